From an optimization exercise on the open Yosys and OpenROAD flow, aimed at small area, a short achievable clock period and few clock cycles per item; shortcuts taken in it are not production practice. Where RTL was checked, it was by simulation tests only, not by an equivalence proof against the original. The runs stand in the order in which they began. Some may have run side by side, so a run need not build on the results above it, and the first need not be the original design. The series may have gaps, and a smaller design here may also do less where the tests do not look. For runs 2 to 6, 8, 9, 14 to 17 and 31, only the layout was checked, not whether the RTL still works. Power figures rest on the tool's default switching activity, not on a simulated workload.

==> flow/design.v <==
`timescale 1ns / 1ps
module bin2BCD(
    input           clk,
    input           rst,
    input           en,
    input   [11:0]  bin_d_in,
    output  [15:0]  bcd_d_out,
    output          rdy
    );
    reg [11:0] bin_q;
    reg        result_rdy;
    always @(posedge clk) begin
        bin_q      <= bin_d_in;
        result_rdy <= en & ~rst;
    end
    function [3:0] add3;
        input [3:0] d;
        add3 = (d > 4) ? d + 4'd3 : d;
    endfunction
    reg [27:0] s;
    integer i;
    always @(*) begin
        s = {16'b0, bin_q};
        for (i = 0; i < 12; i = i + 1) begin
            s[15:12] = add3(s[15:12]);
            s[19:16] = add3(s[19:16]);
            s[23:20] = add3(s[23:20]);
            s[27:24] = add3(s[27:24]);
            s = s << 1;
        end
    end
    assign bcd_d_out = s[27:12];
    assign rdy       = result_rdy;
endmodule
==> flow/run.sh <==
#!/bin/bash
# synth_recipe.tcl (not shown) runs the flow's synth.tcl, then flattens the netlist and writes it again
# the make line also repeats each setting of config.mk as NAME=value (left out here)
make -C /OpenROAD-flow-scripts/flow DESIGN_CONFIG=/design/flow/config.mk WORK_HOME=/design/flow/orfs CLKGATE_MAP_FILE= SYNTH_SCRIPT=/design/flow/synth_recipe.tcl finish
==> flow/config.mk <==
export PLATFORM = sky130hd
export DESIGN_NAME = bin2BCD
export DESIGN_NICKNAME = bin2BCD
export VERILOG_FILES = /design/flow/design.v
export SDC_FILE = /design/flow/constraint.sdc
export NUM_CORES = 4
export LEC_CHECK = 0
export CAP_MARGIN = 20
export CORE_MARGIN = 2
export CORE_UTILIZATION = 40
export SLEW_MARGIN = 20
==> flow/constraint.sdc <==
create_clock -name core_clock -period 5.0 [get_ports {clk}]
set_input_delay 1.0000 -clock core_clock [delete_from_list [all_inputs] [get_ports {clk}]]
set_output_delay 1.0000 -clock core_clock [all_outputs]
set_load 0.01 [all_outputs]
==> results_dict.tcl, run 1 <==
set metrics [dict create \
    outcome "complete, but fails checks" \
    so_faults "negative setup slack" \
    min_path_type "in2reg" \
    fmax_mhz 143 \
    postRouteAntennaNets 0 \
    synth_ff_type "dfxtp_1" \
    finalHoldViolCount 0 \
    design.portCount 32 \
    leakage_uw 0.00261 \
    synthArstFlopShare 0 \
    fin_crit_ns 7.00 \
    synth-edff-count 0 \
    clk_pin_slew_ns 0.07 \
    synth.ff_latch_count 13 \
    syn-num-nets 470 \
    fp.dieArea_um2 8600 \
    worst_path_max_delay_cell "or4_4" \
    htree_levels 1 \
    wirelength_mm 11.6 \
    layout_common_cells "196 x buf_4, 28 x nand2_1, 25 x nor2_1, 24 x buf_6, 23 x a21oi_1" \
    dpl.hpwl_mm 7.88 \
    yosysSeqAreaShare 0.0827 \
    maxSlewHeadroom 0.660 \
    yosysUniqueCellTypes 89 \
    die_h_um 92.7 \
    numCtsBuffers 3 \
    clk_path_buf_depth 2 \
    vias 4362 \
    end_kind "output port" \
    diodes 0 \
    syn-cell-area_um2 3150 \
    critPathRequiredTime_ns 4.00 \
    maxSlewViolCount 0 \
    cts-root-buf "clkbuf_8" \
    grt_pass1_vias 4200 \
    port_buffers 30 \
    final_common_cell "buf_4" \
    cts_tree "done" \
    grt_max_degree 15 \
    arrival_ns 6.00 \
    coreArea_um2 7690 \
    syn_inst 434 \
    avgSynthCellArea_um2 7.25 \
    drc_errors 0 \
    crit_path_start_kind "flip-flop" \
    pre_cts_ws_ns -2.12 \
    clock-sinks 13 \
    initial_core_util 0.410 \
    rsz0062_at_grt "true" \
    drv_cap 0 \
    yosys_warnings 1 \
    power_density_nw_per_um2 484 \
    globalplace.congestion 0.953 \
    drtPass1Iterations 5 \
    critPathKind "reg2out" \
    grt.total_usage 0.258 \
    initialDrtViolationCount 283 \
    tightest_slew_ns 0.509 \
    wl_per_cell_um 15.3 \
    critPathMaxStageDelay_ns 0.42 \
    setup_ws_ns -2.00 \
    period_share 1.40 \
    vdd_drop_max_mv 0.611 \
    worstPathMaxFanout 7 \
    crit_top_cell "ha_4" \
    std_cell_rows 32 \
    p_total_uw 2920 \
    layout-drive-gt1-share 0.593 \
    setup_viol 14 \
    syn_to_final_growth_pct 91.6 \
    nets 696 \
    vias_per_cell 5.73 \
    antenna_found_initial 0 \
    fp.dieW_um 92.7 \
    grt_first_pass_wirelength_mm 18.8 \
    overflow 0 \
]
[layout make-up]
cell class / instances / area (um^2)
Timing Repair Buffer: 249 / 2030
Tap cell: 102 / 128
Fill cell: 537 / 1660
Inverter: 27 / 111
Clock buffer: 3 / 41.3
Sequential cell: 13 / 263
Multi-Input combinational cell: 366 / 3460
Clock inverter: 1 / 5.00
[metrics by stage]
step / TNS [ns] / utilization / hold slack (ns) / instance area [um^2] / cells
final: -23.66 / 0.785 / 1.18 / 6030 / 761
after global routing: -27.09 / 0.785 / 1.18 / 6030 / 761
after CTS: -22.09 / 0.737 / 1.18 / 5670 / 749
after detailed placement: -25.98 / 0.661 / 1.45 / 5080 / 707
after global placement: -24.07 / 0.661 / 1.45 / 5080 / 707
after floorplan: -20.23 / - / 1.03 / 3580 / 434
[final timing paths]
check  cells past startpoint          endpoint               from  slack, ns
min                        1  bin_q[5]$_DFF_P_        bin_d_in[5]       1.18
max                       28      bcd_d_out[4]  bin_q[10]$_DFF_P_      -2.00
[report_power, final]
part	internal (uW)	switching (uW)
combinational	1480	1210
sequential	109	4.94
clock	55.5	53.8
total	1640	1270
[synth_stat cells (8+ instances only)]
master | n | area, um^2
nand2_1 | 37 | 139
nor2_1 | 36 | 135
a21oi_1 | 31 | 155
inv_1 | 26 | 97.6
ha_1 | 21 | 263
nor3_1 | 18 | 90.1
o211ai_1 | 17 | 128
o21ai_0 | 15 | 75.1
dfxtp_1 | 13 | 260
nand3_1 | 13 | 65.1
mux2i_1 | 12 | 120
xnor2_1 | 12 | 105
nand4_1 | 11 | 68.8
buf_2 | 10 | 50.1
clkbuf_1 | 8 | 30.0
[logic make-up (layout without fill, tap and decap cells)]
| group | after synthesis | in the layout | synth area share |
|---|---|---|---|
| AND/OR/NAND/NOR | 158 | 158 | 0.254 |
| AO/OA/AOI/OAI | 150 | 150 | 0.368 |
| buffers and inverters | 55 | 280 | 0.0874 |
| adder cells (fa/ha/maj) | 21 | 21 | 0.0835 |
| multiplexers | 20 | 20 | 0.0739 |
| XOR/XNOR | 16 | 16 | 0.0493 |
| flip-flops | 13 | 13 | 0.0827 |
| other | 1 | 1 | 0.00119 |
[state kept, by name (all words and copies together) (netlist names)]
signal / cells
bin_q: 12
result_rdy: 1
[timing repair]
item                                    CTS  global route
pin swaps                                55            33
gates resized for setup                 119            54
setup buffers                            41            15
hold buffers                              0             0
endpoints found under the setup margin   14            14
[critical path, delay by kind of cell, from the launching register on]
kind,cells,cell delay [ns]
buf+inv,4,0.41
mux,2,0.53
compound gates,6,1.33
simple gates,10,2.05
xor+xnor,1,0.16
flops,1,0.33
fa+ha+maj,5,0.92
[per-layer routing]
metal | share of wire | up-vias | GRT usage
li1 | - | 2090 | -
met1 | 0.43 | 2086 | 0.335
met2 | 0.51 | 163 | 0.473
met3 | 0.046 | 23 | 0.0260
met4 | 0.014 | 0 | 0.0368
met5 | 0 | - | 0
Testbench counts, summed over its fixed seeds: cycles 8,000, items 4,000.
==> run 2, diff against run 1 <==
==> flow/design.v (replaced) <==
`timescale 1ns / 1ps
module bin2BCD(
    input           clk,
    input           rst,
    input           en,
    input   [11:0]  bin_d_in,
    output  [15:0]  bcd_d_out,
    output          rdy
    );
    function [3:0] add3;
        input [3:0] d;
        reg o3;
        begin
            o3 = d[3] | (d[2] & (d[1] | d[0]));
            add3[3] = o3;
            add3[2] = (d[2] & ~d[1] & ~d[0]) | (d[3] & d[0]);
            add3[1] = (d[3] & ~d[0]) | (d[1] & ~d[2]) | (d[1] & d[0]);
            add3[0] = d[0] ^ o3;
        end
    endfunction
    function [27:0] step;
        input [27:0] x;
        begin
            step = {add3(x[27:24]), add3(x[23:20]), add3(x[19:16]), add3(x[15:12]), x[11:0]} << 1;
        end
    endfunction
    reg  [27:0] s1, s2;
    reg  [21:8] mid;
    reg         result_rdy;
    integer i;
    always @(*) begin
        s1 = {16'b0, bin_d_in};
        for (i = 0; i < 8; i = i + 1)
            s1 = step(s1);
    end
    always @(posedge clk) begin
        mid        <= s1[21:8];
        result_rdy <= en & ~rst;
    end
    always @(*) begin
        s2 = 28'b0;
        s2[21:8] = mid;
        for (i = 8; i < 12; i = i + 1)
            s2 = step(s2);
    end
    assign bcd_d_out = s2[27:12];
    assign rdy       = result_rdy;
endmodule
--- a/flow/config.mk
+++ b/flow/config.mk
@@ -7,2 +7,3 @@
 export LEC_CHECK = 0
+export ABC_AREA = 1
 export CAP_MARGIN = 20
==> run 2 against run 1 <==
  * Now clean on timing, DRC and antenna
  * Combinational power shrank 79%
  * Setup slack better by 3.4 ns
  * Sequential power grew 28%
  * Hold slack got worse by 0.0069 ns
  * Fmax increased by 96%
  * Clock power is 42% lower
  * Power decreased by 73%
  * Largest cell class unchanged
  * Highest routed layer unchanged
==> results_dict.tcl, run 2 <==
set metrics [dict create \
    outcome "complete, no violations" \
    cts_resized 0 \
    synth_commonest_cells "47 x nand2_1, 45 x inv_1, 24 x nand2_2" \
    fp.dieArea_um2 3800 \
    drv_cap 0 \
    critPathRequiredTime_ns 4.00 \
    worstPathMaxFanout 5 \
    coreArea_um2 3100 \
    port_buffers 30 \
    numCtsBuffers 3 \
    avgSynthCellArea_um2 6.09 \
    syn_to_final_growth_pct 27.6 \
    grt_first_pass_wirelength_mm 4.29 \
    yosysTopAreaCell "dfxtp_1" \
    vdd_drop_max_mv 0.167 \
    maxSlewViolCount 0 \
    setup_viol 0 \
    leakage_uw 0.000856 \
    globalplace.congestion 0.738 \
    crit_top_cell "nand2_1" \
    clk_path_buf_depth 2 \
    pre_cts_ws_ns 1.70 \
    wl_per_cell_um 8.81 \
    fin_cells 294 \
    synth_ff_type "dfxtp_1" \
    setup_tns_ns 0 \
    synthDominantCellAreaShare 0.226 \
    synth.most_common_cell "nand2_1" \
    rsz0062_at_grt "false" \
    arrival_ns 2.57 \
    top_register "mid" \
    diodes 0 \
    initial_core_util 0.428 \
    cts_setup_buffers 0 \
    period_share 0.715 \
    cts_tree "done" \
    dp_cells 290 \
    largest_registers "mid x14, result_rdy x1" \
    largest_reg_flops 14 \
    postRouteAntennaNets 0 \
    grt_max_degree 9 \
    overflow 0 \
    final_core_util 0.546 \
    drc_errors 0 \
    layout_common_cells "47 x nand2_1, 45 x inv_1, 30 x clkdlybuf4s50_1, 24 x nand2_2, 16 x o22ai_1" \
    drtPass1Iterations 4 \
    layout-drive-gt1-share 0.196 \
    htree_levels 1 \
    syn-cell-area_um2 1330 \
    critPathKind "reg2out" \
    end_kind "output port" \
    nets 266 \
    critPathMaxStageDelay_ns 0.53 \
    yosysUniqueCellTypes 23 \
    die_h_um 61.6 \
    syn_inst 218 \
    cts-root-buf "clkbuf_4" \
    power_density_nw_per_um2 463 \
    syn-num-nets 233 \
    fmax_mhz 280 \
    vias 1382 \
    final_common_cell "nand2_1" \
    vias_per_cell 4.70 \
    crit_path_start_kind "flip-flop" \
    cts_hold_buf 0 \
    path_cells "o21ai_1, nand2_2, xor2_2, nand2_2, nand2_1, nand2_2, nand2_1, nand3_2, nand2_2, nand2_2, nand2_1, nand2_1, nand2_1, nand2_1, nand2_2, nand2_1, nand2_1, clkdlybuf4s50_1" \
    setup_ws_ns 1.43 \
    min_path_type "in2reg" \
    initialDrtViolationCount 38 \
    startpoint "mid[17]$_DFF_P_" \
    grt_pass1_vias 1142 \
    design.portCount 32 \
    worst_path_max_delay_cell "clkdlybuf4s50_1" \
    wirelength_mm 2.59 \
    synth-edff-count 0 \
    dpl.hpwl_mm 2.32 \
    finalHoldViolCount 0 \
    holdCritStartpoint "bin_d_in[3]" \
    clock-sinks 15 \
    antenna_found_initial 0 \
    synth.ff_latch_count 15 \
    fp.dieW_um 61.6 \
    grt.total_usage 0.146 \
    yosysSeqAreaShare 0.226 \
    crit_family "simple AND/OR/NAND/NOR gates" \
    path_buf_inv 1 \
    synthArstFlopShare 0 \
    synthTopCellsByArea "dfxtp_1 23%, nand2_1 13%, inv_1 13%, nand2_2 11%, o22ai_1 7.5%" \
    fin_crit_ns 3.57 \
    std_cell_rows 20 \
    clk_pin_slew_ns 0.08 \
    yosys_warnings 1 \
]
==> run 2: changes by cell type after synthesis, moves of 12 or more <==
cell,before,now
a21oi_1,31,1
nor2_1,36,6
nand2_2,1,24
ha_1,21,0
inv_1,26,45
nor3_1,18,1
o211ai_1,17,0
mux2i_1,12,0
==> run 2: cells by family after synthesis <==
logic type / Yosys count / synth area share
AO/OA/AOI/OAI: 42 / 0.191
buffers and inverters: 53 / 0.156
flip-flops: 15 / 0.226
AND/OR/NAND/NOR: 103 / 0.392
other: 1 / 0.00282
XOR/XNOR: 4 / 0.0321
==> run 2: area by class of cell <==
cell class | instances | area, um^2
tap | 44 | 55.1
sequential | 15 | 300
timing repair buffer | 30 | 300
clock buffer | 4 | 26.3
multi-input combinational | 150 | 821
fill | 341 | 1410
inverter | 51 | 191
==> run 2: final timing paths <==
kind / to / slack (ns) / depth (start not counted)
max: bcd_d_out[5] / 1.43 / 18
min: mid[11]$_DFF_P_ / 1.17 / 1
==> run 2: routing by layer <==
metal	vias up	part of all wire	routed length, um	global-route usage
li1	757	-	-	-
met4	0	0.010	26	0.0547
met3	2	0.019	48	0.0189
met1	607	0.46	1180	0.165
met5	-	0	0	0
met2	16	0.52	1340	0.277
==> run 2: through the flow <==
stage | hold WS [ns] | power [uW] | area [um^2]
after floorplan | 1.03 | 513 | 1330
after global placement | 1.45 | 710 | 1670
after detailed placement | 1.45 | 728 | 1670
after CTS | 1.16 | 794 | 1690
after global routing | 1.15 | 861 | 1690
final | 1.17 | 784 | 1690
==> run 2: power by group <==
part | switching [uW] | internal, uW
combinational | 312 | 263
sequential | 10.0 | 136
clock | 32.5 | 30.9
total | 354 | 430
==> run 3, diff against run 2 <==
--- a/flow/design.v
+++ b/flow/design.v
@@ -27,3 +27,3 @@
     reg  [27:0] s1, s2;
-    reg  [21:8] mid;
+    reg  [18:6] mid;
     reg         result_rdy;
@@ -32,3 +32,3 @@
         s1 = {16'b0, bin_d_in};
-        for (i = 0; i < 8; i = i + 1)
+        for (i = 0; i < 6; i = i + 1)
             s1 = step(s1);
@@ -36,3 +36,3 @@
     always @(posedge clk) begin
-        mid        <= s1[21:8];
+        mid        <= s1[18:6];
         result_rdy <= en & ~rst;
@@ -41,4 +41,4 @@
         s2 = 28'b0;
-        s2[21:8] = mid;
-        for (i = 8; i < 12; i = i + 1)
+        s2[18:6] = mid;
+        for (i = 6; i < 12; i = i + 1)
             s2 = step(s2);
==> run 3 against run 2 <==
  * Synthesized area grew 3.9%
  * Core utilization down 1.5 points
  * Sequential cell count shrank 1
  * Power increased by 18%
  * First-iteration DRC count rose by 21%
  * Hold slack lost 0.020 ns
  * Count of clock-buffer cells in the layout unchanged
  * Routed wire length shrank 8.1%
  * Global-route usage decreased by 1.5 points
  * Non-clock buffer count did not move
  * Cell count increased by 1.4%
  * Highest routed layer unchanged
==> results_dict.tcl, run 3 <==
set metrics [dict create \
    outcome "complete, no violations" \
    critPathRequiredTime_ns 4.00 \
    crit_path_start_kind "flip-flop" \
    numCtsBuffers 3 \
    arrival_ns 3.13 \
    synth-compound-area-share 0.218 \
    antenna_found_initial 0 \
    leakage_uw 0.000879 \
    initial_core_util 0.416 \
    vias 1344 \
    design.portCount 32 \
    drc_errors 0 \
    top_register "mid" \
    met3_usage 0.0108 \
    p_total_uw 924 \
    postRouteAntennaNets 0 \
    worstPathMaxFanout 6 \
    power_density_nw_per_um2 526 \
    final_common_cell "inv_1" \
    syn-num-nets 235 \
    syn_to_final_growth_pct 27.5 \
    period_share 0.826 \
    die_h_um 62.7 \
    yosys_warnings 1 \
    largest_reg_flops 13 \
    std_cell_rows 21 \
    htree_levels 1 \
    synth.most_common_cell "inv_1" \
    final_core_util 0.531 \
    wl_per_cell_um 7.99 \
    largest_registers "mid x13, result_rdy x1" \
    critPathKind "reg2out" \
    vias_per_cell 4.51 \
    synth_fa_ha_area_frac 0 \
    cts-root-buf "clkbuf_4" \
    fp.dieArea_um2 3930 \
    drtPass1Iterations 4 \
    clk_path_buf_depth 2 \
    synthTopCellsByArea "dfxtp_1 20%, nand2_2 13%, inv_1 10%, nand2_1 10%, nand3_1 6.5%" \
    yosysSeqAreaShare 0.203 \
    setup_tns_ns 0 \
    avgSynthCellArea_um2 6.27 \
    port_buffers 30 \
    setup_viol 0 \
    nets 268 \
    met1_usage 0.177 \
    fmax_mhz 242 \
    synth_commonest_cells "38 x inv_1, 37 x nand2_1, 29 x nand2_2" \
    vdd_drop_max_mv 0.219 \
    whs_ns 1.15 \
    grt_pass1_vias 1161 \
    min_to "mid[8]$_DFF_P_" \
    grt.total_usage 0.131 \
    clk_pin_slew_ns 0.09 \
    setup_ws_ns 0.872 \
    synth-xor-area-share 0.0254 \
    end_kind "output port" \
    synth_top_family_by_area "simple AND/OR/NAND/NOR gates" \
    clock-sinks 14 \
    whs_path_depth 1 \
    synth_ff_type "dfxtp_1" \
    synth.ff_latch_count 14 \
    layout-drive-gt1-share 0.230 \
    overflow 0 \
    globalplace.congestion 0.787 \
    cts_setup_buffers 0 \
    cts_hold_buf 0 \
    fp.dieW_um 62.7 \
    synthArstFlopShare 0 \
    yosysUniqueCellTypes 28 \
    synth-edff-count 0 \
    global_route.usage.met2 0.218 \
    cts_tree "done" \
    cts_resized 0 \
    yosysTopAreaCell "dfxtp_1" \
    grt-busiest-layer "met2" \
    coreArea_um2 3310 \
    holdCritStartpoint "bin_d_in[2]" \
    syn-cell-area_um2 1380 \
    pre_cts_ws_ns 1.17 \
    finalHoldViolCount 0 \
    grt_first_pass_wirelength_mm 4.40 \
    layout_common_cells "38 x inv_1, 37 x nand2_1, 30 x clkdlybuf4s50_1, 29 x nand2_2, 18 x nand3_1" \
    drv_cap 0 \
    initialDrtViolationCount 46 \
    syn_inst 220 \
    rsz0062_at_grt "false" \
    wirelength_mm 2.38 \
    fin_crit_ns 4.13 \
    maxSlewViolCount 0 \
    grt_max_degree 9 \
    diodes 0 \
    min_path_type "in2reg" \
    dpl.hpwl_mm 2.08 \
    synthDominantCellAreaShare 0.203 \
    synth_simple_gate_area_frac 0.415 \
    muxShareOfSynthArea 0 \
]
run 3: cell types whose count changed after synthesis, sizes merged, moves of 2 or more:
| cell | delta |
|---|---|
| o21ai | +2 |
| inv | -6 |
| a21oi | +4 |
| a22oi | -2 |
| o22ai | -3 |
| nor2 | +5 |
| and2 | +2 |
run 3: critical path, stage by stage, from the launching register on:
cell             delay, ns
dfxtp_1               0.42
inv_1                 0.11
o22ai_2               0.26
inv_2                 0.10
nand3_1               0.13
nand3_2               0.10
nand2_2               0.09
nand2_4               0.06
nand2_1               0.08
nand3_1               0.08
nand2_2               0.08
nand2_2               0.08
nand2_1               0.09
nand3_1               0.08
nand2_2               0.08
nand2_2               0.08
nand2_1               0.11
nand3_2               0.08
nand2_2               0.08
nand3_1               0.07
nand2_1               0.07
clkdlybuf4s50_1       0.53
run 3: how the worst max path moves through the flow:
stage / from / end / depth (start not counted)
floorplan: mid[12]$_DFF_P_ / bcd_d_out[9] / 22
global placement: mid[12]$_DFF_P_ / bcd_d_out[1] / 21
detailed placement: mid[12]$_DFF_P_ / bcd_d_out[1] / 21
CTS: mid[12]$_DFF_P_ / bcd_d_out[1] / 21
global route: mid[12]$_DFF_P_ / bcd_d_out[5] / 24
finish: mid[12]$_DFF_P_ / bcd_d_out[1] / 21
run 3: area by class of cell:
class,count,area (um^2)
Multi-Input combinational cell,158,911
Tap cell,46,57.6
Timing Repair Buffer,30,300
Inverter,46,173
Sequential cell,14,280
Clock buffer,4,36.3
Fill cell,364,1550
run 3: cell families after synthesis:
| group | after synthesis |
|---|---|
| AO/OA/AOI/OAI | 44 |
| other | 1 |
| XOR/XNOR | 4 |
| flip-flops | 14 |
| AND/OR/NAND/NOR | 109 |
| buffers and inverters | 48 |
run 3: power by group:
group          total, uW  internal [uW]  switching [uW]
Sequential           129            122            7.73
Combinational        714            326             388
Clock               81.4           44.3            37.1
run 3: metal layers:
metal	vias to the layer above	part of all wire
met2	17	0.44
li1	764	-
met3	2	0.021
met4	0	0.0071
met1	561	0.54
met5	-	0
run 3: through the flow:
step	instances	instance area [um^2]
finish	298	1760
floorplan	220	1380
CTS	298	1760
detailed placement	294	1720
global placement	294	1720
global route	298	1760
==> run 4, diff against run 3 <==
--- a/flow/design.v
+++ b/flow/design.v
@@ -27,3 +27,3 @@
     reg  [27:0] s1, s2;
-    reg  [18:6] mid;
+    reg  [22:9] mid;
     reg         result_rdy;
@@ -32,3 +32,3 @@
         s1 = {16'b0, bin_d_in};
-        for (i = 0; i < 6; i = i + 1)
+        for (i = 0; i < 9; i = i + 1)
             s1 = step(s1);
@@ -36,3 +36,3 @@
     always @(posedge clk) begin
-        mid        <= s1[18:6];
+        mid        <= s1[22:9];
         result_rdy <= en & ~rst;
@@ -41,4 +41,4 @@
         s2 = 28'b0;
-        s2[18:6] = mid;
-        for (i = 6; i < 12; i = i + 1)
+        s2[22:9] = mid;
+        for (i = 9; i < 12; i = i + 1)
             s2 = step(s2);
==> run 4 against run 3 <==
  * Routed wire length is 0.76% lower
  * Power down 15%
  * Combinational power down 21%
  * Critical endpoint unchanged
  * Die area is 6.0% lower
  * Highest routed layer unchanged
  * Final area is 5.8% lower
  * Synthesized area decreased by 6.4%
  * Sequential cell count up 1
  * Clock power fell by 21%
  * Via count fell by 1.5%
  * Hold slack better by 0.012 ns
  * Critical path depth decreased by 9
  * Still clean
==> results_dict.tcl, run 4 <==
set metrics [dict create \
    clk_pin_slew_ns 0.08 \
    final_common_cell "inv_1" \
    largest_reg_flops 14 \
    grt_first_pass_wirelength_mm 4.13 \
    dpl.hpwl_mm 2.11 \
    maxSlewViolCount 0 \
    design.portCount 32 \
    cts_hold_buf 0 \
    critPathKind "reg2out" \
    synth.most_common_cell "inv_1" \
    worstPathMaxFanout 7 \
    layout_common_cells "39 x inv_1, 37 x nand2_1, 30 x clkdlybuf4s50_1, 20 x nand2_2, 15 x dfxtp_1" \
    largest_registers "mid x14, result_rdy x1" \
    layout-drive-gt1-share 0.179 \
    cts_tree "done" \
    postRouteAntennaNets 0 \
    outcome "complete, no violations" \
    die_h_um 60.8 \
    whs_ns 1.16 \
    std_cell_rows 20 \
    synth-edff-count 0 \
    end_kind "output port" \
    initialDrtViolationCount 38 \
    synth.ff_latch_count 15 \
    wirelength_mm 2.36 \
    fp.dieW_um 60.8 \
    whs_path_depth 1 \
    grt_max_degree 9 \
    holdCritStartpoint "bin_d_in[1]" \
    dp_cells 280 \
    drtPass1Iterations 4 \
    overflow 0 \
    yosys_warnings 1 \
    numCtsBuffers 3 \
    grt.total_usage 0.144 \
    synthTopCellsByArea "dfxtp_1 23%, inv_1 11%, nand2_1 11%, nand2_2 9.7%, o22ai_1 5.8%" \
    fp.dieArea_um2 3700 \
    yosysSeqAreaShare 0.233 \
    setup_tns_ns 0 \
    synthDominantCellAreaShare 0.233 \
    place_area_um2 1630 \
    synthArstFlopShare 0 \
    grt_pass1_vias 1133 \
    syn_to_final_growth_pct 28.4 \
    fin_crit_ns 3.76 \
    leakage_uw 0.000803 \
    rsz0062_at_grt "false" \
    htree_levels 1 \
    nets 256 \
    period_share 0.751 \
    globalplace.congestion 0.770 \
    clk_path_buf_depth 2 \
    wl_per_cell_um 8.32 \
    setup_viol 0 \
    vdd_drop_max_mv 0.163 \
    avgSynthCellArea_um2 6.20 \
    diodes 0 \
    coreArea_um2 3050 \
    yosysTopAreaCell "dfxtp_1" \
    syn-cell-area_um2 1290 \
    critPathRequiredTime_ns 4.00 \
    power_density_nw_per_um2 473 \
    fin_cells 284 \
    syn_inst 208 \
    crit_path_start_kind "flip-flop" \
    vias 1324 \
    syn-num-nets 223 \
    antenna_found_initial 0 \
    min_path_type "in2reg" \
    arrival_ns 2.76 \
    top_register "mid" \
    clock-sinks 15 \
    drc_errors 0 \
    drv_cap 0 \
    nFillCells 318 \
    cts_setup_buffers 0 \
    min_to "mid[10]$_DFF_P_" \
    finalHoldViolCount 0 \
    synth_commonest_cells "39 x inv_1, 37 x nand2_1, 20 x nand2_2" \
    fmax_mhz 266 \
    cts-root-buf "clkbuf_4" \
    vias_per_cell 4.66 \
    port_buffers 30 \
    synth_ff_type "dfxtp_1" \
    cts_resized 0 \
    p_total_uw 784 \
    fin_area_um2 1660 \
    yosysUniqueCellTypes 24 \
    initial_core_util 0.423 \
]
==> run 4: worst max path at each step <==
stage                         start            to  cells after the start  slack [ns]
floorplan           mid[20]$_DFF_P_  bcd_d_out[9]                     11        2.00
global placement    mid[12]$_DFF_P_  bcd_d_out[1]                     12        1.59
detailed placement  mid[12]$_DFF_P_  bcd_d_out[1]                     12        1.52
CTS                 mid[12]$_DFF_P_  bcd_d_out[1]                     12        1.20
global route        mid[12]$_DFF_P_  bcd_d_out[1]                     12        0.98
finish              mid[12]$_DFF_P_  bcd_d_out[1]                     12        1.24
==> run 4: power breakdown <==
group	switching, uW	internal [uW]
clock	33.3	30.9
combinational	288	274
sequential	16.1	142
==> run 4: per-layer routing <==
| layer | global-route usage | vias to the layer above | wire, um |
|---|---|---|---|
| met3 | 0.0256 | 2 | 78 |
| li1 | - | 722 | - |
| met2 | 0.260 | 25 | 1160 |
| met5 | 0 | - | 0 |
| met1 | 0.171 | 575 | 1110 |
| met4 | 0.0466 | 0 | 19 |
==> run 4: critical path: stages, from the launching register on <==
cell and delay [ns]:
dfxtp_1 0.34, inv_1 0.07, nand2_1 0.06, a21oi_2 0.31, xor2_1 0.26, nand2_1 0.07, nand2_1 0.07, nand2_1 0.14
xor2_1 0.21, nor2_1 0.07, o21ai_1 0.18, xor2_1 0.15, clkdlybuf4s50_1 0.55
==> run 4: stage by stage <==
| step | worst slack, ns | utilization |
|---|---|---|
| after floorplan | 2.00 | - |
| after global placement | 1.59 | 0.534 |
| after detailed placement | 1.52 | 0.534 |
| after CTS | 1.20 | 0.543 |
| after global routing | 0.983 | 0.543 |
| final | 1.24 | 0.543 |
==> run 4: area by class of cell <==
cell class / count / area (um^2) / share of cell area
clock buffer: 4 / 26.3 / 0.0159
tap: 44 / 55.1 / 0.0332
inverter: 47 / 176 / 0.106
timing repair buffer: 30 / 300 / 0.181
multi-input combinational: 144 / 798 / 0.482
sequential: 15 / 300 / 0.181
==> run 4: cell families (layout without fill, tap and decap cells) <==
group           count (synthesis)  count (layout)  synth area share
xor+xnor                        8               8            0.0543
compound gates                 48              48             0.223
other cells                     1               1           0.00291
buf+inv                        49              81             0.148
flops                          15              15             0.233
simple gates                   87              87             0.338
==> run 5, diff against run 4 <==
--- a/flow/design.v
+++ b/flow/design.v
@@ -27,3 +27,3 @@
     reg  [27:0] s1, s2;
-    reg  [22:9] mid;
+    reg  [26:12] mid;
     reg         result_rdy;
@@ -32,3 +32,3 @@
         s1 = {16'b0, bin_d_in};
-        for (i = 0; i < 9; i = i + 1)
+        for (i = 0; i < 12; i = i + 1)
             s1 = step(s1);
@@ -36,3 +36,3 @@
     always @(posedge clk) begin
-        mid        <= s1[22:9];
+        mid        <= s1[26:12];
         result_rdy <= en & ~rst;
@@ -41,4 +41,4 @@
         s2 = 28'b0;
-        s2[22:9] = mid;
-        for (i = 9; i < 12; i = i + 1)
+        s2[26:12] = mid;
+        for (i = 12; i < 12; i = i + 1)
             s2 = step(s2);
==> run 5 against run 4 <==
  * Via count increased by 1.6%
  * Core utilization decreased by 1.0 points
  * Routed wire length increased by 1.3%
  * Cell count increased by 5.6%
  * Die area increased by 10%
  * Non-clock buffer count unchanged
  * Count of clock-buffer cells in the layout decreased by 1
  * Global-route usage decreased by 2.2 points
  * Clock power decreased by 5.6%
  * Synthesized area increased by 11%
  * Synthesized cell count increased by 6.7%
  * Largest cell class unchanged
==> results_dict.tcl, run 5 <==
set metrics [dict create \
    outcome "complete, no violations" \
    yosys_warnings 1 \
    syn-num-nets 237 \
    critPathMaxStageDelay_ns 0.45 \
    clk_pin_slew_ns 0.08 \
    cts_resized 0 \
    cts_tree "done" \
    layout-drive-gt1-share 0.260 \
    drtPass1Iterations 4 \
    overflow 0 \
    cts_hold_buf 0 \
    fin_cells 300 \
    comb_power_share 0.680 \
    setup_tns_ns 0 \
    avgSynthCellArea_um2 6.45 \
    synthDominantCellAreaShare 0.224 \
    synthArstFlopShare 0 \
    synth_commonest_cells "47 x nand2_1, 36 x inv_1, 29 x nand2_2" \
    synth-xor-area-share 0.0184 \
    leakage_uw 0.000888 \
    p_sw_frac 0.441 \
    diodes 0 \
    port_buffers 30 \
    synth_fa_ha_area_frac 0 \
    end_kind "flip-flop" \
    synth-compound-area-share 0.176 \
    worstPathMaxFanout 5 \
    initial_core_util 0.422 \
    clock-sinks 16 \
    fp.dieW_um 63.8 \
    min_path_type "in2reg" \
    cts_setup_buffers 0 \
    vias_per_cell 4.48 \
    vdd_drop_max_mv 0.134 \
    crit_family "simple AND/OR/NAND/NOR gates" \
    grt_pass1_vias 1095 \
    dp_cells 297 \
    vias 1345 \
    yosysTopAreaCell "dfxtp_1" \
    wirelength_mm 2.39 \
    synth_simple_gate_area_frac 0.457 \
    arrival_ns 4.26 \
    power_density_nw_per_um2 430 \
    syn-cell-area_um2 1430 \
    nets 271 \
    yosysUniqueCellTypes 28 \
    synthTopCellsByArea "dfxtp_1 22%, nand2_2 13%, nand2_1 12%, inv_1 9.4%, nand3_1 6.3%" \
    die_h_um 63.8 \
    muxShareOfSynthArea 0 \
    p_int_uw 433 \
    maxSlewViolCount 0 \
    antenna_found_initial 0 \
    period_share 0.818 \
    fmax_mhz 245 \
    largest_reg_flops 15 \
    path_buf_inv 2 \
    grt_max_degree 9 \
    cts-root-buf "clkbuf_4" \
    grt.total_usage 0.121 \
    initialDrtViolationCount 52 \
    top_register "mid" \
    htree_levels 1 \
    power_frac_seq 0.242 \
    drc_errors 0 \
    clockPowerShare 0.078 \
    std_cell_rows 21 \
    crit_path_start_kind "input pin" \
    critPathKind "in2reg" \
    globalplace.congestion 0.745 \
    p_total_uw 775 \
    coreArea_um2 3390 \
    finalHoldViolCount 0 \
    synth-edff-count 0 \
    design.portCount 32 \
    final_common_cell "nand2_1" \
    clk_path_buf_depth 2 \
    syn_to_final_growth_pct 26.0 \
    postRouteAntennaNets 0 \
    switching_power_uw 342 \
    synth.ff_latch_count 16 \
    worst_path_max_delay_cell "clkdlybuf4s50_1" \
    fp.dieArea_um2 4070 \
    largest_registers "mid x15, result_rdy x1" \
    grt_first_pass_wirelength_mm 4.17 \
    synth_ff_type "dfxtp_1" \
    dpl.hpwl_mm 2.09 \
    layout_common_cells "47 x nand2_1, 36 x inv_1, 30 x clkdlybuf4s50_1, 29 x nand2_2, 18 x nand3_1" \
    synth_top_family_by_area "simple AND/OR/NAND/NOR gates" \
    crit_top_cell "nand2_2" \
    rsz0062_at_grt "false" \
    critPathRequiredTime_ns 5.18 \
    synth.most_common_cell "nand2_1" \
    fin_crit_ns 4.09 \
    setup_viol 0 \
    numCtsBuffers 3 \
    syn_inst 222 \
    yosysSeqAreaShare 0.224 \
    wl_per_cell_um 7.98 \
    drv_cap 0 \
]
## run 5: final cells by class
type / count / area, um^2
Timing Repair Buffer: 30 / 300
Inverter: 44 / 168
Sequential cell: 16 / 320
Multi-Input combinational cell: 161 / 936
Tap cell: 46 / 57.6
Fill cell: 344 / 1590
Clock buffer: 3 / 22.5
## run 5: worst paths after layout
| check | start | endpoint | cells past startpoint |
|---|---|---|---|
| setup / recovery | bin_d_in[10] | mid[17]$_DFF_P_ | 35 |
| hold / removal | bin_d_in[0] | mid[12]$_DFF_P_ | 1 |
## run 5: stage by stage
stage	instance area, um^2	worst slack, ns	utilization	hold slack (ns)
2_1_floorplan	1430	1.40	-	1.03
3_3_place_gp	1780	0.554	0.526	1.46
3_5_place_dp	1780	0.598	0.526	1.47
4_1_cts	1800	0.880	0.532	1.17
5_1_grt	1800	0.466	0.532	1.16
6_report	1800	0.910	0.532	1.17
## run 5: logic make-up after synthesis
kind of cell           after synthesis
other                                1
AND/OR/NAND/NOR                    120
XOR/XNOR                             3
flip-flops                          16
AO/OA/AOI/OAI                       37
buffers and inverters               45
## run 5: power by group through the flow
| stage | logic, uW | clock network (uW) | registers (uW) |
|---|---|---|---|
| 3_3_place_gp | 528 | 0 | 190 |
| 2_1_floorplan | 354 | 0 | 217 |
| 6_report | 527 | 60.6 | 187 |
| 5_1_grt | 589 | 70.4 | 191 |
| 3_5_place_dp | 529 | 0 | 191 |
| 4_1_cts | 531 | 63.7 | 188 |
## run 5: per-layer routing
metal | share of wire | track usage
met3 | 0.023 | 0.00704
met2 | 0.44 | 0.193
met1 | 0.53 | 0.168
met5 | 0 | 0
met4 | 0.0046 | 0.0571
==> run 6, diff against run 5 <==
--- a/flow/design.v
+++ b/flow/design.v
@@ -27,3 +27,3 @@
     reg  [27:0] s1, s2;
-    reg  [26:12] mid;
+    reg  [25:11] mid;
     reg         result_rdy;
@@ -32,3 +32,3 @@
         s1 = {16'b0, bin_d_in};
-        for (i = 0; i < 12; i = i + 1)
+        for (i = 0; i < 11; i = i + 1)
             s1 = step(s1);
@@ -36,3 +36,3 @@
     always @(posedge clk) begin
-        mid        <= s1[26:12];
+        mid        <= s1[25:11];
         result_rdy <= en & ~rst;
@@ -41,4 +41,4 @@
         s2 = 28'b0;
-        s2[26:12] = mid;
-        for (i = 12; i < 12; i = i + 1)
+        s2[25:11] = mid;
+        for (i = 11; i < 12; i = i + 1)
             s2 = step(s2);
==> run 6 against run 5 <==
  * Global-route usage rose by 3.0 points
  * Die area fell by 6.2%
  * Setup slack improved by 0.33 ns
  * Non-clock buffer count did not move
  * Highest routed layer unchanged
==> results_dict.tcl, run 6 <==
set metrics [dict create \
    outcome "complete, no violations" \
    clk_pin_slew_ns 0.08 \
    period_share 0.751 \
    synth_ff_type "dfxtp_1" \
    worst_path_max_delay_cell "clkdlybuf4s50_1" \
    synthDominantCellAreaShare 0.240 \
    arrival_ns 3.93 \
    multi_input_area_um2 825 \
    final_common_cell "nand2_1" \
    ff_latch_area_um2 320 \
    grt_max_degree 10 \
    muxShareOfSynthArea 0 \
    startpoint "bin_d_in[9]" \
    setup_tns_ns 0 \
    critPathRequiredTime_ns 5.18 \
    finalHoldViolCount 0 \
    synth_simple_gate_area_frac 0.392 \
    synth-edff-count 0 \
    synth.most_common_cell "nand2_1" \
    drc_errors 0 \
    setup_viol 0 \
    globalplace.congestion 0.768 \
    grt_pass1_vias 1223 \
    clk_path_buf_depth 2 \
    dp_cells 284 \
    top_register "mid" \
    drtPass1Iterations 4 \
    dpl.hpwl_mm 2.32 \
    diodes 0 \
    synth_fa_ha_area_frac 0 \
    critPathKind "in2reg" \
    end_kind "flip-flop" \
    synth_top_family_by_area "simple AND/OR/NAND/NOR gates" \
    wirelength_mm 2.61 \
    met1_usage 0.154 \
    postRouteAntennaNets 0 \
    cts_tree "done" \
    cts_setup_buffers 0 \
    whs_ns 1.16 \
    leakage_uw 0.000830 \
    worstPathMaxFanout 6 \
    fin_area_um2 1700 \
    coreArea_um2 3130 \
    synth.ff_latch_count 16 \
    yosysUniqueCellTypes 26 \
    syn-num-nets 229 \
    synth_commonest_cells "39 x nand2_1, 33 x inv_1, 26 x nand2_2" \
    power_density_nw_per_um2 437 \
    design.portCount 32 \
    met3_usage 0.0145 \
    grt-busiest-layer "met2" \
    global_route.usage.met2 0.314 \
    grt_first_pass_wirelength_mm 4.49 \
    port_buffers 30 \
    synth-compound-area-share 0.196 \
    htree_levels 1 \
    grt.total_usage 0.151 \
    min_path_type "in2reg" \
    vdd_drop_max_mv 0.130 \
    syn_inst 214 \
    fin_cells 288 \
    synthTopCellsByArea "dfxtp_1 24%, nand2_2 12%, nand2_1 11%, inv_1 9.3%, nand3_1 5.2%" \
    overflow 0 \
    nets 260 \
    initial_core_util 0.427 \
    fp.dieW_um 61.8 \
    clock-sinks 16 \
    avgSynthCellArea_um2 6.24 \
    syn_to_final_growth_pct 27.3 \
    yosysTopAreaCell "dfxtp_1" \
    rsz0062_at_grt "false" \
    holdCritStartpoint "bin_d_in[0]" \
    synthArstFlopShare 0 \
    yosys_warnings 1 \
    cts-root-buf "clkbuf_4" \
    std_cell_rows 20 \
    fp.dieArea_um2 3820 \
    initialDrtViolationCount 27 \
    layout-drive-gt1-share 0.217 \
    cts_resized 0 \
    layout_common_cells "39 x nand2_1, 33 x inv_1, 30 x clkdlybuf4s50_1, 26 x nand2_2, 16 x dfxtp_1" \
    critPathMaxStageDelay_ns 0.55 \
    maxSlewViolCount 0 \
    nFillCells 316 \
    place_area_um2 1670 \
    yosysSeqAreaShare 0.240 \
    largest_reg_flops 15 \
    wl_per_cell_um 9.07 \
    largest_registers "mid x15, result_rdy x1" \
    cts_hold_buf 0 \
    crit_top_cell "nand2_2" \
    syn-cell-area_um2 1340 \
    numCtsBuffers 3 \
    drv_cap 0 \
    antenna_found_initial 0 \
    die_h_um 61.8 \
    whs_path_depth 1 \
    vias_per_cell 4.74 \
    fin_crit_ns 3.76 \
    synth-xor-area-share 0.0262 \
    fmax_mhz 266 \
    crit_path_start_kind "input pin" \
    vias 1365 \
]
## run 6: critical path: cells and delay by family
kind / cells / cell delay [ns]
and+or+nand+nor: 30 / 2.32
buffers and inverters: 2 / 0.60
## run 6: power breakdown
part           switching (uW)  internal (uW)
logic                     244            222
clock network            37.4           44.3
registers                25.2            170
total                     307            436
## run 6: worst paths after layout
path / end / slack [ns]
worst max-delay path: mid[13]$_DFF_P_ / 1.24
worst min-delay path: mid[11]$_DFF_P_ / 1.16
## run 6: area by class of cell
class                      instances  share of cell area
sequential                        16               0.188
clock buffer                       4              0.0213
multi-input combinational        150               0.485
timing repair buffer              30               0.176
tap                               44              0.0324
inverter                          44              0.0971
## run 6: cells by family (layout without fill, tap and decap cells)
| group | Yosys count | in the layout |
|---|---|---|
| flops | 16 | 16 |
| simple gates | 102 | 102 |
| buf+inv | 48 | 78 |
| xor+xnor | 4 | 4 |
| compound gates | 43 | 43 |
| other cells | 1 | 1 |
## run 6: stage by stage
stage | total power (uW) | setup slack (ns) | utilization
global placement | 650 | 1.06 | 0.532
floorplan | 486 | 1.80 | -
finish | 743 | 1.24 | 0.544
global route | 820 | 0.888 | 0.544
CTS | 752 | 1.24 | 0.544
detailed placement | 670 | 0.957 | 0.532
## run 6: routing by layer
| layer | wire length (um) | part of all wire |
|---|---|---|
| met1 | 1140 | 0.44 |
| met3 | 77 | 0.029 |
| met2 | 1360 | 0.52 |
| met5 | 0 | 0 |
| met4 | 27 | 0.010 |
==> run 7, diff against run 6 <==
--- a/flow/design.v
+++ b/flow/design.v
@@ -27,3 +27,3 @@
     reg  [27:0] s1, s2;
-    reg  [25:11] mid;
+    reg  [24:10] mid;
     reg         result_rdy;
@@ -32,3 +32,3 @@
         s1 = {16'b0, bin_d_in};
-        for (i = 0; i < 11; i = i + 1)
+        for (i = 0; i < 10; i = i + 1)
             s1 = step(s1);
@@ -36,3 +36,3 @@
     always @(posedge clk) begin
-        mid        <= s1[25:11];
+        mid        <= s1[24:10];
         result_rdy <= en & ~rst;
@@ -41,4 +41,4 @@
         s2 = 28'b0;
-        s2[25:11] = mid;
-        for (i = 11; i < 12; i = i + 1)
+        s2[24:10] = mid;
+        for (i = 10; i < 12; i = i + 1)
             s2 = step(s2);
==> run 7 against run 6 <==
  * Fmax is 11% higher
  * Sequential power is 7% lower
  * Non-clock buffer count is the same
  * Largest power group unchanged
==> results_dict.tcl, run 7 <==
set metrics [dict create \
    grt.total_usage 0.155 \
    cts_resized 0 \
    critPathRequiredTime_ns 5.19 \
    syn-cell-area_um2 1320 \
    multi_input_area_um2 787 \
    htree_levels 1 \
    worstPathMaxFanout 5 \
    nets 262 \
    initialDrtViolationCount 33 \
    fp.dieArea_um2 3780 \
    numCtsBuffers 3 \
    synthDominantCellAreaShare 0.242 \
    synthTopCellsByArea "dfxtp_1 24%, inv_1 13%, nand2_1 12%, o22ai_1 8.5%, nand2_2 7.1%" \
    fin_crit_ns 3.40 \
    cts-root-buf "clkbuf_4" \
    nFillCells 333 \
    outcome "complete, no violations" \
    synth_commonest_cells "47 x inv_1, 42 x nand2_1, 18 x o22ai_1" \
    grt_pass1_vias 1140 \
    drv_cap 0 \
    wl_per_cell_um 9.21 \
    port_buffers 30 \
    whs_ns 1.16 \
    power_density_nw_per_um2 459 \
    largest_reg_flops 15 \
    arrival_ns 3.58 \
    end_kind "flip-flop" \
    fmax_mhz 294 \
    diodes 0 \
    synth_ff_type "dfxtp_1" \
    min_to "mid[11]$_DFF_P_" \
    finalHoldViolCount 0 \
    syn_to_final_growth_pct 27.2 \
    syn-num-nets 230 \
    largest_registers "mid x15, result_rdy x1" \
    yosysSeqAreaShare 0.242 \
    yosysTopAreaCell "dfxtp_1" \
    top_register "mid" \
    layout-drive-gt1-share 0.143 \
    overflow 0 \
    synth.most_common_cell "inv_1" \
    antenna_found_initial 0 \
    std_cell_rows 20 \
    clock-sinks 16 \
    leakage_uw 0.000861 \
    ff_latch_area_um2 320 \
    critPathKind "in2reg" \
    final_core_util 0.542 \
    grt_first_pass_wirelength_mm 4.40 \
    holdCritStartpoint "bin_d_in[1]" \
    setup_tns_ns 0 \
    path_cells "clkdlybuf4s50_1, nand3_1, o21ai_1, inv_2, o22ai_1, nand2_1, nand2_1, o21ai_0, nand2_2, nand2_4, nand2_2, nand3_2, nand2_2, nand2_4, nand2_2, nand3_2, nand2_2, nand2_2, nand2_1, nand2_1" \
    vias 1343 \
    synth.ff_latch_count 16 \
    clk_path_buf_depth 2 \
    min_path_type "in2reg" \
    globalplace.congestion 0.745 \
    drc_errors 0 \
    drtPass1Iterations 4 \
    worst_path_max_delay_cell "clkdlybuf4s50_1" \
    crit_top_cell "nand2_2" \
    coreArea_um2 3100 \
    fp.dieW_um 61.5 \
    initial_core_util 0.426 \
    die_h_um 61.5 \
    grt_max_degree 9 \
    whs_path_depth 1 \
    design.portCount 32 \
    wirelength_mm 2.66 \
    crit_path_start_kind "input pin" \
    rsz0062_at_grt "false" \
    dpl.hpwl_mm 2.37 \
    vdd_drop_max_mv 0.140 \
    yosys_warnings 1 \
    setup_viol 0 \
    syn_inst 215 \
    final_common_cell "inv_1" \
    postRouteAntennaNets 0 \
    cts_hold_buf 0 \
    cts_setup_buffers 0 \
    critPathMaxStageDelay_ns 0.54 \
    period_share 0.679 \
    synth-edff-count 0 \
    maxSlewViolCount 0 \
    cts_tree "done" \
    avgSynthCellArea_um2 6.15 \
    layout_common_cells "47 x inv_1, 42 x nand2_1, 30 x clkdlybuf4s50_1, 18 x o22ai_1, 16 x dfxtp_1" \
    vias_per_cell 4.65 \
    clk_pin_slew_ns 0.08 \
    synthArstFlopShare 0 \
    yosysUniqueCellTypes 23 \
]
run 7: per-layer routing:
metal / GRT usage / routed length [um] / vias to the layer above / part of all wire
li1: - / - / 739 / -
met1: 0.175 / 1210 / 583 / 0.46
met2: 0.283 / 1340 / 17 / 0.50
met3: 0.0315 / 79 / 4 / 0.030
met4: 0.0638 / 34 / 0 / 0.013
met5: 0 / 0 / - / 0
run 7: how the worst max path moves through the flow:
stage	cells past startpoint	endpoint	from	slack (ns)
floorplan	16	mid[13]$_DFF_P_	bin_d_in[9]	2.07
global placement	16	mid[13]$_DFF_P_	bin_d_in[11]	1.40
detailed placement	20	mid[13]$_DFF_P_	bin_d_in[11]	1.27
CTS	20	mid[13]$_DFF_P_	bin_d_in[11]	1.59
global route	21	mid[13]$_DFF_P_	bin_d_in[9]	1.28
finish	20	mid[13]$_DFF_P_	bin_d_in[11]	1.60
run 7: metrics by stage:
step	setup WS, ns	std cells	cell area [um^2]	total power (uW)
2_1_floorplan	2.07	215	1320	501
3_3_place_gp	1.40	286	1660	698
3_5_place_dp	1.27	286	1660	715
4_1_cts	1.59	289	1680	780
5_1_grt	1.28	289	1680	844
6_report	1.60	289	1680	772
run 7: logic make-up after synthesis:
family	after synthesis	synth area share
and+or+nand+nor	93	0.338
buffers and inverters	55	0.162
AOI/OAI and AO/OA	44	0.215
DFF	16	0.242
xor gates and xnor gates	6	0.0398
other	1	0.00284
run 7: layout make-up:
| class | count | area share |
|---|---|---|
| inverter | 52 | 0.116 |
| clock buffer | 3 | 0.0134 |
| timing repair buffer | 30 | 0.179 |
| sequential | 16 | 0.191 |
| tap | 44 | 0.0328 |
| multi-input combinational | 144 | 0.468 |
run 7: power by group:
group | switching [uW] | internal [uW] | total (uW)
Combinational | 273 | 254 | 527
Clock | 36.0 | 28.0 | 63.9
Sequential | 21.0 | 160 | 181
run 7: worst max-delay path, delay by kind of cell:
family,cells,cell delay [ns]
simple gates,15,1.25
compound gates,3,0.69
buf+inv,2,0.63
Testbench counts for the RTL of run 7, summed over its fixed seeds: cycles 8,000, items 4,000.
==> run 8, diff against run 7 <==
==> flow/design.v (replaced) <==
`timescale 1ns / 1ps
module bin2BCD(
    input           clk,
    input           rst,
    input           en,
    input   [11:0]  bin_d_in,
    output  [15:0]  bcd_d_out,
    output          rdy
    );
    function [3:0] step;
        input [2:0] r;
        input       b;
        reg q;
        begin
            q = r[2] | (r[1] & (r[0] | b));
            step[3] = q;
            step[2] = (r[1] & ~r[0] & ~b) | (r[2] & b);
            step[1] = (r[2] & ~b) | (r[0] & ~r[1]) | (r[0] & b);
            step[0] = b ^ q;
        end
    endfunction
    function [2:0] bin3;
        input [2:0] r;
        bin3 = r;
    endfunction
    reg  [10:0] q0;
    reg  [2:0]  r0;
    integer i;
    always @(*) begin
        r0 = 3'b000;
        for (i = 10; i >= 0; i = i - 1)
            {q0[i], r0} = step(r0, bin_d_in[i + 1]);
    end
    reg  [8:0]  q0_q;     
    reg  [3:0]  units;
    reg         result_rdy;
    always @(posedge clk) begin
        q0_q       <= q0[8:0];
        units      <= {bin3(r0), bin_d_in[0]};
        result_rdy <= en & ~rst;
    end
    reg  [7:0]  q1;       
    reg  [2:0]  r1;
    reg  [4:0]  q2;       
    reg  [2:0]  r2;
    always @(*) begin
        r1 = 3'b000;
        for (i = 7; i >= 0; i = i - 1)
            {q1[i], r1} = step(r1, q0_q[i + 1]);
        r2 = 3'b000;
        for (i = 4; i >= 0; i = i - 1)
            {q2[i], r2} = step(r2, q1[i + 1]);
    end
    assign bcd_d_out = {1'b0, q2[2:0], bin3(r2), q1[0], bin3(r1), q0_q[0], units};
    assign rdy       = result_rdy;
endmodule
==> flow/flow/run.sh (new file) <==
#!/bin/bash
# Standard ORFS layout, with the smallest buffer (buf_1) as the port buffer.
set -euo pipefail
export BUFFER_PORTS_ARGS="-buffer_cell sky130_fd_sc_hd__buf_1"
bash standard.sh finish > flow_make.log 2>&1
==> flow/standard.sh (new file) <==
#!/bin/bash
# synth_recipe.tcl (not shown) runs the flow's synth.tcl, then flattens the netlist and writes it again
# the make line also repeats each setting of config.mk as NAME=value (left out here)
make -C /OpenROAD-flow-scripts/flow DESIGN_CONFIG=/design/flow/config.mk WORK_HOME=/design/flow/orfs CLKGATE_MAP_FILE= SYNTH_SCRIPT=/design/flow/synth_recipe.tcl "${@:-finish}"
removed: flow/run.sh
==> run 8 against run 7 <==
  * Sequential share of layout area is 0.38 points lower
  * Synthesized area is 0.76% lower
  * Count of clock-buffer cells in the layout is 1 higher
  * Die area is 0.71% lower
  * Highest routed layer unchanged
==> results_dict.tcl, run 8 <==
set metrics [dict create \
    outcome "complete, no violations" \
    grt_first_pass_wirelength_mm 4.15 \
    drc_errors 0 \
    syn_to_final_growth_pct 14.4 \
    layout-drive-gt1-share 0.213 \
    yosysUniqueCellTypes 30 \
    comb_power_share 0.666 \
    endpoint "bcd_d_out[5]" \
    min_path_type "in2reg" \
    cts-root-buf "clkbuf_4" \
    rsz0062_at_grt "false" \
    vias 1275 \
    htree_levels 1 \
    power_frac_seq 0.222 \
    grt_pass1_vias 1086 \
    path_cells "inv_1, nor3_1, nor2_2, xor2_1, inv_2, o21bai_2, nand2_1, xor2_1, inv_2, o21ai_1, nand2_2, xor2_1, nand2_1, nand2_1, nand2_2, xor2_1, inv_1, nor2_1, o21ai_2, xor2_1, buf_1" \
    overflow 0 \
    crit_family "simple AND/OR/NAND/NOR gates" \
    period_share 0.875 \
    clk_path_buf_depth 2 \
    initialDrtViolationCount 35 \
    cts_tree "done" \
    critPathRequiredTime_ns 4.00 \
    leakage_uw 0.000724 \
    largest_registers "q0_q x9, units x4, result_rdy x1" \
    maxSlewViolCount 0 \
    startpoint "q0_q[8]$_DFF_P_" \
    critPathMaxStageDelay_ns 0.36 \
    coreArea_um2 3080 \
    synthTopCellsByArea "dfxtp_1 21%, nand2_2 11%, nand2_1 9.7%, inv_1 9.4%, nand3_1 5.3%" \
    std_cell_rows 20 \
    worst_path_max_delay_cell "dfxtp_1" \
    drv_cap 0 \
    synth.most_common_cell "nand2_1" \
    wirelength_mm 2.36 \
    yosysTopAreaCell "dfxtp_1" \
    clockPowerShare 0.112 \
    synth_commonest_cells "34 x nand2_1, 33 x inv_1, 23 x nand2_2" \
    p_sw_frac 0.499 \
    vdd_drop_max_mv 0.129 \
    final_common_cell "nand2_1" \
    fin_crit_ns 4.38 \
    globalplace.congestion 0.719 \
    diodes 0 \
    wl_per_cell_um 8.30 \
    finalHoldViolCount 0 \
    yosys_warnings 1 \
    port_buffers 30 \
    numCtsBuffers 3 \
    path_buf_inv 5 \
    yosysSeqAreaShare 0.214 \
    crit_path_start_kind "flip-flop" \
    antenna_found_initial 0 \
    cts_resized 0 \
    crit_top_cell "xor2_1" \
    die_h_um 61.3 \
    synth_ff_type "dfxtp_1" \
    setup_viol 0 \
    ff_latch_area_um2 280 \
    end_kind "output port" \
    switching_power_uw 344 \
    vias_per_cell 4.49 \
    p_int_uw 345 \
    syn-num-nets 223 \
    fp.dieW_um 61.3 \
    grt_max_degree 9 \
    syn_inst 208 \
    postRouteAntennaNets 0 \
    fp.dieArea_um2 3750 \
    cts_setup_buffers 0 \
    final_core_util 0.487 \
    setup_tns_ns 0 \
    syn-cell-area_um2 1310 \
    cp.depth 21 \
    design.portCount 32 \
    drt-met1-wl_mm 1.26 \
    initial_core_util 0.426 \
    cts_hold_buf 0 \
    avgSynthCellArea_um2 6.30 \
    synthDominantCellAreaShare 0.214 \
    layout_common_cells "34 x nand2_1, 33 x inv_1, 30 x buf_1, 23 x nand2_2" \
    top_register "q0_q" \
    synth.ff_latch_count 14 \
    top_layer "met4" \
    power_density_nw_per_um2 459 \
    met2WireLength_mm 1.01 \
    worstPathMaxFanout 7 \
    clock-sinks 14 \
    nets 256 \
    nFillCells 353 \
    critPathKind "reg2out" \
    largest_reg_flops 9 \
    dpl.hpwl_mm 2.09 \
    wl_met3_um 58 \
    synthArstFlopShare 0 \
    clk_pin_slew_ns 0.08 \
    arrival_ns 3.38 \
    synth-edff-count 0 \
    multi_input_area_um2 866 \
    drtPass1Iterations 4 \
    fmax_mhz 229 \
    grt.total_usage 0.142 \
]
## run 8: layout make-up
type | count | share of cell area
inverter | 40 | 0.100
timing repair buffer | 30 | 0.0751
tap | 44 | 0.0367
sequential | 14 | 0.187
multi-input combinational | 152 | 0.577
clock buffer | 4 | 0.0242
## run 8: worst min-delay path by stage
stage                           start          endpoint  slack [ns]  cells past startpoint
final                     bin_d_in[0]  units[0]$_DFF_P_        0.82                      1
after global routing      bin_d_in[0]  units[0]$_DFF_P_        0.79                      1
after CTS                 bin_d_in[0]  units[0]$_DFF_P_        0.81                      1
after detailed placement  bin_d_in[0]  units[0]$_DFF_P_        1.09                      1
after global placement    bin_d_in[0]  units[0]$_DFF_P_        1.09                      1
after floorplan           bin_d_in[0]  units[0]$_DFF_P_        1.03                      0
## run 8: kinds of logic after synthesis
family	after synthesis	share of synthesized area
flip-flops	14	0.214
other	1	0.00286
AND/OR/NAND/NOR	99	0.391
buffers and inverters	42	0.126
XOR/XNOR	7	0.0468
AO/OA/AOI/OAI	45	0.219
## run 8: layer usage
metal,vias to the layer above,track usage
met5,-,0
met4,0,0.0745
met3,2,0.00840
met2,15,0.219
met1,525,0.199
li1,733,-
## run 8: power groups by stage
stage / logic, uW / clock network (uW) / registers [uW]
after floorplan: 356 / 0 / 158
after global routing: 530 / 86.9 / 156
after detailed placement: 464 / 0 / 156
final: 458 / 77.3 / 153
after CTS: 465 / 80.9 / 153
after global placement: 463 / 0 / 156
## run 8: metrics by stage
step / hold WS [ns] / power [uW] / instance area [um^2] / setup slack, ns / std cells
floorplan: 1.03 / 513 / 1310 / 1.14 / 208
global placement: 1.09 / 618 / 1460 / 0.965 / 280
detailed placement: 1.09 / 620 / 1460 / 0.912 / 280
CTS: 0.806 / 699 / 1500 / 0.592 / 284
global route: 0.793 / 773 / 1500 / 0.261 / 284
finish: 0.818 / 688 / 1500 / 0.625 / 284
==> run 9, diff against run 8 <==
--- a/flow/design.v
+++ b/flow/design.v
@@ -9,12 +9,12 @@
     );
-    function [3:0] step;
-        input [2:0] r;
+    function [5:0] step;
+        input [4:0] r;
         input       b;
-        reg q;
         begin
-            q = r[2] | (r[1] & (r[0] | b));
-            step[3] = q;
-            step[2] = (r[1] & ~r[0] & ~b) | (r[2] & b);
-            step[1] = (r[2] & ~b) | (r[0] & ~r[1]) | (r[0] & b);
-            step[0] = b ^ q;
+            step[5] = r[4] | r[3] | (r[2] & b);
+            step[0] = b ? r[2] : r[0];
+            step[1] = b ? r[0] : r[3];
+            step[2] = b ? r[3] : r[1];
+            step[3] = b ? r[1] : r[4];
+            step[4] = b ? r[4] : r[2];
         end
@@ -22,10 +22,10 @@
     function [2:0] bin3;
-        input [2:0] r;
-        bin3 = r;
+        input [4:0] r;
+        bin3 = {r[4], r[3] | r[2], r[3] | r[1]};
     endfunction
     reg  [10:0] q0;
-    reg  [2:0]  r0;
+    reg  [4:0]  r0;
     integer i;
     always @(*) begin
-        r0 = 3'b000;
+        r0 = 5'b00001;
         for (i = 10; i >= 0; i = i - 1)
@@ -42,10 +42,10 @@
     reg  [7:0]  q1;       
-    reg  [2:0]  r1;
+    reg  [4:0]  r1;
     reg  [4:0]  q2;       
-    reg  [2:0]  r2;
+    reg  [4:0]  r2;
     always @(*) begin
-        r1 = 3'b000;
+        r1 = 5'b00001;
         for (i = 7; i >= 0; i = i - 1)
             {q1[i], r1} = step(r1, q0_q[i + 1]);
-        r2 = 3'b000;
+        r2 = 5'b00001;
         for (i = 4; i >= 0; i = i - 1)
==> run 9 against run 8 <==
  * Global-route usage is 2.6 points higher
  * Die area is 19% higher
  * Synthesized area is 20% higher
  * Fmax is 39% higher
  * Largest cell class unchanged
==> results_dict.tcl, run 9 <==
set metrics [dict create \
    outcome "complete, no violations" \
    cts-root-buf "clkbuf_8" \
    synth-edff-count 0 \
    htree_levels 1 \
    pre_cts_ws_ns 2.11 \
    dp_cells 377 \
    crit_path_start_kind "flip-flop" \
    synthDominantCellAreaShare 0.283 \
    period_share 0.629 \
    clk_pin_slew_ns 0.06 \
    overflow 0 \
    worst_path_max_delay_cell "dfxtp_1" \
    vias_per_cell 4.88 \
    nets 349 \
    fp.dieArea_um2 4460 \
    grt_pass1_vias 1613 \
    syn-num-nets 318 \
    wl_per_cell_um 8.70 \
    fin_crit_ns 3.15 \
    yosysSeqAreaShare 0.178 \
    cts_setup_buffers 0 \
    synthArstFlopShare 0 \
    vias 1861 \
    numCtsBuffers 3 \
    syn_inst 303 \
    end_kind "output port" \
    drv_cap 0 \
    top_register "q0_q" \
    critPathKind "reg2out" \
    final_core_util 0.478 \
    setup_ws_ns 1.85 \
    yosys_warnings 1 \
    synth_ff_type "dfxtp_1" \
    dpl.hpwl_mm 2.87 \
    yosysUniqueCellTypes 23 \
    grt_first_pass_wirelength_mm 6.15 \
    clk_path_buf_depth 2 \
    nFillCells 399 \
    antenna_found_initial 0 \
    cts_tree "done" \
    fp.dieW_um 66.8 \
    largest_registers "q0_q x9, units x4, result_rdy x1" \
    largest_reg_flops 9 \
    diodes 0 \
    synthTopCellsByArea "nand2_1 28%, nand3_1 19%, dfxtp_1 18%, inv_1 7.9%, o21ai_1 5.1%" \
    initialDrtViolationCount 82 \
    fin_area_um2 1780 \
    rsz0062_at_grt "false" \
    design.portCount 32 \
    setup_viol 0 \
    std_cell_rows 22 \
    drc_errors 0 \
    grt_max_degree 11 \
    syn_to_final_growth_pct 12.8 \
    power_density_nw_per_um2 302 \
    fmax_mhz 318 \
    yosysTopAreaCell "nand2_1" \
    grt.total_usage 0.168 \
    clock-sinks 14 \
    finalHoldViolCount 0 \
    synth.ff_latch_count 14 \
    leakage_uw 0.000965 \
    worstPathMaxFanout 6 \
    critPathMaxStageDelay_ns 0.32 \
    final_common_cell "nand2_1" \
    synth_commonest_cells "119 x nand2_1, 60 x nand3_1, 33 x inv_1" \
    min_path_type "in2reg" \
    layout-drive-gt1-share 0.0541 \
    cts_hold_buf 0 \
    arrival_ns 2.15 \
    wirelength_mm 3.32 \
    port_buffers 30 \
    cts_resized 0 \
    drtPass1Iterations 4 \
    layout_common_cells "119 x nand2_1, 60 x nand3_1, 33 x inv_1, 30 x buf_1, 16 x o21ai_1" \
    die_h_um 66.8 \
    syn-cell-area_um2 1580 \
    setup_tns_ns 0 \
    maxSlewViolCount 0 \
    globalplace.congestion 0.851 \
    place_area_um2 1720 \
    initial_core_util 0.424 \
    critPathRequiredTime_ns 4.00 \
    path_cells "inv_1, nand2_1, nand2_1, o21ai_1, o21ai_1, o21ai_1, or2_1, nand2_2, nand3_1, o21ai_1, nor2_1, nand2_1, nand2_1, inv_1, buf_1" \
    coreArea_um2 3720 \
    synth.most_common_cell "nand2_1" \
    vdd_drop_max_mv 0.0830 \
    fin_cells 381 \
    postRouteAntennaNets 0 \
    avgSynthCellArea_um2 5.20 \
]
==> run 9: cell types whose count changed in the layout (fill, tap and decap cells not counted), sizes merged, moves of 4 or more <==
| cell | delta |
|---|---|
| nand2 | +65 |
| nand3 | +44 |
| xor2 | -7 |
| o21ai | +6 |
| a21oi | -5 |
| o22a | -5 |
| nand4 | +4 |
| o211ai | +4 |
| o22ai | -4 |
| or2 | -4 |
==> run 9: final timing paths <==
check                  startpoint                to  slack [ns]  depth (start not counted)
setup / recovery  q0_q[8]$_DFF_P_      bcd_d_out[9]        1.85                         15
hold / removal        bin_d_in[0]  units[0]$_DFF_P_        0.87                          1
==> run 9: cells by family after synthesis <==
logic type / count (synthesis) / share of synthesized area
compound gates: 37 / 0.133
flops: 14 / 0.178
simple gates: 208 / 0.578
other cells: 1 / 0.00238
buf+inv: 43 / 0.110
==> run 9: worst max-delay path, delay by kind of cell (launching register included) <==
kind | cells | cell delay, ns
AOI/OAI and AO/OA | 4 | 0.55
buffers and inverters | 3 | 0.27
DFF | 1 | 0.32
and+or+nand+nor | 8 | 0.75
==> run 9: metrics by stage <==
step | hold WS [ns] | power (uW)
floorplan | 1.03 | 365
global placement | 1.09 | 434
detailed placement | 1.12 | 434
CTS | 0.864 | 544
global route | 0.869 | 599
finish | 0.867 | 537
==> run 9: final cells by class <==
type / instances / area (um^2) / area share
multi-input combinational: 246 / 1120 / 0.632
sequential: 14 / 280 / 0.158
inverter: 39 / 146 / 0.0823
timing repair buffer: 30 / 113 / 0.0633
tap: 48 / 60.1 / 0.0338
clock buffer: 4 / 55.1 / 0.0310
==> run 9: per-layer routing <==
metal  global-route usage  vias up  share of wire
met4               0.0459        0         0.0072
met2                0.298       21           0.46
met3               0.0101        2          0.021
met1                0.218      783           0.51
li1                     -     1055              -
met5                    0        -              0
==> run 9: report_power, final <==
group	total (uW)	switching, uW	internal, uW
clock	106	36.9	69.6
combinational	294	195	99.7
sequential	136	10.3	126
==> run 10, diff against run 9 <==
==> flow/design.v (replaced) <==
`timescale 1ns / 1ps
module bin2BCD(
    input           clk,
    input           rst,
    input           en,
    input   [11:0]  bin_d_in,
    output  [15:0]  bcd_d_out,
    output          rdy
    );
    function [3:0] add3;
        input [3:0] d;
        reg o3;
        begin
            o3 = d[3] | (d[2] & (d[1] | d[0]));
            add3[3] = o3;
            add3[2] = (d[2] & ~d[1] & ~d[0]) | (d[3] & d[0]);
            add3[1] = (d[3] & ~d[0]) | (d[1] & ~d[2]) | (d[1] & d[0]);
            add3[0] = d[0] ^ o3;
        end
    endfunction
    function [27:0] step;
        input [27:0] x;
        begin
            step = {add3(x[27:24]), add3(x[23:20]), add3(x[19:16]), add3(x[15:12]), x[11:0]} << 1;
        end
    endfunction
    reg  [27:0] s1, s2;
    reg  [24:10] mid;
    reg         result_rdy;
    integer i;
    always @(*) begin
        s1 = {16'b0, bin_d_in};
        for (i = 0; i < 10; i = i + 1)
            s1 = step(s1);
    end
    always @(posedge clk) begin
        mid        <= s1[24:10];
        result_rdy <= en & ~rst;
    end
    always @(*) begin
        s2 = 28'b0;
        s2[24:10] = mid;
        for (i = 10; i < 12; i = i + 1)
            s2 = step(s2);
    end
    assign bcd_d_out = s2[27:12];
    assign rdy       = result_rdy;
endmodule
--- a/flow/config.mk
+++ b/flow/config.mk
@@ -11,2 +11,3 @@
 export CORE_UTILIZATION = 40
+export SETUP_SLACK_MARGIN = 2.4
 export SLEW_MARGIN = 20
==> run 10 against run 9 <==
  * Still clean on timing, DRC and antenna
  * Hold slack worse by 0.067 ns
  * Fmax grew 11%
  * Critical path depth is 9 higher
  * Cell count shrank 19%
  * Die area is 15% lower
  * Setup slack gained 0.30 ns
  * Count of clock-buffer cells in the layout is the same
  * Via count is 23% lower
  * Global-route usage is 2.4 points lower
  * Synthesized area shrank 16%
  * Routed wire length fell by 16%
  * Sequential power grew about 40%
  * Critical path type is now in2reg
  * Critical endpoint is now mid[13]$_DFF_P_
==> results_dict.tcl, run 10 <==
set metrics [dict create \
    outcome "complete, no violations" \
    path_cells "buf_8, inv_8, buf_4, nand3_4, o21ai_4, inv_2, nand3_1, nand3_2, nand2_2, nand2_4, nand2_2, nand3_2, nand2_2, nand2_4, nand2_4, nand3_2, nand2_2, nand2_4, nand2_4, nand3_2, nand2_2, nand2_2, nand2_1, nand2_1" \
    worst_path_max_delay_cell "o21ai_4" \
    die_h_um 61.5 \
    synth.ff_latch_count 16 \
    fin_crit_ns 2.84 \
    path_buf_inv 4 \
    synth_commonest_cells "47 x inv_1, 42 x nand2_1, 18 x o22ai_1" \
    critPathMaxStageDelay_ns 0.21 \
    wl_per_cell_um 9.07 \
    vias_per_cell 4.63 \
    avgSynthCellArea_um2 6.15 \
    min_path_type "in2reg" \
    crit_top_cell "nand2_2" \
    drv_cap 0 \
    numCtsBuffers 3 \
    fp.dieW_um 61.5 \
    setup_tns_ns 0 \
    overflow 0 \
    maxSlewViolCount 0 \
    layout_common_cells "38 x inv_1, 31 x nand2_1, 20 x nand2_2, 20 x buf_1, 17 x buf_4" \
    yosysSeqAreaShare 0.242 \
    clk_pin_slew_ns 0.09 \
    fmax_mhz 352 \
    grt_max_degree 10 \
    clk_path_buf_depth 2 \
    syn-cell-area_um2 1320 \
    antenna_found_initial 0 \
    syn_to_final_growth_pct 45.9 \
    fp.dieArea_um2 3780 \
    vias 1425 \
    yosys_warnings 1 \
    grt_first_pass_wirelength_mm 4.15 \
    pre_cts_ws_ns 1.57 \
    drtPass1Iterations 5 \
    yosysTopAreaCell "dfxtp_1" \
    vdd_drop_max_mv 0.130 \
    diodes 0 \
    wirelength_mm 2.80 \
    arrival_ns 3.03 \
    synth.most_common_cell "inv_1" \
    coreArea_um2 3100 \
    synthArstFlopShare 0 \
    initialDrtViolationCount 27 \
    syn-num-nets 230 \
    std_cell_rows 20 \
    port_buffers 30 \
    globalplace.congestion 0.756 \
    largest_registers "mid x15, result_rdy x1" \
    grt_pass1_vias 1105 \
    cts-root-buf "clkbuf_4" \
    grt.total_usage 0.143 \
    design.portCount 32 \
    drc_errors 0 \
    largest_reg_flops 15 \
    initial_core_util 0.426 \
    finalHoldViolCount 0 \
    synth-edff-count 0 \
    top_register "mid" \
    critPathKind "in2reg" \
    synth_ff_type "dfxtp_1" \
    crit_family "simple AND/OR/NAND/NOR gates" \
    period_share 0.568 \
    critPathRequiredTime_ns 5.19 \
    cts_tree "done" \
    synthDominantCellAreaShare 0.242 \
    synthTopCellsByArea "dfxtp_1 24%, inv_1 13%, nand2_1 12%, o22ai_1 8.5%, nand2_2 7.1%" \
    end_kind "flip-flop" \
    setup_viol 0 \
    syn_inst 215 \
    leakage_uw 0.000975 \
    power_density_nw_per_um2 436 \
    crit_path_start_kind "input pin" \
    layout-drive-gt1-share 0.424 \
    final_common_cell "inv_1" \
    whs_ns 0.800 \
    yosysUniqueCellTypes 23 \
    dpl.hpwl_mm 1.94 \
    rsz0062_at_grt "true" \
    nets 280 \
    htree_levels 1 \
    worstPathMaxFanout 6 \
    final_core_util 0.621 \
    clock-sinks 16 \
    setup_ws_ns 2.16 \
    postRouteAntennaNets 0 \
]
-- run 10: final timing paths --
path,slack (ns),depth (start not counted),end,start
max,2.16,24,mid[13]$_DFF_P_,bin_d_in[9]
min,0.80,1,mid[11]$_DFF_P_,bin_d_in[1]
-- run 10: routing by layer --
metal,wire length (um),track usage
met5,0,0
met4,31,0.0456
met3,65,0.0315
met2,1420,0.239
met1,1280,0.185
-- run 10: stage by stage --
stage / power, uW / instance area (um^2) / instances
after floorplan: 504 / 1350 / 215
after global placement: 601 / 1500 / 286
after detailed placement: 601 / 1500 / 286
after CTS: 758 / 1770 / 301
after global routing: 932 / 1930 / 308
final: 841 / 1930 / 308
-- run 10: area by class of cell --
| type | count | area [um^2] |
|---|---|---|
| multi-input combinational | 144 | 1000 |
| sequential | 16 | 332 |
| fill | 307 | 1170 |
| clock buffer | 4 | 36.3 |
| tap | 44 | 55.1 |
| inverter | 52 | 205 |
| timing repair buffer | 48 | 299 |
-- run 10: repair_timing --
item                       in CTS  in global routing
hold buffers                    0                  0
gates resized for setup        45                 40
setup buffers                  11                  7
pin swaps                      18                 22
setup endpoints to repair      18                 22
-- run 10: power by group --
group          internal [uW]  switching, uW  leakage (uW)  total [uW]
logic                    251            319      0.000819         570
registers                165           25.4      0.000135         190
clock network           44.3           37.1     0.0000210        81.4
total                    460            382      0.000975         841
-- run 10: kinds of logic after synthesis --
logic type,count (synthesis),share of synthesized area
flops,16,0.242
simple gates,93,0.338
compound gates,44,0.215
xor+xnor,6,0.0398
other cells,1,0.00284
buf+inv,55,0.162
Testbench counts for the RTL of run 10, summed over its fixed seeds: cycles 8,000, items 4,000.
==> run 11, diff against run 10 <==
--- a/flow/config.mk
+++ b/flow/config.mk
@@ -11,3 +11,4 @@
 export CORE_UTILIZATION = 40
-export SETUP_SLACK_MARGIN = 2.4
+export CTS_CLUSTER_DIAMETER = 200
+export CTS_CLUSTER_SIZE = 40
 export SLEW_MARGIN = 20
==> run 11 against run 10 <==
  * Via count shrank 9.3%
  * Sequential power is 6% lower
  * Highest routed layer unchanged
  * Global-route usage decreased by 1.7 points
  * Synthesized area stayed put
  * Count of clock-buffer cells in the layout is the same
  * Cell count fell by 5.8%
  * Non-clock buffer count down 18
  * First-iteration DRC count rose by 74%
==> results_dict.tcl, run 11 <==
set metrics [dict create \
    outcome "complete, no violations" \
    diodes 0 \
    leakage_uw 0.000789 \
    synth.most_common_cell "inv_1" \
    worst_path_max_delay_cell "o21ai_1" \
    crit_path_start_kind "input pin" \
    cts_tree "done" \
    cts_hold_buf 0 \
    antenna_found_initial 0 \
    setup_viol 0 \
    dpl.hpwl_mm 1.92 \
    rsz0062_at_grt "false" \
    initialDrtViolationCount 47 \
    yosysTopAreaCell "dfxtp_1" \
    largest_reg_flops 15 \
    grt.total_usage 0.126 \
    maxSlewViolCount 0 \
    die_h_um 61.5 \
    avgSynthCellArea_um2 6.15 \
    critPathKind "in2reg" \
    layout_common_cells "47 x inv_1, 42 x nand2_1, 30 x buf_1, 18 x o22ai_1, 16 x dfxtp_1" \
    wl_per_cell_um 7.50 \
    period_share 0.593 \
    yosys_warnings 1 \
    synthTopCellsByArea "dfxtp_1 24%, inv_1 13%, nand2_1 12%, o22ai_1 8.5%, nand2_2 7.1%" \
    worstPathMaxFanout 4 \
    design.portCount 32 \
    critPathRequiredTime_ns 5.19 \
    path_buf_inv 3 \
    cts-root-buf "clkbuf_4" \
    largest_registers "mid x15, result_rdy x1" \
    fp.dieArea_um2 3780 \
    fp.dieW_um 61.5 \
    grt_max_degree 10 \
    synth_commonest_cells "47 x inv_1, 42 x nand2_1, 18 x o22ai_1" \
    clk_path_buf_depth 2 \
    crit_family "compound AO/OA/AOI/OAI gates" \
    top_register "mid" \
    min_path_type "in2reg" \
    yosysSeqAreaShare 0.242 \
    critPathMaxStageDelay_ns 0.33 \
    drc_errors 0 \
    grt_first_pass_wirelength_mm 3.68 \
    wirelength_mm 2.17 \
    final_common_cell "inv_1" \
    drtPass1Iterations 4 \
    setup_tns_ns 0 \
    htree_levels 1 \
    whs_ns 0.803 \
    arrival_ns 3.15 \
    numCtsBuffers 3 \
    dp_cells 286 \
    clock-sinks 16 \
    finalHoldViolCount 0 \
    clk_pin_slew_ns 0.09 \
    syn_inst 215 \
    postRouteAntennaNets 0 \
    globalplace.congestion 0.774 \
    cts_resized 0 \
    coreArea_um2 3100 \
    synth.ff_latch_count 16 \
    final_core_util 0.485 \
    vias 1292 \
    port_buffers 30 \
    fmax_mhz 337 \
    path_cells "buf_1, nand3_1, o21ai_1, inv_2, o22ai_1, nand2_1, o22ai_1, inv_1, o21ai_0, nand2_2, nand3_1, nand3_2, nand2_2, nand2_2, nand2_1, nand2_1" \
    synthArstFlopShare 0 \
    yosysUniqueCellTypes 23 \
    cts_setup_buffers 0 \
    initial_core_util 0.426 \
    synth-edff-count 0 \
    power_density_nw_per_um2 444 \
    nets 262 \
    synth_ff_type "dfxtp_1" \
    pre_cts_ws_ns 1.72 \
    syn-cell-area_um2 1320 \
    syn-num-nets 230 \
    drv_cap 0 \
    vias_per_cell 4.46 \
    overflow 0 \
    syn_to_final_growth_pct 14.0 \
    grt_pass1_vias 1019 \
    fin_crit_ns 2.97 \
    layout-drive-gt1-share 0.146 \
    vdd_drop_max_mv 0.119 \
    setup_ws_ns 2.03 \
    synthDominantCellAreaShare 0.242 \
    nFillCells 362 \
    end_kind "flip-flop" \
    fin_cells 290 \
    std_cell_rows 20 \
]
[run 11: cell count changes in the layout (fill, tap and decap cells not counted), moves of 6 or more]
cell	delta
nand2_1	+11
buf_2	-6
inv_1	+9
buf_4	-17
buf_1	+10
inv_2	-7
[run 11: metal layers]
layer | GRT usage | wire [um]
met5 | 0 | 0
met4 | 0.0547 | 34
met3 | 0.0189 | 55
met2 | 0.213 | 949
met1 | 0.159 | 1130
[run 11: area by class of cell]
cell class              instances  area, um^2  area share
clock buffers                   4        36.3      0.0241
inverters                      52         195       0.130
multi-input cells             144         787       0.522
flip-flops and latches         16         320       0.213
well taps                      44        55.1      0.0365
repair buffers                 30         113      0.0748
[run 11: power breakdown]
group | switching, uW | internal [uW]
registers | 19.5 | 160
clock network | 36.8 | 44.3
logic | 262 | 147
total | 319 | 351
[run 11: logic make-up (layout without fill, tap and decap cells)]
group,after synthesis,after routing,synth area share
AO/OA/AOI/OAI,44,44,0.215
other,1,1,0.00284
XOR/XNOR,6,6,0.0398
flip-flops,16,16,0.242
AND/OR/NAND/NOR,93,93,0.338
buffers and inverters,55,86,0.162
[run 11: worst paths after layout]
| check | startpoint | slack (ns) | end | cells after the start |
|---|---|---|---|---|
| max | bin_d_in[11] | 2.03 | mid[13]$_DFF_P_ | 16 |
| min | bin_d_in[2] | 0.80 | mid[12]$_DFF_P_ | 1 |
[run 11: metrics by stage]
step	power [uW]	cell area, um^2
floorplan	501	1320
global placement	595	1470
detailed placement	596	1470
CTS	679	1510
global route	755	1510
finish	669	1510
==> run 12, diff against run 11 <==
==> flow/flow/run.sh (replaced) <==
#!/bin/bash
# Standard ORFS layout with two changes: the port buffers are buf_1, and
# synthesis maps the logic with the ABC script in flow/abc_area.script
# (a copy of ORFS's scripts folder with only that file replaced).
set -euo pipefail
export BUFFER_PORTS_ARGS="-buffer_cell sky130_fd_sc_hd__buf_1"
rm -rf scripts_mod
cp -r "$FLOW_HOME/scripts" scripts_mod
cp flow/abc_area.script scripts_mod/abc_area.script
bash standard.sh SCRIPTS_DIR="$PWD/scripts_mod" synth > flow_synth.log 2>&1
bash standard.sh finish > flow_make.log 2>&1
==> flow/flow/abc_area.script (new file) <==
strash
&get -n
&deepsyn -T 20
&put
balance; rewrite; refactor; balance; rewrite; rewrite -z; balance; refactor -z; rewrite -z; balance
dch -f
amap
topo
--- a/flow/config.mk
+++ b/flow/config.mk
@@ -11,4 +11,2 @@
 export CORE_UTILIZATION = 40
-export CTS_CLUSTER_DIAMETER = 200
-export CTS_CLUSTER_SIZE = 40
 export SLEW_MARGIN = 20
==> run 12 against run 11 <==
  * Final area rose by 20%
  * Hold slack lost 0.0040 ns
  * Synthesized area shrank 20%
  * Routed wire length up 46%
  * The layout now fails its checks (negative setup slack)
  * Non-clock buffer count grew 49
  * Sequential share of layout area fell by 3.5 points
  * Highest routed layer unchanged
  * Fmax shrank 43%
  * Critical endpoint is now mid[16]$_DFF_P_
  * Power grew 19%
  * Via count up 7.4%
  * Core utilization grew 24 points
  * Critical path type unchanged
  * Setup slack got worse by 2.2 ns
  * First-iteration DRC count is 40% lower
==> results_dict.tcl, run 12 <==
set metrics [dict create \
    grt.total_usage 0.176 \
    clk_path_buf_depth 2 \
    critPathKind "in2reg" \
    die_h_um 55.5 \
    worst_path_max_delay_cell "a211oi_4" \
    outcome "complete, but fails checks" \
    setup_ws_ns -0.164 \
    arrival_ns 5.35 \
    synth_commonest_cells "44 x nor2_1, 25 x clkinv_1, 23 x o21ai_0" \
    period_share 1.03 \
    numCtsBuffers 3 \
    critPathRequiredTime_ns 5.19 \
    initialDrtViolationCount 28 \
    finalHoldViolCount 0 \
    final_common_cell "buf_4" \
    setup_viol 5 \
    fin_area_um2 1800 \
    multi_input_area_um2 803 \
    critPathMaxStageDelay_ns 0.28 \
    drv_cap 0 \
    syn_to_final_growth_pct 69.8 \
    leakage_uw 0.000745 \
    overflow 0 \
    rsz0062_at_grt "true" \
    yosysSeqAreaShare 0.302 \
    wl_per_cell_um 11.3 \
    ff_latch_area_um2 320 \
    dpl.hpwl_mm 2.17 \
    synth.most_common_cell "nor2_1" \
    wirelength_mm 3.16 \
    diodes 0 \
    p_total_uw 798 \
    coreArea_um2 2500 \
    yosysUniqueCellTypes 22 \
    syn-cell-area_um2 1060 \
    antenna_found_initial 0 \
    so_faults "negative setup slack" \
    maxSlewViolCount 0 \
    pre_cts_ws_ns -0.400 \
    fin_cells 281 \
    drc_errors 0 \
    end_kind "flip-flop" \
    drtPass1Iterations 4 \
    largest_registers "mid x15, result_rdy x1" \
    synth.ff_latch_count 16 \
    top_register "mid" \
    cts-root-buf "clkbuf_4" \
    yosys_warnings 1 \
    crit_path_start_kind "input pin" \
    synth_ff_type "dfxtp_1" \
    grt_pass1_vias 1180 \
    final_core_util 0.722 \
    design.portCount 32 \
    worstPathMaxFanout 4 \
    synth-edff-count 0 \
    port_buffers 30 \
    yosysTopAreaCell "dfxtp_1" \
    syn-num-nets 186 \
    std_cell_rows 18 \
    htree_levels 1 \
    nets 267 \
    initial_core_util 0.425 \
    avgSynthCellArea_um2 6.21 \
    fin_crit_ns 5.16 \
    clock-sinks 16 \
    power_density_nw_per_um2 442 \
    postRouteAntennaNets 0 \
    vias 1388 \
    fmax_mhz 194 \
    globalplace.congestion 0.817 \
    min_path_type "in2reg" \
    place_area_um2 1510 \
    layout_common_cells "46 x buf_4, 29 x nor2_1, 27 x buf_1, 21 x clkinv_1, 16 x dfxtp_1" \
    synthArstFlopShare 0 \
    dp_cells 264 \
    fp.dieArea_um2 3080 \
    grt_first_pass_wirelength_mm 4.64 \
    synthTopCellsByArea "dfxtp_1 30%, nor2_1 16%, o21ai_0 11%, clkinv_1 8.8%, o22ai_1 7.1%" \
    vias_per_cell 4.94 \
    largest_reg_flops 15 \
    nFillCells 218 \
    syn_inst 171 \
    cts_hold_buf 0 \
    vdd_drop_max_mv 0.378 \
    grt_max_degree 10 \
    cts_tree "done" \
    clk_pin_slew_ns 0.09 \
    synthDominantCellAreaShare 0.302 \
    layout-drive-gt1-share 0.371 \
    fp.dieW_um 55.5 \
]
run 12: cell count changes in the layout (fill, tap and decap cells not counted), sizes merged, moves of 4 or more:
cell,before,now
nand2,60,11
a21oi,7,12
nor2b,0,5
nand3,17,0
or2,0,4
nor2,15,44
inv,52,0
xor2,6,0
buf,30,78
clkinv,0,25
o21ai,16,23
o22ai,18,12
run 12: cell families after synthesis:
logic type,count (synthesis),synth area share
simple gates,67,0.266
other cells,1,0.00353
buf+inv,28,0.106
compound gates,59,0.323
flops,16,0.302
run 12: cell type report:
| cell class | instances | area share |
|---|---|---|
| multi-input cells | 127 | 0.445 |
| flip-flops and latches | 16 | 0.178 |
| repair buffers | 79 | 0.282 |
| well taps | 30 | 0.0208 |
| clock buffers | 4 | 0.0201 |
| inverters | 25 | 0.0548 |
run 12: layer usage:
metal | share of wire | vias up | global-route usage
li1 | - | 750 | -
met3 | 0.028 | 4 | 0.0258
met1 | 0.42 | 603 | 0.222
met2 | 0.54 | 31 | 0.306
met5 | 0 | - | 0
met4 | 0.0082 | 0 | 0.0557
run 12: through the flow:
step / setup TNS, ns / hold slack [ns]
floorplan: -0.265 / 1.03
global placement: -0.724 / 1.09
detailed placement: -2.31 / 1.09
CTS: 0 / 0.789
global route: -2.07 / 0.782
finish: -0.576 / 0.799
run 12: report_power, final:
group | internal (uW) | switching [uW]
registers | 162 | 20.2
logic | 236 | 296
clock network | 44.3 | 39.3
total | 443 | 356
run 12: worst max-delay path: cells and delay by family:
family | cells | cell delay, ns
buffers and inverters | 8 | 0.75
AOI/OAI and AO/OA | 12 | 1.66
and+or+nand+nor | 16 | 1.92
run 12: worst paths after layout:
kind | startpoint | endpoint | cells past startpoint
max | bin_d_in[9] | mid[16]$_DFF_P_ | 36
min | bin_d_in[2] | mid[12]$_DFF_P_ | 1
run 12: timing repair:
item                                    in CTS  in global routing
endpoints found under the setup margin       5                  8
hold endpoints to repair                     0                  0
gates resized for setup                      6                 47
pin swaps                                    3                 33
setup buffers                                0                 13
==> run 13, diff against run 12 <==
--- a/flow/flow/run.sh
+++ b/flow/flow/run.sh
@@ -2,3 +2,3 @@
 # Standard ORFS layout with two changes: the port buffers are buf_1, and
-# synthesis maps the logic with the ABC script in flow/abc_area.script
+# synthesis maps the logic with the ABC script in flow/abc_area.script (ORFS's area script without its buffering and sizing steps)
 # (a copy of ORFS's scripts folder with only that file replaced).
==> flow/flow/abc_area.script (replaced) <==
strash
dch
map -B 0.9
topo
==> run 13 against run 12 <==
  * Now clean on timing, DRC and antenna
  * Core utilization shrank 23 points
  * Fmax grew 49%
  * Critical path type unchanged
  * Highest routed layer is now met3
  * Via count is 6.8% lower
==> results_dict.tcl, run 13 <==
set metrics [dict create \
    outcome "complete, no violations" \
    drc_errors 0 \
    power_density_nw_per_um2 469 \
    rsz0062_at_grt "false" \
    muxShareOfSynthArea 0 \
    syn_to_final_growth_pct 13.9 \
    synth_top_family_by_area "simple AND/OR/NAND/NOR gates" \
    vdd_drop_max_mv 0.149 \
    synth.ff_latch_count 16 \
    min_path_type "in2reg" \
    dp_cells 273 \
    synth_fa_ha_area_frac 0 \
    arrival_ns 3.64 \
    fin_crit_ns 3.46 \
    critPathKind "in2reg" \
    layout-drive-gt1-share 0.0163 \
    maxSlewViolCount 0 \
    wirelength_mm 2.05 \
    syn-num-nets 230 \
    cts-root-buf "clkbuf_4" \
    top_register "mid" \
    final_core_util 0.488 \
    setup_viol 0 \
    syn_inst 215 \
    clk_path_buf_depth 2 \
    grt_first_pass_wirelength_mm 3.69 \
    yosysSeqAreaShare 0.264 \
    grt_max_degree 10 \
    die_h_um 59.1 \
    path_cells "buf_1, clkinv_1, a21oi_1, nand2_1, nand2_1, nand2_1, nand2_1, clkinv_1, a22oi_1, nand2_1, o21ai_0, nand3_1, nand2_1, clkinv_1, o21ai_0, nand3_1, nand2_1, nand2_1, nand2_1, nand2_1, nand2_1, nand2_1" \
    critPathMaxStageDelay_ns 0.30 \
    fin_cells 277 \
    grt_pass1_vias 1002 \
    synth_simple_gate_area_frac 0.307 \
    synth.most_common_cell "nand2_1" \
    synthDominantCellAreaShare 0.264 \
    synth-xor-area-share 0.0433 \
    diodes 0 \
    finalHoldViolCount 0 \
    synth_ff_type "dfxtp_1" \
    port_buffers 30 \
    drtPass1Iterations 4 \
    end_kind "flip-flop" \
    synthTopCellsByArea "dfxtp_1 26%, nand2_1 19%, clkinv_1 16%, o22ai_1 9.3%, nand3_1 7.0%" \
    cts_tree "done" \
    globalplace.congestion 0.777 \
    fp.dieArea_um2 3490 \
    cts_hold_buf 0 \
    yosysTopAreaCell "dfxtp_1" \
    worst_path_max_delay_cell "o21ai_0" \
    leakage_uw 0.000602 \
    wl_per_cell_um 7.42 \
    critPathRequiredTime_ns 5.18 \
    grt.total_usage 0.132 \
    initialDrtViolationCount 30 \
    postRouteAntennaNets 0 \
    setup_tns_ns 0 \
    largest_registers "mid x15, result_rdy x1" \
    worstPathMaxFanout 6 \
    antenna_found_initial 0 \
    yosysUniqueCellTypes 15 \
    overflow 0 \
    vias 1293 \
    clk_pin_slew_ns 0.09 \
    period_share 0.693 \
    vias_per_cell 4.67 \
    numCtsBuffers 3 \
    initial_core_util 0.429 \
    nets 262 \
    crit_top_cell "nand2_1" \
    final_common_cell "nand2_1" \
    synthArstFlopShare 0 \
    whs_ns 0.798 \
    avgSynthCellArea_um2 5.64 \
    synth_commonest_cells "60 x nand2_1, 52 x clkinv_1, 18 x o22ai_1" \
    htree_levels 1 \
    synth-edff-count 0 \
    yosys_warnings 1 \
    drv_cap 0 \
    coreArea_um2 2830 \
    largest_reg_flops 15 \
    clock-sinks 16 \
    syn-cell-area_um2 1210 \
    crit_path_start_kind "input pin" \
    design.portCount 32 \
    std_cell_rows 19 \
    fp.dieW_um 59.1 \
    fmax_mhz 289 \
    cts_resized 0 \
    cts_setup_buffers 0 \
    layout_common_cells "60 x nand2_1, 52 x clkinv_1, 30 x buf_1, 18 x o22ai_1, 17 x nand3_1" \
    synth-compound-area-share 0.206 \
    dpl.hpwl_mm 1.81 \
]
run 13: cell families after synthesis:
kind of cell           after synthesis
AND/OR/NAND/NOR                     93
buffers and inverters               55
AO/OA/AOI/OAI                       44
flip-flops                          16
XOR/XNOR                             6
other                                1
run 13: power breakdown:
part / internal, uW / switching, uW / leakage (uW)
sequential: 160 / 21.5 / 0.000134
clock: 44.3 / 38.4 / 0.0000210
combinational: 136 / 248 / 0.000447
run 13: per-layer routing:
metal,up-vias,wire length (um),track usage
met4,0,0,0.0487
met5,-,0,0
met3,0,64,0.0197
met1,521,1120,0.177
met2,23,865,0.214
li1,749,-,-
run 13: cell type report:
| cell class | count | area, um^2 |
|---|---|---|
| multi-input cells | 144 | 678 |
| repair buffers | 30 | 113 |
| clock buffers | 4 | 36.3 |
| flip-flops and latches | 16 | 320 |
| well taps | 31 | 38.8 |
| fillers | 308 | 1450 |
| inverters | 52 | 195 |
run 13: final timing paths:
check | end | slack [ns] | start | depth (start not counted)
worst max-delay path | mid[17]$_DFF_P_ | 1.54 | bin_d_in[9] | 22
worst min-delay path | mid[10]$_DFF_P_ | 0.80 | bin_d_in[0] | 1
run 13: per-stage QoR:
step	setup slack, ns	cell area (um^2)	total power (uW)
after floorplan	1.75	1210	478
after global placement	1.23	1350	574
after detailed placement	1.26	1350	572
after CTS	1.57	1380	656
after global routing	1.09	1380	727
final	1.54	1380	648
run 13: critical path: cells and delay by family:
kind | cells | cell delay, ns
compound gates | 4 | 1.05
simple gates | 14 | 1.25
buf+inv | 4 | 0.34
==> run 14, diff against run 13 <==
==> flow/design.v (replaced) <==
`timescale 1ns / 1ps
module bin2BCD(
    input           clk,
    input           rst,
    input           en,
    input   [11:0]  bin_d_in,
    output  [15:0]  bcd_d_out,
    output          rdy
    );
    function [3:0] step1;
        input [2:0] r;
        input [0:0] b;
        begin
            step1[3] = (r[1] & b[0]) | r[2] | (r[1] & r[0]);
            step1[2] = (r[2] & b[0]) | (r[1] & ~r[0] & ~b[0]);
            step1[1] = (r[2] & ~b[0]) | (~r[1] & r[0]) | (r[0] & b[0]);
            step1[0] = (r[2] & ~b[0]) | (~r[2] & ~r[1] & b[0]) | (r[1] & r[0] & ~b[0]);
        end
    endfunction
    wire [10:0] c = bin_d_in[11:1];
    wire [0:0] q0s0q;
    wire [2:0] q0s0r;
    wire [0:0] q0s1q;
    wire [2:0] q0s1r;
    wire [0:0] q0s2q;
    wire [2:0] q0s2r;
    wire [0:0] q0s3q;
    wire [2:0] q0s3r;
    wire [0:0] q0s4q;
    wire [2:0] q0s4r;
    wire [0:0] q0s5q;
    wire [2:0] q0s5r;
    wire [0:0] q0s6q;
    wire [2:0] q0s6r;
    wire [0:0] q0s7q;
    wire [2:0] q0s7r;
    wire [0:0] q0s8q;
    wire [2:0] q0s8r;
    wire [0:0] q0s9q;
    wire [2:0] q0s9r;
    wire [0:0] q0s10q;
    wire [2:0] q0s10r;
    wire [0:0] q1s0q;
    wire [2:0] q1s0r;
    wire [0:0] q1s1q;
    wire [2:0] q1s1r;
    wire [0:0] q1s2q;
    wire [2:0] q1s2r;
    wire [0:0] q1s3q;
    wire [2:0] q1s3r;
    wire [0:0] q1s4q;
    wire [2:0] q1s4r;
    wire [0:0] q1s5q;
    wire [2:0] q1s5r;
    wire [0:0] q1s6q;
    wire [2:0] q1s6r;
    wire [0:0] q1s7q;
    wire [2:0] q1s7r;
    wire [0:0] q2s0q;
    wire [2:0] q2s0r;
    wire [0:0] q2s1q;
    wire [2:0] q2s1r;
    wire [0:0] q2s2q;
    wire [2:0] q2s2r;
    wire [0:0] q2s3q;
    wire [2:0] q2s3r;
    wire [0:0] q2s4q;
    wire [2:0] q2s4r;
    assign {q0s0q, q0s0r} = step1(3'd0, {c[10]});
    assign {q0s1q, q0s1r} = step1(q0s0r, {c[9]});
    assign {q0s2q, q0s2r} = step1(q0s1r, {c[8]});
    assign {q0s3q, q0s3r} = step1(q0s2r, {c[7]});
    assign {q0s4q, q0s4r} = step1(q0s3r, {c[6]});
    assign {q0s5q, q0s5r} = step1(q0s4r, {c[5]});
    assign {q0s6q, q0s6r} = step1(q0s5r, {c[4]});
    assign {q0s7q, q0s7r} = step1(q0s6r, {c[3]});
    assign {q0s8q, q0s8r} = step1(q0s7r, {c[2]});
    assign {q0s9q, q0s9r} = step1(q0s8r, {c[1]});
    assign {q0s10q, q0s10r} = step1(q0s9r, {c[0]});
    reg  [2:0] q0_r;
    reg  q0_8;
    reg  q0_7;
    reg  q0_6;
    reg  q0_5;
    reg  q0_4;
    reg  q0_3;
    reg  q0_2;
    reg  q0_1;
    reg  b0;
    reg  x_q0s10q_0;
    reg         result_rdy;
    always @(posedge clk) begin
        q0_r <= q0s10r;
        q0_8 <= q0s2q[0];
        q0_7 <= q0s3q[0];
        q0_6 <= q0s4q[0];
        q0_5 <= q0s5q[0];
        q0_4 <= q0s6q[0];
        q0_3 <= q0s7q[0];
        q0_2 <= q0s8q[0];
        q0_1 <= q0s9q[0];
        b0 <= bin_d_in[0];
        x_q0s10q_0 <= q0s10q[0];
        result_rdy <= en & ~rst;
    end
    assign {q1s0q, q1s0r} = step1(3'd0, {q0_8});
    assign {q1s1q, q1s1r} = step1(q1s0r, {q0_7});
    assign {q1s2q, q1s2r} = step1(q1s1r, {q0_6});
    assign {q1s3q, q1s3r} = step1(q1s2r, {q0_5});
    assign {q1s4q, q1s4r} = step1(q1s3r, {q0_4});
    assign {q1s5q, q1s5r} = step1(q1s4r, {q0_3});
    assign {q1s6q, q1s6r} = step1(q1s5r, {q0_2});
    assign {q1s7q, q1s7r} = step1(q1s6r, {q0_1});
    assign {q2s0q, q2s0r} = step1(3'd0, {q1s2q[0]});
    assign {q2s1q, q2s1r} = step1(q2s0r, {q1s3q[0]});
    assign {q2s2q, q2s2r} = step1(q2s1r, {q1s4q[0]});
    assign {q2s3q, q2s3r} = step1(q2s2r, {q1s5q[0]});
    assign {q2s4q, q2s4r} = step1(q2s3r, {q1s6q[0]});
    assign bcd_d_out = {1'b0, q2s2q[0], q2s3q[0], q2s4q[0], q2s4r, q1s7q[0], q1s7r, x_q0s10q_0, q0_r, b0};
    assign rdy       = result_rdy;
endmodule
==> run 14 against run 13 <==
  * Die area increased by 24%
  * Count of clock-buffer cells in the layout unchanged
  * Routed wire length increased by 48%
  * Combinational power increased by 33%
  * Sequential share of layout area decreased by 6.8 points
  * Cell count increased by 36%
  * Largest cell class unchanged
  * Power increased by 19%
  * Sequential power decreased by 15%
  * Global-route usage increased by 2.0 points
  * First-iteration DRC count increased by 50%
  * Critical path depth decreased by 2
  * Highest routed layer is now met4
  * Sequential cell count decreased by 2
==> results_dict.tcl, run 14 <==
set metrics [dict create \
    largest_reg_flops 3 \
    crit_path_start_kind "flip-flop" \
    worstPathMaxFanout 4 \
    fmax_mhz 229 \
    vias 1773 \
    wl_per_cell_um 8.04 \
    synth_commonest_cells "105 x nand2_1, 55 x clkinv_1, 35 x nand3_1" \
    maxSlewViolCount 0 \
    drtPass1Iterations 4 \
    crit_top_cell "nand2_1" \
    fin_crit_ns 4.36 \
    critPathRequiredTime_ns 4.00 \
    drv_cap 0 \
    setup_tns_ns 0 \
    holdCritStartpoint "bin_d_in[0]" \
    globalplace.congestion 0.863 \
    worst_path_max_delay_cell "dfxtp_1" \
    met2WireLength_mm 1.30 \
    comb_power_share 0.664 \
    syn_to_final_growth_pct 11.4 \
    synth.ff_latch_count 14 \
    antenna_found_initial 0 \
    crit_family "simple AND/OR/NAND/NOR gates" \
    syn_inst 303 \
    clock-sinks 14 \
    wirelength_mm 3.04 \
    avgSynthCellArea_um2 5.05 \
    yosysUniqueCellTypes 18 \
    switching_power_uw 389 \
    p_int_uw 381 \
    synth.most_common_cell "nand2_1" \
    drt-met1-wl_mm 1.65 \
    period_share 0.872 \
    coreArea_um2 3660 \
    p_sw_frac 0.505 \
    dp_cells 374 \
    critPathKind "reg2out" \
    power_density_nw_per_um2 451 \
    vias_per_cell 4.69 \
    synthDominantCellAreaShare 0.257 \
    initialDrtViolationCount 45 \
    power_frac_seq 0.202 \
    path_buf_inv 6 \
    outcome "complete, no violations" \
    grt_first_pass_wirelength_mm 5.40 \
    multi_input_area_um2 992 \
    postRouteAntennaNets 0 \
    fin_cells 378 \
    std_cell_rows 22 \
    port_buffers 30 \
    synthTopCellsByArea "nand2_1 26%, dfxtp_1 18%, clkinv_1 13%, nand3_1 11%, nor2_1 7.6%" \
    vdd_drop_max_mv 0.113 \
    clk_pin_slew_ns 0.05 \
    htree_levels 1 \
    min_to "b0$_DFF_P_" \
    initial_core_util 0.418 \
    fp.dieW_um 65.9 \
    diodes 0 \
    die_h_um 65.9 \
    finalHoldViolCount 0 \
    synthArstFlopShare 0 \
    clk_path_buf_depth 2 \
    synth-edff-count 0 \
    overflow 0 \
    syn-num-nets 318 \
    design.portCount 32 \
    arrival_ns 3.36 \
    whs_path_depth 1 \
    fp.dieArea_um2 4340 \
    top_layer "met4" \
    grt_pass1_vias 1427 \
    top_register "q0_r" \
    setup_viol 0 \
    drc_errors 0 \
    cts_hold_buf 0 \
    clockPowerShare 0.134 \
    layout-drive-gt1-share 0.0152 \
    critPathMaxStageDelay_ns 0.37 \
    wl_met3_um 61 \
    dpl.hpwl_mm 2.66 \
    min_path_type "in2reg" \
    final_common_cell "nand2_1" \
    yosysTopAreaCell "nand2_1" \
    synth_ff_type "dfxtp_1" \
    grt_max_degree 9 \
    ff_latch_area_um2 280 \
    path_cells "nand2_1, nand2_1, nand2_1, clkinv_1, nor2_1, o21ai_0, clkinv_1, nand2_1, nand2_1, o22ai_1, nor2_1, nor3_1, clkinv_1, nor2_1, clkinv_1, nand2_1, clkinv_1, or2_2, a31oi_1, buf_1" \
    nFillCells 439 \
    cts_setup_buffers 0 \
    end_kind "output port" \
    cts-root-buf "clkbuf_8" \
    syn-cell-area_um2 1530 \
    cts_tree "done" \
    grt.total_usage 0.151 \
    p_total_uw 770 \
    leakage_uw 0.000783 \
    rsz0062_at_grt "false" \
    whs_ns 0.856 \
    nets 346 \
    numCtsBuffers 3 \
    cts_resized 0 \
    yosys_warnings 1 \
    layout_common_cells "105 x nand2_1, 55 x clkinv_1, 35 x nand3_1, 31 x nor2_1, 30 x buf_1" \
    yosysSeqAreaShare 0.183 \
]
==> run 14: changes by cell type after synthesis, sizes merged, moves of 3 or more <==
cell	change
nand2	+45
nand3	+18
o22ai	-17
nor2	+16
a21oi	+9
xor2	-6
a31oi	+4
buf	+4
nand4	+4
nor3	+4
clkinv	+3
o211ai	+3
==> run 14: power groups by stage <==
stage	combinational, uW	clock [uW]	sequential (uW)
final	511	103	155
after floorplan	422	0	160
after CTS	515	107	155
after global placement	511	0	157
after global routing	597	116	159
after detailed placement	513	0	157
==> run 14: stage by stage <==
stage | setup slack [ns] | instance area [um^2] | utilization
global route | 0.0798 | 1710 | 0.466
detailed placement | 0.896 | 1650 | 0.451
finish | 0.639 | 1710 | 0.466
global placement | 0.966 | 1650 | 0.451
CTS | 0.625 | 1710 | 0.466
floorplan | 1.34 | 1530 | -
==> run 14: worst max path at each step <==
stage | to | from | slack, ns | cells after the start
floorplan | bcd_d_out[9] | q0_6$_DFF_P_ | 1.34 | 17
global placement | bcd_d_out[9] | q0_8$_DFF_P_ | 0.97 | 20
detailed placement | bcd_d_out[9] | q0_8$_DFF_P_ | 0.90 | 20
CTS | bcd_d_out[9] | q0_8$_DFF_P_ | 0.63 | 20
global route | bcd_d_out[9] | q0_8$_DFF_P_ | 0.08 | 20
finish | bcd_d_out[9] | q0_8$_DFF_P_ | 0.64 | 20
==> run 14: cell type report <==
type | count | share of cell area
Clock buffer | 4 | 0.0323
Inverter | 55 | 0.121
Multi-Input combinational cell | 227 | 0.581
Sequential cell | 14 | 0.164
Tap cell | 48 | 0.0352
Timing Repair Buffer | 30 | 0.0660
==> run 14: routing by layer <==
| metal | up-vias | global-route usage |
|---|---|---|
| met5 | - | 0 |
| met4 | 0 | 0.0625 |
| met3 | 2 | 0.0102 |
| met2 | 22 | 0.241 |
| met1 | 726 | 0.211 |
| li1 | 1023 | - |
==> run 14: kinds of logic after synthesis <==
family / share of synthesized area
compound gates: 0.156
buf+inv: 0.169
flops: 0.183
other cells: 0.00245
simple gates: 0.489
==> run 15, diff against run 14 <==
==> flow/design.v (replaced) <==
`timescale 1ns / 1ps
module bin2BCD(
    input           clk,
    input           rst,
    input           en,
    input   [11:0]  bin_d_in,
    output  [15:0]  bcd_d_out,
    output          rdy
    );
    function [3:0] step;
        input [2:0] r;
        input       b;
        reg q;
        begin
            q = r[2] | (r[1] & (r[0] | b));
            step[3] = q;
            step[2] = (r[1] & ~r[0] & ~b) | (r[2] & b);
            step[1] = (r[2] & ~b) | (r[0] & ~r[1]) | (r[0] & b);
            step[0] = b ^ q;
        end
    endfunction
    function [2:0] bin3;
        input [2:0] r;
        bin3 = r;
    endfunction
    reg  [10:0] q0;
    reg  [2:0]  r0;
    integer i;
    always @(*) begin
        r0 = 3'b000;
        for (i = 10; i >= 0; i = i - 1)
            {q0[i], r0} = step(r0, bin_d_in[i + 1]);
    end
    reg  [8:0]  q0_q;     
    reg  [3:0]  units;
    reg         result_rdy;
    always @(posedge clk) begin
        q0_q       <= q0[8:0];
        units      <= {bin3(r0), bin_d_in[0]};
        result_rdy <= en & ~rst;
    end
    reg  [7:0]  q1;       
    reg  [2:0]  r1;
    reg  [4:0]  q2;       
    reg  [2:0]  r2;
    always @(*) begin
        r1 = 3'b000;
        for (i = 7; i >= 0; i = i - 1)
            {q1[i], r1} = step(r1, q0_q[i + 1]);
        r2 = 3'b000;
        for (i = 4; i >= 0; i = i - 1)
            {q2[i], r2} = step(r2, q1[i + 1]);
    end
    assign bcd_d_out = {1'b0, q2[2:0], bin3(r2), q1[0], bin3(r1), q0_q[0], units};
    assign rdy       = result_rdy;
endmodule
==> run 15 against run 14 <==
  * Setup slack lost 0.075 ns
  * Core utilization rose by 3.2 points
  * Synthesized area fell by 22%
  * Final area decreased by 18%
  * Critical path depth increased by 3
  * Die area down 20%
  * Critical endpoint is now bcd_d_out[5]
==> results_dict.tcl, run 15 <==
set metrics [dict create \
    drc_errors 0 \
    synth-xor-area-share 0.0511 \
    clock-sinks 14 \
    numCtsBuffers 3 \
    fin_crit_ns 4.44 \
    fp.dieW_um 58.7 \
    layout-drive-gt1-share 0.0917 \
    muxShareOfSynthArea 0 \
    nFillCells 305 \
    power_density_nw_per_um2 479 \
    synth_fa_ha_area_frac 0 \
    syn-num-nets 223 \
    worstPathMaxFanout 7 \
    die_h_um 58.7 \
    grt_first_pass_wirelength_mm 3.77 \
    diodes 0 \
    synth-compound-area-share 0.224 \
    drv_cap 0 \
    wl_met3_um 64 \
    startpoint "q0_q[6]$_DFF_P_" \
    overflow 0 \
    final_common_cell "nand2_1" \
    synth_top_family_by_area "simple AND/OR/NAND/NOR gates" \
    grt_max_degree 9 \
    outcome "complete, no violations" \
    met2WireLength_um 833 \
    fmax_mhz 225 \
    min_path_type "in2reg" \
    yosysTopAreaCell "dfxtp_1" \
    clk_path_buf_depth 2 \
    design.portCount 32 \
    crit_path_start_kind "flip-flop" \
    grt_pass1_vias 965 \
    p_sw_frac 0.496 \
    initialDrtViolationCount 41 \
    critPathKind "reg2out" \
    finalHoldViolCount 0 \
    setup_tns_ns 0 \
    end_kind "output port" \
    globalplace.congestion 0.804 \
    yosysUniqueCellTypes 20 \
    wl_per_cell_um 8.03 \
    vdd_drop_max_mv 0.172 \
    top_layer "met4" \
    top_register "q0_q" \
    whs_ns 0.812 \
    critPathRequiredTime_ns 4.00 \
    cts_hold_buf 0 \
    antenna_found_initial 0 \
    htree_levels 1 \
    layout_common_cells "55 x nand2_1, 39 x clkinv_1, 30 x buf_1, 21 x o21ai_0, 20 x nand3_1" \
    p_int_uw 338 \
    synth_simple_gate_area_frac 0.350 \
    period_share 0.887 \
    arrival_ns 3.44 \
    maxSlewViolCount 0 \
    synthTopCellsByArea "dfxtp_1 23%, nand2_1 18%, clkinv_1 13%, o21ai_0 9.6%, nand3_1 8.4%" \
    initial_core_util 0.427 \
    grt.total_usage 0.139 \
    synth-edff-count 0 \
    cts_setup_buffers 0 \
    drt-met1-wl_mm 1.23 \
    port_buffers 30 \
    rsz0062_at_grt "false" \
    syn-cell-area_um2 1200 \
    synth.most_common_cell "nand2_1" \
    dpl.hpwl_mm 1.89 \
    synth.ff_latch_count 14 \
    cts_tree "done" \
    comb_power_share 0.650 \
    synth_commonest_cells "57 x nand2_1, 40 x clkinv_1, 23 x o21ai_0" \
    setup_viol 0 \
    postRouteAntennaNets 0 \
    cts_resized 0 \
    yosysSeqAreaShare 0.234 \
    leakage_uw 0.000601 \
    nets 256 \
    cts-root-buf "clkbuf_4" \
    largest_registers "q0_q x9, units x4, result_rdy x1" \
    coreArea_um2 2810 \
    power_frac_seq 0.230 \
    endpoint "bcd_d_out[5]" \
    vias 1272 \
    synthDominantCellAreaShare 0.234 \
    clockPowerShare 0.120 \
    switching_power_uw 332 \
    vias_per_cell 4.69 \
    wirelength_mm 2.18 \
    yosys_warnings 1 \
    fp.dieArea_um2 3450 \
    syn_to_final_growth_pct 16.6 \
    largest_reg_flops 9 \
    drtPass1Iterations 15 \
    synth_ff_type "dfxtp_1" \
    syn_inst 208 \
    synthArstFlopShare 0 \
    clk_pin_slew_ns 0.08 \
    std_cell_rows 19 \
    avgSynthCellArea_um2 5.76 \
]
run 15: changes by cell type after synthesis, sizes merged, moves of 4 or more:
cell    previous run  this run
buf                7         2
nor3               5         1
clkinv            55        40
or2                1         6
o21ai             18        23
a21oi             16         7
xor2               0         7
o22a               0         5
nand2            105        57
nand3             35        20
nor2              31        13
run 15: logic make-up (layout without fill, tap and decap cells):
logic type,Yosys count,in the layout
AOI/OAI and AO/OA,45,45
other,1,1
buffers and inverters,42,74
DFF,14,14
xor gates and xnor gates,7,7
and+or+nand+nor,99,99
run 15: how the worst min path moves through the flow:
stage                startpoint          endpoint  depth (start not counted)
finish              bin_d_in[0]  units[0]$_DFF_P_                          1
global route        bin_d_in[0]  units[0]$_DFF_P_                          1
CTS                 bin_d_in[0]  units[0]$_DFF_P_                          1
detailed placement  bin_d_in[0]  units[0]$_DFF_P_                          1
global placement    bin_d_in[0]  units[0]$_DFF_P_                          1
floorplan           bin_d_in[0]  units[0]$_DFF_P_                          0
run 15: stage by stage:
| step | setup slack [ns] | power [uW] | cell area [um^2] | cells | utilization |
|---|---|---|---|---|---|
| 4_1_cts | 0.189 | 657 | 1370 | 271 | 0.489 |
| 3_5_place_dp | 0.524 | 576 | 1340 | 267 | 0.476 |
| 6_report | 0.565 | 670 | 1400 | 271 | 0.498 |
| 3_3_place_gp | 0.565 | 578 | 1340 | 267 | 0.476 |
| 5_1_grt | 0.0258 | 749 | 1400 | 271 | 0.498 |
| 2_1_floorplan | 0.726 | 476 | 1200 | 208 | - |
run 15: power groups by stage:
stage / clock network [uW] / registers [uW] / logic, uW
4_1_cts: 82.4 / 153 / 421
2_1_floorplan: 0 / 158 / 318
5_1_grt: 89.6 / 158 / 501
3_3_place_gp: 0 / 155 / 423
3_5_place_dp: 0 / 156 / 420
6_report: 80.2 / 154 / 436
run 15: final cells by class:
cell class | count | area, um^2 | area share
Multi-Input combinational cell | 152 | 779 | 0.558
Inverter | 40 | 150 | 0.107
Sequential cell | 14 | 280 | 0.201
Timing Repair Buffer | 30 | 113 | 0.0806
Clock buffer | 4 | 36.3 | 0.0260
Tap cell | 31 | 38.8 | 0.0278
run 15: routing by layer:
layer  vias to the layer above  GRT usage
li1                        739          -
met1                       509      0.206
met2                        20      0.189
met3                         4     0.0132
met4                         0     0.0877
met5                         -          0
run 15: critical path, stage by stage, from the launching register on:
cell and delay, ns:
dfxtp_1 0.34, clkinv_1 0.09, nor2_1 0.10, clkinv_1 0.10
a21oi_1 0.14, nor2_1 0.10, xor2_1 0.24, inv_2 0.08
o21bai_4 0.14, nand2_1 0.10, xor2_1 0.18, clkinv_1 0.11
o21ai_1 0.15, nand2_2 0.12, xor2_2 0.17, nand2_1 0.06
nand2_1 0.06, nand2_2 0.13, xor2_1 0.16, clkinv_1 0.10
nor2_2 0.10, o21ai_1 0.09, xor2_1 0.13, buf_1 0.16
==> run 16, diff against run 15 <==
==> flow/design.v (replaced) <==
`timescale 1ns / 1ps
module bin2BCD(
    input           clk,
    input           rst,
    input           en,
    input   [11:0]  bin_d_in,
    output  [15:0]  bcd_d_out,
    output          rdy
    );
    function [3:0] add3;
        input [3:0] d;
        reg o3;
        begin
            o3 = d[3] | (d[2] & (d[1] | d[0]));
            add3[3] = o3;
            add3[2] = (d[2] & ~d[1] & ~d[0]) | (d[3] & d[0]);
            add3[1] = (d[3] & ~d[0]) | (d[1] & ~d[2]) | (d[1] & d[0]);
            add3[0] = d[0] ^ o3;
        end
    endfunction
    function [27:0] step;
        input [27:0] x;
        begin
            step = {add3(x[27:24]), add3(x[23:20]), add3(x[19:16]), add3(x[15:12]), x[11:0]} << 1;
        end
    endfunction
    reg  [27:0] s1, s2;
    reg  [25:11] mid;
    reg         result_rdy;
    integer i;
    always @(*) begin
        s1 = {16'b0, bin_d_in};
        for (i = 0; i < 11; i = i + 1)
            s1 = step(s1);
    end
    always @(posedge clk) begin
        mid        <= s1[25:11];
        result_rdy <= en & ~rst;
    end
    always @(*) begin
        s2 = 28'b0;
        s2[25:11] = mid;
        for (i = 11; i < 12; i = i + 1)
            s2 = step(s2);
    end
    assign bcd_d_out = s2[27:12];
    assign rdy       = result_rdy;
endmodule
==> flow/flow/run.sh (replaced) <==
#!/bin/bash
# Standard ORFS layout, with the smallest buffer (buf_1) as the port buffer.
set -euo pipefail
export BUFFER_PORTS_ARGS="-buffer_cell sky130_fd_sc_hd__buf_1"
bash standard.sh finish > flow_make.log 2>&1
removed: flow/flow/abc_area.script
==> run 16 against run 15 <==
  * Sequential power grew 25%
  * Synthesized area grew 11%
  * Final area grew 8.3%
  * Non-clock buffer count is the same
  * Routed wire length shrank 0.41%
  * Cell count grew 6.3%
  * Via count grew 0.39%
  * Synthesized cell count grew 2.9%
  * Fmax grew 34%
  * Combinational power shrank 16%
  * Critical endpoint is now mid[17]$_DFF_P_
  * Hold slack lost 0.0054 ns
  * Sequential share of layout area grew 1.1 points
  * Critical path type is now in2reg
==> results_dict.tcl, run 16 <==
set metrics [dict create \
    outcome "complete, no violations" \
    yosysSeqAreaShare 0.240 \
    synthArstFlopShare 0 \
    comb_power_share 0.574 \
    coreArea_um2 3130 \
    avgSynthCellArea_um2 6.24 \
    top_register "mid" \
    arrival_ns 3.48 \
    holdCritStartpoint "bin_d_in[1]" \
    synth-edff-count 0 \
    vdd_drop_max_mv 0.104 \
    yosysUniqueCellTypes 26 \
    fmax_mhz 303 \
    p_sw_frac 0.456 \
    rsz0062_at_grt "false" \
    synth.most_common_cell "nand2_1" \
    path_buf_inv 3 \
    nets 260 \
    crit_path_start_kind "input pin" \
    cts_tree "done" \
    wirelength_mm 2.17 \
    final_common_cell "nand2_1" \
    critPathKind "in2reg" \
    grt.total_usage 0.123 \
    synthTopCellsByArea "dfxtp_1 24%, nand2_2 12%, nand2_1 11%, inv_1 9.3%, nand3_1 5.2%" \
    drtPass1Iterations 4 \
    fin_crit_ns 3.30 \
    diodes 0 \
    yosysTopAreaCell "dfxtp_1" \
    postRouteAntennaNets 0 \
    syn_inst 214 \
    synth_commonest_cells "39 x nand2_1, 33 x inv_1, 26 x nand2_2" \
    clockPowerShare 0.125 \
    cts_setup_buffers 0 \
    vias 1277 \
    htree_levels 1 \
    crit_top_cell "nand2_2" \
    fp.dieW_um 61.8 \
    std_cell_rows 20 \
    setup_viol 0 \
    worst_path_max_delay_cell "buf_1" \
    largest_registers "mid x15, result_rdy x1" \
    switching_power_uw 292 \
    largest_reg_flops 15 \
    p_total_uw 640 \
    syn_to_final_growth_pct 13.3 \
    maxSlewViolCount 0 \
    drc_errors 0 \
    synthDominantCellAreaShare 0.240 \
    clk_path_buf_depth 2 \
    layout-drive-gt1-share 0.217 \
    overflow 0 \
    min_path_type "in2reg" \
    grt_max_degree 10 \
    nFillCells 352 \
    synth_ff_type "dfxtp_1" \
    clk_pin_slew_ns 0.09 \
    wl_per_cell_um 7.52 \
    port_buffers 30 \
    fp.dieArea_um2 3820 \
    layout_common_cells "39 x nand2_1, 33 x inv_1, 30 x buf_1, 26 x nand2_2, 16 x dfxtp_1" \
    leakage_uw 0.000751 \
    startpoint "bin_d_in[9]" \
    end_kind "flip-flop" \
    period_share 0.661 \
    cts_resized 0 \
    dpl.hpwl_mm 1.90 \
    critPathMaxStageDelay_ns 0.17 \
    synth.ff_latch_count 16 \
    design.portCount 32 \
    critPathRequiredTime_ns 5.18 \
    setup_tns_ns 0 \
    vias_per_cell 4.43 \
    cts-root-buf "clkbuf_4" \
    power_frac_seq 0.300 \
    numCtsBuffers 3 \
    die_h_um 61.8 \
    yosys_warnings 1 \
    crit_family "simple AND/OR/NAND/NOR gates" \
    whs_ns 0.807 \
    clock-sinks 16 \
    antenna_found_initial 0 \
    p_int_uw 348 \
    globalplace.congestion 0.742 \
    syn-num-nets 229 \
    worstPathMaxFanout 6 \
    grt_first_pass_wirelength_mm 3.68 \
    power_density_nw_per_um2 422 \
    initial_core_util 0.427 \
    drv_cap 0 \
    syn-cell-area_um2 1340 \
    cts_hold_buf 0 \
    finalHoldViolCount 0 \
    initialDrtViolationCount 26 \
    grt_pass1_vias 1013 \
]
run 16: metrics by stage:
step                       util  cells  worst slack [ns]  area [um^2]
after floorplan               -    214              1.80         1340
after global placement    0.472    284              1.36         1480
after detailed placement  0.472    284              1.37         1480
after CTS                 0.484    288              1.67         1510
after global routing      0.484    288              1.28         1510
final                     0.484    288              1.70         1510
run 16: power by group through the flow:
stage	clock network [uW]	logic (uW)	registers [uW]
after detailed placement	0	371	196
after global routing	90.9	430	198
after global placement	0	370	196
after CTS	83.2	371	193
final	80.1	367	192
after floorplan	0	294	192
run 16: final cells by class:
type	instances	area, um^2	area share
multi-input combinational	150	825	0.545
sequential	16	320	0.212
inverter	44	165	0.109
timing repair buffer	30	113	0.0744
tap	44	55.1	0.0364
clock buffer	4	36.3	0.0240
run 16: cells by family (layout without fill, tap and decap cells):
logic type | count (synthesis) | count (layout) | synth area share
simple gates | 102 | 102 | 0.392
buf+inv | 48 | 78 | 0.143
compound gates | 43 | 43 | 0.196
flops | 16 | 16 | 0.240
xor+xnor | 4 | 4 | 0.0262
other cells | 1 | 1 | 0.00281
run 16: worst paths after layout:
kind / depth (start not counted) / slack (ns) / to
setup / recovery: 32 / 1.70 / mid[17]$_DFF_P_
hold / removal: 1 / 0.81 / mid[12]$_DFF_P_
run 16: metal layers:
metal	vias to the layer above	track usage	wire length, um
met5	-	0	0
met4	0	0.0638	0
met3	0	0.00621	47
met2	18	0.208	932
met1	522	0.158	1190
li1	737	-	-
==> run 17, diff against run 16 <==
--- a/flow/design.v
+++ b/flow/design.v
@@ -27,3 +27,3 @@
     reg  [27:0] s1, s2;
-    reg  [25:11] mid;
+    reg  [22:9] mid;
     reg         result_rdy;
@@ -32,3 +32,3 @@
         s1 = {16'b0, bin_d_in};
-        for (i = 0; i < 11; i = i + 1)
+        for (i = 0; i < 9; i = i + 1)
             s1 = step(s1);
@@ -36,3 +36,3 @@
     always @(posedge clk) begin
-        mid        <= s1[25:11];
+        mid        <= s1[22:9];
         result_rdy <= en & ~rst;
@@ -41,4 +41,4 @@
         s2 = 28'b0;
-        s2[25:11] = mid;
-        for (i = 11; i < 12; i = i + 1)
+        s2[22:9] = mid;
+        for (i = 9; i < 12; i = i + 1)
             s2 = step(s2);
==> run 17 against run 16 <==
  * Still clean on timing, DRC and antenna
  * Critical path depth down 20
  * Routed wire length decreased by 1.8%
  * Die area fell by 3.2%
  * Synthesized area is 3.5% lower
  * Count of clock-buffer cells in the layout fell by 1
  * Fmax shrank 1.1%
  * Non-clock buffer count is the same
  * Core utilization fell by 0.24 points
  * Final area decreased by 2.9%
  * Global-route usage increased by 0.50 points
  * Combinational power grew 19%
  * Highest routed layer is now met4
==> results_dict.tcl, run 17 <==
set metrics [dict create \
    die_h_um 60.8 \
    critPathRequiredTime_ns 4.00 \
    yosysTopAreaCell "dfxtp_1" \
    yosysUniqueCellTypes 24 \
    leakage_uw 0.000726 \
    port_buffers 30 \
    coreArea_um2 3050 \
    diodes 0 \
    worstPathMaxFanout 7 \
    synth_commonest_cells "39 x inv_1, 37 x nand2_1, 20 x nand2_2" \
    crit_top_cell "nand2_1" \
    final_common_cell "inv_1" \
    fmax_mhz 299 \
    clock-sinks 15 \
    path_cells "inv_1, nand2_1, a21oi_2, xor2_1, nand2_1, nand2_1, nand2_1, xor2_1, nor2_1, o21ai_1, xor2_1, buf_1" \
    layout_common_cells "39 x inv_1, 37 x nand2_1, 30 x buf_1, 20 x nand2_2, 15 x dfxtp_1" \
    cts_setup_buffers 0 \
    numCtsBuffers 3 \
    vias_per_cell 4.40 \
    wl_per_cell_um 7.49 \
    design.portCount 32 \
    cts_resized 0 \
    drtPass1Iterations 4 \
    fp.dieW_um 60.8 \
    syn_inst 208 \
    vdd_drop_max_mv 0.131 \
    initial_core_util 0.423 \
    vias 1251 \
    grt_pass1_vias 984 \
    grt_max_degree 10 \
    period_share 0.668 \
    whs_ns 0.811 \
    postRouteAntennaNets 0 \
    syn-cell-area_um2 1290 \
    largest_registers "mid x14, result_rdy x1" \
    power_density_nw_per_um2 447 \
    synth.most_common_cell "inv_1" \
    top_register "mid" \
    avgSynthCellArea_um2 6.20 \
    grt.total_usage 0.128 \
    setup_viol 0 \
    syn-num-nets 223 \
    layout-drive-gt1-share 0.183 \
    std_cell_rows 20 \
    outcome "complete, no violations" \
    end_kind "output port" \
    nFillCells 349 \
    crit_path_start_kind "flip-flop" \
    fin_crit_ns 3.34 \
    cts-root-buf "clkbuf_4" \
    maxSlewViolCount 0 \
    cts_tree "done" \
    arrival_ns 2.34 \
    dpl.hpwl_mm 1.86 \
    path_buf_inv 2 \
    wirelength_mm 2.13 \
    fin_cells 284 \
    fp.dieArea_um2 3700 \
    yosys_warnings 1 \
    antenna_found_initial 0 \
    dp_cells 280 \
    clk_path_buf_depth 2 \
    synth_ff_type "dfxtp_1" \
    yosysSeqAreaShare 0.233 \
    globalplace.congestion 0.731 \
    min_path_type "in2reg" \
    largest_reg_flops 14 \
    worst_path_max_delay_cell "dfxtp_1" \
    drc_errors 0 \
    synthTopCellsByArea "dfxtp_1 23%, inv_1 11%, nand2_1 11%, nand2_2 9.7%, o22ai_1 5.8%" \
    setup_tns_ns 0 \
    synth.ff_latch_count 15 \
    place_area_um2 1440 \
    critPathMaxStageDelay_ns 0.35 \
    synth-edff-count 0 \
    clk_pin_slew_ns 0.08 \
    nets 256 \
    initialDrtViolationCount 32 \
    crit_family "XOR/XNOR gates" \
    overflow 0 \
    htree_levels 1 \
    cts_hold_buf 0 \
    grt_first_pass_wirelength_mm 3.73 \
    rsz0062_at_grt "false" \
    synthArstFlopShare 0 \
    fin_area_um2 1470 \
    synthDominantCellAreaShare 0.233 \
    syn_to_final_growth_pct 14.0 \
    finalHoldViolCount 0 \
    critPathKind "reg2out" \
    drv_cap 0 \
]
run 17: cell families after synthesis:
group,share of synthesized area
buffers and inverters,0.148
and+or+nand+nor,0.338
xor gates and xnor gates,0.0543
DFF,0.233
AOI/OAI and AO/OA,0.223
other,0.00291
run 17: worst paths after layout:
path                            start         endpoint  slack (ns)  cells after the start
worst max-delay path  mid[12]$_DFF_P_     bcd_d_out[1]        1.66                     12
worst min-delay path      bin_d_in[1]  mid[10]$_DFF_P_        0.81                      1
run 17: cell type report:
| cell class | instances | area [um^2] | share of cell area |
|---|---|---|---|
| inverters | 47 | 176 | 0.120 |
| flip-flops and latches | 15 | 300 | 0.204 |
| clock inverters | 1 | 5.00 | 0.00340 |
| repair buffers | 30 | 113 | 0.0766 |
| multi-input cells | 144 | 798 | 0.543 |
| well taps | 44 | 55.1 | 0.0374 |
| clock buffers | 3 | 22.5 | 0.0153 |
run 17: where the power goes:
part | leakage, uW | total (uW) | switching, uW | internal (uW)
clock | 0.0000177 | 63.2 | 33.6 | 29.6
combinational | 0.000583 | 436 | 280 | 156
sequential | 0.000126 | 157 | 15.4 | 142
total | 0.000726 | 657 | 329 | 328
run 17: metrics by stage:
stage,worst slack (ns),total power (uW),utilization
finish,1.66,657,0.482
global route,1.40,738,0.482
CTS,1.63,665,0.482
floorplan,2.00,499,-
global placement,1.94,600,0.473
detailed placement,1.94,600,0.473
run 17: routing by layer:
layer	vias to the layer above	global-route usage	routed length, um
li1	724	-	-
met1	506	0.187	1160
met2	19	0.192	884
met3	2	0.0149	60
met4	0	0.0466	25
met5	-	0	0
==> run 18, diff against run 17 <==
--- a/flow/design.v
+++ b/flow/design.v
@@ -27,3 +27,3 @@
     reg  [27:0] s1, s2;
-    reg  [22:9] mid;
+    reg  [24:10] mid;
     reg         result_rdy;
@@ -32,3 +32,3 @@
         s1 = {16'b0, bin_d_in};
-        for (i = 0; i < 9; i = i + 1)
+        for (i = 0; i < 10; i = i + 1)
             s1 = step(s1);
@@ -36,3 +36,3 @@
     always @(posedge clk) begin
-        mid        <= s1[22:9];
+        mid        <= s1[24:10];
         result_rdy <= en & ~rst;
@@ -41,4 +41,4 @@
         s2 = 28'b0;
-        s2[22:9] = mid;
-        for (i = 9; i < 12; i = i + 1)
+        s2[24:10] = mid;
+        for (i = 10; i < 12; i = i + 1)
             s2 = step(s2);
--- a/flow/config.mk
+++ b/flow/config.mk
@@ -10,3 +10,3 @@
 export CORE_MARGIN = 2
-export CORE_UTILIZATION = 40
+export CORE_UTILIZATION = 60
 export SLEW_MARGIN = 20
==> run 18 against run 17 <==
  * Highest routed layer unchanged
  * Largest cell class unchanged
  * Critical path type is now in2reg
  * Via count increased by 9.6%
  * Hold slack worse by 0.0074 ns
  * Critical path depth up 10
==> results_dict.tcl, run 18 <==
set metrics [dict create \
    maxSlewViolCount 0 \
    synth_ff_type "dfxtp_1" \
    leakage_uw 0.000789 \
    syn-num-nets 230 \
    cts_hold_buf 0 \
    cts_resized 0 \
    endpoint "mid[13]$_DFF_P_" \
    fp.dieW_um 50.9 \
    diodes 0 \
    design.portCount 32 \
    avgSynthCellArea_um2 6.15 \
    grt_pass1_vias 1239 \
    dpl.hpwl_mm 2.15 \
    vias_per_cell 5.02 \
    numCtsBuffers 3 \
    top_register "mid" \
    largest_reg_flops 15 \
    crit_path_start_kind "input pin" \
    nFillCells 172 \
    setup_tns_ns 0 \
    grt.total_usage 0.212 \
    vias 1371 \
    end_kind "flip-flop" \
    clock-sinks 16 \
    syn_inst 215 \
    syn_to_final_growth_pct 12.4 \
    outcome "complete, no violations" \
    synthArstFlopShare 0 \
    initial_core_util 0.653 \
    globalplace.congestion 0.736 \
    postRouteAntennaNets 0 \
    clk_path_buf_depth 2 \
    critPathRequiredTime_ns 5.18 \
    grt_first_pass_wirelength_mm 4.37 \
    antenna_found_initial 0 \
    arrival_ns 3.21 \
    nets 262 \
    cts-root-buf "clkbuf_4" \
    port_buffers 30 \
    yosysTopAreaCell "dfxtp_1" \
    cts_setup_buffers 0 \
    finalHoldViolCount 0 \
    layout_common_cells "47 x inv_1, 42 x nand2_1, 30 x buf_1, 18 x o22ai_1, 16 x dfxtp_1" \
    yosysUniqueCellTypes 23 \
    fp.dieArea_um2 2590 \
    drtPass1Iterations 4 \
    synth_commonest_cells "47 x inv_1, 42 x nand2_1, 18 x o22ai_1" \
    ff_latch_area_um2 320 \
    drv_cap 0 \
    drc_errors 0 \
    multi_input_area_um2 787 \
    cts_tree "done" \
    fmax_mhz 331 \
    whs_ns 0.804 \
    htree_levels 1 \
    vdd_drop_max_mv 0.286 \
    min_path_type "in2reg" \
    overflow 0 \
    std_cell_rows 16 \
    largest_registers "mid x15, result_rdy x1" \
    power_density_nw_per_um2 459 \
    final_common_cell "inv_1" \
    layout-drive-gt1-share 0.146 \
    syn-cell-area_um2 1320 \
    period_share 0.605 \
    die_h_um 50.9 \
    fin_crit_ns 3.02 \
    synth-edff-count 0 \
    synthTopCellsByArea "dfxtp_1 24%, inv_1 13%, nand2_1 12%, o22ai_1 8.5%, nand2_2 7.1%" \
    rsz0062_at_grt "false" \
    yosys_warnings 1 \
    clk_pin_slew_ns 0.09 \
    wirelength_mm 2.47 \
    synth.most_common_cell "inv_1" \
    synth.ff_latch_count 16 \
    critPathKind "in2reg" \
    wl_per_cell_um 9.05 \
    yosysSeqAreaShare 0.242 \
    setup_viol 0 \
    coreArea_um2 2020 \
    worstPathMaxFanout 4 \
    grt_max_degree 10 \
    initialDrtViolationCount 25 \
    startpoint "bin_d_in[11]" \
    synthDominantCellAreaShare 0.242 \
]
run 18: changes by cell type after synthesis, sizes merged, moves of 2 or more:
cell	previous run	this run
a21oi	10	7
inv	47	52
nand3	15	17
nor2	12	15
o21ai	20	16
o22ai	12	18
run 18: critical path, cell delays in order:
cell and delay [ns]:
buf_1 0.16, nand2_1 0.09, nand2_1 0.07, nand2_2 0.06, nand2_1 0.07, nand2_2 0.06, nand2_2 0.07, nand2_1 0.07
nand2_1 0.08, inv_2 0.05, o22ai_1 0.21, nand2_1 0.11, o22ai_1 0.13, inv_1 0.12, o21ai_0 0.28, nand2_2 0.13
nand3_1 0.12, nand3_2 0.10, nand2_2 0.08, nand2_2 0.05, nand2_1 0.05, nand2_1 0.05
run 18: stage by stage:
step,utilization,power [uW],area [um^2],instances,worst slack (ns)
final,0.735,682,1490,273,1.98
after global routing,0.735,749,1490,273,1.55
after CTS,0.735,685,1490,273,1.98
after detailed placement,0.717,604,1450,269,1.68
after global placement,0.717,582,1450,269,1.81
after floorplan,-,501,1320,215,2.07
run 18: power by group:
part | total (uW) | switching [uW] | internal [uW]
Clock | 80.9 | 36.6 | 44.3
Sequential | 181 | 20.8 | 160
Combinational | 420 | 274 | 147
run 18: cell type report:
type / count / share of cell area
multi-input cells: 144 / 0.530
flip-flops and latches: 16 / 0.216
inverters: 52 / 0.131
repair buffers: 30 / 0.0758
clock buffers: 4 / 0.0244
well taps: 27 / 0.0227
run 18: per-layer routing:
metal / part of all wire / vias up / global-route usage
li1: - / 740 / -
met1: 0.44 / 603 / 0.221
met2: 0.53 / 24 / 0.426
met3: 0.019 / 4 / 0.00877
met4: 0.018 / 0 / 0.0946
met5: 0 / - / 0
run 18: worst min-delay path by stage:
stage | start | end | cells after the start
6_report | bin_d_in[0] | mid[10]$_DFF_P_ | 1
5_1_grt | bin_d_in[0] | mid[10]$_DFF_P_ | 1
4_1_cts | bin_d_in[0] | mid[10]$_DFF_P_ | 1
3_5_place_dp | bin_d_in[0] | mid[10]$_DFF_P_ | 1
3_3_place_gp | bin_d_in[1] | mid[11]$_DFF_P_ | 1
2_1_floorplan | bin_d_in[0] | mid[10]$_DFF_P_ | 0
run 18: kinds of logic after synthesis:
family | synth area share
simple gates | 0.338
buf+inv | 0.162
compound gates | 0.215
flops | 0.242
xor+xnor | 0.0398
other cells | 0.00284
Testbench counts for the RTL of run 18, summed over its fixed seeds: cycles 8,000, items 4,000.
==> run 19, diff against run 18 <==
--- a/flow/config.mk
+++ b/flow/config.mk
@@ -7,6 +7,5 @@
 export LEC_CHECK = 0
-export ABC_AREA = 1
 export CAP_MARGIN = 20
 export CORE_MARGIN = 2
-export CORE_UTILIZATION = 60
+export CORE_UTILIZATION = 40
 export SLEW_MARGIN = 20
==> run 19 against run 18 <==
  * Still clean on timing, DRC and antenna
  * Power is 15% lower
  * Non-clock buffer count is 1 higher
  * Cell count is 27% higher
  * Final area is 40% higher
  * Critical path depth is 13 lower
  * Via count is 41% higher
  * Core utilization is 30 points lower
  * Hold slack better by 0.040 ns
  * Highest routed layer unchanged
==> results_dict.tcl, run 19 <==
set metrics [dict create \
    yosys_warnings 1 \
    clk_path_buf_depth 2 \
    design.portCount 32 \
    vias_per_cell 5.58 \
    min_path_type "in2reg" \
    largest_registers "mid x15, result_rdy x1" \
    yosysTopAreaCell "dfxtp_1" \
    port_buffers 30 \
    cts_resized 0 \
    avgSynthCellArea_um2 7.23 \
    coreArea_um2 4790 \
    cts-root-buf "clkbuf_8" \
    clk_pin_slew_ns 0.05 \
    whs_ns 0.844 \
    fp.dieW_um 74.8 \
    syn_inst 277 \
    postRouteAntennaNets 0 \
    arrival_ns 3.87 \
    fin_crit_ns 3.74 \
    grt_first_pass_wirelength_mm 7.02 \
    setup_tns_ns 0 \
    yosysSeqAreaShare 0.160 \
    initialDrtViolationCount 75 \
    cts_tree "done" \
    yosysUniqueCellTypes 73 \
    tightest_slew_ns 1.04 \
    vias 1936 \
    drv_cap 0 \
    synthTopCellsByArea "dfxtp_1 16%, nand2_1 4.3%, a21oi_1 4.0%, nor2_1 3.9%, nand2b_1 3.7%" \
    clock-sinks 16 \
    wirelength_mm 4.20 \
    initial_core_util 0.419 \
    path_cells "buf_1, clkinv_1, xnor2_1, o2111ai_2, nand2_2, maj3_2, a211oi_4, o21bai_1, a211o_1" \
    maxSlewViolCount 0 \
    drtPass1Iterations 4 \
    cts_hold_buf 0 \
    synth_ff_type "dfxtp_1" \
    wl_per_cell_um 12.1 \
    overflow 0 \
    critPathRequiredTime_ns 5.13 \
    place_area_um2 2040 \
    synthDominantCellAreaShare 0.160 \
    synthArstFlopShare 0 \
    pre_cts_ws_ns 1.01 \
    setup_ws_ns 1.26 \
    drc_errors 0 \
    holdCritStartpoint "bin_d_in[2]" \
    syn-cell-area_um2 2000 \
    syn_to_final_growth_pct 4.00 \
    leakage_uw 0.000744 \
    largest_reg_flops 15 \
    cts_setup_buffers 0 \
    rsz0062_at_grt "false" \
    fp.dieArea_um2 5590 \
    outcome "complete, no violations" \
    worst_path_max_delay_cell "buf_1" \
    final_common_cell "buf_1" \
    synth.ff_latch_count 16 \
    numCtsBuffers 3 \
    min_to "mid[12]$_DFF_P_" \
    synth-edff-count 0 \
    finalHoldViolCount 0 \
    diodes 0 \
    whs_path_depth 1 \
    critPathKind "in2reg" \
    globalplace.congestion 0.800 \
    die_h_um 74.8 \
    layout_common_cells "30 x buf_1, 23 x nand2_1, 21 x nor2_1, 16 x a21oi_1, 16 x dfxtp_1" \
    layout-drive-gt1-share 0.0750 \
    nets 297 \
    fin_area_um2 2080 \
    fin_cells 347 \
    grt.total_usage 0.154 \
    syn-num-nets 292 \
    top_register "mid" \
    worstPathMaxFanout 27 \
    std_cell_rows 25 \
    vdd_drop_max_mv 0.110 \
    maxSlewHeadroom 0.310 \
    period_share 0.748 \
    grt_pass1_vias 1580 \
    critPathMaxStageDelay_ns 0.75 \
    power_density_nw_per_um2 277 \
    synth.most_common_cell "nand2_1" \
    dp_cells 344 \
    fmax_mhz 268 \
    htree_levels 1 \
    dpl.hpwl_mm 2.95 \
    end_kind "flip-flop" \
    antenna_found_initial 0 \
    crit_path_start_kind "input pin" \
    setup_viol 0 \
    grt_max_degree 30 \
    synth_commonest_cells "23 x nand2_1, 21 x nor2_1, 16 x a21oi_1, 16 x dfxtp_1" \
]
run 19: cell count changes in the layout (fill, tap and decap cells not counted), sizes merged, moves of 6 or more:
cell,before,now
o22ai,18,3
xnor2,0,8
nand3,17,9
nor2,15,21
mux2i,0,6
xor2,6,0
a21oi,7,16
nand2b,0,12
a31oi,0,8
inv,52,7
nand2,60,24
nor2b,0,7
run 19: power breakdown:
part           switching [uW]  leakage (uW)  internal (uW)
Clock                    38.0     0.0000216           53.3
Sequential               31.3      0.000134            148
Combinational             177      0.000588            130
run 19: logic make-up (layout without fill, tap and decap cells):
group,after synthesis,after routing,share of synthesized area
buffers and inverters,39,42,0.0974
muxes,7,7,0.0356
DFF,16,16,0.160
xor gates and xnor gates,8,8,0.0350
other,1,1,0.00187
adders and majority gates,4,4,0.0206
and+or+nand+nor,108,108,0.305
AOI/OAI and AO/OA,94,94,0.344
run 19: worst max path at each step:
stage	start	end	depth (start not counted)
floorplan	bin_d_in[11]	mid[20]$_DFF_P_	10
global placement	bin_d_in[11]	mid[20]$_DFF_P_	9
detailed placement	bin_d_in[11]	mid[20]$_DFF_P_	9
CTS	bin_d_in[11]	mid[20]$_DFF_P_	9
global route	bin_d_in[11]	mid[20]$_DFF_P_	9
finish	bin_d_in[11]	mid[20]$_DFF_P_	9
run 19: final cells by class:
type                       count  area [um^2]
fill                         513         2700
multi-input combinational    222         1490
sequential                    16          320
timing repair buffer          31          120
tap                           67         83.8
clock buffer                   3         41.3
inverter                       8         30.0
run 19: per-stage QoR:
| step | util | power [uW] |
|---|---|---|
| after floorplan | - | 428 |
| final | 0.435 | 578 |
| after global routing | 0.435 | 634 |
| after global placement | 0.427 | 486 |
| after detailed placement | 0.427 | 488 |
| after CTS | 0.435 | 582 |
run 19: critical path, delay by kind of cell:
kind / cells / cell delay, ns
buffers and inverters: 2 / 1.09
AND/OR/NAND/NOR: 1 / 0.12
XOR/XNOR: 1 / 0.22
adder cells (fa/ha/maj): 1 / 0.34
AO/OA/AOI/OAI: 4 / 1.08
run 19: layer usage:
metal	vias to the layer above	GRT usage	part of all wire
met4	0	0.0595	0.015
met5	-	0	0
met3	6	0.0120	0.025
met1	867	0.212	0.52
li1	1032	-	-
met2	31	0.251	0.44
==> run 20, diff against run 19 <==
--- a/flow/config.mk
+++ b/flow/config.mk
@@ -7,2 +7,3 @@
 export LEC_CHECK = 0
+export ABC_AREA = 1
 export CAP_MARGIN = 20
@@ -10,2 +11,3 @@
 export CORE_UTILIZATION = 40
+export SETUP_SLACK_MARGIN = 2.1
 export SLEW_MARGIN = 20
==> run 20 against run 19 <==
  * Largest cell class unchanged
  * Critical path type unchanged
  * Die area down 32%
  * Via count down 29%
  * Hold slack worse by 0.035 ns
==> results_dict.tcl, run 20 <==
set metrics [dict create \
    outcome "complete, no violations" \
    drv_cap 0 \
    setup_tns_ns 0 \
    dp_cells 286 \
    vias 1378 \
    overflow 0 \
    leakage_uw 0.000867 \
    maxSlewViolCount 0 \
    syn-num-nets 230 \
    wl_met3_um 84 \
    critPathKind "in2reg" \
    whs_path_depth 1 \
    final_common_cell "inv_1" \
    synthArstFlopShare 0 \
    htree_levels 1 \
    syn_inst 215 \
    fmax_mhz 347 \
    p_total_uw 730 \
    cts_hold_buf 0 \
    clock-sinks 16 \
    fin_cells 297 \
    postRouteAntennaNets 0 \
    coreArea_um2 3100 \
    design.portCount 32 \
    layout_common_cells "41 x inv_1, 35 x nand2_1, 27 x buf_1, 20 x nand2_2, 17 x o22ai_1" \
    std_cell_rows 20 \
    period_share 0.577 \
    nets 269 \
    initial_core_util 0.426 \
    top_layer "met4" \
    synth_commonest_cells "47 x inv_1, 42 x nand2_1, 18 x o22ai_1" \
    largest_reg_flops 15 \
    fp.dieArea_um2 3780 \
    syn_to_final_growth_pct 29.4 \
    clk_path_buf_depth 2 \
    grt.total_usage 0.131 \
    cts-root-buf "clkbuf_4" \
    yosysTopAreaCell "dfxtp_1" \
    fin_crit_ns 2.88 \
    met2WireLength_mm 1.23 \
    drtPass1Iterations 4 \
    numCtsBuffers 3 \
    antenna_found_initial 0 \
    port_buffers 30 \
    setup_viol 0 \
    synth.most_common_cell "inv_1" \
    globalplace.congestion 0.794 \
    syn-cell-area_um2 1320 \
    vias_per_cell 4.64 \
    vdd_drop_max_mv 0.123 \
    synth.ff_latch_count 16 \
    layout-drive-gt1-share 0.285 \
    initialDrtViolationCount 47 \
    synthTopCellsByArea "dfxtp_1 24%, inv_1 13%, nand2_1 12%, o22ai_1 8.5%, nand2_2 7.1%" \
    nFillCells 342 \
    crit_path_start_kind "input pin" \
    top_register "mid" \
    rsz0062_at_grt "true" \
    diodes 0 \
    min_path_type "in2reg" \
    end_kind "flip-flop" \
    cts_tree "done" \
    wl_per_cell_um 8.53 \
    clk_pin_slew_ns 0.08 \
    yosysSeqAreaShare 0.242 \
    critPathRequiredTime_ns 5.18 \
    avgSynthCellArea_um2 6.15 \
    finalHoldViolCount 0 \
    grt_first_pass_wirelength_mm 3.82 \
    grt_max_degree 10 \
    synth-edff-count 0 \
    yosysUniqueCellTypes 23 \
    wirelength_mm 2.53 \
    largest_registers "mid x15, result_rdy x1" \
    worstPathMaxFanout 6 \
    yosys_warnings 1 \
    drt-met1-wl_mm 1.20 \
    die_h_um 61.5 \
    place_area_um2 1470 \
    fp.dieW_um 61.5 \
    fin_area_um2 1710 \
    synthDominantCellAreaShare 0.242 \
    drc_errors 0 \
    grt_pass1_vias 1080 \
    dpl.hpwl_mm 1.93 \
    synth_ff_type "dfxtp_1" \
    power_density_nw_per_um2 427 \
    arrival_ns 3.06 \
]
-- run 20: critical path, stage by stage --
cell	delay, ns
buf_8	0.11
nand2_4	0.06
nand2_2	0.05
nand2_2	0.09
nand2_2	0.05
nand2_2	0.06
nand2_2	0.06
nand2_2	0.07
nand3_2	0.06
nand2_2	0.07
nand2_2	0.06
nand2_2	0.07
nand3_2	0.06
nand2_2	0.09
nand2_4	0.08
o21ai_2	0.16
nand3_1	0.09
nand2_1	0.07
inv_2	0.05
o21ai_2	0.14
nand3_1	0.09
nand2_1	0.11
nand2_2	0.08
nand2_2	0.08
nand2_2	0.05
nand2_1	0.05
nand2_1	0.04
-- run 20: cell type report --
cell class                      count  area (um^2)  share of cell area
Sequential cell                    16          322               0.188
Clock buffer                        4         36.3              0.0212
Tap cell                           44         55.1              0.0322
Timing Repair Buffer               37          195               0.114
Multi-Input combinational cell    144          901               0.527
Inverter                           52          200               0.117
-- run 20: cells by family (layout without fill, tap and decap cells) --
kind of cell           count (synthesis)  after routing  synth area share
AO/OA/AOI/OAI                         44             44             0.215
XOR/XNOR                               6              6            0.0398
buffers and inverters                 55             93             0.162
flip-flops                            16             16             0.242
other                                  1              1           0.00284
AND/OR/NAND/NOR                       93             93             0.338
-- run 20: routing by layer --
metal / global-route usage / vias to the layer above
met5: 0 / -
met3: 0.0189 / 2
met4: 0.0547 / 0
li1: - / 751
met1: 0.152 / 600
met2: 0.240 / 25
-- run 20: per-stage QoR --
stage | util | hold slack [ns] | setup slack (ns)
after floorplan | - | 1.03 | 2.11
after global placement | 0.475 | 1.09 | 1.70
after detailed placement | 0.475 | 1.10 | 1.73
after CTS | 0.499 | 0.798 | 2.10
after global routing | 0.551 | 0.789 | 1.88
final | 0.551 | 0.809 | 2.12
-- run 20: where the power goes --
part / leakage [uW] / internal (uW) / switching (uW)
logic: 0.000712 / 179 / 284
clock network: 0.0000210 / 44.3 / 35.6
registers: 0.000134 / 161 / 26.4
-- run 20: repair_timing --
item / 4_1_cts / 5_1_grt
gates resized for setup: 7 / 42
setup endpoints to repair: 3 / 13
pin swaps: 6 / 14
endpoints found under the hold margin: 0 / 0
setup buffers: 3 / 4
-- run 20: worst paths after layout --
| check | startpoint | to | slack [ns] |
|---|---|---|---|
| min | bin_d_in[2] | mid[12]$_DFF_P_ | 0.81 |
| max | bin_d_in[11] | mid[17]$_DFF_P_ | 2.12 |
==> run 21, diff against run 20 <==
--- a/flow/config.mk
+++ b/flow/config.mk
@@ -11,3 +11,3 @@
 export CORE_UTILIZATION = 40
-export SETUP_SLACK_MARGIN = 2.1
+export SETUP_SLACK_MARGIN = 2.2
 export SLEW_MARGIN = 20
==> run 21 against run 20 <==
  * Die area unchanged
  * Global-route usage decreased by 0.12 points
  * Synthesized area unchanged
  * Routed wire length decreased by 1.5%
  * Count of clock-buffer cells in the layout unchanged
  * Combinational power increased by about 10%
  * Critical path depth unchanged
  * Non-clock buffer count increased by 7
  * Synthesized cell count unchanged
  * Critical path type unchanged
  * Largest cell class unchanged
  * Highest routed layer unchanged
==> results_dict.tcl, run 21 <==
set metrics [dict create \
    outcome "complete, no violations" \
    period_share 0.565 \
    crit_top_cell "nand2_2" \
    initialDrtViolationCount 32 \
    wl_per_cell_um 8.21 \
    clock-sinks 16 \
    globalplace.congestion 0.718 \
    finalHoldViolCount 0 \
    grt_max_degree 10 \
    layout_common_cells "41 x inv_1, 34 x nand2_1, 24 x buf_1, 20 x nand2_2, 15 x nor2_1" \
    synth-edff-count 0 \
    cts-root-buf "clkbuf_4" \
    grt.total_usage 0.130 \
    drc_errors 0 \
    yosys_warnings 1 \
    synthTopCellsByArea "dfxtp_1 24%, inv_1 13%, nand2_1 12%, o22ai_1 8.5%, nand2_2 7.1%" \
    crit_path_start_kind "input pin" \
    startpoint "bin_d_in[9]" \
    nets 276 \
    clk_path_buf_depth 2 \
    vdd_drop_max_mv 0.123 \
    antenna_found_initial 0 \
    wirelength_mm 2.50 \
    cp.depth 27 \
    fp.dieArea_um2 3780 \
    rsz0062_at_grt "true" \
    initial_core_util 0.426 \
    critPathMaxStageDelay_ns 0.23 \
    nFillCells 322 \
    cts_hold_buf 0 \
    clk_pin_slew_ns 0.09 \
    fin_cells 304 \
    yosysSeqAreaShare 0.242 \
    worstPathMaxFanout 6 \
    power_density_nw_per_um2 427 \
    path_buf_inv 4 \
    synthArstFlopShare 0 \
    die_h_um 61.5 \
    port_buffers 30 \
    overflow 0 \
    synth_commonest_cells "47 x inv_1, 42 x nand2_1, 18 x o22ai_1" \
    vias_per_cell 4.49 \
    synth_ff_type "dfxtp_1" \
    syn_inst 215 \
    setup_viol 0 \
    fin_area_um2 1830 \
    leakage_uw 0.000927 \
    design.portCount 32 \
    setup_ws_ns 2.18 \
    maxSlewViolCount 0 \
    cts_tree "done" \
    avgSynthCellArea_um2 6.15 \
    fmax_mhz 354 \
    fin_crit_ns 2.82 \
    dp_cells 286 \
    diodes 0 \
    layout-drive-gt1-share 0.346 \
    setup_tns_ns 0 \
    arrival_ns 3.02 \
    final_common_cell "inv_1" \
    min_path_type "in2reg" \
    syn-num-nets 230 \
    worst_path_max_delay_cell "a22oi_2" \
    yosysTopAreaCell "dfxtp_1" \
    critPathRequiredTime_ns 5.19 \
    numCtsBuffers 3 \
    largest_registers "mid x15, result_rdy x1" \
    endpoint "mid[17]$_DFF_P_" \
    std_cell_rows 20 \
    synth.ff_latch_count 16 \
    dpl.hpwl_mm 1.87 \
    grt_first_pass_wirelength_mm 3.77 \
    yosysUniqueCellTypes 23 \
    fp.dieW_um 61.5 \
    vias 1364 \
    synthDominantCellAreaShare 0.242 \
    place_area_um2 1500 \
    postRouteAntennaNets 0 \
    syn-cell-area_um2 1320 \
    grt_pass1_vias 1039 \
    top_register "mid" \
    crit_family "simple AND/OR/NAND/NOR gates" \
    synth.most_common_cell "inv_1" \
    end_kind "flip-flop" \
    drv_cap 0 \
    critPathKind "in2reg" \
    whs_ns 0.798 \
    largest_reg_flops 15 \
    drtPass1Iterations 4 \
    htree_levels 1 \
    syn_to_final_growth_pct 38.4 \
    coreArea_um2 3100 \
    pre_cts_ws_ns 1.58 \
]
## run 21: cell counts after synthesis
Identical to the previous run, type by type.
## run 21: area by class of cell
cell class,count,area [um^2],share of cell area
Multi-Input combinational cell,144,952,0.521
Sequential cell,16,323,0.176
Tap cell,44,55.1,0.0301
Inverter,52,203,0.111
Timing Repair Buffer,44,260,0.142
Clock buffer,4,36.3,0.0198
## run 21: how the worst min path moves through the flow
stage                 from              end  depth (start not counted)
2_1_floorplan  bin_d_in[0]  mid[10]$_DFF_P_                          0
6_report       bin_d_in[1]  mid[11]$_DFF_P_                          1
3_3_place_gp   bin_d_in[1]  mid[11]$_DFF_P_                          1
3_5_place_dp   bin_d_in[0]  mid[10]$_DFF_P_                          1
5_1_grt        bin_d_in[0]  mid[10]$_DFF_P_                          1
4_1_cts        bin_d_in[1]  mid[11]$_DFF_P_                          1
## run 21: routing by layer
layer,vias up,part of all wire,wire length (um),track usage
li1,768,-,-,-
met1,577,0.49,1230,0.171
met2,17,0.47,1160,0.208
met3,2,0.029,73,0.0252
met4,0,0.011,27,0.0547
met5,-,0,0,0
## run 21: stage by stage
| step | util | power (uW) |
|---|---|---|
| 2_1_floorplan | - | 504 |
| 3_3_place_gp | 0.483 | 599 |
| 3_5_place_dp | 0.483 | 598 |
| 4_1_cts | 0.530 | 705 |
| 5_1_grt | 0.590 | 865 |
| 6_report | 0.590 | 780 |
## run 21: where the power goes
part | internal (uW) | total, uW | switching, uW | leakage (uW)
clock | 44.3 | 82.3 | 38.0 | 0.0000210
combinational | 212 | 510 | 298 | 0.000772
sequential | 161 | 188 | 27.3 | 0.000134
## run 21: kinds of logic (layout without fill, tap and decap cells)
family,Yosys count,in the layout,synth area share
AO/OA/AOI/OAI,44,44,0.215
XOR/XNOR,6,6,0.0398
buffers and inverters,55,100,0.162
flip-flops,16,16,0.242
other,1,1,0.00284
AND/OR/NAND/NOR,93,93,0.338
## run 21: repair_timing
action	4_1_cts	5_1_grt
setup buffers	6	8
pin swaps	9	16
cloned	0	0
resized for setup	22	37
endpoints found under the hold margin	0	0
setup endpoints to repair	11	13
==> run 22, diff against run 21 <==
--- a/flow/config.mk
+++ b/flow/config.mk
@@ -11,3 +11,2 @@
 export CORE_UTILIZATION = 40
-export SETUP_SLACK_MARGIN = 2.2
 export SLEW_MARGIN = 20
==> run 22 against run 21 <==
  * Cell count decreased by 4.6%
  * Combinational power decreased by about 20%
  * Synthesized cell count unchanged
  * Largest cell class unchanged
  * Core utilization decreased by 10 points
  * Count of clock-buffer cells in the layout unchanged
  * Highest routed layer unchanged
  * Final area decreased by 18%
  * Clock power decreased by 1%
  * Non-clock buffer count decreased by 14
  * Sequential power decreased by 5%
  * Die area unchanged
==> results_dict.tcl, run 22 <==
set metrics [dict create \
    layout_common_cells "47 x inv_1, 42 x nand2_1, 30 x buf_1, 18 x o22ai_1, 16 x dfxtp_1" \
    rsz0062_at_grt "false" \
    setup_viol 0 \
    avgSynthCellArea_um2 6.15 \
    grt_first_pass_wirelength_mm 3.68 \
    setup_tns_ns 0 \
    fin_crit_ns 2.97 \
    top_register "mid" \
    power_frac_seq 0.268 \
    initialDrtViolationCount 47 \
    coreArea_um2 3100 \
    synth_ff_type "dfxtp_1" \
    setup_ws_ns 2.03 \
    critPathRequiredTime_ns 5.19 \
    crit_path_start_kind "input pin" \
    clock-sinks 16 \
    place_area_um2 1470 \
    postRouteAntennaNets 0 \
    layout-drive-gt1-share 0.146 \
    dpl.hpwl_mm 1.92 \
    period_share 0.593 \
    yosysTopAreaCell "dfxtp_1" \
    wirelength_mm 2.17 \
    min_path_type "in2reg" \
    port_buffers 30 \
    syn_inst 215 \
    clockPowerShare 0.121 \
    syn-cell-area_um2 1320 \
    nFillCells 362 \
    yosysSeqAreaShare 0.242 \
    synth.most_common_cell "inv_1" \
    fp.dieW_um 61.5 \
    grt.total_usage 0.126 \
    synth.ff_latch_count 16 \
    leakage_uw 0.000789 \
    outcome "complete, no violations" \
    clk_pin_slew_ns 0.09 \
    pre_cts_ws_ns 1.72 \
    switching_power_uw 319 \
    synthDominantCellAreaShare 0.242 \
    drtPass1Iterations 4 \
    diodes 0 \
    synth_commonest_cells "47 x inv_1, 42 x nand2_1, 18 x o22ai_1" \
    syn_to_final_growth_pct 14.0 \
    overflow 0 \
    fin_area_um2 1510 \
    worstPathMaxFanout 4 \
    synth-edff-count 0 \
    synthArstFlopShare 0 \
    vias_per_cell 4.46 \
    synthTopCellsByArea "dfxtp_1 24%, inv_1 13%, nand2_1 12%, o22ai_1 8.5%, nand2_2 7.1%" \
    yosysUniqueCellTypes 23 \
    numCtsBuffers 3 \
    arrival_ns 3.15 \
    clk_path_buf_depth 2 \
    critPathKind "in2reg" \
    die_h_um 61.5 \
    drv_cap 0 \
    cts_hold_buf 0 \
    vias 1292 \
    initial_core_util 0.426 \
    p_sw_frac 0.476 \
    vdd_drop_max_mv 0.119 \
    antenna_found_initial 0 \
    nets 262 \
    end_kind "flip-flop" \
    wl_per_cell_um 7.50 \
    std_cell_rows 20 \
    cts_resized 0 \
    syn-num-nets 230 \
    cts_setup_buffers 0 \
    yosys_warnings 1 \
    cts_tree "done" \
    fp.dieArea_um2 3780 \
    grt_pass1_vias 1019 \
    cts-root-buf "clkbuf_4" \
    htree_levels 1 \
    globalplace.congestion 0.774 \
    fmax_mhz 337 \
    p_int_uw 351 \
    design.portCount 32 \
    largest_registers "mid x15, result_rdy x1" \
    largest_reg_flops 15 \
    power_density_nw_per_um2 444 \
    finalHoldViolCount 0 \
    maxSlewViolCount 0 \
    final_common_cell "inv_1" \
    comb_power_share 0.611 \
    drc_errors 0 \
    grt_max_degree 10 \
]
## run 22: cell types whose count changed in the layout (fill, tap and decap cells not counted), sizes merged
cell    previous run  this run
clkbuf             5         4
buf               43        30
## run 22: stage by stage
| stage | hold WS (ns) | total power, uW | std cells | utilization |
|---|---|---|---|---|
| after detailed placement | 1.10 | 596 | 286 | 0.474 |
| after global routing | 0.783 | 755 | 290 | 0.485 |
| after floorplan | 1.03 | 501 | 215 | - |
| final | 0.803 | 669 | 290 | 0.485 |
| after global placement | 1.09 | 595 | 286 | 0.474 |
| after CTS | 0.794 | 679 | 290 | 0.485 |
## run 22: kinds of logic (layout without fill, tap and decap cells)
logic type	Yosys count	in the layout	synth area share
compound gates	44	44	0.215
other cells	1	1	0.00284
buf+inv	55	86	0.162
flops	16	16	0.242
xor+xnor	6	6	0.0398
simple gates	93	93	0.338
## run 22: worst paths after layout
path	from	end	slack (ns)	cells past startpoint
max	bin_d_in[11]	mid[13]$_DFF_P_	2.03	16
min	bin_d_in[2]	mid[12]$_DFF_P_	0.80	1
## run 22: worst max-delay path: stages
cell,delay (ns)
buf_1,0.16
nand3_1,0.18
o21ai_1,0.33
inv_2,0.09
o22ai_1,0.22
nand2_1,0.10
o22ai_1,0.12
inv_1,0.12
o21ai_0,0.29
nand2_2,0.12
nand3_1,0.12
nand3_2,0.10
nand2_2,0.07
nand2_2,0.05
nand2_1,0.05
nand2_1,0.04
## run 22: routing by layer
layer  track usage  routed length (um)
met1         0.159                1130
met3        0.0189                  55
met2         0.213                 949
met4        0.0547                  34
met5             0                   0
## run 22: cell type report
cell class              instances  area (um^2)  area share
repair buffers                 30          113      0.0748
multi-input cells             144          787       0.522
inverters                      52          195       0.130
flip-flops and latches         16          320       0.213
well taps                      44         55.1      0.0365
clock buffers                   4         36.3      0.0241
## run 22: power by group through the flow
stage	clock (uW)	combinational, uW	sequential (uW)
floorplan	0	321	179
global placement	0	412	183
detailed placement	0	413	183
CTS	85.2	414	180
global route	90.7	480	184
finish	81.1	409	179
==> run 23, diff against run 22 <==
==> flow/flow/run.sh (replaced) <==
#!/bin/bash
# Standard ORFS layout with two changes: the port buffers are buf_1, and
# synthesis maps the logic with the ABC script in flow/abc_area.script (a variant of ORFS's area script)
# (a copy of ORFS's scripts folder with only that file replaced).
set -euo pipefail
export BUFFER_PORTS_ARGS="-buffer_cell sky130_fd_sc_hd__buf_1"
rm -rf scripts_mod
cp -r "$FLOW_HOME/scripts" scripts_mod
cp flow/abc_area.script scripts_mod/abc_area.script
bash standard.sh SCRIPTS_DIR="$PWD/scripts_mod" synth > flow_synth.log 2>&1
bash standard.sh finish > flow_make.log 2>&1
==> flow/flow/abc_area.script (new file) <==
strash
dch
map -B 0.9
topo
stime -c
upsize -c
dnsize -c
==> run 23 against run 22 <==
  * Still clean
  * Die area grew 1.2%
  * Synthesized cell count unchanged
  * Via count up 0.23%
  * Combinational power rose by 2%
  * Critical path type unchanged
  * Largest cell class unchanged
==> results_dict.tcl, run 23 <==
set metrics [dict create \
    yosysSeqAreaShare 0.239 \
    setup_viol 0 \
    min_path_type "in2reg" \
    grt_pass1_vias 1010 \
    critPathRequiredTime_ns 5.18 \
    pre_cts_ws_ns 1.79 \
    synthArstFlopShare 0 \
    crit_path_start_kind "input pin" \
    critPathKind "in2reg" \
    grt.total_usage 0.126 \
    synth_ff_type "dfxtp_1" \
    cp.depth 28 \
    clock-sinks 16 \
    postRouteAntennaNets 0 \
    nets 262 \
    initialDrtViolationCount 28 \
    grt_max_degree 10 \
    vias 1295 \
    cts_setup_buffers 0 \
    end_kind "flip-flop" \
    critPathMaxStageDelay_ns 0.14 \
    cts-root-buf "clkbuf_4" \
    worstPathMaxFanout 6 \
    synth-edff-count 0 \
    arrival_ns 3.08 \
    min_to "mid[11]$_DFF_P_" \
    grt_first_pass_wirelength_mm 3.73 \
    crit_family "simple AND/OR/NAND/NOR gates" \
    crit_top_cell "nand2_2" \
    holdCritStartpoint "bin_d_in[1]" \
    yosys_warnings 1 \
    period_share 0.579 \
    whs_path_depth 1 \
    final_common_cell "nand2_1" \
    coreArea_um2 3280 \
    drc_errors 0 \
    setup_ws_ns 2.11 \
    fp.dieArea_um2 3830 \
    fin_crit_ns 2.89 \
    antenna_found_initial 0 \
    largest_registers "mid x15, result_rdy x1" \
    outcome "complete, no violations" \
    fmax_mhz 345 \
    syn-num-nets 230 \
    design.portCount 32 \
    dpl.hpwl_mm 1.88 \
    layout_common_cells "40 x nand2_1, 33 x clkinv_1, 30 x buf_1, 17 x nand2_2, 17 x o22ai_1" \
    yosysTopAreaCell "dfxtp_1" \
    synth.most_common_cell "nand2_1" \
    overflow 0 \
    leakage_uw 0.000680 \
    diodes 0 \
    cts_tree "done" \
    layout-drive-gt1-share 0.195 \
    drtPass1Iterations 4 \
    clk_pin_slew_ns 0.09 \
    path_buf_inv 1 \
    numCtsBuffers 3 \
    largest_reg_flops 15 \
    syn_to_final_growth_pct 14.0 \
    wirelength_mm 2.10 \
    setup_tns_ns 0 \
    globalplace.congestion 0.765 \
    vdd_drop_max_mv 0.107 \
    rsz0062_at_grt "false" \
    synthDominantCellAreaShare 0.239 \
    syn_inst 215 \
    syn-cell-area_um2 1340 \
    top_register "mid" \
    avgSynthCellArea_um2 6.23 \
    drv_cap 0 \
    worst_path_max_delay_cell "buf_1" \
    vias_per_cell 4.43 \
    wl_per_cell_um 7.18 \
    yosysUniqueCellTypes 24 \
    htree_levels 1 \
    maxSlewViolCount 0 \
    port_buffers 30 \
    synthTopCellsByArea "dfxtp_1 24%, nand2_1 11%, clkinv_1 9.3%, nand2_2 7.9%, o22ai_1 7.9%" \
    synth.ff_latch_count 16 \
    finalHoldViolCount 0 \
    synth_commonest_cells "40 x nand2_1, 33 x clkinv_1, 17 x nand2_2, 17 x o22ai_1, 16 x dfxtp_1" \
    cts_resized 0 \
    die_h_um 61.9 \
    std_cell_rows 21 \
    fp.dieW_um 61.9 \
    power_density_nw_per_um2 445 \
    initial_core_util 0.408 \
    clk_path_buf_depth 2 \
    cts_hold_buf 0 \
]
run 23: routing by layer:
| layer | routed length (um) | track usage | up-vias |
|---|---|---|---|
| li1 | - | - | 749 |
| met4 | 26 | 0.0638 | 0 |
| met1 | 1110 | 0.163 | 526 |
| met3 | 41 | 0.0124 | 2 |
| met5 | 0 | 0 | - |
| met2 | 915 | 0.208 | 18 |
run 23: stage by stage:
| step | hold WS [ns] | util | cell area (um^2) | power, uW | cells |
|---|---|---|---|---|---|
| 2_1_floorplan | 1.03 | - | 1340 | 512 | 215 |
| 3_3_place_gp | 1.09 | 0.454 | 1490 | 606 | 288 |
| 3_5_place_dp | 1.09 | 0.454 | 1490 | 607 | 288 |
| 4_1_cts | 0.791 | 0.465 | 1530 | 689 | 292 |
| 5_1_grt | 0.797 | 0.465 | 1530 | 769 | 292 |
| 6_report | 0.802 | 0.465 | 1530 | 680 | 292 |
run 23: how the worst max path moves through the flow:
stage | startpoint | to | slack, ns
6_report | bin_d_in[11] | mid[13]$_DFF_P_ | 2.11
2_1_floorplan | bin_d_in[9] | mid[13]$_DFF_P_ | 2.11
3_3_place_gp | bin_d_in[11] | mid[13]$_DFF_P_ | 1.78
4_1_cts | mid[12]$_DFF_P_ | bcd_d_out[1] | 2.08
3_5_place_dp | bin_d_in[11] | mid[13]$_DFF_P_ | 1.79
5_1_grt | bin_d_in[10] | mid[13]$_DFF_P_ | 1.78
run 23: cells by family (layout without fill, tap and decap cells):
group	count (synthesis)	count (layout)	share of synthesized area
other	1	1	0.00280
buffers and inverters	55	86	0.170
AND/OR/NAND/NOR	93	93	0.341
XOR/XNOR	6	6	0.0393
flip-flops	16	16	0.239
AO/OA/AOI/OAI	44	44	0.207
run 23: final cells by class:
class                   count  area (um^2)
clock buffers               4         36.3
repair buffers             30          113
multi-input cells         144          791
well taps                  46         57.6
fillers                   351         1760
inverters                  52          209
flip-flops and latches     16          320
run 23: report_power, final:
| part | internal (uW) | switching [uW] |
|---|---|---|
| Combinational | 151 | 267 |
| Clock | 44.3 | 36.9 |
| Sequential | 160 | 21.2 |
| Total | 355 | 325 |
==> run 24, diff against run 23 <==
==> flow/flow/abc_area.script (replaced) <==
strash
balance
dch
map -B 0.9
topo
stime -c
buffer -c
upsize -c
dnsize -c
==> run 24 against run 23 <==
  * Count of clock-buffer cells in the layout did not move
  * Synthesized cell count rose by 1.4%
  * Sequential share of layout area down 0.37 points
  * Critical path depth decreased by 2
  * Sequential cell count is the same
  * Still clean on timing, DRC and antenna
  * Combinational power is 1% higher
  * Cell count up 1.0%
  * Non-clock buffer count unchanged
  * Critical endpoint is now mid[17]$_DFF_P_
  * Highest routed layer unchanged
  * Sequential power increased by 3%
  * Setup slack got worse by 0.094 ns
  * Global-route usage grew 1.4 points
  * Critical path type unchanged
  * Largest cell class unchanged
==> results_dict.tcl, run 24 <==
set metrics [dict create \
    min_to "mid[10]$_DFF_P_" \
    finalHoldViolCount 0 \
    postRouteAntennaNets 0 \
    largest_registers "mid x15, result_rdy x1" \
    dpl.hpwl_mm 2.01 \
    grt_max_degree 10 \
    yosysTopAreaCell "dfxtp_1" \
    critPathKind "in2reg" \
    fin_area_um2 1550 \
    synth.ff_latch_count 16 \
    power_frac_seq 0.272 \
    clockPowerShare 0.116 \
    setup_viol 0 \
    port_buffers 30 \
    vdd_drop_max_mv 0.101 \
    crit_top_cell "nand2_2" \
    holdCritStartpoint "bin_d_in[0]" \
    syn_inst 218 \
    clk_pin_slew_ns 0.08 \
    overflow 0 \
    critPathRequiredTime_ns 5.18 \
    diodes 0 \
    final_core_util 0.469 \
    yosysSeqAreaShare 0.234 \
    syn-num-nets 233 \
    coreArea_um2 3310 \
    place_area_um2 1520 \
    maxSlewViolCount 0 \
    whs_path_depth 1 \
    fin_crit_ns 2.99 \
    synthArstFlopShare 0 \
    leakage_uw 0.000805 \
    end_kind "flip-flop" \
    crit_path_start_kind "input pin" \
    synth.most_common_cell "nand2_1" \
    layout_common_cells "38 x nand2_1, 36 x inv_1, 30 x buf_1, 18 x nand2_2, 18 x nor2_1" \
    cts_hold_buf 0 \
    clock-sinks 16 \
    worstPathMaxFanout 7 \
    worst_path_max_delay_cell "buf_1" \
    synthDominantCellAreaShare 0.234 \
    initialDrtViolationCount 40 \
    synth_ff_type "dfxtp_1" \
    comb_power_share 0.613 \
    wl_per_cell_um 7.86 \
    synth_commonest_cells "38 x nand2_1, 36 x inv_1, 18 x nand2_2, 18 x nor2_1, 16 x dfxtp_1" \
    setup_tns_ns 0 \
    antenna_found_initial 0 \
    top_register "mid" \
    critPathMaxStageDelay_ns 0.16 \
    wirelength_mm 2.32 \
    nets 265 \
    synthTopCellsByArea "dfxtp_1 23%, nand2_1 10%, inv_1 9.9%, nand2_2 8.2%, o22ai_1 5.0%" \
    setup_ws_ns 2.01 \
    period_share 0.598 \
    grt_first_pass_wirelength_mm 4.60 \
    vias 1316 \
    power_density_nw_per_um2 443 \
    vias_per_cell 4.46 \
    arrival_ns 3.17 \
    pre_cts_ws_ns 1.72 \
    switching_power_uw 330 \
    globalplace.congestion 0.743 \
    final_common_cell "nand2_1" \
    outcome "complete, no violations" \
    drc_errors 0 \
    cts_resized 0 \
    p_int_uw 359 \
    htree_levels 1 \
    initial_core_util 0.413 \
    die_h_um 62.4 \
    largest_reg_flops 15 \
    min_path_type "in2reg" \
    grt.total_usage 0.140 \
    yosys_warnings 1 \
    rsz0062_at_grt "false" \
    syn-cell-area_um2 1370 \
    cts-root-buf "clkbuf_4" \
    cts_tree "done" \
    layout-drive-gt1-share 0.213 \
    drv_cap 0 \
    fp.dieW_um 62.4 \
    p_sw_frac 0.479 \
    fp.dieArea_um2 3900 \
    cts_setup_buffers 0 \
    syn_to_final_growth_pct 13.7 \
    synth-edff-count 0 \
    grt_pass1_vias 1197 \
    yosysUniqueCellTypes 29 \
    numCtsBuffers 3 \
    fmax_mhz 335 \
    drtPass1Iterations 4 \
    std_cell_rows 21 \
    design.portCount 32 \
    avgSynthCellArea_um2 6.27 \
    clk_path_buf_depth 2 \
]
[run 24: cell count changes in the layout (fill, tap and decap cells not counted), sizes merged, moves of 2 or more]
cell    before  now
nor2        15   18
nand3       17   15
clkinv      33    0
a22o         0    2
inv         18   51
o21ai       16   19
o22ai       18   12
a21oi        7    9
[run 24: kinds of logic after synthesis]
family	count (synthesis)	synth area share
buffers and inverters	54	0.154
AND/OR/NAND/NOR	94	0.345
flip-flops	16	0.234
XOR/XNOR	6	0.0385
AO/OA/AOI/OAI	47	0.225
other	1	0.00274
[run 24: layout make-up]
cell class                      count  area (um^2)
Inverter                           51          191
Timing Repair Buffer               30          113
Clock buffer                        4         36.3
Tap cell                           46         57.6
Fill cell                         377         1760
Sequential cell                    16          320
Multi-Input combinational cell    148          836
[run 24: routing by layer]
layer,track usage,part of all wire,vias up
li1,-,-,748
met1,0.179,0.51,540
met2,0.230,0.43,24
met3,0.0108,0.034,4
met4,0.0833,0.024,0
met5,0,0,-
[run 24: stage by stage]
step	total power, uW	hold WS, ns	std cells
after floorplan	515	1.03	218
after global placement	613	1.09	291
after CTS	697	0.791	295
after detailed placement	615	1.10	291
after global routing	772	0.785	295
final	689	0.804	295
[run 24: worst max path at each step]
stage                       from         endpoint
global placement    bin_d_in[11]  mid[17]$_DFF_P_
global route        bin_d_in[11]  mid[17]$_DFF_P_
detailed placement  bin_d_in[11]  mid[17]$_DFF_P_
CTS                 bin_d_in[11]  mid[17]$_DFF_P_
floorplan            bin_d_in[9]  mid[17]$_DFF_P_
finish              bin_d_in[11]  mid[17]$_DFF_P_
[run 24: power groups by stage]
stage | Sequential (uW) | Combinational (uW) | Clock (uW)
after floorplan | 185 | 331 | 0
after global placement | 190 | 423 | 0
after detailed placement | 190 | 425 | 0
after CTS | 187 | 426 | 84.1
after global routing | 193 | 488 | 90.7
final | 187 | 422 | 79.6
[run 24: worst max-delay path: cells and delay by family]
family          cells  cell delay (ns)
compound gates      2             0.30
buf+inv             2             0.21
simple gates       22             1.68
==> run 25, diff against run 24 <==
==> flow/flow/abc_area.script (replaced) <==
strash
dch
if -K 4
mfs2 -W 8 -M 5000
strash
dch
map -B 0.9
topo
stime -c
buffer -c
upsize -c
dnsize -c
==> run 25 against run 24 <==
  * Cell count up 8.1%
  * Routed wire length up 9.4%
  * Clock power up 2%
  * Core utilization up 0.31 points
  * Power down 4.4%
  * Via count up 12%
  * Combinational power down 4%
  * Final area up 2.3%
  * Fmax up 6.0%
  * Highest routed layer unchanged
==> results_dict.tcl, run 25 <==
set metrics [dict create \
    outcome "complete, no violations" \
    wirelength_mm 2.54 \
    std_cell_rows 21 \
    worst_path_max_delay_cell "dfxtp_1" \
    clockPowerShare 0.123 \
    comb_power_share 0.613 \
    wl_per_cell_um 7.96 \
    synth_commonest_cells "72 x nand2_1, 31 x inv_1, 25 x nand3_1" \
    antenna_found_initial 0 \
    vdd_drop_max_mv 0.104 \
    end_kind "output port" \
    syn_to_final_growth_pct 13.4 \
    synthArstFlopShare 0 \
    switching_power_uw 317 \
    power_frac_seq 0.265 \
    crit_family "compound AO/OA/AOI/OAI gates" \
    syn-num-nets 257 \
    globalplace.congestion 0.866 \
    synth_ff_type "dfxtp_1" \
    grt_max_degree 10 \
    layout-drive-gt1-share 0.117 \
    numCtsBuffers 3 \
    cts_resized 0 \
    yosysUniqueCellTypes 29 \
    port_buffers 30 \
    grt_first_pass_wirelength_mm 4.66 \
    initialDrtViolationCount 45 \
    htree_levels 1 \
    grt_pass1_vias 1261 \
    drv_cap 0 \
    maxSlewViolCount 0 \
    diodes 0 \
    crit_path_start_kind "flip-flop" \
    min_path_type "in2reg" \
    holdCritStartpoint "bin_d_in[1]" \
    p_total_uw 659 \
    yosysTopAreaCell "dfxtp_1" \
    critPathKind "reg2out" \
    cts_setup_buffers 0 \
    path_buf_inv 2 \
    coreArea_um2 3360 \
    setup_viol 0 \
    whs_path_depth 1 \
    synth.ff_latch_count 16 \
    period_share 0.564 \
    finalHoldViolCount 0 \
    clock-sinks 16 \
    critPathRequiredTime_ns 4.00 \
    fp.dieW_um 63.2 \
    leakage_uw 0.000829 \
    largest_reg_flops 15 \
    fp.dieArea_um2 3990 \
    top_register "mid" \
    nFillCells 407 \
    worstPathMaxFanout 7 \
    syn-cell-area_um2 1400 \
    clk_pin_slew_ns 0.08 \
    setup_tns_ns 0 \
    synthDominantCellAreaShare 0.229 \
    overflow 0 \
    drtPass1Iterations 4 \
    p_int_uw 341 \
    synthTopCellsByArea "dfxtp_1 23%, nand2_1 19%, nand3_1 8.9%, inv_1 8.3%, nand2_2 6.3%" \
    critPathMaxStageDelay_ns 0.33 \
    avgSynthCellArea_um2 5.79 \
    yosys_warnings 1 \
    nets 289 \
    synth.most_common_cell "nand2_1" \
    design.portCount 32 \
    power_density_nw_per_um2 415 \
    tightest_slew_ns 0.584 \
    vias_per_cell 4.63 \
    dpl.hpwl_mm 2.18 \
    p_sw_frac 0.482 \
    initial_core_util 0.417 \
    path_cells "o21ai_0, nand2_1, xor2_1, inv_1, nor2_1, o21ai_0, xor2_1, buf_1" \
    synth-edff-count 0 \
    clk_path_buf_depth 2 \
    maxSlewHeadroom 0.606 \
    final_common_cell "nand2_1" \
    grt.total_usage 0.138 \
    arrival_ns 1.82 \
    cts-root-buf "clkbuf_4" \
    syn_inst 242 \
    die_h_um 63.2 \
    yosysSeqAreaShare 0.229 \
    vias 1477 \
    drc_errors 0 \
    postRouteAntennaNets 0 \
    fin_crit_ns 2.82 \
    layout_common_cells "72 x nand2_1, 31 x inv_1, 30 x buf_1, 25 x nand3_1, 21 x nor2_1" \
    cts_hold_buf 0 \
    rsz0062_at_grt "false" \
    fmax_mhz 355 \
    min_to "mid[11]$_DFF_P_" \
    largest_registers "mid x15, result_rdy x1" \
    cts_tree "done" \
]
run 25: kinds of logic after synthesis:
kind of cell / after synthesis / synth area share
other cells: 1 / 0.00268
buf+inv: 40 / 0.112
compound gates: 39 / 0.174
xor+xnor: 6 / 0.0375
simple gates: 140 / 0.445
flops: 16 / 0.229
run 25: metal layers:
layer / GRT usage / vias up / routed length, um
li1: - / 836 / -
met1: 0.178 / 617 / 1320
met2: 0.235 / 21 / 1130
met3: 0.00714 / 3 / 66
met4: 0.0652 / 0 / 21
met5: 0 / - / 0
run 25: power by group through the flow:
stage	clock network [uW]	registers, uW	logic [uW]
after global placement	0	177	403
after CTS	84.8	175	406
after floorplan	0	174	309
final	80.9	174	404
after detailed placement	0	178	405
after global routing	91.6	179	470
run 25: final cells by class:
cell class	count	area, um^2	area share
well taps	46	57.6	0.0362
multi-input cells	186	923	0.581
clock buffers	4	36.3	0.0228
repair buffers	30	113	0.0709
flip-flops and latches	16	320	0.202
inverters	37	139	0.0874
run 25: worst max path at each step:
| stage | depth (start not counted) | end | slack [ns] | startpoint |
|---|---|---|---|---|
| global route | 8 | bcd_d_out[1] | 1.93 | mid[13]$_DFF_P_ |
| detailed placement | 16 | mid[17]$_DFF_P_ | 2.05 | bin_d_in[11] |
| CTS | 8 | bcd_d_out[5] | 2.14 | mid[17]$_DFF_P_ |
| global placement | 16 | mid[20]$_DFF_P_ | 2.03 | bin_d_in[11] |
| finish | 8 | bcd_d_out[1] | 2.18 | mid[13]$_DFF_P_ |
| floorplan | 16 | mid[17]$_DFF_P_ | 2.46 | bin_d_in[11] |
run 25: metrics by stage:
stage / cell area (um^2) / setup slack, ns / hold slack, ns / cells / util
final: 1590 / 2.18 / 0.802 / 319 / 0.472
after global placement: 1550 / 2.03 / 1.09 / 315 / 0.462
after floorplan: 1400 / 2.46 / 1.03 / 242 / -
after global routing: 1590 / 1.93 / 0.798 / 319 / 0.472
after detailed placement: 1550 / 2.05 / 1.09 / 315 / 0.462
after CTS: 1590 / 2.14 / 0.795 / 319 / 0.472
==> run 26, diff against run 25 <==
==> flow/flow/abc_area.script (replaced) <==
strash
dch
if -K 3
mfs2 -W 8 -M 5000
strash
dch
map -B 0.9
topo
stime -c
buffer -c
upsize -c
dnsize -c
==> run 26 against run 25 <==
  * Largest cell class unchanged
  * Setup slack lost 0.061 ns
  * Sequential power grew 4%
  * Routed wire length fell by 9.6%
  * Via count shrank 11%
==> results_dict.tcl, run 26 <==
set metrics [dict create \
    outcome "complete, no violations" \
    grt_max_degree 10 \
    yosysTopAreaCell "dfxtp_1" \
    diodes 0 \
    setup_tns_ns 0 \
    cts-root-buf "clkbuf_4" \
    arrival_ns 1.88 \
    whs_path_depth 1 \
    layout-drive-gt1-share 0.212 \
    fin_cells 291 \
    synthArstFlopShare 0 \
    synth_ff_type "dfxtp_1" \
    drv_cap 0 \
    yosysSeqAreaShare 0.237 \
    global_route.usage.met2 0.240 \
    numCtsBuffers 3 \
    cts_resized 0 \
    synth.most_common_cell "nand2_1" \
    met1_usage 0.160 \
    clock-sinks 16 \
    grt_first_pass_wirelength_mm 3.97 \
    clk_pin_slew_ns 0.08 \
    top_register "mid" \
    syn_inst 214 \
    avgSynthCellArea_um2 6.31 \
    grt_pass1_vias 1105 \
    synth.ff_latch_count 16 \
    initialDrtViolationCount 37 \
    largest_reg_flops 15 \
    finalHoldViolCount 0 \
    holdCritStartpoint "bin_d_in[0]" \
    coreArea_um2 3280 \
    layout_common_cells "46 x nand2_1, 36 x inv_1, 30 x buf_1, 25 x nand2_2, 16 x dfxtp_1" \
    wirelength_mm 2.30 \
    leakage_uw 0.000777 \
    whs_ns 0.803 \
    period_share 0.576 \
    p_sw_frac 0.478 \
    synth-edff-count 0 \
    syn-num-nets 229 \
    setup_viol 0 \
    yosys_warnings 1 \
    fp.dieArea_um2 3860 \
    p_int_uw 350 \
    drtPass1Iterations 4 \
    rsz0062_at_grt "false" \
    syn_to_final_growth_pct 13.9 \
    vias_per_cell 4.52 \
    initial_core_util 0.411 \
    vias 1314 \
    clockPowerShare 0.121 \
    maxSlewViolCount 0 \
    clk_path_buf_depth 2 \
    power_frac_seq 0.271 \
    startpoint "mid[16]$_DFF_P_" \
    critPathRequiredTime_ns 4.00 \
    largest_registers "mid x15, result_rdy x1" \
    fin_crit_ns 2.88 \
    power_density_nw_per_um2 436 \
    design.portCount 32 \
    final_common_cell "nand2_1" \
    syn-cell-area_um2 1350 \
    met3_usage 0.0124 \
    synth_commonest_cells "46 x nand2_1, 36 x inv_1, 25 x nand2_2" \
    overflow 0 \
    end_kind "output port" \
    grt.total_usage 0.133 \
    critPathKind "reg2out" \
    min_path_type "in2reg" \
    crit_path_start_kind "flip-flop" \
    cts_hold_buf 0 \
    endpoint "bcd_d_out[5]" \
    synthDominantCellAreaShare 0.237 \
    yosysUniqueCellTypes 25 \
    p_total_uw 670 \
    fmax_mhz 347 \
    dp_cells 287 \
    globalplace.congestion 0.758 \
    wl_per_cell_um 7.89 \
    switching_power_uw 320 \
    postRouteAntennaNets 0 \
    cts_tree "done" \
    htree_levels 1 \
    port_buffers 30 \
    antenna_found_initial 0 \
    cts_setup_buffers 0 \
    std_cell_rows 21 \
    dpl.hpwl_mm 2.01 \
    drc_errors 0 \
    comb_power_share 0.609 \
    die_h_um 62.1 \
    fp.dieW_um 62.1 \
    vdd_drop_max_mv 0.0923 \
    synthTopCellsByArea "dfxtp_1 24%, nand2_1 13%, nand2_2 12%, inv_1 10%, nand3_2 4.4%" \
    nets 261 \
    worstPathMaxFanout 4 \
    grt-busiest-layer "met2" \
]
-- run 26: how the worst min path moves through the flow --
stage	endpoint	slack, ns
finish	mid[10]$_DFF_P_	0.80
global route	mid[12]$_DFF_P_	0.79
CTS	mid[11]$_DFF_P_	0.79
detailed placement	mid[10]$_DFF_P_	1.09
global placement	mid[11]$_DFF_P_	1.09
floorplan	mid[10]$_DFF_P_	1.03
-- run 26: metrics by stage --
stage	utilization	worst slack, ns	area (um^2)
after detailed placement	0.457	1.93	1500
after CTS	0.468	2.08	1540
final	0.468	2.12	1540
after global placement	0.457	1.95	1500
after floorplan	-	2.28	1350
after global routing	0.468	1.83	1540
-- run 26: worst max-delay path, cell delays in order (launching register included) --
cell	delay, ns
dfxtp_1	0.35
nor2_1	0.13
inv_1	0.05
a21oi_1	0.22
xor2_1	0.12
nand2_1	0.07
o21ai_0	0.08
o21ai_0	0.26
xor2_1	0.16
buf_1	0.16
-- run 26: per-layer routing --
layer  routed length, um  share of wire
met1                1120           0.49
met2                1080           0.47
met3                  57          0.025
met4                  38          0.017
met5                   0              0
-- run 26: cell families (layout without fill, tap and decap cells) --
group	Yosys count	after routing	share of synthesized area
and+or+nand+nor	106	106	0.385
DFF	16	16	0.237
AOI/OAI and AO/OA	41	41	0.209
xor gates and xnor gates	6	6	0.0389
buffers and inverters	44	75	0.128
other	1	1	0.00278
-- run 26: final cells by class --
class	count	area, um^2
Fill cell	363	1750
Multi-Input combinational cell	154	857
Sequential cell	16	320
Inverter	41	154
Timing Repair Buffer	30	113
Tap cell	46	57.6
Clock buffer	4	36.3
-- run 26: power by group through the flow --
stage	registers, uW	clock network, uW	logic, uW
2_1_floorplan	180	0	316
3_3_place_gp	185	0	407
3_5_place_dp	185	0	412
4_1_cts	182	85.3	413
5_1_grt	186	88.9	485
6_report	181	80.9	408
==> run 27, diff against run 26 <==
==> flow/flow/abc_area.script (replaced) <==
strash
dch
if -K 6
mfs -W 6
strash
dch
map -B 0.9
topo
stime -c
buffer -c
upsize -c
dnsize -c
==> run 27 against run 26 <==
  * Synthesized area is 3.8% lower
  * Final area down 3.5%
  * Power shrank 2.1%
  * Core utilization grew 1.4 points
==> results_dict.tcl, run 27 <==
set metrics [dict create \
    critPathRequiredTime_ns 4.00 \
    nFillCells 339 \
    wirelength_mm 2.12 \
    finalHoldViolCount 0 \
    setup_tns_ns 0 \
    dpl.hpwl_mm 1.83 \
    period_share 0.592 \
    nets 256 \
    cts_hold_buf 0 \
    maxSlewViolCount 0 \
    std_cell_rows 20 \
    path_cells "nor2_1, o21ai_1, xor2_1, nor2_1, o21ai_0, xor2_1, buf_1" \
    path_buf_inv 1 \
    grt_pass1_vias 972 \
    grt.total_usage 0.123 \
    largest_reg_flops 15 \
    synth.most_common_cell "nand2_1" \
    drc_errors 0 \
    clk_path_buf_depth 2 \
    setup_ws_ns 2.04 \
    coreArea_um2 3080 \
    synth-edff-count 0 \
    cts-root-buf "clkbuf_4" \
    synthArstFlopShare 0 \
    synth_simple_gate_area_frac 0.298 \
    layout_common_cells "42 x nand2_1, 37 x inv_1, 30 x buf_1, 17 x nor2_1" \
    fmax_mhz 338 \
    ff_latch_area_um2 320 \
    initial_core_util 0.422 \
    port_buffers 30 \
    synth_top_family_by_area "simple AND/OR/NAND/NOR gates" \
    power_density_nw_per_um2 442 \
    worstPathMaxFanout 6 \
    fin_crit_ns 2.96 \
    critPathMaxStageDelay_ns 0.39 \
    syn-num-nets 224 \
    design.portCount 32 \
    vias 1276 \
    rsz0062_at_grt "false" \
    vias_per_cell 4.49 \
    synth-xor-area-share 0.0472 \
    multi_input_area_um2 791 \
    postRouteAntennaNets 0 \
    synth_commonest_cells "42 x nand2_1, 37 x inv_1, 17 x nor2_1" \
    cts_tree "done" \
    outcome "complete, no violations" \
    overflow 0 \
    drtPass1Iterations 4 \
    synthDominantCellAreaShare 0.247 \
    yosysSeqAreaShare 0.247 \
    leakage_uw 0.000748 \
    worst_path_max_delay_cell "dfxtp_1" \
    wl_per_cell_um 7.48 \
    fin_area_um2 1480 \
    syn_inst 209 \
    arrival_ns 1.96 \
    layout-drive-gt1-share 0.171 \
    place_area_um2 1450 \
    yosysUniqueCellTypes 24 \
    yosysTopAreaCell "dfxtp_1" \
    largest_registers "mid x15, result_rdy x1" \
    vdd_drop_max_mv 0.126 \
    cts_setup_buffers 0 \
    syn_to_final_growth_pct 14.3 \
    fp.dieW_um 61.0 \
    synthTopCellsByArea "dfxtp_1 25%, nand2_1 12%, inv_1 11%, nand2_2 7.2%, o21ai_0 6.2%" \
    fp.dieArea_um2 3720 \
    clk_pin_slew_ns 0.08 \
    antenna_found_initial 0 \
    drv_cap 0 \
    cts_resized 0 \
    syn-cell-area_um2 1300 \
    final_core_util 0.482 \
    top_register "mid" \
    min_path_type "in2reg" \
    globalplace.congestion 0.748 \
    crit_path_start_kind "flip-flop" \
    initialDrtViolationCount 31 \
    diodes 0 \
    synth-compound-area-share 0.261 \
    critPathKind "reg2out" \
    avgSynthCellArea_um2 6.21 \
    synth_ff_type "dfxtp_1" \
    clock-sinks 16 \
    yosys_warnings 1 \
    grt_first_pass_wirelength_mm 3.63 \
    crit_family "compound AO/OA/AOI/OAI gates" \
    die_h_um 61.0 \
    pre_cts_ws_ns 1.78 \
    htree_levels 1 \
    setup_viol 0 \
    grt_max_degree 10 \
    synth_fa_ha_area_frac 0 \
    synth.ff_latch_count 16 \
    end_kind "output port" \
    numCtsBuffers 3 \
    muxShareOfSynthArea 0 \
    final_common_cell "nand2_1" \
]
[run 27: cell count changes after synthesis, moves of 2 or more]
cell     change
inv_2        +3
nand3_2      -5
nor2_2       -2
nand2_2     -10
nor2_1       +2
o21ai_0      +5
nand2_1      -4
o21ai_1      +2
o22ai_1      -2
xor2_1       +2
[run 27: layer usage]
metal | track usage | vias up | wire length [um]
met1 | 0.166 | 529 | 1080
met5 | 0 | - | 0
met2 | 0.206 | 23 | 948
li1 | - | 720 | -
met3 | 0.00640 | 4 | 62
met4 | 0.0466 | 0 | 38
[run 27: worst paths after layout]
kind                             from               to  depth (start not counted)
worst max-delay path  mid[16]$_DFF_P_     bcd_d_out[5]                          7
worst min-delay path      bin_d_in[1]  mid[11]$_DFF_P_                          1
[run 27: cell type report]
class	count	area share
clock buffer	4	0.0245
multi-input combinational	145	0.533
timing repair buffer	30	0.0759
inverter	45	0.114
tap	44	0.0371
sequential	16	0.216
[run 27: stage by stage]
step	hold WS, ns	cells	power [uW]
after floorplan	1.03	209	486
after global placement	1.09	280	578
after detailed placement	1.10	280	581
after CTS	0.796	284	665
after global routing	0.791	284	736
final	0.807	284	656
[run 27: cells by family (layout without fill, tap and decap cells)]
kind of cell,Yosys count,after routing
and+or+nand+nor,87,87
AOI/OAI and AO/OA,50,50
other,1,1
xor gates and xnor gates,7,7
DFF,16,16
buffers and inverters,48,79
[run 27: power breakdown]
part           internal, uW  total, uW  switching (uW)
logic                   141        391             250
clock network          44.3       80.7            36.4
registers               160        184            24.1
==> run 28, diff against run 27 <==
==> flow/flow/abc_area.script (replaced) <==
strash
dch
if -K 4
mfs -W 8
strash
dch
map -B 0.9
topo
stime -c
upsize -c
dnsize -c
==> run 28 against run 27 <==
  * Clock power is essentially flat
  * Count of clock-buffer cells in the layout is the same
  * Largest power group unchanged
  * Synthesized cell count grew 0.96%
  * Synthesized area shrank 5.8%
  * Highest routed layer unchanged
  * Routed wire length shrank 3.2%
  * Via count shrank 1.1%
==> results_dict.tcl, run 28 <==
set metrics [dict create \
    syn_to_final_growth_pct 14.0 \
    vdd_drop_max_mv 0.111 \
    clock-sinks 16 \
    design.portCount 32 \
    std_cell_rows 20 \
    fmax_mhz 339 \
    power_density_nw_per_um2 458 \
    initialDrtViolationCount 35 \
    synth_simple_gate_area_frac 0.281 \
    grt_first_pass_wirelength_mm 3.61 \
    cts-root-buf "clkbuf_4" \
    leakage_uw 0.000648 \
    drc_errors 0 \
    clk_pin_slew_ns 0.08 \
    vias_per_cell 4.59 \
    syn_inst 211 \
    wl_per_cell_um 7.48 \
    coreArea_um2 2980 \
    dpl.hpwl_mm 1.77 \
    outcome "complete, no violations" \
    numCtsBuffers 3 \
    clk_path_buf_depth 2 \
    muxShareOfSynthArea 0 \
    antenna_found_initial 0 \
    crit_path_start_kind "flip-flop" \
    arrival_ns 1.95 \
    htree_levels 1 \
    pre_cts_ws_ns 1.83 \
    synth.ff_latch_count 16 \
    syn-num-nets 226 \
    nets 258 \
    synth_ff_type "dfxtp_1" \
    synth-edff-count 0 \
    power_frac_seq 0.286 \
    layout_common_cells "58 x nand2_1, 30 x buf_1, 25 x clkinv_1, 16 x dfxtp_1, 15 x o21ai_0" \
    cts_setup_buffers 0 \
    switching_power_uw 301 \
    globalplace.congestion 0.710 \
    fp.dieArea_um2 3520 \
    synthArstFlopShare 0 \
    final_common_cell "nand2_1" \
    synth-xor-area-share 0.0429 \
    p_int_uw 338 \
    die_h_um 59.3 \
    comb_power_share 0.589 \
    yosysSeqAreaShare 0.262 \
    setup_viol 0 \
    overflow 0 \
    grt_max_degree 10 \
    drv_cap 0 \
    cts_resized 0 \
    synth_commonest_cells "58 x nand2_1, 25 x clkinv_1, 16 x dfxtp_1" \
    fin_crit_ns 2.95 \
    p_sw_frac 0.471 \
    diodes 0 \
    fin_cells 275 \
    largest_registers "mid x15, result_rdy x1" \
    clockPowerShare 0.126 \
    yosysUniqueCellTypes 23 \
    min_path_type "in2reg" \
    finalHoldViolCount 0 \
    nFillCells 320 \
    grt.total_usage 0.130 \
    wirelength_mm 2.06 \
    layout-drive-gt1-share 0.0992 \
    fp.dieW_um 59.3 \
    vias 1262 \
    multi_input_area_um2 704 \
    grt_pass1_vias 1010 \
    postRouteAntennaNets 0 \
    dp_cells 271 \
    yosys_warnings 1 \
    setup_ws_ns 2.05 \
    largest_reg_flops 15 \
    port_buffers 30 \
    synth.most_common_cell "nand2_1" \
    end_kind "output port" \
    initial_core_util 0.411 \
    synthTopCellsByArea "dfxtp_1 26%, nand2_1 18%, clkinv_1 7.7%, o21ai_0 6.1%, o22ai_1 5.6%" \
    critPathKind "reg2out" \
    synth-compound-area-share 0.248 \
    cts_hold_buf 0 \
    cts_tree "done" \
    maxSlewViolCount 0 \
    setup_tns_ns 0 \
    drtPass1Iterations 4 \
    avgSynthCellArea_um2 5.80 \
    ff_latch_area_um2 320 \
    rsz0062_at_grt "false" \
    synth_fa_ha_area_frac 0 \
    critPathRequiredTime_ns 4.00 \
    syn-cell-area_um2 1220 \
    worstPathMaxFanout 3 \
    yosysTopAreaCell "dfxtp_1" \
    top_register "mid" \
    synthDominantCellAreaShare 0.262 \
    period_share 0.590 \
    synth_top_family_by_area "simple AND/OR/NAND/NOR gates" \
]
==> run 28: cell count changes after synthesis, moves of 2 or more <==
| cell | previous run | this run |
|---|---|---|
| clkinv_1 | 0 | 25 |
| inv_1 | 37 | 9 |
| inv_2 | 8 | 14 |
| nand2_1 | 42 | 58 |
| nand2_2 | 15 | 2 |
| nor2_1 | 17 | 14 |
| o21ai_1 | 6 | 9 |
| o21ai_2 | 6 | 1 |
| o22ai_1 | 5 | 11 |
| o22ai_2 | 3 | 1 |
==> run 28: stage by stage <==
| stage | hold slack (ns) | area, um^2 | total power (uW) | util |
|---|---|---|---|---|
| finish | 0.811 | 1400 | 639 | 0.468 |
| global route | 0.786 | 1400 | 722 | 0.468 |
| CTS | 0.794 | 1400 | 649 | 0.468 |
| detailed placement | 1.09 | 1360 | 564 | 0.456 |
| global placement | 1.09 | 1360 | 564 | 0.456 |
| floorplan | 1.03 | 1220 | 471 | - |
==> run 28: cell families (layout without fill, tap and decap cells) <==
family / after synthesis / count (layout)
compound gates: 51 / 51
xor+xnor: 6 / 6
buf+inv: 51 / 82
flops: 16 / 16
other cells: 1 / 1
simple gates: 86 / 86
==> run 28: cell type report <==
| cell class | count | area share |
|---|---|---|
| Clock buffer | 4 | 0.0260 |
| Inverter | 48 | 0.129 |
| Multi-Input combinational cell | 144 | 0.505 |
| Sequential cell | 16 | 0.230 |
| Tap cell | 33 | 0.0296 |
| Timing Repair Buffer | 30 | 0.0807 |
==> run 28: worst paths after layout <==
path	start	endpoint	slack, ns	depth (start not counted)
min	bin_d_in[2]	mid[12]$_DFF_P_	0.81	1
max	mid[16]$_DFF_P_	bcd_d_out[5]	2.05	8
==> run 28: power groups by stage <==
stage          Clock (uW)  Sequential, uW  Combinational (uW)
6_report             80.4             183                 376
5_1_grt              91.0             188                 443
4_1_cts              86.6             182                 380
3_5_place_dp            0             185                 379
3_3_place_gp            0             185                 379
2_1_floorplan           0             181                 290
==> run 28: metal layers <==
metal  up-vias  wire length, um  global-route usage
li1        734                -                   -
met1       504             1070               0.160
met2        22              897               0.220
met3         2               62             0.00655
met4         0               27              0.0779
met5         -                0                   0
==> run 28: critical path, cell delays in order (launching register included) <==
cell and delay, ns:
dfxtp_1 0.33, nor2_1 0.14, clkinv_1 0.08, a21oi_1 0.28
xor2_1 0.20, nor2_1 0.07, o21ai_0 0.24, xor2_1 0.17
buf_1 0.16
==> run 29, diff against run 28 <==
==> flow/flow/abc_area.script (replaced) <==
strash
dch
if -K 4
mfs -W 10 -a
strash
dch
map -B 0.9
topo
stime -c
upsize -c
dnsize -c
==> run 29 against run 28 <==
  * Die area grew 4.4%
  * Sequential power is essentially flat
  * Sequential share of layout area shrank 0.91 points
  * Sequential cell count is the same
  * First-iteration DRC count shrank 11%
  * Hold slack gained 0.00080 ns
  * Final area grew 4.1%
  * Power is essentially flat
  * Routed wire length grew 7.2%
  * Combinational power grew 5.3%
  * Critical path depth is the same
  * Setup slack gained 0.0045 ns
  * Largest cell class unchanged
  * Largest power group unchanged
  * Highest routed layer unchanged
==> results_dict.tcl, run 29 <==
set metrics [dict create \
    outcome "complete, no violations" \
    min_path_type "in2reg" \
    fmax_mhz 340 \
    place_area_um2 1430 \
    drc_errors 0 \
    fin_area_um2 1450 \
    cts-root-buf "clkbuf_4" \
    startpoint "mid[12]$_DFF_P_" \
    port_buffers 30 \
    dpl.hpwl_mm 1.92 \
    grt_pass1_vias 1111 \
    synthDominantCellAreaShare 0.250 \
    wirelength_mm 2.21 \
    design.portCount 32 \
    synth_commonest_cells "45 x nand2_1, 22 x clkinv_1, 16 x dfxtp_1" \
    syn-num-nets 226 \
    antenna_found_initial 0 \
    vdd_drop_max_mv 0.120 \
    initialDrtViolationCount 31 \
    numCtsBuffers 3 \
    arrival_ns 1.95 \
    setup_ws_ns 2.05 \
    die_h_um 60.6 \
    nets 258 \
    setup_viol 0 \
    synth.ff_latch_count 16 \
    pre_cts_ws_ns 1.86 \
    rsz0062_at_grt "false" \
    leakage_uw 0.000664 \
    syn-cell-area_um2 1280 \
    synthTopCellsByArea "dfxtp_1 25%, nand2_1 13%, nand2_2 7.3%, clkinv_1 6.4%, o21ai_0 5.5%" \
    yosysSeqAreaShare 0.250 \
    worstPathMaxFanout 3 \
    critPathKind "reg2out" \
    finalHoldViolCount 0 \
    maxSlewViolCount 0 \
    drv_cap 0 \
    drtPass1Iterations 4 \
    layout-drive-gt1-share 0.170 \
    grt_first_pass_wirelength_mm 4.02 \
    yosys_warnings 1 \
    synth.most_common_cell "nand2_1" \
    yosysUniqueCellTypes 24 \
    htree_levels 1 \
    cts_setup_buffers 0 \
    largest_reg_flops 15 \
    setup_tns_ns 0 \
    std_cell_rows 20 \
    avgSynthCellArea_um2 6.07 \
    synth_ff_type "dfxtp_1" \
    clock-sinks 16 \
    wl_per_cell_um 7.74 \
    vias_per_cell 4.62 \
    yosysTopAreaCell "dfxtp_1" \
    coreArea_um2 3050 \
    clk_pin_slew_ns 0.08 \
    period_share 0.589 \
    crit_path_start_kind "flip-flop" \
    postRouteAntennaNets 0 \
    cts_tree "done" \
    critPathRequiredTime_ns 4.00 \
    grt.total_usage 0.137 \
    overflow 0 \
    fp.dieArea_um2 3670 \
    end_kind "output port" \
    synth-edff-count 0 \
    top_register "mid" \
    holdCritStartpoint "bin_d_in[1]" \
    fp.dieW_um 60.6 \
    largest_registers "mid x15, result_rdy x1" \
    clk_path_buf_depth 2 \
    power_density_nw_per_um2 440 \
    cts_hold_buf 0 \
    diodes 0 \
    synthArstFlopShare 0 \
    grt_max_degree 9 \
    cts_resized 0 \
    layout_common_cells "45 x nand2_1, 30 x buf_1, 22 x clkinv_1, 16 x dfxtp_1, 15 x nand2_2" \
    final_common_cell "nand2_1" \
    initial_core_util 0.420 \
    syn_to_final_growth_pct 13.4 \
    globalplace.congestion 0.772 \
    final_core_util 0.476 \
    syn_inst 211 \
    fin_crit_ns 2.95 \
    vias 1316 \
]
## run 29: worst paths after layout
path | endpoint | slack (ns) | cells past startpoint
max | bcd_d_out[1] | 2.05 | 8
min | mid[11]$_DFF_P_ | 0.81 | 1
## run 29: cell families (layout without fill, tap and decap cells)
| family | count (synthesis) | after routing | synth area share |
|---|---|---|---|
| flip-flops | 16 | 16 | 0.250 |
| AND/OR/NAND/NOR | 85 | 85 | 0.292 |
| AO/OA/AOI/OAI | 52 | 52 | 0.259 |
| XOR/XNOR | 6 | 6 | 0.0410 |
| other | 1 | 1 | 0.00293 |
| buffers and inverters | 51 | 81 | 0.155 |
## run 29: worst max-delay path, stage by stage, from the launching register on
cell and delay, ns:
dfxtp_1 0.34, nor2_1 0.14, clkinv_1 0.08, a21oi_1 0.26, xor2_1 0.20, nor2_1 0.07, o21ai_0 0.26, xor2_1 0.16
buf_1 0.16
## run 29: routing by layer
metal / track usage / part of all wire
met5: 0 / 0
met4: 0.0559 / 0.011
met3: 0.0128 / 0.020
met2: 0.241 / 0.45
met1: 0.172 / 0.52
## run 29: final cells by class
type                    instances  area, um^2
flip-flops and latches         16         320
clock buffers                   3        22.5
well taps                      44        55.1
inverters                      48         180
repair buffers                 30         113
multi-input cells             144         762
fillers                       350        1600
## run 29: report_power, final
group	internal, uW	switching (uW)
Combinational	141	255
Clock	27.9	32.7
Sequential	160	22.5
## run 29: per-stage QoR
stage	hold WS, ns	total power (uW)	cells
global route	0.802	719	285
detailed placement	1.10	585	282
CTS	0.805	647	285
finish	0.811	639	285
floorplan	1.03	489	211
global placement	1.09	585	282
==> run 30, diff against run 29 <==
==> flow/flow/abc_area.script (replaced) <==
strash
dch
if -K 4
mfs -W 8
strash
dch
map -B 0.9
topo
stime -c
buffer -c
upsize -c
dnsize -c
==> run 30 against run 29 <==
  * Still clean
  * Count of clock-buffer cells in the layout is 1 higher
  * Core utilization is 0.73 points lower
  * Die area is 4.2% lower
  * First-iteration DRC count is 52% higher
  * Setup slack better by 0.048 ns
  * Non-clock buffer count stayed put
  * Fmax is 1.7% higher
  * Highest routed layer is now met3
==> results_dict.tcl, run 30 <==
set metrics [dict create \
    outcome "complete, no violations" \
    cp.depth 28 \
    vias 1287 \
    diodes 0 \
    top_register "mid" \
    cts-root-buf "clkbuf_4" \
    grt_first_pass_wirelength_mm 3.59 \
    vias_per_cell 4.68 \
    nFillCells 340 \
    syn-cell-area_um2 1220 \
    nets 258 \
    syn-num-nets 226 \
    initial_core_util 0.411 \
    crit_path_start_kind "input pin" \
    worstPathMaxFanout 4 \
    grt_pass1_vias 950 \
    synth_ff_type "dfxtp_1" \
    final_common_cell "nand2_1" \
    fin_crit_ns 2.90 \
    critPathRequiredTime_ns 5.18 \
    whs_path_depth 1 \
    drv_cap 0 \
    fp.dieW_um 59.3 \
    synthTopCellsByArea "dfxtp_1 26%, nand2_1 18%, inv_1 12%, o21ai_0 6.1%, o22ai_1 5.6%" \
    critPathKind "in2reg" \
    initialDrtViolationCount 47 \
    clk_path_buf_depth 2 \
    grt_max_degree 10 \
    drc_errors 0 \
    cts_hold_buf 0 \
    layout_common_cells "58 x nand2_1, 38 x inv_1, 30 x buf_1, 16 x dfxtp_1, 15 x o21ai_0" \
    power_density_nw_per_um2 455 \
    grt.total_usage 0.127 \
    worst_path_max_delay_cell "buf_1" \
    synthDominantCellAreaShare 0.262 \
    fp.dieArea_um2 3520 \
    largest_registers "mid x15, result_rdy x1" \
    drtPass1Iterations 4 \
    largest_reg_flops 15 \
    rsz0062_at_grt "false" \
    yosysSeqAreaShare 0.262 \
    cts_tree "done" \
    synth.most_common_cell "nand2_1" \
    port_buffers 30 \
    path_buf_inv 1 \
    end_kind "flip-flop" \
    postRouteAntennaNets 0 \
    maxSlewViolCount 0 \
    critPathMaxStageDelay_ns 0.16 \
    antenna_found_initial 0 \
    yosysUniqueCellTypes 22 \
    synthArstFlopShare 0 \
    cts_resized 0 \
    min_path_type "in2reg" \
    wl_per_cell_um 7.59 \
    clk_pin_slew_ns 0.09 \
    period_share 0.579 \
    numCtsBuffers 3 \
    syn_to_final_growth_pct 14.0 \
    cts_setup_buffers 0 \
    globalplace.congestion 0.754 \
    whs_ns 0.808 \
    synth.ff_latch_count 16 \
    coreArea_um2 2980 \
    clock-sinks 16 \
    synth_commonest_cells "58 x nand2_1, 38 x inv_1, 16 x dfxtp_1" \
    die_h_um 59.3 \
    arrival_ns 3.08 \
    fmax_mhz 345 \
    p_total_uw 635 \
    setup_tns_ns 0 \
    avgSynthCellArea_um2 5.80 \
    crit_top_cell "nand2_1" \
    yosysTopAreaCell "dfxtp_1" \
    synth-edff-count 0 \
    syn_inst 211 \
    dpl.hpwl_mm 1.80 \
    wirelength_mm 2.09 \
    htree_levels 1 \
    leakage_uw 0.000735 \
    finalHoldViolCount 0 \
    vdd_drop_max_mv 0.116 \
    crit_family "simple AND/OR/NAND/NOR gates" \
    overflow 0 \
    design.portCount 32 \
    yosys_warnings 1 \
    layout-drive-gt1-share 0.0826 \
    setup_viol 0 \
    std_cell_rows 20 \
]
## run 30: power breakdown
group	switching (uW)	internal, uW
combinational	241	133
sequential	21.9	160
clock	35.9	44.2
total	298	337
## run 30: path summary, 6_finish.rpt
| kind | start | end |
|---|---|---|
| max | bin_d_in[11] | mid[13]$_DFF_P_ |
| min | bin_d_in[2] | mid[12]$_DFF_P_ |
## run 30: cell families (layout without fill, tap and decap cells)
family	count (synthesis)	after routing	synth area share
AOI/OAI and AO/OA	51	51	0.248
xor gates and xnor gates	6	6	0.0429
buffers and inverters	51	82	0.163
DFF	16	16	0.262
other	1	1	0.00306
and+or+nand+nor	86	86	0.281
## run 30: layout make-up
class / count / area (um^2) / area share
well taps: 33 / 41.3 / 0.0296
multi-input cells: 144 / 704 / 0.505
inverters: 48 / 180 / 0.129
flip-flops and latches: 16 / 320 / 0.230
clock buffers: 4 / 36.3 / 0.0260
repair buffers: 30 / 113 / 0.0807
## run 30: per-layer routing
layer / global-route usage / share of wire
met4: 0.0682 / 0
met3: 0.00655 / 0.023
met1: 0.182 / 0.55
met2: 0.190 / 0.42
met5: 0 / 0
## run 30: per-stage QoR
stage          instance area [um^2]   util  setup slack [ns]  instances
3_3_place_gp                   1360  0.456              1.84        271
3_5_place_dp                   1360  0.456              1.79        271
4_1_cts                        1400  0.468              2.09        275
2_1_floorplan                  1220      -              2.22        211
5_1_grt                        1400  0.468              1.68        275
6_report                       1400  0.468              2.10        275
==> run 31, diff against run 30 <==
--- a/flow/design.v
+++ b/flow/design.v
@@ -27,3 +27,3 @@
     reg  [27:0] s1, s2;
-    reg  [24:10] mid;
+    reg  [22:9] mid;
     reg         result_rdy;
@@ -32,3 +32,3 @@
         s1 = {16'b0, bin_d_in};
-        for (i = 0; i < 10; i = i + 1)
+        for (i = 0; i < 9; i = i + 1)
             s1 = step(s1);
@@ -36,3 +36,3 @@
     always @(posedge clk) begin
-        mid        <= s1[24:10];
+        mid        <= s1[22:9];
         result_rdy <= en & ~rst;
@@ -41,4 +41,4 @@
         s2 = 28'b0;
-        s2[24:10] = mid;
-        for (i = 10; i < 12; i = i + 1)
+        s2[22:9] = mid;
+        for (i = 9; i < 12; i = i + 1)
             s2 = step(s2);
==> run 31 against run 30 <==
  * Still clean on timing, DRC and antenna
  * Via count fell by 2.2%
  * Final area rose by 3.7%
  * Non-clock buffer count did not move
  * Die area grew 3.2%
  * Fmax shrank 11%
  * Synthesized area grew 3.5%
==> results_dict.tcl, run 31 <==
set metrics [dict create \
    outcome "complete, no violations" \
    layout_common_cells "52 x nand2_1, 41 x inv_1, 30 x buf_1, 19 x o21ai_0, 15 x dfxtp_1" \
    yosysUniqueCellTypes 25 \
    synth_top_family_by_area "simple AND/OR/NAND/NOR gates" \
    syn_inst 214 \
    fin_area_um2 1450 \
    design.portCount 32 \
    wl_per_cell_um 7.13 \
    place_area_um2 1420 \
    nets 262 \
    grt_first_pass_wirelength_mm 3.56 \
    fin_crit_ns 3.25 \
    vias 1259 \
    yosysTopAreaCell "dfxtp_1" \
    synthArstFlopShare 0 \
    crit_family "compound AO/OA/AOI/OAI gates" \
    setup_viol 0 \
    clk_path_buf_depth 2 \
    critPathKind "reg2out" \
    wirelength_mm 2.07 \
    worst_path_max_delay_cell "dfxtp_1" \
    min_path_type "in2reg" \
    initial_core_util 0.418 \
    grt_max_degree 10 \
    clk_pin_slew_ns 0.08 \
    avgSynthCellArea_um2 5.92 \
    end_kind "output port" \
    ff_latch_area_um2 300 \
    synth-compound-area-share 0.255 \
    synth.ff_latch_count 15 \
    nFillCells 338 \
    syn_to_final_growth_pct 14.2 \
    layout-drive-gt1-share 0.126 \
    power_density_nw_per_um2 445 \
    period_share 0.651 \
    htree_levels 1 \
    synth-edff-count 0 \
    diodes 0 \
    critPathMaxStageDelay_ns 0.37 \
    synthDominantCellAreaShare 0.237 \
    path_buf_inv 3 \
    clock-sinks 15 \
    path_cells "inv_2, a21oi_1, nor2_2, xor2_1, o21ai_0, nand2_1, xor2_1, inv_1, nor2_1, o21ai_1, xor2_1, buf_1" \
    std_cell_rows 20 \
    synth_ff_type "dfxtp_1" \
    arrival_ns 2.25 \
    antenna_found_initial 0 \
    drtPass1Iterations 4 \
    crit_path_start_kind "flip-flop" \
    syn-cell-area_um2 1270 \
    cts-root-buf "clkbuf_4" \
    synth.most_common_cell "nand2_1" \
    synthTopCellsByArea "dfxtp_1 24%, nand2_1 15%, inv_1 12%, o21ai_0 7.5%, nand2_2 5.4%" \
    drv_cap 0 \
    setup_tns_ns 0 \
    cts_tree "done" \
    largest_reg_flops 14 \
    port_buffers 30 \
    coreArea_um2 3030 \
    die_h_um 60.3 \
    drc_errors 0 \
    synth_fa_ha_area_frac 0 \
    initialDrtViolationCount 43 \
    multi_input_area_um2 767 \
    yosys_warnings 1 \
    top_register "mid" \
    maxSlewViolCount 0 \
    vias_per_cell 4.34 \
    dpl.hpwl_mm 1.78 \
    cts_resized 0 \
    muxShareOfSynthArea 0 \
    grt_pass1_vias 949 \
    globalplace.congestion 0.760 \
    cp.depth 12 \
    postRouteAntennaNets 0 \
    vdd_drop_max_mv 0.136 \
    finalHoldViolCount 0 \
    grt.total_usage 0.123 \
    worstPathMaxFanout 7 \
    endpoint "bcd_d_out[1]" \
    crit_top_cell "xor2_1" \
    syn-num-nets 229 \
    synth_simple_gate_area_frac 0.292 \
    leakage_uw 0.000732 \
    synth-xor-area-share 0.0553 \
    fp.dieArea_um2 3630 \
    overflow 0 \
    numCtsBuffers 3 \
    synth_commonest_cells "52 x nand2_1, 41 x inv_1, 19 x o21ai_0" \
    cts_hold_buf 0 \
    critPathRequiredTime_ns 4.00 \
    fp.dieW_um 60.3 \
    cts_setup_buffers 0 \
    rsz0062_at_grt "false" \
    largest_registers "mid x14, result_rdy x1" \
    fmax_mhz 307 \
    startpoint "mid[12]$_DFF_P_" \
    yosysSeqAreaShare 0.237 \
    final_common_cell "nand2_1" \
]
[run 31: kinds of logic after synthesis]
group	after synthesis
xor gates and xnor gates	8
other	1
buffers and inverters	51
and+or+nand+nor	87
DFF	15
AOI/OAI and AO/OA	52
[run 31: per-layer routing]
metal | track usage | vias up | share of wire
met5 | 0 | - | 0
met4 | 0.0381 | 0 | 0
met3 | 0.0195 | 0 | 0.025
met2 | 0.193 | 14 | 0.45
met1 | 0.173 | 506 | 0.53
li1 | - | 739 | -
[run 31: where the power goes]
part,internal (uW),total [uW],switching (uW)
registers,142,157,14.4
logic,150,426,276
clock network,29.6,62.0,32.5
total,321,644,323
[run 31: worst min path at each step]
stage | startpoint | to | slack (ns) | depth (start not counted)
floorplan | bin_d_in[1] | mid[10]$_DFF_P_ | 1.03 | 0
global placement | bin_d_in[1] | mid[10]$_DFF_P_ | 1.09 | 1
detailed placement | bin_d_in[1] | mid[10]$_DFF_P_ | 1.10 | 1
CTS | bin_d_in[1] | mid[10]$_DFF_P_ | 0.80 | 1
global route | bin_d_in[0] | mid[9]$_DFF_P_ | 0.80 | 1
finish | bin_d_in[1] | mid[10]$_DFF_P_ | 0.81 | 1
[run 31: metrics by stage]
step	total power, uW	setup WS, ns	util	hold WS [ns]	instances
after global placement	585	2.03	0.469	1.09	286
after detailed placement	586	2.02	0.469	1.10	286
after CTS	650	1.71	0.478	0.804	290
after global routing	722	1.45	0.478	0.799	290
after floorplan	487	2.14	-	1.03	214
final	644	1.75	0.478	0.814	290
[run 31: area by class of cell]
| cell class | count | share of cell area |
|---|---|---|
| Clock buffer | 3 | 0.0156 |
| Clock inverter | 1 | 0.00346 |
| Inverter | 49 | 0.127 |
| Multi-Input combinational cell | 148 | 0.530 |
| Sequential cell | 15 | 0.208 |
| Tap cell | 44 | 0.0381 |
| Timing Repair Buffer | 30 | 0.0779 |
==> run 32, diff against run 31 <==
--- a/flow/design.v
+++ b/flow/design.v
@@ -27,3 +27,3 @@
     reg  [27:0] s1, s2;
-    reg  [22:9] mid;
+    reg  [24:10] mid;
     reg         result_rdy;
@@ -32,3 +32,3 @@
         s1 = {16'b0, bin_d_in};
-        for (i = 0; i < 9; i = i + 1)
+        for (i = 0; i < 10; i = i + 1)
             s1 = step(s1);
@@ -36,3 +36,3 @@
     always @(posedge clk) begin
-        mid        <= s1[22:9];
+        mid        <= s1[24:10];
         result_rdy <= en & ~rst;
@@ -41,4 +41,4 @@
         s2 = 28'b0;
-        s2[22:9] = mid;
-        for (i = 9; i < 12; i = i + 1)
+        s2[24:10] = mid;
+        for (i = 10; i < 12; i = i + 1)
             s2 = step(s2);
--- a/flow/flow/run.sh
+++ b/flow/flow/run.sh
@@ -6,2 +6,3 @@
 export BUFFER_PORTS_ARGS="-buffer_cell sky130_fd_sc_hd__buf_1"
+export CTS_ARGS="-sink_clustering_enable -repair_clock_nets -sink_clustering_size 20 -sink_clustering_max_diameter 200"
 rm -rf scripts_mod
==> run 32 against run 31 <==
  * Still clean
  * Sequential cell count grew 1
  * Combinational power is 12% lower
  * Core utilization fell by 0.92 points
  * Synthesized area is 3.4% lower
  * Non-clock buffer count unchanged
  * Power shrank 1.4%
==> results_dict.tcl, run 32 <==
set metrics [dict create \
    outcome "complete, no violations" \
    coreArea_um2 2980 \
    setup_tns_ns 0 \
    period_share 0.579 \
    synth_commonest_cells "58 x nand2_1, 38 x inv_1, 16 x dfxtp_1" \
    layout-drive-gt1-share 0.0826 \
    multi_input_area_um2 704 \
    grt_first_pass_wirelength_mm 3.59 \
    avgSynthCellArea_um2 5.80 \
    clock-sinks 16 \
    design.portCount 32 \
    yosys_warnings 1 \
    whs_ns 0.808 \
    synth_top_family_by_area "simple AND/OR/NAND/NOR gates" \
    final_core_util 0.468 \
    dpl.hpwl_mm 1.80 \
    fp.dieW_um 59.3 \
    cts_resized 0 \
    drv_cap 0 \
    synth_simple_gate_area_frac 0.281 \
    synthTopCellsByArea "dfxtp_1 26%, nand2_1 18%, inv_1 12%, o21ai_0 6.1%, o22ai_1 5.6%" \
    cts_hold_buf 0 \
    maxSlewViolCount 0 \
    fin_crit_ns 2.90 \
    worstPathMaxFanout 4 \
    p_total_uw 635 \
    syn-num-nets 226 \
    syn_inst 211 \
    yosysUniqueCellTypes 22 \
    syn_to_final_growth_pct 14.0 \
    end_kind "flip-flop" \
    nFillCells 340 \
    finalHoldViolCount 0 \
    rsz0062_at_grt "false" \
    nets 258 \
    wl_per_cell_um 7.59 \
    overflow 0 \
    power_density_nw_per_um2 455 \
    diodes 0 \
    drtPass1Iterations 4 \
    vias_per_cell 4.68 \
    cts-root-buf "clkbuf_4" \
    top_register "mid" \
    port_buffers 30 \
    synth.most_common_cell "nand2_1" \
    clk_path_buf_depth 2 \
    synth-xor-area-share 0.0429 \
    numCtsBuffers 3 \
    yosysSeqAreaShare 0.262 \
    synth_fa_ha_area_frac 0 \
    die_h_um 59.3 \
    muxShareOfSynthArea 0 \
    fmax_mhz 345 \
    clk_pin_slew_ns 0.09 \
    crit_path_start_kind "input pin" \
    place_area_um2 1360 \
    vdd_drop_max_mv 0.116 \
    synthDominantCellAreaShare 0.262 \
    largest_reg_flops 15 \
    ff_latch_area_um2 320 \
    arrival_ns 3.08 \
    final_common_cell "nand2_1" \
    setup_viol 0 \
    initial_core_util 0.411 \
    cts_tree "done" \
    fin_area_um2 1400 \
    layout_common_cells "58 x nand2_1, 38 x inv_1, 30 x buf_1, 16 x dfxtp_1, 15 x o21ai_0" \
    drc_errors 0 \
    wirelength_mm 2.09 \
    grt_max_degree 10 \
    synth-edff-count 0 \
    min_path_type "in2reg" \
    initialDrtViolationCount 47 \
    htree_levels 1 \
    antenna_found_initial 0 \
    syn-cell-area_um2 1220 \
    grt.total_usage 0.127 \
    largest_registers "mid x15, result_rdy x1" \
    worst_path_max_delay_cell "buf_1" \
    synth.ff_latch_count 16 \
    grt_pass1_vias 950 \
    std_cell_rows 20 \
    critPathRequiredTime_ns 5.18 \
    critPathKind "in2reg" \
    yosysTopAreaCell "dfxtp_1" \
    synth-compound-area-share 0.248 \
    critPathMaxStageDelay_ns 0.16 \
    leakage_uw 0.000735 \
    postRouteAntennaNets 0 \
    synth_ff_type "dfxtp_1" \
    fp.dieArea_um2 3520 \
    vias 1287 \
    globalplace.congestion 0.754 \
    synthArstFlopShare 0 \
    cts_setup_buffers 0 \
    crit_top_cell "nand2_1" \
]
run 32: cell count changes in the layout (fill, tap and decap cells not counted), moves of 3 or more:
cell / previous run / this run
o31ai_1: 3 / 0
a22oi_1: 2 / 6
inv_1: 41 / 38
nand2_2: 11 / 2
nand2_1: 52 / 58
nand3_1: 8 / 11
o21ai_0: 19 / 15
run 32: layout make-up:
type                    instances  area share
multi-input cells             144       0.505
clock buffers                   4      0.0260
repair buffers                 30      0.0807
inverters                      48       0.129
well taps                      33      0.0296
flip-flops and latches         16       0.230
run 32: worst max-delay path, delay by kind of cell:
kind / cells / cell delay [ns]
and+or+nand+nor: 27 / 1.94
buffers and inverters: 1 / 0.16
run 32: routing by layer:
layer  wire length [um]  global-route usage
met5                  0                   0
met4                  0              0.0682
met3                 49             0.00655
met2                884               0.190
met1               1150               0.182
run 32: cells by family after synthesis:
family	Yosys count
AO/OA/AOI/OAI	51
XOR/XNOR	6
buffers and inverters	51
flip-flops	16
other	1
AND/OR/NAND/NOR	86
run 32: stage by stage:
stage / setup WS [ns] / instances
finish: 2.10 / 275
global route: 1.68 / 275
CTS: 2.09 / 275
detailed placement: 1.79 / 271
global placement: 1.84 / 271
floorplan: 2.22 / 211
run 32: final timing paths:
kind / from / end / slack [ns] / cells past startpoint
max: bin_d_in[11] / mid[13]$_DFF_P_ / 2.10 / 28
min: bin_d_in[2] / mid[12]$_DFF_P_ / 0.81 / 1
run 32: where the power goes:
group / internal (uW) / switching [uW] / total (uW)
combinational: 133 / 241 / 373
sequential: 160 / 21.9 / 182
clock: 44.2 / 35.9 / 80.1
total: 337 / 298 / 635
Testbench counts for the RTL of run 32, summed over its fixed seeds: cycles 8,000, items 4,000.
==> run 33, diff against run 32 <==
--- a/flow/flow/run.sh
+++ b/flow/flow/run.sh
@@ -6,3 +6,3 @@
 export BUFFER_PORTS_ARGS="-buffer_cell sky130_fd_sc_hd__buf_1"
-export CTS_ARGS="-sink_clustering_enable -repair_clock_nets -sink_clustering_size 20 -sink_clustering_max_diameter 200"
+export CTS_ARGS="-sink_clustering_enable -repair_clock_nets -sink_clustering_size 20 -sink_clustering_max_diameter 200 -sink_buffer_max_cap_derate 1.0 -root_buf sky130_fd_sc_hd__clkbuf_8 -buf_list sky130_fd_sc_hd__clkbuf_8"
 rm -rf scripts_mod
==> run 33 against run 32 <==
  * Still clean on timing, DRC and antenna
  * Global-route usage grew 0.50 points
  * Final area grew 1.3%
  * Sequential power is essentially flat
  * Core utilization grew 0.63 points
  * Count of clock-buffer cells in the layout is the same
  * First-iteration DRC count is the same
  * Clock power grew 36%
  * Sequential share of layout area shrank 0.30 points
  * Die area is the same
  * Critical endpoint unchanged
  * Largest power group unchanged
==> results_dict.tcl, run 33 <==
set metrics [dict create \
    outcome "complete, no violations" \
    nFillCells 337 \
    setup_viol 0 \
    nets 258 \
    clk_pin_slew_ns 0.06 \
    grt_first_pass_wirelength_mm 3.65 \
    clockPowerShare 0.164 \
    power_frac_seq 0.274 \
    postRouteAntennaNets 0 \
    holdCritStartpoint "bin_d_in[2]" \
    dpl.hpwl_mm 1.80 \
    arrival_ns 3.08 \
    synth.ff_latch_count 16 \
    cts_hold_buf 0 \
    worstPathMaxFanout 4 \
    syn_to_final_growth_pct 15.5 \
    coreArea_um2 2980 \
    wl_per_cell_um 7.65 \
    cts_resized 0 \
    largest_registers "mid x15, result_rdy x1" \
    die_h_um 59.3 \
    fin_crit_ns 2.94 \
    synth.most_common_cell "nand2_1" \
    synth_commonest_cells "58 x nand2_1, 38 x inv_1, 16 x dfxtp_1" \
    drv_cap 0 \
    initial_core_util 0.411 \
    grt.total_usage 0.132 \
    htree_levels 1 \
    fmax_mhz 341 \
    rsz0062_at_grt "false" \
    setup_ws_ns 2.06 \
    syn_inst 211 \
    clk_path_buf_depth 2 \
    vdd_drop_max_mv 0.121 \
    place_area_um2 1360 \
    globalplace.congestion 0.754 \
    port_buffers 30 \
    cts-root-buf "clkbuf_8" \
    fin_cells 275 \
    top_register "mid" \
    wirelength_mm 2.11 \
    leakage_uw 0.000743 \
    drc_errors 0 \
    p_total_uw 665 \
    end_kind "flip-flop" \
    cts_setup_buffers 0 \
    final_common_cell "nand2_1" \
    grt_max_degree 10 \
    synth-edff-count 0 \
    yosys_warnings 1 \
    synth_ff_type "dfxtp_1" \
    largest_reg_flops 15 \
    yosysTopAreaCell "dfxtp_1" \
    p_sw_frac 0.454 \
    comb_power_share 0.562 \
    setup_tns_ns 0 \
    whs_path_depth 1 \
    synthDominantCellAreaShare 0.262 \
    layout-drive-gt1-share 0.0826 \
    yosysUniqueCellTypes 22 \
    critPathRequiredTime_ns 5.14 \
    syn-cell-area_um2 1220 \
    drtPass1Iterations 4 \
    synthArstFlopShare 0 \
    maxSlewViolCount 0 \
    p_int_uw 363 \
    min_path_type "in2reg" \
    min_to "mid[12]$_DFF_P_" \
    vias_per_cell 4.66 \
    vias 1281 \
    diodes 0 \
    initialDrtViolationCount 47 \
    crit_path_start_kind "input pin" \
    clock-sinks 16 \
    numCtsBuffers 3 \
    dp_cells 271 \
    switching_power_uw 302 \
    fp.dieW_um 59.3 \
    design.portCount 32 \
    std_cell_rows 20 \
    fin_area_um2 1410 \
    fp.dieArea_um2 3520 \
    avgSynthCellArea_um2 5.80 \
    period_share 0.587 \
    cts_tree "done" \
    grt_pass1_vias 949 \
    synthTopCellsByArea "dfxtp_1 26%, nand2_1 18%, inv_1 12%, o21ai_0 6.1%, o22ai_1 5.6%" \
    critPathKind "in2reg" \
    power_density_nw_per_um2 470 \
    finalHoldViolCount 0 \
    syn-num-nets 226 \
    layout_common_cells "58 x nand2_1, 38 x inv_1, 30 x buf_1, 16 x dfxtp_1, 15 x o21ai_0" \
    pre_cts_ws_ns 1.79 \
    overflow 0 \
    antenna_found_initial 0 \
    yosysSeqAreaShare 0.262 \
]
==> run 33: cell counts after synthesis <==
No cell type changed its count.
==> run 33: metrics by stage <==
step	hold WS [ns]	util
2_1_floorplan	1.03	-
6_report	0.844	0.475
5_1_grt	0.841	0.475
4_1_cts	0.843	0.475
3_5_place_dp	1.10	0.456
3_3_place_gp	1.09	0.456
==> run 33: critical path, stage by stage <==
cell and delay [ns]:
buf_1 0.16, nand2_1 0.12, nand2_1 0.12, nand2_1 0.07, nand2_1 0.06, nand3_1 0.06, nand2_1 0.08, nand2_1 0.05
nand2_1 0.07, nand3_1 0.07, nand2_1 0.08, nand2_1 0.05, nand2_1 0.08, nand3_1 0.07, nand2_1 0.08, nand2_1 0.05
nand2_1 0.08, nand3_1 0.07, nand2_1 0.09, nand2_1 0.05, nand2_1 0.09, nand3_1 0.07, nand2_1 0.08, nand2_1 0.07
nand2_1 0.06, nand2_1 0.07, nand2_1 0.06, nand2_1 0.04
==> run 33: kinds of logic (layout without fill, tap and decap cells) <==
group / after synthesis / after routing / share of synthesized area
and+or+nand+nor: 86 / 86 / 0.281
xor gates and xnor gates: 6 / 6 / 0.0429
other: 1 / 1 / 0.00306
buffers and inverters: 51 / 82 / 0.163
AOI/OAI and AO/OA: 51 / 51 / 0.248
DFF: 16 / 16 / 0.262
==> run 33: how the worst max path moves through the flow <==
stage                            start              end  slack, ns
after floorplan            bin_d_in[9]  mid[13]$_DFF_P_       2.22
after global placement    bin_d_in[11]  mid[13]$_DFF_P_       1.84
after detailed placement  bin_d_in[11]  mid[13]$_DFF_P_       1.79
after CTS                 bin_d_in[11]  mid[13]$_DFF_P_       2.05
after global routing      bin_d_in[11]  mid[13]$_DFF_P_       1.63
final                     bin_d_in[11]  mid[13]$_DFF_P_       2.06
==> run 33: final cells by class <==
cell class	instances	area, um^2	share of cell area
multi-input cells	144	704	0.498
flip-flops and latches	16	320	0.227
well taps	33	41.3	0.0292
inverters	48	180	0.127
repair buffers	30	113	0.0796
clock buffers	4	55.1	0.0389
==> run 33: power groups by stage <==
stage / registers (uW) / clock network [uW] / logic, uW
finish: 182 / 109 / 373
global route: 187 / 117 / 437
CTS: 182 / 111 / 376
detailed placement: 185 / 0 / 375
global placement: 185 / 0 / 375
floorplan: 180 / 0 / 286
==> run 33: metal layers <==
metal,share of wire,vias up,GRT usage
li1,-,732,-
met1,0.54,519,0.182
met2,0.41,26,0.198
met3,0.028,4,0.0197
met4,0.023,0,0.0682
met5,0,-,0
==> run 34, diff against run 33 <==
--- a/flow/flow/run.sh
+++ b/flow/flow/run.sh
@@ -6,3 +6,2 @@
 export BUFFER_PORTS_ARGS="-buffer_cell sky130_fd_sc_hd__buf_1"
-export CTS_ARGS="-sink_clustering_enable -repair_clock_nets -sink_clustering_size 20 -sink_clustering_max_diameter 200 -sink_buffer_max_cap_derate 1.0 -root_buf sky130_fd_sc_hd__clkbuf_8 -buf_list sky130_fd_sc_hd__clkbuf_8"
 rm -rf scripts_mod
==> flow/flow/abc_area.script (replaced) <==
strash
balance
dch
if -K 4
mfs -W 12
strash
dch -f
map -B 0.9
topo
stime -c
buffer -c
upsize -c
dnsize -c
==> run 34 against run 33 <==
  * Critical path type unchanged
  * Via count rose by 0.78%
  * Count of clock-buffer cells in the layout unchanged
  * Critical endpoint is now mid[18]$_DFF_P_
  * Core utilization up 0.31 points
  * Non-clock buffer count unchanged
  * Largest power group unchanged
  * Synthesized cell count grew 0.47%
  * First-iteration DRC count is 15% lower
  * Critical path depth shrank 10
  * Combinational power up 2%
  * Hold slack got worse by 0.036 ns
  * Die area rose by 3.8%
==> results_dict.tcl, run 34 <==
set metrics [dict create \
    syn_inst 212 \
    overflow 0 \
    p_int_uw 341 \
    avgSynthCellArea_um2 6.01 \
    wl_per_cell_um 7.43 \
    endpoint "mid[18]$_DFF_P_" \
    path_cells "buf_1, nand3_1, o21ai_0, inv_1, o22ai_1, inv_2, nand3_1, nand2_1, nand2_1, nand2_1, nand2_1, inv_2, nand2_1, nand2_1, o21ai_2, inv_1, o21ai_1, o21ai_0" \
    fmax_mhz 346 \
    yosys_warnings 1 \
    cts_resized 0 \
    synthArstFlopShare 0 \
    grt_first_pass_wirelength_mm 3.73 \
    vdd_drop_max_mv 0.106 \
    coreArea_um2 3050 \
    synth_ff_type "dfxtp_1" \
    vias_per_cell 4.50 \
    initial_core_util 0.417 \
    grt_pass1_vias 1003 \
    setup_viol 0 \
    worst_path_max_delay_cell "buf_1" \
    synth-xor-area-share 0.0413 \
    path_buf_inv 5 \
    grt_max_degree 10 \
    grt.total_usage 0.130 \
    layout-drive-gt1-share 0.115 \
    critPathKind "in2reg" \
    whs_path_depth 1 \
    period_share 0.578 \
    yosysUniqueCellTypes 22 \
    largest_reg_flops 15 \
    crit_top_cell "nand2_1" \
    clock-sinks 16 \
    synth-edff-count 0 \
    cts_setup_buffers 0 \
    worstPathMaxFanout 4 \
    maxSlewViolCount 0 \
    diodes 0 \
    power_frac_seq 0.282 \
    nets 259 \
    yosysSeqAreaShare 0.251 \
    synth_simple_gate_area_frac 0.272 \
    globalplace.congestion 0.770 \
    synth.most_common_cell "nand2_1" \
    whs_ns 0.808 \
    vias 1291 \
    drc_errors 0 \
    postRouteAntennaNets 0 \
    p_sw_frac 0.471 \
    synth_fa_ha_area_frac 0 \
    syn-num-nets 227 \
    layout_common_cells "49 x nand2_1, 44 x inv_1, 30 x buf_1, 19 x o21ai_0, 16 x dfxtp_1" \
    port_buffers 30 \
    rsz0062_at_grt "false" \
    drv_cap 0 \
    syn-cell-area_um2 1270 \
    largest_registers "mid x15, result_rdy x1" \
    clk_pin_slew_ns 0.08 \
    cts_hold_buf 0 \
    antenna_found_initial 0 \
    arrival_ns 3.06 \
    final_common_cell "nand2_1" \
    synth.ff_latch_count 16 \
    wirelength_mm 2.13 \
    finalHoldViolCount 0 \
    fp.dieArea_um2 3650 \
    fin_crit_ns 2.89 \
    critPathMaxStageDelay_ns 0.24 \
    yosysTopAreaCell "dfxtp_1" \
    dpl.hpwl_mm 1.85 \
    switching_power_uw 303 \
    syn_to_final_growth_pct 14.5 \
    startpoint "bin_d_in[11]" \
    synth-compound-area-share 0.270 \
    critPathRequiredTime_ns 5.17 \
    cts-root-buf "clkbuf_4" \
    min_path_type "in2reg" \
    die_h_um 60.4 \
    clockPowerShare 0.125 \
    crit_path_start_kind "input pin" \
    synthDominantCellAreaShare 0.251 \
    htree_levels 1 \
    design.portCount 32 \
    numCtsBuffers 3 \
    end_kind "flip-flop" \
    setup_tns_ns 0 \
    synthTopCellsByArea "dfxtp_1 25%, nand2_1 14%, inv_1 13%, o21ai_0 7.5%, nand2_2 4.4%" \
    outcome "complete, no violations" \
    cp.depth 18 \
    drtPass1Iterations 4 \
    crit_family "simple AND/OR/NAND/NOR gates" \
    clk_path_buf_depth 2 \
    initialDrtViolationCount 40 \
    fp.dieW_um 60.4 \
    cts_tree "done" \
    synth_commonest_cells "49 x nand2_1, 44 x inv_1, 19 x o21ai_0" \
    leakage_uw 0.000751 \
    top_register "mid" \
    synth_top_family_by_area "simple AND/OR/NAND/NOR gates" \
    std_cell_rows 20 \
    power_density_nw_per_um2 441 \
    p_total_uw 644 \
    muxShareOfSynthArea 0 \
    comb_power_share 0.594 \
]
-- run 34: changes by cell type after synthesis, sizes merged --
cell   previous run  this run
o21ai            25        30
inv              48        50
nand2            60        58
nor2             15        13
o22ai            12        10
-- run 34: cells by family after synthesis --
family,Yosys count
buf+inv,53
flops,16
simple gates,82
other cells,1
compound gates,54
xor+xnor,6
-- run 34: worst min path at each step --
| stage | from | slack [ns] | to |
|---|---|---|---|
| global placement | bin_d_in[1] | 1.09 | mid[11]$_DFF_P_ |
| floorplan | bin_d_in[0] | 1.03 | mid[10]$_DFF_P_ |
| detailed placement | bin_d_in[2] | 1.10 | mid[12]$_DFF_P_ |
| global route | bin_d_in[1] | 0.79 | mid[11]$_DFF_P_ |
| CTS | bin_d_in[2] | 0.80 | mid[12]$_DFF_P_ |
| finish | bin_d_in[2] | 0.81 | mid[12]$_DFF_P_ |
-- run 34: area by class of cell --
cell class,instances,area [um^2]
multi-input cells,143,747
inverters,50,188
flip-flops and latches,16,320
well taps,44,55.1
repair buffers,30,113
fillers,339,1590
clock buffers,4,36.3
-- run 34: layer usage --
| layer | routed length (um) | vias to the layer above | GRT usage |
|---|---|---|---|
| li1 | - | 733 | - |
| met1 | 1100 | 535 | 0.176 |
| met2 | 928 | 19 | 0.202 |
| met3 | 64 | 4 | 0.0128 |
| met4 | 43 | 0 | 0.0745 |
| met5 | 0 | - | 0 |
-- run 34: stage by stage --
step	instance area (um^2)	cells	utilization	setup WS, ns
after floorplan	1270	212	-	2.21
after global placement	1420	283	0.466	1.81
after detailed placement	1420	283	0.466	1.81
after CTS	1460	287	0.478	2.08
after global routing	1460	287	0.478	1.74
final	1460	287	0.478	2.11
-- run 34: power groups by stage --
stage	clock [uW]	combinational (uW)	sequential [uW]
final	80.3	382	181
after global routing	89.6	446	186
after CTS	84.3	386	182
after detailed placement	0	385	185
after global placement	0	385	185
after floorplan	0	296	180
==> run 35, diff against run 34 <==
==> flow/flow/abc_area.script (replaced) <==
strash
balance
dch
if -K 4 -a
mfs -W 8
strash
dch -f
map -B 0.9
topo
stime -c
upsize -c
dnsize -c
==> run 35 against run 34 <==
  * Still clean
  * Combinational power grew 2%
  * Die area shrank 1.4%
  * Setup slack lost 0.028 ns
  * Sequential cell count is the same
  * Sequential power is essentially flat
  * Routed wire length shrank 3.4%
  * Final area shrank 1.3%
  * Core utilization shrank 0.22 points
==> results_dict.tcl, run 35 <==
set metrics [dict create \
    outcome "complete, no violations" \
    top_layer "met4" \
    end_kind "output port" \
    clk_path_buf_depth 2 \
    grt_pass1_vias 1005 \
    postRouteAntennaNets 0 \
    std_cell_rows 20 \
    crit_path_start_kind "flip-flop" \
    coreArea_um2 3030 \
    wirelength_mm 2.06 \
    fin_cells 282 \
    syn_to_final_growth_pct 14.8 \
    numCtsBuffers 3 \
    drtPass1Iterations 4 \
    vdd_drop_max_mv 0.116 \
    fp.dieArea_um2 3600 \
    yosysSeqAreaShare 0.255 \
    synth.most_common_cell "nand2_1" \
    synth.ff_latch_count 16 \
    yosysUniqueCellTypes 25 \
    vias 1265 \
    antenna_found_initial 0 \
    fp.dieW_um 60.0 \
    nets 254 \
    cts_resized 0 \
    synth-edff-count 0 \
    diodes 0 \
    cts-root-buf "clkbuf_4" \
    whs_ns 0.810 \
    critPathKind "reg2out" \
    syn-cell-area_um2 1250 \
    fmax_mhz 343 \
    design.portCount 32 \
    final_common_cell "nand2_1" \
    avgSynthCellArea_um2 6.06 \
    largest_reg_flops 15 \
    vias_per_cell 4.49 \
    die_h_um 60.0 \
    met2WireLength_um 877 \
    cts_hold_buf 0 \
    min_path_type "in2reg" \
    dp_cells 278 \
    syn_inst 207 \
    synthArstFlopShare 0 \
    leakage_uw 0.000644 \
    layout-drive-gt1-share 0.164 \
    min_to "mid[12]$_DFF_P_" \
    initialDrtViolationCount 23 \
    setup_viol 0 \
    arrival_ns 1.92 \
    clk_pin_slew_ns 0.08 \
    synthTopCellsByArea "dfxtp_1 26%, nand2_1 13%, clkinv_1 7.2%, o21ai_0 6.4%, nand2_2 6.0%" \
    grt.total_usage 0.132 \
    cts_tree "done" \
    cts_setup_buffers 0 \
    initial_core_util 0.414 \
    setup_tns_ns 0 \
    synthDominantCellAreaShare 0.255 \
    dpl.hpwl_mm 1.82 \
    wl_per_cell_um 7.30 \
    fin_crit_ns 2.92 \
    finalHoldViolCount 0 \
    largest_registers "mid x15, result_rdy x1" \
    rsz0062_at_grt "false" \
    wl_met3_um 55 \
    overflow 0 \
    critPathRequiredTime_ns 4.00 \
    worstPathMaxFanout 3 \
    yosys_warnings 1 \
    yosysTopAreaCell "dfxtp_1" \
    whs_path_depth 1 \
    layout_common_cells "45 x nand2_1, 30 x buf_1, 24 x clkinv_1, 16 x o21ai_0, 16 x dfxtp_1" \
    synth_commonest_cells "45 x nand2_1, 24 x clkinv_1, 16 x dfxtp_1, 16 x o21ai_0, 15 x inv_2" \
    grt_first_pass_wirelength_mm 3.77 \
    globalplace.congestion 0.708 \
    maxSlewViolCount 0 \
    synth_ff_type "dfxtp_1" \
    holdCritStartpoint "bin_d_in[2]" \
    drc_errors 0 \
    syn-num-nets 222 \
    drt-met1-wl_mm 1.08 \
    grt_max_degree 10 \
    period_share 0.584 \
    top_register "mid" \
    port_buffers 30 \
    drv_cap 0 \
    htree_levels 1 \
    clock-sinks 16 \
    power_density_nw_per_um2 452 \
]
run 35: cell count changes after synthesis, moves of 3 or more:
cell	change
o21ai_1	+4
inv_1	-37
nand2_1	-4
clkinv_1	+24
inv_2	+9
nand2_2	+3
o21ai_2	-3
o21ai_0	-3
run 35: power by group:
part	total, uW	switching [uW]	leakage (uW)	internal [uW]
registers	183	22.5	0.000134	160
clock network	80.3	36.0	0.0000210	44.3
logic	388	249	0.000489	139
run 35: worst max-delay path by stage:
stage	from	endpoint	slack [ns]
finish	mid[12]$_DFF_P_	bcd_d_out[1]	2.08
global route	bin_d_in[11]	mid[13]$_DFF_P_	1.71
CTS	mid[12]$_DFF_P_	bcd_d_out[1]	2.05
detailed placement	bin_d_in[11]	mid[14]$_DFF_P_	1.82
global placement	bin_d_in[11]	mid[14]$_DFF_P_	1.81
floorplan	bin_d_in[9]	mid[14]$_DFF_P_	2.18
run 35: cells by family (layout without fill, tap and decap cells):
family | count (synthesis) | after routing | share of synthesized area
AO/OA/AOI/OAI | 53 | 53 | 0.260
flip-flops | 16 | 16 | 0.255
other | 1 | 1 | 0.00299
buffers and inverters | 49 | 80 | 0.153
AND/OR/NAND/NOR | 82 | 82 | 0.287
XOR/XNOR | 6 | 6 | 0.0419
run 35: stage by stage:
step	total power (uW)	area [um^2]	setup slack (ns)	util
finish	651	1440	2.08	0.476
global route	729	1440	1.71	0.476
CTS	658	1440	2.05	0.476
detailed placement	577	1400	1.82	0.464
global placement	577	1400	1.81	0.464
floorplan	484	1250	2.18	-
run 35: layout make-up:
| type | instances | area, um^2 |
|---|---|---|
| Clock buffer | 4 | 36.3 |
| Fill cell | 340 | 1590 |
| Inverter | 46 | 173 |
| Multi-Input combinational cell | 142 | 743 |
| Sequential cell | 16 | 320 |
| Tap cell | 44 | 55.1 |
| Timing Repair Buffer | 30 | 113 |
run 35: metal layers:
| layer | up-vias | track usage |
|---|---|---|
| li1 | 725 | - |
| met1 | 515 | 0.181 |
| met2 | 21 | 0.208 |
| met3 | 4 | 0.0130 |
| met4 | 0 | 0.0571 |
| met5 | - | 0 |
run 35: worst max-delay path: stages, from the launching register on:
cell,delay (ns)
dfxtp_1,0.33
nor2_1,0.13
clkinv_1,0.08
a21oi_1,0.27
xor2_1,0.20
nor2_1,0.07
o21ai_0,0.24
xor2_1,0.16
buf_1,0.16
==> run 36, diff against run 35 <==
==> flow/flow/abc_area.script (replaced) <==
strash
dch
if -K 4
mfs -W 8
strash
dch
map -B 0.9
topo
stime -c
buffer -c
upsize -c
dnsize -c
--- a/flow/config.mk
+++ b/flow/config.mk
@@ -10,3 +10,3 @@
 export CORE_MARGIN = 2
-export CORE_UTILIZATION = 40
+export CORE_UTILIZATION = 55
 export SLEW_MARGIN = 20
==> run 36 against run 35 <==
  * Critical endpoint is now bcd_d_out[5]
  * Critical path type unchanged
  * Sequential cell count stayed put
  * Sequential power hardly changed
  * Final area down 4.5%
  * Largest power group unchanged
  * Routed wire length increased by 13%
  * Fmax fell by 0.47%
==> results_dict.tcl, run 36 <==
set metrics [dict create \
    top_register "mid" \
    power_frac_seq 0.290 \
    vias_per_cell 4.89 \
    synthArstFlopShare 0 \
    avgSynthCellArea_um2 5.80 \
    endpoint "bcd_d_out[5]" \
    comb_power_share 0.612 \
    period_share 0.587 \
    outcome "complete, no violations" \
    grt_first_pass_wirelength_mm 4.18 \
    postRouteAntennaNets 0 \
    end_kind "output port" \
    arrival_ns 1.93 \
    antenna_found_initial 0 \
    fmax_mhz 341 \
    die_h_um 51.2 \
    syn-cell-area_um2 1220 \
    syn_inst 211 \
    nFillCells 210 \
    design.portCount 32 \
    fp.dieArea_um2 2620 \
    place_area_um2 1350 \
    synth.ff_latch_count 16 \
    largest_registers "mid x15, result_rdy x1" \
    wirelength_mm 2.32 \
    setup_viol 0 \
    ff_latch_area_um2 320 \
    final_common_cell "nand2_1" \
    diodes 0 \
    htree_levels 1 \
    synthTopCellsByArea "dfxtp_1 26%, nand2_1 18%, inv_1 12%, o21ai_0 6.1%, o22ai_1 5.6%" \
    multi_input_area_um2 704 \
    min_path_type "in2reg" \
    cts_resized 0 \
    yosysTopAreaCell "dfxtp_1" \
    p_sw_frac 0.488 \
    synth_commonest_cells "58 x nand2_1, 38 x inv_1, 16 x dfxtp_1" \
    grt_max_degree 9 \
    cts-root-buf "clkbuf_4" \
    yosys_warnings 1 \
    synthDominantCellAreaShare 0.262 \
    whs_ns 0.814 \
    rsz0062_at_grt "false" \
    leakage_uw 0.000728 \
    cts_hold_buf 0 \
    clockPowerShare 0.098 \
    worstPathMaxFanout 3 \
    drv_cap 0 \
    vdd_drop_max_mv 0.251 \
    startpoint "mid[16]$_DFF_P_" \
    clk_pin_slew_ns 0.08 \
    syn_to_final_growth_pct 12.4 \
    syn-num-nets 226 \
    largest_reg_flops 15 \
    synth_ff_type "dfxtp_1" \
    grt_pass1_vias 1155 \
    setup_tns_ns 0 \
    yosysUniqueCellTypes 22 \
    synth-edff-count 0 \
    layout-drive-gt1-share 0.0788 \
    port_buffers 30 \
    maxSlewViolCount 0 \
    critPathRequiredTime_ns 4.00 \
    yosysSeqAreaShare 0.262 \
    grt.total_usage 0.202 \
    initialDrtViolationCount 28 \
    fin_crit_ns 2.93 \
    finalHoldViolCount 0 \
    switching_power_uw 306 \
    power_density_nw_per_um2 455 \
    overflow 0 \
    cts_tree "done" \
    nets 258 \
    synth.most_common_cell "nand2_1" \
    p_int_uw 320 \
    critPathKind "reg2out" \
    layout_common_cells "58 x nand2_1, 38 x inv_1, 30 x buf_1, 16 x dfxtp_1, 15 x o21ai_0" \
    fin_area_um2 1380 \
    clk_path_buf_depth 2 \
    drc_errors 0 \
    drtPass1Iterations 4 \
    crit_path_start_kind "flip-flop" \
    coreArea_um2 2150 \
    globalplace.congestion 0.726 \
    numCtsBuffers 3 \
    cts_setup_buffers 0 \
    fin_cells 269 \
    std_cell_rows 17 \
    wl_per_cell_um 8.63 \
    initial_core_util 0.570 \
    fp.dieW_um 51.2 \
    vias 1315 \
    dpl.hpwl_mm 1.97 \
    clock-sinks 16 \
    dp_cells 266 \
]
-- run 36: per-layer routing --
layer / GRT usage / vias up / share of wire
met5: 0 / - / 0
met4: 0.0946 / 0 / 0.016
met3: 0.0117 / 4 / 0.037
met2: 0.385 / 26 / 0.50
met1: 0.226 / 552 / 0.45
li1: - / 733 / -
-- run 36: logic make-up (layout without fill, tap and decap cells) --
family / Yosys count / count (layout) / synth area share
flip-flops: 16 / 16 / 0.262
AO/OA/AOI/OAI: 51 / 51 / 0.248
XOR/XNOR: 6 / 6 / 0.0429
other: 1 / 1 / 0.00306
buffers and inverters: 51 / 81 / 0.163
AND/OR/NAND/NOR: 86 / 86 / 0.281
-- run 36: power groups by stage --
stage / registers [uW] / clock network [uW] / logic (uW)
global placement: 183 / 0 / 360
CTS: 182 / 64.2 / 384
detailed placement: 185 / 0 / 383
global route: 185 / 68.0 / 444
finish: 182 / 61.1 / 383
floorplan: 180 / 0 / 286
-- run 36: worst min path at each step --
stage                            from  depth (start not counted)  slack, ns              end
final                     bin_d_in[2]                          1       0.81  mid[12]$_DFF_P_
after global routing      bin_d_in[2]                          1       0.81  mid[12]$_DFF_P_
after CTS                 bin_d_in[2]                          1       0.81  mid[12]$_DFF_P_
after detailed placement  bin_d_in[2]                          1       1.10  mid[12]$_DFF_P_
after global placement    bin_d_in[0]                          1       1.09  mid[10]$_DFF_P_
after floorplan           bin_d_in[0]                          0       1.03  mid[10]$_DFF_P_
-- run 36: through the flow --
step,setup WS (ns),total power [uW],utilization
floorplan,2.22,466,-
global placement,1.94,544,0.630
detailed placement,1.79,568,0.630
CTS,2.07,630,0.640
global route,1.72,697,0.640
finish,2.07,626,0.640
-- run 36: critical path, stage by stage (launching register included) --
cell and delay [ns]:
dfxtp_1 0.33, nor2_1 0.13, inv_1 0.06, a21oi_1 0.28, xor2_1 0.20, nor2_1 0.07, o21ai_0 0.26, xor2_1 0.17
buf_1 0.16
-- run 36: cell type report --
class	instances	share of cell area
clock buffer	3	0.0164
inverter	48	0.131
multi-input combinational	144	0.512
sequential	16	0.233
tap	28	0.0255
timing repair buffer	30	0.0819
==> run 37, diff against run 36 <==
--- a/flow/config.mk
+++ b/flow/config.mk
@@ -10,3 +10,5 @@
 export CORE_MARGIN = 2
-export CORE_UTILIZATION = 55
+export CORE_UTILIZATION = 40
+export GPL_ROUTABILITY_DRIVEN = 0
+export GPL_TIMING_DRIVEN = 0
 export SLEW_MARGIN = 20
==> run 37 against run 36 <==
  * Sequential cell count unchanged
  * Still clean on timing, DRC and antenna
  * Die area up 34%
  * Clock power up 31%
  * Sequential power hardly changed
  * Sequential share of layout area shrank 0.64 points
  * Routed wire length fell by 11%
  * Final area increased by 2.8%
  * Power rose by 1.4%
  * Non-clock buffer count increased by 3
  * Via count shrank 2.8%
  * Setup slack improved by 0.033 ns
==> results_dict.tcl, run 37 <==
set metrics [dict create \
    synth-edff-count 0 \
    final_common_cell "nand2_1" \
    finalHoldViolCount 0 \
    coreArea_um2 2980 \
    comb_power_share 0.588 \
    holdCritStartpoint "bin_d_in[1]" \
    synth.most_common_cell "nand2_1" \
    arrival_ns 3.13 \
    multi_input_area_um2 704 \
    outcome "complete, no violations" \
    synth_top_family_by_area "simple AND/OR/NAND/NOR gates" \
    yosysUniqueCellTypes 22 \
    synthDominantCellAreaShare 0.262 \
    cts_setup_buffers 0 \
    syn-cell-area_um2 1220 \
    rsz0062_at_grt "false" \
    power_frac_seq 0.286 \
    synth_ff_type "dfxtp_1" \
    end_kind "flip-flop" \
    synth-xor-area-share 0.0429 \
    nFillCells 326 \
    fp.dieArea_um2 3520 \
    synth_fa_ha_area_frac 0 \
    yosysSeqAreaShare 0.262 \
    syn_to_final_growth_pct 15.5 \
    crit_top_cell "nand2_1" \
    synth.ff_latch_count 16 \
    clk_pin_slew_ns 0.09 \
    dpl.hpwl_mm 1.75 \
    fp.dieW_um 59.3 \
    p_int_uw 338 \
    worstPathMaxFanout 4 \
    path_buf_inv 3 \
    dp_cells 274 \
    overflow 0 \
    critPathKind "in2reg" \
    p_sw_frac 0.468 \
    muxShareOfSynthArea 0 \
    grt_pass1_vias 959 \
    cts-root-buf "clkbuf_4" \
    synthArstFlopShare 0 \
    largest_registers "mid x15, result_rdy x1" \
    synth-compound-area-share 0.248 \
    grt_max_degree 10 \
    antenna_found_initial 0 \
    avgSynthCellArea_um2 5.80 \
    critPathMaxStageDelay_ns 0.20 \
    ff_latch_area_um2 320 \
    final_core_util 0.475 \
    power_density_nw_per_um2 449 \
    vias 1278 \
    crit_path_start_kind "input pin" \
    crit_family "simple AND/OR/NAND/NOR gates" \
    syn-num-nets 226 \
    layout_common_cells "58 x nand2_1, 38 x inv_1, 30 x buf_1, 16 x dfxtp_1, 15 x o21ai_0" \
    leakage_uw 0.000747 \
    initialDrtViolationCount 36 \
    clockPowerShare 0.126 \
    largest_reg_flops 15 \
    nets 261 \
    critPathRequiredTime_ns 5.23 \
    syn_inst 211 \
    whs_ns 0.802 \
    diodes 0 \
    fin_cells 278 \
    port_buffers 30 \
    vias_per_cell 4.60 \
    postRouteAntennaNets 0 \
    setup_tns_ns 0 \
    clock-sinks 16 \
    die_h_um 59.3 \
    switching_power_uw 297 \
    top_register "mid" \
    wl_per_cell_um 7.41 \
    layout-drive-gt1-share 0.0898 \
    fin_crit_ns 2.90 \
    min_to "mid[11]$_DFF_P_" \
    yosys_warnings 1 \
    grt_first_pass_wirelength_mm 3.60 \
    synth_simple_gate_area_frac 0.281 \
    synth_commonest_cells "58 x nand2_1, 38 x inv_1, 16 x dfxtp_1" \
    htree_levels 1 \
    cts_resized 0 \
    numCtsBuffers 3 \
    min_path_type "in2reg" \
    wirelength_mm 2.06 \
    maxSlewViolCount 0 \
    std_cell_rows 20 \
    yosysTopAreaCell "dfxtp_1" \
    initial_core_util 0.411 \
    setup_viol 0 \
    cts_hold_buf 0 \
    clk_path_buf_depth 2 \
    period_share 0.580 \
    whs_path_depth 1 \
    worst_path_max_delay_cell "o22ai_1" \
    fmax_mhz 345 \
    design.portCount 32 \
    drc_errors 0 \
    vdd_drop_max_mv 0.110 \
    drv_cap 0 \
    path_cells "buf_1, nand2_1, nand2_1, nand2_1, inv_1, nand2_1, o21ai_1, nand2_1, o22ai_1, inv_2, o21ai_1, nand2_1, nand2_1, o21ai_1, o21ai_0, nand2_1, nand2_1, nand2_1, nand2_1, nand2_1, nand2_1" \
    synthTopCellsByArea "dfxtp_1 26%, nand2_1 18%, inv_1 12%, o21ai_0 6.1%, o22ai_1 5.6%" \
    cts_tree "done" \
    grt.total_usage 0.129 \
    drtPass1Iterations 4 \
]
-- run 37: changes by cell type in the layout (fill, tap and decap cells not counted) --
cell and delta:
clkbuf_1 +1, buf_4 +2, clkbuf_8 +1
-- run 37: stage by stage --
stage	area, um^2	total power, uW	setup WS [ns]
global route	1410	716	1.61
detailed placement	1380	560	1.80
floorplan	1220	466	2.22
CTS	1410	640	2.10
finish	1410	635	2.10
global placement	1380	560	1.81
-- run 37: worst max-delay path by stage --
stage,start,end,slack [ns],cells after the start
2_1_floorplan,bin_d_in[9],mid[13]$_DFF_P_,2.22,28
3_3_place_gp,bin_d_in[11],mid[13]$_DFF_P_,1.81,20
3_5_place_dp,bin_d_in[11],mid[13]$_DFF_P_,1.80,28
4_1_cts,mid[16]$_DFF_P_,bcd_d_out[5],2.10,8
5_1_grt,bin_d_in[11],mid[13]$_DFF_P_,1.61,21
6_report,bin_d_in[11],mid[13]$_DFF_P_,2.10,21
-- run 37: routing by layer --
metal	vias up	track usage	share of wire
met5	-	0	0
met1	521	0.176	0.55
met2	15	0.198	0.41
met3	2	0.0131	0.021
met4	0	0.0682	0.0092
li1	740	-	-
-- run 37: power by group through the flow --
| stage | clock (uW) | combinational (uW) | sequential (uW) |
|---|---|---|---|
| floorplan | 0 | 286 | 180 |
| global placement | 0 | 375 | 185 |
| detailed placement | 0 | 375 | 185 |
| CTS | 82.6 | 376 | 182 |
| global route | 87.9 | 441 | 187 |
| finish | 80.2 | 373 | 182 |
-- run 37: cell type report --
cell class / instances / share of cell area
plain buffers: 3 / 0.0133
clock buffers: 4 / 0.0257
inverters: 48 / 0.127
multi-input cells: 144 / 0.498
flip-flops and latches: 16 / 0.227
well taps: 33 / 0.0292
repair buffers: 30 / 0.0796
-- run 37: logic make-up after synthesis --
kind of cell,count (synthesis)
AND/OR/NAND/NOR,86
AO/OA/AOI/OAI,51
buffers and inverters,51
flip-flops,16
XOR/XNOR,6
other,1
==> run 38, diff against run 37 <==
--- a/flow/config.mk
+++ b/flow/config.mk
@@ -10,5 +10,3 @@
 export CORE_MARGIN = 2
-export CORE_UTILIZATION = 40
-export GPL_ROUTABILITY_DRIVEN = 0
-export GPL_TIMING_DRIVEN = 0
+export CORE_UTILIZATION = 70
 export SLEW_MARGIN = 20
==> run 38 against run 37 <==
  * Hold slack hardly changed
  * Final area is 2.7% lower
  * Die area is 40% lower
  * Synthesized cell count stayed put
  * Routed wire length is 7.0% higher
  * Sequential power hardly changed
  * First-iteration DRC count is 47% lower
  * Power is 1.6% higher
  * Critical path depth is 1 higher
  * Via count is 2.1% higher
  * Cell count is 6.8% lower
  * Critical path type unchanged
==> results_dict.tcl, run 38 <==
set metrics [dict create \
    wirelength_mm 2.20 \
    port_buffers 30 \
    synth_fa_ha_area_frac 0 \
    critPathMaxStageDelay_ns 0.21 \
    setup_tns_ns 0 \
    whs_path_depth 1 \
    min_to "mid[10]$_DFF_P_" \
    numCtsBuffers 3 \
    diodes 0 \
    fin_cells 259 \
    fp.dieArea_um2 2100 \
    dpl.hpwl_mm 1.87 \
    largest_registers "mid x15, result_rdy x1" \
    arrival_ns 3.09 \
    fmax_mhz 345 \
    largest_reg_flops 15 \
    fin_crit_ns 2.90 \
    grt.total_usage 0.217 \
    synthDominantCellAreaShare 0.262 \
    synth_commonest_cells "58 x nand2_1, 38 x inv_1, 16 x dfxtp_1" \
    power_density_nw_per_um2 469 \
    cts_hold_buf 0 \
    syn-cell-area_um2 1220 \
    crit_top_cell "nand2_1" \
    critPathKind "in2reg" \
    place_area_um2 1340 \
    grt_max_degree 10 \
    ff_latch_area_um2 320 \
    finalHoldViolCount 0 \
    fin_area_um2 1380 \
    synth_ff_type "dfxtp_1" \
    vdd_drop_max_mv 0.270 \
    coreArea_um2 1690 \
    std_cell_rows 15 \
    synth-xor-area-share 0.0429 \
    cts_setup_buffers 0 \
    initialDrtViolationCount 19 \
    htree_levels 1 \
    drv_cap 0 \
    syn_to_final_growth_pct 12.4 \
    clk_path_buf_depth 2 \
    whs_ns 0.801 \
    worstPathMaxFanout 4 \
    yosysUniqueCellTypes 22 \
    vias_per_cell 5.04 \
    synth_simple_gate_area_frac 0.281 \
    grt_pass1_vias 942 \
    synth-edff-count 0 \
    muxShareOfSynthArea 0 \
    globalplace.congestion 0.776 \
    yosysTopAreaCell "dfxtp_1" \
    synth_top_family_by_area "simple AND/OR/NAND/NOR gates" \
    vias 1305 \
    worst_path_max_delay_cell "o22ai_1" \
    yosys_warnings 1 \
    syn_inst 211 \
    rsz0062_at_grt "false" \
    path_cells "buf_1, nand2_1, nand2_1, nand2_1, inv_1, nand2_1, o21ai_1, nand2_1, o22ai_1, inv_2, o21ai_1, nand2_1, nand2_1, o21ai_1, nand2_1, nand2_2, inv_2, nand2_1, nand2_1, nand2_1, nand2_1, nand2_1" \
    layout_common_cells "58 x nand2_1, 38 x inv_1, 30 x buf_1, 16 x dfxtp_1, 15 x o21ai_0" \
    synthArstFlopShare 0 \
    critPathRequiredTime_ns 5.19 \
    synthTopCellsByArea "dfxtp_1 26%, nand2_1 18%, inv_1 12%, o21ai_0 6.1%, o22ai_1 5.6%" \
    multi_input_area_um2 704 \
    fp.dieW_um 45.8 \
    min_path_type "in2reg" \
    setup_viol 0 \
    top_register "mid" \
    nFillCells 114 \
    nets 258 \
    end_kind "flip-flop" \
    holdCritStartpoint "bin_d_in[0]" \
    synth-compound-area-share 0.248 \
    wl_per_cell_um 8.51 \
    antenna_found_initial 0 \
    synth.most_common_cell "nand2_1" \
    yosysSeqAreaShare 0.262 \
    drtPass1Iterations 4 \
    cts-root-buf "clkbuf_4" \
    initial_core_util 0.724 \
    leakage_uw 0.000735 \
    clock-sinks 16 \
    final_common_cell "nand2_1" \
    grt_first_pass_wirelength_mm 3.35 \
    cts_resized 0 \
    maxSlewViolCount 0 \
    avgSynthCellArea_um2 5.80 \
    period_share 0.580 \
    drc_errors 0 \
    synth.ff_latch_count 16 \
    cts_tree "done" \
    dp_cells 255 \
    postRouteAntennaNets 0 \
    layout-drive-gt1-share 0.0826 \
    clk_pin_slew_ns 0.08 \
    design.portCount 32 \
    crit_path_start_kind "input pin" \
    overflow 0 \
    syn-num-nets 226 \
    outcome "complete, no violations" \
    die_h_um 45.8 \
]
[run 38: critical path, delay by kind of cell]
family / cells / cell delay [ns]
compound gates: 4 / 0.62
buf+inv: 4 / 0.37
simple gates: 14 / 1.08
[run 38: where the power goes]
group | switching [uW] | internal, uW | leakage (uW) | total [uW]
Combinational | 248 | 133 | 0.000580 | 380
Clock | 37.3 | 44.4 | 0.0000210 | 81.7
Sequential | 23.0 | 160 | 0.000134 | 183
[run 38: worst max-delay path by stage]
| stage | startpoint | to | slack [ns] | cells after the start |
|---|---|---|---|---|
| after floorplan | bin_d_in[9] | mid[13]$_DFF_P_ | 2.22 | 28 |
| after global placement | bin_d_in[11] | mid[17]$_DFF_P_ | 1.94 | 21 |
| after detailed placement | bin_d_in[11] | mid[17]$_DFF_P_ | 1.80 | 22 |
| after CTS | mid[16]$_DFF_P_ | bcd_d_out[5] | 2.10 | 8 |
| after global routing | bin_d_in[11] | mid[13]$_DFF_P_ | 1.71 | 21 |
| final | bin_d_in[11] | mid[17]$_DFF_P_ | 2.10 | 22 |
[run 38: cell families (layout without fill, tap and decap cells)]
group | after synthesis | in the layout
other | 1 | 1
AND/OR/NAND/NOR | 86 | 86
buffers and inverters | 51 | 82
XOR/XNOR | 6 | 6
AO/OA/AOI/OAI | 51 | 51
flip-flops | 16 | 16
[run 38: layout make-up]
type | instances | share of cell area
Timing Repair Buffer | 30 | 0.0819
Multi-Input combinational cell | 144 | 0.512
Inverter | 48 | 0.131
Sequential cell | 16 | 0.233
Clock buffer | 4 | 0.0264
Tap cell | 17 | 0.0155
[run 38: through the flow]
| stage | setup WS (ns) | power, uW | utilization |
|---|---|---|---|
| floorplan | 2.22 | 466 | - |
| global placement | 1.94 | 543 | 0.793 |
| detailed placement | 1.80 | 563 | 0.793 |
| CTS | 2.10 | 645 | 0.814 |
| global route | 1.71 | 713 | 0.814 |
| finish | 2.10 | 645 | 0.814 |
[run 38: per-layer routing]
layer | part of all wire | GRT usage | vias up
met5 | 0 | 0 | -
met4 | 0.0059 | 0.0857 | 0
met3 | 0.027 | 0.0357 | 2
met2 | 0.49 | 0.414 | 23
met1 | 0.48 | 0.231 | 542
li1 | - | - | 738
==> run 39, diff against run 38 <==
==> flow/flow/abc_area.script (replaced) <==
strash
dc2
dch
if -K 4
mfs -W 8
strash
dc2
dch -f
map -B 0.9
topo
stime -c
buffer -c
upsize -c
dnsize -c
--- a/flow/config.mk
+++ b/flow/config.mk
@@ -10,3 +10,4 @@
 export CORE_MARGIN = 2
-export CORE_UTILIZATION = 70
+export CORE_UTILIZATION = 55
+export PLACE_DENSITY = 0.8
 export SLEW_MARGIN = 20
==> run 39 against run 38 <==
  * Still clean on timing, DRC and antenna
  * Setup slack got worse by 0.15 ns
  * Critical path depth is 4 higher
  * Fmax decreased by 4.8%
==> results_dict.tcl, run 39 <==
set metrics [dict create \
    cts_tree "done" \
    dpl.hpwl_mm 2.03 \
    avgSynthCellArea_um2 5.92 \
    yosysSeqAreaShare 0.265 \
    vias 1320 \
    initial_core_util 0.598 \
    syn-cell-area_um2 1210 \
    fin_crit_ns 3.05 \
    syn_inst 204 \
    yosysTopAreaCell "dfxtp_1" \
    fp.dieArea_um2 2590 \
    synth-compound-area-share 0.267 \
    clk_pin_slew_ns 0.08 \
    fin_area_um2 1370 \
    grt_pass1_vias 1162 \
    outcome "complete, no violations" \
    largest_reg_flops 15 \
    cts_hold_buf 0 \
    period_share 0.609 \
    grt.total_usage 0.220 \
    synthArstFlopShare 0 \
    switching_power_uw 299 \
    setup_viol 0 \
    vias_per_cell 5.04 \
    maxSlewViolCount 0 \
    fp.dieW_um 50.9 \
    largest_registers "mid x15, result_rdy x1" \
    synth-xor-area-share 0.0435 \
    top_register "mid" \
    finalHoldViolCount 0 \
    p_int_uw 328 \
    power_density_nw_per_um2 457 \
    leakage_uw 0.000716 \
    critPathKind "in2reg" \
    synth.most_common_cell "nand2_1" \
    cts_resized 0 \
    yosysUniqueCellTypes 22 \
    synth_ff_type "dfxtp_1" \
    power_frac_seq 0.286 \
    synth_top_family_by_area "compound AO/OA/AOI/OAI gates" \
    numCtsBuffers 3 \
    clockPowerShare 0.131 \
    std_cell_rows 16 \
    grt_max_degree 10 \
    syn-num-nets 219 \
    layout_common_cells "48 x nand2_1, 41 x inv_1, 30 x buf_1, 19 x o21ai_0, 16 x dfxtp_1" \
    drtPass1Iterations 4 \
    synth-edff-count 0 \
    muxShareOfSynthArea 0 \
    comb_power_share 0.582 \
    setup_tns_ns 0 \
    crit_path_start_kind "input pin" \
    synthDominantCellAreaShare 0.265 \
    synth_simple_gate_area_frac 0.263 \
    grt_first_pass_wirelength_mm 4.43 \
    cts_setup_buffers 0 \
    vdd_drop_max_mv 0.237 \
    diodes 0 \
    globalplace.congestion 0.807 \
    cts-root-buf "clkbuf_4" \
    coreArea_um2 2020 \
    place_area_um2 1340 \
    critPathRequiredTime_ns 5.19 \
    postRouteAntennaNets 0 \
    design.portCount 32 \
    synth_commonest_cells "48 x nand2_1, 41 x inv_1, 19 x o21ai_0" \
    overflow 0 \
    fmax_mhz 328 \
    htree_levels 1 \
    clock-sinks 16 \
    p_sw_frac 0.477 \
    wl_per_cell_um 9.44 \
    worst_path_max_delay_cell "o22ai_1" \
    nets 251 \
    worstPathMaxFanout 5 \
    critPathMaxStageDelay_ns 0.23 \
    layout-drive-gt1-share 0.0681 \
    end_kind "flip-flop" \
    die_h_um 50.9 \
    synth_fa_ha_area_frac 0 \
    final_common_cell "nand2_1" \
    min_path_type "in2reg" \
    yosys_warnings 1 \
    synth.ff_latch_count 16 \
    crit_top_cell "nand2_1" \
    clk_path_buf_depth 2 \
    drv_cap 0 \
    p_total_uw 627 \
    wirelength_mm 2.47 \
    initialDrtViolationCount 39 \
    antenna_found_initial 0 \
    drc_errors 0 \
    nFillCells 198 \
    port_buffers 30 \
    rsz0062_at_grt "false" \
    arrival_ns 3.24 \
    syn_to_final_growth_pct 13.6 \
    synthTopCellsByArea "dfxtp_1 27%, nand2_1 15%, inv_1 13%, o21ai_0 7.9%, o22ai_1 6.2%" \
]
==> run 39: final cells by class <==
class                   count  area (um^2)  area share
well taps                  27         33.8      0.0246
flip-flops and latches     16          320       0.233
repair buffers             30          113      0.0820
clock buffers               4         36.3      0.0264
multi-input cells         139          697       0.508
inverters                  46          173       0.126
==> run 39: per-stage QoR <==
step	std cells	hold WS (ns)	util	setup slack [ns]
floorplan	204	1.03	-	2.20
global placement	258	1.09	0.661	1.83
detailed placement	258	1.09	0.661	1.69
CTS	262	0.787	0.679	2.00
global route	262	0.790	0.679	1.51
finish	262	0.799	0.679	1.95
==> run 39: path summary, 6_finish.rpt <==
path	slack (ns)	from	cells after the start	endpoint
min	0.80	bin_d_in[1]	1	mid[11]$_DFF_P_
max	1.95	bin_d_in[11]	26	mid[17]$_DFF_P_
==> run 39: routing by layer <==
metal  global-route usage  share of wire  up-vias
met5                    0              0        -
met4                0.113          0.020        0
met3               0.0175          0.035        5
met2                0.408           0.49       36
met1                0.251           0.46      561
li1                     -              -      718
==> run 39: kinds of logic (layout without fill, tap and decap cells) <==
family,count (synthesis),in the layout
AOI/OAI and AO/OA,54,54
xor gates and xnor gates,6,6
buffers and inverters,49,80
DFF,16,16
other,1,1
and+or+nand+nor,78,78
==> run 39: worst max-delay path: cells and delay by family <==
kind	cells	cell delay, ns
buffers and inverters	4	0.35
AOI/OAI and AO/OA	2	0.33
and+or+nand+nor	20	1.55
==> run 39: power by group through the flow <==
| stage | Clock, uW | Combinational, uW | Sequential, uW |
|---|---|---|---|
| finish | 82.3 | 365 | 180 |
| global route | 91.3 | 420 | 183 |
| CTS | 85.2 | 361 | 179 |
| detailed placement | 0 | 360 | 182 |
| global placement | 0 | 343 | 180 |
| floorplan | 0 | 270 | 177 |
==> run 40, diff against run 39 <==
==> flow/flow/abc_area.script (replaced) <==
strash
dch
if -K 4
mfs -W 8
strash
dch
map -B 0.9
topo
stime -c
buffer -c
upsize -c
dnsize -c
--- a/flow/config.mk
+++ b/flow/config.mk
@@ -10,4 +10,3 @@
 export CORE_MARGIN = 2
-export CORE_UTILIZATION = 55
-export PLACE_DENSITY = 0.8
+export CORE_UTILIZATION = 47
 export SLEW_MARGIN = 20
==> run 40 against run 39 <==
  * Via count shrank 0.98%
  * Routed wire length fell by 11%
  * Synthesized area is 1.2% higher
  * Critical path type unchanged
  * Largest power group unchanged
==> results_dict.tcl, run 40 <==
set metrics [dict create \
    outcome "complete, no violations" \
    port_buffers 30 \
    crit_path_start_kind "input pin" \
    synth_commonest_cells "58 x nand2_1, 38 x inv_1, 16 x dfxtp_1" \
    arrival_ns 3.11 \
    switching_power_uw 303 \
    numCtsBuffers 3 \
    synthTopCellsByArea "dfxtp_1 26%, nand2_1 18%, inv_1 12%, o21ai_0 6.1%, o22ai_1 5.6%" \
    whs_ns 0.808 \
    grt_first_pass_wirelength_mm 3.52 \
    die_h_um 55.0 \
    grt_max_degree 10 \
    fin_cells 272 \
    worstPathMaxFanout 4 \
    yosysTopAreaCell "dfxtp_1" \
    cts_resized 0 \
    syn-num-nets 226 \
    power_frac_seq 0.286 \
    grt.total_usage 0.157 \
    place_area_um2 1360 \
    vias_per_cell 4.81 \
    syn-cell-area_um2 1220 \
    fmax_mhz 341 \
    yosysSeqAreaShare 0.262 \
    drv_cap 0 \
    end_kind "flip-flop" \
    power_density_nw_per_um2 460 \
    wl_per_cell_um 8.14 \
    final_core_util 0.562 \
    cts_tree "done" \
    cts-root-buf "clkbuf_4" \
    synth.most_common_cell "nand2_1" \
    design.portCount 32 \
    clock-sinks 16 \
    std_cell_rows 18 \
    yosys_warnings 1 \
    htree_levels 1 \
    coreArea_um2 2480 \
    vdd_drop_max_mv 0.344 \
    clockPowerShare 0.127 \
    rsz0062_at_grt "false" \
    period_share 0.587 \
    grt_pass1_vias 932 \
    final_common_cell "nand2_1" \
    postRouteAntennaNets 0 \
    fp.dieW_um 55.0 \
    layout-drive-gt1-share 0.0826 \
    globalplace.congestion 0.688 \
    maxSlewViolCount 0 \
    largest_registers "mid x15, result_rdy x1" \
    synthArstFlopShare 0 \
    layout_common_cells "58 x nand2_1, 38 x inv_1, 30 x buf_1, 16 x dfxtp_1, 15 x o21ai_0" \
    avgSynthCellArea_um2 5.80 \
    critPathRequiredTime_ns 5.18 \
    drc_errors 0 \
    largest_reg_flops 15 \
    initial_core_util 0.494 \
    fin_crit_ns 2.93 \
    clk_path_buf_depth 2 \
    setup_viol 0 \
    synth_ff_type "dfxtp_1" \
    syn_inst 211 \
    synthDominantCellAreaShare 0.262 \
    fin_area_um2 1390 \
    top_register "mid" \
    synth.ff_latch_count 16 \
    drtPass1Iterations 4 \
    min_path_type "in2reg" \
    fp.dieArea_um2 3030 \
    nFillCells 250 \
    comb_power_share 0.586 \
    dp_cells 268 \
    overflow 0 \
    critPathKind "in2reg" \
    clk_pin_slew_ns 0.09 \
    p_sw_frac 0.474 \
    synth-edff-count 0 \
    yosysUniqueCellTypes 22 \
    finalHoldViolCount 0 \
    antenna_found_initial 0 \
    dpl.hpwl_mm 1.88 \
    wirelength_mm 2.21 \
    vias 1307 \
    p_int_uw 337 \
    leakage_uw 0.000735 \
    setup_tns_ns 0 \
    cts_setup_buffers 0 \
    syn_to_final_growth_pct 13.7 \
    whs_path_depth 1 \
    nets 258 \
    initialDrtViolationCount 25 \
    cts_hold_buf 0 \
    diodes 0 \
]
==> run 40: cell types whose count changed in the layout (fill, tap and decap cells not counted), moves of 2 or more <==
cell	before	now
inv_1	41	38
inv_2	5	10
nand2_1	48	58
nand2_2	4	2
o21ai_0	19	15
o21ai_1	7	9
==> run 40: logic make-up (layout without fill, tap and decap cells) <==
logic type / after synthesis / count (layout) / synth area share
DFF: 16 / 16 / 0.262
xor gates and xnor gates: 6 / 6 / 0.0429
other: 1 / 1 / 0.00306
and+or+nand+nor: 86 / 86 / 0.281
AOI/OAI and AO/OA: 51 / 51 / 0.248
buffers and inverters: 51 / 82 / 0.163
==> run 40: power by group through the flow <==
stage / sequential, uW / combinational, uW / clock [uW]
3_5_place_dp: 186 / 376 / 0
2_1_floorplan: 180 / 286 / 0
3_3_place_gp: 184 / 364 / 0
4_1_cts: 183 / 377 / 85.4
5_1_grt: 188 / 442 / 91.0
6_report: 183 / 375 / 81.6
==> run 40: layer usage <==
layer	track usage	share of wire	up-vias
met2	0.272	0.46	33
met1	0.189	0.49	544
li1	-	-	728
met4	0.0772	0.0086	0
met3	0.0242	0.039	2
met5	0	0	-
==> run 40: critical path, stage by stage <==
cell and delay [ns]:
buf_1 0.16, nand2_1 0.12, nand2_1 0.12, nand2_1 0.08
nand2_1 0.06, nand3_1 0.06, nand2_1 0.08, nand2_1 0.06
nand2_1 0.08, nand3_1 0.07, nand2_1 0.08, nand2_1 0.06
nand2_1 0.08, nand3_1 0.07, nand2_1 0.09, nand2_1 0.05
nand2_1 0.07, nand3_1 0.06, nand2_1 0.08, nand2_1 0.06
nand2_1 0.08, nand3_1 0.07, nand2_1 0.09, nand2_1 0.07
nand2_1 0.06, nand2_1 0.06, nand2_1 0.06, nand2_1 0.05
==> run 40: cell type report <==
type	count	area [um^2]	share of cell area
clock buffer	4	36.3	0.0261
inverter	48	180	0.129
multi-input combinational	144	704	0.506
sequential	16	320	0.230
tap	30	37.5	0.0270
timing repair buffer	30	113	0.0809
==> run 40: path summary, 6_finish.rpt <==
path	from	end
max	bin_d_in[11]	mid[13]$_DFF_P_
min	bin_d_in[1]	mid[11]$_DFF_P_
==> run 40: stage by stage <==
| step | total power (uW) | worst slack, ns |
|---|---|---|
| CTS | 646 | 2.08 |
| detailed placement | 563 | 1.79 |
| floorplan | 466 | 2.22 |
| finish | 640 | 2.07 |
| global placement | 548 | 1.90 |
| global route | 721 | 1.69 |
==> run 41, diff against run 40 <==
--- a/flow/config.mk
+++ b/flow/config.mk
@@ -10,3 +10,4 @@
 export CORE_MARGIN = 2
-export CORE_UTILIZATION = 47
+export CORE_UTILIZATION = 40
+export PLACE_DENSITY = 0.8
 export SLEW_MARGIN = 20
==> run 41 against run 40 <==
  * Die area rose by 16%
  * Synthesized cell count did not move
  * Routed wire length fell by 1.7%
  * Cell count rose by 0.74%
  * Global-route usage fell by 3.2 points
  * Setup slack improved by 0.061 ns
  * Final area fell by 0.72%
==> results_dict.tcl, run 41 <==
set metrics [dict create \
    outcome "complete, no violations" \
    nFillCells 310 \
    drv_cap 0 \
    layout_common_cells "58 x nand2_1, 38 x inv_1, 30 x buf_1, 16 x dfxtp_1, 15 x o21ai_0" \
    syn-cell-area_um2 1220 \
    die_h_um 59.3 \
    yosysUniqueCellTypes 22 \
    wirelength_mm 2.18 \
    synth.most_common_cell "nand2_1" \
    yosysTopAreaCell "dfxtp_1" \
    worst_path_max_delay_cell "o211ai_1" \
    cts_setup_buffers 0 \
    clockPowerShare 0.099 \
    largest_reg_flops 15 \
    largest_registers "mid x15, result_rdy x1" \
    clk_pin_slew_ns 0.08 \
    initialDrtViolationCount 41 \
    synth.ff_latch_count 16 \
    layout-drive-gt1-share 0.0788 \
    design.portCount 32 \
    setup_viol 0 \
    wl_per_cell_um 7.94 \
    setup_tns_ns 0 \
    drc_errors 0 \
    cts_resized 0 \
    vdd_drop_max_mv 0.102 \
    syn-num-nets 226 \
    yosys_warnings 1 \
    clk_path_buf_depth 2 \
    setup_ws_ns 2.13 \
    critPathRequiredTime_ns 5.22 \
    critPathMaxStageDelay_ns 0.17 \
    fp.dieArea_um2 3520 \
    port_buffers 30 \
    rsz0062_at_grt "false" \
    synthDominantCellAreaShare 0.262 \
    coreArea_um2 2980 \
    avgSynthCellArea_um2 5.80 \
    synthArstFlopShare 0 \
    fin_cells 274 \
    p_int_uw 321 \
    cts_hold_buf 0 \
    nets 258 \
    period_share 0.575 \
    worstPathMaxFanout 4 \
    globalplace.congestion 0.823 \
    switching_power_uw 296 \
    overflow 0 \
    yosysSeqAreaShare 0.262 \
    power_frac_seq 0.294 \
    syn_to_final_growth_pct 12.9 \
    crit_family "simple AND/OR/NAND/NOR gates" \
    comb_power_share 0.607 \
    postRouteAntennaNets 0 \
    critPathKind "in2reg" \
    final_common_cell "nand2_1" \
    std_cell_rows 20 \
    cts_tree "done" \
    power_density_nw_per_um2 446 \
    fmax_mhz 348 \
    fp.dieW_um 59.3 \
    synthTopCellsByArea "dfxtp_1 26%, nand2_1 18%, inv_1 12%, o21ai_0 6.1%, o22ai_1 5.6%" \
    end_kind "flip-flop" \
    dp_cells 271 \
    synth_ff_type "dfxtp_1" \
    arrival_ns 3.09 \
    grt_max_degree 9 \
    fin_crit_ns 2.87 \
    cp.depth 25 \
    finalHoldViolCount 0 \
    whs_path_depth 1 \
    drtPass1Iterations 4 \
    antenna_found_initial 0 \
    path_buf_inv 1 \
    grt_first_pass_wirelength_mm 3.46 \
    grt.total_usage 0.126 \
    syn_inst 211 \
    maxSlewViolCount 0 \
    p_sw_frac 0.480 \
    min_path_type "in2reg" \
    diodes 0 \
    leakage_uw 0.000728 \
    pre_cts_ws_ns 1.83 \
    initial_core_util 0.411 \
    cts-root-buf "clkbuf_4" \
    synth-edff-count 0 \
    htree_levels 1 \
    vias_per_cell 4.68 \
    vias 1281 \
    numCtsBuffers 3 \
    grt_pass1_vias 954 \
    dpl.hpwl_mm 1.87 \
    clock-sinks 16 \
    crit_top_cell "nand2_1" \
    synth_commonest_cells "58 x nand2_1, 38 x inv_1, 16 x dfxtp_1" \
    crit_path_start_kind "input pin" \
    top_register "mid" \
]
## run 41: cell type report
| cell class | count | area, um^2 | share of cell area |
|---|---|---|---|
| multi-input combinational | 144 | 704 | 0.510 |
| sequential | 16 | 320 | 0.232 |
| inverter | 48 | 180 | 0.130 |
| timing repair buffer | 30 | 113 | 0.0815 |
| tap | 33 | 41.3 | 0.0299 |
| clock buffer | 3 | 22.5 | 0.0163 |
## run 41: cell families (layout without fill, tap and decap cells)
family                    after synthesis  count (layout)  synth area share
DFF                                    16              16             0.262
and+or+nand+nor                        86              86             0.281
AOI/OAI and AO/OA                      51              51             0.248
xor gates and xnor gates                6               6            0.0429
other                                   1               1           0.00306
buffers and inverters                  51              81             0.163
## run 41: power groups by stage
stage	sequential, uW	combinational [uW]	clock [uW]
final	181	374	61.3
after global routing	185	428	68.5
after CTS	181	376	63.6
after detailed placement	184	375	0
after global placement	184	368	0
after floorplan	180	286	0
## run 41: path summary, 6_finish.rpt
path	start	end	slack [ns]
setup / recovery	bin_d_in[11]	mid[17]$_DFF_P_	2.13
hold / removal	bin_d_in[2]	mid[12]$_DFF_P_	0.81
## run 41: through the flow
| stage | power (uW) | hold WS (ns) | util | cell area (um^2) |
|---|---|---|---|---|
| 6_report | 617 | 0.810 | 0.464 | 1380 |
| 5_1_grt | 681 | 0.798 | 0.464 | 1380 |
| 4_1_cts | 621 | 0.802 | 0.464 | 1380 |
| 3_5_place_dp | 559 | 1.09 | 0.456 | 1360 |
| 3_3_place_gp | 551 | 1.09 | 0.456 | 1360 |
| 2_1_floorplan | 466 | 1.03 | - | 1220 |
## run 41: routing by layer
metal	part of all wire	track usage	vias to the layer above
met5	0	0	-
met4	0.020	0.0584	0
met3	0.032	0.0197	5
met2	0.49	0.226	27
met1	0.46	0.143	520
li1	-	-	729
==> run 42, diff against run 41 <==
--- a/flow/config.mk
+++ b/flow/config.mk
@@ -11,3 +11,3 @@
 export CORE_UTILIZATION = 40
-export PLACE_DENSITY = 0.8
+export PLACE_DENSITY = 0.95
 export SLEW_MARGIN = 20
==> run 42 against run 41 <==
  * Fmax decreased by 1.8%
  * Final area is the same
  * Largest power group unchanged
  * Via count is 2.7% higher
  * Clock power about the same
  * Largest cell class unchanged
  * Sequential share of layout area is the same
  * Still clean on timing, DRC and antenna
==> results_dict.tcl, run 42 <==
set metrics [dict create \
    crit_path_start_kind "input pin" \
    synth_ff_type "dfxtp_1" \
    period_share 0.585 \
    final_core_util 0.464 \
    clock-sinks 16 \
    multi_input_area_um2 704 \
    layout-drive-gt1-share 0.0788 \
    arrival_ns 3.10 \
    ff_latch_area_um2 320 \
    drc_errors 0 \
    numCtsBuffers 3 \
    nets 258 \
    comb_power_share 0.608 \
    std_cell_rows 20 \
    leakage_uw 0.000728 \
    power_density_nw_per_um2 448 \
    drtPass1Iterations 4 \
    fin_crit_ns 2.93 \
    critPathRequiredTime_ns 5.17 \
    clk_pin_slew_ns 0.08 \
    vias_per_cell 4.80 \
    p_sw_frac 0.482 \
    clk_path_buf_depth 2 \
    antenna_found_initial 0 \
    vias 1315 \
    avgSynthCellArea_um2 5.80 \
    coreArea_um2 2980 \
    grt_max_degree 9 \
    p_int_uw 320 \
    initialDrtViolationCount 33 \
    wirelength_mm 2.24 \
    synth.ff_latch_count 16 \
    dpl.hpwl_mm 1.95 \
    syn_to_final_growth_pct 12.9 \
    wl_per_cell_um 8.16 \
    nFillCells 307 \
    postRouteAntennaNets 0 \
    fp.dieArea_um2 3520 \
    synthDominantCellAreaShare 0.262 \
    largest_registers "mid x15, result_rdy x1" \
    rsz0062_at_grt "false" \
    outcome "complete, no violations" \
    syn_inst 211 \
    setup_tns_ns 0 \
    globalplace.congestion 0.782 \
    switching_power_uw 299 \
    synth_fa_ha_area_frac 0 \
    maxSlewViolCount 0 \
    synthArstFlopShare 0 \
    yosysUniqueCellTypes 22 \
    htree_levels 1 \
    cts-root-buf "clkbuf_4" \
    syn-num-nets 226 \
    min_path_type "in2reg" \
    synth.most_common_cell "nand2_1" \
    worstPathMaxFanout 4 \
    initial_core_util 0.411 \
    fp.dieW_um 59.3 \
    whs_ns 0.816 \
    critPathKind "in2reg" \
    muxShareOfSynthArea 0 \
    vdd_drop_max_mv 0.110 \
    power_frac_seq 0.293 \
    layout_common_cells "58 x nand2_1, 38 x inv_1, 30 x buf_1, 16 x dfxtp_1, 15 x o21ai_0" \
    diodes 0 \
    grt_pass1_vias 1113 \
    synthTopCellsByArea "dfxtp_1 26%, nand2_1 18%, inv_1 12%, o21ai_0 6.1%, o22ai_1 5.6%" \
    synth_simple_gate_area_frac 0.281 \
    grt_first_pass_wirelength_mm 3.84 \
    grt.total_usage 0.140 \
    synth-xor-area-share 0.0429 \
    drv_cap 0 \
    port_buffers 30 \
    clockPowerShare 0.099 \
    top_register "mid" \
    setup_viol 0 \
    largest_reg_flops 15 \
    design.portCount 32 \
    synth-edff-count 0 \
    overflow 0 \
    yosysSeqAreaShare 0.262 \
    fmax_mhz 342 \
    cts_tree "done" \
    synth_commonest_cells "58 x nand2_1, 38 x inv_1, 16 x dfxtp_1" \
    end_kind "flip-flop" \
    cts_hold_buf 0 \
    finalHoldViolCount 0 \
    die_h_um 59.3 \
    synth_top_family_by_area "simple AND/OR/NAND/NOR gates" \
    final_common_cell "nand2_1" \
    cts_setup_buffers 0 \
    synth-compound-area-share 0.248 \
    cts_resized 0 \
    syn-cell-area_um2 1220 \
    yosys_warnings 1 \
    yosysTopAreaCell "dfxtp_1" \
]
==> run 42: path summary, 6_finish.rpt <==
check	startpoint	endpoint	slack, ns	cells after the start
min	bin_d_in[2]	mid[12]$_DFF_P_	0.82	1
max	bin_d_in[11]	mid[13]$_DFF_P_	2.07	28
==> run 42: logic make-up (layout without fill, tap and decap cells) <==
kind of cell    after synthesis  after routing
simple gates                 86             86
xor+xnor                      6              6
compound gates               51             51
other cells                   1              1
flops                        16             16
buf+inv                      51             81
==> run 42: per-layer routing <==
layer / track usage / wire (um)
met1: 0.143 / 1000
met2: 0.270 / 1120
met3: 0.0131 / 86
met4: 0.0779 / 24
met5: 0 / 0
==> run 42: metrics by stage <==
stage	instances	setup WS [ns]	power (uW)	area, um^2
3_3_place_gp	271	1.90	548	1360
3_5_place_dp	271	1.81	562	1360
2_1_floorplan	211	2.22	466	1220
6_report	274	2.07	619	1380
5_1_grt	274	1.66	690	1380
4_1_cts	274	2.06	626	1380
==> run 42: worst max-delay path, cell delays in order <==
cell and delay, ns:
buf_1 0.15, nand2_1 0.11, nand2_1 0.12, nand2_1 0.08, nand2_1 0.06, nand3_1 0.07, nand2_1 0.08, nand2_1 0.05
nand2_1 0.07, nand3_1 0.07, nand2_1 0.08, nand2_1 0.05, nand2_1 0.09, nand3_1 0.09, nand2_1 0.09, nand2_1 0.05
nand2_1 0.07, nand3_1 0.07, nand2_1 0.08, nand2_1 0.05, nand2_1 0.08, nand3_1 0.07, nand2_1 0.08, nand2_1 0.07
nand2_1 0.06, nand2_1 0.06, nand2_1 0.06, nand2_1 0.04
==> run 42: power by group through the flow <==
stage / Clock [uW] / Combinational [uW] / Sequential, uW
6_report: 61.1 / 376 / 182
5_1_grt: 69.8 / 435 / 185
4_1_cts: 66.0 / 379 / 181
3_5_place_dp: 0 / 378 / 184
3_3_place_gp: 0 / 365 / 183
2_1_floorplan: 0 / 286 / 180
==> run 42: area by class of cell <==
| cell class | count | area share |
|---|---|---|
| inverters | 48 | 0.130 |
| well taps | 33 | 0.0299 |
| clock buffers | 3 | 0.0163 |
| repair buffers | 30 | 0.0815 |
| flip-flops and latches | 16 | 0.232 |
| multi-input cells | 144 | 0.510 |
==> run 43, diff against run 42 <==
--- a/flow/config.mk
+++ b/flow/config.mk
@@ -11,3 +11,3 @@
 export CORE_UTILIZATION = 40
-export PLACE_DENSITY = 0.95
+export PLACE_DENSITY = 0.7
 export SLEW_MARGIN = 20
==> run 43 against run 42 <==
  * Still clean
  * Critical path depth unchanged
  * Cell count rose by 0.36%
  * Via count fell by 0.15%
  * Critical endpoint unchanged
==> results_dict.tcl, run 43 <==
set metrics [dict create \
    clk_pin_slew_ns 0.08 \
    coreArea_um2 2980 \
    initialDrtViolationCount 21 \
    critPathRequiredTime_ns 5.19 \
    place_area_um2 1360 \
    fin_crit_ns 2.92 \
    yosysUniqueCellTypes 22 \
    initial_core_util 0.411 \
    syn_inst 211 \
    period_share 0.584 \
    wirelength_mm 2.25 \
    synth_ff_type "dfxtp_1" \
    avgSynthCellArea_um2 5.80 \
    design.portCount 32 \
    p_sw_frac 0.472 \
    synthDominantCellAreaShare 0.262 \
    crit_top_cell "nand2_1" \
    critPathMaxStageDelay_ns 0.16 \
    dp_cells 271 \
    cts-root-buf "clkbuf_4" \
    p_int_uw 337 \
    final_common_cell "nand2_1" \
    drv_cap 0 \
    vdd_drop_max_mv 0.137 \
    largest_registers "mid x15, result_rdy x1" \
    die_h_um 59.3 \
    port_buffers 30 \
    fmax_mhz 342 \
    htree_levels 1 \
    cts_setup_buffers 0 \
    critPathKind "in2reg" \
    fp.dieW_um 59.3 \
    syn-cell-area_um2 1220 \
    yosysSeqAreaShare 0.262 \
    p_total_uw 638 \
    outcome "complete, no violations" \
    grt_first_pass_wirelength_mm 3.93 \
    synthTopCellsByArea "dfxtp_1 26%, nand2_1 18%, inv_1 12%, o21ai_0 6.1%, o22ai_1 5.6%" \
    whs_ns 0.802 \
    globalplace.congestion 0.828 \
    syn-num-nets 226 \
    synth-edff-count 0 \
    drc_errors 0 \
    cts_resized 0 \
    cts_tree "done" \
    crit_family "simple AND/OR/NAND/NOR gates" \
    end_kind "flip-flop" \
    clk_path_buf_depth 2 \
    crit_path_start_kind "input pin" \
    rsz0062_at_grt "false" \
    power_frac_seq 0.286 \
    vias_per_cell 4.77 \
    whs_path_depth 1 \
    worst_path_max_delay_cell "buf_1" \
    yosys_warnings 1 \
    setup_viol 0 \
    vias 1313 \
    min_path_type "in2reg" \
    layout_common_cells "58 x nand2_1, 38 x inv_1, 30 x buf_1, 16 x dfxtp_1, 15 x o21ai_0" \
    diodes 0 \
    fin_cells 275 \
    drtPass1Iterations 4 \
    synth.most_common_cell "nand2_1" \
    layout-drive-gt1-share 0.0826 \
    syn_to_final_growth_pct 14.0 \
    dpl.hpwl_mm 1.91 \
    setup_tns_ns 0 \
    leakage_uw 0.000735 \
    comb_power_share 0.585 \
    worstPathMaxFanout 4 \
    fin_area_um2 1400 \
    synth_commonest_cells "58 x nand2_1, 38 x inv_1, 16 x dfxtp_1" \
    top_register "mid" \
    maxSlewViolCount 0 \
    fp.dieArea_um2 3520 \
    clock-sinks 16 \
    grt_max_degree 10 \
    overflow 0 \
    holdCritStartpoint "bin_d_in[2]" \
    std_cell_rows 20 \
    antenna_found_initial 0 \
    finalHoldViolCount 0 \
    grt_pass1_vias 1070 \
    arrival_ns 3.11 \
    yosysTopAreaCell "dfxtp_1" \
    largest_reg_flops 15 \
    min_to "mid[12]$_DFF_P_" \
    synth.ff_latch_count 16 \
    power_density_nw_per_um2 458 \
    path_buf_inv 1 \
    synthArstFlopShare 0 \
    wl_per_cell_um 8.18 \
    cts_hold_buf 0 \
    switching_power_uw 302 \
    postRouteAntennaNets 0 \
    clockPowerShare 0.129 \
    grt.total_usage 0.140 \
    nets 258 \
    numCtsBuffers 3 \
]
==> run 43: cell count changes in the layout (fill, tap and decap cells not counted), sizes merged <==
cell | previous run | this run
clkbuf | 3 | 4
==> run 43: power groups by stage <==
stage	clock [uW]	combinational [uW]	sequential, uW
2_1_floorplan	0	286	180
3_3_place_gp	0	370	185
3_5_place_dp	0	376	186
4_1_cts	84.8	377	183
5_1_grt	89.6	435	187
6_report	82.3	373	183
==> run 43: final cells by class <==
cell class	instances	area, um^2
clock buffer	4	36.3
fill	330	1580
inverter	48	180
multi-input combinational	144	704
sequential	16	320
tap	33	41.3
timing repair buffer	30	113
==> run 43: cells by family after synthesis <==
group | synth area share
compound gates | 0.248
simple gates | 0.281
buf+inv | 0.163
other cells | 0.00306
xor+xnor | 0.0429
flops | 0.262
==> run 43: routing by layer <==
metal / GRT usage / vias up / share of wire
li1: - / 728 / -
met1: 0.157 / 559 / 0.47
met2: 0.265 / 21 / 0.49
met3: 0.0197 / 5 / 0.028
met4: 0.0487 / 0 / 0.013
met5: 0 / - / 0
==> run 43: per-stage QoR <==
step           setup WS (ns)   util
6_report                2.08  0.468
5_1_grt                 1.61  0.468
4_1_cts                 2.08  0.468
3_5_place_dp            1.79  0.456
3_3_place_gp            1.85  0.456
2_1_floorplan           2.22      -
==> run 43: worst max path at each step <==
stage	cells after the start	from	endpoint
after floorplan	28	bin_d_in[9]	mid[13]$_DFF_P_
after global placement	28	bin_d_in[11]	mid[13]$_DFF_P_
after detailed placement	28	bin_d_in[11]	mid[13]$_DFF_P_
after CTS	28	bin_d_in[11]	mid[13]$_DFF_P_
after global routing	29	bin_d_in[11]	mid[13]$_DFF_P_
final	28	bin_d_in[11]	mid[13]$_DFF_P_
==> run 44, diff against run 43 <==
--- a/flow/flow/run.sh
+++ b/flow/flow/run.sh
@@ -6,2 +6,3 @@
 export BUFFER_PORTS_ARGS="-buffer_cell sky130_fd_sc_hd__buf_1"
+export SETUP_MOVE_SEQUENCE="sizeup,swap"
 rm -rf scripts_mod
--- a/flow/config.mk
+++ b/flow/config.mk
@@ -11,3 +11,5 @@
 export CORE_UTILIZATION = 40
-export PLACE_DENSITY = 0.7
+export PLACE_DENSITY = 0.8
+export SETUP_SLACK_MARGIN = 2.6
 export SLEW_MARGIN = 20
+export TNS_END_PERCENT = 0
==> run 44 against run 43 <==
  * Clock power shrank 27%
  * Global-route usage shrank 0.92 points
  * Still clean on timing, DRC and antenna
  * Combinational power rose by 7.5%
  * First-iteration DRC count grew 90%
  * Final area increased by 10%
  * Hold slack improved by 0.020 ns
  * Sequential share of layout area is 2.1 points lower
==> results_dict.tcl, run 44 <==
set metrics [dict create \
    postRouteAntennaNets 0 \
    final_common_cell "nand2_1" \
    place_area_um2 1380 \
    yosysUniqueCellTypes 22 \
    htree_levels 1 \
    syn-num-nets 226 \
    yosysSeqAreaShare 0.262 \
    multi_input_area_um2 816 \
    vdd_drop_max_mv 0.128 \
    cts_tree "done" \
    muxShareOfSynthArea 0 \
    coreArea_um2 2980 \
    synth_fa_ha_area_frac 0 \
    die_h_um 59.3 \
    drv_cap 0 \
    numCtsBuffers 3 \
    layout_common_cells "47 x nand2_1, 36 x inv_1, 27 x buf_1, 16 x dfxtp_1, 14 x nor2_1" \
    clk_pin_slew_ns 0.08 \
    fin_area_um2 1540 \
    holdCritStartpoint "bin_d_in[1]" \
    synthTopCellsByArea "dfxtp_1 26%, nand2_1 18%, inv_1 12%, o21ai_0 6.1%, o22ai_1 5.6%" \
    path_cells "buf_8, inv_2, a21oi_4, nand3_1, o21ai_1, inv_2, o22ai_1, inv_2, o22ai_2, inv_2, o21ai_1, o21ai_0, nand2_2, nand2_2, nand2_1, nand2_1, nand2_1, nand2_1" \
    nFillCells 297 \
    fin_crit_ns 2.78 \
    synth_simple_gate_area_frac 0.281 \
    synth-compound-area-share 0.248 \
    setup_viol 0 \
    vias_per_cell 4.81 \
    wl_per_cell_um 8.41 \
    min_to "mid[11]$_DFF_P_" \
    synth_commonest_cells "58 x nand2_1, 38 x inv_1, 16 x dfxtp_1" \
    ff_latch_area_um2 320 \
    synth_top_family_by_area "simple AND/OR/NAND/NOR gates" \
    fmax_mhz 360 \
    outcome "complete, no violations" \
    critPathKind "in2reg" \
    overflow 0 \
    top_register "mid" \
    arrival_ns 2.95 \
    clock-sinks 16 \
    synth.ff_latch_count 16 \
    grt_max_degree 9 \
    design.portCount 32 \
    crit_path_start_kind "input pin" \
    synth_ff_type "dfxtp_1" \
    nets 258 \
    vias 1317 \
    wirelength_mm 2.31 \
    critPathRequiredTime_ns 5.17 \
    drtPass1Iterations 6 \
    grt.total_usage 0.131 \
    synth-xor-area-share 0.0429 \
    leakage_uw 0.000774 \
    drc_errors 0 \
    setup_tns_ns 0 \
    port_buffers 30 \
    period_share 0.556 \
    setup_ws_ns 2.22 \
    std_cell_rows 20 \
    fp.dieW_um 59.3 \
    synth-edff-count 0 \
    largest_reg_flops 15 \
    critPathMaxStageDelay_ns 0.22 \
    rsz0062_at_grt "true" \
    synthDominantCellAreaShare 0.262 \
    dpl.hpwl_mm 1.84 \
    whs_ns 0.822 \
    largest_registers "mid x15, result_rdy x1" \
    initial_core_util 0.411 \
    worst_path_max_delay_cell "o22ai_1" \
    clk_path_buf_depth 2 \
    yosys_warnings 1 \
    grt_first_pass_wirelength_mm 3.78 \
    grt_pass1_vias 1109 \
    syn_to_final_growth_pct 25.8 \
    syn_inst 211 \
    antenna_found_initial 0 \
    yosysTopAreaCell "dfxtp_1" \
    avgSynthCellArea_um2 5.80 \
    power_density_nw_per_um2 419 \
    whs_path_depth 1 \
    initialDrtViolationCount 40 \
    synthArstFlopShare 0 \
    end_kind "flip-flop" \
    globalplace.congestion 0.801 \
    layout-drive-gt1-share 0.183 \
    min_path_type "in2reg" \
    syn-cell-area_um2 1220 \
    synth.most_common_cell "nand2_1" \
    worstPathMaxFanout 5 \
    cts_hold_buf 0 \
    diodes 0 \
    finalHoldViolCount 0 \
    maxSlewViolCount 0 \
    pre_cts_ws_ns 1.62 \
    cts-root-buf "clkbuf_4" \
    fp.dieArea_um2 3520 \
]
-- run 44: worst max-delay path by stage --
stage	slack, ns	from	to
finish	2.22	bin_d_in[10]	mid[13]$_DFF_P_
global route	1.95	bin_d_in[11]	mid[13]$_DFF_P_
floorplan	2.25	bin_d_in[11]	mid[13]$_DFF_P_
global placement	1.73	bin_d_in[11]	mid[13]$_DFF_P_
detailed placement	1.62	bin_d_in[11]	mid[13]$_DFF_P_
CTS	2.24	bin_d_in[10]	mid[13]$_DFF_P_
-- run 44: kinds of logic after synthesis --
group,count (synthesis)
other,1
AOI/OAI and AO/OA,51
and+or+nand+nor,86
buffers and inverters,51
xor gates and xnor gates,6
DFF,16
-- run 44: layout make-up --
| class | count | area share |
|---|---|---|
| Multi-Input combinational cell | 144 | 0.530 |
| Sequential cell | 16 | 0.208 |
| Inverter | 48 | 0.122 |
| Timing Repair Buffer | 30 | 0.0984 |
| Tap cell | 33 | 0.0268 |
| Clock buffer | 3 | 0.0146 |
-- run 44: timing repair --
item | 4_1_cts | 5_1_grt
resized for setup | 33 | 10
endpoints found under the setup margin | 24 | 23
hold endpoints to repair | 0 | 0
pin swaps | 7 | 4
setup buffers | 0 | 0
-- run 44: metrics by stage --
| stage | utilization | instances | power [uW] |
|---|---|---|---|
| after global placement | 0.462 | 271 | 552 |
| after floorplan | - | 211 | 467 |
| after detailed placement | 0.462 | 271 | 562 |
| after global routing | 0.517 | 274 | 720 |
| final | 0.517 | 274 | 645 |
| after CTS | 0.503 | 274 | 641 |
-- run 44: critical path: cells and delay by family --
family,cells,cell delay (ns)
AND/OR/NAND/NOR,7,0.49
AO/OA/AOI/OAI,6,1.05
buffers and inverters,5,0.41
-- run 44: per-layer routing --
| layer | global-route usage | routed length (um) |
|---|---|---|
| met5 | 0 | 0 |
| met4 | 0.0455 | 0 |
| met3 | 0.00655 | 64 |
| met2 | 0.261 | 1180 |
| met1 | 0.143 | 1060 |
-- run 44: where the power goes --
group | leakage (uW) | internal [uW] | switching [uW] | total (uW)
Sequential | 0.000134 | 160 | 23.9 | 184
Combinational | 0.000626 | 146 | 255 | 401
Clock | 0.0000138 | 27.8 | 32.4 | 60.2
==> run 45, diff against run 44 <==
--- a/flow/config.mk
+++ b/flow/config.mk
@@ -12,3 +12,3 @@
 export PLACE_DENSITY = 0.8
-export SETUP_SLACK_MARGIN = 2.6
+export SETUP_SLACK_MARGIN = 2.3
 export SLEW_MARGIN = 20
==> run 45 against run 44 <==
  * Sequential cell count unchanged
  * Clock power about the same
  * Die area unchanged
  * Largest cell class unchanged
==> results_dict.tcl, run 45 <==
set metrics [dict create \
    outcome "complete, no violations" \
    worstPathMaxFanout 5 \
    syn_inst 211 \
    whs_path_depth 1 \
    setup_viol 0 \
    nFillCells 297 \
    drtPass1Iterations 6 \
    antenna_found_initial 0 \
    muxShareOfSynthArea 0 \
    nets 258 \
    comb_power_share 0.622 \
    vias_per_cell 4.81 \
    synth_simple_gate_area_frac 0.281 \
    syn_to_final_growth_pct 25.8 \
    vias 1317 \
    diodes 0 \
    fmax_mhz 360 \
    period_share 0.556 \
    dpl.hpwl_mm 1.84 \
    dp_cells 271 \
    leakage_uw 0.000774 \
    critPathRequiredTime_ns 5.17 \
    worst_path_max_delay_cell "o22ai_1" \
    fp.dieArea_um2 3520 \
    yosys_warnings 1 \
    synth.ff_latch_count 16 \
    path_cells "buf_8, inv_2, a21oi_4, nand3_1, o21ai_1, inv_2, o22ai_1, inv_2, o22ai_2, inv_2, o21ai_1, o21ai_0, nand2_2, nand2_2, nand2_1, nand2_1, nand2_1, nand2_1" \
    p_int_uw 334 \
    syn-cell-area_um2 1220 \
    std_cell_rows 20 \
    maxSlewViolCount 0 \
    clk_pin_slew_ns 0.08 \
    coreArea_um2 2980 \
    clockPowerShare 0.093 \
    overflow 0 \
    p_sw_frac 0.482 \
    initialDrtViolationCount 40 \
    avgSynthCellArea_um2 5.80 \
    grt_first_pass_wirelength_mm 3.78 \
    holdCritStartpoint "bin_d_in[1]" \
    synth-edff-count 0 \
    fin_crit_ns 2.78 \
    grt.total_usage 0.131 \
    setup_tns_ns 0 \
    yosysSeqAreaShare 0.262 \
    largest_reg_flops 15 \
    wirelength_mm 2.31 \
    synth-compound-area-share 0.248 \
    fin_cells 274 \
    initial_core_util 0.411 \
    rsz0062_at_grt "true" \
    cts_tree "done" \
    largest_registers "mid x15, result_rdy x1" \
    numCtsBuffers 3 \
    cts_hold_buf 0 \
    synthArstFlopShare 0 \
    cts-root-buf "clkbuf_4" \
    final_common_cell "nand2_1" \
    vdd_drop_max_mv 0.128 \
    grt_pass1_vias 1109 \
    yosysUniqueCellTypes 22 \
    grt_max_degree 9 \
    power_frac_seq 0.285 \
    synth-xor-area-share 0.0429 \
    synth_ff_type "dfxtp_1" \
    min_path_type "in2reg" \
    wl_per_cell_um 8.41 \
    layout-drive-gt1-share 0.183 \
    finalHoldViolCount 0 \
    arrival_ns 2.95 \
    synthDominantCellAreaShare 0.262 \
    clk_path_buf_depth 2 \
    synth.most_common_cell "nand2_1" \
    die_h_um 59.3 \
    globalplace.congestion 0.801 \
    design.portCount 32 \
    postRouteAntennaNets 0 \
    crit_path_start_kind "input pin" \
    synth_fa_ha_area_frac 0 \
    fp.dieW_um 59.3 \
    end_kind "flip-flop" \
    cts_setup_buffers 0 \
    min_to "mid[11]$_DFF_P_" \
    whs_ns 0.822 \
    port_buffers 30 \
    drc_errors 0 \
    htree_levels 1 \
    critPathMaxStageDelay_ns 0.22 \
    syn-num-nets 226 \
    synth_top_family_by_area "simple AND/OR/NAND/NOR gates" \
    switching_power_uw 311 \
    clock-sinks 16 \
    yosysTopAreaCell "dfxtp_1" \
    drv_cap 0 \
    synth_commonest_cells "58 x nand2_1, 38 x inv_1, 16 x dfxtp_1" \
    synthTopCellsByArea "dfxtp_1 26%, nand2_1 18%, inv_1 12%, o21ai_0 6.1%, o22ai_1 5.6%" \
    top_register "mid" \
    layout_common_cells "47 x nand2_1, 36 x inv_1, 27 x buf_1, 16 x dfxtp_1, 14 x nor2_1" \
    power_density_nw_per_um2 419 \
    critPathKind "in2reg" \
]
==> run 45: logic make-up after synthesis <==
group                  after synthesis
AO/OA/AOI/OAI                       51
XOR/XNOR                             6
buffers and inverters               51
flip-flops                          16
other                                1
AND/OR/NAND/NOR                     86
==> run 45: routing by layer <==
metal	share of wire	track usage
met4	0	0.0455
met5	0	0
met2	0.51	0.261
met3	0.028	0.00655
met1	0.46	0.143
==> run 45: through the flow <==
stage / power [uW] / util / instance area [um^2] / setup slack (ns)
after detailed placement: 562 / 0.462 / 1380 / 1.62
final: 645 / 0.517 / 1540 / 2.22
after global routing: 720 / 0.517 / 1540 / 1.95
after CTS: 641 / 0.503 / 1500 / 2.24
after global placement: 552 / 0.462 / 1380 / 1.73
after floorplan: 467 / - / 1240 / 2.25
==> run 45: timing repair <==
item / CTS / global route
endpoints found under the setup margin: 16 / 18
endpoints found under the hold margin: 0 / 0
resized for setup: 33 / 10
pin swaps: 7 / 4
==> run 45: area by class of cell <==
cell class              count  area (um^2)  share of cell area
clock buffers               3         22.5              0.0146
multi-input cells         144          816               0.530
flip-flops and latches     16          320               0.208
repair buffers             30          151              0.0984
well taps                  33         41.3              0.0268
inverters                  48          188               0.122
==> run 45: worst max-delay path, delay by kind of cell <==
family,cells,cell delay (ns)
buffers and inverters,5,0.41
and+or+nand+nor,7,0.49
AOI/OAI and AO/OA,6,1.05
==> run 45: worst max-delay path by stage <==
| stage | cells after the start | start | slack [ns] | to |
|---|---|---|---|---|
| finish | 18 | bin_d_in[10] | 2.22 | mid[13]$_DFF_P_ |
| CTS | 29 | bin_d_in[10] | 2.24 | mid[13]$_DFF_P_ |
| global route | 29 | bin_d_in[11] | 1.95 | mid[13]$_DFF_P_ |
| floorplan | 28 | bin_d_in[11] | 2.25 | mid[13]$_DFF_P_ |
| global placement | 28 | bin_d_in[11] | 1.73 | mid[13]$_DFF_P_ |
| detailed placement | 28 | bin_d_in[11] | 1.62 | mid[13]$_DFF_P_ |
==> run 45: power by group through the flow <==
stage          Combinational, uW  Sequential [uW]  Clock [uW]
2_1_floorplan                287              180           0
3_3_place_gp                 368              183           0
3_5_place_dp                 377              185           0
4_1_cts                      394              184        62.4
5_1_grt                      463              188        69.6
6_report                     401              184        60.2
==> run 46, diff against run 45 <==
--- a/flow/flow/run.sh
+++ b/flow/flow/run.sh
@@ -5,4 +5,3 @@
 set -euo pipefail
-export BUFFER_PORTS_ARGS="-buffer_cell sky130_fd_sc_hd__buf_1"
-export SETUP_MOVE_SEQUENCE="sizeup,swap"
+export BUFFER_PORTS_ARGS="-buffer_cell sky130_fd_sc_hd__buf_2"
 rm -rf scripts_mod
--- a/flow/config.mk
+++ b/flow/config.mk
@@ -12,4 +12,2 @@
 export PLACE_DENSITY = 0.8
-export SETUP_SLACK_MARGIN = 2.3
 export SLEW_MARGIN = 20
-export TNS_END_PERCENT = 0
==> run 46 against run 45 <==
  * Combinational power shrank 1%
  * Sequential cell count is the same
  * Sequential power is essentially flat
  * Setup slack lost 0.092 ns
  * Power grew 2.1%
  * Die area is the same
  * Global-route usage grew 0.42 points
  * Still clean
==> results_dict.tcl, run 46 <==
set metrics [dict create \
    design.portCount 32 \
    cts_hold_buf 0 \
    dpl.hpwl_mm 1.94 \
    diodes 0 \
    initialDrtViolationCount 32 \
    min_path_type "in2reg" \
    setup_tns_ns 0 \
    synth_commonest_cells "58 x nand2_1, 38 x inv_1, 16 x dfxtp_1" \
    drtPass1Iterations 5 \
    grt_max_degree 10 \
    critPathMaxStageDelay_ns 0.12 \
    syn-num-nets 226 \
    initial_core_util 0.411 \
    synth_ff_type "dfxtp_1" \
    drv_cap 0 \
    top_register "mid" \
    arrival_ns 3.05 \
    globalplace.congestion 0.857 \
    yosysUniqueCellTypes 22 \
    worstPathMaxFanout 4 \
    wl_per_cell_um 8.17 \
    cts_resized 0 \
    htree_levels 1 \
    synth.most_common_cell "nand2_1" \
    layout_common_cells "58 x nand2_1, 38 x inv_1, 30 x buf_2, 16 x dfxtp_1, 15 x o21ai_0" \
    crit_path_start_kind "input pin" \
    port_buffers 30 \
    yosys_warnings 1 \
    critPathRequiredTime_ns 5.18 \
    outcome "complete, no violations" \
    antenna_found_initial 0 \
    final_common_cell "nand2_1" \
    yosysTopAreaCell "dfxtp_1" \
    critPathKind "in2reg" \
    vdd_drop_max_mv 0.111 \
    end_kind "flip-flop" \
    fin_crit_ns 2.87 \
    synthArstFlopShare 0 \
    maxSlewViolCount 0 \
    grt.total_usage 0.135 \
    grt_first_pass_wirelength_mm 3.81 \
    clock-sinks 16 \
    vias 1328 \
    yosysSeqAreaShare 0.262 \
    fmax_mhz 348 \
    cts_tree "done" \
    fp.dieArea_um2 3520 \
    synth-edff-count 0 \
    cts-root-buf "clkbuf_4" \
    syn_inst 211 \
    syn_to_final_growth_pct 17.1 \
    wirelength_mm 2.25 \
    postRouteAntennaNets 0 \
    period_share 0.574 \
    grt_pass1_vias 1048 \
    avgSynthCellArea_um2 5.80 \
    nets 258 \
    overflow 0 \
    dp_cells 271 \
    fin_cells 275 \
    worst_path_max_delay_cell "buf_2" \
    leakage_uw 0.000825 \
    numCtsBuffers 3 \
    clk_pin_slew_ns 0.08 \
    layout-drive-gt1-share 0.207 \
    vias_per_cell 4.83 \
    synth.ff_latch_count 16 \
    largest_registers "mid x15, result_rdy x1" \
    synthDominantCellAreaShare 0.262 \
    fp.dieW_um 59.3 \
    largest_reg_flops 15 \
    syn-cell-area_um2 1220 \
    die_h_um 59.3 \
    setup_viol 0 \
    rsz0062_at_grt "false" \
    synthTopCellsByArea "dfxtp_1 26%, nand2_1 18%, inv_1 12%, o21ai_0 6.1%, o22ai_1 5.6%" \
    finalHoldViolCount 0 \
    power_density_nw_per_um2 460 \
    std_cell_rows 20 \
    coreArea_um2 2980 \
    cts_setup_buffers 0 \
    crit_top_cell "nand2_1" \
    clk_path_buf_depth 2 \
    drc_errors 0 \
]
run 46: changes by cell type in the layout (fill, tap and decap cells not counted), sizes merged:
| cell | delta |
|---|---|
| clkbuf | +1 |
run 46: logic make-up (layout without fill, tap and decap cells):
family,after synthesis,in the layout,share of synthesized area
simple gates,86,86,0.281
compound gates,51,51,0.248
buf+inv,51,82,0.163
flops,16,16,0.262
xor+xnor,6,6,0.0429
other cells,1,1,0.00306
run 46: path summary, 6_finish.rpt:
kind | start | endpoint | slack [ns] | cells after the start
max | bin_d_in[11] | mid[13]$_DFF_P_ | 2.13 | 29
min | bin_d_in[2] | mid[12]$_DFF_P_ | 0.82 | 1
run 46: metal layers:
metal  GRT usage  routed length [um]  up-vias
met5           0                   0        -
met4      0.0390                  34        0
met3      0.0197                  73        5
met2       0.239                1140       27
met1       0.169                 999      566
li1            -                   -      730
run 46: area by class of cell:
class | instances | area (um^2)
multi-input cells | 144 | 704
inverters | 48 | 180
flip-flops and latches | 16 | 320
repair buffers | 30 | 150
fillers | 310 | 1550
clock buffers | 4 | 36.3
well taps | 33 | 41.3
run 46: power by group:
| part | switching, uW | total (uW) | internal (uW) |
|---|---|---|---|
| clock network | 35.5 | 79.8 | 44.3 |
| logic | 242 | 397 | 155 |
| registers | 22.0 | 182 | 160 |
run 46: worst max-delay path: cells and delay by family:
family | cells | cell delay [ns]
buf+inv | 1 | 0.12
simple gates | 28 | 1.92
run 46: stage by stage:
step / setup WS [ns] / utilization / hold WS (ns) / instance area [um^2] / total power, uW
after floorplan: 2.22 / - / 1.03 / 1220 / 466
after global placement: 1.89 / 0.469 / 1.10 / 1400 / 574
after detailed placement: 1.83 / 0.469 / 1.10 / 1400 / 584
after CTS: 2.12 / 0.481 / 0.814 / 1430 / 663
after global routing: 1.74 / 0.481 / 0.803 / 1430 / 728
final: 2.13 / 0.481 / 0.815 / 1430 / 658
==> run 47, diff against run 46 <==
--- a/flow/design.v
+++ b/flow/design.v
@@ -26,11 +26,15 @@
     endfunction
-    reg  [27:0] s1, s2;
+    function [27:0] steps;
+        input [27:0] x;
+        input integer first, last;
+        integer i;
+        begin
+            steps = x;
+            for (i = first; i < last; i = i + 1)
+                steps = step(steps);
+        end
+    endfunction
+    wire [27:0] s1 = steps({16'b0, bin_d_in}, 0, 10);
     reg  [24:10] mid;
     reg         result_rdy;
-    integer i;
-    always @(*) begin
-        s1 = {16'b0, bin_d_in};
-        for (i = 0; i < 10; i = i + 1)
-            s1 = step(s1);
-    end
     always @(posedge clk) begin
@@ -39,8 +43,3 @@
     end
-    always @(*) begin
-        s2 = 28'b0;
-        s2[24:10] = mid;
-        for (i = 10; i < 12; i = i + 1)
-            s2 = step(s2);
-    end
+    wire [27:0] s2 = steps({3'b0, mid, 10'b0}, 10, 12);
     assign bcd_d_out = s2[27:12];
--- a/flow/flow/run.sh
+++ b/flow/flow/run.sh
@@ -5,3 +5,3 @@
 set -euo pipefail
-export BUFFER_PORTS_ARGS="-buffer_cell sky130_fd_sc_hd__buf_2"
+export BUFFER_PORTS_ARGS="-buffer_cell sky130_fd_sc_hd__buf_1"
 rm -rf scripts_mod
==> run 47 against run 46 <==
  * Still clean on timing, DRC and antenna
  * Synthesized area unchanged
  * Die area unchanged
  * Routed wire length decreased by 3.2%
  * Global-route usage decreased by 0.96 points
  * Final area decreased by 3.6%
  * Hold slack got worse by 0.0050 ns
  * Via count decreased by 3.5%
  * Clock power decreased by 23%
  * Largest cell class unchanged
==> results_dict.tcl, run 47 <==
set metrics [dict create \
    fp.dieW_um 59.3 \
    syn_to_final_growth_pct 12.9 \
    period_share 0.575 \
    fmax_mhz 348 \
    holdCritStartpoint "bin_d_in[2]" \
    fin_area_um2 1380 \
    power_density_nw_per_um2 446 \
    critPathRequiredTime_ns 5.22 \
    grt-busiest-layer "met2" \
    cts_hold_buf 0 \
    drtPass1Iterations 4 \
    p_sw_frac 0.480 \
    syn-cell-area_um2 1220 \
    drc_errors 0 \
    final_core_util 0.464 \
    finalHoldViolCount 0 \
    top_register "mid" \
    rsz0062_at_grt "false" \
    syn-num-nets 226 \
    power_frac_seq 0.294 \
    setup_viol 0 \
    clk_path_buf_depth 2 \
    synthTopCellsByArea "dfxtp_1 26%, nand2_1 18%, inv_1 12%, o21ai_0 6.1%, o22ai_1 5.6%" \
    largest_registers "mid x15, result_rdy x1" \
    worstPathMaxFanout 4 \
    port_buffers 30 \
    layout_common_cells "58 x nand2_1, 38 x inv_1, 30 x buf_1, 16 x dfxtp_1, 15 x o21ai_0" \
    wl_per_cell_um 7.94 \
    synth_commonest_cells "58 x nand2_1, 38 x inv_1, 16 x dfxtp_1" \
    wirelength_mm 2.18 \
    yosysUniqueCellTypes 22 \
    synth.ff_latch_count 16 \
    whs_ns 0.810 \
    end_kind "flip-flop" \
    switching_power_uw 296 \
    cts_tree "done" \
    met1_usage 0.143 \
    initialDrtViolationCount 41 \
    initial_core_util 0.411 \
    coreArea_um2 2980 \
    yosys_warnings 1 \
    yosysTopAreaCell "dfxtp_1" \
    setup_tns_ns 0 \
    clk_pin_slew_ns 0.08 \
    place_area_um2 1360 \
    diodes 0 \
    layout-drive-gt1-share 0.0788 \
    numCtsBuffers 3 \
    comb_power_share 0.607 \
    leakage_uw 0.000728 \
    design.portCount 32 \
    avgSynthCellArea_um2 5.80 \
    antenna_found_initial 0 \
    critPathKind "in2reg" \
    drv_cap 0 \
    synthDominantCellAreaShare 0.262 \
    min_path_type "in2reg" \
    clock-sinks 16 \
    met3_usage 0.0197 \
    globalplace.congestion 0.823 \
    grt.total_usage 0.126 \
    crit_path_start_kind "input pin" \
    synth-edff-count 0 \
    global_route.usage.met2 0.226 \
    dpl.hpwl_mm 1.87 \
    arrival_ns 3.09 \
    startpoint "bin_d_in[11]" \
    outcome "complete, no violations" \
    overflow 0 \
    vias_per_cell 4.68 \
    htree_levels 1 \
    clockPowerShare 0.099 \
    cts_setup_buffers 0 \
    grt_first_pass_wirelength_mm 3.46 \
    p_int_uw 321 \
    maxSlewViolCount 0 \
    synthArstFlopShare 0 \
    final_common_cell "nand2_1" \
    grt_pass1_vias 954 \
    fp.dieArea_um2 3520 \
    fin_crit_ns 2.87 \
    synth_ff_type "dfxtp_1" \
    postRouteAntennaNets 0 \
    yosysSeqAreaShare 0.262 \
    die_h_um 59.3 \
    cts-root-buf "clkbuf_4" \
    synth.most_common_cell "nand2_1" \
    largest_reg_flops 15 \
    vdd_drop_max_mv 0.102 \
    std_cell_rows 20 \
    cts_resized 0 \
    syn_inst 211 \
    grt_max_degree 9 \
    vias 1281 \
    nets 258 \
]
## run 47: cell type report
| cell class | instances | area, um^2 |
|---|---|---|
| Fill cell | 310 | 1600 |
| Sequential cell | 16 | 320 |
| Timing Repair Buffer | 30 | 113 |
| Multi-Input combinational cell | 144 | 704 |
| Clock buffer | 3 | 22.5 |
| Inverter | 48 | 180 |
| Tap cell | 33 | 41.3 |
## run 47: worst paths after layout
kind / end / slack [ns] / cells after the start
max: mid[17]$_DFF_P_ / 2.13 / 25
min: mid[12]$_DFF_P_ / 0.81 / 1
## run 47: logic make-up after synthesis
family | count (synthesis) | share of synthesized area
buffers and inverters | 51 | 0.163
xor gates and xnor gates | 6 | 0.0429
AOI/OAI and AO/OA | 51 | 0.248
and+or+nand+nor | 86 | 0.281
other | 1 | 0.00306
DFF | 16 | 0.262
## run 47: worst max-delay path: stages
cell	delay [ns]
buf_1	0.16
nand2_1	0.11
nand2_1	0.12
nand2_1	0.07
nand2_1	0.06
nand3_1	0.06
nand2_1	0.08
nand2_1	0.05
nand2_1	0.07
nand3_1	0.07
nand2_1	0.08
nand2_1	0.05
nand2_1	0.08
nand2_2	0.09
o21ai_2	0.14
nand2_1	0.10
nand2_1	0.07
nand2_1	0.06
o211ai_1	0.17
nand2_1	0.10
nand2_1	0.09
nand2_1	0.05
nand2_1	0.08
nand2_1	0.05
nand2_1	0.05
## run 47: routing by layer
metal  vias to the layer above  part of all wire
met2                        27              0.49
met3                         5             0.032
met5                         -                 0
met1                       520              0.46
met4                         0             0.020
li1                        729                 -
## run 47: through the flow
step | std cells | total power [uW] | worst slack [ns]
detailed placement | 271 | 559 | 1.83
CTS | 274 | 621 | 2.11
floorplan | 211 | 466 | 2.22
finish | 274 | 617 | 2.13
global placement | 271 | 551 | 1.88
global route | 274 | 681 | 1.78
## run 47: power by group through the flow
stage	registers, uW	clock network (uW)	logic [uW]
after floorplan	180	0	286
after global placement	184	0	368
after detailed placement	184	0	375
after CTS	181	63.6	376
after global routing	185	68.5	428
final	181	61.3	374
Testbench counts for the RTL of run 47, summed over its fixed seeds: cycles 8,000, items 4,000.

-- afterwards: timing with drivers on the ports --
Ports are ideal in the flow. The routed layouts listed here were re-timed in OpenROAD. Step 1: set_driving_cell puts a clkbuf_16 on clk and a buf_2 on each other input, an assumption about the parent block. Step 2, shift: input delay + t, output delay - t, t = (earliest + latest rising clock arrival at the registers) / 2. This alone moves slack from input paths to output paths. a / b / c = no drivers / after step 1 / after step 2; a / b = the first two.
| run | shift t [ns] | setup slack, ns | hold slack, ns |
|---|---|---|---|
| run 1 | 0.284 | -1.998 / -2.025 / -1.740 | 1.176 / 1.173 / 1.457 |
| run 2 | 0.287 | 1.427 / 1.407 / 1.694 | 1.169 / 1.170 / 1.458 |
| run 3 | 0.295 | 0.872 / 0.854 / 1.149 | 1.149 / 1.152 / 1.447 |
| run 4 | 0.289 | 1.245 / 1.225 / 1.515 | 1.161 / 1.166 / 1.455 |
| run 5 | 0.288 | 0.910 / 0.909 / 0.621 | 1.174 / 1.175 / 1.464 |
| run 6 | 0.296 | 1.244 / 1.241 / 0.944 | 1.163 / 1.168 / 1.465 |
| run 7 | 0.301 | 1.604 / 1.598 / 1.297 | 1.157 / 1.154 / 1.456 |
| run 8 | 0.287 | 0.625 / 0.605 / 0.892 | 0.818 / 0.833 / 1.120 |
| run 9 | 0.261 | 1.854 / 1.831 / 2.092 | 0.867 / 0.867 / 1.128 |
| run 10 | 0.298 | 2.159 / 2.130 / 1.832 | 0.800 / 0.802 / 1.100 |
| run 11 | 0.298 | 2.033 / 2.035 / 1.736 | 0.803 / 0.802 / 1.101 |
| run 12 | 0.299 | -0.164 / -0.191 / -0.490 | 0.799 / 0.805 / 1.104 |
| run 13 | 0.297 | 1.536 / 1.532 / 1.235 | 0.798 / 0.805 / 1.102 |
| run 14 | 0.258 | 0.639 / 0.617 / 0.875 | 0.856 / 0.856 / 1.114 |
| run 15 | 0.300 | 0.565 / 0.543 / 0.727 | 0.812 / 0.821 / 1.121 |
| run 16 | 0.291 | 1.697 / 1.693 / 1.402 | 0.807 / 0.814 / 1.105 |
| run 17 | 0.286 | 1.660 / 1.640 / 1.927 | 0.811 / 0.815 / 1.101 |
| run 18 | 0.297 | 1.976 / 1.976 / 1.679 | 0.804 / 0.810 / 1.107 |
| run 19 | 0.268 | 1.262 / 1.259 / 0.991 | 0.844 / 0.842 / 1.110 |
| run 20 | 0.297 | 2.117 / 2.102 / 1.805 | 0.809 / 0.808 / 1.105 |
| run 21 | 0.304 | 2.177 / 2.158 / 1.854 | 0.798 / 0.797 / 1.101 |
| run 22 | 0.298 | 2.033 / 2.035 / 1.736 | 0.803 / 0.802 / 1.101 |
| run 23 | 0.298 | 2.105 / 2.103 / 1.805 | 0.802 / 0.802 / 1.100 |
| run 24 | 0.295 | 2.011 / 2.011 / 1.715 | 0.804 / 0.812 / 1.107 |
| run 25 | 0.297 | 2.182 / 2.161 / 2.048 | 0.802 / 0.804 / 1.101 |
| run 26 | 0.295 | 2.121 / 2.103 / 1.939 | 0.803 / 0.806 / 1.101 |
| run 27 | 0.293 | 2.040 / 2.022 / 1.781 | 0.807 / 0.812 / 1.106 |
| run 28 | 0.294 | 2.050 / 2.029 / 1.857 | 0.811 / 0.811 / 1.105 |
| run 29 | 0.290 | 2.055 / 2.035 / 1.871 | 0.811 / 0.814 / 1.104 |
| run 30 | 0.292 | 2.103 / 2.102 / 1.810 | 0.808 / 0.809 / 1.101 |
| run 31 | 0.284 | 1.745 / 1.726 / 2.010 | 0.814 / 0.817 / 1.101 |
| run 32 | 0.292 | 2.103 / 2.102 / 1.810 | 0.808 / 0.809 / 1.101 |
| run 33 | 0.266 | 2.065 / 2.068 / 1.802 | 0.844 / 0.841 / 1.107 |
| run 34 | 0.297 | 2.108 / 2.086 / 1.813 | 0.808 / 0.810 / 1.107 |
| run 35 | 0.297 | 2.081 / 2.057 / 1.814 | 0.810 / 0.810 / 1.107 |
| run 36 | 0.291 | 2.067 / 2.045 / 1.799 | 0.814 / 0.814 / 1.105 |
| run 37 | 0.297 | 2.100 / 2.100 / 1.803 | 0.802 / 0.802 / 1.099 |
| run 38 | 0.298 | 2.099 / 2.082 / 1.794 | 0.801 / 0.808 / 1.106 |
| run 39 | 0.304 | 1.953 / 1.952 / 1.648 | 0.799 / 0.805 / 1.109 |
| run 40 | 0.295 | 2.066 / 2.062 / 1.766 | 0.808 / 0.810 / 1.105 |
| run 41 | 0.293 | 2.127 / 2.108 / 1.832 | 0.810 / 0.813 / 1.106 |
| run 42 | 0.291 | 2.074 / 2.070 / 1.779 | 0.816 / 0.816 / 1.107 |
| run 43 | 0.301 | 2.080 / 2.080 / 1.779 | 0.802 / 0.802 / 1.104 |
| run 44 | 0.280 | 2.221 / 2.188 / 1.908 | 0.822 / 0.827 / 1.108 |
| run 45 | 0.280 | 2.221 / 2.188 / 1.908 | 0.822 / 0.827 / 1.108 |
| run 46 | 0.297 | 2.129 / 2.108 / 1.833 | 0.815 / 0.816 / 1.113 |
| run 47 | 0.293 | 2.127 / 2.108 / 1.832 | 0.810 / 0.813 / 1.106 |
For run 10, which loses most, drivers alone change the setup slack by -0.029 ns; drivers and shift together by -0.327 ns.
